This is an optimization exercise on Yosys and OpenROAD, whose aim is small area, a short achievable clock period and few clock cycles per item, not a production implementation. Where RTL was checked, it was by simulation tests only, not by an equivalence proof against the original. Order is by start time. A run may have started before the one above it ended, and the first run may already hold edits. Some runs may be left out. An edit can pass the tests and still lose a function that they never use. No functional check of the RTL was part of run 3. Power is estimated from default activity; no workload was simulated.

==> design/flow/config.mk <==
export PLATFORM = sky130hd
export DESIGN_NAME = fpmul
export DESIGN_NICKNAME = fpmul
export VERILOG_FILES = /design/flow/design.v
export SDC_FILE = /design/flow/constraint.sdc
export NUM_CORES = 4
export LEC_CHECK = 0
export CAP_MARGIN = 20
export CORE_MARGIN = 2
export CORE_UTILIZATION = 40
export PLACE_DENSITY = 0.6
export SLEW_MARGIN = 20
==> design/flow/constraint.sdc <==
create_clock -name core_clock -period 8.0 [get_ports {Clk}]
set_input_delay 1.6000 -clock core_clock [delete_from_list [all_inputs] [get_ports {Clk}]]
set_output_delay 1.6000 -clock core_clock [all_outputs]
set_load 0.01 [all_outputs]
==> design/flow/design.v <==
module fpmul_dp (
    input wire clk,
    input wire [31:0] A,
    input wire [31:0] B,
    output wire OpNaN,
    output wire OpInf,
    output wire OpZero,
    output wire [7:0] E,
    output wire [22:0] F,
    output wire UF,
    output wire OF,
    output wire FZ );
    wire [7:0] ea = A[30:23];
    wire [7:0] eb = B[30:23];
    wire [22:0] fa = A[22:0];
    wire [22:0] fb = B[22:0];
    wire a_hi = &ea, b_hi = &eb;
    wire a_lo = ~|ea, b_lo = ~|eb;
    wire a_fz = ~|fa, b_fz = ~|fb;
    wire a_nan = a_hi & ~a_fz, b_nan = b_hi & ~b_fz;
    wire a_inf = a_hi & a_fz,  b_inf = b_hi & b_fz;
    wire a_zero = a_lo & a_fz, b_zero = b_lo & b_fz;
    assign OpNaN  = a_nan | b_nan | (a_inf & b_zero) | (a_zero & b_inf);
    assign OpInf  = (a_inf & ~(b_nan | b_zero)) | (b_inf & ~(a_nan | a_zero));
    assign OpZero = (a_zero & ~(b_nan | b_inf)) | (b_zero & ~(a_nan | a_inf));
    wire [24:0] bx = {1'b1, fb, 1'b0};   
    wire [24:0] ax = {1'b1, fa, 1'b0};   
    wire one0 = bx[1] ^ bx[0];
    wire two0 = (bx[2] & ~bx[1] & ~bx[0]) | (~bx[2] & bx[1] & bx[0]);
    wire neg0 = bx[2];
    wire pp0_0 = ((one0 & ax[1]) | (two0 & ax[0])) ^ neg0;
    wire pp0_1 = ((one0 & ax[2]) | (two0 & ax[1])) ^ neg0;
    wire pp0_2 = ((one0 & ax[3]) | (two0 & ax[2])) ^ neg0;
    wire pp0_3 = ((one0 & ax[4]) | (two0 & ax[3])) ^ neg0;
    wire pp0_4 = ((one0 & ax[5]) | (two0 & ax[4])) ^ neg0;
    wire pp0_5 = ((one0 & ax[6]) | (two0 & ax[5])) ^ neg0;
    wire pp0_6 = ((one0 & ax[7]) | (two0 & ax[6])) ^ neg0;
    wire pp0_7 = ((one0 & ax[8]) | (two0 & ax[7])) ^ neg0;
    wire pp0_8 = ((one0 & ax[9]) | (two0 & ax[8])) ^ neg0;
    wire pp0_9 = ((one0 & ax[10]) | (two0 & ax[9])) ^ neg0;
    wire pp0_10 = ((one0 & ax[11]) | (two0 & ax[10])) ^ neg0;
    wire pp0_11 = ((one0 & ax[12]) | (two0 & ax[11])) ^ neg0;
    wire pp0_12 = ((one0 & ax[13]) | (two0 & ax[12])) ^ neg0;
    wire pp0_13 = ((one0 & ax[14]) | (two0 & ax[13])) ^ neg0;
    wire pp0_14 = ((one0 & ax[15]) | (two0 & ax[14])) ^ neg0;
    wire pp0_15 = ((one0 & ax[16]) | (two0 & ax[15])) ^ neg0;
    wire pp0_16 = ((one0 & ax[17]) | (two0 & ax[16])) ^ neg0;
    wire pp0_17 = ((one0 & ax[18]) | (two0 & ax[17])) ^ neg0;
    wire pp0_18 = ((one0 & ax[19]) | (two0 & ax[18])) ^ neg0;
    wire pp0_19 = ((one0 & ax[20]) | (two0 & ax[19])) ^ neg0;
    wire pp0_20 = ((one0 & ax[21]) | (two0 & ax[20])) ^ neg0;
    wire pp0_21 = ((one0 & ax[22]) | (two0 & ax[21])) ^ neg0;
    wire pp0_22 = ((one0 & ax[23]) | (two0 & ax[22])) ^ neg0;
    wire pp0_23 = ((one0 & ax[24]) | (two0 & ax[23])) ^ neg0;
    wire pp0_24 = ((one0 & 1'b0) | (two0 & ax[24])) ^ neg0;
    wire nneg0 = ~neg0;
    wire one1 = bx[3] ^ bx[2];
    wire two1 = (bx[4] & ~bx[3] & ~bx[2]) | (~bx[4] & bx[3] & bx[2]);
    wire neg1 = bx[4];
    wire pp1_0 = ((one1 & ax[1]) | (two1 & ax[0])) ^ neg1;
    wire pp1_1 = ((one1 & ax[2]) | (two1 & ax[1])) ^ neg1;
    wire pp1_2 = ((one1 & ax[3]) | (two1 & ax[2])) ^ neg1;
    wire pp1_3 = ((one1 & ax[4]) | (two1 & ax[3])) ^ neg1;
    wire pp1_4 = ((one1 & ax[5]) | (two1 & ax[4])) ^ neg1;
    wire pp1_5 = ((one1 & ax[6]) | (two1 & ax[5])) ^ neg1;
    wire pp1_6 = ((one1 & ax[7]) | (two1 & ax[6])) ^ neg1;
    wire pp1_7 = ((one1 & ax[8]) | (two1 & ax[7])) ^ neg1;
    wire pp1_8 = ((one1 & ax[9]) | (two1 & ax[8])) ^ neg1;
    wire pp1_9 = ((one1 & ax[10]) | (two1 & ax[9])) ^ neg1;
    wire pp1_10 = ((one1 & ax[11]) | (two1 & ax[10])) ^ neg1;
    wire pp1_11 = ((one1 & ax[12]) | (two1 & ax[11])) ^ neg1;
    wire pp1_12 = ((one1 & ax[13]) | (two1 & ax[12])) ^ neg1;
    wire pp1_13 = ((one1 & ax[14]) | (two1 & ax[13])) ^ neg1;
    wire pp1_14 = ((one1 & ax[15]) | (two1 & ax[14])) ^ neg1;
    wire pp1_15 = ((one1 & ax[16]) | (two1 & ax[15])) ^ neg1;
    wire pp1_16 = ((one1 & ax[17]) | (two1 & ax[16])) ^ neg1;
    wire pp1_17 = ((one1 & ax[18]) | (two1 & ax[17])) ^ neg1;
    wire pp1_18 = ((one1 & ax[19]) | (two1 & ax[18])) ^ neg1;
    wire pp1_19 = ((one1 & ax[20]) | (two1 & ax[19])) ^ neg1;
    wire pp1_20 = ((one1 & ax[21]) | (two1 & ax[20])) ^ neg1;
    wire pp1_21 = ((one1 & ax[22]) | (two1 & ax[21])) ^ neg1;
    wire pp1_22 = ((one1 & ax[23]) | (two1 & ax[22])) ^ neg1;
    wire pp1_23 = ((one1 & ax[24]) | (two1 & ax[23])) ^ neg1;
    wire pp1_24 = ((one1 & 1'b0) | (two1 & ax[24])) ^ neg1;
    wire nneg1 = ~neg1;
    wire one2 = bx[5] ^ bx[4];
    wire two2 = (bx[6] & ~bx[5] & ~bx[4]) | (~bx[6] & bx[5] & bx[4]);
    wire neg2 = bx[6];
    wire pp2_0 = ((one2 & ax[1]) | (two2 & ax[0])) ^ neg2;
    wire pp2_1 = ((one2 & ax[2]) | (two2 & ax[1])) ^ neg2;
    wire pp2_2 = ((one2 & ax[3]) | (two2 & ax[2])) ^ neg2;
    wire pp2_3 = ((one2 & ax[4]) | (two2 & ax[3])) ^ neg2;
    wire pp2_4 = ((one2 & ax[5]) | (two2 & ax[4])) ^ neg2;
    wire pp2_5 = ((one2 & ax[6]) | (two2 & ax[5])) ^ neg2;
    wire pp2_6 = ((one2 & ax[7]) | (two2 & ax[6])) ^ neg2;
    wire pp2_7 = ((one2 & ax[8]) | (two2 & ax[7])) ^ neg2;
    wire pp2_8 = ((one2 & ax[9]) | (two2 & ax[8])) ^ neg2;
    wire pp2_9 = ((one2 & ax[10]) | (two2 & ax[9])) ^ neg2;
    wire pp2_10 = ((one2 & ax[11]) | (two2 & ax[10])) ^ neg2;
    wire pp2_11 = ((one2 & ax[12]) | (two2 & ax[11])) ^ neg2;
    wire pp2_12 = ((one2 & ax[13]) | (two2 & ax[12])) ^ neg2;
    wire pp2_13 = ((one2 & ax[14]) | (two2 & ax[13])) ^ neg2;
    wire pp2_14 = ((one2 & ax[15]) | (two2 & ax[14])) ^ neg2;
    wire pp2_15 = ((one2 & ax[16]) | (two2 & ax[15])) ^ neg2;
    wire pp2_16 = ((one2 & ax[17]) | (two2 & ax[16])) ^ neg2;
    wire pp2_17 = ((one2 & ax[18]) | (two2 & ax[17])) ^ neg2;
    wire pp2_18 = ((one2 & ax[19]) | (two2 & ax[18])) ^ neg2;
    wire pp2_19 = ((one2 & ax[20]) | (two2 & ax[19])) ^ neg2;
    wire pp2_20 = ((one2 & ax[21]) | (two2 & ax[20])) ^ neg2;
    wire pp2_21 = ((one2 & ax[22]) | (two2 & ax[21])) ^ neg2;
    wire pp2_22 = ((one2 & ax[23]) | (two2 & ax[22])) ^ neg2;
    wire pp2_23 = ((one2 & ax[24]) | (two2 & ax[23])) ^ neg2;
    wire pp2_24 = ((one2 & 1'b0) | (two2 & ax[24])) ^ neg2;
    wire nneg2 = ~neg2;
    wire one3 = bx[7] ^ bx[6];
    wire two3 = (bx[8] & ~bx[7] & ~bx[6]) | (~bx[8] & bx[7] & bx[6]);
    wire neg3 = bx[8];
    wire pp3_0 = ((one3 & ax[1]) | (two3 & ax[0])) ^ neg3;
    wire pp3_1 = ((one3 & ax[2]) | (two3 & ax[1])) ^ neg3;
    wire pp3_2 = ((one3 & ax[3]) | (two3 & ax[2])) ^ neg3;
    wire pp3_3 = ((one3 & ax[4]) | (two3 & ax[3])) ^ neg3;
    wire pp3_4 = ((one3 & ax[5]) | (two3 & ax[4])) ^ neg3;
    wire pp3_5 = ((one3 & ax[6]) | (two3 & ax[5])) ^ neg3;
    wire pp3_6 = ((one3 & ax[7]) | (two3 & ax[6])) ^ neg3;
    wire pp3_7 = ((one3 & ax[8]) | (two3 & ax[7])) ^ neg3;
    wire pp3_8 = ((one3 & ax[9]) | (two3 & ax[8])) ^ neg3;
    wire pp3_9 = ((one3 & ax[10]) | (two3 & ax[9])) ^ neg3;
    wire pp3_10 = ((one3 & ax[11]) | (two3 & ax[10])) ^ neg3;
    wire pp3_11 = ((one3 & ax[12]) | (two3 & ax[11])) ^ neg3;
    wire pp3_12 = ((one3 & ax[13]) | (two3 & ax[12])) ^ neg3;
    wire pp3_13 = ((one3 & ax[14]) | (two3 & ax[13])) ^ neg3;
    wire pp3_14 = ((one3 & ax[15]) | (two3 & ax[14])) ^ neg3;
    wire pp3_15 = ((one3 & ax[16]) | (two3 & ax[15])) ^ neg3;
    wire pp3_16 = ((one3 & ax[17]) | (two3 & ax[16])) ^ neg3;
    wire pp3_17 = ((one3 & ax[18]) | (two3 & ax[17])) ^ neg3;
    wire pp3_18 = ((one3 & ax[19]) | (two3 & ax[18])) ^ neg3;
    wire pp3_19 = ((one3 & ax[20]) | (two3 & ax[19])) ^ neg3;
    wire pp3_20 = ((one3 & ax[21]) | (two3 & ax[20])) ^ neg3;
    wire pp3_21 = ((one3 & ax[22]) | (two3 & ax[21])) ^ neg3;
    wire pp3_22 = ((one3 & ax[23]) | (two3 & ax[22])) ^ neg3;
    wire pp3_23 = ((one3 & ax[24]) | (two3 & ax[23])) ^ neg3;
    wire pp3_24 = ((one3 & 1'b0) | (two3 & ax[24])) ^ neg3;
    wire nneg3 = ~neg3;
    wire one4 = bx[9] ^ bx[8];
    wire two4 = (bx[10] & ~bx[9] & ~bx[8]) | (~bx[10] & bx[9] & bx[8]);
    wire neg4 = bx[10];
    wire pp4_0 = ((one4 & ax[1]) | (two4 & ax[0])) ^ neg4;
    wire pp4_1 = ((one4 & ax[2]) | (two4 & ax[1])) ^ neg4;
    wire pp4_2 = ((one4 & ax[3]) | (two4 & ax[2])) ^ neg4;
    wire pp4_3 = ((one4 & ax[4]) | (two4 & ax[3])) ^ neg4;
    wire pp4_4 = ((one4 & ax[5]) | (two4 & ax[4])) ^ neg4;
    wire pp4_5 = ((one4 & ax[6]) | (two4 & ax[5])) ^ neg4;
    wire pp4_6 = ((one4 & ax[7]) | (two4 & ax[6])) ^ neg4;
    wire pp4_7 = ((one4 & ax[8]) | (two4 & ax[7])) ^ neg4;
    wire pp4_8 = ((one4 & ax[9]) | (two4 & ax[8])) ^ neg4;
    wire pp4_9 = ((one4 & ax[10]) | (two4 & ax[9])) ^ neg4;
    wire pp4_10 = ((one4 & ax[11]) | (two4 & ax[10])) ^ neg4;
    wire pp4_11 = ((one4 & ax[12]) | (two4 & ax[11])) ^ neg4;
    wire pp4_12 = ((one4 & ax[13]) | (two4 & ax[12])) ^ neg4;
    wire pp4_13 = ((one4 & ax[14]) | (two4 & ax[13])) ^ neg4;
    wire pp4_14 = ((one4 & ax[15]) | (two4 & ax[14])) ^ neg4;
    wire pp4_15 = ((one4 & ax[16]) | (two4 & ax[15])) ^ neg4;
    wire pp4_16 = ((one4 & ax[17]) | (two4 & ax[16])) ^ neg4;
    wire pp4_17 = ((one4 & ax[18]) | (two4 & ax[17])) ^ neg4;
    wire pp4_18 = ((one4 & ax[19]) | (two4 & ax[18])) ^ neg4;
    wire pp4_19 = ((one4 & ax[20]) | (two4 & ax[19])) ^ neg4;
    wire pp4_20 = ((one4 & ax[21]) | (two4 & ax[20])) ^ neg4;
    wire pp4_21 = ((one4 & ax[22]) | (two4 & ax[21])) ^ neg4;
    wire pp4_22 = ((one4 & ax[23]) | (two4 & ax[22])) ^ neg4;
    wire pp4_23 = ((one4 & ax[24]) | (two4 & ax[23])) ^ neg4;
    wire pp4_24 = ((one4 & 1'b0) | (two4 & ax[24])) ^ neg4;
    wire nneg4 = ~neg4;
    wire one5 = bx[11] ^ bx[10];
    wire two5 = (bx[12] & ~bx[11] & ~bx[10]) | (~bx[12] & bx[11] & bx[10]);
    wire neg5 = bx[12];
    wire pp5_0 = ((one5 & ax[1]) | (two5 & ax[0])) ^ neg5;
    wire pp5_1 = ((one5 & ax[2]) | (two5 & ax[1])) ^ neg5;
    wire pp5_2 = ((one5 & ax[3]) | (two5 & ax[2])) ^ neg5;
    wire pp5_3 = ((one5 & ax[4]) | (two5 & ax[3])) ^ neg5;
    wire pp5_4 = ((one5 & ax[5]) | (two5 & ax[4])) ^ neg5;
    wire pp5_5 = ((one5 & ax[6]) | (two5 & ax[5])) ^ neg5;
    wire pp5_6 = ((one5 & ax[7]) | (two5 & ax[6])) ^ neg5;
    wire pp5_7 = ((one5 & ax[8]) | (two5 & ax[7])) ^ neg5;
    wire pp5_8 = ((one5 & ax[9]) | (two5 & ax[8])) ^ neg5;
    wire pp5_9 = ((one5 & ax[10]) | (two5 & ax[9])) ^ neg5;
    wire pp5_10 = ((one5 & ax[11]) | (two5 & ax[10])) ^ neg5;
    wire pp5_11 = ((one5 & ax[12]) | (two5 & ax[11])) ^ neg5;
    wire pp5_12 = ((one5 & ax[13]) | (two5 & ax[12])) ^ neg5;
    wire pp5_13 = ((one5 & ax[14]) | (two5 & ax[13])) ^ neg5;
    wire pp5_14 = ((one5 & ax[15]) | (two5 & ax[14])) ^ neg5;
    wire pp5_15 = ((one5 & ax[16]) | (two5 & ax[15])) ^ neg5;
    wire pp5_16 = ((one5 & ax[17]) | (two5 & ax[16])) ^ neg5;
    wire pp5_17 = ((one5 & ax[18]) | (two5 & ax[17])) ^ neg5;
    wire pp5_18 = ((one5 & ax[19]) | (two5 & ax[18])) ^ neg5;
    wire pp5_19 = ((one5 & ax[20]) | (two5 & ax[19])) ^ neg5;
    wire pp5_20 = ((one5 & ax[21]) | (two5 & ax[20])) ^ neg5;
    wire pp5_21 = ((one5 & ax[22]) | (two5 & ax[21])) ^ neg5;
    wire pp5_22 = ((one5 & ax[23]) | (two5 & ax[22])) ^ neg5;
    wire pp5_23 = ((one5 & ax[24]) | (two5 & ax[23])) ^ neg5;
    wire pp5_24 = ((one5 & 1'b0) | (two5 & ax[24])) ^ neg5;
    wire nneg5 = ~neg5;
    wire one6 = bx[13] ^ bx[12];
    wire two6 = (bx[14] & ~bx[13] & ~bx[12]) | (~bx[14] & bx[13] & bx[12]);
    wire neg6 = bx[14];
    wire pp6_0 = ((one6 & ax[1]) | (two6 & ax[0])) ^ neg6;
    wire pp6_1 = ((one6 & ax[2]) | (two6 & ax[1])) ^ neg6;
    wire pp6_2 = ((one6 & ax[3]) | (two6 & ax[2])) ^ neg6;
    wire pp6_3 = ((one6 & ax[4]) | (two6 & ax[3])) ^ neg6;
    wire pp6_4 = ((one6 & ax[5]) | (two6 & ax[4])) ^ neg6;
    wire pp6_5 = ((one6 & ax[6]) | (two6 & ax[5])) ^ neg6;
    wire pp6_6 = ((one6 & ax[7]) | (two6 & ax[6])) ^ neg6;
    wire pp6_7 = ((one6 & ax[8]) | (two6 & ax[7])) ^ neg6;
    wire pp6_8 = ((one6 & ax[9]) | (two6 & ax[8])) ^ neg6;
    wire pp6_9 = ((one6 & ax[10]) | (two6 & ax[9])) ^ neg6;
    wire pp6_10 = ((one6 & ax[11]) | (two6 & ax[10])) ^ neg6;
    wire pp6_11 = ((one6 & ax[12]) | (two6 & ax[11])) ^ neg6;
    wire pp6_12 = ((one6 & ax[13]) | (two6 & ax[12])) ^ neg6;
    wire pp6_13 = ((one6 & ax[14]) | (two6 & ax[13])) ^ neg6;
    wire pp6_14 = ((one6 & ax[15]) | (two6 & ax[14])) ^ neg6;
    wire pp6_15 = ((one6 & ax[16]) | (two6 & ax[15])) ^ neg6;
    wire pp6_16 = ((one6 & ax[17]) | (two6 & ax[16])) ^ neg6;
    wire pp6_17 = ((one6 & ax[18]) | (two6 & ax[17])) ^ neg6;
    wire pp6_18 = ((one6 & ax[19]) | (two6 & ax[18])) ^ neg6;
    wire pp6_19 = ((one6 & ax[20]) | (two6 & ax[19])) ^ neg6;
    wire pp6_20 = ((one6 & ax[21]) | (two6 & ax[20])) ^ neg6;
    wire pp6_21 = ((one6 & ax[22]) | (two6 & ax[21])) ^ neg6;
    wire pp6_22 = ((one6 & ax[23]) | (two6 & ax[22])) ^ neg6;
    wire pp6_23 = ((one6 & ax[24]) | (two6 & ax[23])) ^ neg6;
    wire pp6_24 = ((one6 & 1'b0) | (two6 & ax[24])) ^ neg6;
    wire nneg6 = ~neg6;
    wire one7 = bx[15] ^ bx[14];
    wire two7 = (bx[16] & ~bx[15] & ~bx[14]) | (~bx[16] & bx[15] & bx[14]);
    wire neg7 = bx[16];
    wire pp7_0 = ((one7 & ax[1]) | (two7 & ax[0])) ^ neg7;
    wire pp7_1 = ((one7 & ax[2]) | (two7 & ax[1])) ^ neg7;
    wire pp7_2 = ((one7 & ax[3]) | (two7 & ax[2])) ^ neg7;
    wire pp7_3 = ((one7 & ax[4]) | (two7 & ax[3])) ^ neg7;
    wire pp7_4 = ((one7 & ax[5]) | (two7 & ax[4])) ^ neg7;
    wire pp7_5 = ((one7 & ax[6]) | (two7 & ax[5])) ^ neg7;
    wire pp7_6 = ((one7 & ax[7]) | (two7 & ax[6])) ^ neg7;
    wire pp7_7 = ((one7 & ax[8]) | (two7 & ax[7])) ^ neg7;
    wire pp7_8 = ((one7 & ax[9]) | (two7 & ax[8])) ^ neg7;
    wire pp7_9 = ((one7 & ax[10]) | (two7 & ax[9])) ^ neg7;
    wire pp7_10 = ((one7 & ax[11]) | (two7 & ax[10])) ^ neg7;
    wire pp7_11 = ((one7 & ax[12]) | (two7 & ax[11])) ^ neg7;
    wire pp7_12 = ((one7 & ax[13]) | (two7 & ax[12])) ^ neg7;
    wire pp7_13 = ((one7 & ax[14]) | (two7 & ax[13])) ^ neg7;
    wire pp7_14 = ((one7 & ax[15]) | (two7 & ax[14])) ^ neg7;
    wire pp7_15 = ((one7 & ax[16]) | (two7 & ax[15])) ^ neg7;
    wire pp7_16 = ((one7 & ax[17]) | (two7 & ax[16])) ^ neg7;
    wire pp7_17 = ((one7 & ax[18]) | (two7 & ax[17])) ^ neg7;
    wire pp7_18 = ((one7 & ax[19]) | (two7 & ax[18])) ^ neg7;
    wire pp7_19 = ((one7 & ax[20]) | (two7 & ax[19])) ^ neg7;
    wire pp7_20 = ((one7 & ax[21]) | (two7 & ax[20])) ^ neg7;
    wire pp7_21 = ((one7 & ax[22]) | (two7 & ax[21])) ^ neg7;
    wire pp7_22 = ((one7 & ax[23]) | (two7 & ax[22])) ^ neg7;
    wire pp7_23 = ((one7 & ax[24]) | (two7 & ax[23])) ^ neg7;
    wire pp7_24 = ((one7 & 1'b0) | (two7 & ax[24])) ^ neg7;
    wire nneg7 = ~neg7;
    wire one8 = bx[17] ^ bx[16];
    wire two8 = (bx[18] & ~bx[17] & ~bx[16]) | (~bx[18] & bx[17] & bx[16]);
    wire neg8 = bx[18];
    wire pp8_0 = ((one8 & ax[1]) | (two8 & ax[0])) ^ neg8;
    wire pp8_1 = ((one8 & ax[2]) | (two8 & ax[1])) ^ neg8;
    wire pp8_2 = ((one8 & ax[3]) | (two8 & ax[2])) ^ neg8;
    wire pp8_3 = ((one8 & ax[4]) | (two8 & ax[3])) ^ neg8;
    wire pp8_4 = ((one8 & ax[5]) | (two8 & ax[4])) ^ neg8;
    wire pp8_5 = ((one8 & ax[6]) | (two8 & ax[5])) ^ neg8;
    wire pp8_6 = ((one8 & ax[7]) | (two8 & ax[6])) ^ neg8;
    wire pp8_7 = ((one8 & ax[8]) | (two8 & ax[7])) ^ neg8;
    wire pp8_8 = ((one8 & ax[9]) | (two8 & ax[8])) ^ neg8;
    wire pp8_9 = ((one8 & ax[10]) | (two8 & ax[9])) ^ neg8;
    wire pp8_10 = ((one8 & ax[11]) | (two8 & ax[10])) ^ neg8;
    wire pp8_11 = ((one8 & ax[12]) | (two8 & ax[11])) ^ neg8;
    wire pp8_12 = ((one8 & ax[13]) | (two8 & ax[12])) ^ neg8;
    wire pp8_13 = ((one8 & ax[14]) | (two8 & ax[13])) ^ neg8;
    wire pp8_14 = ((one8 & ax[15]) | (two8 & ax[14])) ^ neg8;
    wire pp8_15 = ((one8 & ax[16]) | (two8 & ax[15])) ^ neg8;
    wire pp8_16 = ((one8 & ax[17]) | (two8 & ax[16])) ^ neg8;
    wire pp8_17 = ((one8 & ax[18]) | (two8 & ax[17])) ^ neg8;
    wire pp8_18 = ((one8 & ax[19]) | (two8 & ax[18])) ^ neg8;
    wire pp8_19 = ((one8 & ax[20]) | (two8 & ax[19])) ^ neg8;
    wire pp8_20 = ((one8 & ax[21]) | (two8 & ax[20])) ^ neg8;
    wire pp8_21 = ((one8 & ax[22]) | (two8 & ax[21])) ^ neg8;
    wire pp8_22 = ((one8 & ax[23]) | (two8 & ax[22])) ^ neg8;
    wire pp8_23 = ((one8 & ax[24]) | (two8 & ax[23])) ^ neg8;
    wire pp8_24 = ((one8 & 1'b0) | (two8 & ax[24])) ^ neg8;
    wire nneg8 = ~neg8;
    wire one9 = bx[19] ^ bx[18];
    wire two9 = (bx[20] & ~bx[19] & ~bx[18]) | (~bx[20] & bx[19] & bx[18]);
    wire neg9 = bx[20];
    wire pp9_0 = ((one9 & ax[1]) | (two9 & ax[0])) ^ neg9;
    wire pp9_1 = ((one9 & ax[2]) | (two9 & ax[1])) ^ neg9;
    wire pp9_2 = ((one9 & ax[3]) | (two9 & ax[2])) ^ neg9;
    wire pp9_3 = ((one9 & ax[4]) | (two9 & ax[3])) ^ neg9;
    wire pp9_4 = ((one9 & ax[5]) | (two9 & ax[4])) ^ neg9;
    wire pp9_5 = ((one9 & ax[6]) | (two9 & ax[5])) ^ neg9;
    wire pp9_6 = ((one9 & ax[7]) | (two9 & ax[6])) ^ neg9;
    wire pp9_7 = ((one9 & ax[8]) | (two9 & ax[7])) ^ neg9;
    wire pp9_8 = ((one9 & ax[9]) | (two9 & ax[8])) ^ neg9;
    wire pp9_9 = ((one9 & ax[10]) | (two9 & ax[9])) ^ neg9;
    wire pp9_10 = ((one9 & ax[11]) | (two9 & ax[10])) ^ neg9;
    wire pp9_11 = ((one9 & ax[12]) | (two9 & ax[11])) ^ neg9;
    wire pp9_12 = ((one9 & ax[13]) | (two9 & ax[12])) ^ neg9;
    wire pp9_13 = ((one9 & ax[14]) | (two9 & ax[13])) ^ neg9;
    wire pp9_14 = ((one9 & ax[15]) | (two9 & ax[14])) ^ neg9;
    wire pp9_15 = ((one9 & ax[16]) | (two9 & ax[15])) ^ neg9;
    wire pp9_16 = ((one9 & ax[17]) | (two9 & ax[16])) ^ neg9;
    wire pp9_17 = ((one9 & ax[18]) | (two9 & ax[17])) ^ neg9;
    wire pp9_18 = ((one9 & ax[19]) | (two9 & ax[18])) ^ neg9;
    wire pp9_19 = ((one9 & ax[20]) | (two9 & ax[19])) ^ neg9;
    wire pp9_20 = ((one9 & ax[21]) | (two9 & ax[20])) ^ neg9;
    wire pp9_21 = ((one9 & ax[22]) | (two9 & ax[21])) ^ neg9;
    wire pp9_22 = ((one9 & ax[23]) | (two9 & ax[22])) ^ neg9;
    wire pp9_23 = ((one9 & ax[24]) | (two9 & ax[23])) ^ neg9;
    wire pp9_24 = ((one9 & 1'b0) | (two9 & ax[24])) ^ neg9;
    wire nneg9 = ~neg9;
    wire one10 = bx[21] ^ bx[20];
    wire two10 = (bx[22] & ~bx[21] & ~bx[20]) | (~bx[22] & bx[21] & bx[20]);
    wire neg10 = bx[22];
    wire pp10_0 = ((one10 & ax[1]) | (two10 & ax[0])) ^ neg10;
    wire pp10_1 = ((one10 & ax[2]) | (two10 & ax[1])) ^ neg10;
    wire pp10_2 = ((one10 & ax[3]) | (two10 & ax[2])) ^ neg10;
    wire pp10_3 = ((one10 & ax[4]) | (two10 & ax[3])) ^ neg10;
    wire pp10_4 = ((one10 & ax[5]) | (two10 & ax[4])) ^ neg10;
    wire pp10_5 = ((one10 & ax[6]) | (two10 & ax[5])) ^ neg10;
    wire pp10_6 = ((one10 & ax[7]) | (two10 & ax[6])) ^ neg10;
    wire pp10_7 = ((one10 & ax[8]) | (two10 & ax[7])) ^ neg10;
    wire pp10_8 = ((one10 & ax[9]) | (two10 & ax[8])) ^ neg10;
    wire pp10_9 = ((one10 & ax[10]) | (two10 & ax[9])) ^ neg10;
    wire pp10_10 = ((one10 & ax[11]) | (two10 & ax[10])) ^ neg10;
    wire pp10_11 = ((one10 & ax[12]) | (two10 & ax[11])) ^ neg10;
    wire pp10_12 = ((one10 & ax[13]) | (two10 & ax[12])) ^ neg10;
    wire pp10_13 = ((one10 & ax[14]) | (two10 & ax[13])) ^ neg10;
    wire pp10_14 = ((one10 & ax[15]) | (two10 & ax[14])) ^ neg10;
    wire pp10_15 = ((one10 & ax[16]) | (two10 & ax[15])) ^ neg10;
    wire pp10_16 = ((one10 & ax[17]) | (two10 & ax[16])) ^ neg10;
    wire pp10_17 = ((one10 & ax[18]) | (two10 & ax[17])) ^ neg10;
    wire pp10_18 = ((one10 & ax[19]) | (two10 & ax[18])) ^ neg10;
    wire pp10_19 = ((one10 & ax[20]) | (two10 & ax[19])) ^ neg10;
    wire pp10_20 = ((one10 & ax[21]) | (two10 & ax[20])) ^ neg10;
    wire pp10_21 = ((one10 & ax[22]) | (two10 & ax[21])) ^ neg10;
    wire pp10_22 = ((one10 & ax[23]) | (two10 & ax[22])) ^ neg10;
    wire pp10_23 = ((one10 & ax[24]) | (two10 & ax[23])) ^ neg10;
    wire pp10_24 = ((one10 & 1'b0) | (two10 & ax[24])) ^ neg10;
    wire nneg10 = ~neg10;
    wire one11 = bx[23] ^ bx[22];
    wire two11 = (bx[24] & ~bx[23] & ~bx[22]) | (~bx[24] & bx[23] & bx[22]);
    wire neg11 = bx[24];
    wire pp11_0 = ((one11 & ax[1]) | (two11 & ax[0])) ^ neg11;
    wire pp11_1 = ((one11 & ax[2]) | (two11 & ax[1])) ^ neg11;
    wire pp11_2 = ((one11 & ax[3]) | (two11 & ax[2])) ^ neg11;
    wire pp11_3 = ((one11 & ax[4]) | (two11 & ax[3])) ^ neg11;
    wire pp11_4 = ((one11 & ax[5]) | (two11 & ax[4])) ^ neg11;
    wire pp11_5 = ((one11 & ax[6]) | (two11 & ax[5])) ^ neg11;
    wire pp11_6 = ((one11 & ax[7]) | (two11 & ax[6])) ^ neg11;
    wire pp11_7 = ((one11 & ax[8]) | (two11 & ax[7])) ^ neg11;
    wire pp11_8 = ((one11 & ax[9]) | (two11 & ax[8])) ^ neg11;
    wire pp11_9 = ((one11 & ax[10]) | (two11 & ax[9])) ^ neg11;
    wire pp11_10 = ((one11 & ax[11]) | (two11 & ax[10])) ^ neg11;
    wire pp11_11 = ((one11 & ax[12]) | (two11 & ax[11])) ^ neg11;
    wire pp11_12 = ((one11 & ax[13]) | (two11 & ax[12])) ^ neg11;
    wire pp11_13 = ((one11 & ax[14]) | (two11 & ax[13])) ^ neg11;
    wire pp11_14 = ((one11 & ax[15]) | (two11 & ax[14])) ^ neg11;
    wire pp11_15 = ((one11 & ax[16]) | (two11 & ax[15])) ^ neg11;
    wire pp11_16 = ((one11 & ax[17]) | (two11 & ax[16])) ^ neg11;
    wire pp11_17 = ((one11 & ax[18]) | (two11 & ax[17])) ^ neg11;
    wire pp11_18 = ((one11 & ax[19]) | (two11 & ax[18])) ^ neg11;
    wire pp11_19 = ((one11 & ax[20]) | (two11 & ax[19])) ^ neg11;
    wire pp11_20 = ((one11 & ax[21]) | (two11 & ax[20])) ^ neg11;
    wire pp11_21 = ((one11 & ax[22]) | (two11 & ax[21])) ^ neg11;
    wire pp11_22 = ((one11 & ax[23]) | (two11 & ax[22])) ^ neg11;
    wire pp11_23 = ((one11 & ax[24]) | (two11 & ax[23])) ^ neg11;
    wire pp11_24 = ((one11 & 1'b0) | (two11 & ax[24])) ^ neg11;
    wire nneg11 = ~neg11;
    wire hs0 = 1'b1 ^ ax[2];
    wire hc0 = 1'b1 & ax[2];
    wire hs1 = 1'b1 ^ ax[3];
    wire hc1 = 1'b1 & ax[3];
    wire hs2 = neg8 ^ pp0_16;
    wire hc2 = neg8 & pp0_16;
    wire hs3 = pp0_17 ^ pp1_15;
    wire hc3 = pp0_17 & pp1_15;
    wire s0 = neg9 ^ pp0_18 ^ pp1_16;
    wire c0 = (neg9 & pp0_18) | (neg9 & pp1_16) | (pp0_18 & pp1_16);
    wire hs4 = pp2_14 ^ pp3_12;
    wire hc4 = pp2_14 & pp3_12;
    wire s1 = pp0_19 ^ pp1_17 ^ pp2_15;
    wire c1 = (pp0_19 & pp1_17) | (pp0_19 & pp2_15) | (pp1_17 & pp2_15);
    wire hs5 = pp3_13 ^ pp4_11;
    wire hc5 = pp3_13 & pp4_11;
    wire s2 = neg10 ^ pp0_20 ^ pp10_0;
    wire c2 = (neg10 & pp0_20) | (neg10 & pp10_0) | (pp0_20 & pp10_0);
    wire s3 = pp1_18 ^ pp2_16 ^ pp3_14;
    wire c3 = (pp1_18 & pp2_16) | (pp1_18 & pp3_14) | (pp2_16 & pp3_14);
    wire hs6 = pp4_12 ^ pp5_10;
    wire hc6 = pp4_12 & pp5_10;
    wire s4 = pp0_21 ^ pp10_1 ^ pp1_19;
    wire c4 = (pp0_21 & pp10_1) | (pp0_21 & pp1_19) | (pp10_1 & pp1_19);
    wire s5 = pp2_17 ^ pp3_15 ^ pp4_13;
    wire c5 = (pp2_17 & pp3_15) | (pp2_17 & pp4_13) | (pp3_15 & pp4_13);
    wire hs7 = pp5_11 ^ pp6_9;
    wire hc7 = pp5_11 & pp6_9;
    wire s6 = neg11 ^ pp0_22 ^ pp10_2;
    wire c6 = (neg11 & pp0_22) | (neg11 & pp10_2) | (pp0_22 & pp10_2);
    wire s7 = pp11_0 ^ pp1_20 ^ pp2_18;
    wire c7 = (pp11_0 & pp1_20) | (pp11_0 & pp2_18) | (pp1_20 & pp2_18);
    wire s8 = pp3_16 ^ pp4_14 ^ pp5_12;
    wire c8 = (pp3_16 & pp4_14) | (pp3_16 & pp5_12) | (pp4_14 & pp5_12);
    wire hs8 = pp6_10 ^ pp7_8;
    wire hc8 = pp6_10 & pp7_8;
    wire s9 = pp0_23 ^ pp10_3 ^ pp11_1;
    wire c9 = (pp0_23 & pp10_3) | (pp0_23 & pp11_1) | (pp10_3 & pp11_1);
    wire s10 = pp1_21 ^ pp2_19 ^ pp3_17;
    wire c10 = (pp1_21 & pp2_19) | (pp1_21 & pp3_17) | (pp2_19 & pp3_17);
    wire s11 = pp4_15 ^ pp5_13 ^ pp6_11;
    wire c11 = (pp4_15 & pp5_13) | (pp4_15 & pp6_11) | (pp5_13 & pp6_11);
    wire hs9 = pp7_9 ^ pp8_7;
    wire hc9 = pp7_9 & pp8_7;
    wire s12 = ax[1] ^ pp0_24 ^ pp10_4;
    wire c12 = (ax[1] & pp0_24) | (ax[1] & pp10_4) | (pp0_24 & pp10_4);
    wire s13 = pp11_2 ^ pp1_22 ^ pp2_20;
    wire c13 = (pp11_2 & pp1_22) | (pp11_2 & pp2_20) | (pp1_22 & pp2_20);
    wire s14 = pp3_18 ^ pp4_16 ^ pp5_14;
    wire c14 = (pp3_18 & pp4_16) | (pp3_18 & pp5_14) | (pp4_16 & pp5_14);
    wire s15 = pp6_12 ^ pp7_10 ^ pp8_8;
    wire c15 = (pp6_12 & pp7_10) | (pp6_12 & pp8_8) | (pp7_10 & pp8_8);
    wire s16 = nneg0 ^ hs0 ^ pp10_5;
    wire c16 = (nneg0 & hs0) | (nneg0 & pp10_5) | (hs0 & pp10_5);
    wire s17 = pp11_3 ^ pp1_23 ^ pp2_21;
    wire c17 = (pp11_3 & pp1_23) | (pp11_3 & pp2_21) | (pp1_23 & pp2_21);
    wire s18 = pp3_19 ^ pp4_17 ^ pp5_15;
    wire c18 = (pp3_19 & pp4_17) | (pp3_19 & pp5_15) | (pp4_17 & pp5_15);
    wire s19 = pp6_13 ^ pp7_11 ^ pp8_9;
    wire c19 = (pp6_13 & pp7_11) | (pp6_13 & pp8_9) | (pp7_11 & pp8_9);
    wire s20 = hc0 ^ hs1 ^ pp10_6;
    wire c20 = (hc0 & hs1) | (hc0 & pp10_6) | (hs1 & pp10_6);
    wire s21 = pp11_4 ^ pp1_24 ^ pp2_22;
    wire c21 = (pp11_4 & pp1_24) | (pp11_4 & pp2_22) | (pp1_24 & pp2_22);
    wire s22 = pp3_20 ^ pp4_18 ^ pp5_16;
    wire c22 = (pp3_20 & pp4_18) | (pp3_20 & pp5_16) | (pp4_18 & pp5_16);
    wire s23 = pp6_14 ^ pp7_12 ^ pp8_10;
    wire c23 = (pp6_14 & pp7_12) | (pp6_14 & pp8_10) | (pp7_12 & pp8_10);
    wire s24 = ax[4] ^ nneg1 ^ hc1;
    wire c24 = (ax[4] & nneg1) | (ax[4] & hc1) | (nneg1 & hc1);
    wire s25 = pp10_7 ^ pp11_5 ^ pp2_23;
    wire c25 = (pp10_7 & pp11_5) | (pp10_7 & pp2_23) | (pp11_5 & pp2_23);
    wire s26 = pp3_21 ^ pp4_19 ^ pp5_17;
    wire c26 = (pp3_21 & pp4_19) | (pp3_21 & pp5_17) | (pp4_19 & pp5_17);
    wire s27 = pp6_15 ^ pp7_13 ^ pp8_11;
    wire c27 = (pp6_15 & pp7_13) | (pp6_15 & pp8_11) | (pp7_13 & pp8_11);
    wire s28 = 1'b1 ^ ax[5] ^ pp10_8;
    wire c28 = (1'b1 & ax[5]) | (1'b1 & pp10_8) | (ax[5] & pp10_8);
    wire s29 = pp11_6 ^ pp2_24 ^ pp3_22;
    wire c29 = (pp11_6 & pp2_24) | (pp11_6 & pp3_22) | (pp2_24 & pp3_22);
    wire s30 = pp4_20 ^ pp5_18 ^ pp6_16;
    wire c30 = (pp4_20 & pp5_18) | (pp4_20 & pp6_16) | (pp5_18 & pp6_16);
    wire hs10 = pp7_14 ^ pp8_12;
    wire hc10 = pp7_14 & pp8_12;
    wire s31 = ax[6] ^ nneg2 ^ pp10_9;
    wire c31 = (ax[6] & nneg2) | (ax[6] & pp10_9) | (nneg2 & pp10_9);
    wire s32 = pp11_7 ^ pp3_23 ^ pp4_21;
    wire c32 = (pp11_7 & pp3_23) | (pp11_7 & pp4_21) | (pp3_23 & pp4_21);
    wire s33 = pp5_19 ^ pp6_17 ^ pp7_15;
    wire c33 = (pp5_19 & pp6_17) | (pp5_19 & pp7_15) | (pp6_17 & pp7_15);
    wire s34 = 1'b1 ^ ax[7] ^ pp10_10;
    wire c34 = (1'b1 & ax[7]) | (1'b1 & pp10_10) | (ax[7] & pp10_10);
    wire s35 = pp11_8 ^ pp3_24 ^ pp4_22;
    wire c35 = (pp11_8 & pp3_24) | (pp11_8 & pp4_22) | (pp3_24 & pp4_22);
    wire hs11 = pp5_20 ^ pp6_18;
    wire hc11 = pp5_20 & pp6_18;
    wire s36 = ax[8] ^ nneg3 ^ pp10_11;
    wire c36 = (ax[8] & nneg3) | (ax[8] & pp10_11) | (nneg3 & pp10_11);
    wire s37 = pp11_9 ^ pp4_23 ^ pp5_21;
    wire c37 = (pp11_9 & pp4_23) | (pp11_9 & pp5_21) | (pp4_23 & pp5_21);
    wire s38 = 1'b1 ^ ax[9] ^ pp10_12;
    wire c38 = (1'b1 & ax[9]) | (1'b1 & pp10_12) | (ax[9] & pp10_12);
    wire hs12 = pp11_10 ^ pp4_24;
    wire hc12 = pp11_10 & pp4_24;
    wire s39 = ax[10] ^ nneg4 ^ pp10_13;
    wire c39 = (ax[10] & nneg4) | (ax[10] & pp10_13) | (nneg4 & pp10_13);
    wire hs13 = 1'b1 ^ ax[11];
    wire hc13 = 1'b1 & ax[11];
    wire hs14 = neg5 ^ pp0_10;
    wire hc14 = neg5 & pp0_10;
    wire hs15 = pp0_11 ^ pp1_9;
    wire hc15 = pp0_11 & pp1_9;
    wire s40 = neg6 ^ pp0_12 ^ pp1_10;
    wire c40 = (neg6 & pp0_12) | (neg6 & pp1_10) | (pp0_12 & pp1_10);
    wire hs16 = pp2_8 ^ pp3_6;
    wire hc16 = pp2_8 & pp3_6;
    wire s41 = pp0_13 ^ pp1_11 ^ pp2_9;
    wire c41 = (pp0_13 & pp1_11) | (pp0_13 & pp2_9) | (pp1_11 & pp2_9);
    wire hs17 = pp3_7 ^ pp4_5;
    wire hc17 = pp3_7 & pp4_5;
    wire s42 = neg7 ^ pp0_14 ^ pp1_12;
    wire c42 = (neg7 & pp0_14) | (neg7 & pp1_12) | (pp0_14 & pp1_12);
    wire s43 = pp2_10 ^ pp3_8 ^ pp4_6;
    wire c43 = (pp2_10 & pp3_8) | (pp2_10 & pp4_6) | (pp3_8 & pp4_6);
    wire hs18 = pp5_4 ^ pp6_2;
    wire hc18 = pp5_4 & pp6_2;
    wire s44 = pp0_15 ^ pp1_13 ^ pp2_11;
    wire c44 = (pp0_15 & pp1_13) | (pp0_15 & pp2_11) | (pp1_13 & pp2_11);
    wire s45 = pp3_9 ^ pp4_7 ^ pp5_5;
    wire c45 = (pp3_9 & pp4_7) | (pp3_9 & pp5_5) | (pp4_7 & pp5_5);
    wire hs19 = pp6_3 ^ pp7_1;
    wire hc19 = pp6_3 & pp7_1;
    wire s46 = pp1_14 ^ pp2_12 ^ pp3_10;
    wire c46 = (pp1_14 & pp2_12) | (pp1_14 & pp3_10) | (pp2_12 & pp3_10);
    wire s47 = pp4_8 ^ pp5_6 ^ pp6_4;
    wire c47 = (pp4_8 & pp5_6) | (pp4_8 & pp6_4) | (pp5_6 & pp6_4);
    wire s48 = pp7_2 ^ pp8_0 ^ hs2;
    wire c48 = (pp7_2 & pp8_0) | (pp7_2 & hs2) | (pp8_0 & hs2);
    wire s49 = pp2_13 ^ pp3_11 ^ pp4_9;
    wire c49 = (pp2_13 & pp3_11) | (pp2_13 & pp4_9) | (pp3_11 & pp4_9);
    wire s50 = pp5_7 ^ pp6_5 ^ pp7_3;
    wire c50 = (pp5_7 & pp6_5) | (pp5_7 & pp7_3) | (pp6_5 & pp7_3);
    wire s51 = pp8_1 ^ hc2 ^ hs3;
    wire c51 = (pp8_1 & hc2) | (pp8_1 & hs3) | (hc2 & hs3);
    wire s52 = pp4_10 ^ pp5_8 ^ pp6_6;
    wire c52 = (pp4_10 & pp5_8) | (pp4_10 & pp6_6) | (pp5_8 & pp6_6);
    wire s53 = pp7_4 ^ pp8_2 ^ pp9_0;
    wire c53 = (pp7_4 & pp8_2) | (pp7_4 & pp9_0) | (pp8_2 & pp9_0);
    wire s54 = hc3 ^ hs4 ^ s0;
    wire c54 = (hc3 & hs4) | (hc3 & s0) | (hs4 & s0);
    wire s55 = pp5_9 ^ pp6_7 ^ pp7_5;
    wire c55 = (pp5_9 & pp6_7) | (pp5_9 & pp7_5) | (pp6_7 & pp7_5);
    wire s56 = pp8_3 ^ pp9_1 ^ hc4;
    wire c56 = (pp8_3 & pp9_1) | (pp8_3 & hc4) | (pp9_1 & hc4);
    wire s57 = hs5 ^ c0 ^ s1;
    wire c57 = (hs5 & c0) | (hs5 & s1) | (c0 & s1);
    wire s58 = pp6_8 ^ pp7_6 ^ pp8_4;
    wire c58 = (pp6_8 & pp7_6) | (pp6_8 & pp8_4) | (pp7_6 & pp8_4);
    wire s59 = pp9_2 ^ hc5 ^ hs6;
    wire c59 = (pp9_2 & hc5) | (pp9_2 & hs6) | (hc5 & hs6);
    wire s60 = c1 ^ s2 ^ s3;
    wire c60 = (c1 & s2) | (c1 & s3) | (s2 & s3);
    wire s61 = pp7_7 ^ pp8_5 ^ pp9_3;
    wire c61 = (pp7_7 & pp8_5) | (pp7_7 & pp9_3) | (pp8_5 & pp9_3);
    wire s62 = hc6 ^ hs7 ^ c2;
    wire c62 = (hc6 & hs7) | (hc6 & c2) | (hs7 & c2);
    wire s63 = c3 ^ s4 ^ s5;
    wire c63 = (c3 & s4) | (c3 & s5) | (s4 & s5);
    wire s64 = pp8_6 ^ pp9_4 ^ hc7;
    wire c64 = (pp8_6 & pp9_4) | (pp8_6 & hc7) | (pp9_4 & hc7);
    wire s65 = hs8 ^ c4 ^ c5;
    wire c65 = (hs8 & c4) | (hs8 & c5) | (c4 & c5);
    wire s66 = s6 ^ s7 ^ s8;
    wire c66 = (s6 & s7) | (s6 & s8) | (s7 & s8);
    wire s67 = pp9_5 ^ hc8 ^ hs9;
    wire c67 = (pp9_5 & hc8) | (pp9_5 & hs9) | (hc8 & hs9);
    wire s68 = c6 ^ c7 ^ c8;
    wire c68 = (c6 & c7) | (c6 & c8) | (c7 & c8);
    wire s69 = s10 ^ s11 ^ s9;
    wire c69 = (s10 & s11) | (s10 & s9) | (s11 & s9);
    wire s70 = pp9_6 ^ hc9 ^ c10;
    wire c70 = (pp9_6 & hc9) | (pp9_6 & c10) | (hc9 & c10);
    wire s71 = c11 ^ c9 ^ s12;
    wire c71 = (c11 & c9) | (c11 & s12) | (c9 & s12);
    wire s72 = s13 ^ s14 ^ s15;
    wire c72 = (s13 & s14) | (s13 & s15) | (s14 & s15);
    wire s73 = pp9_7 ^ c12 ^ c13;
    wire c73 = (pp9_7 & c12) | (pp9_7 & c13) | (c12 & c13);
    wire s74 = c14 ^ c15 ^ s16;
    wire c74 = (c14 & c15) | (c14 & s16) | (c15 & s16);
    wire s75 = s17 ^ s18 ^ s19;
    wire c75 = (s17 & s18) | (s17 & s19) | (s18 & s19);
    wire s76 = pp9_8 ^ c16 ^ c17;
    wire c76 = (pp9_8 & c16) | (pp9_8 & c17) | (c16 & c17);
    wire s77 = c18 ^ c19 ^ s20;
    wire c77 = (c18 & c19) | (c18 & s20) | (c19 & s20);
    wire s78 = s21 ^ s22 ^ s23;
    wire c78 = (s21 & s22) | (s21 & s23) | (s22 & s23);
    wire s79 = pp9_9 ^ s24 ^ c20;
    wire c79 = (pp9_9 & s24) | (pp9_9 & c20) | (s24 & c20);
    wire s80 = c21 ^ c22 ^ c23;
    wire c80 = (c21 & c22) | (c21 & c23) | (c22 & c23);
    wire s81 = s25 ^ s26 ^ s27;
    wire c81 = (s25 & s26) | (s25 & s27) | (s26 & s27);
    wire s82 = c24 ^ pp9_10 ^ hs10;
    wire c82 = (c24 & pp9_10) | (c24 & hs10) | (pp9_10 & hs10);
    wire s83 = c25 ^ c26 ^ c27;
    wire c83 = (c25 & c26) | (c25 & c27) | (c26 & c27);
    wire s84 = s28 ^ s29 ^ s30;
    wire c84 = (s28 & s29) | (s28 & s30) | (s29 & s30);
    wire s85 = pp8_13 ^ pp9_11 ^ hc10;
    wire c85 = (pp8_13 & pp9_11) | (pp8_13 & hc10) | (pp9_11 & hc10);
    wire s86 = c28 ^ c29 ^ c30;
    wire c86 = (c28 & c29) | (c28 & c30) | (c29 & c30);
    wire s87 = s31 ^ s32 ^ s33;
    wire c87 = (s31 & s32) | (s31 & s33) | (s32 & s33);
    wire s88 = pp7_16 ^ pp8_14 ^ pp9_12;
    wire c88 = (pp7_16 & pp8_14) | (pp7_16 & pp9_12) | (pp8_14 & pp9_12);
    wire s89 = hs11 ^ c31 ^ c32;
    wire c89 = (hs11 & c31) | (hs11 & c32) | (c31 & c32);
    wire s90 = c33 ^ s34 ^ s35;
    wire c90 = (c33 & s34) | (c33 & s35) | (s34 & s35);
    wire s91 = pp6_19 ^ pp7_17 ^ pp8_15;
    wire c91 = (pp6_19 & pp7_17) | (pp6_19 & pp8_15) | (pp7_17 & pp8_15);
    wire s92 = pp9_13 ^ hc11 ^ c34;
    wire c92 = (pp9_13 & hc11) | (pp9_13 & c34) | (hc11 & c34);
    wire s93 = c35 ^ s36 ^ s37;
    wire c93 = (c35 & s36) | (c35 & s37) | (s36 & s37);
    wire s94 = pp5_22 ^ pp6_20 ^ pp7_18;
    wire c94 = (pp5_22 & pp6_20) | (pp5_22 & pp7_18) | (pp6_20 & pp7_18);
    wire s95 = pp8_16 ^ pp9_14 ^ hs12;
    wire c95 = (pp8_16 & pp9_14) | (pp8_16 & hs12) | (pp9_14 & hs12);
    wire s96 = c36 ^ c37 ^ s38;
    wire c96 = (c36 & c37) | (c36 & s38) | (c37 & s38);
    wire s97 = pp11_11 ^ pp5_23 ^ pp6_21;
    wire c97 = (pp11_11 & pp5_23) | (pp11_11 & pp6_21) | (pp5_23 & pp6_21);
    wire s98 = pp7_19 ^ pp8_17 ^ pp9_15;
    wire c98 = (pp7_19 & pp8_17) | (pp7_19 & pp9_15) | (pp8_17 & pp9_15);
    wire s99 = hc12 ^ c38 ^ s39;
    wire c99 = (hc12 & c38) | (hc12 & s39) | (c38 & s39);
    wire s100 = hs13 ^ pp10_14 ^ pp11_12;
    wire c100 = (hs13 & pp10_14) | (hs13 & pp11_12) | (pp10_14 & pp11_12);
    wire s101 = pp5_24 ^ pp6_22 ^ pp7_20;
    wire c101 = (pp5_24 & pp6_22) | (pp5_24 & pp7_20) | (pp6_22 & pp7_20);
    wire s102 = pp8_18 ^ pp9_16 ^ c39;
    wire c102 = (pp8_18 & pp9_16) | (pp8_18 & c39) | (pp9_16 & c39);
    wire s103 = ax[12] ^ nneg5 ^ hc13;
    wire c103 = (ax[12] & nneg5) | (ax[12] & hc13) | (nneg5 & hc13);
    wire s104 = pp10_15 ^ pp11_13 ^ pp6_23;
    wire c104 = (pp10_15 & pp11_13) | (pp10_15 & pp6_23) | (pp11_13 & pp6_23);
    wire s105 = pp7_21 ^ pp8_19 ^ pp9_17;
    wire c105 = (pp7_21 & pp8_19) | (pp7_21 & pp9_17) | (pp8_19 & pp9_17);
    wire s106 = 1'b1 ^ ax[13] ^ pp10_16;
    wire c106 = (1'b1 & ax[13]) | (1'b1 & pp10_16) | (ax[13] & pp10_16);
    wire s107 = pp11_14 ^ pp6_24 ^ pp7_22;
    wire c107 = (pp11_14 & pp6_24) | (pp11_14 & pp7_22) | (pp6_24 & pp7_22);
    wire hs20 = pp8_20 ^ pp9_18;
    wire hc20 = pp8_20 & pp9_18;
    wire s108 = ax[14] ^ nneg6 ^ pp10_17;
    wire c108 = (ax[14] & nneg6) | (ax[14] & pp10_17) | (nneg6 & pp10_17);
    wire s109 = pp11_15 ^ pp7_23 ^ pp8_21;
    wire c109 = (pp11_15 & pp7_23) | (pp11_15 & pp8_21) | (pp7_23 & pp8_21);
    wire s110 = 1'b1 ^ ax[15] ^ pp10_18;
    wire c110 = (1'b1 & ax[15]) | (1'b1 & pp10_18) | (ax[15] & pp10_18);
    wire hs21 = pp11_16 ^ pp7_24;
    wire hc21 = pp11_16 & pp7_24;
    wire s111 = ax[16] ^ nneg7 ^ pp10_19;
    wire c111 = (ax[16] & nneg7) | (ax[16] & pp10_19) | (nneg7 & pp10_19);
    wire hs22 = 1'b1 ^ ax[17];
    wire hc22 = 1'b1 & ax[17];
    wire hs23 = neg3 ^ pp0_6;
    wire hc23 = neg3 & pp0_6;
    wire hs24 = pp0_7 ^ pp1_5;
    wire hc24 = pp0_7 & pp1_5;
    wire s112 = neg4 ^ pp0_8 ^ pp1_6;
    wire c112 = (neg4 & pp0_8) | (neg4 & pp1_6) | (pp0_8 & pp1_6);
    wire hs25 = pp2_4 ^ pp3_2;
    wire hc25 = pp2_4 & pp3_2;
    wire s113 = pp0_9 ^ pp1_7 ^ pp2_5;
    wire c113 = (pp0_9 & pp1_7) | (pp0_9 & pp2_5) | (pp1_7 & pp2_5);
    wire hs26 = pp3_3 ^ pp4_1;
    wire hc26 = pp3_3 & pp4_1;
    wire s114 = pp1_8 ^ pp2_6 ^ pp3_4;
    wire c114 = (pp1_8 & pp2_6) | (pp1_8 & pp3_4) | (pp2_6 & pp3_4);
    wire s115 = pp4_2 ^ pp5_0 ^ hs14;
    wire c115 = (pp4_2 & pp5_0) | (pp4_2 & hs14) | (pp5_0 & hs14);
    wire s116 = pp2_7 ^ pp3_5 ^ pp4_3;
    wire c116 = (pp2_7 & pp3_5) | (pp2_7 & pp4_3) | (pp3_5 & pp4_3);
    wire s117 = pp5_1 ^ hc14 ^ hs15;
    wire c117 = (pp5_1 & hc14) | (pp5_1 & hs15) | (hc14 & hs15);
    wire s118 = pp4_4 ^ pp5_2 ^ pp6_0;
    wire c118 = (pp4_4 & pp5_2) | (pp4_4 & pp6_0) | (pp5_2 & pp6_0);
    wire s119 = hc15 ^ hs16 ^ s40;
    wire c119 = (hc15 & hs16) | (hc15 & s40) | (hs16 & s40);
    wire s120 = pp5_3 ^ pp6_1 ^ hc16;
    wire c120 = (pp5_3 & pp6_1) | (pp5_3 & hc16) | (pp6_1 & hc16);
    wire s121 = hs17 ^ c40 ^ s41;
    wire c121 = (hs17 & c40) | (hs17 & s41) | (c40 & s41);
    wire s122 = pp7_0 ^ hc17 ^ hs18;
    wire c122 = (pp7_0 & hc17) | (pp7_0 & hs18) | (hc17 & hs18);
    wire s123 = c41 ^ s42 ^ s43;
    wire c123 = (c41 & s42) | (c41 & s43) | (s42 & s43);
    wire s124 = hc18 ^ hs19 ^ c42;
    wire c124 = (hc18 & hs19) | (hc18 & c42) | (hs19 & c42);
    wire s125 = c43 ^ s44 ^ s45;
    wire c125 = (c43 & s44) | (c43 & s45) | (s44 & s45);
    wire s126 = hc19 ^ c44 ^ c45;
    wire c126 = (hc19 & c44) | (hc19 & c45) | (c44 & c45);
    wire s127 = s46 ^ s47 ^ s48;
    wire c127 = (s46 & s47) | (s46 & s48) | (s47 & s48);
    wire s128 = c46 ^ c47 ^ s49;
    wire c128 = (c46 & c47) | (c46 & s49) | (c47 & s49);
    wire s129 = s50 ^ c48 ^ s51;
    wire c129 = (s50 & c48) | (s50 & s51) | (c48 & s51);
    wire s130 = c49 ^ c50 ^ s52;
    wire c130 = (c49 & c50) | (c49 & s52) | (c50 & s52);
    wire s131 = s53 ^ c51 ^ s54;
    wire c131 = (s53 & c51) | (s53 & s54) | (c51 & s54);
    wire s132 = c52 ^ c53 ^ s55;
    wire c132 = (c52 & c53) | (c52 & s55) | (c53 & s55);
    wire s133 = s56 ^ c54 ^ s57;
    wire c133 = (s56 & c54) | (s56 & s57) | (c54 & s57);
    wire s134 = c55 ^ s58 ^ c56;
    wire c134 = (c55 & s58) | (c55 & c56) | (s58 & c56);
    wire s135 = s59 ^ c57 ^ s60;
    wire c135 = (s59 & c57) | (s59 & s60) | (c57 & s60);
    wire s136 = c58 ^ s61 ^ c59;
    wire c136 = (c58 & s61) | (c58 & c59) | (s61 & c59);
    wire s137 = s62 ^ c60 ^ s63;
    wire c137 = (s62 & c60) | (s62 & s63) | (c60 & s63);
    wire s138 = c61 ^ s64 ^ c62;
    wire c138 = (c61 & s64) | (c61 & c62) | (s64 & c62);
    wire s139 = c63 ^ s65 ^ s66;
    wire c139 = (c63 & s65) | (c63 & s66) | (s65 & s66);
    wire s140 = c64 ^ s67 ^ c65;
    wire c140 = (c64 & s67) | (c64 & c65) | (s67 & c65);
    wire s141 = c66 ^ s68 ^ s69;
    wire c141 = (c66 & s68) | (c66 & s69) | (s68 & s69);
    wire s142 = c67 ^ c68 ^ s70;
    wire c142 = (c67 & c68) | (c67 & s70) | (c68 & s70);
    wire s143 = c69 ^ s71 ^ s72;
    wire c143 = (c69 & s71) | (c69 & s72) | (s71 & s72);
    wire s144 = c70 ^ c71 ^ s73;
    wire c144 = (c70 & c71) | (c70 & s73) | (c71 & s73);
    wire s145 = c72 ^ s74 ^ s75;
    wire c145 = (c72 & s74) | (c72 & s75) | (s74 & s75);
    wire s146 = c73 ^ c74 ^ s76;
    wire c146 = (c73 & c74) | (c73 & s76) | (c74 & s76);
    wire s147 = c75 ^ s77 ^ s78;
    wire c147 = (c75 & s77) | (c75 & s78) | (s77 & s78);
    wire s148 = c76 ^ s79 ^ c77;
    wire c148 = (c76 & s79) | (c76 & c77) | (s79 & c77);
    wire s149 = c78 ^ s80 ^ s81;
    wire c149 = (c78 & s80) | (c78 & s81) | (s80 & s81);
    wire s150 = s82 ^ c79 ^ c80;
    wire c150 = (s82 & c79) | (s82 & c80) | (c79 & c80);
    wire s151 = c81 ^ s83 ^ s84;
    wire c151 = (c81 & s83) | (c81 & s84) | (s83 & s84);
    wire s152 = s85 ^ c82 ^ c83;
    wire c152 = (s85 & c82) | (s85 & c83) | (c82 & c83);
    wire s153 = c84 ^ s86 ^ s87;
    wire c153 = (c84 & s86) | (c84 & s87) | (s86 & s87);
    wire s154 = s88 ^ c85 ^ c86;
    wire c154 = (s88 & c85) | (s88 & c86) | (c85 & c86);
    wire s155 = s89 ^ c87 ^ s90;
    wire c155 = (s89 & c87) | (s89 & s90) | (c87 & s90);
    wire s156 = c88 ^ s91 ^ c89;
    wire c156 = (c88 & s91) | (c88 & c89) | (s91 & c89);
    wire s157 = s92 ^ c90 ^ s93;
    wire c157 = (s92 & c90) | (s92 & s93) | (c90 & s93);
    wire s158 = c91 ^ s94 ^ s95;
    wire c158 = (c91 & s94) | (c91 & s95) | (s94 & s95);
    wire s159 = c92 ^ c93 ^ s96;
    wire c159 = (c92 & c93) | (c92 & s96) | (c93 & s96);
    wire s160 = c94 ^ s97 ^ s98;
    wire c160 = (c94 & s97) | (c94 & s98) | (s97 & s98);
    wire s161 = c95 ^ c96 ^ s99;
    wire c161 = (c95 & c96) | (c95 & s99) | (c96 & s99);
    wire s162 = c97 ^ c98 ^ s100;
    wire c162 = (c97 & c98) | (c97 & s100) | (c98 & s100);
    wire s163 = s101 ^ s102 ^ c99;
    wire c163 = (s101 & s102) | (s101 & c99) | (s102 & c99);
    wire s164 = s103 ^ c100 ^ c101;
    wire c164 = (s103 & c100) | (s103 & c101) | (c100 & c101);
    wire s165 = s104 ^ s105 ^ c102;
    wire c165 = (s104 & s105) | (s104 & c102) | (s105 & c102);
    wire s166 = c103 ^ hs20 ^ c104;
    wire c166 = (c103 & hs20) | (c103 & c104) | (hs20 & c104);
    wire s167 = c105 ^ s106 ^ s107;
    wire c167 = (c105 & s106) | (c105 & s107) | (s106 & s107);
    wire s168 = pp9_19 ^ hc20 ^ c106;
    wire c168 = (pp9_19 & hc20) | (pp9_19 & c106) | (hc20 & c106);
    wire s169 = c107 ^ s108 ^ s109;
    wire c169 = (c107 & s108) | (c107 & s109) | (s108 & s109);
    wire s170 = pp8_22 ^ pp9_20 ^ hs21;
    wire c170 = (pp8_22 & pp9_20) | (pp8_22 & hs21) | (pp9_20 & hs21);
    wire s171 = c108 ^ c109 ^ s110;
    wire c171 = (c108 & c109) | (c108 & s110) | (c109 & s110);
    wire s172 = pp11_17 ^ pp8_23 ^ pp9_21;
    wire c172 = (pp11_17 & pp8_23) | (pp11_17 & pp9_21) | (pp8_23 & pp9_21);
    wire s173 = hc21 ^ c110 ^ s111;
    wire c173 = (hc21 & c110) | (hc21 & s111) | (c110 & s111);
    wire s174 = hs22 ^ pp10_20 ^ pp11_18;
    wire c174 = (hs22 & pp10_20) | (hs22 & pp11_18) | (pp10_20 & pp11_18);
    wire s175 = pp8_24 ^ pp9_22 ^ c111;
    wire c175 = (pp8_24 & pp9_22) | (pp8_24 & c111) | (pp9_22 & c111);
    wire s176 = ax[18] ^ nneg8 ^ hc22;
    wire c176 = (ax[18] & nneg8) | (ax[18] & hc22) | (nneg8 & hc22);
    wire s177 = pp10_21 ^ pp11_19 ^ pp9_23;
    wire c177 = (pp10_21 & pp11_19) | (pp10_21 & pp9_23) | (pp11_19 & pp9_23);
    wire s178 = 1'b1 ^ ax[19] ^ pp10_22;
    wire c178 = (1'b1 & ax[19]) | (1'b1 & pp10_22) | (ax[19] & pp10_22);
    wire hs27 = pp11_20 ^ pp9_24;
    wire hc27 = pp11_20 & pp9_24;
    wire s179 = ax[20] ^ nneg9 ^ pp10_23;
    wire c179 = (ax[20] & nneg9) | (ax[20] & pp10_23) | (nneg9 & pp10_23);
    wire hs28 = 1'b1 ^ ax[21];
    wire hc28 = 1'b1 & ax[21];
    wire hs29 = neg2 ^ pp0_4;
    wire hc29 = neg2 & pp0_4;
    wire hs30 = pp0_5 ^ pp1_3;
    wire hc30 = pp0_5 & pp1_3;
    wire s180 = pp1_4 ^ pp2_2 ^ pp3_0;
    wire c180 = (pp1_4 & pp2_2) | (pp1_4 & pp3_0) | (pp2_2 & pp3_0);
    wire s181 = pp2_3 ^ pp3_1 ^ hc23;
    wire c181 = (pp2_3 & pp3_1) | (pp2_3 & hc23) | (pp3_1 & hc23);
    wire s182 = pp4_0 ^ hc24 ^ hs25;
    wire c182 = (pp4_0 & hc24) | (pp4_0 & hs25) | (hc24 & hs25);
    wire s183 = hc25 ^ hs26 ^ c112;
    wire c183 = (hc25 & hs26) | (hc25 & c112) | (hs26 & c112);
    wire s184 = hc26 ^ c113 ^ s114;
    wire c184 = (hc26 & c113) | (hc26 & s114) | (c113 & s114);
    wire s185 = c114 ^ s116 ^ c115;
    wire c185 = (c114 & s116) | (c114 & c115) | (s116 & c115);
    wire s186 = c116 ^ s118 ^ c117;
    wire c186 = (c116 & s118) | (c116 & c117) | (s118 & c117);
    wire s187 = c118 ^ s120 ^ c119;
    wire c187 = (c118 & s120) | (c118 & c119) | (s120 & c119);
    wire s188 = c120 ^ s122 ^ c121;
    wire c188 = (c120 & s122) | (c120 & c121) | (s122 & c121);
    wire s189 = c122 ^ s124 ^ c123;
    wire c189 = (c122 & s124) | (c122 & c123) | (s124 & c123);
    wire s190 = c124 ^ c125 ^ s126;
    wire c190 = (c124 & c125) | (c124 & s126) | (c125 & s126);
    wire s191 = c126 ^ s128 ^ c127;
    wire c191 = (c126 & s128) | (c126 & c127) | (s128 & c127);
    wire s192 = c128 ^ s130 ^ c129;
    wire c192 = (c128 & s130) | (c128 & c129) | (s130 & c129);
    wire s193 = c130 ^ s132 ^ c131;
    wire c193 = (c130 & s132) | (c130 & c131) | (s132 & c131);
    wire s194 = c132 ^ s134 ^ c133;
    wire c194 = (c132 & s134) | (c132 & c133) | (s134 & c133);
    wire s195 = c134 ^ s136 ^ c135;
    wire c195 = (c134 & s136) | (c134 & c135) | (s136 & c135);
    wire s196 = c136 ^ s138 ^ c137;
    wire c196 = (c136 & s138) | (c136 & c137) | (s138 & c137);
    wire s197 = c138 ^ s140 ^ c139;
    wire c197 = (c138 & s140) | (c138 & c139) | (s140 & c139);
    wire s198 = c140 ^ s142 ^ c141;
    wire c198 = (c140 & s142) | (c140 & c141) | (s142 & c141);
    wire s199 = c142 ^ s144 ^ c143;
    wire c199 = (c142 & s144) | (c142 & c143) | (s144 & c143);
    wire s200 = c144 ^ s146 ^ c145;
    wire c200 = (c144 & s146) | (c144 & c145) | (s146 & c145);
    wire s201 = c146 ^ s148 ^ c147;
    wire c201 = (c146 & s148) | (c146 & c147) | (s148 & c147);
    wire s202 = c148 ^ s150 ^ c149;
    wire c202 = (c148 & s150) | (c148 & c149) | (s150 & c149);
    wire s203 = c150 ^ s152 ^ c151;
    wire c203 = (c150 & s152) | (c150 & c151) | (s152 & c151);
    wire s204 = c152 ^ s154 ^ c153;
    wire c204 = (c152 & s154) | (c152 & c153) | (s154 & c153);
    wire s205 = c154 ^ s156 ^ c155;
    wire c205 = (c154 & s156) | (c154 & c155) | (s156 & c155);
    wire s206 = c156 ^ s158 ^ c157;
    wire c206 = (c156 & s158) | (c156 & c157) | (s158 & c157);
    wire s207 = s160 ^ c158 ^ c159;
    wire c207 = (s160 & c158) | (s160 & c159) | (c158 & c159);
    wire s208 = c160 ^ s162 ^ c161;
    wire c208 = (c160 & s162) | (c160 & c161) | (s162 & c161);
    wire s209 = c162 ^ s164 ^ s165;
    wire c209 = (c162 & s164) | (c162 & s165) | (s164 & s165);
    wire s210 = c164 ^ s166 ^ s167;
    wire c210 = (c164 & s166) | (c164 & s167) | (s166 & s167);
    wire s211 = c166 ^ s168 ^ c167;
    wire c211 = (c166 & s168) | (c166 & c167) | (s168 & c167);
    wire s212 = s170 ^ c168 ^ c169;
    wire c212 = (s170 & c168) | (s170 & c169) | (c168 & c169);
    wire s213 = s172 ^ c170 ^ c171;
    wire c213 = (s172 & c170) | (s172 & c171) | (c170 & c171);
    wire s214 = c172 ^ s174 ^ s175;
    wire c214 = (c172 & s174) | (c172 & s175) | (s174 & s175);
    wire s215 = s176 ^ c174 ^ s177;
    wire c215 = (s176 & c174) | (s176 & s177) | (c174 & s177);
    wire s216 = c176 ^ hs27 ^ c177;
    wire c216 = (c176 & hs27) | (c176 & c177) | (hs27 & c177);
    wire s217 = pp11_21 ^ hc27 ^ c178;
    wire c217 = (pp11_21 & hc27) | (pp11_21 & c178) | (hc27 & c178);
    wire s218 = hs28 ^ pp10_24 ^ pp11_22;
    wire c218 = (hs28 & pp10_24) | (hs28 & pp11_22) | (pp10_24 & pp11_22);
    wire s219 = ax[22] ^ nneg10 ^ hc28;
    wire c219 = (ax[22] & nneg10) | (ax[22] & hc28) | (nneg10 & hc28);
    wire hs31 = 1'b1 ^ ax[23];
    wire hc31 = 1'b1 & ax[23];
    wire hs32 = neg1 ^ pp0_2;
    wire hc32 = neg1 & pp0_2;
    wire hs33 = pp0_3 ^ pp1_1;
    wire hc33 = pp0_3 & pp1_1;
    wire s220 = pp1_2 ^ pp2_0 ^ hs29;
    wire c220 = (pp1_2 & pp2_0) | (pp1_2 & hs29) | (pp2_0 & hs29);
    wire s221 = pp2_1 ^ hc29 ^ hs30;
    wire c221 = (pp2_1 & hc29) | (pp2_1 & hs30) | (hc29 & hs30);
    wire s222 = hc30 ^ hs23 ^ s180;
    wire c222 = (hc30 & hs23) | (hc30 & s180) | (hs23 & s180);
    wire s223 = hs24 ^ c180 ^ s181;
    wire c223 = (hs24 & c180) | (hs24 & s181) | (c180 & s181);
    wire s224 = s112 ^ c181 ^ s182;
    wire c224 = (s112 & c181) | (s112 & s182) | (c181 & s182);
    wire s225 = s113 ^ c182 ^ s183;
    wire c225 = (s113 & c182) | (s113 & s183) | (c182 & s183);
    wire s226 = s115 ^ c183 ^ s184;
    wire c226 = (s115 & c183) | (s115 & s184) | (c183 & s184);
    wire s227 = s117 ^ c184 ^ s185;
    wire c227 = (s117 & c184) | (s117 & s185) | (c184 & s185);
    wire s228 = s119 ^ c185 ^ s186;
    wire c228 = (s119 & c185) | (s119 & s186) | (c185 & s186);
    wire s229 = s121 ^ c186 ^ s187;
    wire c229 = (s121 & c186) | (s121 & s187) | (c186 & s187);
    wire s230 = s123 ^ c187 ^ s188;
    wire c230 = (s123 & c187) | (s123 & s188) | (c187 & s188);
    wire s231 = s125 ^ c188 ^ s189;
    wire c231 = (s125 & c188) | (s125 & s189) | (c188 & s189);
    wire s232 = s127 ^ c189 ^ s190;
    wire c232 = (s127 & c189) | (s127 & s190) | (c189 & s190);
    wire s233 = s129 ^ c190 ^ s191;
    wire c233 = (s129 & c190) | (s129 & s191) | (c190 & s191);
    wire s234 = s131 ^ c191 ^ s192;
    wire c234 = (s131 & c191) | (s131 & s192) | (c191 & s192);
    wire s235 = s133 ^ c192 ^ s193;
    wire c235 = (s133 & c192) | (s133 & s193) | (c192 & s193);
    wire s236 = s135 ^ c193 ^ s194;
    wire c236 = (s135 & c193) | (s135 & s194) | (c193 & s194);
    wire s237 = s137 ^ c194 ^ s195;
    wire c237 = (s137 & c194) | (s137 & s195) | (c194 & s195);
    wire s238 = s139 ^ c195 ^ s196;
    wire c238 = (s139 & c195) | (s139 & s196) | (c195 & s196);
    wire s239 = s141 ^ c196 ^ s197;
    wire c239 = (s141 & c196) | (s141 & s197) | (c196 & s197);
    wire s240 = s143 ^ c197 ^ s198;
    wire c240 = (s143 & c197) | (s143 & s198) | (c197 & s198);
    wire s241 = s145 ^ c198 ^ s199;
    wire c241 = (s145 & c198) | (s145 & s199) | (c198 & s199);
    wire s242 = s147 ^ c199 ^ s200;
    wire c242 = (s147 & c199) | (s147 & s200) | (c199 & s200);
    wire s243 = s149 ^ c200 ^ s201;
    wire c243 = (s149 & c200) | (s149 & s201) | (c200 & s201);
    wire s244 = s151 ^ c201 ^ s202;
    wire c244 = (s151 & c201) | (s151 & s202) | (c201 & s202);
    wire s245 = s153 ^ c202 ^ s203;
    wire c245 = (s153 & c202) | (s153 & s203) | (c202 & s203);
    wire s246 = s155 ^ c203 ^ s204;
    wire c246 = (s155 & c203) | (s155 & s204) | (c203 & s204);
    wire s247 = s157 ^ c204 ^ s205;
    wire c247 = (s157 & c204) | (s157 & s205) | (c204 & s205);
    wire s248 = s159 ^ c205 ^ s206;
    wire c248 = (s159 & c205) | (s159 & s206) | (c205 & s206);
    wire s249 = s161 ^ c206 ^ s207;
    wire c249 = (s161 & c206) | (s161 & s207) | (c206 & s207);
    wire s250 = s163 ^ c207 ^ s208;
    wire c250 = (s163 & c207) | (s163 & s208) | (c207 & s208);
    wire s251 = c163 ^ c208 ^ s209;
    wire c251 = (c163 & c208) | (c163 & s209) | (c208 & s209);
    wire s252 = c165 ^ s210 ^ c209;
    wire c252 = (c165 & s210) | (c165 & c209) | (s210 & c209);
    wire s253 = s169 ^ c210 ^ s211;
    wire c253 = (s169 & c210) | (s169 & s211) | (c210 & s211);
    wire s254 = s171 ^ c211 ^ s212;
    wire c254 = (s171 & c211) | (s171 & s212) | (c211 & s212);
    wire s255 = s173 ^ c212 ^ s213;
    wire c255 = (s173 & c212) | (s173 & s213) | (c212 & s213);
    wire s256 = c173 ^ c213 ^ s214;
    wire c256 = (c173 & c213) | (c173 & s214) | (c213 & s214);
    wire s257 = c175 ^ s215 ^ c214;
    wire c257 = (c175 & s215) | (c175 & c214) | (s215 & c214);
    wire s258 = s178 ^ s216 ^ c215;
    wire c258 = (s178 & s216) | (s178 & c215) | (s216 & c215);
    wire s259 = s179 ^ c216 ^ s217;
    wire c259 = (s179 & c216) | (s179 & s217) | (c216 & s217);
    wire s260 = c179 ^ s218 ^ c217;
    wire c260 = (c179 & s218) | (c179 & c217) | (s218 & c217);
    wire s261 = pp11_23 ^ s219 ^ c218;
    wire c261 = (pp11_23 & s219) | (pp11_23 & c218) | (s219 & c218);
    wire s262 = hs31 ^ c219 ^ pp11_24;
    wire c262 = (hs31 & c219) | (hs31 & pp11_24) | (c219 & pp11_24);
    wire s263 = ax[24] ^ nneg11 ^ hc31;
    wire c263 = (ax[24] & nneg11) | (ax[24] & hc31) | (nneg11 & hc31);
    wire [47:0] X = {s263, s262, s261, s260, c258, s258, c256, c255, c254, c253, s253, s252, c250, c249, c248, c247, c246, c245, c244, c243, c242, c241, c240, c239, c238, c237, c236, c235, c234, c233, c232, c231, c230, c229, c228, c227, c226, c225, c224, c223, c222, c221, c220, hc33, hc32, pp1_0, pp0_1, neg0};
    wire [47:0] Y = {c262, c261, c260, c259, s259, c257, s257, s256, s255, s254, c252, c251, s251, s250, s249, s248, s247, s246, s245, s244, s243, s242, s241, s240, s239, s238, s237, s236, s235, s234, s233, s232, s231, s230, s229, s228, s227, s226, s225, s224, s223, s222, s221, s220, hs33, hs32, 1'b0, pp0_0};
    reg [47:0] Xr, Yr;
    always @(posedge clk) begin
        Xr <= X;
        Yr <= Y;
    end
    wire [47:0] M = Xr + Yr;
    wire [24:0] ra = M[47:23] + 25'd1;
    wire [25:0] rb = M[47:22] + 26'd1;
    wire tie_a = M[23] & ~|M[22:0];
    wire tie_b = M[22] & ~|M[21:0];
    wire t = rb[25];
    wire [22:0] fra = {ra[23:2], ra[1] & ~tie_a};
    wire [22:0] frb = {rb[23:2], rb[1] & ~tie_b};
    wire [22:0] fr = t ? fra : frb;
    wire [9:0] e0 = {2'b00, ea} + {2'b00, eb} - 10'd127;
    wire [9:0] e1 = {2'b00, ea} + {2'b00, eb} - 10'd126;
    wire [9:0] e = t ? e1 : e0;
    assign UF = e[9];
    assign OF = ~e[9] & (e[8] | (&e[7:0]));
    assign E = UF ? 8'h00 : OF ? 8'hff : e[7:0];
    assign F = (UF | OF) ? 23'h0 : fr;
    assign FZ = (UF | OF) | (t ? ~|fra : (a_fz & b_fz));
endmodule
module fpmul_cu (
    input wire Clk,
    input wire Rst,
    input wire Start,
    output wire Done );
    reg busy;
    always @(posedge Clk) begin
        if (Rst) busy <= 1'b0;
        else     busy <= Start & ~busy;
    end
    assign Done = Start & busy;
endmodule
module fpmul(
    input wire Clk,
    input wire Rst,
    input wire Start,
    input wire [31:0] A,
    input wire [31:0] B,
    output wire Done,
    output wire [31:0] P,
    output wire UF,
    output wire OF,
    output wire NaNF,
    output wire InfF,
    output wire DNF,
    output wire ZF );
    wire op_nan, op_inf, op_zero;
    wire [7:0] e_out;
    wire [22:0] f_out;
    wire uf, of, fz;
    fpmul_cu cu (
        .Clk(Clk),
        .Rst(Rst), .Start(Start), .Done(Done));
    fpmul_dp dp (
        .clk(Clk),
        .A(A), .B(B),
        .OpNaN(op_nan), .OpInf(op_inf), .OpZero(op_zero),
        .E(e_out), .F(f_out), .UF(uf), .OF(of), .FZ(fz));
    wire s = A[31] ^ B[31];
    wire normal = ~(op_nan | op_inf | op_zero);
    wire ez = ~|e_out;
    assign P[31] = s;
    assign P[30:23] = (op_nan | op_inf) ? 8'hff :
                      op_zero           ? 8'h00 : e_out;
    assign P[22:0]  = op_nan ? 23'h7fffff :
                      (op_inf | op_zero) ? 23'h0 : f_out;
    assign UF = normal & uf;
    assign OF = normal & of;
    assign NaNF = op_nan;
    assign InfF = op_inf | (normal & of);
    assign DNF  = normal & ez & ~fz;
    assign ZF   = op_zero | (normal & ez & fz);
endmodule
==> design/flow/run.sh <==
#!/bin/bash
# synth_recipe.tcl (not shown) runs the flow's synth.tcl, then flattens the netlist and writes it again
# the make line also repeats each setting of config.mk as NAME=value (left out here)
make -C /OpenROAD-flow-scripts/flow DESIGN_CONFIG=/design/flow/config.mk WORK_HOME=/design/flow/orfs CLKGATE_MAP_FILE= SYNTH_SCRIPT=/design/flow/synth_recipe.tcl finish
==> key figures, run 1 <==
Global routing
  • Maximum number of pins on one net before global-route repair: 77
  • Global-route usage over all layers: 27.15%
  • First-pass GRT wire length: 137500 um
  • Initial antenna violation count: 2
  • Congestion Overflow GR: 0
  • Vias in the first global route: 22.80k

Power
  • Leakage: 10.73 nW
  • Switching part of the total: 55.35%
  • Clock power frac: 4.7%
  • Reg power frac: 8.6%
  • NetSw: 0.005437 W
  • Pwr Density: 368.2 nW/um^2
  • Comb power frac: 86.8%
  • Peak supply drop: 212.0 uV
  • Pint: 0.004386 W
  • Total power: 0.009823 W

STA
  • Fin crit share: 95.82%
  • Setup TNS: 0 ns
  • Min setup slack post-route: 0.3347 ns
  • Final Hold Vio Count: 0
  • Post-layout min period: 7.665 ns
  • Fin Clk Skew: 0 ns
  • Slew of the pin with the lowest slew margin: 1.046 ns
  • Slew headroom: 30.27%
  • Max Freq: 0.1305 GHz
  • Max Slew Vio Count: 0
  • Final setup viols: 0

Place
  • Number of port buffers: 105
  • Dpl ws: 0.2272 ns
  • Placed inst area: 26230 um^2
  • Placer Congestion: 0.9543
  • HPWL after DPL: 65620 um
  • Placed cells: 4221

Status
  • Outcome: timing/DRC/antenna clean

Critical path
  • Slowest stage cell, crit path: or3_2
  • Worst setup SP type: flip-flop
  • CP Capture Type: output pin
  • Setup CP Type: reg2out
  • Crit-path max FO: 11
  • Slowest cell delay on critical path: 0.58 ns
  • WP data arrival: 6.07 ns
  • WP depth: 21
  • Crit path buf inv count: 2
  • R2r worst-path depth: 1
  • Crit path required time: 6.40 ns
  • Top delay family on crit path: compound AO/OA/AOI/OAI gates
  • CP cell instances: ha_1 > ha_1 > a211oi_2 > o211ai_1 > a41oi_2 > a21oi_1 > a21boi_1 > xnor2_2 > ha_2 > nand2_1 > nor4b_4 > nand3_2 > nor4_4 > buf_4 > mux2_2 > nor3_2 > a21oi_1 > o221a_4 > or3_2 > o21ai_1 > clkdlybuf4s50_1

Routing
  • Drt pass-1 iters: 6
  • Vias post-DR: 25.35k
  • DRT met1 WL: 39510 um
  • Final WL: 89030 um
  • DRC Markers: 0
  • Via density: 5.977
  • Avg WL per Cell: 20.99 um
  • Routed met3 length: 8077 um
  • DRT iter0 DRCs: 2961
  • Metal2 WL: 38740 um
  • Top layer in use: met5
  • DRT antenna net count: 0

Synth
  • Register area share after synthesis: 7.673%
  • Top FF cell, synth: dfxtp_1
  • Synthesized instance count: 3574
  • Largest cells by area after synthesis: fa_1, dfxtp_1, o21ai_0
  • Yosys warnings: 2
  • Synthesized flop and latch total: 96
  • FFs w/ async S/R, synth: 0%
  • Area leader, netlist: fa_1
  • EDFF count, synth: 0
  • Count of different cell masters after synthesis: 97
  • Synth Area per Inst: 7.008 um^2
  • Synth top area share: 20.46%
  • Mapped Area: 25050 um^2

Clocking
  • H-tree depth: 3
  • Root Driver: clkbuf_16
  • CTS hold repair buffers: 0
  • Worst-skew pair later-pin latency: 0.35 ns
  • Sink Count: 96
  • Clock transition at path regs: 0.07 ns
  • Longest Clk Path Bufs: 2
  • CTS tree: built
  • Num CTS Buffers: 9

Finish
  • Area growth, synth to finish: 6.514%
  • Filler-free cell count of the finished design: 4241
  • N_diodes: 0
  • Nets@finish: 3817
  • Fin area: 26680 um^2
  • Fillers: 6438
  • Layout cell share with drive strength beyond 1: 6.052%

Floorplanning
  • Die X-Extent: 254.2 um
  • I/O pin count: 106
  • # rows: 91
  • Initial Util: 40.51%
  • Core Region: 61830 um^2
  • Die area: 64630 um^2
  • Die Y: 254.2 um

Flow run
  • # Max-Cap Violations: 0

Worst hold path
  • Hold Path Class: reg2reg
  • Hold Crit Depth: 1
-- layout make-up --
cell class              count  area (um^2)  share of cell area [%]
repair buffers            189         1587                   5.947
flip-flops and latches     96         1922                   7.204
clock buffers              10        229.0                  0.8583
multi-input cells        2759        20510                   76.88
clock inverters             6        91.34                  0.3424
well taps                 837         1047                   3.926
inverters                 344         1291                   4.840
-- cells in the final DEF, fill, tap and decap left out, drive strengths merged, types with 11 or more instances in the layout --
| cell type | count |
|---|---|
| o21a | 21 |
| o21bai | 11 |
| nand4 | 32 |
| maj3 | 86 |
| o211ai | 60 |
| clkdlybuf4s50 | 84 |
| fa | 256 |
| a221oi | 59 |
| xnor2 | 81 |
| and2 | 22 |
| inv | 344 |
| a211oi | 100 |
| nor2 | 355 |
| xor2 | 43 |
| nor4 | 18 |
| and3 | 12 |
| a21oi | 308 |
| ha | 95 |
| o221ai | 12 |
| o21ai | 362 |
| mux2i | 15 |
| a22oi | 64 |
| buf | 105 |
| nand3 | 136 |
| nor3b | 11 |
| dfxtp | 96 |
| nand2 | 313 |
| a21o | 20 |
| o22ai | 77 |
| nor3 | 48 |
| or3 | 14 |
| nand2b | 17 |
-- synthesized netlist by cell type, types with 5 or more instances --
master / count
o221ai_1: 12
nand4_1: 30
o21ai_2: 9
fa_1: 256
xor2_1: 41
buf_2: 14
o21ai_0: 332
dfxtp_1: 96
a31oi_1: 7
inv_1: 342
nor4_1: 15
maj3_1: 86
o21ai_1: 20
o21bai_1: 11
and3_1: 12
ha_1: 95
nand2b_1: 17
and2_1: 22
nand3_1: 134
a22oi_1: 64
mux2i_1: 14
o211ai_1: 60
or2_2: 7
a21oi_1: 305
or3_1: 12
o22ai_1: 77
a221oi_1: 59
a21o_1: 20
a211oi_1: 98
nand2_1: 310
o31ai_1: 6
buf_1: 70
xnor2_1: 79
a311o_1: 5
nor3_1: 48
o21a_1: 20
and4_1: 6
nor3b_1: 11
nor2_1: 355
clkbuf_1: 288
-- cells by family (layout without fill, tap and decap cells) --
group	count (synthesis)	count (layout)	synth area share [%]
AOI/OAI and AO/OA	1167	1167	29.23
and+or+nand+nor	1012	1013	18.26
buffers and inverters	720	549	10.95
adders and majority gates	437	437	28.65
xor gates and xnor gates	124	124	4.456
DFF	96	96	7.673
muxes	18	18	0.7843
-- final timing paths --
path	from	endpoint	slack, ns
max reg2reg	cu.busy$_SDFF_PP0_	cu.busy$_SDFF_PP0_	7.46
max	dp.Yr[0]$_DFF_P_	P[13]	0.33
min reg2reg	cu.busy$_SDFF_PP0_	cu.busy$_SDFF_PP0_	0.41
min	cu.busy$_SDFF_PP0_	cu.busy$_SDFF_PP0_	0.41
-- metrics by stage --
step                      hold WS, ns  utilization [%]
final                          0.4096            43.15
after global routing           0.4527            43.15
after CTS                      0.4105            42.97
after detailed placement       0.4007            42.43
after global placement         0.4017            42.43
after floorplan                0.3877                -
-- sequential cells by signal, summed over array words and instances (netlist names) --
| register | cells |
|---|---|
| dp.Yr | 47 |
| cu.busy | 1 |
| dp.Xr | 48 |
-- power groups by stage --
stage	clock network, W	logic (W)	registers, W
finish	0.000457	0.00852	0.000842
global route	0.000483	0.00953	0.000860
CTS	0.000468	0.00834	0.000845
detailed placement	0	0.00832	0.000854
global placement	0	0.00832	0.000844
floorplan	0	0.00594	0.000829
-- metal layers --
layer	track usage, %	vias to the layer above
li1	-	12050
met1	39.30	11980
met5	0	-
met2	41.63	1175
met4	8.504	4
met3	3.735	139
-- timing repair --
action	in CTS	in global routing
setup endpoints to repair	23	24
gates cloned	0	1
gates resized for setup	0	21
pin swaps	1	2
buffers inserted	2	1
Testbench counts, summed over its fixed seeds: cycles 4,096, items 2,048.
==> run 2: changes to the inputs <==
==> design/flow/design.v (replaced) <==
module fpmul_dp (
    input wire clk,
    input wire [31:0] A,
    input wire [31:0] B,
    output wire [31:0] P,
    output wire UF,
    output wire OF,
    output wire NaNF,
    output wire InfF,
    output wire DNF,
    output wire ZF );
    wire [7:0] ea = A[30:23];
    wire [7:0] eb = B[30:23];
    wire [22:0] fa = A[22:0];
    wire [22:0] fb = B[22:0];
    wire a_hi = &ea, b_hi = &eb;
    wire a_lo = ~|ea, b_lo = ~|eb;
    wire a_fz = ~|fa, b_fz = ~|fb;
    wire a_nan = a_hi & ~a_fz, b_nan = b_hi & ~b_fz;
    wire a_inf = a_hi & a_fz,  b_inf = b_hi & b_fz;
    wire a_zero = a_lo & a_fz, b_zero = b_lo & b_fz;
    wire op_nan  = a_nan | b_nan | (a_inf & b_zero) | (a_zero & b_inf);
    wire op_inf  = (a_inf & ~(b_nan | b_zero)) | (b_inf & ~(a_nan | a_zero));
    wire op_zero = (a_zero & ~(b_nan | b_inf)) | (b_zero & ~(a_nan | a_inf));
    wire [9:0] e_sum = {2'b00, ea} + {2'b00, eb} - 10'd127;
    wire [24:0] bx = {1'b1, fb, 1'b0};   
    wire [24:0] ax = {1'b1, fa, 1'b0};   
    wire one0 = bx[1] ^ bx[0];
    wire two0 = (bx[2] & ~bx[1] & ~bx[0]) | (~bx[2] & bx[1] & bx[0]);
    wire neg0 = bx[2];
    wire pp0_0 = ((one0 & ax[1]) | (two0 & ax[0])) ^ neg0;
    wire pp0_1 = ((one0 & ax[2]) | (two0 & ax[1])) ^ neg0;
    wire pp0_2 = ((one0 & ax[3]) | (two0 & ax[2])) ^ neg0;
    wire pp0_3 = ((one0 & ax[4]) | (two0 & ax[3])) ^ neg0;
    wire pp0_4 = ((one0 & ax[5]) | (two0 & ax[4])) ^ neg0;
    wire pp0_5 = ((one0 & ax[6]) | (two0 & ax[5])) ^ neg0;
    wire pp0_6 = ((one0 & ax[7]) | (two0 & ax[6])) ^ neg0;
    wire pp0_7 = ((one0 & ax[8]) | (two0 & ax[7])) ^ neg0;
    wire pp0_8 = ((one0 & ax[9]) | (two0 & ax[8])) ^ neg0;
    wire pp0_9 = ((one0 & ax[10]) | (two0 & ax[9])) ^ neg0;
    wire pp0_10 = ((one0 & ax[11]) | (two0 & ax[10])) ^ neg0;
    wire pp0_11 = ((one0 & ax[12]) | (two0 & ax[11])) ^ neg0;
    wire pp0_12 = ((one0 & ax[13]) | (two0 & ax[12])) ^ neg0;
    wire pp0_13 = ((one0 & ax[14]) | (two0 & ax[13])) ^ neg0;
    wire pp0_14 = ((one0 & ax[15]) | (two0 & ax[14])) ^ neg0;
    wire pp0_15 = ((one0 & ax[16]) | (two0 & ax[15])) ^ neg0;
    wire pp0_16 = ((one0 & ax[17]) | (two0 & ax[16])) ^ neg0;
    wire pp0_17 = ((one0 & ax[18]) | (two0 & ax[17])) ^ neg0;
    wire pp0_18 = ((one0 & ax[19]) | (two0 & ax[18])) ^ neg0;
    wire pp0_19 = ((one0 & ax[20]) | (two0 & ax[19])) ^ neg0;
    wire pp0_20 = ((one0 & ax[21]) | (two0 & ax[20])) ^ neg0;
    wire pp0_21 = ((one0 & ax[22]) | (two0 & ax[21])) ^ neg0;
    wire pp0_22 = ((one0 & ax[23]) | (two0 & ax[22])) ^ neg0;
    wire pp0_23 = ((one0 & ax[24]) | (two0 & ax[23])) ^ neg0;
    wire pp0_24 = ((one0 & 1'b0) | (two0 & ax[24])) ^ neg0;
    wire nneg0 = ~neg0;
    wire one1 = bx[3] ^ bx[2];
    wire two1 = (bx[4] & ~bx[3] & ~bx[2]) | (~bx[4] & bx[3] & bx[2]);
    wire neg1 = bx[4];
    wire pp1_0 = ((one1 & ax[1]) | (two1 & ax[0])) ^ neg1;
    wire pp1_1 = ((one1 & ax[2]) | (two1 & ax[1])) ^ neg1;
    wire pp1_2 = ((one1 & ax[3]) | (two1 & ax[2])) ^ neg1;
    wire pp1_3 = ((one1 & ax[4]) | (two1 & ax[3])) ^ neg1;
    wire pp1_4 = ((one1 & ax[5]) | (two1 & ax[4])) ^ neg1;
    wire pp1_5 = ((one1 & ax[6]) | (two1 & ax[5])) ^ neg1;
    wire pp1_6 = ((one1 & ax[7]) | (two1 & ax[6])) ^ neg1;
    wire pp1_7 = ((one1 & ax[8]) | (two1 & ax[7])) ^ neg1;
    wire pp1_8 = ((one1 & ax[9]) | (two1 & ax[8])) ^ neg1;
    wire pp1_9 = ((one1 & ax[10]) | (two1 & ax[9])) ^ neg1;
    wire pp1_10 = ((one1 & ax[11]) | (two1 & ax[10])) ^ neg1;
    wire pp1_11 = ((one1 & ax[12]) | (two1 & ax[11])) ^ neg1;
    wire pp1_12 = ((one1 & ax[13]) | (two1 & ax[12])) ^ neg1;
    wire pp1_13 = ((one1 & ax[14]) | (two1 & ax[13])) ^ neg1;
    wire pp1_14 = ((one1 & ax[15]) | (two1 & ax[14])) ^ neg1;
    wire pp1_15 = ((one1 & ax[16]) | (two1 & ax[15])) ^ neg1;
    wire pp1_16 = ((one1 & ax[17]) | (two1 & ax[16])) ^ neg1;
    wire pp1_17 = ((one1 & ax[18]) | (two1 & ax[17])) ^ neg1;
    wire pp1_18 = ((one1 & ax[19]) | (two1 & ax[18])) ^ neg1;
    wire pp1_19 = ((one1 & ax[20]) | (two1 & ax[19])) ^ neg1;
    wire pp1_20 = ((one1 & ax[21]) | (two1 & ax[20])) ^ neg1;
    wire pp1_21 = ((one1 & ax[22]) | (two1 & ax[21])) ^ neg1;
    wire pp1_22 = ((one1 & ax[23]) | (two1 & ax[22])) ^ neg1;
    wire pp1_23 = ((one1 & ax[24]) | (two1 & ax[23])) ^ neg1;
    wire pp1_24 = ((one1 & 1'b0) | (two1 & ax[24])) ^ neg1;
    wire nneg1 = ~neg1;
    wire one2 = bx[5] ^ bx[4];
    wire two2 = (bx[6] & ~bx[5] & ~bx[4]) | (~bx[6] & bx[5] & bx[4]);
    wire neg2 = bx[6];
    wire pp2_0 = ((one2 & ax[1]) | (two2 & ax[0])) ^ neg2;
    wire pp2_1 = ((one2 & ax[2]) | (two2 & ax[1])) ^ neg2;
    wire pp2_2 = ((one2 & ax[3]) | (two2 & ax[2])) ^ neg2;
    wire pp2_3 = ((one2 & ax[4]) | (two2 & ax[3])) ^ neg2;
    wire pp2_4 = ((one2 & ax[5]) | (two2 & ax[4])) ^ neg2;
    wire pp2_5 = ((one2 & ax[6]) | (two2 & ax[5])) ^ neg2;
    wire pp2_6 = ((one2 & ax[7]) | (two2 & ax[6])) ^ neg2;
    wire pp2_7 = ((one2 & ax[8]) | (two2 & ax[7])) ^ neg2;
    wire pp2_8 = ((one2 & ax[9]) | (two2 & ax[8])) ^ neg2;
    wire pp2_9 = ((one2 & ax[10]) | (two2 & ax[9])) ^ neg2;
    wire pp2_10 = ((one2 & ax[11]) | (two2 & ax[10])) ^ neg2;
    wire pp2_11 = ((one2 & ax[12]) | (two2 & ax[11])) ^ neg2;
    wire pp2_12 = ((one2 & ax[13]) | (two2 & ax[12])) ^ neg2;
    wire pp2_13 = ((one2 & ax[14]) | (two2 & ax[13])) ^ neg2;
    wire pp2_14 = ((one2 & ax[15]) | (two2 & ax[14])) ^ neg2;
    wire pp2_15 = ((one2 & ax[16]) | (two2 & ax[15])) ^ neg2;
    wire pp2_16 = ((one2 & ax[17]) | (two2 & ax[16])) ^ neg2;
    wire pp2_17 = ((one2 & ax[18]) | (two2 & ax[17])) ^ neg2;
    wire pp2_18 = ((one2 & ax[19]) | (two2 & ax[18])) ^ neg2;
    wire pp2_19 = ((one2 & ax[20]) | (two2 & ax[19])) ^ neg2;
    wire pp2_20 = ((one2 & ax[21]) | (two2 & ax[20])) ^ neg2;
    wire pp2_21 = ((one2 & ax[22]) | (two2 & ax[21])) ^ neg2;
    wire pp2_22 = ((one2 & ax[23]) | (two2 & ax[22])) ^ neg2;
    wire pp2_23 = ((one2 & ax[24]) | (two2 & ax[23])) ^ neg2;
    wire pp2_24 = ((one2 & 1'b0) | (two2 & ax[24])) ^ neg2;
    wire nneg2 = ~neg2;
    wire one3 = bx[7] ^ bx[6];
    wire two3 = (bx[8] & ~bx[7] & ~bx[6]) | (~bx[8] & bx[7] & bx[6]);
    wire neg3 = bx[8];
    wire pp3_0 = ((one3 & ax[1]) | (two3 & ax[0])) ^ neg3;
    wire pp3_1 = ((one3 & ax[2]) | (two3 & ax[1])) ^ neg3;
    wire pp3_2 = ((one3 & ax[3]) | (two3 & ax[2])) ^ neg3;
    wire pp3_3 = ((one3 & ax[4]) | (two3 & ax[3])) ^ neg3;
    wire pp3_4 = ((one3 & ax[5]) | (two3 & ax[4])) ^ neg3;
    wire pp3_5 = ((one3 & ax[6]) | (two3 & ax[5])) ^ neg3;
    wire pp3_6 = ((one3 & ax[7]) | (two3 & ax[6])) ^ neg3;
    wire pp3_7 = ((one3 & ax[8]) | (two3 & ax[7])) ^ neg3;
    wire pp3_8 = ((one3 & ax[9]) | (two3 & ax[8])) ^ neg3;
    wire pp3_9 = ((one3 & ax[10]) | (two3 & ax[9])) ^ neg3;
    wire pp3_10 = ((one3 & ax[11]) | (two3 & ax[10])) ^ neg3;
    wire pp3_11 = ((one3 & ax[12]) | (two3 & ax[11])) ^ neg3;
    wire pp3_12 = ((one3 & ax[13]) | (two3 & ax[12])) ^ neg3;
    wire pp3_13 = ((one3 & ax[14]) | (two3 & ax[13])) ^ neg3;
    wire pp3_14 = ((one3 & ax[15]) | (two3 & ax[14])) ^ neg3;
    wire pp3_15 = ((one3 & ax[16]) | (two3 & ax[15])) ^ neg3;
    wire pp3_16 = ((one3 & ax[17]) | (two3 & ax[16])) ^ neg3;
    wire pp3_17 = ((one3 & ax[18]) | (two3 & ax[17])) ^ neg3;
    wire pp3_18 = ((one3 & ax[19]) | (two3 & ax[18])) ^ neg3;
    wire pp3_19 = ((one3 & ax[20]) | (two3 & ax[19])) ^ neg3;
    wire pp3_20 = ((one3 & ax[21]) | (two3 & ax[20])) ^ neg3;
    wire pp3_21 = ((one3 & ax[22]) | (two3 & ax[21])) ^ neg3;
    wire pp3_22 = ((one3 & ax[23]) | (two3 & ax[22])) ^ neg3;
    wire pp3_23 = ((one3 & ax[24]) | (two3 & ax[23])) ^ neg3;
    wire pp3_24 = ((one3 & 1'b0) | (two3 & ax[24])) ^ neg3;
    wire nneg3 = ~neg3;
    wire one4 = bx[9] ^ bx[8];
    wire two4 = (bx[10] & ~bx[9] & ~bx[8]) | (~bx[10] & bx[9] & bx[8]);
    wire neg4 = bx[10];
    wire pp4_0 = ((one4 & ax[1]) | (two4 & ax[0])) ^ neg4;
    wire pp4_1 = ((one4 & ax[2]) | (two4 & ax[1])) ^ neg4;
    wire pp4_2 = ((one4 & ax[3]) | (two4 & ax[2])) ^ neg4;
    wire pp4_3 = ((one4 & ax[4]) | (two4 & ax[3])) ^ neg4;
    wire pp4_4 = ((one4 & ax[5]) | (two4 & ax[4])) ^ neg4;
    wire pp4_5 = ((one4 & ax[6]) | (two4 & ax[5])) ^ neg4;
    wire pp4_6 = ((one4 & ax[7]) | (two4 & ax[6])) ^ neg4;
    wire pp4_7 = ((one4 & ax[8]) | (two4 & ax[7])) ^ neg4;
    wire pp4_8 = ((one4 & ax[9]) | (two4 & ax[8])) ^ neg4;
    wire pp4_9 = ((one4 & ax[10]) | (two4 & ax[9])) ^ neg4;
    wire pp4_10 = ((one4 & ax[11]) | (two4 & ax[10])) ^ neg4;
    wire pp4_11 = ((one4 & ax[12]) | (two4 & ax[11])) ^ neg4;
    wire pp4_12 = ((one4 & ax[13]) | (two4 & ax[12])) ^ neg4;
    wire pp4_13 = ((one4 & ax[14]) | (two4 & ax[13])) ^ neg4;
    wire pp4_14 = ((one4 & ax[15]) | (two4 & ax[14])) ^ neg4;
    wire pp4_15 = ((one4 & ax[16]) | (two4 & ax[15])) ^ neg4;
    wire pp4_16 = ((one4 & ax[17]) | (two4 & ax[16])) ^ neg4;
    wire pp4_17 = ((one4 & ax[18]) | (two4 & ax[17])) ^ neg4;
    wire pp4_18 = ((one4 & ax[19]) | (two4 & ax[18])) ^ neg4;
    wire pp4_19 = ((one4 & ax[20]) | (two4 & ax[19])) ^ neg4;
    wire pp4_20 = ((one4 & ax[21]) | (two4 & ax[20])) ^ neg4;
    wire pp4_21 = ((one4 & ax[22]) | (two4 & ax[21])) ^ neg4;
    wire pp4_22 = ((one4 & ax[23]) | (two4 & ax[22])) ^ neg4;
    wire pp4_23 = ((one4 & ax[24]) | (two4 & ax[23])) ^ neg4;
    wire pp4_24 = ((one4 & 1'b0) | (two4 & ax[24])) ^ neg4;
    wire nneg4 = ~neg4;
    wire one5 = bx[11] ^ bx[10];
    wire two5 = (bx[12] & ~bx[11] & ~bx[10]) | (~bx[12] & bx[11] & bx[10]);
    wire neg5 = bx[12];
    wire pp5_0 = ((one5 & ax[1]) | (two5 & ax[0])) ^ neg5;
    wire pp5_1 = ((one5 & ax[2]) | (two5 & ax[1])) ^ neg5;
    wire pp5_2 = ((one5 & ax[3]) | (two5 & ax[2])) ^ neg5;
    wire pp5_3 = ((one5 & ax[4]) | (two5 & ax[3])) ^ neg5;
    wire pp5_4 = ((one5 & ax[5]) | (two5 & ax[4])) ^ neg5;
    wire pp5_5 = ((one5 & ax[6]) | (two5 & ax[5])) ^ neg5;
    wire pp5_6 = ((one5 & ax[7]) | (two5 & ax[6])) ^ neg5;
    wire pp5_7 = ((one5 & ax[8]) | (two5 & ax[7])) ^ neg5;
    wire pp5_8 = ((one5 & ax[9]) | (two5 & ax[8])) ^ neg5;
    wire pp5_9 = ((one5 & ax[10]) | (two5 & ax[9])) ^ neg5;
    wire pp5_10 = ((one5 & ax[11]) | (two5 & ax[10])) ^ neg5;
    wire pp5_11 = ((one5 & ax[12]) | (two5 & ax[11])) ^ neg5;
    wire pp5_12 = ((one5 & ax[13]) | (two5 & ax[12])) ^ neg5;
    wire pp5_13 = ((one5 & ax[14]) | (two5 & ax[13])) ^ neg5;
    wire pp5_14 = ((one5 & ax[15]) | (two5 & ax[14])) ^ neg5;
    wire pp5_15 = ((one5 & ax[16]) | (two5 & ax[15])) ^ neg5;
    wire pp5_16 = ((one5 & ax[17]) | (two5 & ax[16])) ^ neg5;
    wire pp5_17 = ((one5 & ax[18]) | (two5 & ax[17])) ^ neg5;
    wire pp5_18 = ((one5 & ax[19]) | (two5 & ax[18])) ^ neg5;
    wire pp5_19 = ((one5 & ax[20]) | (two5 & ax[19])) ^ neg5;
    wire pp5_20 = ((one5 & ax[21]) | (two5 & ax[20])) ^ neg5;
    wire pp5_21 = ((one5 & ax[22]) | (two5 & ax[21])) ^ neg5;
    wire pp5_22 = ((one5 & ax[23]) | (two5 & ax[22])) ^ neg5;
    wire pp5_23 = ((one5 & ax[24]) | (two5 & ax[23])) ^ neg5;
    wire pp5_24 = ((one5 & 1'b0) | (two5 & ax[24])) ^ neg5;
    wire nneg5 = ~neg5;
    wire one6 = bx[13] ^ bx[12];
    wire two6 = (bx[14] & ~bx[13] & ~bx[12]) | (~bx[14] & bx[13] & bx[12]);
    wire neg6 = bx[14];
    wire pp6_0 = ((one6 & ax[1]) | (two6 & ax[0])) ^ neg6;
    wire pp6_1 = ((one6 & ax[2]) | (two6 & ax[1])) ^ neg6;
    wire pp6_2 = ((one6 & ax[3]) | (two6 & ax[2])) ^ neg6;
    wire pp6_3 = ((one6 & ax[4]) | (two6 & ax[3])) ^ neg6;
    wire pp6_4 = ((one6 & ax[5]) | (two6 & ax[4])) ^ neg6;
    wire pp6_5 = ((one6 & ax[6]) | (two6 & ax[5])) ^ neg6;
    wire pp6_6 = ((one6 & ax[7]) | (two6 & ax[6])) ^ neg6;
    wire pp6_7 = ((one6 & ax[8]) | (two6 & ax[7])) ^ neg6;
    wire pp6_8 = ((one6 & ax[9]) | (two6 & ax[8])) ^ neg6;
    wire pp6_9 = ((one6 & ax[10]) | (two6 & ax[9])) ^ neg6;
    wire pp6_10 = ((one6 & ax[11]) | (two6 & ax[10])) ^ neg6;
    wire pp6_11 = ((one6 & ax[12]) | (two6 & ax[11])) ^ neg6;
    wire pp6_12 = ((one6 & ax[13]) | (two6 & ax[12])) ^ neg6;
    wire pp6_13 = ((one6 & ax[14]) | (two6 & ax[13])) ^ neg6;
    wire pp6_14 = ((one6 & ax[15]) | (two6 & ax[14])) ^ neg6;
    wire pp6_15 = ((one6 & ax[16]) | (two6 & ax[15])) ^ neg6;
    wire pp6_16 = ((one6 & ax[17]) | (two6 & ax[16])) ^ neg6;
    wire pp6_17 = ((one6 & ax[18]) | (two6 & ax[17])) ^ neg6;
    wire pp6_18 = ((one6 & ax[19]) | (two6 & ax[18])) ^ neg6;
    wire pp6_19 = ((one6 & ax[20]) | (two6 & ax[19])) ^ neg6;
    wire pp6_20 = ((one6 & ax[21]) | (two6 & ax[20])) ^ neg6;
    wire pp6_21 = ((one6 & ax[22]) | (two6 & ax[21])) ^ neg6;
    wire pp6_22 = ((one6 & ax[23]) | (two6 & ax[22])) ^ neg6;
    wire pp6_23 = ((one6 & ax[24]) | (two6 & ax[23])) ^ neg6;
    wire pp6_24 = ((one6 & 1'b0) | (two6 & ax[24])) ^ neg6;
    wire nneg6 = ~neg6;
    wire one7 = bx[15] ^ bx[14];
    wire two7 = (bx[16] & ~bx[15] & ~bx[14]) | (~bx[16] & bx[15] & bx[14]);
    wire neg7 = bx[16];
    wire pp7_0 = ((one7 & ax[1]) | (two7 & ax[0])) ^ neg7;
    wire pp7_1 = ((one7 & ax[2]) | (two7 & ax[1])) ^ neg7;
    wire pp7_2 = ((one7 & ax[3]) | (two7 & ax[2])) ^ neg7;
    wire pp7_3 = ((one7 & ax[4]) | (two7 & ax[3])) ^ neg7;
    wire pp7_4 = ((one7 & ax[5]) | (two7 & ax[4])) ^ neg7;
    wire pp7_5 = ((one7 & ax[6]) | (two7 & ax[5])) ^ neg7;
    wire pp7_6 = ((one7 & ax[7]) | (two7 & ax[6])) ^ neg7;
    wire pp7_7 = ((one7 & ax[8]) | (two7 & ax[7])) ^ neg7;
    wire pp7_8 = ((one7 & ax[9]) | (two7 & ax[8])) ^ neg7;
    wire pp7_9 = ((one7 & ax[10]) | (two7 & ax[9])) ^ neg7;
    wire pp7_10 = ((one7 & ax[11]) | (two7 & ax[10])) ^ neg7;
    wire pp7_11 = ((one7 & ax[12]) | (two7 & ax[11])) ^ neg7;
    wire pp7_12 = ((one7 & ax[13]) | (two7 & ax[12])) ^ neg7;
    wire pp7_13 = ((one7 & ax[14]) | (two7 & ax[13])) ^ neg7;
    wire pp7_14 = ((one7 & ax[15]) | (two7 & ax[14])) ^ neg7;
    wire pp7_15 = ((one7 & ax[16]) | (two7 & ax[15])) ^ neg7;
    wire pp7_16 = ((one7 & ax[17]) | (two7 & ax[16])) ^ neg7;
    wire pp7_17 = ((one7 & ax[18]) | (two7 & ax[17])) ^ neg7;
    wire pp7_18 = ((one7 & ax[19]) | (two7 & ax[18])) ^ neg7;
    wire pp7_19 = ((one7 & ax[20]) | (two7 & ax[19])) ^ neg7;
    wire pp7_20 = ((one7 & ax[21]) | (two7 & ax[20])) ^ neg7;
    wire pp7_21 = ((one7 & ax[22]) | (two7 & ax[21])) ^ neg7;
    wire pp7_22 = ((one7 & ax[23]) | (two7 & ax[22])) ^ neg7;
    wire pp7_23 = ((one7 & ax[24]) | (two7 & ax[23])) ^ neg7;
    wire pp7_24 = ((one7 & 1'b0) | (two7 & ax[24])) ^ neg7;
    wire nneg7 = ~neg7;
    wire one8 = bx[17] ^ bx[16];
    wire two8 = (bx[18] & ~bx[17] & ~bx[16]) | (~bx[18] & bx[17] & bx[16]);
    wire neg8 = bx[18];
    wire pp8_0 = ((one8 & ax[1]) | (two8 & ax[0])) ^ neg8;
    wire pp8_1 = ((one8 & ax[2]) | (two8 & ax[1])) ^ neg8;
    wire pp8_2 = ((one8 & ax[3]) | (two8 & ax[2])) ^ neg8;
    wire pp8_3 = ((one8 & ax[4]) | (two8 & ax[3])) ^ neg8;
    wire pp8_4 = ((one8 & ax[5]) | (two8 & ax[4])) ^ neg8;
    wire pp8_5 = ((one8 & ax[6]) | (two8 & ax[5])) ^ neg8;
    wire pp8_6 = ((one8 & ax[7]) | (two8 & ax[6])) ^ neg8;
    wire pp8_7 = ((one8 & ax[8]) | (two8 & ax[7])) ^ neg8;
    wire pp8_8 = ((one8 & ax[9]) | (two8 & ax[8])) ^ neg8;
    wire pp8_9 = ((one8 & ax[10]) | (two8 & ax[9])) ^ neg8;
    wire pp8_10 = ((one8 & ax[11]) | (two8 & ax[10])) ^ neg8;
    wire pp8_11 = ((one8 & ax[12]) | (two8 & ax[11])) ^ neg8;
    wire pp8_12 = ((one8 & ax[13]) | (two8 & ax[12])) ^ neg8;
    wire pp8_13 = ((one8 & ax[14]) | (two8 & ax[13])) ^ neg8;
    wire pp8_14 = ((one8 & ax[15]) | (two8 & ax[14])) ^ neg8;
    wire pp8_15 = ((one8 & ax[16]) | (two8 & ax[15])) ^ neg8;
    wire pp8_16 = ((one8 & ax[17]) | (two8 & ax[16])) ^ neg8;
    wire pp8_17 = ((one8 & ax[18]) | (two8 & ax[17])) ^ neg8;
    wire pp8_18 = ((one8 & ax[19]) | (two8 & ax[18])) ^ neg8;
    wire pp8_19 = ((one8 & ax[20]) | (two8 & ax[19])) ^ neg8;
    wire pp8_20 = ((one8 & ax[21]) | (two8 & ax[20])) ^ neg8;
    wire pp8_21 = ((one8 & ax[22]) | (two8 & ax[21])) ^ neg8;
    wire pp8_22 = ((one8 & ax[23]) | (two8 & ax[22])) ^ neg8;
    wire pp8_23 = ((one8 & ax[24]) | (two8 & ax[23])) ^ neg8;
    wire pp8_24 = ((one8 & 1'b0) | (two8 & ax[24])) ^ neg8;
    wire nneg8 = ~neg8;
    wire one9 = bx[19] ^ bx[18];
    wire two9 = (bx[20] & ~bx[19] & ~bx[18]) | (~bx[20] & bx[19] & bx[18]);
    wire neg9 = bx[20];
    wire pp9_0 = ((one9 & ax[1]) | (two9 & ax[0])) ^ neg9;
    wire pp9_1 = ((one9 & ax[2]) | (two9 & ax[1])) ^ neg9;
    wire pp9_2 = ((one9 & ax[3]) | (two9 & ax[2])) ^ neg9;
    wire pp9_3 = ((one9 & ax[4]) | (two9 & ax[3])) ^ neg9;
    wire pp9_4 = ((one9 & ax[5]) | (two9 & ax[4])) ^ neg9;
    wire pp9_5 = ((one9 & ax[6]) | (two9 & ax[5])) ^ neg9;
    wire pp9_6 = ((one9 & ax[7]) | (two9 & ax[6])) ^ neg9;
    wire pp9_7 = ((one9 & ax[8]) | (two9 & ax[7])) ^ neg9;
    wire pp9_8 = ((one9 & ax[9]) | (two9 & ax[8])) ^ neg9;
    wire pp9_9 = ((one9 & ax[10]) | (two9 & ax[9])) ^ neg9;
    wire pp9_10 = ((one9 & ax[11]) | (two9 & ax[10])) ^ neg9;
    wire pp9_11 = ((one9 & ax[12]) | (two9 & ax[11])) ^ neg9;
    wire pp9_12 = ((one9 & ax[13]) | (two9 & ax[12])) ^ neg9;
    wire pp9_13 = ((one9 & ax[14]) | (two9 & ax[13])) ^ neg9;
    wire pp9_14 = ((one9 & ax[15]) | (two9 & ax[14])) ^ neg9;
    wire pp9_15 = ((one9 & ax[16]) | (two9 & ax[15])) ^ neg9;
    wire pp9_16 = ((one9 & ax[17]) | (two9 & ax[16])) ^ neg9;
    wire pp9_17 = ((one9 & ax[18]) | (two9 & ax[17])) ^ neg9;
    wire pp9_18 = ((one9 & ax[19]) | (two9 & ax[18])) ^ neg9;
    wire pp9_19 = ((one9 & ax[20]) | (two9 & ax[19])) ^ neg9;
    wire pp9_20 = ((one9 & ax[21]) | (two9 & ax[20])) ^ neg9;
    wire pp9_21 = ((one9 & ax[22]) | (two9 & ax[21])) ^ neg9;
    wire pp9_22 = ((one9 & ax[23]) | (two9 & ax[22])) ^ neg9;
    wire pp9_23 = ((one9 & ax[24]) | (two9 & ax[23])) ^ neg9;
    wire pp9_24 = ((one9 & 1'b0) | (two9 & ax[24])) ^ neg9;
    wire nneg9 = ~neg9;
    wire one10 = bx[21] ^ bx[20];
    wire two10 = (bx[22] & ~bx[21] & ~bx[20]) | (~bx[22] & bx[21] & bx[20]);
    wire neg10 = bx[22];
    wire pp10_0 = ((one10 & ax[1]) | (two10 & ax[0])) ^ neg10;
    wire pp10_1 = ((one10 & ax[2]) | (two10 & ax[1])) ^ neg10;
    wire pp10_2 = ((one10 & ax[3]) | (two10 & ax[2])) ^ neg10;
    wire pp10_3 = ((one10 & ax[4]) | (two10 & ax[3])) ^ neg10;
    wire pp10_4 = ((one10 & ax[5]) | (two10 & ax[4])) ^ neg10;
    wire pp10_5 = ((one10 & ax[6]) | (two10 & ax[5])) ^ neg10;
    wire pp10_6 = ((one10 & ax[7]) | (two10 & ax[6])) ^ neg10;
    wire pp10_7 = ((one10 & ax[8]) | (two10 & ax[7])) ^ neg10;
    wire pp10_8 = ((one10 & ax[9]) | (two10 & ax[8])) ^ neg10;
    wire pp10_9 = ((one10 & ax[10]) | (two10 & ax[9])) ^ neg10;
    wire pp10_10 = ((one10 & ax[11]) | (two10 & ax[10])) ^ neg10;
    wire pp10_11 = ((one10 & ax[12]) | (two10 & ax[11])) ^ neg10;
    wire pp10_12 = ((one10 & ax[13]) | (two10 & ax[12])) ^ neg10;
    wire pp10_13 = ((one10 & ax[14]) | (two10 & ax[13])) ^ neg10;
    wire pp10_14 = ((one10 & ax[15]) | (two10 & ax[14])) ^ neg10;
    wire pp10_15 = ((one10 & ax[16]) | (two10 & ax[15])) ^ neg10;
    wire pp10_16 = ((one10 & ax[17]) | (two10 & ax[16])) ^ neg10;
    wire pp10_17 = ((one10 & ax[18]) | (two10 & ax[17])) ^ neg10;
    wire pp10_18 = ((one10 & ax[19]) | (two10 & ax[18])) ^ neg10;
    wire pp10_19 = ((one10 & ax[20]) | (two10 & ax[19])) ^ neg10;
    wire pp10_20 = ((one10 & ax[21]) | (two10 & ax[20])) ^ neg10;
    wire pp10_21 = ((one10 & ax[22]) | (two10 & ax[21])) ^ neg10;
    wire pp10_22 = ((one10 & ax[23]) | (two10 & ax[22])) ^ neg10;
    wire pp10_23 = ((one10 & ax[24]) | (two10 & ax[23])) ^ neg10;
    wire pp10_24 = ((one10 & 1'b0) | (two10 & ax[24])) ^ neg10;
    wire nneg10 = ~neg10;
    wire one11 = bx[23] ^ bx[22];
    wire two11 = (bx[24] & ~bx[23] & ~bx[22]) | (~bx[24] & bx[23] & bx[22]);
    wire neg11 = bx[24];
    wire pp11_0 = ((one11 & ax[1]) | (two11 & ax[0])) ^ neg11;
    wire pp11_1 = ((one11 & ax[2]) | (two11 & ax[1])) ^ neg11;
    wire pp11_2 = ((one11 & ax[3]) | (two11 & ax[2])) ^ neg11;
    wire pp11_3 = ((one11 & ax[4]) | (two11 & ax[3])) ^ neg11;
    wire pp11_4 = ((one11 & ax[5]) | (two11 & ax[4])) ^ neg11;
    wire pp11_5 = ((one11 & ax[6]) | (two11 & ax[5])) ^ neg11;
    wire pp11_6 = ((one11 & ax[7]) | (two11 & ax[6])) ^ neg11;
    wire pp11_7 = ((one11 & ax[8]) | (two11 & ax[7])) ^ neg11;
    wire pp11_8 = ((one11 & ax[9]) | (two11 & ax[8])) ^ neg11;
    wire pp11_9 = ((one11 & ax[10]) | (two11 & ax[9])) ^ neg11;
    wire pp11_10 = ((one11 & ax[11]) | (two11 & ax[10])) ^ neg11;
    wire pp11_11 = ((one11 & ax[12]) | (two11 & ax[11])) ^ neg11;
    wire pp11_12 = ((one11 & ax[13]) | (two11 & ax[12])) ^ neg11;
    wire pp11_13 = ((one11 & ax[14]) | (two11 & ax[13])) ^ neg11;
    wire pp11_14 = ((one11 & ax[15]) | (two11 & ax[14])) ^ neg11;
    wire pp11_15 = ((one11 & ax[16]) | (two11 & ax[15])) ^ neg11;
    wire pp11_16 = ((one11 & ax[17]) | (two11 & ax[16])) ^ neg11;
    wire pp11_17 = ((one11 & ax[18]) | (two11 & ax[17])) ^ neg11;
    wire pp11_18 = ((one11 & ax[19]) | (two11 & ax[18])) ^ neg11;
    wire pp11_19 = ((one11 & ax[20]) | (two11 & ax[19])) ^ neg11;
    wire pp11_20 = ((one11 & ax[21]) | (two11 & ax[20])) ^ neg11;
    wire pp11_21 = ((one11 & ax[22]) | (two11 & ax[21])) ^ neg11;
    wire pp11_22 = ((one11 & ax[23]) | (two11 & ax[22])) ^ neg11;
    wire pp11_23 = ((one11 & ax[24]) | (two11 & ax[23])) ^ neg11;
    wire pp11_24 = ((one11 & 1'b0) | (two11 & ax[24])) ^ neg11;
    wire nneg11 = ~neg11;
    wire ths0 = 1'b1 ^ neg11;
    wire thc0 = 1'b1 & neg11;
    wire ths1 = 1'b1 ^ ax[2];
    wire thc1 = 1'b1 & ax[2];
    wire ths2 = 1'b1 ^ ax[3];
    wire thc2 = 1'b1 & ax[3];
    wire ths3 = neg8 ^ pp0_16;
    wire thc3 = neg8 & pp0_16;
    wire ths4 = pp0_17 ^ pp1_15;
    wire thc4 = pp0_17 & pp1_15;
    wire ts0 = neg9 ^ pp0_18 ^ pp1_16;
    wire tc0 = (neg9 & pp0_18) | (neg9 & pp1_16) | (pp0_18 & pp1_16);
    wire ths5 = pp2_14 ^ pp3_12;
    wire thc5 = pp2_14 & pp3_12;
    wire ts1 = pp0_19 ^ pp1_17 ^ pp2_15;
    wire tc1 = (pp0_19 & pp1_17) | (pp0_19 & pp2_15) | (pp1_17 & pp2_15);
    wire ths6 = pp3_13 ^ pp4_11;
    wire thc6 = pp3_13 & pp4_11;
    wire ts2 = neg10 ^ pp0_20 ^ pp10_0;
    wire tc2 = (neg10 & pp0_20) | (neg10 & pp10_0) | (pp0_20 & pp10_0);
    wire ts3 = pp1_18 ^ pp2_16 ^ pp3_14;
    wire tc3 = (pp1_18 & pp2_16) | (pp1_18 & pp3_14) | (pp2_16 & pp3_14);
    wire ths7 = pp4_12 ^ pp5_10;
    wire thc7 = pp4_12 & pp5_10;
    wire ts4 = pp0_21 ^ pp10_1 ^ pp1_19;
    wire tc4 = (pp0_21 & pp10_1) | (pp0_21 & pp1_19) | (pp10_1 & pp1_19);
    wire ts5 = pp2_17 ^ pp3_15 ^ pp4_13;
    wire tc5 = (pp2_17 & pp3_15) | (pp2_17 & pp4_13) | (pp3_15 & pp4_13);
    wire ths8 = pp5_11 ^ pp6_9;
    wire thc8 = pp5_11 & pp6_9;
    wire ts6 = ths0 ^ pp0_22 ^ pp10_2;
    wire tc6 = (ths0 & pp0_22) | (ths0 & pp10_2) | (pp0_22 & pp10_2);
    wire ts7 = pp11_0 ^ pp1_20 ^ pp2_18;
    wire tc7 = (pp11_0 & pp1_20) | (pp11_0 & pp2_18) | (pp1_20 & pp2_18);
    wire ts8 = pp3_16 ^ pp4_14 ^ pp5_12;
    wire tc8 = (pp3_16 & pp4_14) | (pp3_16 & pp5_12) | (pp4_14 & pp5_12);
    wire ths9 = pp6_10 ^ pp7_8;
    wire thc9 = pp6_10 & pp7_8;
    wire ts9 = thc0 ^ pp0_23 ^ pp10_3;
    wire tc9 = (thc0 & pp0_23) | (thc0 & pp10_3) | (pp0_23 & pp10_3);
    wire ts10 = pp11_1 ^ pp1_21 ^ pp2_19;
    wire tc10 = (pp11_1 & pp1_21) | (pp11_1 & pp2_19) | (pp1_21 & pp2_19);
    wire ts11 = pp3_17 ^ pp4_15 ^ pp5_13;
    wire tc11 = (pp3_17 & pp4_15) | (pp3_17 & pp5_13) | (pp4_15 & pp5_13);
    wire ts12 = pp6_11 ^ pp7_9 ^ pp8_7;
    wire tc12 = (pp6_11 & pp7_9) | (pp6_11 & pp8_7) | (pp7_9 & pp8_7);
    wire ts13 = ax[1] ^ pp0_24 ^ pp10_4;
    wire tc13 = (ax[1] & pp0_24) | (ax[1] & pp10_4) | (pp0_24 & pp10_4);
    wire ts14 = pp11_2 ^ pp1_22 ^ pp2_20;
    wire tc14 = (pp11_2 & pp1_22) | (pp11_2 & pp2_20) | (pp1_22 & pp2_20);
    wire ts15 = pp3_18 ^ pp4_16 ^ pp5_14;
    wire tc15 = (pp3_18 & pp4_16) | (pp3_18 & pp5_14) | (pp4_16 & pp5_14);
    wire ts16 = pp6_12 ^ pp7_10 ^ pp8_8;
    wire tc16 = (pp6_12 & pp7_10) | (pp6_12 & pp8_8) | (pp7_10 & pp8_8);
    wire ts17 = nneg0 ^ ths1 ^ pp10_5;
    wire tc17 = (nneg0 & ths1) | (nneg0 & pp10_5) | (ths1 & pp10_5);
    wire ts18 = pp11_3 ^ pp1_23 ^ pp2_21;
    wire tc18 = (pp11_3 & pp1_23) | (pp11_3 & pp2_21) | (pp1_23 & pp2_21);
    wire ts19 = pp3_19 ^ pp4_17 ^ pp5_15;
    wire tc19 = (pp3_19 & pp4_17) | (pp3_19 & pp5_15) | (pp4_17 & pp5_15);
    wire ts20 = pp6_13 ^ pp7_11 ^ pp8_9;
    wire tc20 = (pp6_13 & pp7_11) | (pp6_13 & pp8_9) | (pp7_11 & pp8_9);
    wire ts21 = thc1 ^ ths2 ^ pp10_6;
    wire tc21 = (thc1 & ths2) | (thc1 & pp10_6) | (ths2 & pp10_6);
    wire ts22 = pp11_4 ^ pp1_24 ^ pp2_22;
    wire tc22 = (pp11_4 & pp1_24) | (pp11_4 & pp2_22) | (pp1_24 & pp2_22);
    wire ts23 = pp3_20 ^ pp4_18 ^ pp5_16;
    wire tc23 = (pp3_20 & pp4_18) | (pp3_20 & pp5_16) | (pp4_18 & pp5_16);
    wire ts24 = pp6_14 ^ pp7_12 ^ pp8_10;
    wire tc24 = (pp6_14 & pp7_12) | (pp6_14 & pp8_10) | (pp7_12 & pp8_10);
    wire ts25 = ax[4] ^ nneg1 ^ thc2;
    wire tc25 = (ax[4] & nneg1) | (ax[4] & thc2) | (nneg1 & thc2);
    wire ts26 = pp10_7 ^ pp11_5 ^ pp2_23;
    wire tc26 = (pp10_7 & pp11_5) | (pp10_7 & pp2_23) | (pp11_5 & pp2_23);
    wire ts27 = pp3_21 ^ pp4_19 ^ pp5_17;
    wire tc27 = (pp3_21 & pp4_19) | (pp3_21 & pp5_17) | (pp4_19 & pp5_17);
    wire ts28 = pp6_15 ^ pp7_13 ^ pp8_11;
    wire tc28 = (pp6_15 & pp7_13) | (pp6_15 & pp8_11) | (pp7_13 & pp8_11);
    wire ts29 = 1'b1 ^ ax[5] ^ pp10_8;
    wire tc29 = (1'b1 & ax[5]) | (1'b1 & pp10_8) | (ax[5] & pp10_8);
    wire ts30 = pp11_6 ^ pp2_24 ^ pp3_22;
    wire tc30 = (pp11_6 & pp2_24) | (pp11_6 & pp3_22) | (pp2_24 & pp3_22);
    wire ts31 = pp4_20 ^ pp5_18 ^ pp6_16;
    wire tc31 = (pp4_20 & pp5_18) | (pp4_20 & pp6_16) | (pp5_18 & pp6_16);
    wire ths10 = pp7_14 ^ pp8_12;
    wire thc10 = pp7_14 & pp8_12;
    wire ts32 = ax[6] ^ nneg2 ^ pp10_9;
    wire tc32 = (ax[6] & nneg2) | (ax[6] & pp10_9) | (nneg2 & pp10_9);
    wire ts33 = pp11_7 ^ pp3_23 ^ pp4_21;
    wire tc33 = (pp11_7 & pp3_23) | (pp11_7 & pp4_21) | (pp3_23 & pp4_21);
    wire ts34 = pp5_19 ^ pp6_17 ^ pp7_15;
    wire tc34 = (pp5_19 & pp6_17) | (pp5_19 & pp7_15) | (pp6_17 & pp7_15);
    wire ts35 = 1'b1 ^ ax[7] ^ pp10_10;
    wire tc35 = (1'b1 & ax[7]) | (1'b1 & pp10_10) | (ax[7] & pp10_10);
    wire ts36 = pp11_8 ^ pp3_24 ^ pp4_22;
    wire tc36 = (pp11_8 & pp3_24) | (pp11_8 & pp4_22) | (pp3_24 & pp4_22);
    wire ths11 = pp5_20 ^ pp6_18;
    wire thc11 = pp5_20 & pp6_18;
    wire ts37 = ax[8] ^ nneg3 ^ pp10_11;
    wire tc37 = (ax[8] & nneg3) | (ax[8] & pp10_11) | (nneg3 & pp10_11);
    wire ts38 = pp11_9 ^ pp4_23 ^ pp5_21;
    wire tc38 = (pp11_9 & pp4_23) | (pp11_9 & pp5_21) | (pp4_23 & pp5_21);
    wire ts39 = 1'b1 ^ ax[9] ^ pp10_12;
    wire tc39 = (1'b1 & ax[9]) | (1'b1 & pp10_12) | (ax[9] & pp10_12);
    wire ths12 = pp11_10 ^ pp4_24;
    wire thc12 = pp11_10 & pp4_24;
    wire ts40 = ax[10] ^ nneg4 ^ pp10_13;
    wire tc40 = (ax[10] & nneg4) | (ax[10] & pp10_13) | (nneg4 & pp10_13);
    wire ths13 = 1'b1 ^ ax[11];
    wire thc13 = 1'b1 & ax[11];
    wire ths14 = neg5 ^ pp0_10;
    wire thc14 = neg5 & pp0_10;
    wire ths15 = pp0_11 ^ pp1_9;
    wire thc15 = pp0_11 & pp1_9;
    wire ts41 = neg6 ^ pp0_12 ^ pp1_10;
    wire tc41 = (neg6 & pp0_12) | (neg6 & pp1_10) | (pp0_12 & pp1_10);
    wire ths16 = pp2_8 ^ pp3_6;
    wire thc16 = pp2_8 & pp3_6;
    wire ts42 = pp0_13 ^ pp1_11 ^ pp2_9;
    wire tc42 = (pp0_13 & pp1_11) | (pp0_13 & pp2_9) | (pp1_11 & pp2_9);
    wire ths17 = pp3_7 ^ pp4_5;
    wire thc17 = pp3_7 & pp4_5;
    wire ts43 = neg7 ^ pp0_14 ^ pp1_12;
    wire tc43 = (neg7 & pp0_14) | (neg7 & pp1_12) | (pp0_14 & pp1_12);
    wire ts44 = pp2_10 ^ pp3_8 ^ pp4_6;
    wire tc44 = (pp2_10 & pp3_8) | (pp2_10 & pp4_6) | (pp3_8 & pp4_6);
    wire ths18 = pp5_4 ^ pp6_2;
    wire thc18 = pp5_4 & pp6_2;
    wire ts45 = pp0_15 ^ pp1_13 ^ pp2_11;
    wire tc45 = (pp0_15 & pp1_13) | (pp0_15 & pp2_11) | (pp1_13 & pp2_11);
    wire ts46 = pp3_9 ^ pp4_7 ^ pp5_5;
    wire tc46 = (pp3_9 & pp4_7) | (pp3_9 & pp5_5) | (pp4_7 & pp5_5);
    wire ths19 = pp6_3 ^ pp7_1;
    wire thc19 = pp6_3 & pp7_1;
    wire ts47 = pp1_14 ^ pp2_12 ^ pp3_10;
    wire tc47 = (pp1_14 & pp2_12) | (pp1_14 & pp3_10) | (pp2_12 & pp3_10);
    wire ts48 = pp4_8 ^ pp5_6 ^ pp6_4;
    wire tc48 = (pp4_8 & pp5_6) | (pp4_8 & pp6_4) | (pp5_6 & pp6_4);
    wire ts49 = pp7_2 ^ pp8_0 ^ ths3;
    wire tc49 = (pp7_2 & pp8_0) | (pp7_2 & ths3) | (pp8_0 & ths3);
    wire ts50 = pp2_13 ^ pp3_11 ^ pp4_9;
    wire tc50 = (pp2_13 & pp3_11) | (pp2_13 & pp4_9) | (pp3_11 & pp4_9);
    wire ts51 = pp5_7 ^ pp6_5 ^ pp7_3;
    wire tc51 = (pp5_7 & pp6_5) | (pp5_7 & pp7_3) | (pp6_5 & pp7_3);
    wire ts52 = pp8_1 ^ thc3 ^ ths4;
    wire tc52 = (pp8_1 & thc3) | (pp8_1 & ths4) | (thc3 & ths4);
    wire ts53 = pp4_10 ^ pp5_8 ^ pp6_6;
    wire tc53 = (pp4_10 & pp5_8) | (pp4_10 & pp6_6) | (pp5_8 & pp6_6);
    wire ts54 = pp7_4 ^ pp8_2 ^ pp9_0;
    wire tc54 = (pp7_4 & pp8_2) | (pp7_4 & pp9_0) | (pp8_2 & pp9_0);
    wire ts55 = thc4 ^ ths5 ^ ts0;
    wire tc55 = (thc4 & ths5) | (thc4 & ts0) | (ths5 & ts0);
    wire ts56 = pp5_9 ^ pp6_7 ^ pp7_5;
    wire tc56 = (pp5_9 & pp6_7) | (pp5_9 & pp7_5) | (pp6_7 & pp7_5);
    wire ts57 = pp8_3 ^ pp9_1 ^ thc5;
    wire tc57 = (pp8_3 & pp9_1) | (pp8_3 & thc5) | (pp9_1 & thc5);
    wire ts58 = ths6 ^ tc0 ^ ts1;
    wire tc58 = (ths6 & tc0) | (ths6 & ts1) | (tc0 & ts1);
    wire ts59 = pp6_8 ^ pp7_6 ^ pp8_4;
    wire tc59 = (pp6_8 & pp7_6) | (pp6_8 & pp8_4) | (pp7_6 & pp8_4);
    wire ts60 = pp9_2 ^ thc6 ^ ths7;
    wire tc60 = (pp9_2 & thc6) | (pp9_2 & ths7) | (thc6 & ths7);
    wire ts61 = tc1 ^ ts2 ^ ts3;
    wire tc61 = (tc1 & ts2) | (tc1 & ts3) | (ts2 & ts3);
    wire ts62 = pp7_7 ^ pp8_5 ^ pp9_3;
    wire tc62 = (pp7_7 & pp8_5) | (pp7_7 & pp9_3) | (pp8_5 & pp9_3);
    wire ts63 = thc7 ^ ths8 ^ tc2;
    wire tc63 = (thc7 & ths8) | (thc7 & tc2) | (ths8 & tc2);
    wire ts64 = tc3 ^ ts4 ^ ts5;
    wire tc64 = (tc3 & ts4) | (tc3 & ts5) | (ts4 & ts5);
    wire ts65 = pp8_6 ^ pp9_4 ^ thc8;
    wire tc65 = (pp8_6 & pp9_4) | (pp8_6 & thc8) | (pp9_4 & thc8);
    wire ts66 = ths9 ^ tc4 ^ tc5;
    wire tc66 = (ths9 & tc4) | (ths9 & tc5) | (tc4 & tc5);
    wire ts67 = ts6 ^ ts7 ^ ts8;
    wire tc67 = (ts6 & ts7) | (ts6 & ts8) | (ts7 & ts8);
    wire ts68 = pp9_5 ^ thc9 ^ tc6;
    wire tc68 = (pp9_5 & thc9) | (pp9_5 & tc6) | (thc9 & tc6);
    wire ts69 = tc7 ^ tc8 ^ ts9;
    wire tc69 = (tc7 & tc8) | (tc7 & ts9) | (tc8 & ts9);
    wire ts70 = ts10 ^ ts11 ^ ts12;
    wire tc70 = (ts10 & ts11) | (ts10 & ts12) | (ts11 & ts12);
    wire ts71 = pp9_6 ^ tc9 ^ tc10;
    wire tc71 = (pp9_6 & tc9) | (pp9_6 & tc10) | (tc9 & tc10);
    wire ts72 = tc11 ^ tc12 ^ ts13;
    wire tc72 = (tc11 & tc12) | (tc11 & ts13) | (tc12 & ts13);
    wire ts73 = ts14 ^ ts15 ^ ts16;
    wire tc73 = (ts14 & ts15) | (ts14 & ts16) | (ts15 & ts16);
    wire ts74 = pp9_7 ^ tc13 ^ tc14;
    wire tc74 = (pp9_7 & tc13) | (pp9_7 & tc14) | (tc13 & tc14);
    wire ts75 = tc15 ^ tc16 ^ ts17;
    wire tc75 = (tc15 & tc16) | (tc15 & ts17) | (tc16 & ts17);
    wire ts76 = ts18 ^ ts19 ^ ts20;
    wire tc76 = (ts18 & ts19) | (ts18 & ts20) | (ts19 & ts20);
    wire ts77 = pp9_8 ^ tc17 ^ tc18;
    wire tc77 = (pp9_8 & tc17) | (pp9_8 & tc18) | (tc17 & tc18);
    wire ts78 = tc19 ^ tc20 ^ ts21;
    wire tc78 = (tc19 & tc20) | (tc19 & ts21) | (tc20 & ts21);
    wire ts79 = ts22 ^ ts23 ^ ts24;
    wire tc79 = (ts22 & ts23) | (ts22 & ts24) | (ts23 & ts24);
    wire ts80 = pp9_9 ^ ts25 ^ tc21;
    wire tc80 = (pp9_9 & ts25) | (pp9_9 & tc21) | (ts25 & tc21);
    wire ts81 = tc22 ^ tc23 ^ tc24;
    wire tc81 = (tc22 & tc23) | (tc22 & tc24) | (tc23 & tc24);
    wire ts82 = ts26 ^ ts27 ^ ts28;
    wire tc82 = (ts26 & ts27) | (ts26 & ts28) | (ts27 & ts28);
    wire ts83 = tc25 ^ pp9_10 ^ ths10;
    wire tc83 = (tc25 & pp9_10) | (tc25 & ths10) | (pp9_10 & ths10);
    wire ts84 = tc26 ^ tc27 ^ tc28;
    wire tc84 = (tc26 & tc27) | (tc26 & tc28) | (tc27 & tc28);
    wire ts85 = ts29 ^ ts30 ^ ts31;
    wire tc85 = (ts29 & ts30) | (ts29 & ts31) | (ts30 & ts31);
    wire ts86 = pp8_13 ^ pp9_11 ^ thc10;
    wire tc86 = (pp8_13 & pp9_11) | (pp8_13 & thc10) | (pp9_11 & thc10);
    wire ts87 = tc29 ^ tc30 ^ tc31;
    wire tc87 = (tc29 & tc30) | (tc29 & tc31) | (tc30 & tc31);
    wire ts88 = ts32 ^ ts33 ^ ts34;
    wire tc88 = (ts32 & ts33) | (ts32 & ts34) | (ts33 & ts34);
    wire ts89 = pp7_16 ^ pp8_14 ^ pp9_12;
    wire tc89 = (pp7_16 & pp8_14) | (pp7_16 & pp9_12) | (pp8_14 & pp9_12);
    wire ts90 = ths11 ^ tc32 ^ tc33;
    wire tc90 = (ths11 & tc32) | (ths11 & tc33) | (tc32 & tc33);
    wire ts91 = tc34 ^ ts35 ^ ts36;
    wire tc91 = (tc34 & ts35) | (tc34 & ts36) | (ts35 & ts36);
    wire ts92 = pp6_19 ^ pp7_17 ^ pp8_15;
    wire tc92 = (pp6_19 & pp7_17) | (pp6_19 & pp8_15) | (pp7_17 & pp8_15);
    wire ts93 = pp9_13 ^ thc11 ^ tc35;
    wire tc93 = (pp9_13 & thc11) | (pp9_13 & tc35) | (thc11 & tc35);
    wire ts94 = tc36 ^ ts37 ^ ts38;
    wire tc94 = (tc36 & ts37) | (tc36 & ts38) | (ts37 & ts38);
    wire ts95 = pp5_22 ^ pp6_20 ^ pp7_18;
    wire tc95 = (pp5_22 & pp6_20) | (pp5_22 & pp7_18) | (pp6_20 & pp7_18);
    wire ts96 = pp8_16 ^ pp9_14 ^ ths12;
    wire tc96 = (pp8_16 & pp9_14) | (pp8_16 & ths12) | (pp9_14 & ths12);
    wire ts97 = tc37 ^ tc38 ^ ts39;
    wire tc97 = (tc37 & tc38) | (tc37 & ts39) | (tc38 & ts39);
    wire ts98 = pp11_11 ^ pp5_23 ^ pp6_21;
    wire tc98 = (pp11_11 & pp5_23) | (pp11_11 & pp6_21) | (pp5_23 & pp6_21);
    wire ts99 = pp7_19 ^ pp8_17 ^ pp9_15;
    wire tc99 = (pp7_19 & pp8_17) | (pp7_19 & pp9_15) | (pp8_17 & pp9_15);
    wire ts100 = thc12 ^ tc39 ^ ts40;
    wire tc100 = (thc12 & tc39) | (thc12 & ts40) | (tc39 & ts40);
    wire ts101 = ths13 ^ pp10_14 ^ pp11_12;
    wire tc101 = (ths13 & pp10_14) | (ths13 & pp11_12) | (pp10_14 & pp11_12);
    wire ts102 = pp5_24 ^ pp6_22 ^ pp7_20;
    wire tc102 = (pp5_24 & pp6_22) | (pp5_24 & pp7_20) | (pp6_22 & pp7_20);
    wire ts103 = pp8_18 ^ pp9_16 ^ tc40;
    wire tc103 = (pp8_18 & pp9_16) | (pp8_18 & tc40) | (pp9_16 & tc40);
    wire ts104 = ax[12] ^ nneg5 ^ thc13;
    wire tc104 = (ax[12] & nneg5) | (ax[12] & thc13) | (nneg5 & thc13);
    wire ts105 = pp10_15 ^ pp11_13 ^ pp6_23;
    wire tc105 = (pp10_15 & pp11_13) | (pp10_15 & pp6_23) | (pp11_13 & pp6_23);
    wire ts106 = pp7_21 ^ pp8_19 ^ pp9_17;
    wire tc106 = (pp7_21 & pp8_19) | (pp7_21 & pp9_17) | (pp8_19 & pp9_17);
    wire ts107 = 1'b1 ^ ax[13] ^ pp10_16;
    wire tc107 = (1'b1 & ax[13]) | (1'b1 & pp10_16) | (ax[13] & pp10_16);
    wire ts108 = pp11_14 ^ pp6_24 ^ pp7_22;
    wire tc108 = (pp11_14 & pp6_24) | (pp11_14 & pp7_22) | (pp6_24 & pp7_22);
    wire ths20 = pp8_20 ^ pp9_18;
    wire thc20 = pp8_20 & pp9_18;
    wire ts109 = ax[14] ^ nneg6 ^ pp10_17;
    wire tc109 = (ax[14] & nneg6) | (ax[14] & pp10_17) | (nneg6 & pp10_17);
    wire ts110 = pp11_15 ^ pp7_23 ^ pp8_21;
    wire tc110 = (pp11_15 & pp7_23) | (pp11_15 & pp8_21) | (pp7_23 & pp8_21);
    wire ts111 = 1'b1 ^ ax[15] ^ pp10_18;
    wire tc111 = (1'b1 & ax[15]) | (1'b1 & pp10_18) | (ax[15] & pp10_18);
    wire ths21 = pp11_16 ^ pp7_24;
    wire thc21 = pp11_16 & pp7_24;
    wire ts112 = ax[16] ^ nneg7 ^ pp10_19;
    wire tc112 = (ax[16] & nneg7) | (ax[16] & pp10_19) | (nneg7 & pp10_19);
    wire ths22 = 1'b1 ^ ax[17];
    wire thc22 = 1'b1 & ax[17];
    wire ths23 = neg3 ^ pp0_6;
    wire thc23 = neg3 & pp0_6;
    wire ths24 = pp0_7 ^ pp1_5;
    wire thc24 = pp0_7 & pp1_5;
    wire ts113 = neg4 ^ pp0_8 ^ pp1_6;
    wire tc113 = (neg4 & pp0_8) | (neg4 & pp1_6) | (pp0_8 & pp1_6);
    wire ths25 = pp2_4 ^ pp3_2;
    wire thc25 = pp2_4 & pp3_2;
    wire ts114 = pp0_9 ^ pp1_7 ^ pp2_5;
    wire tc114 = (pp0_9 & pp1_7) | (pp0_9 & pp2_5) | (pp1_7 & pp2_5);
    wire ths26 = pp3_3 ^ pp4_1;
    wire thc26 = pp3_3 & pp4_1;
    wire ts115 = pp1_8 ^ pp2_6 ^ pp3_4;
    wire tc115 = (pp1_8 & pp2_6) | (pp1_8 & pp3_4) | (pp2_6 & pp3_4);
    wire ts116 = pp4_2 ^ pp5_0 ^ ths14;
    wire tc116 = (pp4_2 & pp5_0) | (pp4_2 & ths14) | (pp5_0 & ths14);
    wire ts117 = pp2_7 ^ pp3_5 ^ pp4_3;
    wire tc117 = (pp2_7 & pp3_5) | (pp2_7 & pp4_3) | (pp3_5 & pp4_3);
    wire ts118 = pp5_1 ^ thc14 ^ ths15;
    wire tc118 = (pp5_1 & thc14) | (pp5_1 & ths15) | (thc14 & ths15);
    wire ts119 = pp4_4 ^ pp5_2 ^ pp6_0;
    wire tc119 = (pp4_4 & pp5_2) | (pp4_4 & pp6_0) | (pp5_2 & pp6_0);
    wire ts120 = thc15 ^ ths16 ^ ts41;
    wire tc120 = (thc15 & ths16) | (thc15 & ts41) | (ths16 & ts41);
    wire ts121 = pp5_3 ^ pp6_1 ^ thc16;
    wire tc121 = (pp5_3 & pp6_1) | (pp5_3 & thc16) | (pp6_1 & thc16);
    wire ts122 = ths17 ^ tc41 ^ ts42;
    wire tc122 = (ths17 & tc41) | (ths17 & ts42) | (tc41 & ts42);
    wire ts123 = pp7_0 ^ thc17 ^ ths18;
    wire tc123 = (pp7_0 & thc17) | (pp7_0 & ths18) | (thc17 & ths18);
    wire ts124 = tc42 ^ ts43 ^ ts44;
    wire tc124 = (tc42 & ts43) | (tc42 & ts44) | (ts43 & ts44);
    wire ts125 = thc18 ^ ths19 ^ tc43;
    wire tc125 = (thc18 & ths19) | (thc18 & tc43) | (ths19 & tc43);
    wire ts126 = tc44 ^ ts45 ^ ts46;
    wire tc126 = (tc44 & ts45) | (tc44 & ts46) | (ts45 & ts46);
    wire ts127 = thc19 ^ tc45 ^ tc46;
    wire tc127 = (thc19 & tc45) | (thc19 & tc46) | (tc45 & tc46);
    wire ts128 = ts47 ^ ts48 ^ ts49;
    wire tc128 = (ts47 & ts48) | (ts47 & ts49) | (ts48 & ts49);
    wire ts129 = tc47 ^ tc48 ^ ts50;
    wire tc129 = (tc47 & tc48) | (tc47 & ts50) | (tc48 & ts50);
    wire ts130 = ts51 ^ tc49 ^ ts52;
    wire tc130 = (ts51 & tc49) | (ts51 & ts52) | (tc49 & ts52);
    wire ts131 = tc50 ^ tc51 ^ ts53;
    wire tc131 = (tc50 & tc51) | (tc50 & ts53) | (tc51 & ts53);
    wire ts132 = ts54 ^ tc52 ^ ts55;
    wire tc132 = (ts54 & tc52) | (ts54 & ts55) | (tc52 & ts55);
    wire ts133 = tc53 ^ tc54 ^ ts56;
    wire tc133 = (tc53 & tc54) | (tc53 & ts56) | (tc54 & ts56);
    wire ts134 = ts57 ^ tc55 ^ ts58;
    wire tc134 = (ts57 & tc55) | (ts57 & ts58) | (tc55 & ts58);
    wire ts135 = tc56 ^ ts59 ^ tc57;
    wire tc135 = (tc56 & ts59) | (tc56 & tc57) | (ts59 & tc57);
    wire ts136 = ts60 ^ tc58 ^ ts61;
    wire tc136 = (ts60 & tc58) | (ts60 & ts61) | (tc58 & ts61);
    wire ts137 = tc59 ^ ts62 ^ tc60;
    wire tc137 = (tc59 & ts62) | (tc59 & tc60) | (ts62 & tc60);
    wire ts138 = ts63 ^ tc61 ^ ts64;
    wire tc138 = (ts63 & tc61) | (ts63 & ts64) | (tc61 & ts64);
    wire ts139 = tc62 ^ ts65 ^ tc63;
    wire tc139 = (tc62 & ts65) | (tc62 & tc63) | (ts65 & tc63);
    wire ts140 = tc64 ^ ts66 ^ ts67;
    wire tc140 = (tc64 & ts66) | (tc64 & ts67) | (ts66 & ts67);
    wire ts141 = tc65 ^ tc66 ^ ts68;
    wire tc141 = (tc65 & tc66) | (tc65 & ts68) | (tc66 & ts68);
    wire ts142 = tc67 ^ ts69 ^ ts70;
    wire tc142 = (tc67 & ts69) | (tc67 & ts70) | (ts69 & ts70);
    wire ts143 = tc68 ^ tc69 ^ ts71;
    wire tc143 = (tc68 & tc69) | (tc68 & ts71) | (tc69 & ts71);
    wire ts144 = tc70 ^ ts72 ^ ts73;
    wire tc144 = (tc70 & ts72) | (tc70 & ts73) | (ts72 & ts73);
    wire ts145 = tc71 ^ tc72 ^ ts74;
    wire tc145 = (tc71 & tc72) | (tc71 & ts74) | (tc72 & ts74);
    wire ts146 = tc73 ^ ts75 ^ ts76;
    wire tc146 = (tc73 & ts75) | (tc73 & ts76) | (ts75 & ts76);
    wire ts147 = tc74 ^ tc75 ^ ts77;
    wire tc147 = (tc74 & tc75) | (tc74 & ts77) | (tc75 & ts77);
    wire ts148 = tc76 ^ ts78 ^ ts79;
    wire tc148 = (tc76 & ts78) | (tc76 & ts79) | (ts78 & ts79);
    wire ts149 = tc77 ^ ts80 ^ tc78;
    wire tc149 = (tc77 & ts80) | (tc77 & tc78) | (ts80 & tc78);
    wire ts150 = tc79 ^ ts81 ^ ts82;
    wire tc150 = (tc79 & ts81) | (tc79 & ts82) | (ts81 & ts82);
    wire ts151 = ts83 ^ tc80 ^ tc81;
    wire tc151 = (ts83 & tc80) | (ts83 & tc81) | (tc80 & tc81);
    wire ts152 = tc82 ^ ts84 ^ ts85;
    wire tc152 = (tc82 & ts84) | (tc82 & ts85) | (ts84 & ts85);
    wire ts153 = ts86 ^ tc83 ^ tc84;
    wire tc153 = (ts86 & tc83) | (ts86 & tc84) | (tc83 & tc84);
    wire ts154 = tc85 ^ ts87 ^ ts88;
    wire tc154 = (tc85 & ts87) | (tc85 & ts88) | (ts87 & ts88);
    wire ts155 = ts89 ^ tc86 ^ tc87;
    wire tc155 = (ts89 & tc86) | (ts89 & tc87) | (tc86 & tc87);
    wire ts156 = ts90 ^ tc88 ^ ts91;
    wire tc156 = (ts90 & tc88) | (ts90 & ts91) | (tc88 & ts91);
    wire ts157 = tc89 ^ ts92 ^ tc90;
    wire tc157 = (tc89 & ts92) | (tc89 & tc90) | (ts92 & tc90);
    wire ts158 = ts93 ^ tc91 ^ ts94;
    wire tc158 = (ts93 & tc91) | (ts93 & ts94) | (tc91 & ts94);
    wire ts159 = tc92 ^ ts95 ^ ts96;
    wire tc159 = (tc92 & ts95) | (tc92 & ts96) | (ts95 & ts96);
    wire ts160 = tc93 ^ tc94 ^ ts97;
    wire tc160 = (tc93 & tc94) | (tc93 & ts97) | (tc94 & ts97);
    wire ts161 = tc95 ^ ts98 ^ ts99;
    wire tc161 = (tc95 & ts98) | (tc95 & ts99) | (ts98 & ts99);
    wire ts162 = tc96 ^ tc97 ^ ts100;
    wire tc162 = (tc96 & tc97) | (tc96 & ts100) | (tc97 & ts100);
    wire ts163 = tc98 ^ tc99 ^ ts101;
    wire tc163 = (tc98 & tc99) | (tc98 & ts101) | (tc99 & ts101);
    wire ts164 = ts102 ^ ts103 ^ tc100;
    wire tc164 = (ts102 & ts103) | (ts102 & tc100) | (ts103 & tc100);
    wire ts165 = ts104 ^ tc101 ^ tc102;
    wire tc165 = (ts104 & tc101) | (ts104 & tc102) | (tc101 & tc102);
    wire ts166 = ts105 ^ ts106 ^ tc103;
    wire tc166 = (ts105 & ts106) | (ts105 & tc103) | (ts106 & tc103);
    wire ts167 = tc104 ^ ths20 ^ tc105;
    wire tc167 = (tc104 & ths20) | (tc104 & tc105) | (ths20 & tc105);
    wire ts168 = tc106 ^ ts107 ^ ts108;
    wire tc168 = (tc106 & ts107) | (tc106 & ts108) | (ts107 & ts108);
    wire ts169 = pp9_19 ^ thc20 ^ tc107;
    wire tc169 = (pp9_19 & thc20) | (pp9_19 & tc107) | (thc20 & tc107);
    wire ts170 = tc108 ^ ts109 ^ ts110;
    wire tc170 = (tc108 & ts109) | (tc108 & ts110) | (ts109 & ts110);
    wire ts171 = pp8_22 ^ pp9_20 ^ ths21;
    wire tc171 = (pp8_22 & pp9_20) | (pp8_22 & ths21) | (pp9_20 & ths21);
    wire ts172 = tc109 ^ tc110 ^ ts111;
    wire tc172 = (tc109 & tc110) | (tc109 & ts111) | (tc110 & ts111);
    wire ts173 = pp11_17 ^ pp8_23 ^ pp9_21;
    wire tc173 = (pp11_17 & pp8_23) | (pp11_17 & pp9_21) | (pp8_23 & pp9_21);
    wire ts174 = thc21 ^ tc111 ^ ts112;
    wire tc174 = (thc21 & tc111) | (thc21 & ts112) | (tc111 & ts112);
    wire ts175 = ths22 ^ pp10_20 ^ pp11_18;
    wire tc175 = (ths22 & pp10_20) | (ths22 & pp11_18) | (pp10_20 & pp11_18);
    wire ts176 = pp8_24 ^ pp9_22 ^ tc112;
    wire tc176 = (pp8_24 & pp9_22) | (pp8_24 & tc112) | (pp9_22 & tc112);
    wire ts177 = ax[18] ^ nneg8 ^ thc22;
    wire tc177 = (ax[18] & nneg8) | (ax[18] & thc22) | (nneg8 & thc22);
    wire ts178 = pp10_21 ^ pp11_19 ^ pp9_23;
    wire tc178 = (pp10_21 & pp11_19) | (pp10_21 & pp9_23) | (pp11_19 & pp9_23);
    wire ts179 = 1'b1 ^ ax[19] ^ pp10_22;
    wire tc179 = (1'b1 & ax[19]) | (1'b1 & pp10_22) | (ax[19] & pp10_22);
    wire ths27 = pp11_20 ^ pp9_24;
    wire thc27 = pp11_20 & pp9_24;
    wire ts180 = ax[20] ^ nneg9 ^ pp10_23;
    wire tc180 = (ax[20] & nneg9) | (ax[20] & pp10_23) | (nneg9 & pp10_23);
    wire ths28 = 1'b1 ^ ax[21];
    wire thc28 = 1'b1 & ax[21];
    wire ths29 = neg2 ^ pp0_4;
    wire thc29 = neg2 & pp0_4;
    wire ths30 = pp0_5 ^ pp1_3;
    wire thc30 = pp0_5 & pp1_3;
    wire ts181 = pp1_4 ^ pp2_2 ^ pp3_0;
    wire tc181 = (pp1_4 & pp2_2) | (pp1_4 & pp3_0) | (pp2_2 & pp3_0);
    wire ts182 = pp2_3 ^ pp3_1 ^ thc23;
    wire tc182 = (pp2_3 & pp3_1) | (pp2_3 & thc23) | (pp3_1 & thc23);
    wire ts183 = pp4_0 ^ thc24 ^ ths25;
    wire tc183 = (pp4_0 & thc24) | (pp4_0 & ths25) | (thc24 & ths25);
    wire ts184 = thc25 ^ ths26 ^ tc113;
    wire tc184 = (thc25 & ths26) | (thc25 & tc113) | (ths26 & tc113);
    wire ts185 = thc26 ^ tc114 ^ ts115;
    wire tc185 = (thc26 & tc114) | (thc26 & ts115) | (tc114 & ts115);
    wire ts186 = tc115 ^ ts117 ^ tc116;
    wire tc186 = (tc115 & ts117) | (tc115 & tc116) | (ts117 & tc116);
    wire ts187 = tc117 ^ ts119 ^ tc118;
    wire tc187 = (tc117 & ts119) | (tc117 & tc118) | (ts119 & tc118);
    wire ts188 = tc119 ^ ts121 ^ tc120;
    wire tc188 = (tc119 & ts121) | (tc119 & tc120) | (ts121 & tc120);
    wire ts189 = tc121 ^ ts123 ^ tc122;
    wire tc189 = (tc121 & ts123) | (tc121 & tc122) | (ts123 & tc122);
    wire ts190 = tc123 ^ ts125 ^ tc124;
    wire tc190 = (tc123 & ts125) | (tc123 & tc124) | (ts125 & tc124);
    wire ts191 = tc125 ^ tc126 ^ ts127;
    wire tc191 = (tc125 & tc126) | (tc125 & ts127) | (tc126 & ts127);
    wire ts192 = tc127 ^ ts129 ^ tc128;
    wire tc192 = (tc127 & ts129) | (tc127 & tc128) | (ts129 & tc128);
    wire ts193 = tc129 ^ ts131 ^ tc130;
    wire tc193 = (tc129 & ts131) | (tc129 & tc130) | (ts131 & tc130);
    wire ts194 = tc131 ^ ts133 ^ tc132;
    wire tc194 = (tc131 & ts133) | (tc131 & tc132) | (ts133 & tc132);
    wire ts195 = tc133 ^ ts135 ^ tc134;
    wire tc195 = (tc133 & ts135) | (tc133 & tc134) | (ts135 & tc134);
    wire ts196 = tc135 ^ ts137 ^ tc136;
    wire tc196 = (tc135 & ts137) | (tc135 & tc136) | (ts137 & tc136);
    wire ts197 = tc137 ^ ts139 ^ tc138;
    wire tc197 = (tc137 & ts139) | (tc137 & tc138) | (ts139 & tc138);
    wire ts198 = tc139 ^ ts141 ^ tc140;
    wire tc198 = (tc139 & ts141) | (tc139 & tc140) | (ts141 & tc140);
    wire ts199 = tc141 ^ ts143 ^ tc142;
    wire tc199 = (tc141 & ts143) | (tc141 & tc142) | (ts143 & tc142);
    wire ts200 = tc143 ^ ts145 ^ tc144;
    wire tc200 = (tc143 & ts145) | (tc143 & tc144) | (ts145 & tc144);
    wire ts201 = tc145 ^ ts147 ^ tc146;
    wire tc201 = (tc145 & ts147) | (tc145 & tc146) | (ts147 & tc146);
    wire ts202 = tc147 ^ ts149 ^ tc148;
    wire tc202 = (tc147 & ts149) | (tc147 & tc148) | (ts149 & tc148);
    wire ts203 = tc149 ^ ts151 ^ tc150;
    wire tc203 = (tc149 & ts151) | (tc149 & tc150) | (ts151 & tc150);
    wire ts204 = tc151 ^ ts153 ^ tc152;
    wire tc204 = (tc151 & ts153) | (tc151 & tc152) | (ts153 & tc152);
    wire ts205 = tc153 ^ ts155 ^ tc154;
    wire tc205 = (tc153 & ts155) | (tc153 & tc154) | (ts155 & tc154);
    wire ts206 = tc155 ^ ts157 ^ tc156;
    wire tc206 = (tc155 & ts157) | (tc155 & tc156) | (ts157 & tc156);
    wire ts207 = tc157 ^ ts159 ^ tc158;
    wire tc207 = (tc157 & ts159) | (tc157 & tc158) | (ts159 & tc158);
    wire ts208 = ts161 ^ tc159 ^ tc160;
    wire tc208 = (ts161 & tc159) | (ts161 & tc160) | (tc159 & tc160);
    wire ts209 = tc161 ^ ts163 ^ tc162;
    wire tc209 = (tc161 & ts163) | (tc161 & tc162) | (ts163 & tc162);
    wire ts210 = tc163 ^ ts165 ^ ts166;
    wire tc210 = (tc163 & ts165) | (tc163 & ts166) | (ts165 & ts166);
    wire ts211 = tc165 ^ ts167 ^ ts168;
    wire tc211 = (tc165 & ts167) | (tc165 & ts168) | (ts167 & ts168);
    wire ts212 = tc167 ^ ts169 ^ tc168;
    wire tc212 = (tc167 & ts169) | (tc167 & tc168) | (ts169 & tc168);
    wire ts213 = ts171 ^ tc169 ^ tc170;
    wire tc213 = (ts171 & tc169) | (ts171 & tc170) | (tc169 & tc170);
    wire ts214 = ts173 ^ tc171 ^ tc172;
    wire tc214 = (ts173 & tc171) | (ts173 & tc172) | (tc171 & tc172);
    wire ts215 = tc173 ^ ts175 ^ ts176;
    wire tc215 = (tc173 & ts175) | (tc173 & ts176) | (ts175 & ts176);
    wire ts216 = ts177 ^ tc175 ^ ts178;
    wire tc216 = (ts177 & tc175) | (ts177 & ts178) | (tc175 & ts178);
    wire ts217 = tc177 ^ ths27 ^ tc178;
    wire tc217 = (tc177 & ths27) | (tc177 & tc178) | (ths27 & tc178);
    wire ts218 = pp11_21 ^ thc27 ^ tc179;
    wire tc218 = (pp11_21 & thc27) | (pp11_21 & tc179) | (thc27 & tc179);
    wire ts219 = ths28 ^ pp10_24 ^ pp11_22;
    wire tc219 = (ths28 & pp10_24) | (ths28 & pp11_22) | (pp10_24 & pp11_22);
    wire ts220 = ax[22] ^ nneg10 ^ thc28;
    wire tc220 = (ax[22] & nneg10) | (ax[22] & thc28) | (nneg10 & thc28);
    wire ths31 = 1'b1 ^ ax[23];
    wire thc31 = 1'b1 & ax[23];
    wire ths32 = neg1 ^ pp0_2;
    wire thc32 = neg1 & pp0_2;
    wire ths33 = pp0_3 ^ pp1_1;
    wire thc33 = pp0_3 & pp1_1;
    wire ts221 = pp1_2 ^ pp2_0 ^ ths29;
    wire tc221 = (pp1_2 & pp2_0) | (pp1_2 & ths29) | (pp2_0 & ths29);
    wire ts222 = pp2_1 ^ thc29 ^ ths30;
    wire tc222 = (pp2_1 & thc29) | (pp2_1 & ths30) | (thc29 & ths30);
    wire ts223 = thc30 ^ ths23 ^ ts181;
    wire tc223 = (thc30 & ths23) | (thc30 & ts181) | (ths23 & ts181);
    wire ts224 = ths24 ^ tc181 ^ ts182;
    wire tc224 = (ths24 & tc181) | (ths24 & ts182) | (tc181 & ts182);
    wire ts225 = ts113 ^ tc182 ^ ts183;
    wire tc225 = (ts113 & tc182) | (ts113 & ts183) | (tc182 & ts183);
    wire ts226 = ts114 ^ tc183 ^ ts184;
    wire tc226 = (ts114 & tc183) | (ts114 & ts184) | (tc183 & ts184);
    wire ts227 = ts116 ^ tc184 ^ ts185;
    wire tc227 = (ts116 & tc184) | (ts116 & ts185) | (tc184 & ts185);
    wire ts228 = ts118 ^ tc185 ^ ts186;
    wire tc228 = (ts118 & tc185) | (ts118 & ts186) | (tc185 & ts186);
    wire ts229 = ts120 ^ tc186 ^ ts187;
    wire tc229 = (ts120 & tc186) | (ts120 & ts187) | (tc186 & ts187);
    wire ts230 = ts122 ^ tc187 ^ ts188;
    wire tc230 = (ts122 & tc187) | (ts122 & ts188) | (tc187 & ts188);
    wire ts231 = ts124 ^ tc188 ^ ts189;
    wire tc231 = (ts124 & tc188) | (ts124 & ts189) | (tc188 & ts189);
    wire ts232 = ts126 ^ tc189 ^ ts190;
    wire tc232 = (ts126 & tc189) | (ts126 & ts190) | (tc189 & ts190);
    wire ts233 = ts128 ^ tc190 ^ ts191;
    wire tc233 = (ts128 & tc190) | (ts128 & ts191) | (tc190 & ts191);
    wire ts234 = ts130 ^ tc191 ^ ts192;
    wire tc234 = (ts130 & tc191) | (ts130 & ts192) | (tc191 & ts192);
    wire ts235 = ts132 ^ tc192 ^ ts193;
    wire tc235 = (ts132 & tc192) | (ts132 & ts193) | (tc192 & ts193);
    wire ts236 = ts134 ^ tc193 ^ ts194;
    wire tc236 = (ts134 & tc193) | (ts134 & ts194) | (tc193 & ts194);
    wire ts237 = ts136 ^ tc194 ^ ts195;
    wire tc237 = (ts136 & tc194) | (ts136 & ts195) | (tc194 & ts195);
    wire ts238 = ts138 ^ tc195 ^ ts196;
    wire tc238 = (ts138 & tc195) | (ts138 & ts196) | (tc195 & ts196);
    wire ts239 = ts140 ^ tc196 ^ ts197;
    wire tc239 = (ts140 & tc196) | (ts140 & ts197) | (tc196 & ts197);
    wire ts240 = ts142 ^ tc197 ^ ts198;
    wire tc240 = (ts142 & tc197) | (ts142 & ts198) | (tc197 & ts198);
    wire ts241 = ts144 ^ tc198 ^ ts199;
    wire tc241 = (ts144 & tc198) | (ts144 & ts199) | (tc198 & ts199);
    wire ts242 = ts146 ^ tc199 ^ ts200;
    wire tc242 = (ts146 & tc199) | (ts146 & ts200) | (tc199 & ts200);
    wire ts243 = ts148 ^ tc200 ^ ts201;
    wire tc243 = (ts148 & tc200) | (ts148 & ts201) | (tc200 & ts201);
    wire ts244 = ts150 ^ tc201 ^ ts202;
    wire tc244 = (ts150 & tc201) | (ts150 & ts202) | (tc201 & ts202);
    wire ts245 = ts152 ^ tc202 ^ ts203;
    wire tc245 = (ts152 & tc202) | (ts152 & ts203) | (tc202 & ts203);
    wire ts246 = ts154 ^ tc203 ^ ts204;
    wire tc246 = (ts154 & tc203) | (ts154 & ts204) | (tc203 & ts204);
    wire ts247 = ts156 ^ tc204 ^ ts205;
    wire tc247 = (ts156 & tc204) | (ts156 & ts205) | (tc204 & ts205);
    wire ts248 = ts158 ^ tc205 ^ ts206;
    wire tc248 = (ts158 & tc205) | (ts158 & ts206) | (tc205 & ts206);
    wire ts249 = ts160 ^ tc206 ^ ts207;
    wire tc249 = (ts160 & tc206) | (ts160 & ts207) | (tc206 & ts207);
    wire ts250 = ts162 ^ tc207 ^ ts208;
    wire tc250 = (ts162 & tc207) | (ts162 & ts208) | (tc207 & ts208);
    wire ts251 = ts164 ^ tc208 ^ ts209;
    wire tc251 = (ts164 & tc208) | (ts164 & ts209) | (tc208 & ts209);
    wire ts252 = tc164 ^ tc209 ^ ts210;
    wire tc252 = (tc164 & tc209) | (tc164 & ts210) | (tc209 & ts210);
    wire ts253 = tc166 ^ ts211 ^ tc210;
    wire tc253 = (tc166 & ts211) | (tc166 & tc210) | (ts211 & tc210);
    wire ts254 = ts170 ^ tc211 ^ ts212;
    wire tc254 = (ts170 & tc211) | (ts170 & ts212) | (tc211 & ts212);
    wire ts255 = ts172 ^ tc212 ^ ts213;
    wire tc255 = (ts172 & tc212) | (ts172 & ts213) | (tc212 & ts213);
    wire ts256 = ts174 ^ tc213 ^ ts214;
    wire tc256 = (ts174 & tc213) | (ts174 & ts214) | (tc213 & ts214);
    wire ts257 = tc174 ^ tc214 ^ ts215;
    wire tc257 = (tc174 & tc214) | (tc174 & ts215) | (tc214 & ts215);
    wire ts258 = tc176 ^ ts216 ^ tc215;
    wire tc258 = (tc176 & ts216) | (tc176 & tc215) | (ts216 & tc215);
    wire ts259 = ts179 ^ ts217 ^ tc216;
    wire tc259 = (ts179 & ts217) | (ts179 & tc216) | (ts217 & tc216);
    wire ts260 = ts180 ^ tc217 ^ ts218;
    wire tc260 = (ts180 & tc217) | (ts180 & ts218) | (tc217 & ts218);
    wire ts261 = tc180 ^ ts219 ^ tc218;
    wire tc261 = (tc180 & ts219) | (tc180 & tc218) | (ts219 & tc218);
    wire ts262 = pp11_23 ^ ts220 ^ tc219;
    wire tc262 = (pp11_23 & ts220) | (pp11_23 & tc219) | (ts220 & tc219);
    wire ts263 = ths31 ^ tc220 ^ pp11_24;
    wire tc263 = (ths31 & tc220) | (ths31 & pp11_24) | (tc220 & pp11_24);
    wire ts264 = ax[24] ^ nneg11 ^ thc31;
    wire tc264 = (ax[24] & nneg11) | (ax[24] & thc31) | (nneg11 & thc31);
    wire [47:0] X = {ts264, ts263, ts262, ts261, tc259, ts259, tc257, tc256, tc255, tc254, ts254, ts253, tc251, tc250, tc249, tc248, tc247, tc246, tc245, tc244, tc243, tc242, tc241, tc240, tc239, tc238, tc237, tc236, tc235, tc234, tc233, tc232, tc231, tc230, tc229, tc228, tc227, tc226, tc225, tc224, tc223, tc222, tc221, thc33, thc32, pp1_0, pp0_1, neg0};
    wire [47:0] Y = {tc263, tc262, tc261, tc260, ts260, tc258, ts258, ts257, ts256, ts255, tc253, tc252, ts252, ts251, ts250, ts249, ts248, ts247, ts246, ts245, ts244, ts243, ts242, ts241, ts240, ts239, ts238, ts237, ts236, ts235, ts234, ts233, ts232, ts231, ts230, ts229, ts228, ts227, ts226, ts225, ts224, ts223, ts222, ts221, ths33, ths32, 1'b0, pp0_0};
    wire [24:0] hx_d = X[47:23] ^ Y[47:23];
    wire [24:1] hy_d = X[46:23] & Y[46:23];
    reg [24:0] hx;
    reg [24:1] hy;
    reg [22:0] xl, yl;
    reg [9:0] e0;
    reg nan_r, inf_r, zero_r, sgn_r, fz1_r;
    always @(posedge clk) begin
        hx <= hx_d;
        hy <= hy_d;
        xl <= X[22:0];
        yl <= Y[22:0];
        e0 <= e_sum;
        nan_r <= op_nan;
        inf_r <= op_inf;
        zero_r <= op_zero;
        sgn_r <= A[31] ^ B[31];
        fz1_r <= a_fz & b_fz;
    end
    wire [22:0] lg = xl & yl;
    wire [22:0] lp = xl ^ yl;
    wire [22:0] lo = xl | yl;
    wire [23:0] lcg, lcp;
    prefix24 lpf (.g({1'b0, lg}), .p({1'b0, lp}), .cg(lcg), .cp(lcp));
    wire c22 = lcg[22];
    wire c23 = lcg[23];
    wire z22 = lp[22] ^ c22;
    wire low_zero = (lp[21:0] == {lo[20:0], 1'b0});
    wire [23:0] ug = hx[24:1] & hy[24:1];
    wire [23:0] up = hx[24:1] ^ hy[24:1];
    wire [23:0] cg, cp;
    prefix24 pf (.g(ug), .p(up), .cg(cg), .cp(cp));
    wire [23:0] W0 = up ^ cg;
    wire [23:0] W1 = up ^ (cg | cp);
    wire x23 = hx[0];
    wire carry_b = x23 & c23;
    wire bit23_b = x23 ^ c23;
    wire carry_a = (x23 & c23) | (x23 & z22) | (c23 & z22);
    wire tie_b = low_zero & ~z22;
    wire tie_a = low_zero & z22 & bit23_b;
    wire t = carry_b ? W1[23] : W0[23];
    wire [22:0] fb_r = {carry_b ? W1[21:0] : W0[21:0], bit23_b & ~tie_b};
    wire [22:0] fa0 = {W0[22:1], W0[0] & ~tie_a};
    wire [22:0] fa1 = {W1[22:1], W1[0] & ~tie_a};
    wire [22:0] fa_r = carry_a ? fa1 : fa0;
    wire fa_z = carry_a ? ~|fa1 : ~|fa0;
    wire normal = ~(nan_r | inf_r | zero_r);
    wire [9:0] e1 = e0 + 10'd1;
    wire uf0 = e0[9], uf1 = e1[9];
    wire of0 = ~e0[9] & (e0[8] | (&e0[7:0]));
    wire of1 = ~e1[9] & (e1[8] | (&e1[7:0]));
    wire ez0 = ~|e0[7:0], ez1 = ~|e1[7:0];
    wire [7:0] pe0 = (nan_r | inf_r | (normal & of0)) ? 8'hff : (zero_r | uf0) ? 8'h00 : e0[7:0];
    wire [7:0] pe1 = (nan_r | inf_r | (normal & of1)) ? 8'hff : (zero_r | uf1) ? 8'h00 : e1[7:0];
    wire kill0 = inf_r | zero_r | uf0 | of0;
    wire kill1 = inf_r | zero_r | uf1 | of1;
    wire [22:0] pf0 = nan_r ? 23'h7fffff : kill0 ? 23'h0 : fb_r;
    wire [22:0] pf1 = nan_r ? 23'h7fffff : kill1 ? 23'h0 : fa_r;
    wire dn0 = normal & ~of0 & ~uf0 & ez0 & ~fz1_r;
    wire dn1 = normal & ~of1 & ~uf1 & ez1 & ~fa_z;
    wire zf0 = zero_r | (normal & (uf0 | (~of0 & ez0 & fz1_r)));
    wire zf1 = zero_r | (normal & (uf1 | (~of1 & ez1 & fa_z)));
    assign P[31] = sgn_r;
    assign P[30:23] = t ? pe1 : pe0;
    assign P[22:0] = t ? pf1 : pf0;
    assign UF = normal & (t ? uf1 : uf0);
    assign OF = normal & (t ? of1 : of0);
    assign NaNF = nan_r;
    assign InfF = inf_r | (normal & (t ? of1 : of0));
    assign DNF = t ? dn1 : dn0;
    assign ZF = t ? zf1 : zf0;
endmodule
module prefix24 (
    input wire [23:0] g,
    input wire [23:0] p,
    output wire [23:0] cg,
    output wire [23:0] cp );
    wire [23:0] G [0:5];
    wire [23:0] Pp [0:5];
    assign G[0] = g;
    assign Pp[0] = p;
    genvar l, i;
    generate
        for (l = 0; l < 5; l = l + 1) begin : lvl
            for (i = 0; i < 24; i = i + 1) begin : bt
                if ((i >> l) & 1) begin : comb
                    localparam integer j = ((i >> l) << l) - 1;
                    assign G[l+1][i] = G[l][i] | (Pp[l][i] & G[l][j]);
                    assign Pp[l+1][i] = Pp[l][i] & Pp[l][j];
                end else begin : pass
                    assign G[l+1][i] = G[l][i];
                    assign Pp[l+1][i] = Pp[l][i];
                end
            end
        end
    endgenerate
    assign cg = {G[5][22:0], 1'b0};
    assign cp = {Pp[5][22:0], 1'b1};
endmodule
module fpmul_cu (
    input wire Clk,
    input wire Rst,
    input wire Start,
    output wire Done );
    reg busy;
    always @(posedge Clk) begin
        if (Rst) busy <= 1'b0;
        else     busy <= Start & ~busy;
    end
    assign Done = Start & busy;
endmodule
module fpmul(
    input wire Clk,
    input wire Rst,
    input wire Start,
    input wire [31:0] A,
    input wire [31:0] B,
    output wire Done,
    output wire [31:0] P,
    output wire UF,
    output wire OF,
    output wire NaNF,
    output wire InfF,
    output wire DNF,
    output wire ZF );
    fpmul_cu cu (
        .Clk(Clk), .Rst(Rst), .Start(Start), .Done(Done));
    fpmul_dp dp (
        .clk(Clk), .A(A), .B(B),
        .P(P), .UF(UF), .OF(OF), .NaNF(NaNF), .InfF(InfF), .DNF(DNF), .ZF(ZF));
endmodule
--- a/design/flow/config.mk
+++ b/design/flow/config.mk
@@ -9,4 +9,6 @@
 export CORE_MARGIN = 2
 export CORE_UTILIZATION = 40
 export PLACE_DENSITY = 0.6
+export SETUP_SLACK_MARGIN = 2.5
 export SLEW_MARGIN = 20
+export SYNTH_HIERARCHICAL = 1
==> key figures, run 2 <==
STA
  • Fin crit share: 68.00%
  • Max Freq: 0.1838 GHz
  • Unrepaired setup endpoints after global routing: true
  • Final hold slack: 0.4310 ns
  • Post-layout min period: 5.440 ns
  • Setup TNS: 0 ns
  • Slew of the pin with the lowest slew margin: 0.9277 ns
  • Min setup slack post-route: 2.560 ns
  • Final setup viols: 0
  • Max Slew Vio Count: 0
  • Slew headroom: 38.08%
  • Fin Clk Skew: 0 ns
  • Final Hold Vio Count: 0

Finish
  • Fillers: 5767
  • Max reg flops: 25
  • Area growth, synth to finish: 15.89%
  • Commonest non-fill, non-tap cell in the layout: a21oi_1
  • Biggest register: dp.hx
  • Most frequent cells in the layout: a21oi_1, inv_1, fa_1
  • Nets@finish: 3563
  • Final Util: 46.70%
  • Layout cell share with drive strength beyond 1: 13.82%
  • Largest regs: dp.hx x25, dp.hy x24, dp.xl x23

Worst hold path
  • Hold Path Class: reg2reg
  • Hold Crit Depth: 1

Global routing
  • Congestion Overflow GR: 0
  • Maximum number of pins on one net before global-route repair: 75
  • Global-route usage over all layers: 30.16%
  • Vias in the first global route: 22.78k
  • Initial antenna violation count: 3
  • First-pass GRT wire length: 141000 um

Critical path
  • R2r startpoint: cu.busy$_SDFF_PP0_
  • Worst setup SP type: input port
  • WP data arrival: 5.72 ns
  • CP Capture Type: flip-flop
  • R2r setup slk: 7.45 ns
  • R2r worst-path depth: 1
  • Crit-path max FO: 22
  • Crit path required time: 8.28 ns
  • Setup CP Type: in2reg
  • Worst R2R End: cu.busy$_SDFF_PP0_
  • Beginning of the critical path: A[20]
  • CP Capture Point: dp.hx[6]$_DFF_P_

Floorplanning
  • Die Y: 247.2 um
  • Initial Util: 40.30%
  • Die area: 61090 um^2
  • Core Region: 58690 um^2
  • Die X-Extent: 247.2 um
  • I/O pin count: 106
  • # rows: 89

Routing
  • DRC Markers: 0
  • DRT antenna net count: 0
  • DRT iter0 DRCs: 3916
  • Avg WL per Cell: 24.75 um
  • Via density: 6.366
  • Final WL: 95820 um
  • Vias post-DR: 24.65k
  • Drt pass-1 iters: 7

Clocking
  • CTS tree: built
  • Clock transition at path regs: 0.09 ns
  • Longest Clk Path Bufs: 2
  • H-tree depth: 3
  • Worst-skew pair later-pin latency: 0.38 ns
  • Sink Count: 110
  • Root Driver: clkbuf_16
  • Num CTS Buffers: 9

Power
  • Pwr Density: 345.0 nW/um^2
  • Leakage: 11.40 nW
  • Peak supply drop: 269.4 uV

Synth
  • Mapped Area: 23650 um^2
  • Synth Area per Inst: 7.456 um^2
  • Yosys warnings: 9
  • Synthesized instance count: 3172

Flow run
  • # Max-Cap Violations: 0

Place
  • Dpl ws: 1.293 ns
  • Placer Congestion: 0.9312
  • Number of port buffers: 105
  • HPWL after DPL: 65480 um

Status
  • Outcome: timing/DRC/antenna clean
## run 2: repair_timing
action | in CTS | in global routing
gates resized for setup | 283 | 147
endpoints found under the setup margin | 92 | 61
pin swaps | 32 | 33
gates cloned | 13 | 10
hold buffers | 0 | 0
setup buffers | 41 | 25
## run 2: stage by stage
stage | total power (W) | area (um^2) | std cells
final | 0.009457 | 27410 | 3872
after global routing | 0.01029 | 27410 | 3871
after CTS | 0.008971 | 26500 | 3835
after detailed placement | 0.008081 | 24740 | 3766
after global placement | 0.007948 | 24740 | 3766
after floorplan | 0.005801 | 23710 | 3172
## run 2: critical path: stages
cell and delay (ns):
clkbuf_4 0.27, inv_1 0.31, buf_4 0.33, nor3_1 0.07, o21ai_0 0.16, o221ai_1 0.15, fa_1 0.54, fa_1 0.54
fa_1 0.43, inv_1 0.09, fa_1 0.42, fa_1 0.49, ha_1 0.30
## run 2: how the worst min path moves through the flow
stage	startpoint	endpoint
after CTS	cu.busy$_SDFF_PP0_	cu.busy$_SDFF_PP0_
after floorplan	cu.busy$_SDFF_PP0_	cu.busy$_SDFF_PP0_
after global routing	cu.busy$_SDFF_PP0_	cu.busy$_SDFF_PP0_
final	cu.busy$_SDFF_PP0_	cu.busy$_SDFF_PP0_
after detailed placement	cu.busy$_SDFF_PP0_	cu.busy$_SDFF_PP0_
after global placement	cu.busy$_SDFF_PP0_	cu.busy$_SDFF_PP0_
## run 2: power by group
group	internal [W]	total, W	switching [W]
clock network	0.000232	0.000476	0.000244
logic	0.00352	0.00791	0.00440
registers	0.000882	0.00107	0.000188
## run 2: layout make-up
type | instances | area [um^2] | area share, %
timing repair buffer | 274 | 2927 | 10.68
antenna | 2 | 5.005 | 0.01826
sequential | 110 | 2220 | 8.098
clock inverter | 4 | 35.03 | 0.1278
multi-input combinational | 2341 | 19620 | 71.59
tap | 773 | 967.2 | 3.529
clock buffer | 11 | 252.7 | 0.9221
inverter | 356 | 1374 | 5.012
timing repair inverter | 1 | 7.507 | 0.02739
## run 2: routing by layer
layer	global-route usage [%]	share of wire [%]	vias up
li1	-	-	10900
met3	6.241	12	240
met1	42.12	41	11880
met5	0	0.015	-
met4	10.61	3.8	2
met2	45.90	44	1627
Testbench counts for the RTL of run 2, summed over its fixed seeds: cycles 4,096, items 2,048.
==> run 3: changes to the inputs <==
--- a/design/flow/design.v
+++ b/design/flow/design.v
@@ -27,351 +27,363 @@
     wire [24:0] ax = {1'b1, fa, 1'b0};   
     wire one0 = bx[1] ^ bx[0];
     wire two0 = (bx[2] & ~bx[1] & ~bx[0]) | (~bx[2] & bx[1] & bx[0]);
-    wire neg0 = bx[2];
-    wire pp0_0 = ((one0 & ax[1]) | (two0 & ax[0])) ^ neg0;
-    wire pp0_1 = ((one0 & ax[2]) | (two0 & ax[1])) ^ neg0;
-    wire pp0_2 = ((one0 & ax[3]) | (two0 & ax[2])) ^ neg0;
-    wire pp0_3 = ((one0 & ax[4]) | (two0 & ax[3])) ^ neg0;
-    wire pp0_4 = ((one0 & ax[5]) | (two0 & ax[4])) ^ neg0;
-    wire pp0_5 = ((one0 & ax[6]) | (two0 & ax[5])) ^ neg0;
-    wire pp0_6 = ((one0 & ax[7]) | (two0 & ax[6])) ^ neg0;
-    wire pp0_7 = ((one0 & ax[8]) | (two0 & ax[7])) ^ neg0;
-    wire pp0_8 = ((one0 & ax[9]) | (two0 & ax[8])) ^ neg0;
-    wire pp0_9 = ((one0 & ax[10]) | (two0 & ax[9])) ^ neg0;
-    wire pp0_10 = ((one0 & ax[11]) | (two0 & ax[10])) ^ neg0;
-    wire pp0_11 = ((one0 & ax[12]) | (two0 & ax[11])) ^ neg0;
-    wire pp0_12 = ((one0 & ax[13]) | (two0 & ax[12])) ^ neg0;
-    wire pp0_13 = ((one0 & ax[14]) | (two0 & ax[13])) ^ neg0;
-    wire pp0_14 = ((one0 & ax[15]) | (two0 & ax[14])) ^ neg0;
-    wire pp0_15 = ((one0 & ax[16]) | (two0 & ax[15])) ^ neg0;
-    wire pp0_16 = ((one0 & ax[17]) | (two0 & ax[16])) ^ neg0;
-    wire pp0_17 = ((one0 & ax[18]) | (two0 & ax[17])) ^ neg0;
-    wire pp0_18 = ((one0 & ax[19]) | (two0 & ax[18])) ^ neg0;
-    wire pp0_19 = ((one0 & ax[20]) | (two0 & ax[19])) ^ neg0;
-    wire pp0_20 = ((one0 & ax[21]) | (two0 & ax[20])) ^ neg0;
-    wire pp0_21 = ((one0 & ax[22]) | (two0 & ax[21])) ^ neg0;
-    wire pp0_22 = ((one0 & ax[23]) | (two0 & ax[22])) ^ neg0;
-    wire pp0_23 = ((one0 & ax[24]) | (two0 & ax[23])) ^ neg0;
-    wire pp0_24 = ((one0 & 1'b0) | (two0 & ax[24])) ^ neg0;
+    wire neg0 = bx[2] & ~(bx[1] & bx[0]);
+    wire [24:0] ax0 = ax ^ {25{neg0}};
+    wire pp0_0 = (one0 & ax0[1]) | (two0 & ax0[0]);
+    wire pp0_1 = (one0 & ax0[2]) | (two0 & ax0[1]);
+    wire pp0_2 = (one0 & ax0[3]) | (two0 & ax0[2]);
+    wire pp0_3 = (one0 & ax0[4]) | (two0 & ax0[3]);
+    wire pp0_4 = (one0 & ax0[5]) | (two0 & ax0[4]);
+    wire pp0_5 = (one0 & ax0[6]) | (two0 & ax0[5]);
+    wire pp0_6 = (one0 & ax0[7]) | (two0 & ax0[6]);
+    wire pp0_7 = (one0 & ax0[8]) | (two0 & ax0[7]);
+    wire pp0_8 = (one0 & ax0[9]) | (two0 & ax0[8]);
+    wire pp0_9 = (one0 & ax0[10]) | (two0 & ax0[9]);
+    wire pp0_10 = (one0 & ax0[11]) | (two0 & ax0[10]);
+    wire pp0_11 = (one0 & ax0[12]) | (two0 & ax0[11]);
+    wire pp0_12 = (one0 & ax0[13]) | (two0 & ax0[12]);
+    wire pp0_13 = (one0 & ax0[14]) | (two0 & ax0[13]);
+    wire pp0_14 = (one0 & ax0[15]) | (two0 & ax0[14]);
+    wire pp0_15 = (one0 & ax0[16]) | (two0 & ax0[15]);
+    wire pp0_16 = (one0 & ax0[17]) | (two0 & ax0[16]);
+    wire pp0_17 = (one0 & ax0[18]) | (two0 & ax0[17]);
+    wire pp0_18 = (one0 & ax0[19]) | (two0 & ax0[18]);
+    wire pp0_19 = (one0 & ax0[20]) | (two0 & ax0[19]);
+    wire pp0_20 = (one0 & ax0[21]) | (two0 & ax0[20]);
+    wire pp0_21 = (one0 & ax0[22]) | (two0 & ax0[21]);
+    wire pp0_22 = (one0 & ax0[23]) | (two0 & ax0[22]);
+    wire pp0_23 = (one0 & ax0[24]) | (two0 & ax0[23]);
+    wire pp0_24 = (one0 & neg0) | (two0 & ax0[24]);
     wire nneg0 = ~neg0;
     wire one1 = bx[3] ^ bx[2];
     wire two1 = (bx[4] & ~bx[3] & ~bx[2]) | (~bx[4] & bx[3] & bx[2]);
-    wire neg1 = bx[4];
-    wire pp1_0 = ((one1 & ax[1]) | (two1 & ax[0])) ^ neg1;
-    wire pp1_1 = ((one1 & ax[2]) | (two1 & ax[1])) ^ neg1;
-    wire pp1_2 = ((one1 & ax[3]) | (two1 & ax[2])) ^ neg1;
-    wire pp1_3 = ((one1 & ax[4]) | (two1 & ax[3])) ^ neg1;
-    wire pp1_4 = ((one1 & ax[5]) | (two1 & ax[4])) ^ neg1;
-    wire pp1_5 = ((one1 & ax[6]) | (two1 & ax[5])) ^ neg1;
-    wire pp1_6 = ((one1 & ax[7]) | (two1 & ax[6])) ^ neg1;
-    wire pp1_7 = ((one1 & ax[8]) | (two1 & ax[7])) ^ neg1;
-    wire pp1_8 = ((one1 & ax[9]) | (two1 & ax[8])) ^ neg1;
-    wire pp1_9 = ((one1 & ax[10]) | (two1 & ax[9])) ^ neg1;
-    wire pp1_10 = ((one1 & ax[11]) | (two1 & ax[10])) ^ neg1;
-    wire pp1_11 = ((one1 & ax[12]) | (two1 & ax[11])) ^ neg1;
-    wire pp1_12 = ((one1 & ax[13]) | (two1 & ax[12])) ^ neg1;
-    wire pp1_13 = ((one1 & ax[14]) | (two1 & ax[13])) ^ neg1;
-    wire pp1_14 = ((one1 & ax[15]) | (two1 & ax[14])) ^ neg1;
-    wire pp1_15 = ((one1 & ax[16]) | (two1 & ax[15])) ^ neg1;
-    wire pp1_16 = ((one1 & ax[17]) | (two1 & ax[16])) ^ neg1;
-    wire pp1_17 = ((one1 & ax[18]) | (two1 & ax[17])) ^ neg1;
-    wire pp1_18 = ((one1 & ax[19]) | (two1 & ax[18])) ^ neg1;
-    wire pp1_19 = ((one1 & ax[20]) | (two1 & ax[19])) ^ neg1;
-    wire pp1_20 = ((one1 & ax[21]) | (two1 & ax[20])) ^ neg1;
-    wire pp1_21 = ((one1 & ax[22]) | (two1 & ax[21])) ^ neg1;
-    wire pp1_22 = ((one1 & ax[23]) | (two1 & ax[22])) ^ neg1;
-    wire pp1_23 = ((one1 & ax[24]) | (two1 & ax[23])) ^ neg1;
-    wire pp1_24 = ((one1 & 1'b0) | (two1 & ax[24])) ^ neg1;
+    wire neg1 = bx[4] & ~(bx[3] & bx[2]);
+    wire [24:0] ax1 = ax ^ {25{neg1}};
+    wire pp1_0 = (one1 & ax1[1]) | (two1 & ax1[0]);
+    wire pp1_1 = (one1 & ax1[2]) | (two1 & ax1[1]);
+    wire pp1_2 = (one1 & ax1[3]) | (two1 & ax1[2]);
+    wire pp1_3 = (one1 & ax1[4]) | (two1 & ax1[3]);
+    wire pp1_4 = (one1 & ax1[5]) | (two1 & ax1[4]);
+    wire pp1_5 = (one1 & ax1[6]) | (two1 & ax1[5]);
+    wire pp1_6 = (one1 & ax1[7]) | (two1 & ax1[6]);
+    wire pp1_7 = (one1 & ax1[8]) | (two1 & ax1[7]);
+    wire pp1_8 = (one1 & ax1[9]) | (two1 & ax1[8]);
+    wire pp1_9 = (one1 & ax1[10]) | (two1 & ax1[9]);
+    wire pp1_10 = (one1 & ax1[11]) | (two1 & ax1[10]);
+    wire pp1_11 = (one1 & ax1[12]) | (two1 & ax1[11]);
+    wire pp1_12 = (one1 & ax1[13]) | (two1 & ax1[12]);
+    wire pp1_13 = (one1 & ax1[14]) | (two1 & ax1[13]);
+    wire pp1_14 = (one1 & ax1[15]) | (two1 & ax1[14]);
+    wire pp1_15 = (one1 & ax1[16]) | (two1 & ax1[15]);
+    wire pp1_16 = (one1 & ax1[17]) | (two1 & ax1[16]);
+    wire pp1_17 = (one1 & ax1[18]) | (two1 & ax1[17]);
+    wire pp1_18 = (one1 & ax1[19]) | (two1 & ax1[18]);
+    wire pp1_19 = (one1 & ax1[20]) | (two1 & ax1[19]);
+    wire pp1_20 = (one1 & ax1[21]) | (two1 & ax1[20]);
+    wire pp1_21 = (one1 & ax1[22]) | (two1 & ax1[21]);
+    wire pp1_22 = (one1 & ax1[23]) | (two1 & ax1[22]);
+    wire pp1_23 = (one1 & ax1[24]) | (two1 & ax1[23]);
+    wire pp1_24 = (one1 & neg1) | (two1 & ax1[24]);
     wire nneg1 = ~neg1;
     wire one2 = bx[5] ^ bx[4];
     wire two2 = (bx[6] & ~bx[5] & ~bx[4]) | (~bx[6] & bx[5] & bx[4]);
-    wire neg2 = bx[6];
-    wire pp2_0 = ((one2 & ax[1]) | (two2 & ax[0])) ^ neg2;
-    wire pp2_1 = ((one2 & ax[2]) | (two2 & ax[1])) ^ neg2;
-    wire pp2_2 = ((one2 & ax[3]) | (two2 & ax[2])) ^ neg2;
-    wire pp2_3 = ((one2 & ax[4]) | (two2 & ax[3])) ^ neg2;
-    wire pp2_4 = ((one2 & ax[5]) | (two2 & ax[4])) ^ neg2;
-    wire pp2_5 = ((one2 & ax[6]) | (two2 & ax[5])) ^ neg2;
-    wire pp2_6 = ((one2 & ax[7]) | (two2 & ax[6])) ^ neg2;
-    wire pp2_7 = ((one2 & ax[8]) | (two2 & ax[7])) ^ neg2;
-    wire pp2_8 = ((one2 & ax[9]) | (two2 & ax[8])) ^ neg2;
-    wire pp2_9 = ((one2 & ax[10]) | (two2 & ax[9])) ^ neg2;
-    wire pp2_10 = ((one2 & ax[11]) | (two2 & ax[10])) ^ neg2;
-    wire pp2_11 = ((one2 & ax[12]) | (two2 & ax[11])) ^ neg2;
-    wire pp2_12 = ((one2 & ax[13]) | (two2 & ax[12])) ^ neg2;
-    wire pp2_13 = ((one2 & ax[14]) | (two2 & ax[13])) ^ neg2;
-    wire pp2_14 = ((one2 & ax[15]) | (two2 & ax[14])) ^ neg2;
-    wire pp2_15 = ((one2 & ax[16]) | (two2 & ax[15])) ^ neg2;
-    wire pp2_16 = ((one2 & ax[17]) | (two2 & ax[16])) ^ neg2;
-    wire pp2_17 = ((one2 & ax[18]) | (two2 & ax[17])) ^ neg2;
-    wire pp2_18 = ((one2 & ax[19]) | (two2 & ax[18])) ^ neg2;
-    wire pp2_19 = ((one2 & ax[20]) | (two2 & ax[19])) ^ neg2;
-    wire pp2_20 = ((one2 & ax[21]) | (two2 & ax[20])) ^ neg2;
-    wire pp2_21 = ((one2 & ax[22]) | (two2 & ax[21])) ^ neg2;
-    wire pp2_22 = ((one2 & ax[23]) | (two2 & ax[22])) ^ neg2;
-    wire pp2_23 = ((one2 & ax[24]) | (two2 & ax[23])) ^ neg2;
-    wire pp2_24 = ((one2 & 1'b0) | (two2 & ax[24])) ^ neg2;
+    wire neg2 = bx[6] & ~(bx[5] & bx[4]);
+    wire [24:0] ax2 = ax ^ {25{neg2}};
+    wire pp2_0 = (one2 & ax2[1]) | (two2 & ax2[0]);
+    wire pp2_1 = (one2 & ax2[2]) | (two2 & ax2[1]);
+    wire pp2_2 = (one2 & ax2[3]) | (two2 & ax2[2]);
+    wire pp2_3 = (one2 & ax2[4]) | (two2 & ax2[3]);
+    wire pp2_4 = (one2 & ax2[5]) | (two2 & ax2[4]);
+    wire pp2_5 = (one2 & ax2[6]) | (two2 & ax2[5]);
+    wire pp2_6 = (one2 & ax2[7]) | (two2 & ax2[6]);
+    wire pp2_7 = (one2 & ax2[8]) | (two2 & ax2[7]);
+    wire pp2_8 = (one2 & ax2[9]) | (two2 & ax2[8]);
+    wire pp2_9 = (one2 & ax2[10]) | (two2 & ax2[9]);
+    wire pp2_10 = (one2 & ax2[11]) | (two2 & ax2[10]);
+    wire pp2_11 = (one2 & ax2[12]) | (two2 & ax2[11]);
+    wire pp2_12 = (one2 & ax2[13]) | (two2 & ax2[12]);
+    wire pp2_13 = (one2 & ax2[14]) | (two2 & ax2[13]);
+    wire pp2_14 = (one2 & ax2[15]) | (two2 & ax2[14]);
+    wire pp2_15 = (one2 & ax2[16]) | (two2 & ax2[15]);
+    wire pp2_16 = (one2 & ax2[17]) | (two2 & ax2[16]);
+    wire pp2_17 = (one2 & ax2[18]) | (two2 & ax2[17]);
+    wire pp2_18 = (one2 & ax2[19]) | (two2 & ax2[18]);
+    wire pp2_19 = (one2 & ax2[20]) | (two2 & ax2[19]);
+    wire pp2_20 = (one2 & ax2[21]) | (two2 & ax2[20]);
+    wire pp2_21 = (one2 & ax2[22]) | (two2 & ax2[21]);
+    wire pp2_22 = (one2 & ax2[23]) | (two2 & ax2[22]);
+    wire pp2_23 = (one2 & ax2[24]) | (two2 & ax2[23]);
+    wire pp2_24 = (one2 & neg2) | (two2 & ax2[24]);
     wire nneg2 = ~neg2;
     wire one3 = bx[7] ^ bx[6];
     wire two3 = (bx[8] & ~bx[7] & ~bx[6]) | (~bx[8] & bx[7] & bx[6]);
-    wire neg3 = bx[8];
-    wire pp3_0 = ((one3 & ax[1]) | (two3 & ax[0])) ^ neg3;
-    wire pp3_1 = ((one3 & ax[2]) | (two3 & ax[1])) ^ neg3;
-    wire pp3_2 = ((one3 & ax[3]) | (two3 & ax[2])) ^ neg3;
-    wire pp3_3 = ((one3 & ax[4]) | (two3 & ax[3])) ^ neg3;
-    wire pp3_4 = ((one3 & ax[5]) | (two3 & ax[4])) ^ neg3;
-    wire pp3_5 = ((one3 & ax[6]) | (two3 & ax[5])) ^ neg3;
-    wire pp3_6 = ((one3 & ax[7]) | (two3 & ax[6])) ^ neg3;
-    wire pp3_7 = ((one3 & ax[8]) | (two3 & ax[7])) ^ neg3;
-    wire pp3_8 = ((one3 & ax[9]) | (two3 & ax[8])) ^ neg3;
-    wire pp3_9 = ((one3 & ax[10]) | (two3 & ax[9])) ^ neg3;
-    wire pp3_10 = ((one3 & ax[11]) | (two3 & ax[10])) ^ neg3;
-    wire pp3_11 = ((one3 & ax[12]) | (two3 & ax[11])) ^ neg3;
-    wire pp3_12 = ((one3 & ax[13]) | (two3 & ax[12])) ^ neg3;
-    wire pp3_13 = ((one3 & ax[14]) | (two3 & ax[13])) ^ neg3;
-    wire pp3_14 = ((one3 & ax[15]) | (two3 & ax[14])) ^ neg3;
-    wire pp3_15 = ((one3 & ax[16]) | (two3 & ax[15])) ^ neg3;
-    wire pp3_16 = ((one3 & ax[17]) | (two3 & ax[16])) ^ neg3;
-    wire pp3_17 = ((one3 & ax[18]) | (two3 & ax[17])) ^ neg3;
-    wire pp3_18 = ((one3 & ax[19]) | (two3 & ax[18])) ^ neg3;
-    wire pp3_19 = ((one3 & ax[20]) | (two3 & ax[19])) ^ neg3;
-    wire pp3_20 = ((one3 & ax[21]) | (two3 & ax[20])) ^ neg3;
-    wire pp3_21 = ((one3 & ax[22]) | (two3 & ax[21])) ^ neg3;
-    wire pp3_22 = ((one3 & ax[23]) | (two3 & ax[22])) ^ neg3;
-    wire pp3_23 = ((one3 & ax[24]) | (two3 & ax[23])) ^ neg3;
-    wire pp3_24 = ((one3 & 1'b0) | (two3 & ax[24])) ^ neg3;
+    wire neg3 = bx[8] & ~(bx[7] & bx[6]);
+    wire [24:0] ax3 = ax ^ {25{neg3}};
+    wire pp3_0 = (one3 & ax3[1]) | (two3 & ax3[0]);
+    wire pp3_1 = (one3 & ax3[2]) | (two3 & ax3[1]);
+    wire pp3_2 = (one3 & ax3[3]) | (two3 & ax3[2]);
+    wire pp3_3 = (one3 & ax3[4]) | (two3 & ax3[3]);
+    wire pp3_4 = (one3 & ax3[5]) | (two3 & ax3[4]);
+    wire pp3_5 = (one3 & ax3[6]) | (two3 & ax3[5]);
+    wire pp3_6 = (one3 & ax3[7]) | (two3 & ax3[6]);
+    wire pp3_7 = (one3 & ax3[8]) | (two3 & ax3[7]);
+    wire pp3_8 = (one3 & ax3[9]) | (two3 & ax3[8]);
+    wire pp3_9 = (one3 & ax3[10]) | (two3 & ax3[9]);
+    wire pp3_10 = (one3 & ax3[11]) | (two3 & ax3[10]);
+    wire pp3_11 = (one3 & ax3[12]) | (two3 & ax3[11]);
+    wire pp3_12 = (one3 & ax3[13]) | (two3 & ax3[12]);
+    wire pp3_13 = (one3 & ax3[14]) | (two3 & ax3[13]);
+    wire pp3_14 = (one3 & ax3[15]) | (two3 & ax3[14]);
+    wire pp3_15 = (one3 & ax3[16]) | (two3 & ax3[15]);
+    wire pp3_16 = (one3 & ax3[17]) | (two3 & ax3[16]);
+    wire pp3_17 = (one3 & ax3[18]) | (two3 & ax3[17]);
+    wire pp3_18 = (one3 & ax3[19]) | (two3 & ax3[18]);
+    wire pp3_19 = (one3 & ax3[20]) | (two3 & ax3[19]);
+    wire pp3_20 = (one3 & ax3[21]) | (two3 & ax3[20]);
+    wire pp3_21 = (one3 & ax3[22]) | (two3 & ax3[21]);
+    wire pp3_22 = (one3 & ax3[23]) | (two3 & ax3[22]);
+    wire pp3_23 = (one3 & ax3[24]) | (two3 & ax3[23]);
+    wire pp3_24 = (one3 & neg3) | (two3 & ax3[24]);
     wire nneg3 = ~neg3;
     wire one4 = bx[9] ^ bx[8];
     wire two4 = (bx[10] & ~bx[9] & ~bx[8]) | (~bx[10] & bx[9] & bx[8]);
-    wire neg4 = bx[10];
-    wire pp4_0 = ((one4 & ax[1]) | (two4 & ax[0])) ^ neg4;
-    wire pp4_1 = ((one4 & ax[2]) | (two4 & ax[1])) ^ neg4;
-    wire pp4_2 = ((one4 & ax[3]) | (two4 & ax[2])) ^ neg4;
-    wire pp4_3 = ((one4 & ax[4]) | (two4 & ax[3])) ^ neg4;
-    wire pp4_4 = ((one4 & ax[5]) | (two4 & ax[4])) ^ neg4;
-    wire pp4_5 = ((one4 & ax[6]) | (two4 & ax[5])) ^ neg4;
-    wire pp4_6 = ((one4 & ax[7]) | (two4 & ax[6])) ^ neg4;
-    wire pp4_7 = ((one4 & ax[8]) | (two4 & ax[7])) ^ neg4;
-    wire pp4_8 = ((one4 & ax[9]) | (two4 & ax[8])) ^ neg4;
-    wire pp4_9 = ((one4 & ax[10]) | (two4 & ax[9])) ^ neg4;
-    wire pp4_10 = ((one4 & ax[11]) | (two4 & ax[10])) ^ neg4;
-    wire pp4_11 = ((one4 & ax[12]) | (two4 & ax[11])) ^ neg4;
-    wire pp4_12 = ((one4 & ax[13]) | (two4 & ax[12])) ^ neg4;
-    wire pp4_13 = ((one4 & ax[14]) | (two4 & ax[13])) ^ neg4;
-    wire pp4_14 = ((one4 & ax[15]) | (two4 & ax[14])) ^ neg4;
-    wire pp4_15 = ((one4 & ax[16]) | (two4 & ax[15])) ^ neg4;
-    wire pp4_16 = ((one4 & ax[17]) | (two4 & ax[16])) ^ neg4;
-    wire pp4_17 = ((one4 & ax[18]) | (two4 & ax[17])) ^ neg4;
-    wire pp4_18 = ((one4 & ax[19]) | (two4 & ax[18])) ^ neg4;
-    wire pp4_19 = ((one4 & ax[20]) | (two4 & ax[19])) ^ neg4;
-    wire pp4_20 = ((one4 & ax[21]) | (two4 & ax[20])) ^ neg4;
-    wire pp4_21 = ((one4 & ax[22]) | (two4 & ax[21])) ^ neg4;
-    wire pp4_22 = ((one4 & ax[23]) | (two4 & ax[22])) ^ neg4;
-    wire pp4_23 = ((one4 & ax[24]) | (two4 & ax[23])) ^ neg4;
-    wire pp4_24 = ((one4 & 1'b0) | (two4 & ax[24])) ^ neg4;
+    wire neg4 = bx[10] & ~(bx[9] & bx[8]);
+    wire [24:0] ax4 = ax ^ {25{neg4}};
+    wire pp4_0 = (one4 & ax4[1]) | (two4 & ax4[0]);
+    wire pp4_1 = (one4 & ax4[2]) | (two4 & ax4[1]);
+    wire pp4_2 = (one4 & ax4[3]) | (two4 & ax4[2]);
+    wire pp4_3 = (one4 & ax4[4]) | (two4 & ax4[3]);
+    wire pp4_4 = (one4 & ax4[5]) | (two4 & ax4[4]);
+    wire pp4_5 = (one4 & ax4[6]) | (two4 & ax4[5]);
+    wire pp4_6 = (one4 & ax4[7]) | (two4 & ax4[6]);
+    wire pp4_7 = (one4 & ax4[8]) | (two4 & ax4[7]);
+    wire pp4_8 = (one4 & ax4[9]) | (two4 & ax4[8]);
+    wire pp4_9 = (one4 & ax4[10]) | (two4 & ax4[9]);
+    wire pp4_10 = (one4 & ax4[11]) | (two4 & ax4[10]);
+    wire pp4_11 = (one4 & ax4[12]) | (two4 & ax4[11]);
+    wire pp4_12 = (one4 & ax4[13]) | (two4 & ax4[12]);
+    wire pp4_13 = (one4 & ax4[14]) | (two4 & ax4[13]);
+    wire pp4_14 = (one4 & ax4[15]) | (two4 & ax4[14]);
+    wire pp4_15 = (one4 & ax4[16]) | (two4 & ax4[15]);
+    wire pp4_16 = (one4 & ax4[17]) | (two4 & ax4[16]);
+    wire pp4_17 = (one4 & ax4[18]) | (two4 & ax4[17]);
+    wire pp4_18 = (one4 & ax4[19]) | (two4 & ax4[18]);
+    wire pp4_19 = (one4 & ax4[20]) | (two4 & ax4[19]);
+    wire pp4_20 = (one4 & ax4[21]) | (two4 & ax4[20]);
+    wire pp4_21 = (one4 & ax4[22]) | (two4 & ax4[21]);
+    wire pp4_22 = (one4 & ax4[23]) | (two4 & ax4[22]);
+    wire pp4_23 = (one4 & ax4[24]) | (two4 & ax4[23]);
+    wire pp4_24 = (one4 & neg4) | (two4 & ax4[24]);
     wire nneg4 = ~neg4;
     wire one5 = bx[11] ^ bx[10];
     wire two5 = (bx[12] & ~bx[11] & ~bx[10]) | (~bx[12] & bx[11] & bx[10]);
-    wire neg5 = bx[12];
-    wire pp5_0 = ((one5 & ax[1]) | (two5 & ax[0])) ^ neg5;
-    wire pp5_1 = ((one5 & ax[2]) | (two5 & ax[1])) ^ neg5;
-    wire pp5_2 = ((one5 & ax[3]) | (two5 & ax[2])) ^ neg5;
-    wire pp5_3 = ((one5 & ax[4]) | (two5 & ax[3])) ^ neg5;
-    wire pp5_4 = ((one5 & ax[5]) | (two5 & ax[4])) ^ neg5;
-    wire pp5_5 = ((one5 & ax[6]) | (two5 & ax[5])) ^ neg5;
-    wire pp5_6 = ((one5 & ax[7]) | (two5 & ax[6])) ^ neg5;
-    wire pp5_7 = ((one5 & ax[8]) | (two5 & ax[7])) ^ neg5;
-    wire pp5_8 = ((one5 & ax[9]) | (two5 & ax[8])) ^ neg5;
-    wire pp5_9 = ((one5 & ax[10]) | (two5 & ax[9])) ^ neg5;
-    wire pp5_10 = ((one5 & ax[11]) | (two5 & ax[10])) ^ neg5;
-    wire pp5_11 = ((one5 & ax[12]) | (two5 & ax[11])) ^ neg5;
-    wire pp5_12 = ((one5 & ax[13]) | (two5 & ax[12])) ^ neg5;
-    wire pp5_13 = ((one5 & ax[14]) | (two5 & ax[13])) ^ neg5;
-    wire pp5_14 = ((one5 & ax[15]) | (two5 & ax[14])) ^ neg5;
-    wire pp5_15 = ((one5 & ax[16]) | (two5 & ax[15])) ^ neg5;
-    wire pp5_16 = ((one5 & ax[17]) | (two5 & ax[16])) ^ neg5;
-    wire pp5_17 = ((one5 & ax[18]) | (two5 & ax[17])) ^ neg5;
-    wire pp5_18 = ((one5 & ax[19]) | (two5 & ax[18])) ^ neg5;
-    wire pp5_19 = ((one5 & ax[20]) | (two5 & ax[19])) ^ neg5;
-    wire pp5_20 = ((one5 & ax[21]) | (two5 & ax[20])) ^ neg5;
-    wire pp5_21 = ((one5 & ax[22]) | (two5 & ax[21])) ^ neg5;
-    wire pp5_22 = ((one5 & ax[23]) | (two5 & ax[22])) ^ neg5;
-    wire pp5_23 = ((one5 & ax[24]) | (two5 & ax[23])) ^ neg5;
-    wire pp5_24 = ((one5 & 1'b0) | (two5 & ax[24])) ^ neg5;
+    wire neg5 = bx[12] & ~(bx[11] & bx[10]);
+    wire [24:0] ax5 = ax ^ {25{neg5}};
+    wire pp5_0 = (one5 & ax5[1]) | (two5 & ax5[0]);
+    wire pp5_1 = (one5 & ax5[2]) | (two5 & ax5[1]);
+    wire pp5_2 = (one5 & ax5[3]) | (two5 & ax5[2]);
+    wire pp5_3 = (one5 & ax5[4]) | (two5 & ax5[3]);
+    wire pp5_4 = (one5 & ax5[5]) | (two5 & ax5[4]);
+    wire pp5_5 = (one5 & ax5[6]) | (two5 & ax5[5]);
+    wire pp5_6 = (one5 & ax5[7]) | (two5 & ax5[6]);
+    wire pp5_7 = (one5 & ax5[8]) | (two5 & ax5[7]);
+    wire pp5_8 = (one5 & ax5[9]) | (two5 & ax5[8]);
+    wire pp5_9 = (one5 & ax5[10]) | (two5 & ax5[9]);
+    wire pp5_10 = (one5 & ax5[11]) | (two5 & ax5[10]);
+    wire pp5_11 = (one5 & ax5[12]) | (two5 & ax5[11]);
+    wire pp5_12 = (one5 & ax5[13]) | (two5 & ax5[12]);
+    wire pp5_13 = (one5 & ax5[14]) | (two5 & ax5[13]);
+    wire pp5_14 = (one5 & ax5[15]) | (two5 & ax5[14]);
+    wire pp5_15 = (one5 & ax5[16]) | (two5 & ax5[15]);
+    wire pp5_16 = (one5 & ax5[17]) | (two5 & ax5[16]);
+    wire pp5_17 = (one5 & ax5[18]) | (two5 & ax5[17]);
+    wire pp5_18 = (one5 & ax5[19]) | (two5 & ax5[18]);
+    wire pp5_19 = (one5 & ax5[20]) | (two5 & ax5[19]);
+    wire pp5_20 = (one5 & ax5[21]) | (two5 & ax5[20]);
+    wire pp5_21 = (one5 & ax5[22]) | (two5 & ax5[21]);
+    wire pp5_22 = (one5 & ax5[23]) | (two5 & ax5[22]);
+    wire pp5_23 = (one5 & ax5[24]) | (two5 & ax5[23]);
+    wire pp5_24 = (one5 & neg5) | (two5 & ax5[24]);
     wire nneg5 = ~neg5;
     wire one6 = bx[13] ^ bx[12];
     wire two6 = (bx[14] & ~bx[13] & ~bx[12]) | (~bx[14] & bx[13] & bx[12]);
-    wire neg6 = bx[14];
-    wire pp6_0 = ((one6 & ax[1]) | (two6 & ax[0])) ^ neg6;
-    wire pp6_1 = ((one6 & ax[2]) | (two6 & ax[1])) ^ neg6;
-    wire pp6_2 = ((one6 & ax[3]) | (two6 & ax[2])) ^ neg6;
-    wire pp6_3 = ((one6 & ax[4]) | (two6 & ax[3])) ^ neg6;
-    wire pp6_4 = ((one6 & ax[5]) | (two6 & ax[4])) ^ neg6;
-    wire pp6_5 = ((one6 & ax[6]) | (two6 & ax[5])) ^ neg6;
-    wire pp6_6 = ((one6 & ax[7]) | (two6 & ax[6])) ^ neg6;
-    wire pp6_7 = ((one6 & ax[8]) | (two6 & ax[7])) ^ neg6;
-    wire pp6_8 = ((one6 & ax[9]) | (two6 & ax[8])) ^ neg6;
-    wire pp6_9 = ((one6 & ax[10]) | (two6 & ax[9])) ^ neg6;
-    wire pp6_10 = ((one6 & ax[11]) | (two6 & ax[10])) ^ neg6;
-    wire pp6_11 = ((one6 & ax[12]) | (two6 & ax[11])) ^ neg6;
-    wire pp6_12 = ((one6 & ax[13]) | (two6 & ax[12])) ^ neg6;
-    wire pp6_13 = ((one6 & ax[14]) | (two6 & ax[13])) ^ neg6;
-    wire pp6_14 = ((one6 & ax[15]) | (two6 & ax[14])) ^ neg6;
-    wire pp6_15 = ((one6 & ax[16]) | (two6 & ax[15])) ^ neg6;
-    wire pp6_16 = ((one6 & ax[17]) | (two6 & ax[16])) ^ neg6;
-    wire pp6_17 = ((one6 & ax[18]) | (two6 & ax[17])) ^ neg6;
-    wire pp6_18 = ((one6 & ax[19]) | (two6 & ax[18])) ^ neg6;
-    wire pp6_19 = ((one6 & ax[20]) | (two6 & ax[19])) ^ neg6;
-    wire pp6_20 = ((one6 & ax[21]) | (two6 & ax[20])) ^ neg6;
-    wire pp6_21 = ((one6 & ax[22]) | (two6 & ax[21])) ^ neg6;
-    wire pp6_22 = ((one6 & ax[23]) | (two6 & ax[22])) ^ neg6;
-    wire pp6_23 = ((one6 & ax[24]) | (two6 & ax[23])) ^ neg6;
-    wire pp6_24 = ((one6 & 1'b0) | (two6 & ax[24])) ^ neg6;
+    wire neg6 = bx[14] & ~(bx[13] & bx[12]);
+    wire [24:0] ax6 = ax ^ {25{neg6}};
+    wire pp6_0 = (one6 & ax6[1]) | (two6 & ax6[0]);
+    wire pp6_1 = (one6 & ax6[2]) | (two6 & ax6[1]);
+    wire pp6_2 = (one6 & ax6[3]) | (two6 & ax6[2]);
+    wire pp6_3 = (one6 & ax6[4]) | (two6 & ax6[3]);
+    wire pp6_4 = (one6 & ax6[5]) | (two6 & ax6[4]);
+    wire pp6_5 = (one6 & ax6[6]) | (two6 & ax6[5]);
+    wire pp6_6 = (one6 & ax6[7]) | (two6 & ax6[6]);
+    wire pp6_7 = (one6 & ax6[8]) | (two6 & ax6[7]);
+    wire pp6_8 = (one6 & ax6[9]) | (two6 & ax6[8]);
+    wire pp6_9 = (one6 & ax6[10]) | (two6 & ax6[9]);
+    wire pp6_10 = (one6 & ax6[11]) | (two6 & ax6[10]);
+    wire pp6_11 = (one6 & ax6[12]) | (two6 & ax6[11]);
+    wire pp6_12 = (one6 & ax6[13]) | (two6 & ax6[12]);
+    wire pp6_13 = (one6 & ax6[14]) | (two6 & ax6[13]);
+    wire pp6_14 = (one6 & ax6[15]) | (two6 & ax6[14]);
+    wire pp6_15 = (one6 & ax6[16]) | (two6 & ax6[15]);
+    wire pp6_16 = (one6 & ax6[17]) | (two6 & ax6[16]);
+    wire pp6_17 = (one6 & ax6[18]) | (two6 & ax6[17]);
+    wire pp6_18 = (one6 & ax6[19]) | (two6 & ax6[18]);
+    wire pp6_19 = (one6 & ax6[20]) | (two6 & ax6[19]);
+    wire pp6_20 = (one6 & ax6[21]) | (two6 & ax6[20]);
+    wire pp6_21 = (one6 & ax6[22]) | (two6 & ax6[21]);
+    wire pp6_22 = (one6 & ax6[23]) | (two6 & ax6[22]);
+    wire pp6_23 = (one6 & ax6[24]) | (two6 & ax6[23]);
+    wire pp6_24 = (one6 & neg6) | (two6 & ax6[24]);
     wire nneg6 = ~neg6;
     wire one7 = bx[15] ^ bx[14];
     wire two7 = (bx[16] & ~bx[15] & ~bx[14]) | (~bx[16] & bx[15] & bx[14]);
-    wire neg7 = bx[16];
-    wire pp7_0 = ((one7 & ax[1]) | (two7 & ax[0])) ^ neg7;
-    wire pp7_1 = ((one7 & ax[2]) | (two7 & ax[1])) ^ neg7;
-    wire pp7_2 = ((one7 & ax[3]) | (two7 & ax[2])) ^ neg7;
-    wire pp7_3 = ((one7 & ax[4]) | (two7 & ax[3])) ^ neg7;
-    wire pp7_4 = ((one7 & ax[5]) | (two7 & ax[4])) ^ neg7;
-    wire pp7_5 = ((one7 & ax[6]) | (two7 & ax[5])) ^ neg7;
-    wire pp7_6 = ((one7 & ax[7]) | (two7 & ax[6])) ^ neg7;
-    wire pp7_7 = ((one7 & ax[8]) | (two7 & ax[7])) ^ neg7;
-    wire pp7_8 = ((one7 & ax[9]) | (two7 & ax[8])) ^ neg7;
-    wire pp7_9 = ((one7 & ax[10]) | (two7 & ax[9])) ^ neg7;
-    wire pp7_10 = ((one7 & ax[11]) | (two7 & ax[10])) ^ neg7;
-    wire pp7_11 = ((one7 & ax[12]) | (two7 & ax[11])) ^ neg7;
-    wire pp7_12 = ((one7 & ax[13]) | (two7 & ax[12])) ^ neg7;
-    wire pp7_13 = ((one7 & ax[14]) | (two7 & ax[13])) ^ neg7;
-    wire pp7_14 = ((one7 & ax[15]) | (two7 & ax[14])) ^ neg7;
-    wire pp7_15 = ((one7 & ax[16]) | (two7 & ax[15])) ^ neg7;
-    wire pp7_16 = ((one7 & ax[17]) | (two7 & ax[16])) ^ neg7;
-    wire pp7_17 = ((one7 & ax[18]) | (two7 & ax[17])) ^ neg7;
-    wire pp7_18 = ((one7 & ax[19]) | (two7 & ax[18])) ^ neg7;
-    wire pp7_19 = ((one7 & ax[20]) | (two7 & ax[19])) ^ neg7;
-    wire pp7_20 = ((one7 & ax[21]) | (two7 & ax[20])) ^ neg7;
-    wire pp7_21 = ((one7 & ax[22]) | (two7 & ax[21])) ^ neg7;
-    wire pp7_22 = ((one7 & ax[23]) | (two7 & ax[22])) ^ neg7;
-    wire pp7_23 = ((one7 & ax[24]) | (two7 & ax[23])) ^ neg7;
-    wire pp7_24 = ((one7 & 1'b0) | (two7 & ax[24])) ^ neg7;
+    wire neg7 = bx[16] & ~(bx[15] & bx[14]);
+    wire [24:0] ax7 = ax ^ {25{neg7}};
+    wire pp7_0 = (one7 & ax7[1]) | (two7 & ax7[0]);
+    wire pp7_1 = (one7 & ax7[2]) | (two7 & ax7[1]);
+    wire pp7_2 = (one7 & ax7[3]) | (two7 & ax7[2]);
+    wire pp7_3 = (one7 & ax7[4]) | (two7 & ax7[3]);
+    wire pp7_4 = (one7 & ax7[5]) | (two7 & ax7[4]);
+    wire pp7_5 = (one7 & ax7[6]) | (two7 & ax7[5]);
+    wire pp7_6 = (one7 & ax7[7]) | (two7 & ax7[6]);
+    wire pp7_7 = (one7 & ax7[8]) | (two7 & ax7[7]);
+    wire pp7_8 = (one7 & ax7[9]) | (two7 & ax7[8]);
+    wire pp7_9 = (one7 & ax7[10]) | (two7 & ax7[9]);
+    wire pp7_10 = (one7 & ax7[11]) | (two7 & ax7[10]);
+    wire pp7_11 = (one7 & ax7[12]) | (two7 & ax7[11]);
+    wire pp7_12 = (one7 & ax7[13]) | (two7 & ax7[12]);
+    wire pp7_13 = (one7 & ax7[14]) | (two7 & ax7[13]);
+    wire pp7_14 = (one7 & ax7[15]) | (two7 & ax7[14]);
+    wire pp7_15 = (one7 & ax7[16]) | (two7 & ax7[15]);
+    wire pp7_16 = (one7 & ax7[17]) | (two7 & ax7[16]);
+    wire pp7_17 = (one7 & ax7[18]) | (two7 & ax7[17]);
+    wire pp7_18 = (one7 & ax7[19]) | (two7 & ax7[18]);
+    wire pp7_19 = (one7 & ax7[20]) | (two7 & ax7[19]);
+    wire pp7_20 = (one7 & ax7[21]) | (two7 & ax7[20]);
+    wire pp7_21 = (one7 & ax7[22]) | (two7 & ax7[21]);
+    wire pp7_22 = (one7 & ax7[23]) | (two7 & ax7[22]);
+    wire pp7_23 = (one7 & ax7[24]) | (two7 & ax7[23]);
+    wire pp7_24 = (one7 & neg7) | (two7 & ax7[24]);
     wire nneg7 = ~neg7;
     wire one8 = bx[17] ^ bx[16];
     wire two8 = (bx[18] & ~bx[17] & ~bx[16]) | (~bx[18] & bx[17] & bx[16]);
-    wire neg8 = bx[18];
-    wire pp8_0 = ((one8 & ax[1]) | (two8 & ax[0])) ^ neg8;
-    wire pp8_1 = ((one8 & ax[2]) | (two8 & ax[1])) ^ neg8;
-    wire pp8_2 = ((one8 & ax[3]) | (two8 & ax[2])) ^ neg8;
-    wire pp8_3 = ((one8 & ax[4]) | (two8 & ax[3])) ^ neg8;
-    wire pp8_4 = ((one8 & ax[5]) | (two8 & ax[4])) ^ neg8;
-    wire pp8_5 = ((one8 & ax[6]) | (two8 & ax[5])) ^ neg8;
-    wire pp8_6 = ((one8 & ax[7]) | (two8 & ax[6])) ^ neg8;
-    wire pp8_7 = ((one8 & ax[8]) | (two8 & ax[7])) ^ neg8;
-    wire pp8_8 = ((one8 & ax[9]) | (two8 & ax[8])) ^ neg8;
-    wire pp8_9 = ((one8 & ax[10]) | (two8 & ax[9])) ^ neg8;
-    wire pp8_10 = ((one8 & ax[11]) | (two8 & ax[10])) ^ neg8;
-    wire pp8_11 = ((one8 & ax[12]) | (two8 & ax[11])) ^ neg8;
-    wire pp8_12 = ((one8 & ax[13]) | (two8 & ax[12])) ^ neg8;
-    wire pp8_13 = ((one8 & ax[14]) | (two8 & ax[13])) ^ neg8;
-    wire pp8_14 = ((one8 & ax[15]) | (two8 & ax[14])) ^ neg8;
-    wire pp8_15 = ((one8 & ax[16]) | (two8 & ax[15])) ^ neg8;
-    wire pp8_16 = ((one8 & ax[17]) | (two8 & ax[16])) ^ neg8;
-    wire pp8_17 = ((one8 & ax[18]) | (two8 & ax[17])) ^ neg8;
-    wire pp8_18 = ((one8 & ax[19]) | (two8 & ax[18])) ^ neg8;
-    wire pp8_19 = ((one8 & ax[20]) | (two8 & ax[19])) ^ neg8;
-    wire pp8_20 = ((one8 & ax[21]) | (two8 & ax[20])) ^ neg8;
-    wire pp8_21 = ((one8 & ax[22]) | (two8 & ax[21])) ^ neg8;
-    wire pp8_22 = ((one8 & ax[23]) | (two8 & ax[22])) ^ neg8;
-    wire pp8_23 = ((one8 & ax[24]) | (two8 & ax[23])) ^ neg8;
-    wire pp8_24 = ((one8 & 1'b0) | (two8 & ax[24])) ^ neg8;
+    wire neg8 = bx[18] & ~(bx[17] & bx[16]);
+    wire [24:0] ax8 = ax ^ {25{neg8}};
+    wire pp8_0 = (one8 & ax8[1]) | (two8 & ax8[0]);
+    wire pp8_1 = (one8 & ax8[2]) | (two8 & ax8[1]);
+    wire pp8_2 = (one8 & ax8[3]) | (two8 & ax8[2]);
+    wire pp8_3 = (one8 & ax8[4]) | (two8 & ax8[3]);
+    wire pp8_4 = (one8 & ax8[5]) | (two8 & ax8[4]);
+    wire pp8_5 = (one8 & ax8[6]) | (two8 & ax8[5]);
+    wire pp8_6 = (one8 & ax8[7]) | (two8 & ax8[6]);
+    wire pp8_7 = (one8 & ax8[8]) | (two8 & ax8[7]);
+    wire pp8_8 = (one8 & ax8[9]) | (two8 & ax8[8]);
+    wire pp8_9 = (one8 & ax8[10]) | (two8 & ax8[9]);
+    wire pp8_10 = (one8 & ax8[11]) | (two8 & ax8[10]);
+    wire pp8_11 = (one8 & ax8[12]) | (two8 & ax8[11]);
+    wire pp8_12 = (one8 & ax8[13]) | (two8 & ax8[12]);
+    wire pp8_13 = (one8 & ax8[14]) | (two8 & ax8[13]);
+    wire pp8_14 = (one8 & ax8[15]) | (two8 & ax8[14]);
+    wire pp8_15 = (one8 & ax8[16]) | (two8 & ax8[15]);
+    wire pp8_16 = (one8 & ax8[17]) | (two8 & ax8[16]);
+    wire pp8_17 = (one8 & ax8[18]) | (two8 & ax8[17]);
+    wire pp8_18 = (one8 & ax8[19]) | (two8 & ax8[18]);
+    wire pp8_19 = (one8 & ax8[20]) | (two8 & ax8[19]);
+    wire pp8_20 = (one8 & ax8[21]) | (two8 & ax8[20]);
+    wire pp8_21 = (one8 & ax8[22]) | (two8 & ax8[21]);
+    wire pp8_22 = (one8 & ax8[23]) | (two8 & ax8[22]);
+    wire pp8_23 = (one8 & ax8[24]) | (two8 & ax8[23]);
+    wire pp8_24 = (one8 & neg8) | (two8 & ax8[24]);
     wire nneg8 = ~neg8;
     wire one9 = bx[19] ^ bx[18];
     wire two9 = (bx[20] & ~bx[19] & ~bx[18]) | (~bx[20] & bx[19] & bx[18]);
-    wire neg9 = bx[20];
-    wire pp9_0 = ((one9 & ax[1]) | (two9 & ax[0])) ^ neg9;
-    wire pp9_1 = ((one9 & ax[2]) | (two9 & ax[1])) ^ neg9;
-    wire pp9_2 = ((one9 & ax[3]) | (two9 & ax[2])) ^ neg9;
-    wire pp9_3 = ((one9 & ax[4]) | (two9 & ax[3])) ^ neg9;
-    wire pp9_4 = ((one9 & ax[5]) | (two9 & ax[4])) ^ neg9;
-    wire pp9_5 = ((one9 & ax[6]) | (two9 & ax[5])) ^ neg9;
-    wire pp9_6 = ((one9 & ax[7]) | (two9 & ax[6])) ^ neg9;
-    wire pp9_7 = ((one9 & ax[8]) | (two9 & ax[7])) ^ neg9;
-    wire pp9_8 = ((one9 & ax[9]) | (two9 & ax[8])) ^ neg9;
-    wire pp9_9 = ((one9 & ax[10]) | (two9 & ax[9])) ^ neg9;
-    wire pp9_10 = ((one9 & ax[11]) | (two9 & ax[10])) ^ neg9;
-    wire pp9_11 = ((one9 & ax[12]) | (two9 & ax[11])) ^ neg9;
-    wire pp9_12 = ((one9 & ax[13]) | (two9 & ax[12])) ^ neg9;
-    wire pp9_13 = ((one9 & ax[14]) | (two9 & ax[13])) ^ neg9;
-    wire pp9_14 = ((one9 & ax[15]) | (two9 & ax[14])) ^ neg9;
-    wire pp9_15 = ((one9 & ax[16]) | (two9 & ax[15])) ^ neg9;
-    wire pp9_16 = ((one9 & ax[17]) | (two9 & ax[16])) ^ neg9;
-    wire pp9_17 = ((one9 & ax[18]) | (two9 & ax[17])) ^ neg9;
-    wire pp9_18 = ((one9 & ax[19]) | (two9 & ax[18])) ^ neg9;
-    wire pp9_19 = ((one9 & ax[20]) | (two9 & ax[19])) ^ neg9;
-    wire pp9_20 = ((one9 & ax[21]) | (two9 & ax[20])) ^ neg9;
-    wire pp9_21 = ((one9 & ax[22]) | (two9 & ax[21])) ^ neg9;
-    wire pp9_22 = ((one9 & ax[23]) | (two9 & ax[22])) ^ neg9;
-    wire pp9_23 = ((one9 & ax[24]) | (two9 & ax[23])) ^ neg9;
-    wire pp9_24 = ((one9 & 1'b0) | (two9 & ax[24])) ^ neg9;
+    wire neg9 = bx[20] & ~(bx[19] & bx[18]);
+    wire [24:0] ax9 = ax ^ {25{neg9}};
+    wire pp9_0 = (one9 & ax9[1]) | (two9 & ax9[0]);
+    wire pp9_1 = (one9 & ax9[2]) | (two9 & ax9[1]);
+    wire pp9_2 = (one9 & ax9[3]) | (two9 & ax9[2]);
+    wire pp9_3 = (one9 & ax9[4]) | (two9 & ax9[3]);
+    wire pp9_4 = (one9 & ax9[5]) | (two9 & ax9[4]);
+    wire pp9_5 = (one9 & ax9[6]) | (two9 & ax9[5]);
+    wire pp9_6 = (one9 & ax9[7]) | (two9 & ax9[6]);
+    wire pp9_7 = (one9 & ax9[8]) | (two9 & ax9[7]);
+    wire pp9_8 = (one9 & ax9[9]) | (two9 & ax9[8]);
+    wire pp9_9 = (one9 & ax9[10]) | (two9 & ax9[9]);
+    wire pp9_10 = (one9 & ax9[11]) | (two9 & ax9[10]);
+    wire pp9_11 = (one9 & ax9[12]) | (two9 & ax9[11]);
+    wire pp9_12 = (one9 & ax9[13]) | (two9 & ax9[12]);
+    wire pp9_13 = (one9 & ax9[14]) | (two9 & ax9[13]);
+    wire pp9_14 = (one9 & ax9[15]) | (two9 & ax9[14]);
+    wire pp9_15 = (one9 & ax9[16]) | (two9 & ax9[15]);
+    wire pp9_16 = (one9 & ax9[17]) | (two9 & ax9[16]);
+    wire pp9_17 = (one9 & ax9[18]) | (two9 & ax9[17]);
+    wire pp9_18 = (one9 & ax9[19]) | (two9 & ax9[18]);
+    wire pp9_19 = (one9 & ax9[20]) | (two9 & ax9[19]);
+    wire pp9_20 = (one9 & ax9[21]) | (two9 & ax9[20]);
+    wire pp9_21 = (one9 & ax9[22]) | (two9 & ax9[21]);
+    wire pp9_22 = (one9 & ax9[23]) | (two9 & ax9[22]);
+    wire pp9_23 = (one9 & ax9[24]) | (two9 & ax9[23]);
+    wire pp9_24 = (one9 & neg9) | (two9 & ax9[24]);
     wire nneg9 = ~neg9;
     wire one10 = bx[21] ^ bx[20];
     wire two10 = (bx[22] & ~bx[21] & ~bx[20]) | (~bx[22] & bx[21] & bx[20]);
-    wire neg10 = bx[22];
-    wire pp10_0 = ((one10 & ax[1]) | (two10 & ax[0])) ^ neg10;
-    wire pp10_1 = ((one10 & ax[2]) | (two10 & ax[1])) ^ neg10;
-    wire pp10_2 = ((one10 & ax[3]) | (two10 & ax[2])) ^ neg10;
-    wire pp10_3 = ((one10 & ax[4]) | (two10 & ax[3])) ^ neg10;
-    wire pp10_4 = ((one10 & ax[5]) | (two10 & ax[4])) ^ neg10;
-    wire pp10_5 = ((one10 & ax[6]) | (two10 & ax[5])) ^ neg10;
-    wire pp10_6 = ((one10 & ax[7]) | (two10 & ax[6])) ^ neg10;
-    wire pp10_7 = ((one10 & ax[8]) | (two10 & ax[7])) ^ neg10;
-    wire pp10_8 = ((one10 & ax[9]) | (two10 & ax[8])) ^ neg10;
-    wire pp10_9 = ((one10 & ax[10]) | (two10 & ax[9])) ^ neg10;
-    wire pp10_10 = ((one10 & ax[11]) | (two10 & ax[10])) ^ neg10;
-    wire pp10_11 = ((one10 & ax[12]) | (two10 & ax[11])) ^ neg10;
-    wire pp10_12 = ((one10 & ax[13]) | (two10 & ax[12])) ^ neg10;
-    wire pp10_13 = ((one10 & ax[14]) | (two10 & ax[13])) ^ neg10;
-    wire pp10_14 = ((one10 & ax[15]) | (two10 & ax[14])) ^ neg10;
-    wire pp10_15 = ((one10 & ax[16]) | (two10 & ax[15])) ^ neg10;
-    wire pp10_16 = ((one10 & ax[17]) | (two10 & ax[16])) ^ neg10;
-    wire pp10_17 = ((one10 & ax[18]) | (two10 & ax[17])) ^ neg10;
-    wire pp10_18 = ((one10 & ax[19]) | (two10 & ax[18])) ^ neg10;
-    wire pp10_19 = ((one10 & ax[20]) | (two10 & ax[19])) ^ neg10;
-    wire pp10_20 = ((one10 & ax[21]) | (two10 & ax[20])) ^ neg10;
-    wire pp10_21 = ((one10 & ax[22]) | (two10 & ax[21])) ^ neg10;
-    wire pp10_22 = ((one10 & ax[23]) | (two10 & ax[22])) ^ neg10;
-    wire pp10_23 = ((one10 & ax[24]) | (two10 & ax[23])) ^ neg10;
-    wire pp10_24 = ((one10 & 1'b0) | (two10 & ax[24])) ^ neg10;
+    wire neg10 = bx[22] & ~(bx[21] & bx[20]);
+    wire [24:0] ax10 = ax ^ {25{neg10}};
+    wire pp10_0 = (one10 & ax10[1]) | (two10 & ax10[0]);
+    wire pp10_1 = (one10 & ax10[2]) | (two10 & ax10[1]);
+    wire pp10_2 = (one10 & ax10[3]) | (two10 & ax10[2]);
+    wire pp10_3 = (one10 & ax10[4]) | (two10 & ax10[3]);
+    wire pp10_4 = (one10 & ax10[5]) | (two10 & ax10[4]);
+    wire pp10_5 = (one10 & ax10[6]) | (two10 & ax10[5]);
+    wire pp10_6 = (one10 & ax10[7]) | (two10 & ax10[6]);
+    wire pp10_7 = (one10 & ax10[8]) | (two10 & ax10[7]);
+    wire pp10_8 = (one10 & ax10[9]) | (two10 & ax10[8]);
+    wire pp10_9 = (one10 & ax10[10]) | (two10 & ax10[9]);
+    wire pp10_10 = (one10 & ax10[11]) | (two10 & ax10[10]);
+    wire pp10_11 = (one10 & ax10[12]) | (two10 & ax10[11]);
+    wire pp10_12 = (one10 & ax10[13]) | (two10 & ax10[12]);
+    wire pp10_13 = (one10 & ax10[14]) | (two10 & ax10[13]);
+    wire pp10_14 = (one10 & ax10[15]) | (two10 & ax10[14]);
+    wire pp10_15 = (one10 & ax10[16]) | (two10 & ax10[15]);
+    wire pp10_16 = (one10 & ax10[17]) | (two10 & ax10[16]);
+    wire pp10_17 = (one10 & ax10[18]) | (two10 & ax10[17]);
+    wire pp10_18 = (one10 & ax10[19]) | (two10 & ax10[18]);
+    wire pp10_19 = (one10 & ax10[20]) | (two10 & ax10[19]);
+    wire pp10_20 = (one10 & ax10[21]) | (two10 & ax10[20]);
+    wire pp10_21 = (one10 & ax10[22]) | (two10 & ax10[21]);
+    wire pp10_22 = (one10 & ax10[23]) | (two10 & ax10[22]);
+    wire pp10_23 = (one10 & ax10[24]) | (two10 & ax10[23]);
+    wire pp10_24 = (one10 & neg10) | (two10 & ax10[24]);
     wire nneg10 = ~neg10;
     wire one11 = bx[23] ^ bx[22];
     wire two11 = (bx[24] & ~bx[23] & ~bx[22]) | (~bx[24] & bx[23] & bx[22]);
-    wire neg11 = bx[24];
-    wire pp11_0 = ((one11 & ax[1]) | (two11 & ax[0])) ^ neg11;
-    wire pp11_1 = ((one11 & ax[2]) | (two11 & ax[1])) ^ neg11;
-    wire pp11_2 = ((one11 & ax[3]) | (two11 & ax[2])) ^ neg11;
-    wire pp11_3 = ((one11 & ax[4]) | (two11 & ax[3])) ^ neg11;
-    wire pp11_4 = ((one11 & ax[5]) | (two11 & ax[4])) ^ neg11;
-    wire pp11_5 = ((one11 & ax[6]) | (two11 & ax[5])) ^ neg11;
-    wire pp11_6 = ((one11 & ax[7]) | (two11 & ax[6])) ^ neg11;
-    wire pp11_7 = ((one11 & ax[8]) | (two11 & ax[7])) ^ neg11;
-    wire pp11_8 = ((one11 & ax[9]) | (two11 & ax[8])) ^ neg11;
-    wire pp11_9 = ((one11 & ax[10]) | (two11 & ax[9])) ^ neg11;
-    wire pp11_10 = ((one11 & ax[11]) | (two11 & ax[10])) ^ neg11;
-    wire pp11_11 = ((one11 & ax[12]) | (two11 & ax[11])) ^ neg11;
-    wire pp11_12 = ((one11 & ax[13]) | (two11 & ax[12])) ^ neg11;
-    wire pp11_13 = ((one11 & ax[14]) | (two11 & ax[13])) ^ neg11;
-    wire pp11_14 = ((one11 & ax[15]) | (two11 & ax[14])) ^ neg11;
-    wire pp11_15 = ((one11 & ax[16]) | (two11 & ax[15])) ^ neg11;
-    wire pp11_16 = ((one11 & ax[17]) | (two11 & ax[16])) ^ neg11;
-    wire pp11_17 = ((one11 & ax[18]) | (two11 & ax[17])) ^ neg11;
-    wire pp11_18 = ((one11 & ax[19]) | (two11 & ax[18])) ^ neg11;
-    wire pp11_19 = ((one11 & ax[20]) | (two11 & ax[19])) ^ neg11;
-    wire pp11_20 = ((one11 & ax[21]) | (two11 & ax[20])) ^ neg11;
-    wire pp11_21 = ((one11 & ax[22]) | (two11 & ax[21])) ^ neg11;
-    wire pp11_22 = ((one11 & ax[23]) | (two11 & ax[22])) ^ neg11;
-    wire pp11_23 = ((one11 & ax[24]) | (two11 & ax[23])) ^ neg11;
-    wire pp11_24 = ((one11 & 1'b0) | (two11 & ax[24])) ^ neg11;
+    wire neg11 = bx[24] & ~(bx[23] & bx[22]);
+    wire [24:0] ax11 = ax ^ {25{neg11}};
+    wire pp11_0 = (one11 & ax11[1]) | (two11 & ax11[0]);
+    wire pp11_1 = (one11 & ax11[2]) | (two11 & ax11[1]);
+    wire pp11_2 = (one11 & ax11[3]) | (two11 & ax11[2]);
+    wire pp11_3 = (one11 & ax11[4]) | (two11 & ax11[3]);
+    wire pp11_4 = (one11 & ax11[5]) | (two11 & ax11[4]);
+    wire pp11_5 = (one11 & ax11[6]) | (two11 & ax11[5]);
+    wire pp11_6 = (one11 & ax11[7]) | (two11 & ax11[6]);
+    wire pp11_7 = (one11 & ax11[8]) | (two11 & ax11[7]);
+    wire pp11_8 = (one11 & ax11[9]) | (two11 & ax11[8]);
+    wire pp11_9 = (one11 & ax11[10]) | (two11 & ax11[9]);
+    wire pp11_10 = (one11 & ax11[11]) | (two11 & ax11[10]);
+    wire pp11_11 = (one11 & ax11[12]) | (two11 & ax11[11]);
+    wire pp11_12 = (one11 & ax11[13]) | (two11 & ax11[12]);
+    wire pp11_13 = (one11 & ax11[14]) | (two11 & ax11[13]);
+    wire pp11_14 = (one11 & ax11[15]) | (two11 & ax11[14]);
+    wire pp11_15 = (one11 & ax11[16]) | (two11 & ax11[15]);
+    wire pp11_16 = (one11 & ax11[17]) | (two11 & ax11[16]);
+    wire pp11_17 = (one11 & ax11[18]) | (two11 & ax11[17]);
+    wire pp11_18 = (one11 & ax11[19]) | (two11 & ax11[18]);
+    wire pp11_19 = (one11 & ax11[20]) | (two11 & ax11[19]);
+    wire pp11_20 = (one11 & ax11[21]) | (two11 & ax11[20]);
+    wire pp11_21 = (one11 & ax11[22]) | (two11 & ax11[21]);
+    wire pp11_22 = (one11 & ax11[23]) | (two11 & ax11[22]);
+    wire pp11_23 = (one11 & ax11[24]) | (two11 & ax11[23]);
+    wire pp11_24 = (one11 & neg11) | (two11 & ax11[24]);
     wire nneg11 = ~neg11;
     wire ths0 = 1'b1 ^ neg11;
     wire thc0 = 1'b1 & neg11;
==> design/flow/flow/run.sh (new file) <==
#!/bin/bash
# Layout flow: the standard flow (standard.sh), run unchanged for
# synthesis, then for the rest of the layout with two ORFS settings changed:
# the port buffers are buf_4 cells (instead of the delay cells the resizer
# picks by default), and timing repair may resize a cell to one of another
# footprint. Each make run's output is kept in its own log file here.
set -euo pipefail
cd "$(dirname "$0")/.."
bash standard.sh synth > synth.log 2>&1
sed 's|"\${@:-finish}"|MATCH_CELL_FOOTPRINT=0 "BUFFER_PORTS_ARGS=-buffer_cell sky130_fd_sc_hd__buf_4" "${@:-finish}"|' \
    standard.sh > layout.sh
grep -q 'MATCH_CELL_FOOTPRINT=0' layout.sh
bash layout.sh finish > layout.log 2>&1
==> design/flow/standard.sh (new file) <==
#!/bin/bash
# synth_recipe.tcl (not shown) runs the flow's synth.tcl, then flattens the netlist and writes it again
# the make line also repeats each setting of config.mk as NAME=value (left out here)
make -C /OpenROAD-flow-scripts/flow DESIGN_CONFIG=/design/flow/config.mk WORK_HOME=/design/flow/orfs CLKGATE_MAP_FILE= SYNTH_SCRIPT=/design/flow/synth_recipe.tcl "${@:-finish}"
removed: design/flow/run.sh
==> key figures, run 3 <==
Critical path
  • Crit path required time: 8.26 ns
  • CP Capture Type: flip-flop
  • Crit-path max FO: 11
  • Worst setup SP type: input port
  • WP data arrival: 5.70 ns
  • Setup CP Type: in2reg

Place
  • Placer Congestion: 1.004
  • Dpl ws: 1.631 ns
  • Placed cells: 2976
  • Number of port buffers: 105
  • HPWL after DPL: 54510 um

Routing
  • Top layer in use: met4
  • DRT antenna net count: 0
  • Routed met3 length: 6639 um
  • Avg WL per Cell: 22.83 um
  • DRT iter0 DRCs: 1581
  • Metal2 WL: 30190 um
  • Vias post-DR: 17.33k
  • DRT met1 WL: 29120 um
  • Via density: 5.681
  • Drt pass-1 iters: 5
  • Final WL: 69630 um
  • DRC Markers: 0

Global routing
  • First-pass GRT wire length: 104600 um
  • Initial antenna violation count: 0
  • Maximum number of pins on one net before global-route repair: 36
  • Vias in the first global route: 17.22k
  • Global-route usage over all layers: 26.20%
  • Congestion Overflow GR: 0

STA
  • Fin Clk Skew: 0 ns
  • Fin crit share: 67.99%
  • Post-layout min period: 5.439 ns
  • Final hold slack: 0.4261 ns
  • Unrepaired setup endpoints after global routing: true
  • Final Hold Vio Count: 0
  • Min setup slack post-route: 2.561 ns
  • Max Freq: 0.1839 GHz
  • Max Slew Vio Count: 0
  • Setup TNS: 0 ns
  • Slew headroom: 24.80%
  • Slew of the pin with the lowest slew margin: 1.121 ns
  • Final setup viols: 0

Floorplanning
  • Die area: 52330 um^2
  • Die Y: 228.8 um
  • Initial Util: 40.44%
  • # rows: 82
  • I/O pin count: 106
  • Core Region: 49970 um^2
  • Die X-Extent: 228.8 um

Clocking
  • Root Driver: clkbuf_16
  • Worst-skew pair later-pin latency: 0.38 ns
  • CTS hold repair buffers: 0
  • H-tree depth: 3
  • Longest Clk Path Bufs: 2
  • CTS tree: built
  • Clock transition at path regs: 0.09 ns
  • Num CTS Buffers: 9
  • Sink Count: 110

Finish
  • Area growth, synth to finish: 14.50%
  • N_diodes: 0
  • Biggest register: dp.hx
  • Most frequent cells in the layout: inv_1, xnor2_1, fa_1
  • Filler-free cell count of the finished design: 3050
  • Fillers: 4871
  • Commonest non-fill, non-tap cell in the layout: inv_1
  • Max reg flops: 25
  • Layout cell share with drive strength beyond 1: 16.61%
  • Nets@finish: 2870
  • Largest regs: dp.hx x25, dp.hy x24, dp.xl x23

Power
  • Pwr Density: 395.4 nW/um^2
  • Peak supply drop: 199.6 uV
  • Leakage: 9.923 nW

Worst hold path
  • Hold Path Class: reg2reg

Status
  • Outcome: timing/DRC/antenna clean

Flow run
  • # Max-Cap Violations: 0

Synth
  • Mapped Area: 20210 um^2
  • Synthesized instance count: 2351
  • Synth Area per Inst: 8.594 um^2
  • Yosys warnings: 9
## run 3: changes by cell type in the layout (fill, tap and decap cells not counted), sizes merged, moves of 60 or more
cell    change
nor2      -117
xnor2     +213
o21ai     -156
nand2      -69
a22oi      -60
a21oi     -231
a221oi     -85
## run 3: worst paths after layout
check / from / to / slack (ns) / cells past startpoint
max: B[17] / dp.hx[1]$_DFF_P_ / 2.56 / 11
min: cu.busy$_SDFF_PP0_ / cu.busy$_SDFF_PP0_ / 0.43 / 1
max reg2reg: cu.busy$_SDFF_PP0_ / cu.busy$_SDFF_PP0_ / 7.46 / 1
min reg2reg: cu.busy$_SDFF_PP0_ / cu.busy$_SDFF_PP0_ / 0.43 / 1
## run 3: layer usage
metal	GRT usage [%]	up-vias
met3	5.452	199
met2	39.88	873
met5	0	-
li1	-	7776
met1	35.17	8480
met4	13.36	0
## run 3: area by class of cell
cell class	instances	area [um^2]	share of cell area, %
Clock inverter	6	53.80	0.2326
Sequential cell	110	2227	9.627
Tap cell	672	840.8	3.634
Inverter	374	1580	6.831
Multi-Input combinational cell	1701	16790	72.57
Timing Repair inverter	5	43.79	0.1893
Timing Repair Buffer	172	1370	5.922
Clock buffer	10	229.0	0.9897
## run 3: through the flow
stage,cell area [um^2],power [W],util [%]
after floorplan,20310,0.005883,-
after global placement,21230,0.007849,42.49
after detailed placement,21230,0.008047,42.49
after CTS,22290,0.008843,44.61
after global routing,23130,0.01013,46.30
final,23130,0.009148,46.30
## run 3: timing repair
item | 4_1_cts | 5_1_grt
setup endpoints to repair | 70 | 41
setup buffers | 18 | 33
gates cloned | 4 | 3
resized for setup | 138 | 116
pin swaps | 6 | 27
## run 3: critical path, cell delays in order
cell,delay (ns)
buf_4,0.14
nor2_1,0.41
nand2_1,0.14
o21ai_1,0.61
a22oi_1,0.37
fa_1,0.55
fa_1,0.54
inv_1,0.05
fa_1,0.48
fa_1,0.49
ha_1,0.29
## run 3: power by group
part | total [W] | internal, W | switching [W]
registers | 0.00106 | 0.000898 | 0.000163
logic | 0.00765 | 0.00340 | 0.00425
clock network | 0.000440 | 0.000217 | 0.000223
==> run 4: changes to the inputs <==
--- a/design/flow/design.v
+++ b/design/flow/design.v
@@ -1,4 +1,4 @@
-module fpmul_dp (
+module fpmul_dp #(parameter LK = 12) (
     input wire clk,
     input wire [31:0] A,
     input wire [31:0] B,
@@ -987,16 +987,26 @@
     wire [47:0] Y = {tc263, tc262, tc261, tc260, ts260, tc258, ts258, ts257, ts256, ts255, tc253, tc252, ts252, ts251, ts250, ts249, ts248, ts247, ts246, ts245, ts244, ts243, ts242, ts241, ts240, ts239, ts238, ts237, ts236, ts235, ts234, ts233, ts232, ts231, ts230, ts229, ts228, ts227, ts226, ts225, ts224, ts223, ts222, ts221, ths33, ths32, 1'b0, pp0_0};
     wire [24:0] hx_d = X[47:23] ^ Y[47:23];
     wire [24:1] hy_d = X[46:23] & Y[46:23];
+    wire [LK-1:0] l1g = X[LK-1:0] & Y[LK-1:0];
+    wire [LK-1:0] l1p = X[LK-1:0] ^ Y[LK-1:0];
+    wire [LK-1:0] l1o = X[LK-1:0] | Y[LK-1:0];
+    wire [23:0] l1cg, l1cp;
+    prefix24 l1pf (.g({{(24-LK){1'b0}}, l1g}), .p({{(24-LK){1'b0}}, l1p}), .cg(l1cg), .cp(l1cp));
+    wire clk_d = l1cg[LK];
+    wire zlk_d = (l1p == {l1o[LK-2:0], 1'b0});
     reg [24:0] hx;
     reg [24:1] hy;
-    reg [22:0] xl, yl;
+    reg [22:LK] xl, yl;
+    reg clk_r, zlk_r;
     reg [9:0] e0;
     reg nan_r, inf_r, zero_r, sgn_r, fz1_r;
     always @(posedge clk) begin
         hx <= hx_d;
         hy <= hy_d;
-        xl <= X[22:0];
-        yl <= Y[22:0];
+        xl <= X[22:LK];
+        yl <= Y[22:LK];
+        clk_r <= clk_d;
+        zlk_r <= zlk_d;
         e0 <= e_sum;
         nan_r <= op_nan;
         inf_r <= op_inf;
@@ -1004,15 +1014,15 @@
         sgn_r <= A[31] ^ B[31];
         fz1_r <= a_fz & b_fz;
     end
-    wire [22:0] lg = xl & yl;
-    wire [22:0] lp = xl ^ yl;
-    wire [22:0] lo = xl | yl;
+    wire [22:LK] lg = xl & yl;
+    wire [22:LK] lp = xl ^ yl;
+    wire [22:LK] lo = xl | yl;
     wire [23:0] lcg, lcp;
-    prefix24 lpf (.g({1'b0, lg}), .p({1'b0, lp}), .cg(lcg), .cp(lcp));
-    wire c22 = lcg[22];
-    wire c23 = lcg[23];
+    prefix24 lpf (.g({{(LK+1){1'b0}}, lg}), .p({{(LK+1){1'b0}}, lp}), .cg(lcg), .cp(lcp));
+    wire c22 = lcg[22-LK] | (lcp[22-LK] & clk_r);
+    wire c23 = lcg[23-LK] | (lcp[23-LK] & clk_r);
     wire z22 = lp[22] ^ c22;
-    wire low_zero = (lp[21:0] == {lo[20:0], 1'b0});
+    wire low_zero = zlk_r & (lp[LK] == clk_r) & (lp[21:LK+1] == lo[20:LK]);
     wire [23:0] ug = hx[24:1] & hy[24:1];
     wire [23:0] up = hx[24:1] ^ hy[24:1];
     wire [23:0] cg, cp;
==> key figures, run 4 <==
Power
  • Peak supply drop: 212.7 uV
  • Clock power frac: 5.2%
  • Leakage: 9.697 nW
  • Reg power frac: 10.2%
  • Switching part of the total: 51.29%
  • Pint: 0.004308 W
  • Pwr Density: 393.0 nW/um^2
  • NetSw: 0.004536 W
  • Comb power frac: 84.6%

Critical path
  • CP cell instances: inv_1 > ha_2 > a21oi_2 > inv_1 > a21oi_2 > o21ai_2 > a221o_1 > a21o_1 > ha_4 > nand4_1 > or4_4 > a2111o_1 > o21ai_2 > a221o_1 > buf_6
  • Top delay family on crit path: compound AO/OA/AOI/OAI gates
  • Crit path required time: 6.40 ns
  • Worst setup SP type: flip-flop
  • CP Capture Type: output pin
  • WP data arrival: 3.89 ns
  • R2r setup slk: 7.46 ns
  • Slowest stage cell, crit path: or4_4
  • R2r startpoint: cu.busy$_SDFF_PP0_
  • Slowest cell delay on critical path: 0.56 ns
  • Setup CP Type: reg2out
  • Crit-path max FO: 4
  • Worst R2R End: cu.busy$_SDFF_PP0_
  • Crit path buf inv count: 3
  • R2r worst-path depth: 1

Worst hold path
  • Hold Crit Depth: 1
  • Worst Hold End: cu.busy$_SDFF_PP0_
  • Hold wc startpoint: cu.busy$_SDFF_PP0_
  • Hold Path Class: reg2reg

Routing
  • Drt pass-1 iters: 6
  • Via density: 5.826
  • DRC Markers: 0
  • Avg WL per Cell: 23.82 um
  • DRT antenna net count: 0
  • DRT iter0 DRCs: 1766
  • Final WL: 71540 um
  • Vias post-DR: 17.49k

Place
  • Placed cells: 2928
  • Placer Congestion: 0.9739
  • HPWL after DPL: 54690 um
  • Number of port buffers: 105

Finish
  • Largest regs: dp.hx x25, dp.hy x24
  • Biggest register: dp.hx
  • N_diodes: 0
  • Max reg flops: 25
  • Most frequent cells in the layout: inv_1, xnor2_1, fa_1
  • Nets@finish: 2872
  • Layout cell share with drive strength beyond 1: 15.58%
  • Fillers: 4693
  • Area growth, synth to finish: 14.78%
  • Commonest non-fill, non-tap cell in the layout: inv_1
  • Filler-free cell count of the finished design: 3003

Global routing
  • First-pass GRT wire length: 106800 um
  • GR Util met1: 38.53%
  • Vias in the first global route: 17.45k
  • GR peak layer: met2
  • Maximum number of pins on one net before global-route repair: 54
  • Congestion Overflow GR: 0
  • Initial antenna violation count: 1
  • Global-route usage over all layers: 28.16%
  • GR Util met3: 5.632%
  • Met2 Usage GRT: 42.97%

Floorplanning
  • I/O pin count: 106
  • Initial Util: 40.30%
  • Die X-Extent: 225.4 um
  • Die Y: 225.4 um
  • Core Region: 48650 um^2
  • # rows: 81
  • Die area: 50800 um^2

STA
  • Max Slew Vio Count: 0
  • Post-layout min period: 5.488 ns
  • Setup TNS: 0 ns
  • Final setup viols: 0
  • Unrepaired setup endpoints after global routing: true
  • Slew headroom: 25.12%
  • Max Freq: 0.1822 GHz
  • Final Hold Vio Count: 0
  • Slew of the pin with the lowest slew margin: 1.111 ns
  • Fin Clk Skew: 0 ns
  • Fin crit share: 68.60%

Synth
  • Synthesized instance count: 2330
  • Synth Area per Inst: 8.415 um^2
  • Yosys warnings: 9
  • Mapped Area: 19610 um^2

Clocking
  • Num CTS Buffers: 9
  • Root Driver: clkbuf_16
  • Sink Count: 89
  • H-tree depth: 3
  • CTS tree: built
  • Worst-skew pair later-pin latency: 0.37 ns
  • Longest Clk Path Bufs: 2
  • Clock transition at path regs: 0.07 ns

Flow run
  • # Max-Cap Violations: 0

Status
  • Outcome: timing/DRC/antenna clean
-- run 4: layout make-up --
type / count / area (um^2) / area share [%]
Clock buffer: 11 / 242.7 / 1.079
Clock inverter: 5 / 62.56 / 0.2780
Timing Repair inverter: 4 / 35.03 / 0.1557
Timing Repair Buffer: 178 / 1451 / 6.449
Tap cell: 622 / 778.2 / 3.458
Inverter: 372 / 1572 / 6.983
Multi-Input combinational cell: 1722 / 16570 / 73.64
Sequential cell: 89 / 1792 / 7.962
-- run 4: power by group through the flow --
| stage | sequential [W] | combinational [W] | clock (W) |
|---|---|---|---|
| floorplan | 0.000812 | 0.00497 | 0 |
| finish | 0.000902 | 0.00748 | 0.000460 |
| detailed placement | 0.000885 | 0.00693 | 0 |
| CTS | 0.000881 | 0.00725 | 0.000471 |
| global route | 0.000916 | 0.00847 | 0.000487 |
| global placement | 0.000890 | 0.00676 | 0 |
-- run 4: repair_timing --
item,CTS,global route
pin swaps,8,26
gates cloned,7,1
endpoints found under the hold margin,0,0
setup endpoints to repair,69,63
buffers inserted,20,31
resized for setup,139,103
hold buffers,0,0
-- run 4: worst max-delay path by stage --
stage | start | endpoint | slack (ns) | cells past startpoint
final | dp.xl[19]$_DFF_P_ | ZF | 2.51 | 15
after global routing | dp.xl[19]$_DFF_P_ | ZF | 2.34 | 15
after CTS | dp.hy[9]$_DFF_P_ | ZF | 2.50 | 13
after detailed placement | B[1] | dp.zlk_r$_DFF_P_ | 1.23 | 17
after global placement | B[1] | dp.zlk_r$_DFF_P_ | 1.24 | 17
after floorplan | B[21] | dp.hx[8]$_DFF_P_ | 2.50 | 14
-- run 4: metrics by stage --
stage	util (%)	total power, W	cell area [um^2]	worst slack [ns]	hold slack, ns
floorplan	-	0.005783	19730	2.496	0.4006
global placement	42.58	0.007654	20710	1.235	0.4087
detailed placement	42.58	0.007815	20710	1.232	0.4099
CTS	44.74	0.008598	21760	2.500	0.4202
global route	46.26	0.009870	22500	2.337	0.4240
finish	46.26	0.008844	22500	2.512	0.4171
-- run 4: metal layers --
layer  wire length (um)  vias to the layer above  part of all wire [%]
met5                 13                        -                 0.018
met4               3481                        2                   4.9
li1                   -                     7801                     -
met1              30150                     8522                    42
met3               6931                      213                   9.7
met2              30970                      956                    43
Testbench counts for the RTL of run 4, summed over its fixed seeds: cycles 4,096, items 2,048.
## Run 5: large edit since run 4, in outline
design/flow/design.v: 1128 -> 1148 lines; modules unchanged: 3
  fpmul_dp: edited, 1069 -> 1072 lines, shown in part
  fpmul_fa: new, 9 lines
  fpmul_ha: new, 8 lines
==> module fpmul_dp as of run 5, first 42 of 1072 lines <==
module fpmul_dp #(parameter LK = 12) (
    input wire clk,
    input wire [31:0] A,
    input wire [31:0] B,
    output wire [31:0] P,
    output wire UF,
    output wire OF,
    output wire NaNF,
    output wire InfF,
    output wire DNF,
    output wire ZF );
    wire [7:0] ea = A[30:23];
    wire [7:0] eb = B[30:23];
    wire [22:0] fa = A[22:0];
    wire [22:0] fb = B[22:0];
    wire a_hi = &ea, b_hi = &eb;
    wire a_lo = ~|ea, b_lo = ~|eb;
    wire a_fz = ~|fa, b_fz = ~|fb;
    wire a_nan = a_hi & ~a_fz, b_nan = b_hi & ~b_fz;
    wire a_inf = a_hi & a_fz,  b_inf = b_hi & b_fz;
    wire a_zero = a_lo & a_fz, b_zero = b_lo & b_fz;
    wire op_nan  = a_nan | b_nan | (a_inf & b_zero) | (a_zero & b_inf);
    wire op_inf  = (a_inf & ~(b_nan | b_zero)) | (b_inf & ~(a_nan | a_zero));
    wire op_zero = (a_zero & ~(b_nan | b_inf)) | (b_zero & ~(a_nan | a_inf));
    wire [9:0] e_sum = {2'b00, ea} + {2'b00, eb} - 10'd127;
    wire [24:0] bx = {1'b1, fb, 1'b0};   
    wire [24:0] ax = {1'b1, fa, 1'b0};   
    wire one0 = bx[1] ^ bx[0];
    wire two0 = (bx[2] & ~bx[1] & ~bx[0]) | (~bx[2] & bx[1] & bx[0]);
    wire neg0 = bx[2] & ~(bx[1] & bx[0]);
    wire [24:0] ax0 = ax ^ {25{neg0}};
    wire pp0_0 = (one0 & ax0[1]) | (two0 & ax0[0]);
    wire pp0_1 = (one0 & ax0[2]) | (two0 & ax0[1]);
    wire pp0_2 = (one0 & ax0[3]) | (two0 & ax0[2]);
    wire pp0_3 = (one0 & ax0[4]) | (two0 & ax0[3]);
    wire pp0_4 = (one0 & ax0[5]) | (two0 & ax0[4]);
    wire pp0_5 = (one0 & ax0[6]) | (two0 & ax0[5]);
    wire pp0_6 = (one0 & ax0[7]) | (two0 & ax0[6]);
    wire pp0_7 = (one0 & ax0[8]) | (two0 & ax0[7]);
    wire pp0_8 = (one0 & ax0[9]) | (two0 & ax0[8]);
    wire pp0_9 = (one0 & ax0[10]) | (two0 & ax0[9]);
    wire pp0_10 = (one0 & ax0[11]) | (two0 & ax0[10]);
==> module fpmul_fa as of run 5 <==
module fpmul_fa (
    input wire a,
    input wire b,
    input wire c,
    output wire s,
    output wire co );
    assign s = a ^ b ^ c;
    assign co = (a & b) | (a & c) | (b & c);
endmodule
==> module fpmul_ha as of run 5 <==
module fpmul_ha (
    input wire a,
    input wire b,
    output wire s,
    output wire co );
    assign s = a ^ b;
    assign co = a & b;
endmodule
==> key figures, run 5 <==
Status
  • Outcome: timing/DRC/antenna clean

Global routing
  • Maximum number of pins on one net before global-route repair: 54
  • Global-route usage over all layers: 24.39%
  • Initial antenna violation count: 0
  • First-pass GRT wire length: 91160 um
  • Vias in the first global route: 15.98k
  • Congestion Overflow GR: 0

Clocking
  • CTS tree: built
  • Sink Count: 89
  • Worst-skew pair later-pin latency: 0.37 ns
  • CTS hold repair buffers: 0
  • Clock transition at path regs: 0.07 ns
  • H-tree depth: 3
  • Root Driver: clkbuf_16
  • Num CTS Buffers: 9
  • Longest Clk Path Bufs: 2

Critical path
  • Crit-path max FO: 24
  • R2r setup slk: 7.46 ns
  • CP Capture Type: flip-flop
  • Slowest cell delay on critical path: 0.53 ns
  • Slowest stage cell, crit path: fa_1
  • Crit path required time: 8.26 ns
  • Most common cell on crit path: fa_1
  • Worst R2R End: cu.busy$_SDFF_PP0_
  • R2r startpoint: cu.busy$_SDFF_PP0_
  • R2r worst-path depth: 1
  • CP cell instances: buf_4 > ha_1 > clkinvlp_4 > o22ai_1 > fa_1 > fa_1 > fa_1 > fa_1 > fa_1 > ha_1
  • WP data arrival: 5.71 ns
  • Worst setup SP type: input port
  • Setup CP Type: in2reg

Routing
  • DRT antenna net count: 0
  • Final WL: 58890 um
  • Drt pass-1 iters: 6
  • Via density: 5.867
  • DRT iter0 DRCs: 1318
  • Vias post-DR: 15.63k
  • Avg WL per Cell: 22.10 um
  • DRC Markers: 0

Floorplanning
  • Die Y: 220.4 um
  • I/O pin count: 106
  • Initial Util: 40.39%
  • Core Region: 46360 um^2
  • # rows: 79
  • Die X-Extent: 220.4 um
  • Die area: 48560 um^2

Finish
  • Largest regs: dp.hx x25, dp.hy x24
  • Layout cell share with drive strength beyond 1: 13.90%
  • Area growth, synth to finish: 12.73%
  • Fillers: 4405
  • Nets@finish: 2563
  • N_diodes: 0
  • Max reg flops: 25
  • Most frequent cells in the layout: xnor2_1, fa_1, o22ai_1
  • Commonest non-fill, non-tap cell in the layout: xnor2_1
  • Biggest register: dp.hx
  • Fin area: 21110 um^2

Flow run
  • # Max-Cap Violations: 0

Synth
  • Synthesized instance count: 2040
  • Synth Area per Inst: 9.179 um^2
  • Yosys warnings: 9
  • Mapped Area: 18730 um^2

STA
  • Max Freq: 0.1834 GHz
  • Final setup viols: 0
  • Fin Clk Skew: 0 ns
  • Fin crit share: 68.15%
  • Slew headroom: 32.81%
  • Post-layout min period: 5.452 ns
  • Final Hold Vio Count: 0
  • Slew of the pin with the lowest slew margin: 1.008 ns
  • Max Slew Vio Count: 0
  • Setup TNS: 0 ns
  • Unrepaired setup endpoints after global routing: true

Power
  • Peak supply drop: 224.6 uV
  • Leakage: 8.457 nW
  • Pwr Density: 394.3 nW/um^2

Worst hold path
  • Hold Crit Depth: 1
  • Hold Path Class: reg2reg
  • Hold wc startpoint: cu.busy$_SDFF_PP0_
  • Worst Hold End: cu.busy$_SDFF_PP0_

Place
  • Placer Congestion: 0.9406
  • Placed inst area: 19790 um^2
  • HPWL after DPL: 45130 um
  • Number of port buffers: 105
-- run 5: what timing repair did --
action	4_1_cts	5_1_grt
gates cloned	5	4
resized for setup	81	71
setup endpoints to repair	64	56
setup buffers	9	13
pin swaps	20	18
-- run 5: stage by stage --
stage                     util, %  hold slack, ns  std cells  setup slack (ns)  power, W
after floorplan                 -          0.4006       2053             2.529  0.005359
after global placement      42.70          0.4092       2617             1.771  0.007159
after detailed placement    42.70          0.4187       2617             1.758  0.007325
after CTS                   44.55          0.4353       2647             2.501  0.008154
after global routing        45.53          0.4565       2664             2.439  0.009251
final                       45.53          0.4344       2664             2.548  0.008323
-- run 5: cell type report --
type	count	area, um^2	share of cell area (%)
well taps	607	759.5	3.598
repair buffers	144	1166	5.524
repair inverters	3	26.28	0.1245
flip-flops and latches	89	1793	8.494
inverters	136	696.9	3.302
clock inverters	7	83.83	0.3971
multi-input cells	1669	16360	77.49
clock buffers	9	225.2	1.067
-- run 5: how the worst max path moves through the flow --
| stage | to | cells after the start | slack, ns | start |
|---|---|---|---|---|
| finish | dp.hx[6]$_DFF_P_ | 10 | 2.55 | B[19] |
| global route | P[5] | 18 | 2.44 | dp.yl[13]$_DFF_P_ |
| CTS | P[16] | 15 | 2.50 | dp.hx[8]$_DFF_P_ |
| detailed placement | dp.zlk_r$_DFF_P_ | 14 | 1.76 | B[9] |
| global placement | dp.zlk_r$_DFF_P_ | 14 | 1.77 | B[9] |
| floorplan | dp.zlk_r$_DFF_P_ | 16 | 2.53 | B[1] |
-- run 5: worst max-delay path: cells and delay by family --
kind,cells,cell delay [ns]
adders and majority gates,7,3.08
AOI/OAI and AO/OA,1,0.37
buffers and inverters,2,0.64
-- run 5: layer usage --
layer | vias to the layer above | wire length, um | track usage [%]
li1 | 7095 | - | -
met2 | 742 | 26310 | 38.48
met1 | 7664 | 25060 | 33.00
met4 | 0 | 1936 | 9.038
met3 | 130 | 5578 | 5.017
met5 | - | 0 | 0
-- run 5: power by group --
part | internal (W) | switching, W
logic | 0.00319 | 0.00380
clock network | 0.000224 | 0.000219
registers | 0.000753 | 0.000136
Testbench counts for the RTL of run 5, summed over its fixed seeds: cycles 4,096, items 2,048.
==> run 6: changes to the inputs <==
--- a/design/flow/config.mk
+++ b/design/flow/config.mk
@@ -7,8 +7,8 @@
 export LEC_CHECK = 0
 export CAP_MARGIN = 20
 export CORE_MARGIN = 2
-export CORE_UTILIZATION = 40
-export PLACE_DENSITY = 0.6
+export CORE_UTILIZATION = 70
+export PLACE_DENSITY = 0.85
 export SETUP_SLACK_MARGIN = 2.5
 export SLEW_MARGIN = 20
 export SYNTH_HIERARCHICAL = 1
==> key figures, run 6 <==
Global routing
  • Vias in the first global route: 16.49k
  • Congestion Overflow GR: 0
  • Initial antenna violation count: 0
  • Global-route usage over all layers: 40.16%
  • Maximum number of pins on one net before global-route repair: 54
  • First-pass GRT wire length: 88210 um

Critical path
  • CP cell instances: buf_4 > ha_1 > clkinvlp_4 > o22ai_1 > fa_1 > fa_1 > fa_1 > fa_1 > fa_1 > ha_1
  • Slowest cell delay on critical path: 0.55 ns
  • R2r worst-path depth: 1
  • R2r startpoint: cu.busy$_SDFF_PP0_
  • CP Capture Type: flip-flop
  • R2r setup slk: 7.45 ns
  • Crit-path max FO: 24
  • WP data arrival: 5.71 ns
  • Worst R2R End: cu.busy$_SDFF_PP0_
  • Crit path required time: 8.23 ns
  • Setup CP Type: in2reg
  • Slowest stage cell, crit path: fa_1
  • Most common cell on crit path: fa_1
  • Worst setup SP type: input port

STA
  • Setup TNS: 0 ns
  • Max Freq: 0.1826 GHz
  • Slew of the pin with the lowest slew margin: 0.8718 ns
  • Slew headroom: 41.81%
  • Final setup viols: 0
  • Max Slew Vio Count: 0
  • Fin crit share: 68.47%
  • Unrepaired setup endpoints after global routing: true
  • Fin Clk Skew: 0 ns
  • Post-layout min period: 5.478 ns
  • Final Hold Vio Count: 0

Clocking
  • CTS hold repair buffers: 0
  • Root Driver: clkbuf_16
  • CTS tree: built
  • Sink Count: 89
  • Clock transition at path regs: 0.07 ns
  • H-tree depth: 3
  • Num CTS Buffers: 9
  • Worst-skew pair later-pin latency: 0.34 ns
  • Longest Clk Path Bufs: 2

Place
  • HPWL after DPL: 41810 um
  • Placer Congestion: 1.029
  • Number of port buffers: 105

Routing
  • Drt pass-1 iters: 9
  • DRT antenna net count: 0
  • Avg WL per Cell: 24.50 um
  • Final WL: 58600 um
  • Vias post-DR: 16.62k
  • Via density: 6.946
  • DRC Markers: 0
  • DRT iter0 DRCs: 2211

Synth
  • Mapped Area: 18730 um^2
  • Yosys warnings: 9
  • Synth Area per Inst: 9.179 um^2
  • Synthesized instance count: 2040

Finish
  • Fillers: 1683
  • Most frequent cells in the layout: xnor2_1, fa_1, o22ai_1
  • Commonest non-fill, non-tap cell in the layout: xnor2_1
  • Biggest register: dp.hx
  • Nets@finish: 2563
  • Largest regs: dp.hx x25, dp.hy x24
  • Max reg flops: 25
  • Area growth, synth to finish: 11.04%
  • Layout cell share with drive strength beyond 1: 13.81%
  • N_diodes: 0

Worst hold path
  • Hold wc startpoint: cu.busy$_SDFF_PP0_
  • Worst Hold End: cu.busy$_SDFF_PP0_
  • Hold Crit Depth: 1
  • Hold Path Class: reg2reg

Floorplanning
  • Initial Util: 71.66%
  • I/O pin count: 106
  • Die Y: 167.6 um
  • Die X-Extent: 167.6 um
  • # rows: 59
  • Die area: 28070 um^2
  • Core Region: 26130 um^2

Power
  • Leakage: 8.446 nW
  • Peak supply drop: 238.2 uV
  • Pwr Density: 402.1 nW/um^2
  • Total power: 0.008360 W

Flow run
  • # Max-Cap Violations: 0

Status
  • Outcome: timing/DRC/antenna clean
-- run 6: report_power, final --
group	switching, W	total, W	leakage, nW	internal, W
Combinational	0.00381	0.00698	7.54	0.00317
Clock	0.000188	0.000481	0.163	0.000293
Sequential	0.000146	0.000898	0.746	0.000752
Total	0.00414	0.00836	8.45	0.00421
-- run 6: worst max-delay path, delay by kind of cell --
kind | cells | cell delay [ns]
fa+ha+maj | 7 | 3.11
compound gates | 1 | 0.35
buf+inv | 2 | 0.64
-- run 6: repair_timing --
action,in CTS,in global routing
pin swaps,8,9
endpoints found under the setup margin,63,62
setup buffers,4,12
cloned,5,9
resized for setup,77,71
-- run 6: worst max path at each step --
stage,cells after the start,endpoint,startpoint
2_1_floorplan,16,dp.zlk_r$_DFF_P_,B[1]
3_3_place_gp,14,dp.zlk_r$_DFF_P_,B[1]
3_5_place_dp,15,dp.zlk_r$_DFF_P_,B[1]
4_1_cts,12,dp.zlk_r$_DFF_P_,B[3]
5_1_grt,19,P[25],dp.xl[16]$_DFF_P_
6_report,10,dp.hx[3]$_DFF_P_,B[19]
-- run 6: metal layers --
metal	share of wire (%)	up-vias	track usage [%]
li1	-	7091	-
met5	0	-	0
met4	7.3	0	20.98
met3	13	355	11.70
met2	43	1256	63.38
met1	36	7914	50.32
-- run 6: through the flow --
step	setup slack (ns)	hold slack, ns	area [um^2]	utilization [%]	instances
after floorplan	2.529	0.4006	18780	-	2053
after global placement	1.896	0.4106	19460	74.47	2346
after detailed placement	1.782	0.4222	19460	74.47	2346
after CTS	2.502	0.4317	20260	77.51	2371
after global routing	2.438	0.4505	20790	79.57	2392
final	2.522	0.4302	20790	79.57	2392
-- run 6: final cells by class --
type                       instances  area (um^2)  area share (%)
sequential                        89         1790           8.611
tap                              335        419.2           2.016
timing repair inverter             9        63.81          0.3069
timing repair buffer             138         1120           5.386
clock buffer                      11        252.7           1.216
inverter                         136        714.4           3.436
clock inverter                     5        85.08          0.4092
multi-input combinational       1669        16350           78.62
==> run 7: changes to the inputs <==
--- a/design/flow/design.v
+++ b/design/flow/design.v
@@ -385,12 +385,12 @@
     wire pp11_23 = (one11 & ax11[24]) | (two11 & ax11[23]);
     wire pp11_24 = (one11 & neg11) | (two11 & ax11[24]);
     wire nneg11 = ~neg11;
-    wire ths0, thc0;
-    fpmul_ha u_ths0 (.a(1'b1), .b(neg11), .s(ths0), .co(thc0));
-    wire ths1, thc1;
-    fpmul_ha u_ths1 (.a(1'b1), .b(ax[2]), .s(ths1), .co(thc1));
-    wire ths2, thc2;
-    fpmul_ha u_ths2 (.a(1'b1), .b(ax[3]), .s(ths2), .co(thc2));
+    wire ths0 = ~neg11;
+    wire thc0 = neg11;
+    wire ths1 = ~ax[2];
+    wire thc1 = ax[2];
+    wire ths2 = ~ax[3];
+    wire thc2 = ax[3];
     wire ths3, thc3;
     fpmul_ha u_ths3 (.a(neg8), .b(pp0_16), .s(ths3), .co(thc3));
     wire ths4, thc4;
@@ -463,8 +463,8 @@
     fpmul_fa u_ts27 (.a(pp3_21), .b(pp4_19), .c(pp5_17), .s(ts27), .co(tc27));
     wire ts28, tc28;
     fpmul_fa u_ts28 (.a(pp6_15), .b(pp7_13), .c(pp8_11), .s(ts28), .co(tc28));
-    wire ts29, tc29;
-    fpmul_fa u_ts29 (.a(1'b1), .b(ax[5]), .c(pp10_8), .s(ts29), .co(tc29));
+    wire ts29 = ~(ax[5] ^ pp10_8);
+    wire tc29 = ax[5] | pp10_8;
     wire ts30, tc30;
     fpmul_fa u_ts30 (.a(pp11_6), .b(pp2_24), .c(pp3_22), .s(ts30), .co(tc30));
     wire ts31, tc31;
@@ -477,8 +477,8 @@
     fpmul_fa u_ts33 (.a(pp11_7), .b(pp3_23), .c(pp4_21), .s(ts33), .co(tc33));
     wire ts34, tc34;
     fpmul_fa u_ts34 (.a(pp5_19), .b(pp6_17), .c(pp7_15), .s(ts34), .co(tc34));
-    wire ts35, tc35;
-    fpmul_fa u_ts35 (.a(1'b1), .b(ax[7]), .c(pp10_10), .s(ts35), .co(tc35));
+    wire ts35 = ~(ax[7] ^ pp10_10);
+    wire tc35 = ax[7] | pp10_10;
     wire ts36, tc36;
     fpmul_fa u_ts36 (.a(pp11_8), .b(pp3_24), .c(pp4_22), .s(ts36), .co(tc36));
     wire ths11, thc11;
@@ -487,14 +487,14 @@
     fpmul_fa u_ts37 (.a(ax[8]), .b(nneg3), .c(pp10_11), .s(ts37), .co(tc37));
     wire ts38, tc38;
     fpmul_fa u_ts38 (.a(pp11_9), .b(pp4_23), .c(pp5_21), .s(ts38), .co(tc38));
-    wire ts39, tc39;
-    fpmul_fa u_ts39 (.a(1'b1), .b(ax[9]), .c(pp10_12), .s(ts39), .co(tc39));
+    wire ts39 = ~(ax[9] ^ pp10_12);
+    wire tc39 = ax[9] | pp10_12;
     wire ths12, thc12;
     fpmul_ha u_ths12 (.a(pp11_10), .b(pp4_24), .s(ths12), .co(thc12));
     wire ts40, tc40;
     fpmul_fa u_ts40 (.a(ax[10]), .b(nneg4), .c(pp10_13), .s(ts40), .co(tc40));
-    wire ths13, thc13;
-    fpmul_ha u_ths13 (.a(1'b1), .b(ax[11]), .s(ths13), .co(thc13));
+    wire ths13 = ~ax[11];
+    wire thc13 = ax[11];
     wire ths14, thc14;
     fpmul_ha u_ths14 (.a(neg5), .b(pp0_10), .s(ths14), .co(thc14));
     wire ths15, thc15;
@@ -639,8 +639,8 @@
     fpmul_fa u_ts105 (.a(pp10_15), .b(pp11_13), .c(pp6_23), .s(ts105), .co(tc105));
     wire ts106, tc106;
     fpmul_fa u_ts106 (.a(pp7_21), .b(pp8_19), .c(pp9_17), .s(ts106), .co(tc106));
-    wire ts107, tc107;
-    fpmul_fa u_ts107 (.a(1'b1), .b(ax[13]), .c(pp10_16), .s(ts107), .co(tc107));
+    wire ts107 = ~(ax[13] ^ pp10_16);
+    wire tc107 = ax[13] | pp10_16;
     wire ts108, tc108;
     fpmul_fa u_ts108 (.a(pp11_14), .b(pp6_24), .c(pp7_22), .s(ts108), .co(tc108));
     wire ths20, thc20;
@@ -649,14 +649,14 @@
     fpmul_fa u_ts109 (.a(ax[14]), .b(nneg6), .c(pp10_17), .s(ts109), .co(tc109));
     wire ts110, tc110;
     fpmul_fa u_ts110 (.a(pp11_15), .b(pp7_23), .c(pp8_21), .s(ts110), .co(tc110));
-    wire ts111, tc111;
-    fpmul_fa u_ts111 (.a(1'b1), .b(ax[15]), .c(pp10_18), .s(ts111), .co(tc111));
+    wire ts111 = ~(ax[15] ^ pp10_18);
+    wire tc111 = ax[15] | pp10_18;
     wire ths21, thc21;
     fpmul_ha u_ths21 (.a(pp11_16), .b(pp7_24), .s(ths21), .co(thc21));
     wire ts112, tc112;
     fpmul_fa u_ts112 (.a(ax[16]), .b(nneg7), .c(pp10_19), .s(ts112), .co(tc112));
-    wire ths22, thc22;
-    fpmul_ha u_ths22 (.a(1'b1), .b(ax[17]), .s(ths22), .co(thc22));
+    wire ths22 = ~ax[17];
+    wire thc22 = ax[17];
     wire ths23, thc23;
     fpmul_ha u_ths23 (.a(neg3), .b(pp0_6), .s(ths23), .co(thc23));
     wire ths24, thc24;
@@ -797,14 +797,14 @@
     fpmul_fa u_ts177 (.a(ax[18]), .b(nneg8), .c(thc22), .s(ts177), .co(tc177));
     wire ts178, tc178;
     fpmul_fa u_ts178 (.a(pp10_21), .b(pp11_19), .c(pp9_23), .s(ts178), .co(tc178));
-    wire ts179, tc179;
-    fpmul_fa u_ts179 (.a(1'b1), .b(ax[19]), .c(pp10_22), .s(ts179), .co(tc179));
+    wire ts179 = ~(ax[19] ^ pp10_22);
+    wire tc179 = ax[19] | pp10_22;
     wire ths27, thc27;
     fpmul_ha u_ths27 (.a(pp11_20), .b(pp9_24), .s(ths27), .co(thc27));
     wire ts180, tc180;
     fpmul_fa u_ts180 (.a(ax[20]), .b(nneg9), .c(pp10_23), .s(ts180), .co(tc180));
-    wire ths28, thc28;
-    fpmul_ha u_ths28 (.a(1'b1), .b(ax[21]), .s(ths28), .co(thc28));
+    wire ths28 = ~ax[21];
+    wire thc28 = ax[21];
     wire ths29, thc29;
     fpmul_ha u_ths29 (.a(neg2), .b(pp0_4), .s(ths29), .co(thc29));
     wire ths30, thc30;
@@ -889,8 +889,8 @@
     fpmul_fa u_ts219 (.a(ths28), .b(pp10_24), .c(pp11_22), .s(ts219), .co(tc219));
     wire ts220, tc220;
     fpmul_fa u_ts220 (.a(ax[22]), .b(nneg10), .c(thc28), .s(ts220), .co(tc220));
-    wire ths31, thc31;
-    fpmul_ha u_ths31 (.a(1'b1), .b(ax[23]), .s(ths31), .co(thc31));
+    wire ths31 = ~ax[23];
+    wire thc31 = ax[23];
     wire ths32, thc32;
     fpmul_ha u_ths32 (.a(neg1), .b(pp0_2), .s(ths32), .co(thc32));
     wire ths33, thc33;
@@ -985,8 +985,6 @@
     fpmul_fa u_ts264 (.a(ax[24]), .b(nneg11), .c(thc31), .s(ts264), .co(tc264));
     wire [47:0] X = {ts264, ts263, ts262, ts261, tc259, ts259, tc257, tc256, tc255, tc254, ts254, ts253, tc251, tc250, tc249, tc248, tc247, tc246, tc245, tc244, tc243, tc242, tc241, tc240, tc239, tc238, tc237, tc236, tc235, tc234, tc233, tc232, tc231, tc230, tc229, tc228, tc227, tc226, tc225, tc224, tc223, tc222, tc221, thc33, thc32, pp1_0, pp0_1, neg0};
     wire [47:0] Y = {tc263, tc262, tc261, tc260, ts260, tc258, ts258, ts257, ts256, ts255, tc253, tc252, ts252, ts251, ts250, ts249, ts248, ts247, ts246, ts245, ts244, ts243, ts242, ts241, ts240, ts239, ts238, ts237, ts236, ts235, ts234, ts233, ts232, ts231, ts230, ts229, ts228, ts227, ts226, ts225, ts224, ts223, ts222, ts221, ths33, ths32, 1'b0, pp0_0};
-    wire [24:0] hx_d = X[47:23] ^ Y[47:23];
-    wire [24:1] hy_d = X[46:23] & Y[46:23];
     wire [LK-1:0] l1g = X[LK-1:0] & Y[LK-1:0];
     wire [LK-1:0] l1p = X[LK-1:0] ^ Y[LK-1:0];
     wire [LK-1:0] l1o = X[LK-1:0] | Y[LK-1:0];
@@ -994,15 +992,15 @@
     prefix24 l1pf (.g({{(24-LK){1'b0}}, l1g}), .p({{(24-LK){1'b0}}, l1p}), .cg(l1cg), .cp(l1cp));
     wire clk_d = l1cg[LK];
     wire zlk_d = (l1p == {l1o[LK-2:0], 1'b0});
-    reg [24:0] hx;
-    reg [24:1] hy;
+    reg [24:0] xu;
+    reg [24:0] yu;
     reg [22:LK] xl, yl;
     reg clk_r, zlk_r;
     reg [9:0] e0;
     reg nan_r, inf_r, zero_r, sgn_r, fz1_r;
     always @(posedge clk) begin
-        hx <= hx_d;
-        hy <= hy_d;
+        xu <= X[47:23];
+        yu <= Y[47:23];
         xl <= X[22:LK];
         yl <= Y[22:LK];
         clk_r <= clk_d;
@@ -1017,16 +1015,18 @@
     wire [22:LK] lg = xl & yl;
     wire [22:LK] lp = xl ^ yl;
     wire [22:LK] lo = xl | yl;
-    wire [23:0] lcg, lcp;
-    prefix24 lpf (.g({{(LK+1){1'b0}}, lg}), .p({{(LK+1){1'b0}}, lp}), .cg(lcg), .cp(lcp));
-    wire c22 = lcg[22-LK] | (lcp[22-LK] & clk_r);
-    wire c23 = lcg[23-LK] | (lcp[23-LK] & clk_r);
+    wire [12:0] lcg, lcp;
+    prefix13ks lpf (.g({{(12-(23-LK)){1'b0}}, lg, clk_r}), .p({{(12-(23-LK)){1'b0}}, lp, 1'b0}), .cg(lcg), .cp(lcp));
+    wire c22 = lcg[23-LK];
+    wire c23 = lcg[24-LK];
     wire z22 = lp[22] ^ c22;
     wire low_zero = zlk_r & (lp[LK] == clk_r) & (lp[21:LK+1] == lo[20:LK]);
+    wire [24:0] hx = xu ^ yu;
+    wire [24:1] hy = xu[23:0] & yu[23:0];
     wire [23:0] ug = hx[24:1] & hy[24:1];
     wire [23:0] up = hx[24:1] ^ hy[24:1];
     wire [23:0] cg, cp;
-    prefix24 pf (.g(ug), .p(up), .cg(cg), .cp(cp));
+    prefix24ks pf (.g(ug), .p(up), .cg(cg), .cp(cp));
     wire [23:0] W0 = up ^ cg;
     wire [23:0] W1 = up ^ (cg | cp);
     wire x23 = hx[0];
@@ -1097,6 +1097,432 @@
     assign cg = {G[5][22:0], 1'b0};
     assign cp = {Pp[5][22:0], 1'b1};
 endmodule
+module prefix24ks (
+    input wire [23:0] g,
+    input wire [23:0] p,
+    output wire [23:0] cg,
+    output wire [23:0] cp );
+    wire g1_0, p1_0;
+    assign g1_0 = ~g[0];
+    assign p1_0 = ~p[0];
+    wire g1_1, p1_1;
+    fpmul_pgn u1_1 (.gh(g[1]), .ph(p[1]), .gl(g[0]), .pl(p[0]), .go(g1_1), .po(p1_1));
+    wire g1_2, p1_2;
+    fpmul_pgn u1_2 (.gh(g[2]), .ph(p[2]), .gl(g[1]), .pl(p[1]), .go(g1_2), .po(p1_2));
+    wire g1_3, p1_3;
+    fpmul_pgn u1_3 (.gh(g[3]), .ph(p[3]), .gl(g[2]), .pl(p[2]), .go(g1_3), .po(p1_3));
+    wire g1_4, p1_4;
+    fpmul_pgn u1_4 (.gh(g[4]), .ph(p[4]), .gl(g[3]), .pl(p[3]), .go(g1_4), .po(p1_4));
+    wire g1_5, p1_5;
+    fpmul_pgn u1_5 (.gh(g[5]), .ph(p[5]), .gl(g[4]), .pl(p[4]), .go(g1_5), .po(p1_5));
+    wire g1_6, p1_6;
+    fpmul_pgn u1_6 (.gh(g[6]), .ph(p[6]), .gl(g[5]), .pl(p[5]), .go(g1_6), .po(p1_6));
+    wire g1_7, p1_7;
+    fpmul_pgn u1_7 (.gh(g[7]), .ph(p[7]), .gl(g[6]), .pl(p[6]), .go(g1_7), .po(p1_7));
+    wire g1_8, p1_8;
+    fpmul_pgn u1_8 (.gh(g[8]), .ph(p[8]), .gl(g[7]), .pl(p[7]), .go(g1_8), .po(p1_8));
+    wire g1_9, p1_9;
+    fpmul_pgn u1_9 (.gh(g[9]), .ph(p[9]), .gl(g[8]), .pl(p[8]), .go(g1_9), .po(p1_9));
+    wire g1_10, p1_10;
+    fpmul_pgn u1_10 (.gh(g[10]), .ph(p[10]), .gl(g[9]), .pl(p[9]), .go(g1_10), .po(p1_10));
+    wire g1_11, p1_11;
+    fpmul_pgn u1_11 (.gh(g[11]), .ph(p[11]), .gl(g[10]), .pl(p[10]), .go(g1_11), .po(p1_11));
+    wire g1_12, p1_12;
+    fpmul_pgn u1_12 (.gh(g[12]), .ph(p[12]), .gl(g[11]), .pl(p[11]), .go(g1_12), .po(p1_12));
+    wire g1_13, p1_13;
+    fpmul_pgn u1_13 (.gh(g[13]), .ph(p[13]), .gl(g[12]), .pl(p[12]), .go(g1_13), .po(p1_13));
+    wire g1_14, p1_14;
+    fpmul_pgn u1_14 (.gh(g[14]), .ph(p[14]), .gl(g[13]), .pl(p[13]), .go(g1_14), .po(p1_14));
+    wire g1_15, p1_15;
+    fpmul_pgn u1_15 (.gh(g[15]), .ph(p[15]), .gl(g[14]), .pl(p[14]), .go(g1_15), .po(p1_15));
+    wire g1_16, p1_16;
+    fpmul_pgn u1_16 (.gh(g[16]), .ph(p[16]), .gl(g[15]), .pl(p[15]), .go(g1_16), .po(p1_16));
+    wire g1_17, p1_17;
+    fpmul_pgn u1_17 (.gh(g[17]), .ph(p[17]), .gl(g[16]), .pl(p[16]), .go(g1_17), .po(p1_17));
+    wire g1_18, p1_18;
+    fpmul_pgn u1_18 (.gh(g[18]), .ph(p[18]), .gl(g[17]), .pl(p[17]), .go(g1_18), .po(p1_18));
+    wire g1_19, p1_19;
+    fpmul_pgn u1_19 (.gh(g[19]), .ph(p[19]), .gl(g[18]), .pl(p[18]), .go(g1_19), .po(p1_19));
+    wire g1_20, p1_20;
+    fpmul_pgn u1_20 (.gh(g[20]), .ph(p[20]), .gl(g[19]), .pl(p[19]), .go(g1_20), .po(p1_20));
+    wire g1_21, p1_21;
+    fpmul_pgn u1_21 (.gh(g[21]), .ph(p[21]), .gl(g[20]), .pl(p[20]), .go(g1_21), .po(p1_21));
+    wire g1_22, p1_22;
+    fpmul_pgn u1_22 (.gh(g[22]), .ph(p[22]), .gl(g[21]), .pl(p[21]), .go(g1_22), .po(p1_22));
+    wire g1_23, p1_23;
+    fpmul_pgn u1_23 (.gh(g[23]), .ph(p[23]), .gl(g[22]), .pl(p[22]), .go(g1_23), .po(p1_23));
+    wire g2_0, p2_0;
+    assign g2_0 = ~g1_0;
+    assign p2_0 = ~p1_0;
+    wire g2_1, p2_1;
+    assign g2_1 = ~g1_1;
+    assign p2_1 = ~p1_1;
+    wire g2_2, p2_2;
+    fpmul_pgp u2_2 (.gh(g1_2), .ph(p1_2), .gl(g1_0), .pl(p1_0), .go(g2_2), .po(p2_2));
+    wire g2_3, p2_3;
+    fpmul_pgp u2_3 (.gh(g1_3), .ph(p1_3), .gl(g1_1), .pl(p1_1), .go(g2_3), .po(p2_3));
+    wire g2_4, p2_4;
+    fpmul_pgp u2_4 (.gh(g1_4), .ph(p1_4), .gl(g1_2), .pl(p1_2), .go(g2_4), .po(p2_4));
+    wire g2_5, p2_5;
+    fpmul_pgp u2_5 (.gh(g1_5), .ph(p1_5), .gl(g1_3), .pl(p1_3), .go(g2_5), .po(p2_5));
+    wire g2_6, p2_6;
+    fpmul_pgp u2_6 (.gh(g1_6), .ph(p1_6), .gl(g1_4), .pl(p1_4), .go(g2_6), .po(p2_6));
+    wire g2_7, p2_7;
+    fpmul_pgp u2_7 (.gh(g1_7), .ph(p1_7), .gl(g1_5), .pl(p1_5), .go(g2_7), .po(p2_7));
+    wire g2_8, p2_8;
+    fpmul_pgp u2_8 (.gh(g1_8), .ph(p1_8), .gl(g1_6), .pl(p1_6), .go(g2_8), .po(p2_8));
+    wire g2_9, p2_9;
+    fpmul_pgp u2_9 (.gh(g1_9), .ph(p1_9), .gl(g1_7), .pl(p1_7), .go(g2_9), .po(p2_9));
+    wire g2_10, p2_10;
+    fpmul_pgp u2_10 (.gh(g1_10), .ph(p1_10), .gl(g1_8), .pl(p1_8), .go(g2_10), .po(p2_10));
+    wire g2_11, p2_11;
+    fpmul_pgp u2_11 (.gh(g1_11), .ph(p1_11), .gl(g1_9), .pl(p1_9), .go(g2_11), .po(p2_11));
+    wire g2_12, p2_12;
+    fpmul_pgp u2_12 (.gh(g1_12), .ph(p1_12), .gl(g1_10), .pl(p1_10), .go(g2_12), .po(p2_12));
+    wire g2_13, p2_13;
+    fpmul_pgp u2_13 (.gh(g1_13), .ph(p1_13), .gl(g1_11), .pl(p1_11), .go(g2_13), .po(p2_13));
+    wire g2_14, p2_14;
+    fpmul_pgp u2_14 (.gh(g1_14), .ph(p1_14), .gl(g1_12), .pl(p1_12), .go(g2_14), .po(p2_14));
+    wire g2_15, p2_15;
+    fpmul_pgp u2_15 (.gh(g1_15), .ph(p1_15), .gl(g1_13), .pl(p1_13), .go(g2_15), .po(p2_15));
+    wire g2_16, p2_16;
+    fpmul_pgp u2_16 (.gh(g1_16), .ph(p1_16), .gl(g1_14), .pl(p1_14), .go(g2_16), .po(p2_16));
+    wire g2_17, p2_17;
+    fpmul_pgp u2_17 (.gh(g1_17), .ph(p1_17), .gl(g1_15), .pl(p1_15), .go(g2_17), .po(p2_17));
+    wire g2_18, p2_18;
+    fpmul_pgp u2_18 (.gh(g1_18), .ph(p1_18), .gl(g1_16), .pl(p1_16), .go(g2_18), .po(p2_18));
+    wire g2_19, p2_19;
+    fpmul_pgp u2_19 (.gh(g1_19), .ph(p1_19), .gl(g1_17), .pl(p1_17), .go(g2_19), .po(p2_19));
+    wire g2_20, p2_20;
+    fpmul_pgp u2_20 (.gh(g1_20), .ph(p1_20), .gl(g1_18), .pl(p1_18), .go(g2_20), .po(p2_20));
+    wire g2_21, p2_21;
+    fpmul_pgp u2_21 (.gh(g1_21), .ph(p1_21), .gl(g1_19), .pl(p1_19), .go(g2_21), .po(p2_21));
+    wire g2_22, p2_22;
+    fpmul_pgp u2_22 (.gh(g1_22), .ph(p1_22), .gl(g1_20), .pl(p1_20), .go(g2_22), .po(p2_22));
+    wire g2_23, p2_23;
+    fpmul_pgp u2_23 (.gh(g1_23), .ph(p1_23), .gl(g1_21), .pl(p1_21), .go(g2_23), .po(p2_23));
+    wire g3_0, p3_0;
+    assign g3_0 = ~g2_0;
+    assign p3_0 = ~p2_0;
+    wire g3_1, p3_1;
+    assign g3_1 = ~g2_1;
+    assign p3_1 = ~p2_1;
+    wire g3_2, p3_2;
+    assign g3_2 = ~g2_2;
+    assign p3_2 = ~p2_2;
+    wire g3_3, p3_3;
+    assign g3_3 = ~g2_3;
+    assign p3_3 = ~p2_3;
+    wire g3_4, p3_4;
+    fpmul_pgn u3_4 (.gh(g2_4), .ph(p2_4), .gl(g2_0), .pl(p2_0), .go(g3_4), .po(p3_4));
+    wire g3_5, p3_5;
+    fpmul_pgn u3_5 (.gh(g2_5), .ph(p2_5), .gl(g2_1), .pl(p2_1), .go(g3_5), .po(p3_5));
+    wire g3_6, p3_6;
+    fpmul_pgn u3_6 (.gh(g2_6), .ph(p2_6), .gl(g2_2), .pl(p2_2), .go(g3_6), .po(p3_6));
+    wire g3_7, p3_7;
+    fpmul_pgn u3_7 (.gh(g2_7), .ph(p2_7), .gl(g2_3), .pl(p2_3), .go(g3_7), .po(p3_7));
+    wire g3_8, p3_8;
+    fpmul_pgn u3_8 (.gh(g2_8), .ph(p2_8), .gl(g2_4), .pl(p2_4), .go(g3_8), .po(p3_8));
+    wire g3_9, p3_9;
+    fpmul_pgn u3_9 (.gh(g2_9), .ph(p2_9), .gl(g2_5), .pl(p2_5), .go(g3_9), .po(p3_9));
+    wire g3_10, p3_10;
+    fpmul_pgn u3_10 (.gh(g2_10), .ph(p2_10), .gl(g2_6), .pl(p2_6), .go(g3_10), .po(p3_10));
+    wire g3_11, p3_11;
+    fpmul_pgn u3_11 (.gh(g2_11), .ph(p2_11), .gl(g2_7), .pl(p2_7), .go(g3_11), .po(p3_11));
+    wire g3_12, p3_12;
+    fpmul_pgn u3_12 (.gh(g2_12), .ph(p2_12), .gl(g2_8), .pl(p2_8), .go(g3_12), .po(p3_12));
+    wire g3_13, p3_13;
+    fpmul_pgn u3_13 (.gh(g2_13), .ph(p2_13), .gl(g2_9), .pl(p2_9), .go(g3_13), .po(p3_13));
+    wire g3_14, p3_14;
+    fpmul_pgn u3_14 (.gh(g2_14), .ph(p2_14), .gl(g2_10), .pl(p2_10), .go(g3_14), .po(p3_14));
+    wire g3_15, p3_15;
+    fpmul_pgn u3_15 (.gh(g2_15), .ph(p2_15), .gl(g2_11), .pl(p2_11), .go(g3_15), .po(p3_15));
+    wire g3_16, p3_16;
+    fpmul_pgn u3_16 (.gh(g2_16), .ph(p2_16), .gl(g2_12), .pl(p2_12), .go(g3_16), .po(p3_16));
+    wire g3_17, p3_17;
+    fpmul_pgn u3_17 (.gh(g2_17), .ph(p2_17), .gl(g2_13), .pl(p2_13), .go(g3_17), .po(p3_17));
+    wire g3_18, p3_18;
+    fpmul_pgn u3_18 (.gh(g2_18), .ph(p2_18), .gl(g2_14), .pl(p2_14), .go(g3_18), .po(p3_18));
+    wire g3_19, p3_19;
+    fpmul_pgn u3_19 (.gh(g2_19), .ph(p2_19), .gl(g2_15), .pl(p2_15), .go(g3_19), .po(p3_19));
+    wire g3_20, p3_20;
+    fpmul_pgn u3_20 (.gh(g2_20), .ph(p2_20), .gl(g2_16), .pl(p2_16), .go(g3_20), .po(p3_20));
+    wire g3_21, p3_21;
+    fpmul_pgn u3_21 (.gh(g2_21), .ph(p2_21), .gl(g2_17), .pl(p2_17), .go(g3_21), .po(p3_21));
+    wire g3_22, p3_22;
+    fpmul_pgn u3_22 (.gh(g2_22), .ph(p2_22), .gl(g2_18), .pl(p2_18), .go(g3_22), .po(p3_22));
+    wire g3_23, p3_23;
+    fpmul_pgn u3_23 (.gh(g2_23), .ph(p2_23), .gl(g2_19), .pl(p2_19), .go(g3_23), .po(p3_23));
+    wire g4_0, p4_0;
+    assign g4_0 = ~g3_0;
+    assign p4_0 = ~p3_0;
+    wire g4_1, p4_1;
+    assign g4_1 = ~g3_1;
+    assign p4_1 = ~p3_1;
+    wire g4_2, p4_2;
+    assign g4_2 = ~g3_2;
+    assign p4_2 = ~p3_2;
+    wire g4_3, p4_3;
+    assign g4_3 = ~g3_3;
+    assign p4_3 = ~p3_3;
+    wire g4_4, p4_4;
+    assign g4_4 = ~g3_4;
+    assign p4_4 = ~p3_4;
+    wire g4_5, p4_5;
+    assign g4_5 = ~g3_5;
+    assign p4_5 = ~p3_5;
+    wire g4_6, p4_6;
+    assign g4_6 = ~g3_6;
+    assign p4_6 = ~p3_6;
+    wire g4_7, p4_7;
+    assign g4_7 = ~g3_7;
+    assign p4_7 = ~p3_7;
+    wire g4_8, p4_8;
+    fpmul_pgp u4_8 (.gh(g3_8), .ph(p3_8), .gl(g3_0), .pl(p3_0), .go(g4_8), .po(p4_8));
+    wire g4_9, p4_9;
+    fpmul_pgp u4_9 (.gh(g3_9), .ph(p3_9), .gl(g3_1), .pl(p3_1), .go(g4_9), .po(p4_9));
+    wire g4_10, p4_10;
+    fpmul_pgp u4_10 (.gh(g3_10), .ph(p3_10), .gl(g3_2), .pl(p3_2), .go(g4_10), .po(p4_10));
+    wire g4_11, p4_11;
+    fpmul_pgp u4_11 (.gh(g3_11), .ph(p3_11), .gl(g3_3), .pl(p3_3), .go(g4_11), .po(p4_11));
+    wire g4_12, p4_12;
+    fpmul_pgp u4_12 (.gh(g3_12), .ph(p3_12), .gl(g3_4), .pl(p3_4), .go(g4_12), .po(p4_12));
+    wire g4_13, p4_13;
+    fpmul_pgp u4_13 (.gh(g3_13), .ph(p3_13), .gl(g3_5), .pl(p3_5), .go(g4_13), .po(p4_13));
+    wire g4_14, p4_14;
+    fpmul_pgp u4_14 (.gh(g3_14), .ph(p3_14), .gl(g3_6), .pl(p3_6), .go(g4_14), .po(p4_14));
+    wire g4_15, p4_15;
+    fpmul_pgp u4_15 (.gh(g3_15), .ph(p3_15), .gl(g3_7), .pl(p3_7), .go(g4_15), .po(p4_15));
+    wire g4_16, p4_16;
+    fpmul_pgp u4_16 (.gh(g3_16), .ph(p3_16), .gl(g3_8), .pl(p3_8), .go(g4_16), .po(p4_16));
+    wire g4_17, p4_17;
+    fpmul_pgp u4_17 (.gh(g3_17), .ph(p3_17), .gl(g3_9), .pl(p3_9), .go(g4_17), .po(p4_17));
+    wire g4_18, p4_18;
+    fpmul_pgp u4_18 (.gh(g3_18), .ph(p3_18), .gl(g3_10), .pl(p3_10), .go(g4_18), .po(p4_18));
+    wire g4_19, p4_19;
+    fpmul_pgp u4_19 (.gh(g3_19), .ph(p3_19), .gl(g3_11), .pl(p3_11), .go(g4_19), .po(p4_19));
+    wire g4_20, p4_20;
+    fpmul_pgp u4_20 (.gh(g3_20), .ph(p3_20), .gl(g3_12), .pl(p3_12), .go(g4_20), .po(p4_20));
+    wire g4_21, p4_21;
+    fpmul_pgp u4_21 (.gh(g3_21), .ph(p3_21), .gl(g3_13), .pl(p3_13), .go(g4_21), .po(p4_21));
+    wire g4_22, p4_22;
+    fpmul_pgp u4_22 (.gh(g3_22), .ph(p3_22), .gl(g3_14), .pl(p3_14), .go(g4_22), .po(p4_22));
+    wire g4_23, p4_23;
+    fpmul_pgp u4_23 (.gh(g3_23), .ph(p3_23), .gl(g3_15), .pl(p3_15), .go(g4_23), .po(p4_23));
+    wire g5_0, p5_0;
+    assign g5_0 = ~g4_0;
+    assign p5_0 = ~p4_0;
+    wire g5_1, p5_1;
+    assign g5_1 = ~g4_1;
+    assign p5_1 = ~p4_1;
+    wire g5_2, p5_2;
+    assign g5_2 = ~g4_2;
+    assign p5_2 = ~p4_2;
+    wire g5_3, p5_3;
+    assign g5_3 = ~g4_3;
+    assign p5_3 = ~p4_3;
+    wire g5_4, p5_4;
+    assign g5_4 = ~g4_4;
+    assign p5_4 = ~p4_4;
+    wire g5_5, p5_5;
+    assign g5_5 = ~g4_5;
+    assign p5_5 = ~p4_5;
+    wire g5_6, p5_6;
+    assign g5_6 = ~g4_6;
+    assign p5_6 = ~p4_6;
+    wire g5_7, p5_7;
+    assign g5_7 = ~g4_7;
+    assign p5_7 = ~p4_7;
+    wire g5_8, p5_8;
+    assign g5_8 = ~g4_8;
+    assign p5_8 = ~p4_8;
+    wire g5_9, p5_9;
+    assign g5_9 = ~g4_9;
+    assign p5_9 = ~p4_9;
+    wire g5_10, p5_10;
+    assign g5_10 = ~g4_10;
+    assign p5_10 = ~p4_10;
+    wire g5_11, p5_11;
+    assign g5_11 = ~g4_11;
+    assign p5_11 = ~p4_11;
+    wire g5_12, p5_12;
+    assign g5_12 = ~g4_12;
+    assign p5_12 = ~p4_12;
+    wire g5_13, p5_13;
+    assign g5_13 = ~g4_13;
+    assign p5_13 = ~p4_13;
+    wire g5_14, p5_14;
+    assign g5_14 = ~g4_14;
+    assign p5_14 = ~p4_14;
+    wire g5_15, p5_15;
+    assign g5_15 = ~g4_15;
+    assign p5_15 = ~p4_15;
+    wire g5_16, p5_16;
+    fpmul_pgn u5_16 (.gh(g4_16), .ph(p4_16), .gl(g4_0), .pl(p4_0), .go(g5_16), .po(p5_16));
+    wire g5_17, p5_17;
+    fpmul_pgn u5_17 (.gh(g4_17), .ph(p4_17), .gl(g4_1), .pl(p4_1), .go(g5_17), .po(p5_17));
+    wire g5_18, p5_18;
+    fpmul_pgn u5_18 (.gh(g4_18), .ph(p4_18), .gl(g4_2), .pl(p4_2), .go(g5_18), .po(p5_18));
+    wire g5_19, p5_19;
+    fpmul_pgn u5_19 (.gh(g4_19), .ph(p4_19), .gl(g4_3), .pl(p4_3), .go(g5_19), .po(p5_19));
+    wire g5_20, p5_20;
+    fpmul_pgn u5_20 (.gh(g4_20), .ph(p4_20), .gl(g4_4), .pl(p4_4), .go(g5_20), .po(p5_20));
+    wire g5_21, p5_21;
+    fpmul_pgn u5_21 (.gh(g4_21), .ph(p4_21), .gl(g4_5), .pl(p4_5), .go(g5_21), .po(p5_21));
+    wire g5_22, p5_22;
+    fpmul_pgn u5_22 (.gh(g4_22), .ph(p4_22), .gl(g4_6), .pl(p4_6), .go(g5_22), .po(p5_22));
+    wire g5_23, p5_23;
+    fpmul_pgn u5_23 (.gh(g4_23), .ph(p4_23), .gl(g4_7), .pl(p4_7), .go(g5_23), .po(p5_23));
+    assign cg = {~g5_22, ~g5_21, ~g5_20, ~g5_19, ~g5_18, ~g5_17, ~g5_16, ~g5_15, ~g5_14, ~g5_13, ~g5_12, ~g5_11, ~g5_10, ~g5_9, ~g5_8, ~g5_7, ~g5_6, ~g5_5, ~g5_4, ~g5_3, ~g5_2, ~g5_1, ~g5_0, 1'b0};
+    assign cp = {~p5_22, ~p5_21, ~p5_20, ~p5_19, ~p5_18, ~p5_17, ~p5_16, ~p5_15, ~p5_14, ~p5_13, ~p5_12, ~p5_11, ~p5_10, ~p5_9, ~p5_8, ~p5_7, ~p5_6, ~p5_5, ~p5_4, ~p5_3, ~p5_2, ~p5_1, ~p5_0, 1'b1};
+endmodule
+module fpmul_pgn (
+    input wire gh,
+    input wire ph,
+    input wire gl,
+    input wire pl,
+    output wire go,
+    output wire po );
+    assign go = ~(gh | (ph & gl));
+    assign po = ~(ph & pl);
+endmodule
+module fpmul_pgp (
+    input wire gh,
+    input wire ph,
+    input wire gl,
+    input wire pl,
+    output wire go,
+    output wire po );
+    assign go = ~(gh & (ph | gl));
+    assign po = ~(ph | pl);
+endmodule
+module prefix13ks (
+    input wire [12:0] g,
+    input wire [12:0] p,
+    output wire [12:0] cg,
+    output wire [12:0] cp );
+    wire g1_0, p1_0;
+    assign g1_0 = ~g[0];
+    assign p1_0 = ~p[0];
+    wire g1_1, p1_1;
+    fpmul_pgn u1_1 (.gh(g[1]), .ph(p[1]), .gl(g[0]), .pl(p[0]), .go(g1_1), .po(p1_1));
+    wire g1_2, p1_2;
+    fpmul_pgn u1_2 (.gh(g[2]), .ph(p[2]), .gl(g[1]), .pl(p[1]), .go(g1_2), .po(p1_2));
+    wire g1_3, p1_3;
+    fpmul_pgn u1_3 (.gh(g[3]), .ph(p[3]), .gl(g[2]), .pl(p[2]), .go(g1_3), .po(p1_3));
+    wire g1_4, p1_4;
+    fpmul_pgn u1_4 (.gh(g[4]), .ph(p[4]), .gl(g[3]), .pl(p[3]), .go(g1_4), .po(p1_4));
+    wire g1_5, p1_5;
+    fpmul_pgn u1_5 (.gh(g[5]), .ph(p[5]), .gl(g[4]), .pl(p[4]), .go(g1_5), .po(p1_5));
+    wire g1_6, p1_6;
+    fpmul_pgn u1_6 (.gh(g[6]), .ph(p[6]), .gl(g[5]), .pl(p[5]), .go(g1_6), .po(p1_6));
+    wire g1_7, p1_7;
+    fpmul_pgn u1_7 (.gh(g[7]), .ph(p[7]), .gl(g[6]), .pl(p[6]), .go(g1_7), .po(p1_7));
+    wire g1_8, p1_8;
+    fpmul_pgn u1_8 (.gh(g[8]), .ph(p[8]), .gl(g[7]), .pl(p[7]), .go(g1_8), .po(p1_8));
+    wire g1_9, p1_9;
+    fpmul_pgn u1_9 (.gh(g[9]), .ph(p[9]), .gl(g[8]), .pl(p[8]), .go(g1_9), .po(p1_9));
+    wire g1_10, p1_10;
+    fpmul_pgn u1_10 (.gh(g[10]), .ph(p[10]), .gl(g[9]), .pl(p[9]), .go(g1_10), .po(p1_10));
+    wire g1_11, p1_11;
+    fpmul_pgn u1_11 (.gh(g[11]), .ph(p[11]), .gl(g[10]), .pl(p[10]), .go(g1_11), .po(p1_11));
+    wire g1_12, p1_12;
+    fpmul_pgn u1_12 (.gh(g[12]), .ph(p[12]), .gl(g[11]), .pl(p[11]), .go(g1_12), .po(p1_12));
+    wire g2_0, p2_0;
+    assign g2_0 = ~g1_0;
+    assign p2_0 = ~p1_0;
+    wire g2_1, p2_1;
+    assign g2_1 = ~g1_1;
+    assign p2_1 = ~p1_1;
+    wire g2_2, p2_2;
+    fpmul_pgp u2_2 (.gh(g1_2), .ph(p1_2), .gl(g1_0), .pl(p1_0), .go(g2_2), .po(p2_2));
+    wire g2_3, p2_3;
+    fpmul_pgp u2_3 (.gh(g1_3), .ph(p1_3), .gl(g1_1), .pl(p1_1), .go(g2_3), .po(p2_3));
+    wire g2_4, p2_4;
+    fpmul_pgp u2_4 (.gh(g1_4), .ph(p1_4), .gl(g1_2), .pl(p1_2), .go(g2_4), .po(p2_4));
+    wire g2_5, p2_5;
+    fpmul_pgp u2_5 (.gh(g1_5), .ph(p1_5), .gl(g1_3), .pl(p1_3), .go(g2_5), .po(p2_5));
+    wire g2_6, p2_6;
+    fpmul_pgp u2_6 (.gh(g1_6), .ph(p1_6), .gl(g1_4), .pl(p1_4), .go(g2_6), .po(p2_6));
+    wire g2_7, p2_7;
+    fpmul_pgp u2_7 (.gh(g1_7), .ph(p1_7), .gl(g1_5), .pl(p1_5), .go(g2_7), .po(p2_7));
+    wire g2_8, p2_8;
+    fpmul_pgp u2_8 (.gh(g1_8), .ph(p1_8), .gl(g1_6), .pl(p1_6), .go(g2_8), .po(p2_8));
+    wire g2_9, p2_9;
+    fpmul_pgp u2_9 (.gh(g1_9), .ph(p1_9), .gl(g1_7), .pl(p1_7), .go(g2_9), .po(p2_9));
+    wire g2_10, p2_10;
+    fpmul_pgp u2_10 (.gh(g1_10), .ph(p1_10), .gl(g1_8), .pl(p1_8), .go(g2_10), .po(p2_10));
+    wire g2_11, p2_11;
+    fpmul_pgp u2_11 (.gh(g1_11), .ph(p1_11), .gl(g1_9), .pl(p1_9), .go(g2_11), .po(p2_11));
+    wire g2_12, p2_12;
+    fpmul_pgp u2_12 (.gh(g1_12), .ph(p1_12), .gl(g1_10), .pl(p1_10), .go(g2_12), .po(p2_12));
+    wire g3_0, p3_0;
+    assign g3_0 = ~g2_0;
+    assign p3_0 = ~p2_0;
+    wire g3_1, p3_1;
+    assign g3_1 = ~g2_1;
+    assign p3_1 = ~p2_1;
+    wire g3_2, p3_2;
+    assign g3_2 = ~g2_2;
+    assign p3_2 = ~p2_2;
+    wire g3_3, p3_3;
+    assign g3_3 = ~g2_3;
+    assign p3_3 = ~p2_3;
+    wire g3_4, p3_4;
+    fpmul_pgn u3_4 (.gh(g2_4), .ph(p2_4), .gl(g2_0), .pl(p2_0), .go(g3_4), .po(p3_4));
+    wire g3_5, p3_5;
+    fpmul_pgn u3_5 (.gh(g2_5), .ph(p2_5), .gl(g2_1), .pl(p2_1), .go(g3_5), .po(p3_5));
+    wire g3_6, p3_6;
+    fpmul_pgn u3_6 (.gh(g2_6), .ph(p2_6), .gl(g2_2), .pl(p2_2), .go(g3_6), .po(p3_6));
+    wire g3_7, p3_7;
+    fpmul_pgn u3_7 (.gh(g2_7), .ph(p2_7), .gl(g2_3), .pl(p2_3), .go(g3_7), .po(p3_7));
+    wire g3_8, p3_8;
+    fpmul_pgn u3_8 (.gh(g2_8), .ph(p2_8), .gl(g2_4), .pl(p2_4), .go(g3_8), .po(p3_8));
+    wire g3_9, p3_9;
+    fpmul_pgn u3_9 (.gh(g2_9), .ph(p2_9), .gl(g2_5), .pl(p2_5), .go(g3_9), .po(p3_9));
+    wire g3_10, p3_10;
+    fpmul_pgn u3_10 (.gh(g2_10), .ph(p2_10), .gl(g2_6), .pl(p2_6), .go(g3_10), .po(p3_10));
+    wire g3_11, p3_11;
+    fpmul_pgn u3_11 (.gh(g2_11), .ph(p2_11), .gl(g2_7), .pl(p2_7), .go(g3_11), .po(p3_11));
+    wire g3_12, p3_12;
+    fpmul_pgn u3_12 (.gh(g2_12), .ph(p2_12), .gl(g2_8), .pl(p2_8), .go(g3_12), .po(p3_12));
+    wire g4_0, p4_0;
+    assign g4_0 = ~g3_0;
+    assign p4_0 = ~p3_0;
+    wire g4_1, p4_1;
+    assign g4_1 = ~g3_1;
+    assign p4_1 = ~p3_1;
+    wire g4_2, p4_2;
+    assign g4_2 = ~g3_2;
+    assign p4_2 = ~p3_2;
+    wire g4_3, p4_3;
+    assign g4_3 = ~g3_3;
+    assign p4_3 = ~p3_3;
+    wire g4_4, p4_4;
+    assign g4_4 = ~g3_4;
+    assign p4_4 = ~p3_4;
+    wire g4_5, p4_5;
+    assign g4_5 = ~g3_5;
+    assign p4_5 = ~p3_5;
+    wire g4_6, p4_6;
+    assign g4_6 = ~g3_6;
+    assign p4_6 = ~p3_6;
+    wire g4_7, p4_7;
+    assign g4_7 = ~g3_7;
+    assign p4_7 = ~p3_7;
+    wire g4_8, p4_8;
+    fpmul_pgp u4_8 (.gh(g3_8), .ph(p3_8), .gl(g3_0), .pl(p3_0), .go(g4_8), .po(p4_8));
+    wire g4_9, p4_9;
+    fpmul_pgp u4_9 (.gh(g3_9), .ph(p3_9), .gl(g3_1), .pl(p3_1), .go(g4_9), .po(p4_9));
+    wire g4_10, p4_10;
+    fpmul_pgp u4_10 (.gh(g3_10), .ph(p3_10), .gl(g3_2), .pl(p3_2), .go(g4_10), .po(p4_10));
+    wire g4_11, p4_11;
+    fpmul_pgp u4_11 (.gh(g3_11), .ph(p3_11), .gl(g3_3), .pl(p3_3), .go(g4_11), .po(p4_11));
+    wire g4_12, p4_12;
+    fpmul_pgp u4_12 (.gh(g3_12), .ph(p3_12), .gl(g3_4), .pl(p3_4), .go(g4_12), .po(p4_12));
+    assign cg = {g4_11, g4_10, g4_9, g4_8, g4_7, g4_6, g4_5, g4_4, g4_3, g4_2, g4_1, g4_0, 1'b0};
+    assign cp = {p4_11, p4_10, p4_9, p4_8, p4_7, p4_6, p4_5, p4_4, p4_3, p4_2, p4_1, p4_0, 1'b1};
+endmodule
 module fpmul_fa (
     input wire a,
     input wire b,
--- a/design/flow/config.mk
+++ b/design/flow/config.mk
@@ -7,8 +7,8 @@
 export LEC_CHECK = 0
 export CAP_MARGIN = 20
 export CORE_MARGIN = 2
-export CORE_UTILIZATION = 70
-export PLACE_DENSITY = 0.85
-export SETUP_SLACK_MARGIN = 2.5
+export CORE_UTILIZATION = 40
+export PLACE_DENSITY = 0.6
+export SETUP_SLACK_MARGIN = 3.0
 export SLEW_MARGIN = 20
 export SYNTH_HIERARCHICAL = 1
==> key figures, run 7 <==
Status
  • Outcome: timing/DRC/antenna clean

Finish
  • N_diodes: 0
  • Most frequent cells in the layout: xnor2_1, fa_1, buf_4
  • Layout cell share with drive strength beyond 1: 26.13%
  • Commonest non-fill, non-tap cell in the layout: xnor2_1
  • Fillers: 4475
  • Fin area: 23230 um^2
  • Nets@finish: 2734
  • Largest regs: dp.xu x25, dp.yu x25
  • Multi-input logic area: 17470 um^2
  • Final Util: 48.55%
  • Area growth, synth to finish: 19.59%
  • Seq. cell area: 1827 um^2

Routing
  • DRT antenna net count: 0
  • Via density: 5.976
  • DRC Markers: 0
  • DRT iter0 DRCs: 1568
  • Vias post-DR: 17.03k
  • Avg WL per Cell: 24.44 um
  • Drt pass-1 iters: 6
  • Final WL: 69650 um

Global routing
  • First-pass GRT wire length: 103300 um
  • Global-route usage over all layers: 26.95%
  • Congestion Overflow GR: 0
  • Initial antenna violation count: 1
  • Vias in the first global route: 17.51k
  • Maximum number of pins on one net before global-route repair: 50

Worst hold path
  • Hold Path Class: reg2reg
  • Hold Crit Depth: 1

STA
  • Final Hold Vio Count: 0
  • Fin Clk Skew: 0 ns
  • Unrepaired setup endpoints after global routing: true
  • Final setup viols: 0
  • Max Slew Vio Count: 0
  • Post-layout min period: 4.999 ns
  • Slew of the pin with the lowest slew margin: 0.8583 ns
  • Slew headroom: 42.72%
  • Setup TNS: 0 ns
  • Max Freq: 0.2001 GHz
  • Final hold slack: 0.4279 ns
  • Fin crit share: 62.48%

Clocking
  • H-tree depth: 3
  • Num CTS Buffers: 9
  • Clock transition at path regs: 0.07 ns
  • Longest Clk Path Bufs: 2
  • Sink Count: 90
  • Worst-skew pair later-pin latency: 0.37 ns
  • Root Driver: clkbuf_16
  • CTS hold repair buffers: 0
  • CTS tree: built

Place
  • Placer Congestion: 0.9577
  • Number of port buffers: 105
  • Placed inst area: 20410 um^2
  • HPWL after DPL: 50640 um

Floorplanning
  • Die area: 50340 um^2
  • # rows: 80
  • Core Region: 47850 um^2
  • Die X-Extent: 224.4 um
  • I/O pin count: 106
  • Initial Util: 40.60%
  • Die Y: 224.4 um

Critical path
  • Crit path required time: 8.26 ns
  • Crit-path max FO: 28
  • WP depth: 10
  • Worst setup SP type: input port
  • Top delay family on crit path: adder cells
  • CP Capture Type: flip-flop
  • Slowest stage cell, crit path: fa_1
  • CP cell instances: buf_16 > ha_1 > clkinvlp_4 > buf_4 > o22ai_1 > fa_1 > fa_1 > fa_1 > fa_1 > fa_1
  • Most common cell on crit path: fa_1
  • Crit path buf inv count: 3
  • WP data arrival: 5.26 ns
  • R2r worst-path depth: 1
  • Slowest cell delay on critical path: 0.53 ns
  • Setup CP Type: in2reg

Power
  • Peak supply drop: 291.0 uV
  • Pwr Density: 488.8 nW/um^2
  • Leakage: 9.233 nW

Synth
  • Synth Area per Inst: 9.022 um^2
  • Mapped Area: 19420 um^2
  • Synthesized instance count: 2153
  • Yosys warnings: 9

Flow run
  • # Max-Cap Violations: 0
[run 7: through the flow]
step	instances	setup WS, ns	total power (W)
2_1_floorplan	2153	2.907	0.006915
3_3_place_gp	2709	2.041	0.009017
3_5_place_dp	2709	2.022	0.009205
4_1_cts	2779	3.009	0.01078
5_1_grt	2850	2.924	0.01232
6_report	2850	3.002	0.01135
[run 7: layout make-up]
cell class	count	area share, %
Timing Repair Buffer	231	8.058
Clock buffer	12	1.061
Multi-Input combinational cell	1704	75.21
Clock inverter	4	0.3178
Sequential cell	90	7.864
Timing Repair inverter	15	0.5171
Inverter	179	3.663
Tap cell	615	3.313
[run 7: final timing paths]
path,endpoint,slack (ns),startpoint
worst max register to register,cu.busy$_SDFF_PP0_,7.46,cu.busy$_SDFF_PP0_
worst min-delay path,cu.busy$_SDFF_PP0_,0.43,cu.busy$_SDFF_PP0_
worst min register to register,cu.busy$_SDFF_PP0_,0.43,cu.busy$_SDFF_PP0_
worst max-delay path,dp.yu[1]$_DFF_P_,3.00,B[1]
[run 7: what timing repair did]
item	in CTS	in global routing
buffers inserted	42	62
cloned	12	9
pin swaps	40	54
gates resized for setup	207	100
setup endpoints to repair	82	65
[run 7: routing by layer]
layer  vias to the layer above  wire [um]  GRT usage [%]
met3                       198       5699          4.611
met4                         2       3558          12.01
li1                       7532          -              -
met5                         -         13              0
met1                      8440      28350          35.04
met2                       859      32030          44.04
[run 7: power by group]
group / internal [W] / switching [W]
Sequential: 0.000744 / 0.000160
Clock: 0.000283 / 0.000189
Combinational: 0.00458 / 0.00540
Testbench counts for the RTL of run 7, summed over its fixed seeds: cycles 4,096, items 2,048.
==> run 8: changes to the inputs <==
--- a/design/flow/config.mk
+++ b/design/flow/config.mk
@@ -9,6 +9,6 @@
 export CORE_MARGIN = 2
 export CORE_UTILIZATION = 40
 export PLACE_DENSITY = 0.6
-export SETUP_SLACK_MARGIN = 3.0
+export SETUP_SLACK_MARGIN = 2.75
 export SLEW_MARGIN = 20
 export SYNTH_HIERARCHICAL = 1
==> key figures, run 8 <==
Synth
  • Mapped Area: 19420 um^2
  • Synthesized instance count: 2153
  • Yosys warnings: 9
  • Synth Area per Inst: 9.022 um^2

Floorplanning
  • Die X-Extent: 224.4 um
  • I/O pin count: 106
  • Die Y: 224.4 um
  • Initial Util: 40.60%
  • Core Region: 47850 um^2
  • # rows: 80
  • Die area: 50340 um^2

Power
  • Pwr Density: 483.4 nW/um^2
  • Peak supply drop: 232.1 uV
  • Leakage: 8.619 nW

Critical path
  • Slowest cell delay on critical path: 0.55 ns
  • Worst setup SP type: input port
  • Slowest stage cell, crit path: fa_1
  • R2r startpoint: cu.busy$_SDFF_PP0_
  • CP cell instances: buf_4 > ha_1 > clkinvlp_4 > buf_4 > o21ai_0 > nand2_1 > o31ai_1 > fa_1 > fa_1 > fa_1 > fa_1 > fa_1
  • Most common cell on crit path: fa_1
  • Crit-path max FO: 7
  • CP Capture Type: flip-flop
  • Crit path required time: 8.25 ns
  • Beginning of the critical path: B[3]
  • WP data arrival: 5.43 ns
  • Setup CP Type: in2reg

Routing
  • DRT iter0 DRCs: 1354
  • DRT antenna net count: 0
  • Final WL: 64490 um
  • Avg WL per Cell: 23.48 um
  • DRC Markers: 0
  • Via density: 5.938
  • Vias post-DR: 16.31k
  • Drt pass-1 iters: 5

STA
  • Fin Clk Skew: 0 ns
  • Unrepaired setup endpoints after global routing: true
  • Fin crit share: 64.74%
  • Setup TNS: 0 ns
  • Final Hold Vio Count: 0
  • Post-layout min period: 5.179 ns
  • Slew headroom: 26.24%
  • Min setup slack post-route: 2.821 ns
  • Max Slew Vio Count: 0
  • Slew of the pin with the lowest slew margin: 1.105 ns
  • Final setup viols: 0
  • Max Freq: 0.1931 GHz

Finish
  • Filler-free cell count of the finished design: 2747
  • Layout cell share with drive strength beyond 1: 17.68%
  • N_diodes: 0
  • Commonest non-fill, non-tap cell in the layout: xnor2_1
  • Largest regs: dp.xu x25, dp.yu x25
  • Most frequent cells in the layout: xnor2_1, fa_1, o22ai_1
  • Area growth, synth to finish: 11.79%
  • Nets@finish: 2631
  • Fillers: 4590

Place
  • Placer Congestion: 0.9537
  • Dpl ws: 1.958 ns
  • Number of port buffers: 105
  • Placed cells: 2707
  • HPWL after DPL: 49710 um

Global routing
  • Vias in the first global route: 16.75k
  • Maximum number of pins on one net before global-route repair: 54
  • Global-route usage over all layers: 25.60%
  • First-pass GRT wire length: 98620 um
  • Congestion Overflow GR: 0
  • Initial antenna violation count: 1

Clocking
  • CTS hold repair buffers: 0
  • CTS tree: built
  • H-tree depth: 3
  • Num CTS Buffers: 9
  • Sink Count: 90
  • Root Driver: clkbuf_16
  • Longest Clk Path Bufs: 2
  • Worst-skew pair later-pin latency: 0.38 ns
  • Clock transition at path regs: 0.07 ns

Worst hold path
  • Hold wc startpoint: cu.busy$_SDFF_PP0_
  • Hold Path Class: reg2reg

Flow run
  • # Max-Cap Violations: 0

Status
  • Outcome: timing/DRC/antenna clean
## run 8: changes by cell type in the layout (fill, tap and decap cells not counted), moves of 8 or more
cell     change
buf_4       -83
ha_1        +20
ha_4        -19
inv_1       +18
dfxtp_1     +15
inv_2       -15
dfxtp_2     -14
xnor2_1     +14
nand2_1     +12
o22ai_1     +12
o22ai_2     -12
nand2_2     -11
xnor2_2     -11
buf_6        -8
## run 8: report_power, final
part / internal (W) / switching (W) / total [W]
Clock: 0.000307 / 0.000195 / 0.000502
Combinational: 0.00405 / 0.00508 / 0.00913
Sequential: 0.000734 / 0.000129 / 0.000863
Total: 0.00510 / 0.00540 / 0.0105
## run 8: timing repair
action,4_1_cts,5_1_grt
gates resized for setup,112,71
setup endpoints to repair,72,55
setup buffers,4,9
pin swaps,3,10
gates cloned,3,7
## run 8: path summary, 6_finish.rpt
kind / endpoint / slack [ns] / cells past startpoint
max: dp.yu[5]$_DFF_P_ / 2.82 / 12
min: cu.busy$_SDFF_PP0_ / 0.44 / 1
max reg2reg: cu.busy$_SDFF_PP0_ / 7.44 / 1
min reg2reg: cu.busy$_SDFF_PP0_ / 0.44 / 1
## run 8: worst max-delay path: cells and delay by family
family | cells | cell delay, ns
and+or+nand+nor | 1 | 0.08
buffers and inverters | 3 | 0.63
AOI/OAI and AO/OA | 2 | 0.18
adders and majority gates | 6 | 2.93
## run 8: routing by layer
metal / global-route usage (%) / wire length [um] / vias to the layer above
met4: 9.079 / 2420 / 2
li1: - / - / 7333
met3: 4.611 / 5099 / 144
met2: 41.25 / 29510 / 737
met5: 0 / 12 / -
met1: 34.54 / 27450 / 8097
## run 8: metrics by stage
step	area [um^2]	power (W)	util, %	hold WS (ns)
after floorplan	19450	0.006865	-	0.4006
after global routing	21720	0.01147	45.39	0.4458
after global placement	20300	0.008962	42.44	0.4098
final	21720	0.01050	45.39	0.4378
after detailed placement	20300	0.009176	42.44	0.4281
after CTS	21180	0.01011	44.27	0.4383
## run 8: cell type report
cell class / instances / area [um^2] / area share (%)
multi-input combinational: 1704 / 16860 / 77.64
sequential: 90 / 1805 / 8.314
timing repair buffer: 135 / 1059 / 4.874
inverter: 179 / 817.0 / 3.762
tap: 615 / 769.5 / 3.543
clock buffer: 10 / 229.0 / 1.054
clock inverter: 6 / 112.6 / 0.5186
timing repair inverter: 8 / 62.56 / 0.2881
==> run 9: changes to the inputs <==
--- a/design/flow/design.v
+++ b/design/flow/design.v
@@ -985,6 +985,8 @@
     fpmul_fa u_ts264 (.a(ax[24]), .b(nneg11), .c(thc31), .s(ts264), .co(tc264));
     wire [47:0] X = {ts264, ts263, ts262, ts261, tc259, ts259, tc257, tc256, tc255, tc254, ts254, ts253, tc251, tc250, tc249, tc248, tc247, tc246, tc245, tc244, tc243, tc242, tc241, tc240, tc239, tc238, tc237, tc236, tc235, tc234, tc233, tc232, tc231, tc230, tc229, tc228, tc227, tc226, tc225, tc224, tc223, tc222, tc221, thc33, thc32, pp1_0, pp0_1, neg0};
     wire [47:0] Y = {tc263, tc262, tc261, tc260, ts260, tc258, ts258, ts257, ts256, ts255, tc253, tc252, ts252, ts251, ts250, ts249, ts248, ts247, ts246, ts245, ts244, ts243, ts242, ts241, ts240, ts239, ts238, ts237, ts236, ts235, ts234, ts233, ts232, ts231, ts230, ts229, ts228, ts227, ts226, ts225, ts224, ts223, ts222, ts221, ths33, ths32, 1'b0, pp0_0};
+    wire [24:0] hx_d = X[47:23] ^ Y[47:23];
+    wire [24:1] hy_d = X[46:23] & Y[46:23];
     wire [LK-1:0] l1g = X[LK-1:0] & Y[LK-1:0];
     wire [LK-1:0] l1p = X[LK-1:0] ^ Y[LK-1:0];
     wire [LK-1:0] l1o = X[LK-1:0] | Y[LK-1:0];
@@ -992,15 +994,15 @@
     prefix24 l1pf (.g({{(24-LK){1'b0}}, l1g}), .p({{(24-LK){1'b0}}, l1p}), .cg(l1cg), .cp(l1cp));
     wire clk_d = l1cg[LK];
     wire zlk_d = (l1p == {l1o[LK-2:0], 1'b0});
-    reg [24:0] xu;
-    reg [24:0] yu;
+    reg [24:0] hx;
+    reg [24:1] hy;
     reg [22:LK] xl, yl;
     reg clk_r, zlk_r;
     reg [9:0] e0;
     reg nan_r, inf_r, zero_r, sgn_r, fz1_r;
     always @(posedge clk) begin
-        xu <= X[47:23];
-        yu <= Y[47:23];
+        hx <= hx_d;
+        hy <= hy_d;
         xl <= X[22:LK];
         yl <= Y[22:LK];
         clk_r <= clk_d;
@@ -1021,8 +1023,6 @@
     wire c23 = lcg[24-LK];
     wire z22 = lp[22] ^ c22;
     wire low_zero = zlk_r & (lp[LK] == clk_r) & (lp[21:LK+1] == lo[20:LK]);
-    wire [24:0] hx = xu ^ yu;
-    wire [24:1] hy = xu[23:0] & yu[23:0];
     wire [23:0] ug = hx[24:1] & hy[24:1];
     wire [23:0] up = hx[24:1] ^ hy[24:1];
     wire [23:0] cg, cp;
==> key figures, run 9 <==
Status
  • Outcome: timing/DRC/antenna clean

Synth
  • Synthesized instance count: 2127
  • Yosys warnings: 9
  • Synth Area per Inst: 9.081 um^2
  • Mapped Area: 19320 um^2

Finish
  • Max reg flops: 25
  • Commonest non-fill, non-tap cell in the layout: xnor2_1
  • Fillers: 4630
  • Seq. cell area: 1782 um^2
  • Nets@finish: 2619
  • Most frequent cells in the layout: xnor2_1, fa_1, o22ai_1
  • Multi-input logic area: 16490 um^2
  • Biggest register: dp.hx
  • Layout cell share with drive strength beyond 1: 18.21%
  • Area growth, synth to finish: 10.88%
  • N_diodes: 0
  • Largest regs: dp.hx x25, dp.hy x24

Critical path
  • WP data arrival: 5.48 ns
  • R2r startpoint: cu.busy$_SDFF_PP0_
  • Crit path required time: 8.26 ns
  • Beginning of the critical path: B[3]
  • Setup CP Type: in2reg
  • Slowest cell delay on critical path: 0.55 ns
  • CP Capture Type: flip-flop
  • R2r worst-path depth: 1
  • Worst setup SP type: input port
  • Slowest stage cell, crit path: fa_1
  • CP cell instances: buf_4 > nor3b_2 > a21oi_4 > a21oi_1 > fa_1 > fa_1 > fa_1 > fa_1 > fa_1 > ha_1
  • Most common cell on crit path: fa_1
  • Crit-path max FO: 13

STA
  • Max Slew Vio Count: 0
  • Max Freq: 0.1918 GHz
  • Final setup viols: 0
  • Slew headroom: 29.23%
  • Unrepaired setup endpoints after global routing: true
  • Setup TNS: 0 ns
  • Final Hold Vio Count: 0
  • Fin Clk Skew: 0 ns
  • Slew of the pin with the lowest slew margin: 1.060 ns
  • Fin crit share: 65.19%
  • Post-layout min period: 5.215 ns

Global routing
  • Maximum number of pins on one net before global-route repair: 50
  • Global-route usage over all layers: 24.26%
  • Vias in the first global route: 16.15k
  • Initial antenna violation count: 2
  • First-pass GRT wire length: 93720 um
  • Congestion Overflow GR: 0

Routing
  • Via density: 5.924
  • DRT antenna net count: 0
  • Vias post-DR: 16.20k
  • DRC Markers: 0
  • Drt pass-1 iters: 6
  • Final WL: 62250 um
  • Avg WL per Cell: 22.76 um
  • DRT iter0 DRCs: 1518

Power
  • Peak supply drop: 243.8 uV
  • Total power: 0.008717 W
  • Pwr Density: 407.0 nW/um^2
  • Leakage: 8.518 nW

Clocking
  • Clock transition at path regs: 0.07 ns
  • Worst-skew pair later-pin latency: 0.36 ns
  • CTS tree: built
  • Num CTS Buffers: 9
  • H-tree depth: 3
  • CTS hold repair buffers: 0
  • Root Driver: clkbuf_16
  • Sink Count: 89
  • Longest Clk Path Bufs: 2

Place
  • Number of port buffers: 105
  • HPWL after DPL: 47570 um
  • Placer Congestion: 0.9806

Worst hold path
  • Hold Crit Depth: 1
  • Hold Path Class: reg2reg
  • Hold wc startpoint: cu.busy$_SDFF_PP0_

Floorplanning
  • Die Y: 223.8 um
  • Core Region: 47750 um^2
  • Initial Util: 40.46%
  • # rows: 80
  • Die area: 50060 um^2
  • I/O pin count: 106
  • Die X-Extent: 223.8 um

Flow run
  • # Max-Cap Violations: 0
[run 9: changes by cell type in the layout (fill, tap and decap cells not counted), sizes merged, moves of 4 or more]
cell,before,now
nor2,86,73
o22a,0,5
o2bb2ai,6,1
mux2i,1,5
buf,135,141
clkinvlp,10,18
a21oi,155,148
a221oi,0,5
nor2b,13,17
o21ai,89,79
o22ai,219,226
nand3,18,14
[run 9: cell type report]
type,count,share of cell area [%]
well taps,615,3.593
clock buffers,10,1.069
multi-input cells,1682,76.99
inverters,177,3.879
clock inverters,6,0.3330
repair buffers,143,5.357
repair inverters,13,0.4557
flip-flops and latches,89,8.319
[run 9: routing by layer]
layer  up-vias  GRT usage, %  routed length, um
met3       138         4.119               5754
met1      7954         33.82              26780
met4         0         8.516               2359
met2       822         37.99              27350
met5         -             0                  0
li1       7289             -                  -
[run 9: power by group]
group | switching (W) | leakage (nW) | internal (W) | total, W
clock | 0.000203 | 0.145 | 0.000246 | 0.000450
combinational | 0.00411 | 7.63 | 0.00328 | 0.00740
sequential | 0.000125 | 0.745 | 0.000748 | 0.000873
total | 0.00444 | 8.52 | 0.00428 | 0.00872
[run 9: repair_timing]
item | 4_1_cts | 5_1_grt
endpoints found under the setup margin | 77 | 52
gates resized for setup | 85 | 68
gates cloned | 7 | 11
pin swaps | 2 | 3
buffers inserted | 6 | 14
[run 9: critical path, delay by kind of cell]
kind	cells	cell delay, ns
adders and majority gates	6	2.70
AOI/OAI and AO/OA	2	0.52
and+or+nand+nor	1	0.45
buffers and inverters	1	0.20
[run 9: worst paths after layout]
check	end	slack, ns
hold / removal	cu.busy$_SDFF_PP0_	0.43
setup reg to reg	cu.busy$_SDFF_PP0_	7.46
hold reg to reg	cu.busy$_SDFF_PP0_	0.43
setup / recovery	dp.hx[5]$_DFF_P_	2.78
[run 9: stage by stage]
stage	util [%]	worst slack, ns	instance area, um^2	std cells	hold WS [ns]
2_1_floorplan	-	2.736	19510	2127	0.4006
4_1_cts	43.89	2.730	20960	2710	0.4314
6_report	44.86	2.785	21420	2735	0.4271
3_5_place_dp	42.38	1.868	20230	2681	0.4217
5_1_grt	44.86	2.663	21420	2735	0.4407
3_3_place_gp	42.38	1.900	20230	2681	0.4083
Testbench counts for the RTL of run 9, summed over its fixed seeds: cycles 4,096, items 2,048.
==> run 10: changes to the inputs <==
--- a/design/flow/config.mk
+++ b/design/flow/config.mk
@@ -9,6 +9,6 @@
 export CORE_MARGIN = 2
 export CORE_UTILIZATION = 40
 export PLACE_DENSITY = 0.6
-export SETUP_SLACK_MARGIN = 2.75
+export SETUP_SLACK_MARGIN = 2.9
 export SLEW_MARGIN = 20
 export SYNTH_HIERARCHICAL = 1
==> key figures, run 10 <==
Status
  • Outcome: timing/DRC/antenna clean

STA
  • Fin crit share: 63.55%
  • Final Hold Vio Count: 0
  • Post-layout min period: 5.084 ns
  • Max Freq: 0.1967 GHz
  • Setup TNS: 0 ns
  • Final setup viols: 0
  • Slew of the pin with the lowest slew margin: 1.073 ns
  • Unrepaired setup endpoints after global routing: true
  • Max Slew Vio Count: 0
  • Fin Clk Skew: 0 ns
  • Slew headroom: 28.36%

Floorplanning
  • Die Y: 223.8 um
  • # rows: 80
  • Die X-Extent: 223.8 um
  • Core Region: 47750 um^2
  • Initial Util: 40.46%
  • I/O pin count: 106
  • Die area: 50060 um^2

Global routing
  • Met2 Usage GRT: 42.41%
  • Initial antenna violation count: 0
  • GR Util met1: 35.16%
  • First-pass GRT wire length: 101200 um
  • Maximum number of pins on one net before global-route repair: 45
  • Congestion Overflow GR: 0
  • GR peak layer: met2
  • GR Util met3: 5.470%
  • Vias in the first global route: 17.03k
  • Global-route usage over all layers: 26.40%

Flow run
  • # Max-Cap Violations: 0

Critical path
  • Slowest stage cell, crit path: fa_1
  • Worst setup SP type: input port
  • WP data arrival: 5.34 ns
  • CP Capture Type: flip-flop
  • Crit-path max FO: 7
  • Setup CP Type: in2reg
  • R2r worst-path depth: 1
  • Slowest cell delay on critical path: 0.59 ns
  • Crit path required time: 8.25 ns
  • Most common cell on crit path: fa_1
  • CP cell instances: buf_4 > ha_1 > nand2b_4 > clkinv_8 > buf_4 > xnor2_1 > o22ai_1 > fa_1 > fa_1 > fa_1 > fa_1 > fa_1 > ha_1

Finish
  • Biggest register: dp.hx
  • Area growth, synth to finish: 19.86%
  • Most frequent cells in the layout: xnor2_1, fa_1, o22ai_1
  • N_diodes: 0
  • Max reg flops: 25
  • Layout cell share with drive strength beyond 1: 25.44%
  • Filler-free cell count of the finished design: 2769
  • Largest regs: dp.hx x25, dp.hy x24
  • Nets@finish: 2653
  • Commonest non-fill, non-tap cell in the layout: xnor2_1

Clocking
  • Root Driver: clkbuf_16
  • Clock transition at path regs: 0.07 ns
  • CTS tree: built
  • Longest Clk Path Bufs: 2
  • H-tree depth: 3
  • Num CTS Buffers: 9
  • CTS hold repair buffers: 0
  • Sink Count: 89
  • Worst-skew pair later-pin latency: 0.36 ns

Synth
  • Yosys warnings: 9
  • Mapped Area: 19320 um^2
  • Synthesized instance count: 2127
  • Synth Area per Inst: 9.081 um^2

Routing
  • Via density: 6.016
  • Drt pass-1 iters: 5
  • Final WL: 66920 um
  • DRC Markers: 0
  • DRT iter0 DRCs: 1760
  • DRT antenna net count: 0
  • Vias post-DR: 16.66k
  • Avg WL per Cell: 24.17 um

Worst hold path
  • Hold Crit Depth: 1
  • Hold Path Class: reg2reg

Power
  • Leakage: 9.103 nW
  • Pwr Density: 408.3 nW/um^2
  • Peak supply drop: 230.1 uV

Place
  • Placed cells: 2684
  • HPWL after DPL: 48610 um
  • Placer Congestion: 0.9527
  • Number of port buffers: 105
==> run 10: area by class of cell <==
type	count	area (um^2)
Clock inverter	6	121.4
Multi-Input combinational cell	1683	17700
Clock buffer	10	239.0
Fill cell	4422	24590
Timing Repair Buffer	175	1555
Timing Repair inverter	14	127.6
Tap cell	615	769.5
Inverter	177	845.8
Sequential cell	89	1792
==> run 10: routing by layer <==
layer	wire length (um)	vias up
met2	30230	925
met4	2614	0
met1	27720	8203
li1	-	7376
met5	0	-
met3	6345	153
==> run 10: repair_timing <==
item	CTS	global route
buffers inserted	25	21
resized for setup	135	124
endpoints found under the setup margin	74	64
cloned	18	5
pin swaps	8	22
==> run 10: metrics by stage <==
step | hold slack (ns) | instance area [um^2] | power (W) | utilization [%] | setup WS [ns]
2_1_floorplan | 0.4006 | 20130 | 0.006125 | - | 2.840
3_3_place_gp | 0.4081 | 20720 | 0.008015 | 43.39 | 1.861
3_5_place_dp | 0.4213 | 20720 | 0.008139 | 43.39 | 1.823
4_1_cts | 0.4312 | 22200 | 0.009136 | 46.49 | 2.900
5_1_grt | 0.4503 | 23150 | 0.01041 | 48.49 | 2.813
6_report | 0.4259 | 23150 | 0.009454 | 48.49 | 2.916
==> run 10: final timing paths <==
kind | startpoint | endpoint | slack (ns)
max | B[2] | dp.hx[0]$_DFF_P_ | 2.92
min reg2reg | cu.busy$_SDFF_PP0_ | cu.busy$_SDFF_PP0_ | 0.43
max reg2reg | cu.busy$_SDFF_PP0_ | cu.busy$_SDFF_PP0_ | 7.46
min | cu.busy$_SDFF_PP0_ | cu.busy$_SDFF_PP0_ | 0.43
==> run 10: critical path, delay by kind of cell <==
| kind | cells | cell delay (ns) |
|---|---|---|
| fa+ha+maj | 7 | 2.75 |
| buf+inv | 3 | 0.40 |
| xor+xnor | 1 | 0.25 |
| simple gates | 1 | 0.16 |
| compound gates | 1 | 0.16 |
==> run 10: where the power goes <==
part	internal, W	switching, W
Sequential	0.000752	0.000138
Clock	0.000320	0.000206
Combinational	0.00367	0.00437
==> run 11: changes to the inputs <==
==> design/flow/flow/run.sh (replaced) <==
#!/bin/bash
# Layout flow: the standard flow (standard.sh), run unchanged for
# synthesis, then for the rest of the layout with two ORFS settings changed:
# the port buffers are buf_2 cells (instead of the delay cells the resizer
# picks by default), and timing repair may resize a cell to one of another
# footprint. Each make run's output is kept in its own log file here.
set -euo pipefail
cd "$(dirname "$0")/.."
bash standard.sh synth > synth.log 2>&1
sed 's|"\${@:-finish}"|MATCH_CELL_FOOTPRINT=0 "BUFFER_PORTS_ARGS=-buffer_cell sky130_fd_sc_hd__buf_2" "${@:-finish}"|' \
    standard.sh > layout.sh
grep -q 'MATCH_CELL_FOOTPRINT=0' layout.sh
bash layout.sh finish > layout.log 2>&1
--- a/design/flow/config.mk
+++ b/design/flow/config.mk
@@ -9,6 +9,6 @@
 export CORE_MARGIN = 2
 export CORE_UTILIZATION = 40
 export PLACE_DENSITY = 0.6
-export SETUP_SLACK_MARGIN = 2.9
+export SETUP_SLACK_MARGIN = 2.75
 export SLEW_MARGIN = 20
 export SYNTH_HIERARCHICAL = 1
==> key figures, run 11 <==
Worst hold path
  • Hold wc startpoint: cu.busy$_SDFF_PP0_
  • Hold Path Class: reg2reg
  • Hold Crit Depth: 1
  • Worst Hold End: cu.busy$_SDFF_PP0_

Critical path
  • CP Capture Type: flip-flop
  • Setup CP Type: in2reg
  • Most common cell on crit path: fa_1
  • Crit-path max FO: 12
  • Crit path required time: 8.25 ns
  • WP data arrival: 5.45 ns
  • Slowest cell delay on critical path: 0.53 ns
  • R2r worst-path depth: 1
  • Slowest stage cell, crit path: fa_1
  • R2r setup slk: 7.47 ns
  • Worst R2R End: cu.busy$_SDFF_PP0_
  • R2r startpoint: cu.busy$_SDFF_PP0_
  • CP cell instances: buf_2 > ha_1 > nand2b_4 > buf_4 > inv_6 > xnor2_1 > o22ai_1 > fa_1 > fa_1 > fa_1 > fa_1 > fa_1 > ha_1
  • Crit path buf inv count: 3
  • Top delay family on crit path: adder cells
  • Worst setup SP type: input port

Routing
  • Via density: 5.963
  • Routed met3 length: 5768 um
  • DRT met1 WL: 27140 um
  • Vias post-DR: 16.35k
  • Drt pass-1 iters: 6
  • DRT antenna net count: 0
  • Avg WL per Cell: 23.25 um
  • Metal2 WL: 27920 um
  • Final WL: 63740 um
  • Top layer in use: met4
  • DRT iter0 DRCs: 1572
  • DRC Markers: 0

Clocking
  • Worst-skew pair later-pin latency: 0.36 ns
  • Clock transition at path regs: 0.07 ns
  • H-tree depth: 3
  • Longest Clk Path Bufs: 2
  • Num CTS Buffers: 9
  • Sink Count: 89
  • Root Driver: clkbuf_16
  • CTS tree: built

Flow run
  • # Max-Cap Violations: 0

Synth
  • Mapped Area: 19320 um^2
  • Synth Area per Inst: 9.081 um^2
  • Yosys warnings: 9
  • Synthesized instance count: 2127

Finish
  • Largest regs: dp.hx x25, dp.hy x24
  • Biggest register: dp.hx
  • Most frequent cells in the layout: xnor2_1, fa_1, o22ai_1
  • Nets@finish: 2626
  • N_diodes: 0
  • Fillers: 4566
  • Max reg flops: 25
  • Area growth, synth to finish: 11.24%
  • Commonest non-fill, non-tap cell in the layout: xnor2_1
  • Seq. cell area: 1782 um^2
  • Multi-input logic area: 16680 um^2
  • Final Util: 45.00%
  • Layout cell share with drive strength beyond 1: 18.90%

STA
  • Unrepaired setup endpoints after global routing: true
  • Final Hold Vio Count: 0
  • Fin crit share: 64.99%
  • Fin Clk Skew: 0 ns
  • Final setup viols: 0
  • Post-layout min period: 5.199 ns
  • Max Freq: 0.1923 GHz
  • Slew headroom: 28.10%
  • Final hold slack: 0.4249 ns
  • Slew of the pin with the lowest slew margin: 1.077 ns
  • Max Slew Vio Count: 0
  • Setup TNS: 0 ns

Floorplanning
  • Die area: 50060 um^2
  • Core Region: 47750 um^2
  • # rows: 80
  • Die X-Extent: 223.8 um
  • I/O pin count: 106
  • Die Y: 223.8 um
  • Initial Util: 40.46%

Status
  • Outcome: timing/DRC/antenna clean

Global routing
  • Initial antenna violation count: 0
  • Congestion Overflow GR: 0
  • Global-route usage over all layers: 24.94%
  • Vias in the first global route: 16.66k
  • First-pass GRT wire length: 96500 um
  • Maximum number of pins on one net before global-route repair: 49

Power
  • Peak supply drop: 246.3 uV
  • Leakage: 8.585 nW
  • Pwr Density: 408.9 nW/um^2

Place
  • HPWL after DPL: 48040 um
  • Number of port buffers: 105
  • Placer Congestion: 0.9846
-- run 11: worst max path at each step --
| stage | start | slack, ns | end | cells after the start |
|---|---|---|---|---|
| after detailed placement | B[3] | 1.79 | dp.zlk_r$_DFF_P_ | 14 |
| after global routing | dp.hx[3]$_DFF_P_ | 2.71 | InfF | 15 |
| after floorplan | A[3] | 2.74 | dp.zlk_r$_DFF_P_ | 13 |
| final | B[9] | 2.80 | dp.hx[9]$_DFF_P_ | 13 |
| after CTS | B[13] | 2.75 | dp.hx[2]$_DFF_P_ | 12 |
| after global placement | B[3] | 1.83 | dp.zlk_r$_DFF_P_ | 14 |
-- run 11: power breakdown --
part,internal (W),switching (W),leakage (nW)
Clock,0.000245,0.000197,0.150
Combinational,0.00325,0.00422,7.69
Sequential,0.000748,0.000125,0.745
-- run 11: what timing repair did --
action,CTS,global route
buffers inserted,16,14
pin swaps,3,8
hold buffers,0,0
gates resized for setup,115,81
cloned,10,3
endpoints found under the setup margin,71,61
-- run 11: metal layers --
layer / GRT usage [%] / vias up
li1: - / 7288
met1: 33.97 / 8020
met2: 38.87 / 866
met3: 4.604 / 177
met4: 10.62 / 0
met5: 0 / -
-- run 11: stage by stage --
step | power [W] | std cells | worst slack [ns] | instance area (um^2)
final | 0.008785 | 2742 | 2.801 | 21490
after global routing | 0.009754 | 2742 | 2.707 | 21490
after CTS | 0.008622 | 2725 | 2.754 | 20930
after detailed placement | 0.007933 | 2683 | 1.787 | 19990
after global placement | 0.007779 | 2683 | 1.831 | 19990
after floorplan | 0.006031 | 2127 | 2.736 | 19510
-- run 11: area by class of cell --
type                    instances  share of cell area, %
inverters                     177                  3.989
flip-flops and latches         89                  8.292
repair buffers                153                  4.618
clock inverters                 7                 0.3669
repair inverters               13                 0.4950
multi-input cells            1679                  77.61
well taps                     615                  3.581
clock buffers                   9                  1.048
==> run 12: changes to the inputs <==
==> design/flow/flow/run.sh (replaced) <==
#!/bin/bash
# Layout flow: the standard flow (standard.sh), run unchanged for
# synthesis, then for the rest of the layout with two ORFS settings changed:
# the port buffers are buf_4 cells (instead of the delay cells the resizer
# picks by default), and timing repair may resize a cell to one of another
# footprint. Each make run's output is kept in its own log file here.
set -euo pipefail
cd "$(dirname "$0")/.."
bash standard.sh synth > synth.log 2>&1
sed 's|"\${@:-finish}"|MATCH_CELL_FOOTPRINT=0 "BUFFER_PORTS_ARGS=-buffer_cell sky130_fd_sc_hd__buf_4" "${@:-finish}"|' \
    standard.sh > layout.sh
grep -q 'MATCH_CELL_FOOTPRINT=0' layout.sh
bash layout.sh finish > layout.log 2>&1
--- a/design/flow/config.mk
+++ b/design/flow/config.mk
@@ -9,6 +9,6 @@
 export CORE_MARGIN = 2
 export CORE_UTILIZATION = 40
 export PLACE_DENSITY = 0.6
-export SETUP_SLACK_MARGIN = 2.75
+export SETUP_SLACK_MARGIN = 2.6
 export SLEW_MARGIN = 20
 export SYNTH_HIERARCHICAL = 1
==> key figures, run 12 <==
Status
  • Outcome: timing/DRC/antenna clean

Synth
  • Synth Area per Inst: 9.081 um^2
  • Yosys warnings: 9
  • Mapped Area: 19320 um^2
  • Synthesized instance count: 2127

STA
  • Max Slew Vio Count: 0
  • Final setup viols: 0
  • Post-layout min period: 5.315 ns
  • Fin Clk Skew: 0 ns
  • Slew of the pin with the lowest slew margin: 1.088 ns
  • Min setup slack post-route: 2.685 ns
  • Max Freq: 0.1881 GHz
  • Unrepaired setup endpoints after global routing: true
  • Slew headroom: 27.38%
  • Final Hold Vio Count: 0
  • Setup TNS: 0 ns
  • Fin crit share: 66.44%

Routing
  • Avg WL per Cell: 22.60 um
  • Metal2 WL: 27550 um
  • Vias post-DR: 16.03k
  • Final WL: 61390 um
  • Drt pass-1 iters: 8
  • DRC Markers: 0
  • Top layer in use: met4
  • Via density: 5.900
  • Routed met3 length: 5161 um
  • DRT antenna net count: 0
  • DRT iter0 DRCs: 1655
  • DRT met1 WL: 26980 um

Floorplanning
  • Die Y: 223.8 um
  • Die X-Extent: 223.8 um
  • # rows: 80
  • Die area: 50060 um^2
  • Core Region: 47750 um^2
  • Initial Util: 40.46%
  • I/O pin count: 106

Critical path
  • Crit-path max FO: 12
  • WP data arrival: 5.61 ns
  • CP Capture Type: flip-flop
  • Slowest cell delay on critical path: 0.56 ns
  • Setup CP Type: in2reg
  • Crit path buf inv count: 3
  • Beginning of the critical path: B[3]
  • Worst setup SP type: input port
  • Top delay family on crit path: adder cells
  • Most common cell on crit path: ha_1
  • Crit path required time: 8.30 ns
  • CP cell instances: buf_4 > ha_1 > clkinvlp_2 > o22ai_1 > ha_1 > fa_1 > fa_1 > inv_1 > ha_1 > xor2_1 > nand4_1 > or4_1 > a21oi_1
  • Slowest stage cell, crit path: clkinvlp_2
  • R2r startpoint: cu.busy$_SDFF_PP0_

Global routing
  • Initial antenna violation count: 0
  • Congestion Overflow GR: 0
  • First-pass GRT wire length: 93230 um
  • Global-route usage over all layers: 24.04%
  • Maximum number of pins on one net before global-route repair: 50
  • Vias in the first global route: 16.00k

Finish
  • Layout cell share with drive strength beyond 1: 15.98%
  • Max reg flops: 25
  • Commonest non-fill, non-tap cell in the layout: xnor2_1
  • Most frequent cells in the layout: xnor2_1, fa_1, o22ai_1
  • Largest regs: dp.hx x25, dp.hy x24
  • Nets@finish: 2601
  • Area growth, synth to finish: 8.939%
  • Biggest register: dp.hx
  • Final Util: 44.07%
  • N_diodes: 0
  • Fillers: 4604

Clocking
  • Root Driver: clkbuf_16
  • H-tree depth: 3
  • Worst-skew pair later-pin latency: 0.36 ns
  • Longest Clk Path Bufs: 2
  • Clock transition at path regs: 0.07 ns
  • Sink Count: 89
  • Num CTS Buffers: 9
  • CTS tree: built

Power
  • Leakage: 8.438 nW
  • Pwr Density: 406.9 nW/um^2
  • Peak supply drop: 237.3 uV

Place
  • Dpl ws: 1.786 ns
  • Number of port buffers: 105
  • HPWL after DPL: 48290 um
  • Placer Congestion: 0.9817

Worst hold path
  • Hold Path Class: reg2reg
  • Hold wc startpoint: cu.busy$_SDFF_PP0_

Flow run
  • # Max-Cap Violations: 0
[run 12: power breakdown]
part	switching, W	leakage, nW	internal [W]	total [W]
sequential	0.000126	0.745	0.000748	0.000874
clock	0.000188	0.154	0.000261	0.000449
combinational	0.00407	7.54	0.00317	0.00724
[run 12: routing by layer]
layer	up-vias	GRT usage [%]
met3	107	4.066
met1	7866	33.53
met2	835	38.53
met5	-	0
met4	0	6.495
li1	7223	-
[run 12: cell type report]
class	count	area, um^2	share of cell area (%)
well taps	615	769.5	3.657
flip-flops and latches	89	1782	8.467
repair inverters	7	48.80	0.2319
repair buffers	133	1021	4.852
clock buffers	11	252.7	1.201
multi-input cells	1680	16270	77.30
inverters	177	840.8	3.996
clock inverters	5	62.56	0.2973
[run 12: worst paths after layout]
kind              slack [ns]                 end  depth (start not counted)
setup / recovery        2.68    dp.zlk_r$_DFF_P_                         13
hold / removal          0.42  cu.busy$_SDFF_PP0_                          1
setup reg to reg        7.46  cu.busy$_SDFF_PP0_                          1
hold reg to reg         0.42  cu.busy$_SDFF_PP0_                          1
[run 12: stage by stage]
step                cell area (um^2)  total power, W  instances  hold slack, ns
floorplan                      19360        0.006016       2127          0.4006
global placement               20200        0.007821       2681          0.4078
detailed placement             20200        0.007974       2681          0.4172
CTS                            20720        0.008544       2700          0.4271
global route                   21040        0.009515       2717          0.4619
finish                         21040        0.008562       2717          0.4227
[run 12: what timing repair did]
item | CTS | global route
endpoints found under the setup margin | 70 | 58
hold buffers | 0 | 0
pin swaps | 2 | 2
gates resized for setup | 54 | 55
setup buffers | 2 | 10
cloned | 1 | 7
==> run 13: changes to the inputs <==
--- a/design/flow/config.mk
+++ b/design/flow/config.mk
@@ -7,8 +7,8 @@
 export LEC_CHECK = 0
 export CAP_MARGIN = 20
 export CORE_MARGIN = 2
-export CORE_UTILIZATION = 40
-export PLACE_DENSITY = 0.6
-export SETUP_SLACK_MARGIN = 2.6
+export CORE_UTILIZATION = 50
+export PLACE_DENSITY = 0.7
+export SETUP_SLACK_MARGIN = 2.75
 export SLEW_MARGIN = 20
 export SYNTH_HIERARCHICAL = 1
==> key figures, run 13 <==
Power
  • Peak supply drop: 317.1 uV
  • Pwr Density: 405.0 nW/um^2
  • Leakage: 8.698 nW

Floorplanning
  • Initial Util: 51.04%
  • Die area: 40220 um^2
  • Die Y: 200.6 um
  • # rows: 71
  • Die X-Extent: 200.6 um
  • Core Region: 37840 um^2
  • I/O pin count: 106

Critical path
  • Setup CP Type: in2reg
  • Crit-path max FO: 25
  • CP Capture Type: flip-flop
  • WP data arrival: 5.45 ns
  • Worst setup SP type: input port
  • Crit path required time: 8.24 ns

STA
  • Fin Clk Skew: 0 ns
  • Max Slew Vio Count: 0
  • Slew headroom: 31.20%
  • Final setup viols: 0
  • Fin crit share: 65.07%
  • Post-layout min period: 5.206 ns
  • Unrepaired setup endpoints after global routing: false
  • Max Freq: 0.1921 GHz
  • Final Hold Vio Count: 0
  • Setup TNS: 0 ns
  • Slew of the pin with the lowest slew margin: 1.031 ns

Clocking
  • Num CTS Buffers: 9
  • Clock transition at path regs: 0.07 ns
  • Worst-skew pair later-pin latency: 0.35 ns
  • CTS hold repair buffers: 0
  • Longest Clk Path Bufs: 2
  • H-tree depth: 3
  • CTS tree: built
  • Sink Count: 89
  • Root Driver: clkbuf_16

Routing
  • Final WL: 62190 um
  • DRT iter0 DRCs: 1934
  • Avg WL per Cell: 23.48 um
  • Via density: 6.342
  • Drt pass-1 iters: 6
  • Vias post-DR: 16.80k
  • DRC Markers: 0
  • DRT antenna net count: 0

Finish
  • Max reg flops: 25
  • Area growth, synth to finish: 12.27%
  • Commonest non-fill, non-tap cell in the layout: xnor2_1
  • Fillers: 3330
  • Biggest register: dp.hx
  • Seq. cell area: 1782 um^2
  • Multi-input logic area: 16680 um^2
  • Largest regs: dp.hx x25, dp.hy x24
  • Final Util: 57.31%
  • N_diodes: 0
  • Most frequent cells in the layout: xnor2_1, fa_1, o22ai_1
  • Nets@finish: 2637
  • Layout cell share with drive strength beyond 1: 19.64%
  • Fin area: 21690 um^2

Place
  • Number of port buffers: 105
  • Placed inst area: 20100 um^2
  • HPWL after DPL: 46320 um
  • Placer Congestion: 0.9665

Synth
  • Mapped Area: 19320 um^2
  • Yosys warnings: 9
  • Synthesized instance count: 2127
  • Synth Area per Inst: 9.081 um^2

Global routing
  • Vias in the first global route: 16.60k
  • Congestion Overflow GR: 0
  • Maximum number of pins on one net before global-route repair: 51
  • Initial antenna violation count: 0
  • First-pass GRT wire length: 93440 um
  • Global-route usage over all layers: 29.43%

Worst hold path
  • Hold Path Class: reg2reg

Flow run
  • # Max-Cap Violations: 0

Status
  • Outcome: timing/DRC/antenna clean
[run 13: path summary, 6_finish.rpt]
kind | startpoint | end | slack, ns | cells past startpoint
worst max-delay path | B[1] | dp.hx[0]$_DFF_P_ | 2.79 | 11
worst min-delay path | cu.busy$_SDFF_PP0_ | cu.busy$_SDFF_PP0_ | 0.43 | 1
worst max register to register | cu.busy$_SDFF_PP0_ | cu.busy$_SDFF_PP0_ | 7.47 | 1
worst min register to register | cu.busy$_SDFF_PP0_ | cu.busy$_SDFF_PP0_ | 0.43 | 1
[run 13: power by group]
| part | total (W) | switching (W) | leakage, nW | internal [W] |
|---|---|---|---|---|
| sequential | 0.000881 | 0.000133 | 0.745 | 0.000748 |
| clock | 0.000439 | 0.000186 | 0.142 | 0.000253 |
| combinational | 0.00746 | 0.00415 | 7.81 | 0.00332 |
[run 13: layer usage]
metal	share of wire, %	GRT usage, %	vias up
met5	0	0	-
met4	4.5	11.75	0
met3	11	5.601	229
met2	45	47.22	1075
met1	40	39.25	8162
li1	-	-	7333
[run 13: area by class of cell]
type	count	area share (%)
repair buffers	159	6.052
repair inverters	16	0.5481
inverters	177	3.894
well taps	511	2.948
clock inverters	5	0.2885
clock buffers	11	1.119
multi-input cells	1681	76.93
flip-flops and latches	89	8.216
[run 13: worst max-delay path, stage by stage]
cell,delay [ns]
buf_16,0.14
ha_2,0.41
clkinvlp_4,0.22
buf_4,0.21
o22ai_1,0.19
fa_2,0.50
fa_1,0.49
fa_1,0.48
fa_1,0.51
fa_1,0.41
ha_1,0.27
[run 13: repair_timing]
item | in CTS | in global routing
pin swaps | 7 | 9
resized for setup | 111 | 70
endpoints found under the hold margin | 0 | 0
setup buffers | 8 | 27
endpoints found under the setup margin | 74 | 56
gates cloned | 12 | 9
[run 13: per-stage QoR]
| step | power, W | worst slack [ns] | instances | hold slack [ns] |
|---|---|---|---|---|
| floorplan | 0.006031 | 2.736 | 2127 | 0.4006 |
| global placement | 0.007743 | 1.884 | 2577 | 0.4074 |
| detailed placement | 0.007972 | 1.780 | 2577 | 0.4160 |
| CTS | 0.008631 | 2.734 | 2613 | 0.4315 |
| global route | 0.009696 | 2.731 | 2649 | 0.4540 |
| finish | 0.008784 | 2.794 | 2649 | 0.4266 |
## Run 14: large edit since run 13, in outline
design/flow/design.v: 1574 -> 1918 lines; modules unchanged: 9
  fpmul_dp: edited, 1072 -> 1408 lines, shown in part
  fpmul_bseln: new, 8 lines
==> module fpmul_dp, changes in run 14, first 36 of 999 lines <==
@@ -29,362 +29,698 @@
     wire two0 = (bx[2] & ~bx[1] & ~bx[0]) | (~bx[2] & bx[1] & bx[0]);
     wire neg0 = bx[2] & ~(bx[1] & bx[0]);
     wire [24:0] ax0 = ax ^ {25{neg0}};
-    wire pp0_0 = (one0 & ax0[1]) | (two0 & ax0[0]);
-    wire pp0_1 = (one0 & ax0[2]) | (two0 & ax0[1]);
-    wire pp0_2 = (one0 & ax0[3]) | (two0 & ax0[2]);
-    wire pp0_3 = (one0 & ax0[4]) | (two0 & ax0[3]);
-    wire pp0_4 = (one0 & ax0[5]) | (two0 & ax0[4]);
-    wire pp0_5 = (one0 & ax0[6]) | (two0 & ax0[5]);
-    wire pp0_6 = (one0 & ax0[7]) | (two0 & ax0[6]);
-    wire pp0_7 = (one0 & ax0[8]) | (two0 & ax0[7]);
-    wire pp0_8 = (one0 & ax0[9]) | (two0 & ax0[8]);
-    wire pp0_9 = (one0 & ax0[10]) | (two0 & ax0[9]);
-    wire pp0_10 = (one0 & ax0[11]) | (two0 & ax0[10]);
-    wire pp0_11 = (one0 & ax0[12]) | (two0 & ax0[11]);
-    wire pp0_12 = (one0 & ax0[13]) | (two0 & ax0[12]);
-    wire pp0_13 = (one0 & ax0[14]) | (two0 & ax0[13]);
-    wire pp0_14 = (one0 & ax0[15]) | (two0 & ax0[14]);
-    wire pp0_15 = (one0 & ax0[16]) | (two0 & ax0[15]);
-    wire pp0_16 = (one0 & ax0[17]) | (two0 & ax0[16]);
-    wire pp0_17 = (one0 & ax0[18]) | (two0 & ax0[17]);
-    wire pp0_18 = (one0 & ax0[19]) | (two0 & ax0[18]);
-    wire pp0_19 = (one0 & ax0[20]) | (two0 & ax0[19]);
-    wire pp0_20 = (one0 & ax0[21]) | (two0 & ax0[20]);
-    wire pp0_21 = (one0 & ax0[22]) | (two0 & ax0[21]);
-    wire pp0_22 = (one0 & ax0[23]) | (two0 & ax0[22]);
-    wire pp0_23 = (one0 & ax0[24]) | (two0 & ax0[23]);
-    wire pp0_24 = (one0 & neg0) | (two0 & ax0[24]);
     wire nneg0 = ~neg0;
+    wire one0_n = ~one0;
+    wire two0_n = ~two0;
+    wire [24:0] ax0_n = ~ax0;
+    wire pp0_0;
+    fpmul_bseln u_pp0_0 (.one_n(one0_n), .two_n(two0_n), .x1_n(ax0_n[1]), .x0_n(ax0_n[0]), .pp(pp0_0));
+    wire pp0_1;
==> module fpmul_bseln as of run 14 <==
module fpmul_bseln (
    input wire one_n,
    input wire two_n,
    input wire x1_n,
    input wire x0_n,
    output wire pp );
    assign pp = ~((one_n | x1_n) & (two_n | x0_n));
endmodule
--- a/design/flow/config.mk
+++ b/design/flow/config.mk
@@ -7,8 +7,8 @@
 export LEC_CHECK = 0
 export CAP_MARGIN = 20
 export CORE_MARGIN = 2
-export CORE_UTILIZATION = 50
-export PLACE_DENSITY = 0.7
+export CORE_UTILIZATION = 40
+export PLACE_DENSITY = 0.6
 export SETUP_SLACK_MARGIN = 2.75
 export SLEW_MARGIN = 20
 export SYNTH_HIERARCHICAL = 1
==> key figures, run 14 <==
Global routing
  • Initial antenna violation count: 1
  • Congestion Overflow GR: 0
  • Vias in the first global route: 16.74k
  • Maximum number of pins on one net before global-route repair: 33
  • First-pass GRT wire length: 97690 um
  • Global-route usage over all layers: 25.74%

Worst hold path
  • Hold Path Class: reg2reg

Finish
  • Filler-free cell count of the finished design: 2744
  • Largest regs: dp.hx x25, dp.hy x24
  • Seq. cell area: 1789 um^2
  • Most frequent cells in the layout: xnor2_1, o22ai_1, fa_1
  • Max reg flops: 25
  • Nets@finish: 2636
  • Layout cell share with drive strength beyond 1: 20.27%
  • Biggest register: dp.hx
  • Commonest non-fill, non-tap cell in the layout: xnor2_1
  • Multi-input logic area: 16380 um^2
  • Fillers: 4442
  • Area growth, synth to finish: 14.41%

Place
  • Number of port buffers: 105
  • Placed cells: 2650
  • Placer Congestion: 0.9175
  • HPWL after DPL: 46450 um

STA
  • Fin Clk Skew: 0 ns
  • Max Freq: 0.1910 GHz
  • Slew headroom: 26.67%
  • Unrepaired setup endpoints after global routing: false
  • Final setup viols: 0
  • Setup TNS: 0 ns
  • Final Hold Vio Count: 0
  • Post-layout min period: 5.236 ns
  • Slew of the pin with the lowest slew margin: 1.098 ns
  • Fin crit share: 65.45%
  • Max Slew Vio Count: 0

Status
  • Outcome: timing/DRC/antenna clean

Critical path
  • R2r setup slk: 7.46 ns
  • R2r startpoint: cu.busy$_SDFF_PP0_
  • Worst setup SP type: input port
  • Top delay family on crit path: adder cells
  • CP Capture Type: flip-flop
  • Crit path buf inv count: 2
  • CP cell instances: buf_4 > ha_1 > nor2b_4 > buf_12 > xnor2_1 > o22ai_1 > fa_1 > fa_1 > fa_1 > fa_1 > fa_1 > ha_1
  • Beginning of the critical path: B[11]
  • Worst R2R End: cu.busy$_SDFF_PP0_
  • Most common cell on crit path: fa_1
  • R2r worst-path depth: 1
  • CP Capture Point: dp.hx[2]$_DFF_P_
  • Setup CP Type: in2reg
  • Slowest stage cell, crit path: fa_1
  • WP data arrival: 5.50 ns
  • Crit path required time: 8.26 ns
  • Slowest cell delay on critical path: 0.63 ns
  • WP depth: 12
  • Crit-path max FO: 9

Clocking
  • Worst-skew pair later-pin latency: 0.37 ns
  • Clock transition at path regs: 0.07 ns
  • Longest Clk Path Bufs: 2
  • CTS tree: built
  • Sink Count: 89
  • H-tree depth: 3
  • Num CTS Buffers: 9
  • Root Driver: clkbuf_16
  • CTS hold repair buffers: 0

Synth
  • Synth Area per Inst: 9.244 um^2
  • Yosys warnings: 9
  • Mapped Area: 18980 um^2
  • Synthesized instance count: 2053

Floorplanning
  • I/O pin count: 106
  • Die Y: 221.8 um
  • Core Region: 46650 um^2
  • # rows: 79
  • Initial Util: 40.68%
  • Die X-Extent: 221.8 um
  • Die area: 49200 um^2

Routing
  • Avg WL per Cell: 23.69 um
  • Drt pass-1 iters: 16
  • DRT iter0 DRCs: 1614
  • DRC Markers: 0
  • Vias post-DR: 16.53k
  • DRT antenna net count: 0
  • Via density: 6.023
  • Final WL: 65000 um

Power
  • Leakage: 8.635 nW
  • Peak supply drop: 230.7 uV
  • Pwr Density: 411.8 nW/um^2

Flow run
  • # Max-Cap Violations: 0
-- run 14: worst min path at each step --
stage	from	endpoint	cells past startpoint
4_1_cts	cu.busy$_SDFF_PP0_	cu.busy$_SDFF_PP0_	1
3_5_place_dp	cu.busy$_SDFF_PP0_	cu.busy$_SDFF_PP0_	1
2_1_floorplan	cu.busy$_SDFF_PP0_	cu.busy$_SDFF_PP0_	1
5_1_grt	cu.busy$_SDFF_PP0_	cu.busy$_SDFF_PP0_	1
3_3_place_gp	cu.busy$_SDFF_PP0_	cu.busy$_SDFF_PP0_	1
6_report	cu.busy$_SDFF_PP0_	cu.busy$_SDFF_PP0_	1
-- run 14: area by class of cell --
type | instances | area share (%)
multi-input cells | 1647 | 75.45
inverters | 189 | 3.475
repair buffers | 187 | 7.531
clock buffers | 11 | 1.164
diodes | 1 | 0.01152
clock inverters | 4 | 0.3515
repair inverters | 9 | 0.2766
flip-flops and latches | 89 | 8.240
well taps | 607 | 3.498
-- run 14: power breakdown --
part	switching [W]	internal, W	total, W
logic	0.00420	0.00337	0.00756
registers	0.000155	0.000752	0.000907
clock network	0.000183	0.000289	0.000472
total	0.00453	0.00441	0.00894
-- run 14: per-stage QoR --
step | total power [W] | worst slack [ns] | cell area, um^2 | hold WS [ns] | utilization [%]
after floorplan | 0.006096 | 2.751 | 19150 | 0.4006 | -
after global placement | 0.007924 | 1.881 | 20090 | 0.4082 | 43.06
after detailed placement | 0.008113 | 1.805 | 20090 | 0.4175 | 43.06
after CTS | 0.008801 | 2.711 | 21070 | 0.4274 | 45.17
after global routing | 0.009908 | 2.695 | 21710 | 0.4314 | 46.54
final | 0.008942 | 2.764 | 21710 | 0.4224 | 46.54
-- run 14: what timing repair did --
action | in CTS | in global routing
buffers inserted | 33 | 28
gates cloned | 14 | 3
setup endpoints to repair | 75 | 68
resized for setup | 51 | 76
pin swaps | 9 | 6
-- run 14: routing by layer --
metal  wire length [um]  track usage [%]  share of wire (%)
met5                  0                0                  0
met4               2964            11.01                4.6
met3               7856            6.653                 12
met2              28220            39.67                 43
met1              25960            34.17                 40
Testbench counts for the RTL of run 14, summed over its fixed seeds: cycles 4,096, items 2,048.

re-timing with driven ports:
In the flow no input, the clock included, has a driving cell. The finished layouts below were timed again as built, in two steps.
Step 1 sets driving cells, clkbuf_16 on the clock port and buf_2 on the other inputs (assumed; they add their load-dependent delay and slew).
Step 2 also shifts input and output timing later by t, the mid clock arrival at the registers, as if the neighbouring blocks saw the same clock.
a / b / c = no drivers / after step 1 / after step 2; a / b = the first two.
| run | t, ns | setup WS [ns] | worst register clock-pin slew, ns |
|---|---|---|---|
| run 1 | 0.394 | 0.335 / 0.285 / 0.456 | 0.07 / 0.07 |
| run 2 | 0.433 | 2.560 / 2.516 / 2.112 | 0.09 / 0.09 |
| run 3 | 0.420 | 2.561 / 2.559 / 2.168 | 0.09 / 0.09 |
| run 4 | 0.421 | 2.512 / 2.460 / 2.161 | 0.07 / 0.07 |
| run 5 | 0.423 | 2.548 / 2.577 / 2.155 | 0.08 / 0.08 |
| run 6 | 0.401 | 2.522 / 2.535 / 2.150 | 0.08 / 0.08 |
| run 7 | 0.423 | 3.001 / 2.931 / 2.508 | 0.07 / 0.07 |
| run 8 | 0.424 | 2.821 / 2.818 / 2.413 | 0.07 / 0.07 |
| run 9 | 0.424 | 2.785 / 2.810 / 2.385 | 0.09 / 0.09 |
| run 10 | 0.417 | 2.916 / 2.801 / 2.384 | 0.08 / 0.08 |
| run 11 | 0.409 | 2.801 / 2.829 / 2.419 | 0.07 / 0.07 |
| run 12 | 0.412 | 2.685 / 2.714 / 2.301 | 0.07 / 0.07 |
| run 13 | 0.398 | 2.794 / 2.748 / 2.350 | 0.08 / 0.08 |
| run 14 | 0.416 | 2.764 / 2.785 / 2.369 | 0.07 / 0.07 |
After both steps setup and hold are still met in every run listed. For run 10, which loses most, drivers alone change the setup slack by -0.115 ns; drivers and shift together by -0.532 ns.
